What follows belongs to an exercise in optimizing a design on an open flow for small area, a short achievable clock period and few clock cycles; a production flow would make more cautious choices. At most, simulation tests tie the RTL to the original design; equivalence was not proved. The runs stand in the order in which they began. Some may have run side by side, so a run need not build on the results above it, and the first need not be the original design. The series may have gaps, and a smaller design here may also do less where the tests do not look. The RTL of runs 3 to 9, 14, 19 and 20 was laid out without a check of its function.

**design/flow/config.mk**
```make
export PLATFORM = sky130hd
export DESIGN_NAME = Gcd
export DESIGN_NICKNAME = Gcd
export VERILOG_FILES = /design/flow/design.v
export SDC_FILE = /design/flow/constraint.sdc
export NUM_CORES = 4
export LEC_CHECK = 0
export CAP_MARGIN = 20
export CORE_MARGIN = 2
export CORE_UTILIZATION = 40
export PLACE_DENSITY = 0.6
export SLEW_MARGIN = 20
```
**design/flow/constraint.sdc**
```tcl
create_clock -name core_clock -period 4.5 [get_ports {clk}]
set_input_delay 0.9000 -clock core_clock [delete_from_list [all_inputs] [get_ports {clk}]]
set_output_delay 0.9000 -clock core_clock [all_outputs]
set_load 0.01 [all_outputs]
```
**design/flow/design.v**
```verilog
`timescale 1ns / 1ps
module Gcd(
	input [15:0] d1,
	input [15:0] d2,
	input clk,
	input rst,
	input start,
	output ready,
	output [15:0] gcd,
	output finished_flag
); 
reg [15:0] 	tmp1;
reg [15:0] 	tmp2;
reg [15:0]  result_q;
reg 		busy;
reg enable;
always@(posedge clk)begin
	if(~rst)begin
		tmp1 <= 16'd0;
		tmp2 <= 16'd0;
		result_q <= 16'd0;
		busy <= 1'b0;
		enable <= 1'b0;
	end
	else begin
		enable <= 1'b0;
		if(!busy)begin
			if(start)begin
				tmp1 <= d1;
				tmp2 <= d2;
				busy <= 1'b1;
			end
		end
		else begin
			if(tmp1==tmp2 || tmp1 == 0 || tmp2 == 0)begin
				busy <= 1'b0;
				result_q <= (tmp2 == 0) ? tmp1 : tmp2;
				enable <= 1'b1;
			end
			else if(tmp1 > tmp2)begin
				tmp1 <= tmp1 - tmp2;
			end
			else begin
				tmp2 <= tmp2 - tmp1;
			end
		end
	end
end
assign ready = ~busy;
assign gcd = result_q;
assign finished_flag = enable;
endmodule
```
**design/flow/run.sh**
```bash
#!/bin/bash
# synth_recipe.tcl (not shown) runs the flow's synth.tcl, then flattens the netlist and writes it again
# the make line also repeats each setting of config.mk as NAME=value (left out here)
make -C /OpenROAD-flow-scripts/flow DESIGN_CONFIG=/design/flow/config.mk WORK_HOME=/design/flow/orfs CLKGATE_MAP_FILE= SYNTH_SCRIPT=/design/flow/synth_recipe.tcl finish
```
==> flow_metrics.env, run 1 <==
export IMPL_synth_distinct_cells=67
export IMPL_reg2reg_slack_ps=1330
export IMPL_fp_row_count=37
export IMPL_die_h_microns=107
export IMPL_syn_inst=531
export IMPL_drt_iter0_drc=459
export IMPL_max_stage_delay_ps=610
export IMPL_grt_busiest_layer="met2"
export IMPL_drive_above_1_share=0.0662
export IMPL_ys_seq_area_frac=0.237
export IMPL_synth_adder_area_share=0.101
export IMPL_outcome="timing/DRC/antenna clean"
export IMPL_cts_repair_resized=0
export IMPL_via_per_inst=5.95
export IMPL_drt_pass1_iterations=6
export IMPL_fin_cells=695
export IMPL_gr_usage_met3=0.0310
export IMPL_clkTransAtPathRegs_ps=110
export IMPL_syn_nets=599
export IMPL_synth_top_family_by_area="compound AO/OA/AOI/OAI gates"
export IMPL_vias=4135
export IMPL_cts_tree="yes"
export IMPL_fin_tns_setup_ps=0
export IMPL_nets=626
export IMPL_synth_area_sq_um=4230
export IMPL_yosys_warnings=1
export IMPL_critPathSlowestCell="nor4_4"
export IMPL_drv_slew=0
export IMPL_finClkSkew_ps=15.9
export IMPL_clock_latency_ps=320
export IMPL_io_pins=53
export IMPL_regArea_sq_um=1000
export IMPL_min_to="result_q[2]"
export IMPL_die_x_microns=107
export IMPL_crit_reg2reg_launch="tmp1[9]"
export IMPL_port_buffers=52
export IMPL_htreeDepth=2
export IMPL_crit_path_start_kind="flip-flop"
export IMPL_grt_usage=0.242
export IMPL_hpwl_microns=10300
export IMPL_synth_mux_area_frac=0.0722
export IMPL_route_detailed_drc=0
export IMPL_synth_enable_flop_cells=0
export IMPL_synth_xor_area_frac=0.0124
export IMPL_fmax_ghz=0.316
export IMPL_relSlewSlack=0.310
export IMPL_diodes=0
export IMPL_syn_area_per_cell_sq_um=7.96
export IMPL_worst_pin_slew_ps=1030
export IMPL_cp_data_arrival_time_ps=3380
export IMPL_cts_buffer_depth=2
export IMPL_fin_crit_sh=0.704
export IMPL_synth_seq_cells=50
export IMPL_worstHoldStart="result_q[2]"
export IMPL_finalSetupViolations=0
export IMPL_async_reset_ff_frac=0
export IMPL_cts_setup_buffers=0
export IMPL_holdPathStages=2
export IMPL_hold_class="reg2reg"
export IMPL_cts_sinks=50
export IMPL_gr_total_overflow=0
export IMPL_ys_flop_type="dfxtp_1"
export IMPL_multi_input_area_sq_um=2900
export IMPL_rr_endpoint="tmp2[12]"
export IMPL_rsz0062_at_grt="no"
export IMPL_grt_antenna_before_repair=0
export IMPL_use_met1=0.342
export IMPL_grt_max_degree=45
export IMPL_cts_root_buf="clkbuf_8"
export IMPL_numCtsBuffers=5
export IMPL_reg2regPathDepth=8
export IMPL_ant_nets=0
export IMPL_nFillCells=1039
export IMPL_cp_required_ps=4720
export IMPL_maxCapViolCount=0
export IMPL_die_area_sq_um=11400
export IMPL_crit_fanout=12
export IMPL_area_growth_pct=16.0
export IMPL_period_minus_slack_ps=3170
export IMPL_crit_type="reg2reg"
export IMPL_holdBufCountCts=0
export IMPL_initial_core_util=0.411
export IMPL_synth_compound_area_frac=0.309
export IMPL_grt_util_met2=0.386
export IMPL_grt_pass1_vias=3865
export IMPL_avgRoutedWirePerCell_microns=19.7
export IMPL_grt_pass1_wl_microns=21400
export IMPL_crit_chain="inv_1 -> ha_1 -> nand4_4 -> nor4_4 -> nor3_2 -> a21oi_4 -> a21oi_2 -> a2111oi_2"
export IMPL_globalplace_congestion=0.972
export IMPL_place_inst=686
export IMPL_cp_end_kind="flip-flop"
export IMPL_wl_microns=13700
export IMPL_coreArea_sq_um=10300
export IMPL_hold_violations=0
export IMPL_synth_simple_area_share=0.191
critical path: cells and delay by family, from the launching register on:
kind	cells	cell delay, ps
AO/OA/AOI/OAI	3	790
buffers and inverters	1	80
flip-flops	1	490
adder cells (fa/ha/maj)	1	550
AND/OR/NAND/NOR	3	1150
cells in the mapped netlist (all sizes together), types with 3 or more instances:
master / instances / area [sq um]
a211oi: 33 / 248
a21o: 3 / 22.5
nor2b: 18 / 113
o221ai: 4 / 35.0
o21ai: 30 / 169
a311oi: 3 / 26.3
a221o: 4 / 40.0
nor2: 40 / 153
a22o: 3 / 26.3
o211ai: 8 / 60.1
dfxtp: 50 / 1000
buf: 24 / 133
and2: 3 / 18.8
o31a: 4 / 35.0
o21a: 4 / 30.0
nand2: 46 / 173
nor3: 10 / 55.1
nand3: 3 / 15.0
o31ai: 4 / 43.8
or3: 4 / 25.0
nand2b: 6 / 37.5
nor4: 9 / 71.3
ha: 31 / 388
mux2i: 26 / 260
mux2: 4 / 45.0
nand4: 8 / 86.3
a31oi: 5 / 31.3
a21oi: 49 / 272
a221oi: 6 / 65.1
inv: 39 / 146
clkbuf: 13 / 48.8
xnor2: 4 / 35.0
o211a: 5 / 50.1
kinds of logic after synthesis:
kind of cell	Yosys count
flops	50
fa+ha+maj	33
simple gates	155
compound gates	181
xor+xnor	6
buf+inv	76
mux	30
worst max-delay path by stage:
stage / from / end / slack [ps] / cells past startpoint
2_1_floorplan: tmp1[9] / tmp2[15] / 2080 / 10
3_3_place_gp: tmp1[9] / tmp2[12] / 1470 / 8
3_5_place_dp: tmp1[9] / tmp2[12] / 1410 / 8
4_1_cts: tmp1[9] / tmp2[12] / 1370 / 8
5_1_grt: tmp1[9] / tmp2[12] / 1070 / 8
6_report: tmp1[9] / tmp2[12] / 1330 / 8
per-layer routing:
layer,part of all wire,vias to the layer above,routed length [microns]
met4,0.023,0,310
met5,0,-,0
li1,-,2000,-
met1,0.45,1914,6220
met2,0.46,191,6250
met3,0.065,30,895
placed cells by master, fill, tap and decap left out, drive strengths merged, types with 4 or more instances in the layout:
master and instances:
nand4 8, a21oi 49, nor4 9, o211a 5, o21ai 30, o211ai 8, nor2b 18, nor2 40
clkdlybuf4s50 52, o31a 4, a31oi 5, mux2i 26, a221o 4, or3 4, dfxtp 50, o31ai 4
ha 31, nand2b 6, a211oi 33, o21a 4, mux2 4, xnor2 4, nor3 10, clkbuf 6
nand2 46, o221ai 4, inv 40, a221oi 6, buf 5
area by class of cell:
cell class / instances / share of cell area
flip-flops and latches: 50 / 0.204
well taps: 136 / 0.0347
clock inverters: 2 / 0.00791
clock buffers: 6 / 0.0168
multi-input cells: 405 / 0.591
repair buffers: 57 / 0.115
inverters: 39 / 0.0299
state kept, by name (all words and copies together) (netlist names):
name and count:
busy 1, tmp2 16, enable 1, tmp1 16, result_q 16
per-stage QoR:
| step | hold slack, ps | util | setup slack, ps | instance area (sq um) |
|---|---|---|---|---|
| 3_5_place_dp | 492 | 0.464 | 1410 | 4770 |
| 6_report | 502 | 0.477 | 1330 | 4900 |
| 2_1_floorplan | 479 | - | 2080 | 4230 |
| 4_1_cts | 506 | 0.476 | 1370 | 4890 |
| 5_1_grt | 525 | 0.477 | 1070 | 4900 |
| 3_3_place_gp | 488 | 0.464 | 1470 | 4770 |
Testbench counts, summed over its fixed seeds: cycles 513,033.
Power of run 1 is not shown: the default activity estimate is doubtful for this run.
==> inputs of run 2 (changes only) <==
==> design/flow/design.v (replaced) <==
`timescale 1ns / 1ps
module Gcd(
	input [15:0] d1,
	input [15:0] d2,
	input clk,
	input rst,
	input start,
	output ready,
	output [15:0] gcd,
	output finished_flag
);
reg [15:0] a;
reg [15:0] b;
reg        busy;
wire done = (a == b) | (a == 16'd0) | (b == 16'd0);
assign ready         = ~busy | done;
assign finished_flag = busy & done;
assign gcd           = a | b;
wire [15:0] p = a | b;
wire [15:0] zp;
genvar gi;
generate
	for (gi = 0; gi < 16; gi = gi + 1) begin : g_zp
		assign zp[gi] = ~|p[gi:0];
	end
endgenerate
wire [15:0] lo = p & {zp[14:0], 1'b1};
wire a_even = ~|(a & lo);    
wire b_even = ~|(b & lo);    
wire [15:0] y = a_even ? a : (a ^ b);
wire c1 = ~|(y & {zp[14:0], 1'b1});
wire c2 = ~|(y & {zp[13:0], 2'b11});
wire c3 = ~|(y & {zp[12:0], 3'b111});
wire [16:0] dab = {1'b0, a} - {1'b0, b};
wire [15:0] dba = b - a;
wire        a_lt_b = dab[16];
wire [15:0] dabs = a_lt_b ? dba : dab[15:0];
wire [15:0] x  = a_even ? a : dabs;
wire [15:0] a_step = c3 ? {3'b0, x[15:3]} : c2 ? {2'b0, x[15:2]} : c1 ? {1'b0, x[15:1]} : x;
wire b_take_a = ~a_even & (b_even | a_lt_b);
always @(posedge clk) begin
	if (ready) begin
		a <= d1;
		b <= d2;
	end else begin
		a <= a_step;
		if (b_take_a)
			b <= a;
	end
	if (~rst)
		busy <= 1'b0;
	else if (ready)
		busy <= start;
end
endmodule
==> run 2 against run 1 <==
Compared with the run above: worst setup slack lost 1200 ps; highest routed layer unchanged; critical path type is now reg2out; critical endpoint is now ready; sequential share of layout area shrank 6.7 points; critical path depth grew 1.
==> flow_metrics.env, run 2 <==
export IMPL_yosys_warnings=1
export IMPL_crit_path_end="ready"
export IMPL_ant_nets=0
export IMPL_initial_core_util=0.412
export IMPL_cp_data_arrival_time_ps=3450
export IMPL_grt_usage=0.320
export IMPL_crit_reg2reg_launch="a[13]"
export IMPL_syn_area_per_cell_sq_um=7.69
export IMPL_clock_latency_ps=290
export IMPL_cts_tree="yes"
export IMPL_reg2regPathDepth=12
export IMPL_crit_fanout=8
export IMPL_port_buffers=52
export IMPL_wl_microns=21100
export IMPL_relSlewSlack=0.329
export IMPL_final_cell_mix="inv_1 (61), clkdlybuf4s50_1 (52), buf_4 (51)"
export IMPL_synth_area_sq_um=4990
export IMPL_route_detailed_drc=0
export IMPL_gr_total_overflow=0
export IMPL_die_h_microns=116
export IMPL_nets=802
export IMPL_finalSetupViolations=0
export IMPL_worst_path_buf_inv=3
export IMPL_coreArea_sq_um=12100
export IMPL_crit_cells=9
export IMPL_synth_distinct_cells=85
export IMPL_drt_pass1_iterations=5
export IMPL_grt_antenna_before_repair=1
export IMPL_via_per_inst=6.20
export IMPL_cp_top_family="simple AND/OR/NAND/NOR gates"
export IMPL_crit_chain="inv_1 -> ha_1 -> or4_4 -> nor4_2 -> nand4_1 -> and3_1 -> and2_1 -> inv_1 -> clkdlybuf4s50_1"
export IMPL_vias=5491
export IMPL_cts_repair_resized=0
export IMPL_place_ws_ps=298
export IMPL_avgRoutedWirePerCell_microns=23.9
export IMPL_fp_row_count=40
export IMPL_io_pins=53
export IMPL_area_growth_pct=21.3
export IMPL_grt_pass1_vias=5320
export IMPL_drv_slew=0
export IMPL_reg2reg_slack_ps=240
export IMPL_cts_setup_buffers=0
export IMPL_critPathSlowestCell="or4_4"
export IMPL_synthTopCellsByArea="ha_1 (12%), edfxtp_1 (10%), dfxtp_1 (6.4%)"
export IMPL_finClkSkew_ps=6.19
export IMPL_ys_flop_type="edfxtp_1"
export IMPL_rsz0062_at_grt="no"
export IMPL_fin_tns_setup_ps=0
export IMPL_htreeDepth=2
export IMPL_period_minus_slack_ps=4350
export IMPL_grt_max_degree=52
export IMPL_ys_seq_area_frac=0.167
export IMPL_syn_inst=648
export IMPL_max_stage_delay_ps=540
export IMPL_synth_most_common_cell="inv_1"
export IMPL_crit_path_start="a[13]"
export IMPL_synth_area_leader_cell="ha_1"
export IMPL_syn_nets=733
export IMPL_cts_root_buf="clkbuf_16"
export IMPL_synthTopCellsByCount="inv_1 (61), ha_1 (48), nand2_1 (45)"
export IMPL_maxCapViolCount=0
export IMPL_diodes=0
export IMPL_synth_top_area_share=0.120
export IMPL_synth_enable_flop_cells=17
export IMPL_synth_seq_cells=33
export IMPL_cpMostUsedCell="inv_1"
export IMPL_drt_iter0_drc=643
export IMPL_hpwl_microns=17100
export IMPL_async_reset_ff_frac=0
export IMPL_holdBufCountCts=0
export IMPL_numCtsBuffers=5
export IMPL_globalplace_congestion=0.976
export IMPL_hold_class="reg2reg"
export IMPL_cp_end_kind="primary output"
export IMPL_clkTransAtPathRegs_ps=60
export IMPL_rr_endpoint="a[7]"
export IMPL_grt_pass1_wl_microns=31800
export IMPL_fmax_ghz=0.230
export IMPL_cts_sinks=33
export IMPL_outcome="timing/DRC/antenna clean"
export IMPL_crit_path_start_kind="flip-flop"
export IMPL_cts_buffer_depth=2
export IMPL_die_area_sq_um=13400
export IMPL_hold_violations=0
export IMPL_final_common_cell="inv_1"
export IMPL_cp_required_ps=3600
export IMPL_die_x_microns=116
export IMPL_fin_crit_sh=0.967
export IMPL_crit_type="reg2out"
export IMPL_drive_above_1_share=0.135
export IMPL_worst_pin_slew_ps=998
export IMPL_fin_ws_ps=150
export IMPL_largestRegisters="a x16, b x16, busy x1"
[run 2: changes by cell type after synthesis, moves of 9 or more]
cell / change
dfxtp_1: -34
ha_1: +17
a211oi_1: -28
inv_1: +23
buf_2: -11
o21ai_0: +10
nor3_1: +9
nand3_1: +30
edfxtp_1: +17
[run 2: worst register-to-register path: stages, from the launching register on]
cell and delay [ps]:
dfxtp_1 490, inv_1 150, ha_1 380, or4_4 540, or4_1 510, a211oi_2 300
a31o_1 280, mux2i_1 270, o211ai_1 200, or3_4 420, a31oi_4 310, o21ai_1 120
a221oi_2 210
[run 2: cells by family (layout without fill, tap and decap cells)]
logic type                 after synthesis  count (layout)  share of synthesized area
DFF                                     33              33                      0.167
and+or+nand+nor                        225             225                      0.237
adders and majority gates               50              50                      0.128
muxes                                   31              31                     0.0655
buffers and inverters                  105             175                      0.104
xor gates and xnor gates                11              11                     0.0208
AOI/OAI and AO/OA                      193             193                      0.278
[run 2: layout make-up]
cell class              count  area [sq um]
clock inverters             1          6.26
flip-flops and latches     33           831
repair buffers            105           943
well taps                 168           210
multi-input cells         510          3650
clock buffers               7           164
fillers                  1258          6060
inverters                  62           246
[run 2: metrics by stage]
step	util	std cells	hold slack, ps	cell area, sq um
floorplan	-	648	669	4990
global placement	0.484	878	666	5870
global route	0.499	886	737	6050
finish	0.499	886	689	6050
detailed placement	0.484	878	685	5870
CTS	0.498	886	701	6040
[run 2: worst min path at each step]
stage,slack (ps),cells after the start,end,from
global placement,670,2,b[14],a[14]
global route,740,2,b[14],a[14]
floorplan,670,2,b[15],a[15]
CTS,700,2,b[14],a[14]
detailed placement,690,2,b[14],a[14]
finish,690,2,b[14],a[14]
[run 2: layer usage]
| metal | wire length [microns] | GRT usage |
|---|---|---|
| met3 | 1860 | 0.0680 |
| met1 | 9670 | 0.459 |
| met2 | 8910 | 0.477 |
| met5 | 0 | 0 |
| met4 | 693 | 0.108 |
Testbench counts for the RTL of run 2, summed over its fixed seeds: cycles 23,269.
Power of run 2 is left out: the tool's default activity adds up to more than one toggle a clock period on the data nets, which glitch-free logic cannot reach.
==> inputs of run 3 (changes only) <==
--- a/design/flow/design.v
+++ b/design/flow/design.v
@@ -29,3 +29,3 @@
 wire b_even = ~|(b & lo);    
-wire [15:0] y = a_even ? a : (a ^ b);
+wire [15:0] y = a_even ? a : axb;
 wire c1 = ~|(y & {zp[14:0], 1'b1});
@@ -33,6 +33,16 @@
 wire c3 = ~|(y & {zp[12:0], 3'b111});
+wire [15:0] axb = a ^ b;
+wire [15:0] ox;
+generate
+	for (gi = 0; gi < 16; gi = gi + 1) begin : g_ox
+		if (gi == 0) begin : g0
+			assign ox[gi] = 1'b0;
+		end else begin : gn
+			assign ox[gi] = |axb[gi-1:0];
+		end
+	end
+endgenerate
 wire [16:0] dab = {1'b0, a} - {1'b0, b};
-wire [15:0] dba = b - a;
 wire        a_lt_b = dab[16];
-wire [15:0] dabs = a_lt_b ? dba : dab[15:0];
+wire [15:0] dabs = dab[15:0] ^ (ox & {16{a_lt_b}});
 wire [15:0] x  = a_even ? a : dabs;
--- a/design/flow/config.mk
+++ b/design/flow/config.mk
@@ -7,2 +7,3 @@
 export LEC_CHECK = 0
+export ABC_AREA = 1
 export CAP_MARGIN = 20
@@ -11,2 +12,3 @@
 export PLACE_DENSITY = 0.6
+export SETUP_SLACK_MARGIN = 1.2
 export SLEW_MARGIN = 20
==> run 3 against run 2 <==
Compared with the run above: register-to-register slack better by 1000 ps; synthesized area down 9.5%; utilization up 7.4 points; critical endpoint is now finished_flag; clock skew up 2.6 ps.
==> flow_metrics.env, run 3 <==
export IMPL_nets=936
export IMPL_crit_reg2reg_launch="b[10]"
export IMPL_crit_chain="buf_4 -> nor4_1 -> nand4_1 -> o41ai_1 -> a21oi_2 -> nand2b_4 -> inv_1 -> clkdlybuf4s15_2"
export IMPL_drt_pass1_iterations=5
export IMPL_synth_enable_flop_cells=17
export IMPL_crit_type="reg2out"
export IMPL_die_area_sq_um=12100
export IMPL_grt_max_degree=59
export IMPL_multi_input_area_sq_um=3500
export IMPL_cts_tree="yes"
export IMPL_route_detailed_drc=0
export IMPL_synthTopCellsByArea="nand2_1 (18%), edfxtp_1 (11%), nand3_1 (11%)"
export IMPL_via_per_inst=5.44
export IMPL_synth_seq_cells=33
export IMPL_critPathSlowestCell="nor4_1"
export IMPL_place_inst=936
export IMPL_synth_area_leader_cell="nand2_1"
export IMPL_drive_above_1_share=0.219
export IMPL_maxCapViolCount=0
export IMPL_grt_antenna_before_repair=0
export IMPL_fmax_ghz=0.307
export IMPL_drv_slew=0
export IMPL_fin_crit_sh=0.724
export IMPL_htreeDepth=2
export IMPL_ant_nets=0
export IMPL_syn_area_per_cell_sq_um=6.01
export IMPL_grt_pass1_vias=4926
export IMPL_hold_slack_ps=727
export IMPL_final_common_cell="nand2_1"
export IMPL_cp_data_arrival_time_ps=2360
export IMPL_ys_flop_type="edfxtp_1"
export IMPL_crit_fanout=2
export IMPL_vias=5487
export IMPL_cts_sinks=33
export IMPL_area_growth_pct=38.9
export IMPL_cts_buffer_depth=2
export IMPL_cp_required_ps=3600
export IMPL_hpwl_microns=12900
export IMPL_syn_inst=751
export IMPL_diodes=0
export IMPL_synth_top_area_share=0.178
export IMPL_port_buffers=52
export IMPL_crit_path_start="b[0]"
export IMPL_clock_latency_ps=300
export IMPL_largestRegisters="a x16, b x16, busy x1"
export IMPL_numCtsBuffers=5
export IMPL_die_h_microns=110
export IMPL_io_pins=53
export IMPL_regArea_sq_um=842
export IMPL_holdBufCountCts=0
export IMPL_ys_seq_area_frac=0.184
export IMPL_fin_tns_setup_ps=0
export IMPL_cp_end_kind="primary output"
export IMPL_hold_violations=0
export IMPL_coreArea_sq_um=10900
export IMPL_worst_pin_slew_ps=597
export IMPL_synthTopCellsByCount="nand2_1 (214), inv_1 (108), nand3_1 (97)"
export IMPL_gr_total_overflow=0
export IMPL_cts_root_buf="clkbuf_16"
export IMPL_wl_microns=17300
export IMPL_synth_area_sq_um=4510
export IMPL_fin_cells=1008
export IMPL_clkTransAtPathRegs_ps=60
export IMPL_drt_iter0_drc=558
export IMPL_relSlewSlack=0.599
export IMPL_grt_usage=0.280
export IMPL_rsz0062_at_grt="yes"
export IMPL_synth_most_common_cell="nand2_1"
export IMPL_finalSetupViolations=0
export IMPL_crit_path_start_kind="flip-flop"
export IMPL_fp_row_count=38
export IMPL_async_reset_ff_frac=0
export IMPL_syn_nets=820
export IMPL_period_minus_slack_ps=3260
export IMPL_max_stage_delay_ps=550
export IMPL_hold_class="reg2reg"
export IMPL_finClkSkew_ps=8.77
export IMPL_avgRoutedWirePerCell_microns=17.2
export IMPL_nFillCells=1094
export IMPL_worstHoldStart="a[14]"
export IMPL_die_x_microns=110
export IMPL_synth_distinct_cells=42
export IMPL_outcome="timing/DRC/antenna clean"
export IMPL_globalplace_congestion=0.999
export IMPL_final_cell_mix="nand2_1 (198), nand3_1 (95), inv_1 (91)"
export IMPL_grt_pass1_wl_microns=25600
export IMPL_yosys_warnings=1
export IMPL_initial_core_util=0.412
run 3: per-stage QoR:
step / setup slack (ps) / cell area, sq um / util
4_1_cts: 1190 / 5630 / 0.515
2_1_floorplan: 1220 / 4510 / -
6_report: 1240 / 6270 / 0.573
3_3_place_gp: 566 / 5190 / 0.474
5_1_grt: 1100 / 6270 / 0.573
3_5_place_dp: 550 / 5190 / 0.474
run 3: final timing paths:
check | to | slack (ps) | cells past startpoint
max reg2reg | a[9] | 1270 | 23
min reg2reg | b[14] | 730 | 2
max | finished_flag | 1240 | 8
min | b[14] | 730 | 2
run 3: cell type report:
type                    count  share of cell area
multi-input cells         587               0.558
inverters                 112              0.0697
repair buffers            128               0.186
flip-flops and latches     33               0.134
well taps                 140              0.0280
clock buffers               8              0.0234
run 3: per-layer routing:
layer	part of all wire	GRT usage
met5	0	0
met2	0.43	0.413
met4	0.027	0.107
met1	0.46	0.414
met3	0.081	0.0341
run 3: cells by family after synthesis:
kind of cell | count (synthesis) | share of synthesized area
AND/OR/NAND/NOR | 435 | 0.447
buffers and inverters | 132 | 0.120
AO/OA/AOI/OAI | 104 | 0.125
adder cells (fa/ha/maj) | 34 | 0.0960
flip-flops | 33 | 0.184
XOR/XNOR | 13 | 0.0283
run 3: worst max-delay path, delay by kind of cell, from the launching register on:
family	cells	cell delay [ps]
AOI/OAI and AO/OA	2	280
buffers and inverters	3	430
DFF	1	420
and+or+nand+nor	3	920
run 3: what timing repair did:
| item | 4_1_cts | 5_1_grt |
|---|---|---|
| pin swaps | 7 | 30 |
| cloned | 1 | 3 |
| gates resized for setup | 48 | 74 |
| buffers inserted | 14 | 46 |
| endpoints found under the setup margin | 35 | 27 |
Power of run 3 is not shown: the default activity estimate is doubtful for this run.
==> inputs of run 4 (changes only) <==
--- a/design/flow/config.mk
+++ b/design/flow/config.mk
@@ -12,3 +12,2 @@
 export PLACE_DENSITY = 0.6
-export SETUP_SLACK_MARGIN = 1.2
 export SLEW_MARGIN = 20
==> run 4 against run 3 <==
Compared with the run above: final cell count is 6.3% lower; cell area down 15%; hold slack got worse by 9.9 ps; critical path depth rose by 12; still clean; critical path type is now reg2reg; largest cell class unchanged; via count is 6.7% lower; clock skew shrank 5.7 ps; maximum frequency fell by 20%; first-iteration DRC count shrank 21%; wire length shrank 8.3%.
==> flow_metrics.env, run 4 <==
export IMPL_die_h_microns=110
export IMPL_synth_distinct_cells=42
export IMPL_drv_slew=0
export IMPL_regArea_sq_um=831
export IMPL_crit_path_start_kind="flip-flop"
export IMPL_synth_area_sq_um=4510
export IMPL_critPathSlowestCell="edfxtp_1"
export IMPL_drt_pass1_iterations=5
export IMPL_wl_microns=15900
export IMPL_globalplace_congestion=0.999
export IMPL_numCtsBuffers=5
export IMPL_synthTopCellsByArea="nand2_1 (18%), edfxtp_1 (11%), nand3_1 (11%)"
export IMPL_place_inst=936
export IMPL_finClkSkew_ps=3.10
export IMPL_diodes=0
export IMPL_syn_inst=751
export IMPL_drt_iter0_drc=443
export IMPL_grt_usage=0.273
export IMPL_hold_class="reg2reg"
export IMPL_nets=872
export IMPL_worst_path_buf_inv=4
export IMPL_cts_tree="yes"
export IMPL_cts_sinks=33
export IMPL_crit_reg2reg_launch="a[0]"
export IMPL_fin_tns_setup_ps=0
export IMPL_fmax_ghz=0.245
export IMPL_synth_area_leader_cell="nand2_1"
export IMPL_grt_pass1_vias=4813
export IMPL_cpMostUsedCell="nand2_1"
export IMPL_final_common_cell="nand2_1"
export IMPL_hpwl_microns=12900
export IMPL_ant_nets=0
export IMPL_largestRegisters="a x16, b x16, busy x1"
export IMPL_relSlewSlack=0.599
export IMPL_worst_pin_slew_ps=601
export IMPL_max_stage_delay_ps=430
export IMPL_syn_area_per_cell_sq_um=6.01
export IMPL_grt_antenna_before_repair=0
export IMPL_avgRoutedWirePerCell_microns=16.8
export IMPL_cts_buffer_depth=2
export IMPL_cp_end_kind="flip-flop"
export IMPL_clock_latency_ps=300
export IMPL_ys_flop_type="edfxtp_1"
export IMPL_crit_type="reg2reg"
export IMPL_syn_nets=820
export IMPL_fin_cells=944
export IMPL_crit_fanout=18
export IMPL_maxCapViolCount=0
export IMPL_grt_max_degree=59
export IMPL_drive_above_1_share=0.0622
export IMPL_rsz0062_at_grt="no"
export IMPL_port_buffers=52
export IMPL_holdPathStages=2
export IMPL_cts_root_buf="clkbuf_16"
export IMPL_final_cell_mix="nand2_1 (213), inv_1 (108), nand3_1 (97)"
export IMPL_die_area_sq_um=12100
export IMPL_synthTopCellsByCount="nand2_1 (214), inv_1 (108), nand3_1 (97)"
export IMPL_crit_cells=20
export IMPL_clkTransAtPathRegs_ps=60
export IMPL_worstHoldStart="a[14]"
export IMPL_synth_most_common_cell="nand2_1"
export IMPL_multi_input_area_sq_um=3140
export IMPL_io_pins=53
export IMPL_fin_crit_sh=0.909
export IMPL_outcome="timing/DRC/antenna clean"
export IMPL_finalSetupViolations=0
export IMPL_hold_slack_ps=717
export IMPL_fp_row_count=38
export IMPL_die_x_microns=110
export IMPL_cts_repair_resized=0
export IMPL_reg2reg_slack_ps=410
export IMPL_route_detailed_drc=0
export IMPL_area_growth_pct=18.3
export IMPL_synth_seq_cells=33
export IMPL_vias=5117
export IMPL_grt_pass1_wl_microns=24900
export IMPL_gr_total_overflow=0
export IMPL_ys_seq_area_frac=0.184
export IMPL_rr_endpoint="a[1]"
export IMPL_yosys_warnings=1
export IMPL_synth_top_area_share=0.178
export IMPL_htreeDepth=2
export IMPL_fin_util=0.488
export IMPL_via_per_inst=5.42
export IMPL_synth_enable_flop_cells=17
export IMPL_initial_core_util=0.412
export IMPL_period_minus_slack_ps=4090
export IMPL_async_reset_ff_frac=0
export IMPL_cp_required_ps=4690
export IMPL_crit_chain="inv_1 -> ha_1 -> inv_1 -> nand2_1 -> nand2_1 -> nor2_1 -> nand2_1 -> nor3_2 -> nand3_4 -> inv_2 -> nand2_1 -> nand3_1 -> nand2_1 -> nor2_1 -> nand2_1 -> nor2_4 -> inv_2 -> nand3_1 -> nand2_1 -> a21oi_1"
export IMPL_cp_top_family="simple AND/OR/NAND/NOR gates"
export IMPL_cts_setup_buffers=0
export IMPL_holdBufCountCts=0
export IMPL_cp_data_arrival_time_ps=4280
export IMPL_hold_violations=0
export IMPL_nFillCells=1175
export IMPL_min_to="b[14]"
export IMPL_reg2regPathDepth=20
export IMPL_coreArea_sq_um=10900
## run 4: how the worst max path moves through the flow
| stage | startpoint | end | slack (ps) |
|---|---|---|---|
| finish | a[0] | a[1] | 410 |
| global route | a[3] | a[1] | 110 |
| CTS | a[0] | a[1] | 480 |
| detailed placement | a[0] | a[1] | 550 |
| global placement | a[3] | a[1] | 570 |
| floorplan | a[0] | ready | 1220 |
## run 4: routing by layer
metal	share of wire	routed length, microns	up-vias	track usage
met5	0	0	-	0
met2	0.41	6480	204	0.391
met4	0.029	457	0	0.109
met1	0.49	7760	2320	0.409
li1	-	-	2568	-
met3	0.075	1200	25	0.0341
## run 4: layout make-up
| class | instances | share of cell area |
|---|---|---|
| timing repair buffer | 65 | 0.116 |
| tap | 140 | 0.0328 |
| inverter | 112 | 0.0788 |
| multi-input combinational | 586 | 0.589 |
| clock buffer | 8 | 0.0274 |
| sequential | 33 | 0.156 |
## run 4: logic make-up (layout without fill, tap and decap cells)
logic type	count (synthesis)	count (layout)	share of synthesized area
and+or+nand+nor	435	435	0.447
DFF	33	33	0.184
adders and majority gates	34	34	0.0960
AOI/OAI and AO/OA	104	104	0.125
xor gates and xnor gates	13	13	0.0283
buffers and inverters	132	185	0.120
## run 4: worst reg2reg max path, delay by kind of cell, from the launching register on
| family | cells | cell delay (ps) |
|---|---|---|
| AOI/OAI and AO/OA | 1 | 250 |
| adders and majority gates | 1 | 330 |
| and+or+nand+nor | 14 | 2220 |
| DFF | 1 | 430 |
| buffers and inverters | 4 | 740 |
## run 4: metrics by stage
stage / cell area, sq um / setup slack [ps]
after global routing: 5330 / 114
after floorplan: 4510 / 1220
after CTS: 5330 / 483
after detailed placement: 5190 / 550
after global placement: 5190 / 566
final: 5330 / 410
Power of run 4 is not shown: the default activity estimate is doubtful for this run.
==> inputs of run 5 (changes only) <==
==> design/flow/design.v (replaced) <==
`timescale 1ns / 1ps
module Gcd(
	input [15:0] d1,
	input [15:0] d2,
	input clk,
	input rst,
	input start,
	output ready,
	output [15:0] gcd,
	output finished_flag
);
reg [15:0] a;
reg [15:0] b;
reg        busy;
function [3:0] enc;
	input [15:0] h;
	begin
		enc[0] = |(h & 16'hAAAA);
		enc[1] = |(h & 16'hCCCC);
		enc[2] = |(h & 16'hF0F0);
		enc[3] = |(h & 16'hFF00);
	end
endfunction
wire [15:0] axb = a ^ b;
wire done = ~|axb | ~|a | ~|b;
assign ready         = ~busy | done;
assign finished_flag = busy & done;
assign gcd           = a | b;
function [15:0] lowbit;
	input [15:0] v;
	reg [15:0] o;
	integer l, i;
	begin
		o = v;
		for (l = 0; l < 4; l = l + 1)
			for (i = 0; i < 16; i = i + 1)
				if ((i >> l) & 1)
					o[i] = o[i] | o[((i >> l) << l) - 1];
		lowbit = v & ~{o[14:0], 1'b0};
	end
endfunction
wire [15:0] p  = a | b;
wire [15:0] lo = lowbit(p);      
wire [15:0] la = lowbit(a);
wire [15:0] lx = lowbit(axb);
wire a_even = ~|(a & lo);    
wire b_even = ~|(b & lo);    
wire [3:0]  tk = enc(lo);
wire [3:0]  ty = enc(la) ^ enc(lx) ^ tk;
wire [4:0]  sd = {1'b0, ty} - {1'b0, tk};
wire [2:0]  s  = sd[3] ? 3'd7 : sd[2:0];
genvar gi;
wire [15:0] ox;
generate
	for (gi = 0; gi < 16; gi = gi + 1) begin : g_ox
		if (gi == 0) begin : g0
			assign ox[gi] = 1'b0;
		end else begin : gn
			assign ox[gi] = |axb[gi-1:0];
		end
	end
endgenerate
reg [15:0] cg, cp;
reg [16:0] cy;
integer li, ii;
always @* begin
	cg = a & ~b;
	cp = ~axb;
	cg[0] = cg[0] | cp[0];    
	for (li = 0; li < 4; li = li + 1)
		for (ii = (2 << li) - 1; ii < 16; ii = ii + (2 << li)) begin
			cg[ii] = cg[ii] | (cp[ii] & cg[ii - (1 << li)]);
			cp[ii] = cp[ii] & cp[ii - (1 << li)];
		end
	for (li = 2; li >= 0; li = li - 1)
		for (ii = 3 * (1 << li) - 1; ii < 16; ii = ii + (2 << li)) begin
			cg[ii] = cg[ii] | (cp[ii] & cg[ii - (1 << li)]);
			cp[ii] = cp[ii] & cp[ii - (1 << li)];
		end
	cy = {cg, 1'b1};
end
wire [15:0] dab_lo = ~axb ^ cy[15:0];
wire        a_lt_b = ~cy[16];
wire [16:0] dab = {a_lt_b, dab_lo};
wire [15:0] dabs = dab[15:0] ^ (ox & {16{a_lt_b}});
wire [15:0] x = a_even ? a : dabs;
wire [15:0] a_step = x >> s;
wire b_take_a = ~a_even & (b_even | a_lt_b);
always @(posedge clk) begin
	if (ready) begin
		a <= d1;
		b <= d2;
	end else begin
		a <= a_step;
		if (b_take_a)
			b <= a;
	end
	if (~rst)
		busy <= 1'b0;
	else if (ready)
		busy <= start;
end
endmodule
--- a/design/flow/config.mk
+++ b/design/flow/config.mk
@@ -12,2 +12,3 @@
 export PLACE_DENSITY = 0.6
+export SETUP_SLACK_MARGIN = 0
 export SLEW_MARGIN = 20
==> run 5 against run 4 <==
Compared with the run above: largest cell class unchanged; critical endpoint is now a[7]; synthesized cell count fell by 4.1%; sequential share of layout area decreased by 0.29 points; flip-flop and latch count is the same; wire length shrank 1.6%; register-to-register slack got worse by 30 ps; die area grew 1.8%; global-route usage is 1.3 points lower; utilization is 0.77 points lower; still clean on timing, DRC and antenna; first-iteration DRC count is 18% lower; maximum frequency decreased by 0.62%.
==> flow_metrics.env, run 5 <==
export IMPL_outcome="timing/DRC/antenna clean"
export IMPL_synth_top_area_share=0.161
export IMPL_fp_row_count=39
export IMPL_ys_flop_type="edfxtp_1"
export IMPL_worst_pin_slew_ps=775
export IMPL_reg2regPathDepth=17
export IMPL_cts_tree="yes"
export IMPL_synthTopCellsByArea="nand2_1 (16%), nand3_1 (11%), edfxtp_1 (11%)"
export IMPL_relSlewSlack=0.482
export IMPL_drt_iter0_drc=363
export IMPL_synth_enable_flop_cells=17
export IMPL_synth_area_leader_cell="nand2_1"
export IMPL_ant_nets=0
export IMPL_final_cell_mix="nand2_1 (197), inv_1 (105), nand3_1 (102)"
export IMPL_synthTopCellsByCount="nand2_1 (197), inv_1 (105), nand3_1 (102)"
export IMPL_rr_endpoint="a[7]"
export IMPL_globalplace_congestion=0.970
export IMPL_crit_type="reg2reg"
export IMPL_holdPathStages=4
export IMPL_synth_area_sq_um=4590
export IMPL_diodes=0
export IMPL_die_x_microns=111
export IMPL_die_h_microns=111
export IMPL_clkTransAtPathRegs_ps=60
export IMPL_htreeDepth=2
export IMPL_synth_most_common_cell="nand2_1"
export IMPL_fmax_ghz=0.243
export IMPL_crit_cells=17
export IMPL_cts_sinks=33
export IMPL_reg2reg_slack_ps=380
export IMPL_coreArea_sq_um=11300
export IMPL_grt_antenna_before_repair=0
export IMPL_async_reset_ff_frac=0
export IMPL_yosys_warnings=1
export IMPL_rsz0062_at_grt="no"
export IMPL_largestRegisters="a x16, b x16, busy x1"
export IMPL_place_area_sq_um=5250
export IMPL_clock_latency_ps=300
export IMPL_place_inst=909
export IMPL_worst_path_buf_inv=1
export IMPL_avgRoutedWirePerCell_microns=17.1
export IMPL_period_minus_slack_ps=4120
export IMPL_crit_path_end="a[7]"
export IMPL_grt_usage=0.260
export IMPL_grt_pass1_vias=4908
export IMPL_finalInstanceArea_sq_um=5440
export IMPL_fin_crit_sh=0.915
export IMPL_maxCapViolCount=0
export IMPL_synth_seq_cells=33
export IMPL_finClkSkew_ps=9.15
export IMPL_cp_required_ps=4720
export IMPL_route_detailed_drc=0
export IMPL_vias=4935
export IMPL_gr_total_overflow=0
export IMPL_crit_fanout=18
export IMPL_hold_class="reg2reg"
export IMPL_grt_max_degree=28
export IMPL_via_per_inst=5.38
export IMPL_drive_above_1_share=0.103
export IMPL_final_common_cell="nand2_1"
export IMPL_syn_area_per_cell_sq_um=6.38
export IMPL_max_stage_delay_ps=510
export IMPL_cp_top_family="simple AND/OR/NAND/NOR gates"
export IMPL_syn_nets=796
export IMPL_crit_reg2reg_launch="a[5]"
export IMPL_grt_pass1_wl_microns=25400
export IMPL_port_buffers=52
export IMPL_syn_inst=720
export IMPL_initial_core_util=0.406
export IMPL_cts_buffer_depth=2
export IMPL_finalSetupViolations=0
export IMPL_drt_pass1_iterations=5
export IMPL_synth_distinct_cells=46
export IMPL_hold_slack_ps=667
export IMPL_cp_end_kind="flip-flop"
export IMPL_area_growth_pct=18.3
export IMPL_drv_slew=0
export IMPL_cp_data_arrival_time_ps=4340
export IMPL_io_pins=53
export IMPL_fin_tns_setup_ps=0
export IMPL_crit_chain="inv_1 -> ha_1 -> nor2_1 -> nand2_1 -> nor2_4 -> nand2_1 -> or2_2 -> o221ai_1 -> xnor2_1 -> ha_1 -> nor2_1 -> nand2_2 -> nand3_2 -> nand2_4 -> a21oi_2 -> nand3_1 -> nand3_1"
export IMPL_die_area_sq_um=12400
export IMPL_crit_path_start_kind="flip-flop"
export IMPL_ys_seq_area_frac=0.181
export IMPL_fin_cells=917
export IMPL_numCtsBuffers=5
export IMPL_crit_path_start="a[5]"
export IMPL_worstHoldStart="busy"
export IMPL_wl_microns=15600
export IMPL_critPathSlowestCell="a21oi_2"
export IMPL_hold_violations=0
export IMPL_cts_root_buf="clkbuf_16"
export IMPL_hpwl_microns=13000
export IMPL_nets=849
run 5: changes by cell type in the layout (fill, tap and decap cells not counted), moves of 4 or more:
cell	previous run	this run
a21oi_1	51	20
fa_1	1	8
nand2_1	213	197
nand2_2	4	11
nand3_1	97	102
nand3_2	0	16
nor2_1	53	40
o21ai_0	37	33
o22ai_1	0	7
xnor2_1	2	7
xor2_1	10	5
run 5: kinds of logic after synthesis:
logic type,synth area share
buf+inv,0.121
compound gates,0.0975
flops,0.181
simple gates,0.447
xor+xnor,0.0289
fa+ha+maj,0.125
run 5: metrics by stage:
step | worst slack, ps | util
final | 385 | 0.480
after global routing | 23.5 | 0.480
after CTS | 298 | 0.479
after detailed placement | 307 | 0.464
after global placement | 341 | 0.464
after floorplan | 1050 | -
run 5: timing repair:
| action | 4_1_cts | 5_1_grt |
|---|---|---|
| setup buffers | 0 | 0 |
| endpoints found under the setup margin | 0 | 5 |
| gates resized for setup | 0 | 3 |
| hold buffers | 0 | 0 |
run 5: final cells by class:
| cell class | count | area (sq um) |
|---|---|---|
| Timing Repair Buffer | 64 | 611 |
| Clock buffer | 8 | 168 |
| Multi-Input combinational cell | 556 | 3220 |
| Fill cell | 1181 | 5890 |
| Sequential cell | 33 | 831 |
| Inverter | 113 | 429 |
| Tap cell | 143 | 179 |
run 5: how the worst min path moves through the flow:
stage	endpoint	slack [ps]
global route	b[9]	710
floorplan	a[3]	580
global placement	a[1]	670
CTS	a[1]	680
finish	a[1]	670
detailed placement	a[1]	670
run 5: metal layers:
layer / share of wire / wire length [microns] / GRT usage / up-vias
met5: 0 / 0 / 0 / -
met4: 0.028 / 435 / 0.0856 / 0
met3: 0.044 / 686 / 0.0470 / 31
met2: 0.49 / 7650 / 0.453 / 142
met1: 0.44 / 6860 / 0.323 / 2294
li1: - / - / - / 2468
run 5: worst min-delay path, delay by kind of cell (launching register included):
kind	cells	cell delay (ps)
AND/OR/NAND/NOR	3	270
buffers and inverters	1	50
flip-flops	1	300
Power of run 5 is not shown: default switching activity piles up to over one toggle a cycle in this logic, so the estimate is an artifact.
==> inputs of run 6 (changes only) <==
--- a/design/flow/config.mk
+++ b/design/flow/config.mk
@@ -12,3 +12,3 @@
 export PLACE_DENSITY = 0.6
-export SETUP_SLACK_MARGIN = 0
+export SETUP_SLACK_MARGIN = 1.0
 export SLEW_MARGIN = 20
==> run 6 against run 5 <==
Compared with the run above: first-iteration DRC count is 20% lower; hold slack lost 57 ps; sequential share of layout area shrank 1.7 points; register-to-register slack gained 680 ps; via count rose by 6.6%; wire length up 9.5%; flip-flop and latch count stayed put; utilization is 8.1 points higher; die area stayed put; critical path depth is the same; worst setup slack improved by 680 ps; clock skew is 1.7 ps lower; critical path type unchanged.
==> flow_metrics.env, run 6 <==
export IMPL_outcome="timing/DRC/antenna clean"
export IMPL_die_area_sq_um=12400
export IMPL_cp_data_arrival_time_ps=3490
export IMPL_reg2reg_slack_ps=1060
export IMPL_vias=5263
export IMPL_htreeDepth=2
export IMPL_worst_pin_slew_ps=785
export IMPL_hold_class="reg2reg"
export IMPL_crit_type="reg2reg"
export IMPL_grt_pass1_wl_microns=26500
export IMPL_cp_required_ps=4550
export IMPL_fin_crit_sh=0.764
export IMPL_synth_most_common_cell="nand2_1"
export IMPL_fmax_ghz=0.291
export IMPL_globalplace_congestion=0.970
export IMPL_gr_total_overflow=0
export IMPL_area_growth_pct=38.4
export IMPL_maxCapViolCount=0
export IMPL_die_h_microns=111
export IMPL_hpwl_microns=13000
export IMPL_avgRoutedWirePerCell_microns=17.7
export IMPL_crit_reg2reg_launch="b[4]"
export IMPL_cts_root_buf="clkbuf_16"
export IMPL_cts_buffer_depth=2
export IMPL_synth_area_sq_um=4590
export IMPL_cts_tree="yes"
export IMPL_synth_seq_cells=33
export IMPL_port_buffers=52
export IMPL_crit_path_end="a[0]"
export IMPL_clock_latency_ps=300
export IMPL_largestRegisters="a x16, b x16, busy x1"
export IMPL_regArea_sq_um=861
export IMPL_grt_pass1_vias=5078
export IMPL_drv_slew=0
export IMPL_finalSetupViolations=0
export IMPL_ant_nets=0
export IMPL_drive_above_1_share=0.266
export IMPL_synthTopCellsByArea="nand2_1 (16%), nand3_1 (11%), edfxtp_1 (11%)"
export IMPL_relSlewSlack=0.476
export IMPL_syn_nets=796
export IMPL_holdPathStages=4
export IMPL_final_common_cell="nand2_1"
export IMPL_initial_core_util=0.406
export IMPL_grt_max_degree=28
export IMPL_synthTopCellsByCount="nand2_1 (197), inv_1 (105), nand3_1 (102)"
export IMPL_finClkSkew_ps=7.44
export IMPL_grt_usage=0.271
export IMPL_rsz0062_at_grt="yes"
export IMPL_numCtsBuffers=5
export IMPL_async_reset_ff_frac=0
export IMPL_synth_top_area_share=0.161
export IMPL_period_minus_slack_ps=3440
export IMPL_ys_flop_type="edfxtp_1"
export IMPL_die_x_microns=111
export IMPL_place_area_sq_um=5250
export IMPL_multi_input_area_sq_um=3680
export IMPL_rr_endpoint="a[0]"
export IMPL_io_pins=53
export IMPL_syn_inst=720
export IMPL_final_cell_mix="nand2_1 (187), nand3_1 (85), inv_1 (84)"
export IMPL_drt_iter0_drc=292
export IMPL_reg2regPathDepth=17
export IMPL_diodes=0
export IMPL_crit_path_start_kind="flip-flop"
export IMPL_cts_sinks=33
export IMPL_via_per_inst=5.45
export IMPL_clkTransAtPathRegs_ps=60
export IMPL_crit_fanout=8
export IMPL_synth_enable_flop_cells=17
export IMPL_hold_violations=0
export IMPL_fp_row_count=39
export IMPL_cp_end_kind="flip-flop"
export IMPL_grt_antenna_before_repair=0
export IMPL_drt_pass1_iterations=6
export IMPL_route_detailed_drc=0
export IMPL_nets=897
export IMPL_coreArea_sq_um=11300
export IMPL_wl_microns=17100
export IMPL_fin_tns_setup_ps=0
export IMPL_yosys_warnings=1
export IMPL_finalInstanceArea_sq_um=6360
export IMPL_synth_area_leader_cell="nand2_1"
export IMPL_nFillCells=1087
export IMPL_ys_seq_area_frac=0.181
export IMPL_syn_area_per_cell_sq_um=6.38
export IMPL_crit_path_start="b[4]"
export IMPL_synth_distinct_cells=46
[run 6: what timing repair did]
item,in CTS,in global routing
hold buffers,0,0
endpoints found under the setup margin,19,34
gates cloned,2,1
pin swaps,11,29
gates resized for setup,50,86
setup buffers,20,25
[run 6: cells by family after synthesis]
logic type | Yosys count | synth area share
and+or+nand+nor | 423 | 0.447
DFF | 33 | 0.181
xor gates and xnor gates | 13 | 0.0289
adders and majority gates | 41 | 0.125
AOI/OAI and AO/OA | 79 | 0.0975
buffers and inverters | 131 | 0.121
[run 6: routing by layer]
layer  track usage  part of all wire  wire length [microns]  vias up
met4        0.0938             0.027                    465        0
met5             0                 0                      0        -
met1         0.339              0.42                   7260     2488
met3        0.0454             0.050                    861       39
li1              -                 -                      -     2567
met2         0.470              0.50                   8540      169
[run 6: how the worst min path moves through the flow]
stage | from | end | slack (ps)
after floorplan | busy | a[3] | 580
after global placement | busy | a[1] | 670
after detailed placement | busy | a[1] | 670
after CTS | busy | a[2] | 620
after global routing | busy | a[1] | 640
final | busy | a[1] | 610
[run 6: worst max-delay path, stage by stage (launching register included)]
cell	delay [ps]
edfxtp_1	430
inv_2	120
ha_4	210
nor2_2	160
nand2_2	100
nor2_4	220
nand2_2	110
or2_4	250
o221ai_4	200
xnor2_1	140
ha_2	320
xnor2_4	220
buf_4	160
nand3_4	140
nand2_1	110
nand3_1	100
nand3_1	100
nand3_2	90
[run 6: per-stage QoR]
step	cells	utilization	hold slack, ps	worst slack (ps)
4_1_cts	939	0.515	622	957
3_5_place_dp	909	0.464	670	307
3_3_place_gp	909	0.464	670	341
5_1_grt	965	0.562	644	867
6_report	965	0.562	610	1060
2_1_floorplan	720	-	581	1050
[run 6: area by class of cell]
type,count,area share
clock buffer,8,0.0264
inverter,113,0.0693
multi-input combinational,558,0.580
sequential,33,0.135
tap,143,0.0281
timing repair buffer,109,0.160
timing repair inverter,1,0.00138
Power of run 6 is left out for the same reason.
==> inputs of run 7 (changes only) <==
--- a/design/flow/config.mk
+++ b/design/flow/config.mk
@@ -10,5 +10,5 @@
 export CORE_MARGIN = 2
-export CORE_UTILIZATION = 40
-export PLACE_DENSITY = 0.6
-export SETUP_SLACK_MARGIN = 1.0
+export CORE_UTILIZATION = 65
+export PLACE_DENSITY = 0.8
+export SETUP_SLACK_MARGIN = 0
 export SLEW_MARGIN = 20
==> run 7 against run 6 <==
Compared with the run above: wire length down 15%; maximum frequency down 17%; count of clock-buffer cells in the layout down 3; register-to-register slack worse by 730 ps; hold slack better by 60 ps; non-clock buffer count down 51; sequential share of layout area up 2.3 points; clock skew up 3.8 ps; die area down 37%.
==> flow_metrics.env, run 7 <==
export IMPL_cts_tree="yes"
export IMPL_synth_enable_flop_cells=17
export IMPL_synthTopCellsByArea="nand2_1 (16%), nand3_1 (11%), edfxtp_1 (11%)"
export IMPL_drv_slew=0
export IMPL_synth_seq_cells=33
export IMPL_finalInstanceArea_sq_um=5240
export IMPL_die_x_microns=88.1
export IMPL_nets=843
export IMPL_max_stage_delay_ps=450
export IMPL_drive_above_1_share=0.0977
export IMPL_synth_top_area_share=0.161
export IMPL_cts_repair_resized=0
export IMPL_finClkSkew_ps=11.3
export IMPL_synthTopCellsByCount="nand2_1 (197), inv_1 (105), nand3_1 (102)"
export IMPL_drt_pass1_iterations=6
export IMPL_final_common_cell="nand2_1"
export IMPL_synth_area_sq_um=4590
export IMPL_die_h_microns=88.1
export IMPL_holdBufCountCts=0
export IMPL_cts_root_buf="clkbuf_8"
export IMPL_initial_core_util=0.673
export IMPL_cts_setup_buffers=0
export IMPL_synth_adder_area_share=0.125
export IMPL_cts_buffer_depth=2
export IMPL_period_minus_slack_ps=4170
export IMPL_place_area_sq_um=5150
export IMPL_final_cell_mix="nand2_1 (197), inv_1 (105), nand3_1 (102)"
export IMPL_synth_mux_area_frac=0
export IMPL_syn_inst=720
export IMPL_crit_path_start_kind="flip-flop"
export IMPL_crit_chain="inv_1 -> ha_1 -> nor2_2 -> nand2_2 -> nor2_4 -> nand2_1 -> or2_2 -> o221ai_1 -> xnor2_1 -> ha_1 -> inv_1 -> nand3_2 -> nand2_1 -> nand3_2 -> nand3_2 -> inv_2 -> nand3_1 -> nand3_1 -> nand3_1"
export IMPL_maxCapViolCount=0
export IMPL_cp_top_family="simple AND/OR/NAND/NOR gates"
export IMPL_io_pins=53
export IMPL_synth_simple_area_share=0.447
export IMPL_ant_nets=0
export IMPL_cp_end_kind="flip-flop"
export IMPL_syn_area_per_cell_sq_um=6.38
export IMPL_grt_max_degree=35
export IMPL_route_detailed_drc=0
export IMPL_gr_total_overflow=0
export IMPL_largestRegisters="a x16, b x16, busy x1"
export IMPL_synth_most_common_cell="nand2_1"
export IMPL_htreeDepth=2
export IMPL_hold_class="reg2reg"
export IMPL_finalSetupViolations=0
export IMPL_fin_tns_setup_ps=0
export IMPL_grt_antenna_before_repair=0
export IMPL_ys_flop_type="edfxtp_1"
export IMPL_numCtsBuffers=5
export IMPL_grt_pass1_wl_microns=23600
export IMPL_grt_usage=0.390
export IMPL_globalplace_congestion=1.00
export IMPL_die_area_sq_um=7760
export IMPL_worst_path_buf_inv=3
export IMPL_avgRoutedWirePerCell_microns=16.9
export IMPL_relSlewSlack=0.533
export IMPL_synth_area_leader_cell="nand2_1"
export IMPL_grt_pass1_vias=4949
export IMPL_synth_distinct_cells=46
export IMPL_clock_latency_ps=300
export IMPL_cp_required_ps=4540
export IMPL_outcome="timing/DRC/antenna clean"
export IMPL_hold_violations=0
export IMPL_clkTransAtPathRegs_ps=70
export IMPL_synth_xor_area_frac=0.0289
export IMPL_rsz0062_at_grt="no"
export IMPL_critPathSlowestCell="dfxtp_1"
export IMPL_area_growth_pct=13.9
export IMPL_async_reset_ff_frac=0
export IMPL_via_per_inst=6.06
export IMPL_synth_top_family_by_area="simple AND/OR/NAND/NOR gates"
export IMPL_fmax_ghz=0.240
export IMPL_synth_compound_area_frac=0.0975
export IMPL_worst_pin_slew_ps=700
export IMPL_hold_slack_ps=670
export IMPL_fin_crit_sh=0.926
export IMPL_hpwl_microns=11600
export IMPL_port_buffers=52
export IMPL_coreArea_sq_um=6830
export IMPL_crit_fanout=14
export IMPL_fp_row_count=30
export IMPL_cts_sinks=33
export IMPL_cp_data_arrival_time_ps=4210
export IMPL_ys_seq_area_frac=0.181
export IMPL_syn_nets=796
export IMPL_vias=5232
export IMPL_yosys_warnings=1
export IMPL_wl_microns=14600
export IMPL_crit_type="reg2reg"
export IMPL_diodes=0
export IMPL_drt_iter0_drc=581
## run 7: cell counts after synthesis
No cell type changed its count.
## run 7: cells by family (layout without fill, tap and decap cells)
family / count (synthesis) / after routing
AND/OR/NAND/NOR: 423 / 423
buffers and inverters: 131 / 179
AO/OA/AOI/OAI: 79 / 79
adder cells (fa/ha/maj): 41 / 41
flip-flops: 33 / 33
XOR/XNOR: 13 / 13
## run 7: area by class of cell
| cell class | instances | area (sq um) |
|---|---|---|
| clock inverters | 3 | 17.5 |
| multi-input cells | 556 | 3210 |
| repair buffers | 58 | 566 |
| well taps | 96 | 120 |
| inverters | 113 | 427 |
| flip-flops and latches | 33 | 831 |
| clock buffers | 5 | 68.8 |
| fillers | 566 | 1600 |
## run 7: worst paths after layout
kind         start    to  slack, ps  cells after the start
min reg2reg   busy  a[1]        670                      4
min           busy  a[1]        670                      4
max           a[3]  a[0]        330                     19
max reg2reg   a[3]  a[0]        330                     19
## run 7: stage by stage
| step | std cells | worst slack, ps | util |
|---|---|---|---|
| after detailed placement | 856 | 479 | 0.754 |
| final | 864 | 335 | 0.766 |
| after global placement | 856 | 635 | 0.754 |
| after global routing | 864 | 63.0 | 0.766 |
| after CTS | 864 | 451 | 0.766 |
| after floorplan | 720 | 1050 | - |
## run 7: worst min-delay path: cells and delay by family (launching register included)
family	cells	cell delay, ps
simple gates	3	250
buf+inv	1	50
flops	1	320
## run 7: per-layer routing
layer | wire length, microns | up-vias | GRT usage
met2 | 7100 | 314 | 0.679
li1 | - | 2455 | -
met1 | 5520 | 2399 | 0.473
met5 | 0 | - | 0
met4 | 686 | 0 | 0.180
met3 | 1260 | 64 | 0.0594
Power of run 7 is left out for the same reason.
==> inputs of run 8 (changes only) <==
--- a/design/flow/config.mk
+++ b/design/flow/config.mk
@@ -12,3 +12,3 @@
 export PLACE_DENSITY = 0.8
-export SETUP_SLACK_MARGIN = 0
+export SETUP_SLACK_MARGIN = 0.6
 export SLEW_MARGIN = 20
==> run 8 against run 7 <==
Compared with the run above: worst setup slack better by 340 ps; wire length up 11%; register-to-register slack improved by 340 ps; critical path type unchanged; critical endpoint is now a[11].
==> flow_metrics.env, run 8 <==
export IMPL_diodes=0
export IMPL_cts_tree="yes"
export IMPL_crit_path_start_kind="flip-flop"
export IMPL_synth_area_leader_cell="nand2_1"
export IMPL_grt_pass1_wl_microns=23800
export IMPL_cp_top_family="simple AND/OR/NAND/NOR gates"
export IMPL_clkTransAtPathRegs_ps=80
export IMPL_worstHoldStart="busy"
export IMPL_synthTopCellsByArea="nand2_1 (16%), nand3_1 (11%), edfxtp_1 (11%)"
export IMPL_cts_buffer_depth=2
export IMPL_fin_tns_setup_ps=0
export IMPL_crit_type="reg2reg"
export IMPL_wl_microns=16200
export IMPL_cp_end_kind="flip-flop"
export IMPL_crit_fanout=8
export IMPL_drt_iter0_drc=928
export IMPL_async_reset_ff_frac=0
export IMPL_finClkSkew_ps=12.8
export IMPL_htreeDepth=2
export IMPL_hold_class="reg2reg"
export IMPL_port_buffers=52
export IMPL_largestRegisters="a x16, b x16, busy x1"
export IMPL_worst_pin_slew_ps=689
export IMPL_globalplace_congestion=1.00
export IMPL_rr_endpoint="a[11]"
export IMPL_synth_distinct_cells=46
export IMPL_fin_crit_sh=0.850
export IMPL_grt_usage=0.394
export IMPL_clock_latency_ps=300
export IMPL_gr_total_overflow=0
export IMPL_outcome="timing/DRC/antenna clean"
export IMPL_critPathSlowestCell="dfxtp_2"
export IMPL_numCtsBuffers=5
export IMPL_avgRoutedWirePerCell_microns=18.2
export IMPL_ys_seq_area_frac=0.181
export IMPL_drv_slew=0
export IMPL_crit_reg2reg_launch="a[6]"
export IMPL_coreArea_sq_um=6830
export IMPL_synth_seq_cells=33
export IMPL_period_minus_slack_ps=3830
export IMPL_io_pins=53
export IMPL_final_common_cell="nand2_1"
export IMPL_maxCapViolCount=0
export IMPL_max_stage_delay_ps=400
export IMPL_finalSetupViolations=0
export IMPL_crit_chain="inv_1 -> ha_1 -> nor2_2 -> nand2_2 -> nor2_4 -> nand2_1 -> or2_2 -> o221ai_1 -> xnor2_1 -> ha_1 -> inv_1 -> nand3_2 -> nand2_1 -> nand3_4 -> nand3_4 -> clkinvlp_4 -> nand2_1 -> nand3_1 -> nand3_1 -> nand3_1"
export IMPL_cts_root_buf="clkbuf_8"
export IMPL_hold_violations=0
export IMPL_hpwl_microns=11600
export IMPL_holdBufCountCts=0
export IMPL_die_h_microns=88.1
export IMPL_synth_most_common_cell="nand2_1"
export IMPL_rsz0062_at_grt="yes"
export IMPL_initial_core_util=0.673
export IMPL_synth_enable_flop_cells=17
export IMPL_die_area_sq_um=7760
export IMPL_nets=868
export IMPL_drt_pass1_iterations=16
export IMPL_cp_required_ps=4650
export IMPL_grt_max_degree=35
export IMPL_grt_antenna_before_repair=0
export IMPL_cp_data_arrival_time_ps=3980
export IMPL_vias=5641
export IMPL_fmax_ghz=0.261
export IMPL_syn_inst=720
export IMPL_synth_top_area_share=0.161
export IMPL_area_growth_pct=20.4
export IMPL_route_detailed_drc=0
export IMPL_ys_flop_type="edfxtp_1"
export IMPL_synth_area_sq_um=4590
export IMPL_holdPathStages=4
export IMPL_reg2reg_slack_ps=670
export IMPL_ant_nets=0
export IMPL_fp_row_count=30
export IMPL_relSlewSlack=0.540
export IMPL_drive_above_1_share=0.149
export IMPL_syn_area_per_cell_sq_um=6.38
export IMPL_reg2regPathDepth=20
export IMPL_grt_pass1_vias=4959
export IMPL_die_x_microns=88.1
export IMPL_cts_sinks=33
export IMPL_worst_path_buf_inv=3
export IMPL_via_per_inst=6.35
export IMPL_syn_nets=796
export IMPL_synthTopCellsByCount="nand2_1 (197), inv_1 (105), nand3_1 (102)"
export IMPL_min_to="a[3]"
export IMPL_final_cell_mix="nand2_1 (195), inv_1 (104), nand3_1 (102)"
export IMPL_yosys_warnings=1
run 8: cell counts after synthesis:
No cell type changed its count.
run 8: how the worst max path moves through the flow:
| stage | start | to | slack [ps] | cells after the start |
|---|---|---|---|---|
| floorplan | a[3] | a[0] | 1050 | 18 |
| global placement | a[6] | a[0] | 640 | 19 |
| detailed placement | a[3] | a[0] | 480 | 19 |
| CTS | a[6] | a[9] | 600 | 20 |
| global route | a[13] | a[7] | 540 | 19 |
| finish | a[6] | a[11] | 670 | 20 |
run 8: layer usage:
| metal | part of all wire | vias up | track usage |
|---|---|---|---|
| met4 | 0.072 | 0 | 0.174 |
| li1 | - | 2516 | - |
| met1 | 0.35 | 2529 | 0.477 |
| met5 | 0 | - | 0 |
| met2 | 0.46 | 458 | 0.687 |
| met3 | 0.11 | 138 | 0.0650 |
run 8: cell type report:
class | count | area [sq um]
timing repair buffer | 80 | 731
sequential | 33 | 841
tap | 96 | 120
clock buffer | 5 | 68.8
inverter | 113 | 435
multi-input combinational | 559 | 3320
clock inverter | 3 | 17.5
fill | 511 | 1300
run 8: worst min-delay path, cell delays in order, from the launching register on:
cell and delay, ps:
dfxtp_1 320, inv_1 60, nor2_2 70, nand2_1 80, nand3_1 50
run 8: what timing repair did:
action	CTS	global route
resized for setup	3	28
cloned	0	3
setup endpoints to repair	9	18
pin swaps	0	4
buffers inserted	0	22
run 8: cells by family (layout without fill, tap and decap cells):
group,count (synthesis),in the layout,synth area share
and+or+nand+nor,423,426,0.447
adders and majority gates,41,41,0.125
buffers and inverters,131,201,0.121
DFF,33,33,0.181
AOI/OAI and AO/OA,79,79,0.0975
xor gates and xnor gates,13,13,0.0289
run 8: through the flow:
stage          cells   util  hold slack, ps  worst slack (ps)  area [sq um]
6_report         889  0.810             623               674          5530
3_5_place_dp     856  0.754             665               479          5150
4_1_cts          864  0.769             677               602          5250
3_3_place_gp     856  0.754             630               635          5150
5_1_grt          889  0.810             687               544          5530
2_1_floorplan    720      -             581              1050          4590
Power of run 8 is left out for the same reason.
==> inputs of run 9 (changes only) <==
==> design/flow/flow/run.sh (new file) <==
#!/bin/bash
# Standard layout, except that synthesis leaves the adder cells (fa/ha) to
# abc instead of mapping them first (ADDER_MAP_FILE empty).
set -euo pipefail
bash standard.sh ADDER_MAP_FILE= synth > synth.log 2>&1
bash standard.sh > layout.log 2>&1
==> design/flow/standard.sh (new file) <==
#!/bin/bash
# synth_recipe.tcl (not shown) runs the flow's synth.tcl, then flattens the netlist and writes it again
# the make line also repeats each setting of config.mk as NAME=value (left out here)
make -C /OpenROAD-flow-scripts/flow DESIGN_CONFIG=/design/flow/config.mk WORK_HOME=/design/flow/orfs CLKGATE_MAP_FILE= SYNTH_SCRIPT=/design/flow/synth_recipe.tcl "${@:-finish}"
--- a/design/flow/config.mk
+++ b/design/flow/config.mk
@@ -10,5 +10,4 @@
 export CORE_MARGIN = 2
-export CORE_UTILIZATION = 65
-export PLACE_DENSITY = 0.8
-export SETUP_SLACK_MARGIN = 0.6
+export CORE_UTILIZATION = 40
+export PLACE_DENSITY = 0.6
 export SLEW_MARGIN = 20
removed: design/flow/run.sh
==> run 9 against run 8 <==
Compared with the run above: still clean on timing, DRC and antenna; non-clock buffer count fell by 25; die area rose by 47%; first-iteration DRC count down 44%; hold slack better by 100 ps; cell area decreased by 11%; sequential share of layout area is 1.6 points higher.
==> flow_metrics.env, run 9 <==
export IMPL_wl_met2_microns=6500
export IMPL_vias=5118
export IMPL_met3_length_microns=1160
export IMPL_avgRoutedWirePerCell_microns=16.9
export IMPL_via_per_inst=5.49
export IMPL_fmax_ghz=0.253
export IMPL_hold_violations=0
export IMPL_drt_pass1_iterations=7
export IMPL_port_buffers=52
export IMPL_rsz0062_at_grt="no"
export IMPL_yosys_warnings=1
export IMPL_cts_repair_resized=0
export IMPL_numCtsBuffers=5
export IMPL_finClkSkew_ps=13.1
export IMPL_cp_end_kind="flip-flop"
export IMPL_ys_flop_type="edfxtp_1"
export IMPL_crit_fanout=18
export IMPL_grt_pass1_vias=4597
export IMPL_wl_met1_microns=7630
export IMPL_worstHoldStart="a[6]"
export IMPL_ys_seq_area_frac=0.197
export IMPL_syn_nets=785
export IMPL_critPathSlowestCell="nand2_1"
export IMPL_io_pins=53
export IMPL_relSlewSlack=0.512
export IMPL_max_stage_delay_ps=500
export IMPL_ant_nets=0
export IMPL_htreeDepth=2
export IMPL_grt_max_degree=51
export IMPL_die_h_microns=107
export IMPL_syn_area_per_cell_sq_um=5.63
export IMPL_route_detailed_drc=0
export IMPL_synth_distinct_cells=50
export IMPL_hold_class="reg2reg"
export IMPL_crit_path_start="a[0]"
export IMPL_largestRegisters="a x16, b x16, busy x1"
export IMPL_nets=831
export IMPL_place_inst=925
export IMPL_syn_inst=750
export IMPL_area_growth_pct=17.1
export IMPL_initial_core_util=0.411
export IMPL_synth_area_sq_um=4220
export IMPL_synth_enable_flop_cells=17
export IMPL_cts_tree="yes"
export IMPL_async_reset_ff_frac=0
export IMPL_synth_most_common_cell="nand2_1"
export IMPL_cts_root_buf="clkbuf_8"
export IMPL_finalSetupViolations=0
export IMPL_holdBufCountCts=0
export IMPL_cts_sinks=33
export IMPL_die_area_sq_um=11400
export IMPL_diodes=0
export IMPL_drv_slew=0
export IMPL_die_x_microns=107
export IMPL_grt_usage=0.279
export IMPL_fin_cells=933
export IMPL_hpwl_microns=13200
export IMPL_fin_tns_setup_ps=0
export IMPL_nFillCells=1126
export IMPL_synthTopCellsByArea="nand2_1 (21%), nand3_1 (15%), edfxtp_1 (12%)"
export IMPL_drt_iter0_drc=517
export IMPL_cp_data_arrival_time_ps=3990
export IMPL_crit_reg2reg_launch="a[0]"
export IMPL_outcome="timing/DRC/antenna clean"
export IMPL_grt_pass1_wl_microns=24500
export IMPL_cts_setup_buffers=0
export IMPL_synthTopCellsByCount="nand2_1 (239), nand3_1 (126), inv_1 (87)"
export IMPL_crit_type="reg2reg"
export IMPL_final_cell_mix="nand2_1 (239), nand3_1 (125), inv_1 (87)"
export IMPL_crit_path_start_kind="flip-flop"
export IMPL_drive_above_1_share=0.0954
export IMPL_clock_latency_ps=300
export IMPL_cp_required_ps=4550
export IMPL_maxCapViolCount=0
export IMPL_crit_chain="nor2_1 -> nand2_1 -> nor2_2 -> inv_2 -> nor2_8 -> inv_2 -> nor4_1 -> nor2_1 -> nand2_1 -> buf_4 -> nor2_1 -> a21oi_1 -> nand4_1 -> nand3_1 -> nand2_1 -> nand2_1 -> nand3_1"
export IMPL_cpMostUsedCell="nand2_1"
export IMPL_coreArea_sq_um=10300
export IMPL_synth_seq_cells=33
export IMPL_highest_layer="met4"
export IMPL_fp_row_count=37
export IMPL_grt_antenna_before_repair=0
export IMPL_clkTransAtPathRegs_ps=80
export IMPL_globalplace_congestion=0.968
export IMPL_final_common_cell="nand2_1"
export IMPL_fin_crit_sh=0.877
export IMPL_synth_area_leader_cell="nand2_1"
export IMPL_cts_buffer_depth=2
export IMPL_wl_microns=15800
export IMPL_worst_pin_slew_ps=730
export IMPL_synth_top_area_share=0.213
export IMPL_period_minus_slack_ps=3950
export IMPL_gr_total_overflow=0
[run 9: cell count changes after synthesis, moves of 7 or more]
cell / change
o21ai_0: +7
nand3_1: +24
nand3_2: -13
fa_1: -8
inv_1: -18
nor2_1: +24
nand2_1: +42
inv_2: +13
ha_1: -33
[run 9: cell type report]
type | count | area [sq um] | share of cell area
Tap cell | 136 | 170 | 0.0344
Clock inverter | 2 | 33.8 | 0.00683
Timing Repair Buffer | 55 | 543 | 0.110
Multi-Input combinational cell | 592 | 2880 | 0.583
Clock buffer | 6 | 72.6 | 0.0147
Inverter | 109 | 410 | 0.0830
Sequential cell | 33 | 831 | 0.168
[run 9: cells by family after synthesis]
| logic type | count (synthesis) | synth area share |
|---|---|---|
| other | 1 | 0.000888 |
| and+or+nand+nor | 505 | 0.558 |
| buffers and inverters | 125 | 0.121 |
| xor gates and xnor gates | 5 | 0.0122 |
| AOI/OAI and AO/OA | 81 | 0.111 |
| DFF | 33 | 0.197 |
[run 9: metrics by stage]
step / hold WS, ps / setup slack [ps] / instance area (sq um) / utilization
detailed placement: 706 / 619 / 4840 / 0.471
global placement: 691 / 537 / 4840 / 0.471
finish: 726 / 555 / 4940 / 0.481
global route: 748 / 308 / 4940 / 0.481
floorplan: 635 / 1620 / 4220 / -
CTS: 720 / 587 / 4940 / 0.481
[run 9: routing by layer]
layer / vias to the layer above / GRT usage
met3: 24 / 0.0328
li1: 2534 / -
met5: - / 0
met1: 2322 / 0.424
met2: 238 / 0.409
met4: 0 / 0.0881
[run 9: path summary, 6_finish.rpt]
check	slack (ps)	cells past startpoint	to
max	550	17	a[0]
min reg2reg	730	2	b[6]
min	730	2	b[6]
max reg2reg	550	17	a[0]
[run 9: worst max-delay path: cells and delay by family (launching register included)]
family                 cells  cell delay (ps)
AOI/OAI and AO/OA          1              310
buffers and inverters      3              460
DFF                        1              490
and+or+nand+nor           13             2430
Power of run 9 is left out for the same reason.
==> inputs of run 10 (changes only) <==
--- a/design/flow/design.v
+++ b/design/flow/design.v
@@ -24,3 +24,3 @@
 wire [15:0] axb = a ^ b;
-wire done = ~|axb | ~|a | ~|b;
+wire done;
 assign ready         = ~busy | done;
@@ -28,8 +28,7 @@
 assign gcd           = a | b;
-function [15:0] lowbit;
+function [15:0] pfx;
 	input [15:0] v;
-	reg [15:0] o;
 	integer l, i;
 	begin
-		o = v;
+		pfx = v;
 		for (l = 0; l < 4; l = l + 1)
@@ -37,10 +36,13 @@
 				if ((i >> l) & 1)
-					o[i] = o[i] | o[((i >> l) << l) - 1];
-		lowbit = v & ~{o[14:0], 1'b0};
+					pfx[i] = pfx[i] | pfx[((i >> l) << l) - 1];
 	end
 endfunction
+wire [15:0] pp = pfx(a | b);
+wire [15:0] pa = pfx(a);
+wire [15:0] px = pfx(axb);
 wire [15:0] p  = a | b;
-wire [15:0] lo = lowbit(p);      
-wire [15:0] la = lowbit(a);
-wire [15:0] lx = lowbit(axb);
+assign done = ~px[15] | ~pa[15] | ~|b;
+wire [15:0] lo = p & ~{pp[14:0], 1'b0};      
+wire [15:0] la = a & ~{pa[14:0], 1'b0};
+wire [15:0] lx = axb & ~{px[14:0], 1'b0};
 wire a_even = ~|(a & lo);    
@@ -51,13 +53,3 @@
 wire [2:0]  s  = sd[3] ? 3'd7 : sd[2:0];
-genvar gi;
-wire [15:0] ox;
-generate
-	for (gi = 0; gi < 16; gi = gi + 1) begin : g_ox
-		if (gi == 0) begin : g0
-			assign ox[gi] = 1'b0;
-		end else begin : gn
-			assign ox[gi] = |axb[gi-1:0];
-		end
-	end
-endgenerate
+wire [15:0] ox = {px[14:0], 1'b0};
 reg [15:0] cg, cp;
--- a/design/flow/config.mk
+++ b/design/flow/config.mk
@@ -12,2 +12,3 @@
 export PLACE_DENSITY = 0.6
+export SETUP_SLACK_MARGIN = 0
 export SLEW_MARGIN = 20
==> run 10 against run 9 <==
Compared with the run above: still clean; count of clock-buffer cells in the layout increased by 1; utilization decreased by 0.35 points; wire length decreased by 10%; hold slack got worse by 27 ps; final cell count decreased by 1.2%; flip-flop and latch count unchanged; synthesized area decreased by 0.15%; maximum frequency increased by 7.6%; sequential share of layout area increased by 0.12 points; clock skew decreased by 6.3 ps; non-clock buffer count increased by 1; cell area decreased by 0.73%.
==> flow_metrics.env, run 10 <==
export IMPL_coreArea_sq_um=10300
export IMPL_ys_seq_area_frac=0.197
export IMPL_grt_antenna_before_repair=0
export IMPL_nFillCells=1149
export IMPL_maxCapViolCount=0
export IMPL_fmax_ghz=0.273
export IMPL_syn_inst=739
export IMPL_synth_top_area_share=0.212
export IMPL_crit_type="reg2reg"
export IMPL_synth_enable_flop_cells=17
export IMPL_outcome="timing/DRC/antenna clean"
export IMPL_cp_top_family="simple AND/OR/NAND/NOR gates"
export IMPL_grt_max_degree=30
export IMPL_fin_tns_setup_ps=0
export IMPL_io_pins=53
export IMPL_grt_pass1_wl_microns=22100
export IMPL_cpMostUsedCell="nand2_1"
export IMPL_drt_pass1_iterations=5
export IMPL_cts_repair_resized=0
export IMPL_synth_area_leader_cell="nand2_1"
export IMPL_gr_total_overflow=0
export IMPL_via_per_inst=5.36
export IMPL_hpwl_microns=12000
export IMPL_numCtsBuffers=5
export IMPL_ys_flop_type="edfxtp_1"
export IMPL_die_area_sq_um=11400
export IMPL_cts_root_buf="clkbuf_8"
export IMPL_route_detailed_drc=0
export IMPL_crit_chain="nor2_1 -> nand2_1 -> nor2_4 -> nand2_2 -> nor2_4 -> inv_1 -> nor3_1 -> nand2_1 -> o21ai_0 -> nor2_1 -> nand2_1 -> buf_4 -> nand2_1 -> o21ai_0 -> inv_1 -> nand3_1 -> nand2_1 -> nand2_1 -> nand3_1 -> nand3_1"
export IMPL_hold_class="reg2reg"
export IMPL_syn_nets=774
export IMPL_ant_nets=0
export IMPL_fin_crit_sh=0.815
export IMPL_clock_latency_ps=280
export IMPL_nets=820
export IMPL_port_buffers=52
export IMPL_crit_fanout=15
export IMPL_vias=4939
export IMPL_largestRegisters="a x16, b x16, busy x1"
export IMPL_globalplace_congestion=0.906
export IMPL_initial_core_util=0.410
export IMPL_synth_most_common_cell="nand2_1"
export IMPL_avgRoutedWirePerCell_microns=15.4
export IMPL_regArea_sq_um=831
export IMPL_worst_path_buf_inv=3
export IMPL_finalInstanceArea_sq_um=4910
export IMPL_hold_violations=0
export IMPL_clkTransAtPathRegs_ps=70
export IMPL_async_reset_ff_frac=0
export IMPL_synth_area_sq_um=4220
export IMPL_synthTopCellsByArea="nand2_1 (21%), nand3_1 (14%), edfxtp_1 (12%)"
export IMPL_grt_pass1_vias=4401
export IMPL_area_growth_pct=16.4
export IMPL_cts_setup_buffers=0
export IMPL_syn_area_per_cell_sq_um=5.70
export IMPL_synth_seq_cells=33
export IMPL_relSlewSlack=0.500
export IMPL_rsz0062_at_grt="no"
export IMPL_cp_end_kind="flip-flop"
export IMPL_reg2reg_slack_ps=830
export IMPL_drv_slew=0
export IMPL_diodes=0
export IMPL_synthTopCellsByCount="nand2_1 (238), nand3_1 (120), inv_1 (80)"
export IMPL_final_cell_mix="nand2_1 (238), nand3_1 (119), inv_1 (80)"
export IMPL_yosys_warnings=1
export IMPL_cp_required_ps=4650
export IMPL_drive_above_1_share=0.0903
export IMPL_drt_iter0_drc=417
export IMPL_htreeDepth=2
export IMPL_fp_row_count=37
export IMPL_finClkSkew_ps=6.79
export IMPL_wl_microns=14200
export IMPL_die_h_microns=107
export IMPL_finalSetupViolations=0
export IMPL_synth_distinct_cells=44
export IMPL_cp_data_arrival_time_ps=3820
export IMPL_cts_sinks=33
export IMPL_place_area_sq_um=4830
export IMPL_die_x_microns=107
export IMPL_period_minus_slack_ps=3670
export IMPL_crit_path_start_kind="flip-flop"
export IMPL_worst_pin_slew_ps=748
export IMPL_critPathSlowestCell="nand2_1"
export IMPL_max_stage_delay_ps=430
export IMPL_holdBufCountCts=0
export IMPL_multi_input_area_sq_um=2920
export IMPL_cts_buffer_depth=2
export IMPL_grt_usage=0.248
export IMPL_final_common_cell="nand2_1"
export IMPL_cts_tree="yes"
## run 10: cell families (layout without fill, tap and decap cells)
kind of cell    Yosys count  count (layout)  share of synthesized area
flops                    33              33                      0.197
other cells               1               1                   0.000890
simple gates            496             496                      0.544
compound gates           80              80                      0.108
buf+inv                 111             158                      0.111
xor+xnor                 18              18                     0.0392
## run 10: path summary, 6_finish.rpt
check / start / depth (start not counted) / end
worst max register to register: a[0] / 20 / a[0]
worst max-delay path: a[0] / 20 / a[0]
worst min register to register: a[1] / 2 / b[1]
worst min-delay path: a[1] / 2 / b[1]
## run 10: routing by layer
layer / wire length [microns] / global-route usage / vias up
met5: 0 / 0 / -
met4: 138 / 0.0492 / 0
met3: 863 / 0.0231 / 10
met2: 6450 / 0.408 / 172
met1: 6730 / 0.354 / 2259
li1: - / - / 2498
## run 10: cell type report
class / count / area share
multi-input combinational: 595 / 0.595
sequential: 33 / 0.169
clock inverter: 1 / 0.00102
clock buffer: 7 / 0.0155
timing repair buffer: 56 / 0.112
inverter: 94 / 0.0719
tap: 136 / 0.0347
## run 10: per-stage QoR
step | utilization | worst slack, ps | hold slack, ps | std cells
detailed placement | 0.470 | 876 | 690 | 914
global placement | 0.470 | 800 | 665 | 914
global route | 0.478 | 503 | 744 | 922
floorplan | - | 1780 | 633 | 739
finish | 0.478 | 833 | 699 | 922
CTS | 0.478 | 867 | 699 | 922
## run 10: worst register-to-register path: stages (launching register included)
cell	delay [ps]
edfxtp_1	420
nor2_1	330
nand2_1	170
nor2_4	170
nand2_2	120
nor2_4	300
inv_1	70
nor3_1	220
nand2_1	70
o21ai_0	80
nor2_1	60
nand2_1	430
buf_4	300
nand2_1	90
o21ai_0	150
inv_1	120
nand3_1	120
nand2_1	70
nand2_1	70
nand3_1	80
nand3_1	90
Testbench counts for the RTL of run 10, summed over its fixed seeds: cycles 21,359.
Power of run 10 is left out for the same reason.
==> inputs of run 11 (changes only) <==
--- a/design/flow/config.mk
+++ b/design/flow/config.mk
@@ -12,3 +12,3 @@
 export PLACE_DENSITY = 0.6
-export SETUP_SLACK_MARGIN = 0
+export SETUP_SLACK_MARGIN = 0.8
 export SLEW_MARGIN = 20
==> run 11 against run 10 <==
Compared with the run above: synthesized cell count did not move; hold slack gained 13 ps; count of clock-buffer cells in the layout is the same; die area stayed put; register-to-register slack improved by 290 ps; utilization up 0.94 points; global-route usage stayed put; non-clock buffer count is 11 higher; critical endpoint is now ready; largest cell class unchanged; highest routed layer unchanged.
==> flow_metrics.env, run 11 <==
export IMPL_cts_root_buf="clkbuf_8"
export IMPL_drv_slew=0
export IMPL_die_x_microns=107
export IMPL_globalplace_congestion=0.906
export IMPL_hold_class="reg2reg"
export IMPL_rsz0062_at_grt="no"
export IMPL_syn_nets=774
export IMPL_fin_crit_sh=0.784
export IMPL_ant_nets=0
export IMPL_avgRoutedWirePerCell_microns=15.4
export IMPL_yosys_warnings=1
export IMPL_fin_cells=933
export IMPL_diodes=0
export IMPL_fin_tns_setup_ps=0
export IMPL_clock_latency_ps=290
export IMPL_async_reset_ff_frac=0
export IMPL_maxCapViolCount=0
export IMPL_synth_seq_cells=33
export IMPL_coreArea_sq_um=10300
export IMPL_gr_total_overflow=0
export IMPL_largestRegisters="a x16, b x16, busy x1"
export IMPL_relSlewSlack=0.492
export IMPL_hold_violations=0
export IMPL_grt_pass1_wl_microns=22100
export IMPL_reg2regPathDepth=17
export IMPL_crit_type="reg2out"
export IMPL_crit_reg2reg_launch="a[0]"
export IMPL_area_growth_pct=18.7
export IMPL_drt_iter0_drc=419
export IMPL_place_inst=914
export IMPL_crit_path_start_kind="flip-flop"
export IMPL_cts_sinks=33
export IMPL_grt_pass1_vias=4401
export IMPL_ys_flop_type="edfxtp_1"
export IMPL_numCtsBuffers=5
export IMPL_finalSetupViolations=0
export IMPL_grt_antenna_before_repair=0
export IMPL_fmax_ghz=0.284
export IMPL_clkTransAtPathRegs_ps=70
export IMPL_ys_seq_area_frac=0.197
export IMPL_min_to="b[5]"
export IMPL_critPathSlowestCell="clkdlybuf4s50_1"
export IMPL_nets=831
export IMPL_via_per_inst=5.38
export IMPL_initial_core_util=0.410
export IMPL_fp_row_count=37
export IMPL_cpMostUsedCell="nor2_1"
export IMPL_cp_data_arrival_time_ps=2630
export IMPL_synthTopCellsByArea="nand2_1 (21%), nand3_1 (14%), edfxtp_1 (12%)"
export IMPL_synth_top_area_share=0.212
export IMPL_grt_max_degree=30
export IMPL_grt_usage=0.248
export IMPL_synth_most_common_cell="nand2_1"
export IMPL_route_detailed_drc=0
export IMPL_cp_required_ps=3600
export IMPL_period_minus_slack_ps=3530
export IMPL_syn_inst=739
export IMPL_worstHoldStart="a[5]"
export IMPL_max_stage_delay_ps=570
export IMPL_die_h_microns=107
export IMPL_io_pins=53
export IMPL_crit_chain="inv_1 -> nor2_1 -> nor2_1 -> inv_1 -> nor2_1 -> nand2_1 -> nor2_1 -> nand2_1 -> nand3_2 -> buf_6 -> clkdlybuf4s50_1"
export IMPL_port_buffers=52
export IMPL_syn_area_per_cell_sq_um=5.70
export IMPL_htreeDepth=2
export IMPL_final_cell_mix="nand2_1 (237), nand3_1 (119), inv_1 (79)"
export IMPL_die_area_sq_um=11400
export IMPL_rr_endpoint="a[8]"
export IMPL_holdPathStages=2
export IMPL_synth_area_sq_um=4220
export IMPL_drt_pass1_iterations=5
export IMPL_wl_microns=14400
export IMPL_final_common_cell="nand2_1"
export IMPL_synthTopCellsByCount="nand2_1 (238), nand3_1 (120), inv_1 (80)"
export IMPL_hpwl_microns=12000
export IMPL_reg2reg_slack_ps=1120
export IMPL_cp_end_kind="primary output"
export IMPL_finClkSkew_ps=6.56
export IMPL_synth_enable_flop_cells=17
export IMPL_synth_area_leader_cell="nand2_1"
export IMPL_crit_fanout=29
export IMPL_synth_distinct_cells=44
export IMPL_cts_tree="yes"
export IMPL_drive_above_1_share=0.109
export IMPL_vias=5017
export IMPL_cts_buffer_depth=2
export IMPL_worst_pin_slew_ps=757
export IMPL_outcome="timing/DRC/antenna clean"
## run 11: repair_timing
action                     CTS  global route
buffers inserted             0            11
gates resized for setup      0             6
hold buffers                 0             0
setup endpoints to repair    0            34
## run 11: kinds of logic (layout without fill, tap and decap cells)
logic type	after synthesis	after routing	synth area share
xor+xnor	18	18	0.0392
flops	33	33	0.197
compound gates	80	80	0.108
buf+inv	111	169	0.111
simple gates	496	496	0.544
other cells	1	1	0.000890
## run 11: worst max path at each step
stage	slack (ps)	depth (start not counted)	end	from
2_1_floorplan	1780	9	ready	b[3]
3_3_place_gp	800	20	a[0]	a[0]
3_5_place_dp	880	20	a[0]	a[0]
4_1_cts	870	20	a[0]	a[0]
5_1_grt	820	10	ready	b[10]
6_report	970	11	ready	b[15]
## run 11: layout make-up
type | count | area, sq um
Multi-Input combinational cell | 595 | 2930
Clock inverter | 1 | 5.00
Inverter | 94 | 353
Clock buffer | 7 | 76.3
Sequential cell | 33 | 831
Timing Repair Buffer | 67 | 637
Tap cell | 136 | 170
Fill cell | 1140 | 5270
## run 11: per-layer routing
| layer | GRT usage | vias to the layer above | part of all wire |
|---|---|---|---|
| li1 | - | 2519 | - |
| met1 | 0.354 | 2316 | 0.47 |
| met2 | 0.408 | 170 | 0.46 |
| met3 | 0.0231 | 12 | 0.061 |
| met4 | 0.0492 | 0 | 0.011 |
| met5 | 0 | - | 0 |
## run 11: critical path: cells and delay by family (launching register included)
family	cells	cell delay [ps]
buffers and inverters	4	1020
and+or+nand+nor	7	880
DFF	1	420
## run 11: through the flow
| stage | hold WS [ps] | setup slack [ps] | utilization | cell area [sq um] |
|---|---|---|---|---|
| 2_1_floorplan | 633 | 1780 | - | 4220 |
| 4_1_cts | 699 | 867 | 0.478 | 4910 |
| 6_report | 712 | 973 | 0.487 | 5000 |
| 5_1_grt | 744 | 815 | 0.487 | 5000 |
| 3_3_place_gp | 665 | 800 | 0.470 | 4830 |
| 3_5_place_dp | 690 | 876 | 0.470 | 4830 |
Power of run 11 is left out for the same reason.
==> inputs of run 12 (changes only) <==
--- a/design/flow/config.mk
+++ b/design/flow/config.mk
@@ -12,3 +12,3 @@
 export PLACE_DENSITY = 0.6
-export SETUP_SLACK_MARGIN = 0.8
+export SETUP_SLACK_MARGIN = 1.4
 export SLEW_MARGIN = 20
==> run 12 against run 11 <==
Compared with the run above: worst setup slack improved by 440 ps; die area did not move; register-to-register slack improved by 290 ps.
==> flow_metrics.env, run 12 <==
export IMPL_crit_type="reg2reg"
export IMPL_synth_area_sq_um=4220
export IMPL_grt_pass1_wl_microns=22600
export IMPL_coreArea_sq_um=10300
export IMPL_synth_top_area_share=0.212
export IMPL_die_x_microns=107
export IMPL_grt_max_degree=30
export IMPL_drt_iter0_drc=417
export IMPL_final_cell_mix="nand2_1 (215), nand3_1 (103), inv_1 (74)"
export IMPL_finClkSkew_ps=6.80
export IMPL_ant_nets=0
export IMPL_place_inst=914
export IMPL_holdPathStages=2
export IMPL_critPathSlowestCell="edfxtp_1"
export IMPL_cp_end_kind="flip-flop"
export IMPL_finalSetupViolations=0
export IMPL_synth_seq_cells=33
export IMPL_multi_input_area_sq_um=3370
export IMPL_async_reset_ff_frac=0
export IMPL_fmax_ghz=0.324
export IMPL_rsz0062_at_grt="yes"
export IMPL_grt_antenna_before_repair=0
export IMPL_initial_core_util=0.410
export IMPL_syn_inst=739
export IMPL_fin_util=0.560
export IMPL_final_common_cell="nand2_1"
export IMPL_ys_seq_area_frac=0.197
export IMPL_reg2regPathDepth=19
export IMPL_via_per_inst=5.49
export IMPL_grt_pass1_vias=4535
export IMPL_globalplace_congestion=0.906
export IMPL_cp_data_arrival_time_ps=3120
export IMPL_fin_cells=960
export IMPL_die_area_sq_um=11400
export IMPL_nFillCells=1073
export IMPL_fp_row_count=37
export IMPL_synthTopCellsByArea="nand2_1 (21%), nand3_1 (14%), edfxtp_1 (12%)"
export IMPL_hold_class="reg2reg"
export IMPL_port_buffers=52
export IMPL_die_h_microns=107
export IMPL_outcome="timing/DRC/antenna clean"
export IMPL_avgRoutedWirePerCell_microns=16.4
export IMPL_cts_root_buf="clkbuf_8"
export IMPL_largestRegisters="a x16, b x16, busy x1"
export IMPL_cts_sinks=33
export IMPL_yosys_warnings=1
export IMPL_htreeDepth=2
export IMPL_cts_tree="yes"
export IMPL_cts_buffer_depth=2
export IMPL_drive_above_1_share=0.229
export IMPL_maxCapViolCount=0
export IMPL_diodes=0
export IMPL_area_growth_pct=36.6
export IMPL_crit_chain="nor2_4 -> nand2_2 -> nor2_4 -> o2111ai_1 -> nand2_1 -> nor2_1 -> inv_1 -> nand3_2 -> nand2_2 -> nand2_2 -> nand2_4 -> nand2_4 -> nand2_8 -> buf_12 -> nand3b_4 -> nand3_1 -> nand2_1 -> nand2_1 -> nand3_1"
export IMPL_max_stage_delay_ps=500
export IMPL_synth_distinct_cells=44
export IMPL_grt_usage=0.253
export IMPL_vias=5267
export IMPL_clkTransAtPathRegs_ps=70
export IMPL_crit_fanout=15
export IMPL_fin_tns_setup_ps=0
export IMPL_nets=858
export IMPL_worst_pin_slew_ps=760
export IMPL_hold_violations=0
export IMPL_crit_path_start_kind="flip-flop"
export IMPL_drv_slew=0
export IMPL_hpwl_microns=12000
export IMPL_clock_latency_ps=290
export IMPL_numCtsBuffers=5
export IMPL_cp_required_ps=4540
export IMPL_synthTopCellsByCount="nand2_1 (238), nand3_1 (120), inv_1 (80)"
export IMPL_synth_most_common_cell="nand2_1"
export IMPL_drt_pass1_iterations=5
export IMPL_synth_area_leader_cell="nand2_1"
export IMPL_route_detailed_drc=0
export IMPL_io_pins=53
export IMPL_syn_area_per_cell_sq_um=5.70
export IMPL_syn_nets=774
export IMPL_period_minus_slack_ps=3090
export IMPL_regArea_sq_um=847
export IMPL_synth_enable_flop_cells=17
export IMPL_relSlewSlack=0.492
export IMPL_fin_crit_sh=0.686
export IMPL_gr_total_overflow=0
export IMPL_ys_flop_type="edfxtp_1"
export IMPL_wl_microns=15700
## run 12: final cells by class
class,instances,area share
multi-input combinational,598,0.585
timing repair buffer,91,0.161
sequential,33,0.147
inverter,94,0.0628
tap,136,0.0296
clock buffer,7,0.0133
clock inverter,1,0.000869
## run 12: stage by stage
step	hold slack [ps]	cell area (sq um)	setup WS (ps)
floorplan	633	4220	1780
global placement	665	4830	800
detailed placement	690	4830	876
CTS	660	5060	1340
global route	699	5760	1270
finish	670	5760	1410
## run 12: worst paths after layout
path	slack, ps	start	endpoint
worst max-delay path	1410	a[0]	a[0]
worst min-delay path	670	a[8]	b[8]
worst max register to register	1410	a[0]	a[0]
worst min register to register	670	a[8]	b[8]
## run 12: kinds of logic (layout without fill, tap and decap cells)
group / after synthesis / in the layout / share of synthesized area
AO/OA/AOI/OAI: 80 / 80 / 0.108
XOR/XNOR: 18 / 18 / 0.0392
buffers and inverters: 111 / 193 / 0.111
flip-flops: 33 / 33 / 0.197
other: 1 / 1 / 0.000890
AND/OR/NAND/NOR: 496 / 499 / 0.544
## run 12: routing by layer
metal,track usage,up-vias,part of all wire
met5,0,-,0
met4,0.0566,0,0.021
met3,0.0176,26,0.071
met2,0.421,209,0.47
met1,0.358,2450,0.44
li1,-,2582,-
## run 12: critical path: cells and delay by family (launching register included)
| kind | cells | cell delay, ps |
|---|---|---|
| flops | 1 | 500 |
| simple gates | 16 | 1900 |
| compound gates | 1 | 190 |
| buf+inv | 2 | 230 |
## run 12: what timing repair did
item                                    in CTS  in global routing
gates resized for setup                     28                110
gates cloned                                 1                  5
pin swaps                                    3                 33
setup buffers                               10                 22
endpoints found under the setup margin      34                 34
hold buffers                                 0                  0
Power of run 12 is left out for the same reason.
==> inputs of run 13 (changes only) <==
==> design/flow/design.v (replaced) <==
`timescale 1ns / 1ps
module Gcd(
	input [15:0] d1,
	input [15:0] d2,
	input clk,
	input rst,
	input start,
	output ready,
	output [15:0] gcd,
	output finished_flag
);
reg [15:0] a;
reg [15:0] b;
reg        busy;
function [15:0] pfx;
	input [15:0] v;
	integer l, i;
	begin
		pfx = v;
		for (l = 0; l < 4; l = l + 1)
			for (i = 0; i < 16; i = i + 1)
				if ((i >> l) & 1)
					pfx[i] = pfx[i] | pfx[((i >> l) << l) - 1];
	end
endfunction
function [3:0] enc;
	input [15:0] h;
	begin
		enc[0] = |(h & 16'hAAAA);
		enc[1] = |(h & 16'hCCCC);
		enc[2] = |(h & 16'hF0F0);
		enc[3] = |(h & 16'hFF00);
	end
endfunction
wire [15:0] axb = a ^ b;
wire [15:0] p   = a | b;
wire [15:0] pp  = pfx(p);
wire [15:0] px  = pfx(axb);
wire done = ~px[15] | ~|a | ~|b;
assign ready         = ~busy | done;
assign finished_flag = busy & done;
assign gcd           = a | b;
wire [15:0] lo = p & ~{pp[14:0], 1'b0};      
wire [15:0] lx = axb & ~{px[14:0], 1'b0};    
wire b_even = ~|(b & lo);                    
wire [3:0] s = enc(lx) - enc(lo);
reg [15:0] cg, cp;
integer li, ii;
always @* begin
	cg = a & ~b;
	cp = ~axb;
	cg[0] = cg[0] | cp[0];    
	for (li = 0; li < 4; li = li + 1)
		for (ii = (2 << li) - 1; ii < 16; ii = ii + (2 << li)) begin
			cg[ii] = cg[ii] | (cp[ii] & cg[ii - (1 << li)]);
			cp[ii] = cp[ii] & cp[ii - (1 << li)];
		end
	for (li = 2; li >= 0; li = li - 1)
		for (ii = 3 * (1 << li) - 1; ii < 16; ii = ii + (2 << li)) begin
			cg[ii] = cg[ii] | (cp[ii] & cg[ii - (1 << li)]);
			cp[ii] = cp[ii] & cp[ii - (1 << li)];
		end
end
wire [15:0] dab    = ~axb ^ {cg[14:0], 1'b1};
wire        a_lt_b = ~cg[15];
wire [15:0] dabs   = dab ^ ({px[14:0], 1'b0} & {16{a_lt_b}});
wire [15:0] a_step   = dabs >> s;
wire        b_take_a = b_even | a_lt_b;
always @(posedge clk) begin
	if (ready) begin
		a <= d1;
		b <= d2;
	end else begin
		a <= a_step;
		if (b_take_a)
			b <= a;
	end
	if (~rst)
		busy <= 1'b0;
	else if (ready)
		busy <= start;
end
endmodule
--- a/design/flow/config.mk
+++ b/design/flow/config.mk
@@ -12,3 +12,3 @@
 export PLACE_DENSITY = 0.6
-export SETUP_SLACK_MARGIN = 1.4
+export SETUP_SLACK_MARGIN = 0.8
 export SLEW_MARGIN = 20
==> run 13 against run 12 <==
Compared with the run above: still clean; synthesized cell count is 6.2% lower; global-route usage rose by 0.32 points; sequential share of layout area increased by 3.0 points.
==> flow_metrics.env, run 13 <==
export IMPL_hpwl_microns=10600
export IMPL_synth_simple_area_share=0.585
export IMPL_drv_slew=0
export IMPL_initial_core_util=0.407
export IMPL_ys_flop_type="dfxtp_1"
export IMPL_synth_distinct_cells=43
export IMPL_fp_row_count=36
export IMPL_outcome="timing/DRC/antenna clean"
export IMPL_rsz0062_at_grt="no"
export IMPL_grt_max_degree=54
export IMPL_period_minus_slack_ps=3460
export IMPL_synth_area_sq_um=3940
export IMPL_crit_type="reg2out"
export IMPL_synthTopCellsByCount="nand2_1 (257), nand3_1 (106), inv_1 (84)"
export IMPL_hold_class="reg2reg"
export IMPL_synth_xor_area_frac=0.0111
export IMPL_min_to="b[6]"
export IMPL_synth_area_leader_cell="nand2_1"
export IMPL_synth_mux_area_frac=0
export IMPL_clkTransAtPathRegs_ps=80
export IMPL_multi_input_area_sq_um=2670
export IMPL_vias=4456
export IMPL_gr_usage_met3=0.0343
export IMPL_via_per_inst=5.09
export IMPL_numCtsBuffers=5
export IMPL_cts_root_buf="clkbuf_8"
export IMPL_synth_enable_flop_cells=16
export IMPL_die_h_microns=103
export IMPL_globalplace_congestion=0.935
export IMPL_diodes=0
export IMPL_hold_violations=0
export IMPL_grt_pass1_vias=4324
export IMPL_synth_adder_area_share=0
export IMPL_area_growth_pct=17.9
export IMPL_cts_setup_buffers=0
export IMPL_io_pins=53
export IMPL_relSlewSlack=0.589
export IMPL_finalSetupViolations=0
export IMPL_fin_tns_setup_ps=0
export IMPL_die_area_sq_um=10700
export IMPL_synth_seq_cells=33
export IMPL_reg2regPathDepth=11
export IMPL_grt_pass1_wl_microns=20900
export IMPL_synthTopCellsByArea="nand2_1 (24%), nand3_1 (13%), edfxtp_1 (12%)"
export IMPL_ys_seq_area_frac=0.208
export IMPL_cp_data_arrival_time_ps=2560
export IMPL_coreArea_sq_um=9680
export IMPL_crit_fanout=13
export IMPL_nets=777
export IMPL_syn_nets=728
export IMPL_grt_usage=0.256
export IMPL_nFillCells=1051
export IMPL_yosys_warnings=1
export IMPL_reg2reg_slack_ps=1370
export IMPL_htreeDepth=2
export IMPL_cp_required_ps=3600
export IMPL_crit_reg2reg_launch="b[7]"
export IMPL_fin_crit_sh=0.768
export IMPL_maxCapViolCount=0
export IMPL_final_common_cell="nand2_1"
export IMPL_largestRegisters="a x16, b x16, busy x1"
export IMPL_clock_latency_ps=290
export IMPL_drt_iter0_drc=271
export IMPL_async_reset_ff_frac=0
export IMPL_cp_end_kind="primary output"
export IMPL_route_detailed_drc=0
export IMPL_grt_antenna_before_repair=0
export IMPL_avgRoutedWirePerCell_microns=14.6
export IMPL_port_buffers=52
export IMPL_worst_pin_slew_ps=608
export IMPL_drive_above_1_share=0.105
export IMPL_grt_busiest_layer="met2"
export IMPL_regArea_sq_um=821
export IMPL_syn_area_per_cell_sq_um=5.69
export IMPL_worstHoldStart="a[6]"
export IMPL_crit_path_start_kind="flip-flop"
export IMPL_synth_compound_area_frac=0.0797
export IMPL_synth_top_family_by_area="simple AND/OR/NAND/NOR gates"
export IMPL_cts_buffer_depth=2
export IMPL_use_met1=0.315
export IMPL_ant_nets=0
export IMPL_syn_inst=693
export IMPL_drt_pass1_iterations=4
export IMPL_finClkSkew_ps=7.42
export IMPL_die_x_microns=103
export IMPL_fmax_ghz=0.289
export IMPL_synth_most_common_cell="nand2_1"
export IMPL_final_cell_mix="nand2_1 (257), nand3_1 (105), inv_1 (84)"
export IMPL_holdPathStages=2
export IMPL_grt_util_met2=0.470
export IMPL_gr_total_overflow=0
export IMPL_cts_tree="yes"
export IMPL_synth_top_area_share=0.245
export IMPL_rr_endpoint="b[15]"
export IMPL_cts_sinks=33
export IMPL_wl_microns=12800
==> run 13: cell types whose count changed after synthesis, moves of 4 or more <==
| cell | change |
|---|---|
| a21oi_1 | -4 |
| xnor2_1 | -5 |
| o21ai_0 | -19 |
| xor2_1 | -7 |
| o211ai_1 | -6 |
| nand3_1 | -14 |
| inv_1 | +4 |
| nor2_1 | -11 |
| nand2_4 | +4 |
| nand2_1 | +19 |
| nor3_1 | -6 |
==> run 13: worst max-delay path by stage <==
stage | start | end | depth (start not counted)
finish | b[7] | finished_flag | 8
global placement | b[9] | finished_flag | 8
global route | b[14] | finished_flag | 10
floorplan | b[14] | ready | 10
CTS | b[14] | finished_flag | 10
detailed placement | b[14] | b[12] | 13
==> run 13: metrics by stage <==
step | hold WS [ps] | area (sq um) | std cells | setup WS [ps] | utilization
2_1_floorplan | 604 | 3940 | 693 | 1650 | -
3_3_place_gp | 648 | 4560 | 868 | 1380 | 0.471
3_5_place_dp | 650 | 4560 | 868 | 1370 | 0.471
4_1_cts | 662 | 4640 | 876 | 1030 | 0.479
5_1_grt | 700 | 4650 | 876 | 837 | 0.480
6_report | 668 | 4650 | 876 | 1040 | 0.480
==> run 13: logic make-up (layout without fill, tap and decap cells) <==
kind of cell / after synthesis / count (layout)
flops: 33 / 33
buf+inv: 109 / 159
simple gates: 493 / 493
compound gates: 53 / 53
xor+xnor: 5 / 5
==> run 13: what timing repair did <==
action                     in CTS  in global routing
gates resized for setup         0                  1
setup endpoints to repair       0                  1
hold buffers                    0                  0
==> run 13: worst max-delay path, cell delays in order, from the launching register on <==
cell and delay, ps:
edfxtp_1 440, nor2_1 230, nor2_2 100, nor2_1 150, nand2_2 110, nor2_4 300
nand2_1 150, a21boi_0 210, clkdlybuf4s50_1 570
==> run 13: layout make-up <==
| type | instances | share of cell area |
|---|---|---|
| Timing Repair Buffer | 55 | 0.117 |
| Inverter | 96 | 0.0781 |
| Multi-Input combinational cell | 551 | 0.575 |
| Clock buffer | 6 | 0.0156 |
| Tap cell | 133 | 0.0358 |
| Clock inverter | 2 | 0.00215 |
| Sequential cell | 33 | 0.177 |
==> run 13: routing by layer <==
metal,routed length [microns],share of wire
met5,0,0
met4,295,0.023
met3,483,0.038
met2,6290,0.49
met1,5720,0.45
Testbench counts for the RTL of run 13, summed over its fixed seeds: cycles 21,896.
Power of run 13 is not shown: the default activity estimate is doubtful for this run.
==> inputs of run 14 (changes only) <==
--- a/design/flow/design.v
+++ b/design/flow/design.v
@@ -14,2 +14,3 @@
 reg        busy;
+reg        zero;    
 function [15:0] pfx;
@@ -38,3 +39,3 @@
 wire [15:0] px  = pfx(axb);
-wire done = ~px[15] | ~|a | ~|b;
+wire done = ~px[15] | zero;
 assign ready         = ~busy | done;
@@ -72,2 +73,3 @@
 		b <= d2;
+		zero <= ~|d1 | ~|d2;
 	end else begin
==> run 14 against run 13 <==
Compared with the run above: critical path depth is 1 higher; still clean on timing, DRC and antenna; clock skew up 4.4 ps; non-clock buffer count down 1; die area is 3.2% higher; wire length rose by 6.2%; critical path type unchanged; via count is 1.8% higher; largest cell class unchanged; first-iteration DRC count grew 14%; critical endpoint is now ready; sequential share of layout area is essentially flat; count of clock-buffer cells in the layout stayed put; worst setup slack got worse by 17 ps; flip-flop and latch count is 1 higher.
==> flow_metrics.env, run 14 <==
export IMPL_place_area_sq_um=4680
export IMPL_synth_enable_flop_cells=17
export IMPL_gr_usage_met3=0.0281
export IMPL_grt_pass1_vias=4278
export IMPL_numCtsBuffers=5
export IMPL_cp_top_family="simple AND/OR/NAND/NOR gates"
export IMPL_io_pins=53
export IMPL_area_growth_pct=18.1
export IMPL_clkTransAtPathRegs_ps=80
export IMPL_grt_usage=0.251
export IMPL_yosys_warnings=1
export IMPL_synth_area_leader_cell="nand2_1"
export IMPL_fp_row_count=36
export IMPL_synth_top_family_by_area="simple AND/OR/NAND/NOR gates"
export IMPL_ys_seq_area_frac=0.209
export IMPL_ys_flop_type="edfxtp_1"
export IMPL_synth_distinct_cells=42
export IMPL_synthTopCellsByArea="nand2_1 (22%), edfxtp_1 (13%), nand3_1 (12%)"
export IMPL_regArea_sq_um=851
export IMPL_outcome="timing/DRC/antenna clean"
export IMPL_drt_pass1_iterations=5
export IMPL_holdBufCountCts=0
export IMPL_cts_buffer_depth=2
export IMPL_die_h_microns=105
export IMPL_via_per_inst=5.14
export IMPL_crit_reg2reg_launch="b[7]"
export IMPL_nets=785
export IMPL_min_to="b[0]"
export IMPL_final_common_cell="nand2_1"
export IMPL_route_detailed_drc=0
export IMPL_synth_simple_area_share=0.550
export IMPL_coreArea_sq_um=9820
export IMPL_holdPathStages=2
export IMPL_cp_data_arrival_time_ps=2570
export IMPL_reg2reg_slack_ps=1210
export IMPL_grt_antenna_before_repair=0
export IMPL_synth_compound_area_frac=0.0980
export IMPL_fmax_ghz=0.288
export IMPL_htreeDepth=2
export IMPL_syn_inst=703
export IMPL_vias=4537
export IMPL_rsz0062_at_grt="no"
export IMPL_crit_path_start="b[7]"
export IMPL_die_area_sq_um=11000
export IMPL_maxCapViolCount=0
export IMPL_crit_type="reg2out"
export IMPL_hold_class="reg2reg"
export IMPL_fin_tns_setup_ps=0
export IMPL_grt_pass1_wl_microns=21600
export IMPL_drive_above_1_share=0.105
export IMPL_worst_pin_slew_ps=920
export IMPL_largestRegisters="a x16, b x16"
export IMPL_nFillCells=1106
export IMPL_gr_total_overflow=0
export IMPL_synthTopCellsByCount="nand2_1 (240), nand3_1 (101), inv_1 (93)"
export IMPL_worstHoldStart="a[0]"
export IMPL_wl_microns=13600
export IMPL_rr_endpoint="b[3]"
export IMPL_crit_path_start_kind="flip-flop"
export IMPL_hpwl_microns=11500
export IMPL_worst_path_buf_inv=2
export IMPL_clock_latency_ps=290
export IMPL_hold_violations=0
export IMPL_reg2regPathDepth=11
export IMPL_grt_busiest_layer="met2"
export IMPL_period_minus_slack_ps=3470
export IMPL_diodes=0
export IMPL_async_reset_ff_frac=0
export IMPL_synth_adder_area_share=0
export IMPL_syn_nets=738
export IMPL_synth_xor_area_frac=0.0194
export IMPL_final_cell_mix="nand2_1 (240), nand3_1 (101), inv_1 (93)"
export IMPL_critPathSlowestCell="clkdlybuf4s50_1"
export IMPL_initial_core_util=0.415
export IMPL_cp_required_ps=3600
export IMPL_syn_area_per_cell_sq_um=5.79
export IMPL_synth_most_common_cell="nand2_1"
export IMPL_synth_area_sq_um=4070
export IMPL_port_buffers=52
export IMPL_use_met1=0.351
export IMPL_cts_root_buf="clkbuf_8"
export IMPL_relSlewSlack=0.385
export IMPL_globalplace_congestion=0.913
export IMPL_cts_tree="yes"
export IMPL_ant_nets=0
export IMPL_grt_max_degree=32
export IMPL_cts_sinks=34
export IMPL_fin_crit_sh=0.772
export IMPL_finalInstanceArea_sq_um=4810
export IMPL_cp_end_kind="primary output"
export IMPL_fin_util=0.490
export IMPL_grt_util_met2=0.402
export IMPL_crit_fanout=31
export IMPL_drv_slew=0
export IMPL_cpMostUsedCell="nor2_8"
export IMPL_synth_mux_area_frac=0
export IMPL_avgRoutedWirePerCell_microns=15.4
export IMPL_die_x_microns=105
export IMPL_synth_top_area_share=0.221
export IMPL_synth_seq_cells=34
export IMPL_crit_chain="nor2_2 -> nor2_4 -> nor2_8 -> nand2_2 -> nor2_8 -> nand2_1 -> nand3_1 -> buf_8 -> clkdlybuf4s50_1"
export IMPL_drt_iter0_drc=309
export IMPL_max_stage_delay_ps=570
export IMPL_multi_input_area_sq_um=2730
export IMPL_finalSetupViolations=0
export IMPL_finClkSkew_ps=11.9
==> run 14: cell types whose count changed after synthesis, sizes merged, moves of 5 or more <==
cell,previous run,this run
inv,95,108
nand2,282,266
nand3,111,106
nand4,13,6
==> run 14: worst max-delay path by stage <==
| stage | slack, ps | endpoint | cells after the start |
|---|---|---|---|
| finish | 1030 | ready | 9 |
| global route | 810 | ready | 10 |
| CTS | 810 | ready | 9 |
| detailed placement | 1140 | ready | 9 |
| global placement | 1200 | ready | 9 |
| floorplan | 1780 | b[0] | 12 |
==> run 14: tightest hold or removal path, stage by stage (launching register included) <==
cell	delay, ps
dfxtp_1	340
inv_2	70
o21ai_0	80
==> run 14: kinds of logic after synthesis <==
group,after synthesis
buffers and inverters,122
DFF,34
and+or+nand+nor,471
xor gates and xnor gates,9
AOI/OAI and AO/OA,67
==> run 14: timing repair <==
| action | CTS | global route |
|---|---|---|
| gates resized for setup | 0 | 5 |
| setup endpoints to repair | 0 | 2 |
| setup buffers | 0 | 0 |
==> run 14: routing by layer <==
metal	vias up	wire length, microns	share of wire
met3	23	636	0.047
li1	2350	-	-
met4	0	427	0.031
met5	-	0	0
met2	125	5940	0.44
met1	2039	6580	0.48
==> run 14: final cells by class <==
cell class                      count  area share
Tap cell                          133      0.0346
Sequential cell                    34       0.177
Clock inverter                      1     0.00625
Multi-Input combinational cell    547       0.567
Clock buffer                        6      0.0172
Timing Repair Buffer               54       0.113
Inverter                          108      0.0848
==> run 14: per-stage QoR <==
stage | worst slack [ps] | hold WS [ps] | cells
final | 1030 | 649 | 883
after detailed placement | 1140 | 644 | 876
after CTS | 807 | 655 | 883
after global placement | 1200 | 643 | 876
after floorplan | 1780 | 560 | 703
after global routing | 812 | 683 | 883
Power of run 14 is not shown: the default activity estimate is doubtful for this run.
==> inputs of run 15 (changes only) <==
--- a/design/flow/design.v
+++ b/design/flow/design.v
@@ -14,3 +14,2 @@
 reg        busy;
-reg        zero;    
 function [15:0] pfx;
@@ -39,3 +38,3 @@
 wire [15:0] px  = pfx(axb);
-wire done = ~px[15] | zero;
+wire done = ~px[15] | ~|a | ~|b;
 assign ready         = ~busy | done;
@@ -73,3 +72,2 @@
 		b <= d2;
-		zero <= ~|d1 | ~|d2;
 	end else begin
--- a/design/flow/config.mk
+++ b/design/flow/config.mk
@@ -10,4 +10,4 @@
 export CORE_MARGIN = 2
-export CORE_UTILIZATION = 40
-export PLACE_DENSITY = 0.6
+export CORE_UTILIZATION = 55
+export PLACE_DENSITY = 0.7
 export SETUP_SLACK_MARGIN = 0.8
==> run 15 against run 14 <==
Compared with the run above: wire length decreased by 9.9%; via count up 1.8%; flip-flop and latch count down 1; count of clock-buffer cells in the layout rose by 2; non-clock buffer count is 1 lower; utilization rose by 18 points; cell area decreased by 4.4%; synthesized area down 3.2%; first-iteration DRC count up 31%; hold slack gained 20 ps.
==> flow_metrics.env, run 15 <==
export IMPL_crit_chain="nor2_1 -> inv_1 -> nand2_1 -> nand2_1 -> nor2_2 -> inv_1 -> nor2_1 -> nand2_1 -> a21boi_1 -> clkdlybuf4s50_1"
export IMPL_outcome="timing/DRC/antenna clean"
export IMPL_cts_root_buf="clkbuf_8"
export IMPL_final_cell_mix="nand2_1 (257), nand3_1 (105), inv_1 (84)"
export IMPL_drt_iter0_drc=404
export IMPL_relSlewSlack=0.387
export IMPL_finClkSkew_ps=16.5
export IMPL_synth_area_leader_cell="nand2_1"
export IMPL_die_h_microns=88.7
export IMPL_synth_enable_flop_cells=16
export IMPL_hold_violations=0
export IMPL_cpMostUsedCell="nand2_1"
export IMPL_clock_latency_ps=300
export IMPL_fmax_ghz=0.284
export IMPL_via_per_inst=5.52
export IMPL_crit_fanout=5
export IMPL_numCtsBuffers=5
export IMPL_hpwl_microns=10000
export IMPL_period_minus_slack_ps=3520
export IMPL_cp_end_kind="primary output"
export IMPL_grt_pass1_wl_microns=19800
export IMPL_coreArea_sq_um=6870
export IMPL_critPathSlowestCell="clkdlybuf4s50_1"
export IMPL_synth_most_common_cell="nand2_1"
export IMPL_vias=4620
export IMPL_cts_setup_buffers=0
export IMPL_syn_inst=693
export IMPL_clkTransAtPathRegs_ps=80
export IMPL_place_inst=829
export IMPL_synthTopCellsByCount="nand2_1 (257), nand3_1 (106), inv_1 (84)"
export IMPL_largestRegisters="a x16, b x16, busy x1"
export IMPL_grt_pass1_vias=4210
export IMPL_ys_flop_type="dfxtp_1"
export IMPL_gr_total_overflow=0
export IMPL_crit_path_start_kind="flip-flop"
export IMPL_grt_antenna_before_repair=0
export IMPL_synth_distinct_cells=43
export IMPL_finalSetupViolations=0
export IMPL_synthTopCellsByArea="nand2_1 (24%), nand3_1 (13%), edfxtp_1 (12%)"
export IMPL_syn_area_per_cell_sq_um=5.69
export IMPL_initial_core_util=0.574
export IMPL_fin_crit_sh=0.782
export IMPL_max_stage_delay_ps=580
export IMPL_cts_sinks=33
export IMPL_fin_cells=837
export IMPL_cp_required_ps=3600
export IMPL_hold_class="reg2reg"
export IMPL_regArea_sq_um=821
export IMPL_nFillCells=663
export IMPL_crit_type="reg2out"
export IMPL_fp_row_count=30
export IMPL_port_buffers=52
export IMPL_cts_buffer_depth=2
export IMPL_ant_nets=0
export IMPL_die_area_sq_um=7860
export IMPL_wl_microns=12200
export IMPL_cts_tree="yes"
export IMPL_holdBufCountCts=0
export IMPL_cp_top_family="simple AND/OR/NAND/NOR gates"
export IMPL_synth_seq_cells=33
export IMPL_die_x_microns=88.7
export IMPL_yosys_warnings=1
export IMPL_io_pins=53
export IMPL_fin_tns_setup_ps=0
export IMPL_synth_area_sq_um=3940
export IMPL_multi_input_area_sq_um=2680
export IMPL_diodes=0
export IMPL_grt_max_degree=46
export IMPL_area_growth_pct=16.6
export IMPL_nets=775
export IMPL_htreeDepth=2
export IMPL_worst_pin_slew_ps=916
export IMPL_route_detailed_drc=0
export IMPL_async_reset_ff_frac=0
export IMPL_ys_seq_area_frac=0.208
export IMPL_globalplace_congestion=0.987
export IMPL_rsz0062_at_grt="yes"
export IMPL_final_common_cell="nand2_1"
export IMPL_drv_slew=0
export IMPL_synth_top_area_share=0.245
export IMPL_drt_pass1_iterations=5
export IMPL_drive_above_1_share=0.0999
export IMPL_grt_usage=0.329
export IMPL_avgRoutedWirePerCell_microns=14.6
export IMPL_cts_repair_resized=0
export IMPL_worst_path_buf_inv=3
export IMPL_syn_nets=728
export IMPL_maxCapViolCount=0
export IMPL_cp_data_arrival_time_ps=2620
run 15: cell families after synthesis:
kind of cell,synth area share
buffers and inverters,0.116
and+or+nand+nor,0.585
AOI/OAI and AO/OA,0.0797
xor gates and xnor gates,0.0111
DFF,0.208
run 15: stage by stage:
| stage | util | cell area [sq um] | hold slack (ps) | worst slack, ps |
|---|---|---|---|---|
| after floorplan | - | 3940 | 604 | 1650 |
| after global placement | 0.655 | 4500 | 652 | 1350 |
| after detailed placement | 0.655 | 4500 | 645 | 1280 |
| after CTS | 0.668 | 4590 | 659 | 962 |
| after global routing | 0.669 | 4600 | 681 | 786 |
| final | 0.669 | 4600 | 669 | 982 |
run 15: final timing paths:
path | from | end | slack, ps | cells past startpoint
setup / recovery | b[14] | finished_flag | 980 | 10
hold / removal | busy | a[1] | 670 | 3
setup reg to reg | b[11] | a[5] | 1330 | 16
hold reg to reg | busy | a[1] | 670 | 3
run 15: cell type report:
cell class	instances	share of cell area
repair buffers	53	0.115
clock buffers	8	0.0196
flip-flops and latches	33	0.179
well taps	96	0.0261
multi-input cells	551	0.582
inverters	96	0.0789
run 15: tightest hold or removal path, cell delays in order (launching register included):
cell	delay, ps
dfxtp_1	340
nand3_4	190
nand2_1	70
nand2_1	50
run 15: layer usage:
layer,vias up,part of all wire,track usage
met1,2049,0.41,0.409
met4,0,0.034,0.105
met3,33,0.075,0.0485
met5,-,0,0
li1,2320,-,-
met2,218,0.48,0.583
Testbench counts for the RTL of run 15, summed over its fixed seeds: cycles 21,896.
Power of run 15 is not shown: the default activity estimate is doubtful for this run.
==> inputs of run 16 (changes only) <==
--- a/design/flow/config.mk
+++ b/design/flow/config.mk
@@ -10,5 +10,5 @@
 export CORE_MARGIN = 2
-export CORE_UTILIZATION = 55
-export PLACE_DENSITY = 0.7
-export SETUP_SLACK_MARGIN = 0.8
+export CORE_UTILIZATION = 40
+export PLACE_DENSITY = 0.6
+export SETUP_SLACK_MARGIN = 1.6
 export SLEW_MARGIN = 20
==> run 16 against run 15 <==
Compared with the run above: largest cell class unchanged; non-clock buffer count is 39 higher; wire length is 12% higher; critical endpoint is now a[6]; worst setup slack better by 550 ps; synthesized area stayed put; utilization is 12 points lower; register-to-register slack better by 210 ps; final cell count is 9.2% higher; sequential share of layout area is 2.2 points lower; still clean; flip-flop and latch count stayed put; die area is 36% higher; highest routed layer unchanged.
==> flow_metrics.env, run 16 <==
export IMPL_cp_required_ps=4670
export IMPL_place_ws_ps=1370
export IMPL_via_per_inst=5.15
export IMPL_die_x_microns=103
export IMPL_grt_pass1_wl_microns=21100
export IMPL_rsz0062_at_grt="yes"
export IMPL_hpwl_microns=10600
export IMPL_die_h_microns=103
export IMPL_cp_data_arrival_time_ps=3130
export IMPL_crit_fanout=6
export IMPL_syn_area_per_cell_sq_um=5.69
export IMPL_hold_violations=0
export IMPL_outcome="timing/DRC/antenna clean"
export IMPL_yosys_warnings=1
export IMPL_gr_total_overflow=0
export IMPL_holdBufCountCts=0
export IMPL_crit_type="reg2reg"
export IMPL_grt_max_degree=54
export IMPL_wl_microns=13700
export IMPL_crit_path_start_kind="flip-flop"
export IMPL_ys_seq_area_frac=0.208
export IMPL_synth_area_leader_cell="nand2_1"
export IMPL_ant_nets=0
export IMPL_final_cell_mix="nand2_1 (237), nand3_1 (95), inv_1 (83)"
export IMPL_max_stage_delay_ps=440
export IMPL_synth_top_area_share=0.245
export IMPL_synth_distinct_cells=43
export IMPL_area_growth_pct=33.7
export IMPL_port_buffers=52
export IMPL_fin_tns_setup_ps=0
export IMPL_fin_crit_sh=0.659
export IMPL_crit_chain="buf_4 -> nor2_2 -> nor2_2 -> nor2_2 -> nand2_2 -> nor2_4 -> buf_6 -> nand3_2 -> nand2_2 -> nor2_4 -> nand3_4 -> nand2_4 -> nand2_4 -> nand2_8 -> nand2_4 -> nand2_4 -> nand2_8 -> buf_4 -> nand3_1 -> nand3_1 -> nand2_1"
export IMPL_grt_usage=0.259
export IMPL_die_area_sq_um=10700
export IMPL_worstHoldStart="a[6]"
export IMPL_finClkSkew_ps=7.16
export IMPL_final_common_cell="nand2_1"
export IMPL_io_pins=53
export IMPL_synthTopCellsByArea="nand2_1 (24%), nand3_1 (13%), edfxtp_1 (12%)"
export IMPL_vias=4706
export IMPL_reg2regPathDepth=21
export IMPL_synth_enable_flop_cells=16
export IMPL_fmax_ghz=0.337
export IMPL_critPathSlowestCell="edfxtp_1"
export IMPL_crit_reg2reg_launch="b[7]"
export IMPL_synth_most_common_cell="nand2_1"
export IMPL_worst_pin_slew_ps=579
export IMPL_numCtsBuffers=5
export IMPL_cts_buffer_depth=2
export IMPL_holdPathStages=2
export IMPL_coreArea_sq_um=9680
export IMPL_clkTransAtPathRegs_ps=80
export IMPL_finalSetupViolations=0
export IMPL_ys_flop_type="dfxtp_1"
export IMPL_cts_sinks=33
export IMPL_use_met1=0.315
export IMPL_syn_nets=728
export IMPL_globalplace_congestion=0.935
export IMPL_synth_area_sq_um=3940
export IMPL_relSlewSlack=0.609
export IMPL_diodes=0
export IMPL_drive_above_1_share=0.218
export IMPL_period_minus_slack_ps=2960
export IMPL_largestRegisters="a x16, b x16, busy x1"
export IMPL_syn_inst=693
export IMPL_drt_iter0_drc=304
export IMPL_min_to="b[6]"
export IMPL_grt_busiest_layer="met2"
export IMPL_cts_tree="yes"
export IMPL_async_reset_ff_frac=0
export IMPL_fin_ws_ps=1540
export IMPL_grt_pass1_vias=4425
export IMPL_cts_root_buf="clkbuf_8"
export IMPL_clock_latency_ps=300
export IMPL_htreeDepth=2
export IMPL_synth_seq_cells=33
export IMPL_cp_end_kind="flip-flop"
export IMPL_hold_slack_ps=672
export IMPL_maxCapViolCount=0
export IMPL_drv_slew=0
export IMPL_initial_core_util=0.407
export IMPL_grt_antenna_before_repair=0
export IMPL_gr_usage_met3=0.0410
export IMPL_nets=815
export IMPL_fp_row_count=36
export IMPL_synthTopCellsByCount="nand2_1 (257), nand3_1 (106), inv_1 (84)"
export IMPL_cpMostUsedCell="nand2_4"
export IMPL_route_detailed_drc=0
export IMPL_reg2reg_slack_ps=1540
export IMPL_grt_util_met2=0.471
export IMPL_avgRoutedWirePerCell_microns=15.0
export IMPL_drt_pass1_iterations=5
export IMPL_hold_class="reg2reg"
export IMPL_rr_endpoint="a[6]"
## run 16: cell count changes in the layout (fill, tap and decap cells not counted), sizes merged
cell	delta
buf	+40
clkdlybuf4s50	-2
clkbuf	-1
clkinv	+1
inv	+1
nand2	+1
## run 16: logic make-up after synthesis
kind of cell | count (synthesis) | synth area share
simple gates | 493 | 0.585
flops | 33 | 0.208
compound gates | 53 | 0.0797
xor+xnor | 5 | 0.0111
buf+inv | 109 | 0.116
## run 16: through the flow
| stage | cell area (sq um) | cells | utilization |
|---|---|---|---|
| 2_1_floorplan | 3940 | 693 | - |
| 3_3_place_gp | 4560 | 868 | 0.471 |
| 3_5_place_dp | 4560 | 868 | 0.471 |
| 4_1_cts | 4810 | 886 | 0.496 |
| 5_1_grt | 5270 | 914 | 0.544 |
| 6_report | 5270 | 914 | 0.544 |
## run 16: metal layers
metal,vias to the layer above,wire length [microns]
met2,117,6900
li1,2398,-
met5,-,0
met4,0,245
met3,19,496
met1,2172,6020
## run 16: worst max-delay path by stage
stage | startpoint | end | depth (start not counted)
4_1_cts | b[12] | finished_flag | 11
2_1_floorplan | b[14] | ready | 10
5_1_grt | b[9] | a[7] | 21
3_5_place_dp | b[14] | b[12] | 13
6_report | b[7] | a[6] | 21
3_3_place_gp | b[9] | finished_flag | 8
## run 16: layout make-up
class	instances	area, sq um
Clock inverter	2	10.0
Inverter	96	375
Clock buffer	6	72.6
Fill cell	993	4410
Sequential cell	33	823
Multi-Input combinational cell	552	2970
Tap cell	133	166
Timing Repair Buffer	92	856
## run 16: repair_timing
item	CTS	global route
endpoints found under the hold margin	0	0
cloned	0	2
setup buffers	10	26
pin swaps	4	31
gates resized for setup	26	71
setup endpoints to repair	30	34
## run 16: critical path, delay by kind of cell (launching register included)
family                 cells  cell delay [ps]
buffers and inverters      3              460
DFF                        1              440
and+or+nand+nor           18             1940
Power of run 16 is not shown: the default activity estimate is doubtful for this run.
==> inputs of run 17 (changes only) <==
--- a/design/flow/config.mk
+++ b/design/flow/config.mk
@@ -12,3 +12,3 @@
 export PLACE_DENSITY = 0.6
-export SETUP_SLACK_MARGIN = 1.6
+export SETUP_SLACK_MARGIN = 2.0
 export SLEW_MARGIN = 20
==> run 17 against run 16 <==
Compared with the run above: highest routed layer unchanged; worst setup slack improved by 95 ps; synthesized area did not move; non-clock buffer count rose by 56.
==> flow_metrics.env, run 17 <==
export IMPL_clkTransAtPathRegs_ps=80
export IMPL_period_minus_slack_ps=2870
export IMPL_die_h_microns=103
export IMPL_synth_area_leader_cell="nand2_1"
export IMPL_drt_pass1_iterations=5
export IMPL_cts_sinks=33
export IMPL_die_area_sq_um=10700
export IMPL_drv_slew=0
export IMPL_cp_end_kind="primary output"
export IMPL_die_x_microns=103
export IMPL_finalSetupViolations=0
export IMPL_synth_seq_cells=33
export IMPL_htreeDepth=2
export IMPL_gr_total_overflow=0
export IMPL_nFillCells=791
export IMPL_grt_pass1_vias=5017
export IMPL_worst_pin_slew_ps=599
export IMPL_fmax_ghz=0.349
export IMPL_syn_inst=693
export IMPL_holdBufCountCts=0
export IMPL_finalInstanceArea_sq_um=6700
export IMPL_diodes=0
export IMPL_nets=872
export IMPL_ys_flop_type="dfxtp_1"
export IMPL_cts_buffer_depth=2
export IMPL_syn_nets=728
export IMPL_crit_chain="nor2_2 -> inv_2 -> nand2_4 -> nand2_2 -> nor2_4 -> inv_2 -> nor2_4 -> nand2_2 -> a21boi_2 -> buf_2"
export IMPL_fin_tns_setup_ps=0
export IMPL_final_cell_mix="nand2_1 (187), inv_1 (74), nand2_2 (63)"
export IMPL_vias=5369
export IMPL_synth_enable_flop_cells=16
export IMPL_syn_area_per_cell_sq_um=5.69
export IMPL_wl_microns=17000
export IMPL_synth_top_area_share=0.245
export IMPL_port_buffers=52
export IMPL_cp_required_ps=3600
export IMPL_clock_latency_ps=300
export IMPL_critPathSlowestCell="edfxtp_1"
export IMPL_cts_tree="yes"
export IMPL_grt_antenna_before_repair=0
export IMPL_crit_type="reg2out"
export IMPL_ys_seq_area_frac=0.208
export IMPL_cts_root_buf="clkbuf_8"
export IMPL_fin_crit_sh=0.638
export IMPL_synthTopCellsByCount="nand2_1 (257), nand3_1 (106), inv_1 (84)"
export IMPL_numCtsBuffers=5
export IMPL_crit_fanout=5
export IMPL_yosys_warnings=1
export IMPL_hold_slack_ps=695
export IMPL_grt_usage=0.298
export IMPL_hold_class="reg2reg"
export IMPL_relSlewSlack=0.594
export IMPL_grt_max_degree=49
export IMPL_drive_above_1_share=0.419
export IMPL_grt_pass1_wl_microns=24400
export IMPL_via_per_inst=5.53
export IMPL_place_area_sq_um=4560
export IMPL_cp_data_arrival_time_ps=1970
export IMPL_io_pins=53
export IMPL_final_common_cell="nand2_1"
export IMPL_finClkSkew_ps=6.24
export IMPL_hpwl_microns=10600
export IMPL_synth_most_common_cell="nand2_1"
export IMPL_outcome="timing/DRC/antenna clean"
export IMPL_max_stage_delay_ps=440
export IMPL_route_detailed_drc=0
export IMPL_globalplace_congestion=0.936
export IMPL_initial_core_util=0.407
export IMPL_async_reset_ff_frac=0
export IMPL_hold_violations=0
export IMPL_synth_distinct_cells=43
export IMPL_largestRegisters="a x16, b x16, busy x1"
export IMPL_crit_path_start_kind="flip-flop"
export IMPL_synthTopCellsByArea="nand2_1 (24%), nand3_1 (13%), edfxtp_1 (12%)"
export IMPL_drt_iter0_drc=391
export IMPL_fp_row_count=36
export IMPL_ant_nets=0
export IMPL_synth_area_sq_um=3940
export IMPL_coreArea_sq_um=9680
export IMPL_maxCapViolCount=0
export IMPL_area_growth_pct=70.1
export IMPL_avgRoutedWirePerCell_microns=17.5
export IMPL_rsz0062_at_grt="yes"
run 17: cell counts after synthesis:
No cell type changed its count.
run 17: repair_timing:
action                     in CTS  in global routing
setup endpoints to repair      50                 55
pin swaps                      47                 76
setup buffers                  68                 24
resized for setup             157                158
gates cloned                    4                  1
run 17: final timing paths:
check	end	slack, ps	startpoint	depth (start not counted)
worst max-delay path	finished_flag	1630	b[14]	10
worst min-delay path	b[11]	700	a[11]	2
worst max register to register	a[7]	1650	b[3]	23
worst min register to register	b[11]	700	a[11]	2
run 17: area by class of cell:
class	count	area, sq um	share of cell area
multi-input cells	552	3700	0.551
repair buffers	148	1470	0.219
flip-flops and latches	33	833	0.124
inverters	96	397	0.0592
well taps	133	166	0.0248
clock buffers	5	68.8	0.0103
clock inverters	3	65.1	0.00971
repair inverters	1	11.3	0.00168
run 17: metal layers:
layer	up-vias	global-route usage	wire length, microns
li1	2515	-	-
met1	2496	0.359	6520
met2	284	0.522	8280
met3	74	0.0390	1160
met4	0	0.144	1000
met5	-	0	0
run 17: stage by stage:
| stage | setup slack, ps | utilization | instances |
|---|---|---|---|
| final | 1630 | 0.692 | 971 |
| after global routing | 1540 | 0.692 | 971 |
| after CTS | 1590 | 0.607 | 946 |
| after detailed placement | 1350 | 0.470 | 866 |
| after global placement | 1330 | 0.470 | 866 |
| after floorplan | 1990 | - | 693 |
run 17: critical path, delay by kind of cell (launching register included):
family	cells	cell delay [ps]
AOI/OAI and AO/OA	1	160
and+or+nand+nor	6	760
buffers and inverters	3	300
DFF	1	440
run 17: cells by family after synthesis:
family	Yosys count	share of synthesized area
AND/OR/NAND/NOR	493	0.585
buffers and inverters	109	0.116
AO/OA/AOI/OAI	53	0.0797
flip-flops	33	0.208
XOR/XNOR	5	0.0111
Power of run 17 is left out: the tool's default activity adds up to more than one toggle a clock period on the data nets, which glitch-free logic cannot reach.
==> inputs of run 18 (changes only) <==
--- a/design/flow/config.mk
+++ b/design/flow/config.mk
@@ -12,3 +12,3 @@
 export PLACE_DENSITY = 0.6
-export SETUP_SLACK_MARGIN = 2.0
+export SETUP_SLACK_MARGIN = 1.2
 export SLEW_MARGIN = 20
==> run 18 against run 17 <==
Compared with the run above: synthesized area did not move; via count fell by 15%; utilization shrank 20 points; global-route usage down 4.0 points.
==> flow_metrics.env, run 18 <==
export IMPL_outcome="timing/DRC/antenna clean"
export IMPL_cts_tree="yes"
export IMPL_die_x_microns=103
export IMPL_crit_fanout=5
export IMPL_yosys_warnings=1
export IMPL_clkTransAtPathRegs_ps=70
export IMPL_cts_root_buf="clkbuf_8"
export IMPL_final_common_cell="nand2_1"
export IMPL_initial_core_util=0.407
export IMPL_fin_crit_sh=0.695
export IMPL_fin_tns_setup_ps=0
export IMPL_synth_most_common_cell="nand2_1"
export IMPL_synth_area_sq_um=3940
export IMPL_drive_above_1_share=0.125
export IMPL_synth_enable_flop_cells=16
export IMPL_period_minus_slack_ps=3130
export IMPL_synth_distinct_cells=43
export IMPL_cp_data_arrival_time_ps=2230
export IMPL_worst_pin_slew_ps=638
export IMPL_cts_buffer_depth=2
export IMPL_coreArea_sq_um=9680
export IMPL_numCtsBuffers=5
export IMPL_ys_flop_type="dfxtp_1"
export IMPL_reg2regPathDepth=14
export IMPL_area_growth_pct=20.8
export IMPL_syn_nets=728
export IMPL_ant_nets=0
export IMPL_nets=785
export IMPL_clock_latency_ps=290
export IMPL_globalplace_congestion=0.935
export IMPL_synthTopCellsByCount="nand2_1 (257), nand3_1 (106), inv_1 (84)"
export IMPL_port_buffers=52
export IMPL_finalSetupViolations=0
export IMPL_holdPathStages=2
export IMPL_synth_top_area_share=0.245
export IMPL_grt_max_degree=54
export IMPL_fmax_ghz=0.320
export IMPL_vias=4544
export IMPL_cts_sinks=33
export IMPL_async_reset_ff_frac=0
export IMPL_hold_class="reg2reg"
export IMPL_finClkSkew_ps=9.64
export IMPL_die_area_sq_um=10700
export IMPL_largestRegisters="a x16, b x16, busy x1"
export IMPL_rsz0062_at_grt="no"
export IMPL_synthTopCellsByArea="nand2_1 (24%), nand3_1 (13%), edfxtp_1 (12%)"
export IMPL_grt_antenna_before_repair=0
export IMPL_max_stage_delay_ps=400
export IMPL_hold_violations=0
export IMPL_drv_slew=0
export IMPL_holdBufCountCts=0
export IMPL_synth_area_leader_cell="nand2_1"
export IMPL_die_h_microns=103
export IMPL_final_cell_mix="nand2_1 (253), nand3_1 (105), inv_1 (84)"
export IMPL_wl_microns=12900
export IMPL_synth_seq_cells=33
export IMPL_io_pins=53
export IMPL_cp_end_kind="primary output"
export IMPL_syn_inst=693
export IMPL_ys_seq_area_frac=0.208
export IMPL_critPathSlowestCell="edfxtp_1"
export IMPL_fp_row_count=36
export IMPL_maxCapViolCount=0
export IMPL_cp_required_ps=3600
export IMPL_grt_pass1_vias=4357
export IMPL_relSlewSlack=0.569
export IMPL_via_per_inst=5.14
export IMPL_avgRoutedWirePerCell_microns=14.6
export IMPL_syn_area_per_cell_sq_um=5.69
export IMPL_drt_pass1_iterations=6
export IMPL_crit_type="reg2out"
export IMPL_hpwl_microns=10600
export IMPL_diodes=0
export IMPL_crit_chain="inv_2 -> nand2_2 -> nand2_2 -> nor2_4 -> inv_1 -> nor2_2 -> inv_1 -> nor2_4 -> nand2_1 -> a21boi_0 -> dlygate4sd2_1"
export IMPL_route_detailed_drc=0
export IMPL_htreeDepth=2
export IMPL_crit_path_start_kind="flip-flop"
export IMPL_grt_pass1_wl_microns=20900
export IMPL_gr_total_overflow=0
export IMPL_drt_iter0_drc=261
export IMPL_grt_usage=0.258
## run 18: cell counts after synthesis
No cell type changed its count.
## run 18: critical path: cells and delay by family (launching register included)
| family | cells | cell delay (ps) |
|---|---|---|
| AND/OR/NAND/NOR | 6 | 780 |
| buffers and inverters | 4 | 560 |
| flip-flops | 1 | 400 |
| AO/OA/AOI/OAI | 1 | 200 |
## run 18: area by class of cell
| type | count | area, sq um |
|---|---|---|
| clock inverter | 2 | 10.0 |
| sequential | 33 | 822 |
| timing repair buffer | 63 | 604 |
| inverter | 96 | 363 |
| tap | 133 | 166 |
| fill | 1040 | 4920 |
| multi-input combinational | 551 | 2720 |
| clock buffer | 6 | 72.6 |
## run 18: layer usage
metal  track usage  vias up  wire length [microns]  part of all wire
met2         0.467      108                   6330              0.49
li1              -     2331                      -                 -
met5             0        -                      0                 0
met3        0.0410       20                    474             0.037
met4        0.0698        0                    329             0.025
met1         0.316     2085                   5790              0.45
## run 18: path summary, 6_finish.rpt
| check | startpoint | end | slack, ps |
|---|---|---|---|
| max | b[12] | finished_flag | 1370 |
| min | a[6] | b[6] | 670 |
| max reg2reg | b[12] | b[15] | 1420 |
| min reg2reg | a[6] | b[6] | 670 |
## run 18: cell families after synthesis
logic type                share of synthesized area
AOI/OAI and AO/OA                            0.0797
xor gates and xnor gates                     0.0111
buffers and inverters                         0.116
DFF                                           0.208
and+or+nand+nor                               0.585
## run 18: timing repair
item / 4_1_cts / 5_1_grt
buffers inserted: 1 / 7
pin swaps: 1 / 2
hold endpoints to repair: 0 / 0
resized for setup: 3 / 13
endpoints found under the setup margin: 2 / 28
## run 18: through the flow
step	setup WS, ps	hold WS (ps)	std cells	instance area (sq um)	utilization
2_1_floorplan	1650	604	693	3940	-
4_1_cts	1240	662	877	4660	0.481
3_3_place_gp	1380	648	868	4560	0.471
5_1_grt	1200	700	884	4760	0.492
3_5_place_dp	1370	650	868	4560	0.471
6_report	1370	670	884	4760	0.492
Power of run 18 is not shown: the default activity estimate is doubtful for this run.
==> inputs of run 19 (changes only) <==
--- a/design/flow/design.v
+++ b/design/flow/design.v
@@ -14,2 +14,3 @@
 reg        busy;
+reg        zero;    
 function [15:0] pfx;
@@ -38,3 +39,3 @@
 wire [15:0] px  = pfx(axb);
-wire done = ~px[15] | ~|a | ~|b;
+wire done = ~px[15] | zero;
 assign ready         = ~busy | done;
@@ -72,2 +73,3 @@
 		b <= d2;
+		zero <= ~|d1 | ~|d2;
 	end else begin
==> run 19 against run 18 <==
Compared with the run above: still clean on timing, DRC and antenna; critical path depth shrank 2; register-to-register slack improved by 70 ps; non-clock buffer count fell by 7; flip-flop and latch count is 1 higher; final cell count grew 0.11%; synthesized cell count up 1.4%; wire length is 6.5% higher; hold slack worse by 23 ps; count of clock-buffer cells in the layout did not move; critical path type unchanged; critical endpoint is now ready.
==> flow_metrics.env, run 19 <==
export IMPL_outcome="timing/DRC/antenna clean"
export IMPL_fin_crit_sh=0.689
export IMPL_drt_iter0_drc=311
export IMPL_synth_seq_cells=34
export IMPL_clkTransAtPathRegs_ps=80
export IMPL_final_common_cell="nand2_1"
export IMPL_cp_data_arrival_time_ps=2200
export IMPL_crit_chain="nor2_2 -> nor2_4 -> nor2_8 -> nand2_2 -> nor2_8 -> nand2_2 -> nand3_2 -> buf_12 -> dlygate4sd2_1"
export IMPL_cp_end_kind="primary output"
export IMPL_multi_input_area_sq_um=2750
export IMPL_crit_type="reg2out"
export IMPL_grt_pass1_vias=4309
export IMPL_drv_slew=0
export IMPL_maxCapViolCount=0
export IMPL_syn_area_per_cell_sq_um=5.79
export IMPL_async_reset_ff_frac=0
export IMPL_nets=787
export IMPL_relSlewSlack=0.600
export IMPL_die_x_microns=105
export IMPL_globalplace_congestion=0.913
export IMPL_worst_path_buf_inv=2
export IMPL_route_detailed_drc=0
export IMPL_yosys_warnings=1
export IMPL_critPathSlowestCell="edfxtp_1"
export IMPL_crit_path_start_kind="flip-flop"
export IMPL_fin_ws_ps=1400
export IMPL_crit_path_end="ready"
export IMPL_syn_inst=703
export IMPL_grt_antenna_before_repair=0
export IMPL_gr_total_overflow=0
export IMPL_synthTopCellsByArea="nand2_1 (22%), edfxtp_1 (13%), nand3_1 (12%)"
export IMPL_ys_flop_type="edfxtp_1"
export IMPL_reg2regPathDepth=18
export IMPL_hpwl_microns=11500
export IMPL_die_area_sq_um=11000
export IMPL_final_cell_mix="nand2_1 (239), nand3_1 (99), inv_1 (93)"
export IMPL_finClkSkew_ps=12.3
export IMPL_fin_tns_setup_ps=0
export IMPL_wl_microns=13800
export IMPL_synth_enable_flop_cells=17
export IMPL_htreeDepth=2
export IMPL_fp_row_count=36
export IMPL_initial_core_util=0.415
export IMPL_crit_fanout=16
export IMPL_numCtsBuffers=5
export IMPL_diodes=0
export IMPL_largestRegisters="a x16, b x16"
export IMPL_avgRoutedWirePerCell_microns=15.6
export IMPL_worst_pin_slew_ps=595
export IMPL_rsz0062_at_grt="no"
export IMPL_synth_simple_area_share=0.550
export IMPL_crit_reg2reg_launch="b[3]"
export IMPL_synth_xor_area_frac=0.0194
export IMPL_ant_nets=0
export IMPL_synth_top_family_by_area="simple AND/OR/NAND/NOR gates"
export IMPL_synth_mux_area_frac=0
export IMPL_cp_required_ps=3600
export IMPL_place_ws_ps=1140
export IMPL_period_minus_slack_ps=3100
export IMPL_synth_top_area_share=0.221
export IMPL_crit_path_start="b[7]"
export IMPL_die_h_microns=105
export IMPL_regArea_sq_um=851
export IMPL_holdBufCountCts=0
export IMPL_cts_buffer_depth=2
export IMPL_synth_compound_area_frac=0.0980
export IMPL_synth_adder_area_share=0
export IMPL_nFillCells=1107
export IMPL_synth_area_leader_cell="nand2_1"
export IMPL_synth_area_sq_um=4070
export IMPL_coreArea_sq_um=9820
export IMPL_cts_tree="yes"
export IMPL_finalSetupViolations=0
export IMPL_synthTopCellsByCount="nand2_1 (240), nand3_1 (101), inv_1 (93)"
export IMPL_hold_slack_ps=647
export IMPL_syn_nets=738
export IMPL_hold_violations=0
export IMPL_ys_seq_area_frac=0.209
export IMPL_grt_pass1_wl_microns=21800
export IMPL_clock_latency_ps=300
export IMPL_max_stage_delay_ps=460
export IMPL_synth_distinct_cells=42
export IMPL_reg2reg_slack_ps=1490
export IMPL_via_per_inst=5.18
export IMPL_drive_above_1_share=0.113
export IMPL_cts_root_buf="clkbuf_8"
export IMPL_grt_max_degree=18
export IMPL_io_pins=53
export IMPL_synth_most_common_cell="nand2_1"
export IMPL_fmax_ghz=0.323
export IMPL_drt_pass1_iterations=7
export IMPL_port_buffers=52
export IMPL_vias=4585
export IMPL_hold_class="reg2reg"
export IMPL_cts_sinks=34
export IMPL_grt_usage=0.254
export IMPL_area_growth_pct=19.7
export IMPL_crit_cells=9
export IMPL_cp_top_family="simple AND/OR/NAND/NOR gates"
export IMPL_rr_endpoint="a[7]"
[run 19: cell types whose count changed after synthesis, moves of 4 or more]
cell / previous run / this run
nand3_1: 106 / 101
nand2_1: 257 / 240
inv_1: 84 / 93
o21ai_1: 4 / 8
nand4_1: 13 / 6
inv_2: 10 / 14
a41oi_1: 0 / 4
nand3b_1: 2 / 6
nor2_2: 12 / 5
[run 19: worst register-to-register path, cell delays in order (launching register included)]
cell and delay, ps:
edfxtp_1 440, nand2_1 110, inv_1 70, nor2_4 170
nor2_1 60, nor2_1 130, nand2_1 140, nand2_1 110
nand2_1 120, nand2_2 310, nand2_1 210, nor2_1 200
nand3_1 130, nand3_1 130, nand3_1 80, nand2_1 110
nor2_1 50, o21ai_1 260, nand2_1 80
[run 19: kinds of logic after synthesis]
group,Yosys count
AOI/OAI and AO/OA,67
xor gates and xnor gates,9
buffers and inverters,122
DFF,34
and+or+nand+nor,471
[run 19: per-layer routing]
layer,routed length (microns),share of wire,track usage
met1,6420,0.47,0.356
met2,6080,0.44,0.404
met4,439,0.032,0.0819
met5,0,0,0
met3,819,0.060,0.0299
[run 19: timing repair]
item	4_1_cts	5_1_grt
pin swaps	1	1
cloned	1	0
setup endpoints to repair	2	29
setup buffers	1	0
gates resized for setup	11	3
[run 19: worst min path at each step]
stage / depth (start not counted) / startpoint / end
finish: 2 / a[0] / b[0]
global route: 2 / a[0] / b[0]
detailed placement: 2 / a[13] / b[13]
CTS: 2 / a[13] / b[13]
floorplan: 2 / a[7] / b[7]
global placement: 2 / a[0] / b[0]
[run 19: final cells by class]
cell class | instances | share of cell area
multi-input combinational | 547 | 0.564
sequential | 34 | 0.175
timing repair buffer | 56 | 0.120
inverter | 108 | 0.0837
tap | 133 | 0.0341
clock buffer | 6 | 0.0169
clock inverter | 1 | 0.00616
[run 19: metrics by stage]
stage | area (sq um) | utilization | std cells
CTS | 4860 | 0.495 | 885
floorplan | 4070 | - | 703
global placement | 4680 | 0.476 | 876
global route | 4870 | 0.496 | 885
detailed placement | 4680 | 0.476 | 876
finish | 4870 | 0.496 | 885
Power of run 19 is not shown: the default activity estimate is doubtful for this run.
==> inputs of run 20 (changes only) <==
--- a/design/flow/design.v
+++ b/design/flow/design.v
@@ -14,3 +14,2 @@
 reg        busy;
-reg        zero;    
 function [15:0] pfx;
@@ -39,3 +38,3 @@
 wire [15:0] px  = pfx(axb);
-wire done = ~px[15] | zero;
+wire done = ~px[15] | ~|a | ~|b;
 assign ready         = ~busy | done;
@@ -54,11 +53,7 @@
 	for (li = 0; li < 4; li = li + 1)
-		for (ii = (2 << li) - 1; ii < 16; ii = ii + (2 << li)) begin
-			cg[ii] = cg[ii] | (cp[ii] & cg[ii - (1 << li)]);
-			cp[ii] = cp[ii] & cp[ii - (1 << li)];
-		end
-	for (li = 2; li >= 0; li = li - 1)
-		for (ii = 3 * (1 << li) - 1; ii < 16; ii = ii + (2 << li)) begin
-			cg[ii] = cg[ii] | (cp[ii] & cg[ii - (1 << li)]);
-			cp[ii] = cp[ii] & cp[ii - (1 << li)];
-		end
+		for (ii = 0; ii < 16; ii = ii + 1)
+			if ((ii >> li) & 1) begin
+				cg[ii] = cg[ii] | (cp[ii] & cg[((ii >> li) << li) - 1]);
+				cp[ii] = cp[ii] & cp[((ii >> li) << li) - 1];
+			end
 end
@@ -73,3 +68,2 @@
 		b <= d2;
-		zero <= ~|d1 | ~|d2;
 	end else begin
==> run 20 against run 19 <==
Compared with the run above: sequential share of layout area shrank 1.8 points; highest routed layer unchanged; synthesized cell count grew 11%; die area grew 6.4%; maximum frequency grew 2.2%; cell area grew 7.7%; still clean; register-to-register slack lost 20 ps; synthesized area grew 6.6%; final cell count grew 11%; hold slack gained 3.1 ps.
==> flow_metrics.env, run 20 <==
export IMPL_crit_path_end="b[11]"
export IMPL_cts_tree="yes"
export IMPL_nets=878
export IMPL_reg2reg_slack_ps=1470
export IMPL_synth_enable_flop_cells=16
export IMPL_synth_most_common_cell="nand2_1"
export IMPL_largestRegisters="a x16, b x16, busy x1"
export IMPL_synthTopCellsByCount="nand2_1 (310), nand3_1 (108), inv_1 (82)"
export IMPL_drv_slew=0
export IMPL_relSlewSlack=0.346
export IMPL_outcome="timing/DRC/antenna clean"
export IMPL_finClkSkew_ps=7.52
export IMPL_coreArea_sq_um=10700
export IMPL_cp_data_arrival_time_ps=2970
export IMPL_async_reset_ff_frac=0
export IMPL_cp_end_kind="flip-flop"
export IMPL_ys_seq_area_frac=0.189
export IMPL_worst_pin_slew_ps=957
export IMPL_holdBufCountCts=0
export IMPL_die_x_microns=108
export IMPL_fin_tns_setup_ps=0
export IMPL_port_buffers=52
export IMPL_synthTopCellsByArea="nand2_1 (27%), nand3_1 (12%), edfxtp_1 (11%)"
export IMPL_initial_core_util=0.406
export IMPL_synth_area_leader_cell="nand2_1"
export IMPL_crit_path_start_kind="flip-flop"
export IMPL_synth_distinct_cells=43
export IMPL_globalplace_congestion=0.933
export IMPL_grt_pass1_vias=4860
export IMPL_diodes=0
export IMPL_vias=5137
export IMPL_io_pins=53
export IMPL_crit_fanout=16
export IMPL_grt_usage=0.266
export IMPL_drt_pass1_iterations=7
export IMPL_cts_buffer_depth=2
export IMPL_syn_nets=818
export IMPL_worstHoldStart="a[1]"
export IMPL_nFillCells=1186
export IMPL_numCtsBuffers=5
export IMPL_cts_sinks=33
export IMPL_hpwl_microns=12600
export IMPL_drt_iter0_drc=419
export IMPL_route_detailed_drc=0
export IMPL_ys_flop_type="dfxtp_1"
export IMPL_hold_violations=0
export IMPL_synth_seq_cells=33
export IMPL_die_h_microns=108
export IMPL_grt_max_degree=28
export IMPL_syn_inst=783
export IMPL_htreeDepth=2
export IMPL_gr_total_overflow=0
export IMPL_yosys_warnings=1
export IMPL_wl_microns=15500
export IMPL_final_common_cell="nand2_1"
export IMPL_crit_reg2reg_launch="b[10]"
export IMPL_rr_endpoint="b[11]"
export IMPL_crit_type="reg2reg"
export IMPL_reg2regPathDepth=9
export IMPL_fmax_ghz=0.330
export IMPL_syn_area_per_cell_sq_um=5.55
export IMPL_hold_class="reg2reg"
export IMPL_via_per_inst=5.22
export IMPL_synth_top_area_share=0.268
export IMPL_ant_nets=0
export IMPL_cp_required_ps=4440
export IMPL_die_area_sq_um=11700
export IMPL_finalSetupViolations=0
export IMPL_drive_above_1_share=0.141
export IMPL_rsz0062_at_grt="yes"
export IMPL_clock_latency_ps=290
export IMPL_fp_row_count=38
export IMPL_grt_pass1_wl_microns=23900
export IMPL_period_minus_slack_ps=3030
export IMPL_area_growth_pct=20.9
export IMPL_cts_root_buf="clkbuf_8"
export IMPL_synth_area_sq_um=4340
export IMPL_crit_path_start="b[10]"
export IMPL_fin_crit_sh=0.674
export IMPL_grt_antenna_before_repair=0
export IMPL_clkTransAtPathRegs_ps=70
export IMPL_avgRoutedWirePerCell_microns=15.7
export IMPL_maxCapViolCount=0
export IMPL_final_cell_mix="nand2_1 (305), nand3_1 (106), inv_1 (82)"
-- run 20: cell families (layout without fill, tap and decap cells) --
logic type,after synthesis,after routing,synth area share
AND/OR/NAND/NOR,559,560,0.593
AO/OA/AOI/OAI,63,63,0.0873
flip-flops,33,33,0.189
XOR/XNOR,6,6,0.0121
buffers and inverters,122,182,0.119
-- run 20: area by class of cell --
| type | count | area, sq um | share of cell area |
|---|---|---|---|
| Sequential cell | 33 | 821 | 0.156 |
| Clock inverter | 2 | 10.0 | 0.00191 |
| Multi-Input combinational cell | 629 | 3130 | 0.595 |
| Timing Repair Buffer | 68 | 646 | 0.123 |
| Inverter | 106 | 400 | 0.0763 |
| Tap cell | 140 | 175 | 0.0334 |
| Clock buffer | 6 | 72.6 | 0.0138 |
-- run 20: timing repair --
action	in CTS	in global routing
resized for setup	14	12
pin swaps	4	5
setup buffers	2	12
setup endpoints to repair	18	33
cloned	1	0
-- run 20: how the worst min path moves through the flow --
stage	to	slack [ps]	cells after the start
floorplan	b[15]	600	2
global placement	b[1]	640	2
global route	b[0]	680	2
detailed placement	b[1]	640	2
CTS	b[1]	660	2
finish	b[1]	650	2
-- run 20: critical path, cell delays in order (launching register included) --
cell	delay, ps
edfxtp_1	460
inv_1	110
nand2_1	90
inv_1	100
nor2_1	80
a221oi_1	260
a21oi_1	110
a2111oi_0	770
o21ai_0	280
nand3_2	410
-- run 20: metal layers --
metal  routed length, microns  GRT usage  vias to the layer above
met5                        0          0                        -
met4                      385     0.0742                        0
met3                      859     0.0428                       25
met2                     7500      0.475                      160
met1                     6710      0.329                     2342
li1                         -          -                     2610
-- run 20: through the flow --
stage / area [sq um] / instances / setup WS (ps) / util / hold WS (ps)
after floorplan: 4340 / 783 / 1800 / - / 604
after global placement: 4940 / 961 / 1100 / 0.462 / 635
after detailed placement: 4940 / 961 / 1110 / 0.462 / 643
after CTS: 5100 / 972 / 1140 / 0.477 / 657
after global routing: 5250 / 984 / 1120 / 0.491 / 683
final: 5250 / 984 / 1470 / 0.491 / 650
Power of run 20 is not shown: the default activity estimate is doubtful for this run.
==> inputs of run 21 (changes only) <==
--- a/design/flow/design.v
+++ b/design/flow/design.v
@@ -53,7 +53,11 @@
 	for (li = 0; li < 4; li = li + 1)
-		for (ii = 0; ii < 16; ii = ii + 1)
-			if ((ii >> li) & 1) begin
-				cg[ii] = cg[ii] | (cp[ii] & cg[((ii >> li) << li) - 1]);
-				cp[ii] = cp[ii] & cp[((ii >> li) << li) - 1];
-			end
+		for (ii = (2 << li) - 1; ii < 16; ii = ii + (2 << li)) begin
+			cg[ii] = cg[ii] | (cp[ii] & cg[ii - (1 << li)]);
+			cp[ii] = cp[ii] & cp[ii - (1 << li)];
+		end
+	for (li = 2; li >= 0; li = li - 1)
+		for (ii = 3 * (1 << li) - 1; ii < 16; ii = ii + (2 << li)) begin
+			cg[ii] = cg[ii] | (cp[ii] & cg[ii - (1 << li)]);
+			cp[ii] = cp[ii] & cp[ii - (1 << li)];
+		end
 end
==> design/flow/flow/run.sh (replaced) <==
#!/bin/bash
# Standard layout, except:
# - synthesis leaves the adder cells (fa/ha) to abc instead of mapping them
#   first (ADDER_MAP_FILE empty);
# - the port buffers are sky130_fd_sc_hd__buf_2 instead of the cell
#   buffer_ports picks by itself (clkdlybuf4s50_1).
set -euo pipefail
bash standard.sh ADDER_MAP_FILE= synth > synth.log 2>&1
bash standard.sh "BUFFER_PORTS_ARGS=-buffer_cell sky130_fd_sc_hd__buf_2" > layout.log 2>&1
==> run 21 against run 20 <==
Compared with the run above: first-iteration DRC count decreased by 22%; utilization decreased by 3.5 points; via count shrank 12%; count of clock-buffer cells in the layout is the same; synthesized area is 9.2% lower; synthesized cell count is 11% lower; hold slack lost 15 ps; largest cell class unchanged; still clean; critical path type is now reg2out; wire length decreased by 16%; flip-flop and latch count unchanged; final cell count shrank 11%; clock skew rose by 3.6 ps.
==> flow_metrics.env, run 21 <==
export IMPL_cts_buffer_depth=2
export IMPL_hold_class="reg2reg"
export IMPL_maxCapViolCount=0
export IMPL_hold_violations=0
export IMPL_vias=4521
export IMPL_cts_setup_buffers=0
export IMPL_diodes=0
export IMPL_cts_repair_resized=0
export IMPL_period_minus_slack_ps=3170
export IMPL_globalplace_congestion=0.934
export IMPL_die_area_sq_um=10700
export IMPL_fin_ws_ps=1330
export IMPL_finalSetupViolations=0
export IMPL_drt_iter0_drc=327
export IMPL_cts_root_buf="clkbuf_8"
export IMPL_drive_above_1_share=0.174
export IMPL_nets=775
export IMPL_synthTopCellsByArea="nand2_1 (24%), nand3_1 (13%), edfxtp_1 (12%)"
export IMPL_synth_distinct_cells=43
export IMPL_avgRoutedWirePerCell_microns=14.8
export IMPL_grt_pass1_vias=4377
export IMPL_cp_data_arrival_time_ps=2270
export IMPL_finClkSkew_ps=11.2
export IMPL_grt_antenna_before_repair=0
export IMPL_relSlewSlack=0.443
export IMPL_cp_end_kind="primary output"
export IMPL_nFillCells=1078
export IMPL_fmax_ghz=0.316
export IMPL_io_pins=53
export IMPL_crit_type="reg2out"
export IMPL_die_x_microns=103
export IMPL_synth_top_area_share=0.245
export IMPL_synth_most_common_cell="nand2_1"
export IMPL_synth_seq_cells=33
export IMPL_cp_required_ps=3600
export IMPL_fin_tns_setup_ps=0
export IMPL_synth_area_sq_um=3940
export IMPL_ant_nets=0
export IMPL_area_growth_pct=12.1
export IMPL_hpwl_microns=10700
export IMPL_grt_max_degree=51
export IMPL_syn_area_per_cell_sq_um=5.69
export IMPL_syn_inst=693
export IMPL_fp_row_count=36
export IMPL_largestRegisters="a x16, b x16, busy x1"
export IMPL_final_cell_mix="nand2_1 (257), nand3_1 (104), inv_1 (84)"
export IMPL_initial_core_util=0.407
export IMPL_drt_pass1_iterations=5
export IMPL_holdBufCountCts=0
export IMPL_fin_util=0.456
export IMPL_die_h_microns=103
export IMPL_crit_fanout=5
export IMPL_drv_slew=0
export IMPL_via_per_inst=5.17
export IMPL_yosys_warnings=1
export IMPL_wl_microns=12900
export IMPL_synth_area_leader_cell="nand2_1"
export IMPL_rsz0062_at_grt="yes"
export IMPL_final_common_cell="nand2_1"
export IMPL_fin_crit_sh=0.704
export IMPL_hold_slack_ps=635
export IMPL_cts_tree="yes"
export IMPL_async_reset_ff_frac=0
export IMPL_outcome="timing/DRC/antenna clean"
export IMPL_synthTopCellsByCount="nand2_1 (257), nand3_1 (106), inv_1 (84)"
export IMPL_gr_total_overflow=0
export IMPL_synth_enable_flop_cells=16
export IMPL_syn_nets=728
export IMPL_grt_pass1_wl_microns=21400
export IMPL_place_ws_ps=1270
export IMPL_cts_sinks=33
export IMPL_grt_usage=0.260
export IMPL_worst_pin_slew_ps=825
export IMPL_htreeDepth=2
export IMPL_route_detailed_drc=0
export IMPL_numCtsBuffers=5
export IMPL_coreArea_sq_um=9680
export IMPL_clkTransAtPathRegs_ps=80
export IMPL_crit_path_start_kind="flip-flop"
export IMPL_port_buffers=52
export IMPL_ys_seq_area_frac=0.208
export IMPL_clock_latency_ps=300
export IMPL_ys_flop_type="dfxtp_1"
## run 21: cell types whose count changed after synthesis, moves of 3 or more
cell | before | now
inv_2 | 21 | 10
nand2_1 | 310 | 257
a21oi_1 | 11 | 14
nand4_1 | 9 | 13
nor2_1 | 65 | 58
nand2_2 | 22 | 17
o21ai_0 | 31 | 22
## run 21: layout make-up
type | count | area [sq um] | area share
Clock buffer | 6 | 93.8 | 0.0212
Sequential cell | 33 | 821 | 0.186
Tap cell | 133 | 166 | 0.0377
Multi-Input combinational cell | 551 | 2690 | 0.609
Timing Repair Buffer | 53 | 268 | 0.0606
Inverter | 96 | 363 | 0.0821
Clock inverter | 2 | 16.3 | 0.00368
## run 21: metal layers
metal | share of wire | wire length (microns) | global-route usage
met1 | 0.46 | 5900 | 0.329
met2 | 0.48 | 6220 | 0.467
met3 | 0.036 | 466 | 0.0289
met4 | 0.027 | 350 | 0.0729
met5 | 0 | 0 | 0
## run 21: worst max-delay path: stages, from the launching register on
cell and delay, ps:
edfxtp_1 430, nor2_1 150, inv_1 90, nand2_1 150, nand2_1 120, nor2_2 190, inv_1 100, nor2_1 230
nand2_1 140, a21boi_0 200, buf_2 160
## run 21: logic make-up after synthesis
group,after synthesis,share of synthesized area
and+or+nand+nor,493,0.585
buffers and inverters,109,0.116
AOI/OAI and AO/OA,53,0.0797
DFF,33,0.208
xor gates and xnor gates,5,0.0111
## run 21: worst paths after layout
| path | from | endpoint | slack (ps) | cells past startpoint |
|---|---|---|---|---|
| min | busy | b[15] | 640 | 3 |
| min reg2reg | busy | b[15] | 640 | 3 |
| max | b[14] | finished_flag | 1330 | 10 |
| max reg2reg | b[3] | a[9] | 1480 | 16 |
## run 21: metrics by stage
stage	area (sq um)	cells
5_1_grt	4420	874
6_report	4420	874
3_5_place_dp	4290	866
2_1_floorplan	3940	693
4_1_cts	4400	874
3_3_place_gp	4290	866
Testbench counts for the RTL of run 21, summed over its fixed seeds: cycles 21,896.
Power of run 21 is not shown: the default activity estimate is doubtful for this run.
==> inputs of run 22 (changes only) <==
==> design/flow/flow/run.sh (replaced) <==
#!/bin/bash
# Standard layout, except:
# - synthesis leaves the adder cells (fa/ha) to abc instead of mapping them
#   first (ADDER_MAP_FILE empty);
# - the port buffers are sky130_fd_sc_hd__buf_1 instead of the cell
#   buffer_ports picks by itself (clkdlybuf4s50_1).
set -euo pipefail
bash standard.sh ADDER_MAP_FILE= synth > synth.log 2>&1
bash standard.sh "BUFFER_PORTS_ARGS=-buffer_cell sky130_fd_sc_hd__buf_1" > layout.log 2>&1
==> run 22 against run 21 <==
Compared with the run above: still clean; synthesized cell count unchanged; cell area shrank 1.0%; flip-flop and latch count stayed put; final cell count is 0.11% higher; clock skew up 0.79 ps; via count down 0.35%; utilization is 0.47 points lower; global-route usage shrank 1.3 points; maximum frequency up 0.91%; count of clock-buffer cells in the layout down 1; critical endpoint unchanged; largest cell class unchanged.
==> flow_metrics.env, run 22 <==
export IMPL_syn_nets=728
export IMPL_maxCapViolCount=0
export IMPL_drv_slew=0
export IMPL_worst_path_buf_inv=1
export IMPL_cpMostUsedCell="nor2_1"
export IMPL_io_pins=53
export IMPL_grt_antenna_before_repair=0
export IMPL_synth_distinct_cells=43
export IMPL_synthTopCellsByCount="nand2_1 (257), nand3_1 (106), inv_1 (84)"
export IMPL_crit_path_start_kind="flip-flop"
export IMPL_cp_data_arrival_time_ps=2240
export IMPL_syn_inst=693
export IMPL_grt_pass1_vias=4361
export IMPL_synthTopCellsByArea="nand2_1 (24%), nand3_1 (13%), edfxtp_1 (12%)"
export IMPL_max_stage_delay_ps=430
export IMPL_hold_violations=0
export IMPL_area_growth_pct=11.0
export IMPL_numCtsBuffers=5
export IMPL_cp_top_family="simple AND/OR/NAND/NOR gates"
export IMPL_ys_flop_type="dfxtp_1"
export IMPL_initial_core_util=0.407
export IMPL_final_cell_mix="nand2_1 (257), nand3_1 (104), inv_1 (84)"
export IMPL_ys_seq_area_frac=0.208
export IMPL_hold_class="reg2reg"
export IMPL_worst_pin_slew_ps=529
export IMPL_relSlewSlack=0.647
export IMPL_synth_simple_area_share=0.585
export IMPL_vias=4505
export IMPL_grt_pass1_wl_microns=20400
export IMPL_die_x_microns=103
export IMPL_drive_above_1_share=0.106
export IMPL_crit_fanout=13
export IMPL_crit_type="reg2out"
export IMPL_cp_end_kind="primary output"
export IMPL_synth_most_common_cell="nand2_1"
export IMPL_cts_buffer_depth=2
export IMPL_coreArea_sq_um=9680
export IMPL_syn_area_per_cell_sq_um=5.69
export IMPL_hold_slack_ps=668
export IMPL_die_area_sq_um=10700
export IMPL_port_buffers=52
export IMPL_synth_adder_area_share=0
export IMPL_synth_xor_area_frac=0.0111
export IMPL_async_reset_ff_frac=0
export IMPL_fp_row_count=36
export IMPL_globalplace_congestion=0.996
export IMPL_outcome="timing/DRC/antenna clean"
export IMPL_fin_crit_sh=0.698
export IMPL_synth_top_area_share=0.245
export IMPL_crit_path_start="b[7]"
export IMPL_hpwl_microns=10200
export IMPL_finalSetupViolations=0
export IMPL_wl_microns=12400
export IMPL_critPathSlowestCell="edfxtp_1"
export IMPL_synth_compound_area_frac=0.0797
export IMPL_worstHoldStart="busy"
export IMPL_fin_ws_ps=1360
export IMPL_crit_chain="nor2_1 -> nor2_2 -> nor2_1 -> nand2_2 -> nor2_4 -> nand2_1 -> a21boi_1 -> buf_1"
export IMPL_place_ws_ps=1360
export IMPL_fin_util=0.452
export IMPL_synth_top_family_by_area="simple AND/OR/NAND/NOR gates"
export IMPL_htreeDepth=2
export IMPL_final_common_cell="nand2_1"
export IMPL_route_detailed_drc=0
export IMPL_crit_reg2reg_launch="b[7]"
export IMPL_fin_tns_setup_ps=0
export IMPL_rsz0062_at_grt="yes"
export IMPL_finClkSkew_ps=11.9
export IMPL_synth_seq_cells=33
export IMPL_cts_root_buf="clkbuf_8"
export IMPL_ant_nets=0
export IMPL_avgRoutedWirePerCell_microns=14.2
export IMPL_cts_tree="yes"
export IMPL_die_h_microns=103
export IMPL_synth_mux_area_frac=0
export IMPL_cp_required_ps=3600
export IMPL_diodes=0
export IMPL_holdBufCountCts=0
export IMPL_fmax_ghz=0.319
export IMPL_grt_max_degree=52
export IMPL_via_per_inst=5.15
export IMPL_period_minus_slack_ps=3140
export IMPL_largestRegisters="a x16, b x16, busy x1"
export IMPL_drt_iter0_drc=325
export IMPL_nets=776
export IMPL_synth_area_leader_cell="nand2_1"
export IMPL_yosys_warnings=1
export IMPL_clock_latency_ps=300
export IMPL_drt_pass1_iterations=8
export IMPL_clkTransAtPathRegs_ps=90
export IMPL_grt_usage=0.247
export IMPL_synth_enable_flop_cells=16
export IMPL_cts_sinks=33
export IMPL_gr_total_overflow=0
export IMPL_synth_area_sq_um=3940
-- run 22: cell types whose count changed in the layout (fill, tap and decap cells not counted), sizes merged --
cell / previous run / this run
inv: 95 / 96
clkinv: 2 / 1
clkinvlp: 1 / 0
clkbuf: 6 / 5
bufinv: 0 / 2
buf: 53 / 54
-- run 22: logic make-up (layout without fill, tap and decap cells) --
group,count (synthesis),after routing
AO/OA/AOI/OAI,53,53
buffers and inverters,109,158
AND/OR/NAND/NOR,493,493
XOR/XNOR,5,5
flip-flops,33,33
-- run 22: layer usage --
metal  track usage  routed length (microns)  part of all wire  up-vias
li1              -                        -                 -     2313
met1         0.313                     5620              0.45     2053
met2         0.447                     5910              0.48      124
met3        0.0329                      671             0.054       15
met4        0.0516                      218             0.018        0
met5             0                        0                 0        -
-- run 22: final cells by class --
class,instances,area [sq um]
clock inverters,3,68.8
fillers,1059,5310
well taps,133,166
clock buffers,5,68.8
repair buffers,54,210
multi-input cells,551,2680
flip-flops and latches,33,821
inverters,96,363
-- run 22: path summary, 6_finish.rpt --
path | endpoint | slack, ps | depth (start not counted)
worst min-delay path | b[15] | 670 | 3
worst max register to register | a[0] | 1380 | 18
worst min register to register | b[15] | 670 | 3
worst max-delay path | finished_flag | 1360 | 8
-- run 22: tightest hold or removal path: stages, from the launching register on --
cell and delay, ps:
dfxtp_1 330, nand3_2 90, nand2_1 50, o21ai_0 70
-- run 22: timing repair --
action / in CTS / in global routing
endpoints found under the setup margin: 0 / 21
buffers inserted: 0 / 0
resized for setup: 0 / 3
-- run 22: through the flow --
stage / cell area, sq um / std cells
after floorplan: 3940 / 693
after global placement: 4230 / 867
after detailed placement: 4230 / 867
after CTS: 4370 / 875
after global routing: 4370 / 875
final: 4370 / 875
Power of run 22 is not shown: the default activity estimate is doubtful for this run.
==> inputs of run 23 (changes only) <==
==> design/flow/flow/run.sh (replaced) <==
#!/bin/bash
# Standard layout, except:
# - synthesis leaves the adder cells (fa/ha) to abc instead of mapping them
#   first (ADDER_MAP_FILE empty), and abc runs flow/abc.script: ORFS's area
#   script without its final upsize/dnsize passes (the layout's own repair
#   sizes the cells);
# - the port buffers are sky130_fd_sc_hd__buf_1 instead of the cell
#   buffer_ports picks by itself (clkdlybuf4s50_1).
set -euo pipefail
here=$PWD
cat > my_synth.tcl <<TCL
proc abc {args} {
  set i [lsearch -exact \$args -script]
  if {\$i >= 0} { lset args [expr {\$i + 1}] $here/flow/abc.script }
  puts "abc with script $here/flow/abc.script"
  yosys abc {*}\$args
}
TCL
cat synth_recipe.tcl >> my_synth.tcl
bash standard.sh ADDER_MAP_FILE= SYNTH_SCRIPT=$here/my_synth.tcl synth > synth.log 2>&1
bash standard.sh "BUFFER_PORTS_ARGS=-buffer_cell sky130_fd_sc_hd__buf_1" > layout.log 2>&1
==> design/flow/flow/abc.script (new file) <==
strash
dch
map -B 0.9
topo
stime -c
buffer -c
==> run 23 against run 22 <==
Compared with the run above: via count increased by 4.7%; die area down 4.2%; maximum frequency grew 0.25%; global-route usage increased by 0.68 points; critical path type unchanged; utilization up 2.1 points; flip-flop and latch count stayed put; hold slack improved by 17 ps; highest routed layer unchanged; synthesized cell count unchanged; clock skew decreased by 0.79 ps; count of clock-buffer cells in the layout up 2; critical path depth is 3 higher.
==> flow_metrics.env, run 23 <==
export IMPL_cts_tree="yes"
export IMPL_nets=798
export IMPL_holdPathStages=2
export IMPL_hold_class="reg2reg"
export IMPL_htreeDepth=2
export IMPL_syn_area_per_cell_sq_um=5.44
export IMPL_clkTransAtPathRegs_ps=80
export IMPL_die_h_microns=101
export IMPL_fin_ws_ps=1370
export IMPL_gr_total_overflow=0
export IMPL_grt_antenna_before_repair=0
export IMPL_grt_max_degree=24
export IMPL_die_x_microns=101
export IMPL_async_reset_ff_frac=0
export IMPL_numCtsBuffers=5
export IMPL_route_detailed_drc=0
export IMPL_synth_adder_area_share=0
export IMPL_outcome="timing/DRC/antenna clean"
export IMPL_synthTopCellsByArea="nand2_1 (28%), nand3_1 (15%), edfxtp_1 (13%)"
export IMPL_finClkSkew_ps=11.2
export IMPL_cts_sinks=33
export IMPL_reg2reg_slack_ps=1380
export IMPL_diodes=0
export IMPL_vias=4716
export IMPL_coreArea_sq_um=9200
export IMPL_syn_inst=693
export IMPL_globalplace_congestion=1.03
export IMPL_drive_above_1_share=0.0877
export IMPL_relSlewSlack=0.588
export IMPL_hold_violations=0
export IMPL_final_cell_mix="nand2_1 (270), nand3_1 (109), inv_1 (93)"
export IMPL_cts_buffer_depth=2
export IMPL_period_minus_slack_ps=3130
export IMPL_fp_row_count=35
export IMPL_grt_pass1_vias=4317
export IMPL_fin_crit_sh=0.696
export IMPL_clock_latency_ps=300
export IMPL_synthTopCellsByCount="nand2_1 (282), nand3_1 (110), inv_1 (95)"
export IMPL_reg2regPathDepth=18
export IMPL_cts_root_buf="clkbuf_8"
export IMPL_largestRegisters="a x16, b x16, busy x1"
export IMPL_crit_path_start_kind="flip-flop"
export IMPL_synth_area_leader_cell="nand2_1"
export IMPL_initial_core_util=0.410
export IMPL_rr_endpoint="a[12]"
export IMPL_holdBufCountCts=0
export IMPL_synth_area_sq_um=3770
export IMPL_rsz0062_at_grt="no"
export IMPL_synth_top_area_share=0.281
export IMPL_worst_pin_slew_ps=610
export IMPL_synth_enable_flop_cells=16
export IMPL_port_buffers=52
export IMPL_crit_path_start="b[12]"
export IMPL_min_to="b[2]"
export IMPL_grt_pass1_wl_microns=20500
export IMPL_io_pins=53
export IMPL_synth_most_common_cell="nand2_1"
export IMPL_wl_microns=13000
export IMPL_cp_required_ps=3600
export IMPL_cp_data_arrival_time_ps=2230
export IMPL_die_area_sq_um=10200
export IMPL_place_ws_ps=584
export IMPL_via_per_inst=5.39
export IMPL_synth_distinct_cells=30
export IMPL_final_common_cell="nand2_1"
export IMPL_fmax_ghz=0.319
export IMPL_cp_end_kind="primary output"
export IMPL_drt_pass1_iterations=6
export IMPL_synth_compound_area_frac=0.0790
export IMPL_area_growth_pct=15.3
export IMPL_ys_flop_type="dfxtp_1"
export IMPL_synth_seq_cells=33
export IMPL_crit_fanout=5
export IMPL_synth_mux_area_frac=0
export IMPL_syn_nets=728
export IMPL_avgRoutedWirePerCell_microns=14.8
export IMPL_hpwl_microns=9970
export IMPL_crit_type="reg2out"
export IMPL_ys_seq_area_frac=0.218
export IMPL_drv_slew=0
export IMPL_synth_simple_area_share=0.544
export IMPL_worstHoldStart="a[2]"
export IMPL_synth_top_family_by_area="simple AND/OR/NAND/NOR gates"
export IMPL_drt_iter0_drc=322
export IMPL_fin_tns_setup_ps=0
export IMPL_synth_xor_area_frac=0.0116
export IMPL_maxCapViolCount=0
export IMPL_finalSetupViolations=0
export IMPL_ant_nets=0
export IMPL_crit_reg2reg_launch="b[2]"
export IMPL_yosys_warnings=1
export IMPL_grt_usage=0.254
run 23: final cells by class:
type	count	area, sq um
Sequential cell	33	822
Clock inverter	1	30.0
Timing Repair Buffer	74	373
Multi-Input combinational cell	553	2530
Clock buffer	7	86.3
Fill cell	993	4850
Tap cell	111	139
Inverter	96	365
run 23: per-layer routing:
metal | track usage | wire (microns)
met1 | 0.331 | 5550
met5 | 0 | 0
met3 | 0.0333 | 930
met4 | 0.0852 | 441
met2 | 0.430 | 6070
run 23: repair_timing:
item / CTS / global route
gates cloned: 1 / 1
buffers inserted: 4 / 14
setup endpoints to repair: 33 / 18
pin swaps: 2 / 3
resized for setup: 11 / 30
endpoints found under the hold margin: 0 / 0
run 23: cells by family after synthesis:
group                     Yosys count
AOI/OAI and AO/OA                  53
xor gates and xnor gates            5
and+or+nand+nor                   493
buffers and inverters             109
DFF                                33
run 23: how the worst max path moves through the flow:
stage	end	slack, ps	depth (start not counted)
6_report	finished_flag	1370	11
5_1_grt	a[12]	1130	18
4_1_cts	finished_flag	1190	8
3_5_place_dp	a[12]	580	19
3_3_place_gp	a[0]	770	18
2_1_floorplan	a[7]	1580	22
run 23: critical path, stage by stage, from the launching register on:
cell and delay, ps:
edfxtp_1 370, inv_1 60, nand2_1 190, nand2_2 140, nor2_2 160, inv_1 90, nor2_1 140, inv_1 100
nor2_4 160, nand2_2 140, a21boi_0 200, buf_1 170
run 23: stage by stage:
stage	utilization	std cells	hold slack (ps)	instance area [sq um]
6_report	0.473	875	685	4350
5_1_grt	0.473	875	727	4350
4_1_cts	0.449	860	666	4130
3_5_place_dp	0.428	847	654	3940
3_3_place_gp	0.428	847	643	3940
2_1_floorplan	-	693	604	3770
Power of run 23 is not shown: the default activity estimate is doubtful for this run.
==> inputs of run 24 (changes only) <==
--- a/design/flow/flow/run.sh
+++ b/design/flow/flow/run.sh
@@ -6,3 +6,3 @@
 #   sizes the cells);
-# - the port buffers are sky130_fd_sc_hd__buf_1 instead of the cell
+# - the port buffers are sky130_fd_sc_hd__buf_2 instead of the cell
 #   buffer_ports picks by itself (clkdlybuf4s50_1).
@@ -20,2 +20,2 @@
 bash standard.sh ADDER_MAP_FILE= SYNTH_SCRIPT=$here/my_synth.tcl synth > synth.log 2>&1
-bash standard.sh "BUFFER_PORTS_ARGS=-buffer_cell sky130_fd_sc_hd__buf_1" > layout.log 2>&1
+bash standard.sh "BUFFER_PORTS_ARGS=-buffer_cell sky130_fd_sc_hd__buf_2" > layout.log 2>&1
==> design/flow/flow/abc.script (replaced) <==
strash
dc2
dch
map -B 0.9
topo
stime -c
buffer -c
==> run 24 against run 23 <==
Compared with the run above: maximum frequency down 0.91%; sequential share of layout area down 0.98 points; non-clock buffer count up 8; final cell count up 3.2%; synthesized cell count up 0.43%; worst setup slack worse by 29 ps; critical path depth up 6; global-route usage up 3.7 points; via count up 3.5%; register-to-register slack worse by 40 ps; utilization up 2.5 points; first-iteration DRC count up 2.8%; critical path type is now reg2reg; largest cell class unchanged.
==> flow_metrics.env, run 24 <==
export IMPL_fin_cells=903
export IMPL_drive_above_1_share=0.187
export IMPL_cp_end_kind="flip-flop"
export IMPL_clock_latency_ps=310
export IMPL_syn_inst=696
export IMPL_synth_top_area_share=0.233
export IMPL_die_area_sq_um=10400
export IMPL_hold_slack_ps=682
export IMPL_cp_required_ps=4680
export IMPL_synth_most_common_cell="nand2_1"
export IMPL_cpMostUsedCell="nand2_2"
export IMPL_async_reset_ff_frac=0
export IMPL_crit_fanout=5
export IMPL_ant_nets=0
export IMPL_grt_antenna_before_repair=0
export IMPL_avgRoutedWirePerCell_microns=16.2
export IMPL_grt_max_degree=48
export IMPL_diodes=0
export IMPL_initial_core_util=0.412
export IMPL_finalSetupViolations=0
export IMPL_rsz0062_at_grt="yes"
export IMPL_via_per_inst=5.41
export IMPL_coreArea_sq_um=9280
export IMPL_nFillCells=1026
export IMPL_crit_type="reg2reg"
export IMPL_yosys_warnings=1
export IMPL_port_buffers=52
export IMPL_io_pins=53
export IMPL_grt_pass1_wl_microns=23200
export IMPL_max_stage_delay_ps=470
export IMPL_final_cell_mix="nand2_1 (226), nand3_1 (125), inv_1 (107)"
export IMPL_ys_seq_area_frac=0.214
export IMPL_final_common_cell="nand2_1"
export IMPL_reg2reg_slack_ps=1340
export IMPL_crit_chain="nor2_2 -> nand2_1 -> nor2_4 -> nand2_2 -> nor2_4 -> nand2_2 -> or2_2 -> nand2_2 -> nand4_1 -> nand2_1 -> nand2_1 -> nand2_2 -> nand2_2 -> xnor2_1 -> nor2_1 -> nand3_1 -> nand2_1"
export IMPL_syn_area_per_cell_sq_um=5.50
export IMPL_drv_slew=0
export IMPL_cts_tree="yes"
export IMPL_place_inst=870
export IMPL_crit_path_start_kind="flip-flop"
export IMPL_fp_row_count=35
export IMPL_worst_pin_slew_ps=686
export IMPL_hpwl_microns=11900
export IMPL_clkTransAtPathRegs_ps=90
export IMPL_synth_seq_cells=33
export IMPL_finClkSkew_ps=16.8
export IMPL_crit_path_start="b[1]"
export IMPL_htreeDepth=2
export IMPL_cts_sinks=33
export IMPL_die_x_microns=102
export IMPL_hold_class="reg2reg"
export IMPL_worst_path_buf_inv=0
export IMPL_critPathSlowestCell="edfxtp_1"
export IMPL_relSlewSlack=0.537
export IMPL_route_detailed_drc=0
export IMPL_maxCapViolCount=0
export IMPL_vias=4881
export IMPL_cp_top_family="simple AND/OR/NAND/NOR gates"
export IMPL_largestRegisters="a x16, b x16, busy x1"
export IMPL_reg2regPathDepth=17
export IMPL_fin_tns_setup_ps=0
export IMPL_numCtsBuffers=5
export IMPL_globalplace_congestion=1.01
export IMPL_cts_root_buf="clkbuf_8"
export IMPL_ys_flop_type="dfxtp_1"
export IMPL_holdPathStages=2
export IMPL_grt_pass1_vias=4616
export IMPL_drt_pass1_iterations=5
export IMPL_crit_path_end="a[0]"
export IMPL_fin_crit_sh=0.702
export IMPL_syn_nets=731
export IMPL_period_minus_slack_ps=3160
export IMPL_synth_area_sq_um=3830
export IMPL_synth_area_leader_cell="nand2_1"
export IMPL_hold_violations=0
export IMPL_drt_iter0_drc=331
export IMPL_crit_reg2reg_launch="b[1]"
export IMPL_synth_distinct_cells=31
export IMPL_holdBufCountCts=0
export IMPL_cp_data_arrival_time_ps=3340
export IMPL_crit_cells=17
export IMPL_gr_total_overflow=0
export IMPL_synth_enable_flop_cells=16
export IMPL_die_h_microns=102
export IMPL_synthTopCellsByArea="nand2_1 (23%), nand3_1 (16%), edfxtp_1 (13%)"
export IMPL_area_growth_pct=20.8
export IMPL_outcome="timing/DRC/antenna clean"
export IMPL_fmax_ghz=0.316
export IMPL_rr_endpoint="a[0]"
export IMPL_fin_util=0.498
export IMPL_nets=808
export IMPL_grt_usage=0.291
export IMPL_cts_buffer_depth=2
export IMPL_synthTopCellsByCount="nand2_1 (238), nand3_1 (125), inv_1 (109)"
export IMPL_wl_microns=14600
## run 24: cells by family after synthesis
| logic type | after synthesis | share of synthesized area |
|---|---|---|
| flip-flops | 33 | 0.214 |
| XOR/XNOR | 6 | 0.0137 |
| AND/OR/NAND/NOR | 469 | 0.522 |
| buffers and inverters | 124 | 0.150 |
| AO/OA/AOI/OAI | 64 | 0.0991 |
## run 24: worst min-delay path by stage
stage	endpoint	slack (ps)	startpoint
after global placement	b[13]	670	a[13]
after floorplan	b[3]	560	a[3]
final	b[15]	680	a[15]
after detailed placement	b[15]	670	a[15]
after CTS	b[15]	680	a[15]
after global routing	b[15]	720	a[15]
## run 24: tightest hold or removal path, stage by stage (launching register included)
cell and delay, ps:
dfxtp_1 390, nand2_1 100, nand2_1 40
## run 24: layout make-up
| cell class | instances | area [sq um] | share of cell area |
|---|---|---|---|
| clock inverter | 2 | 13.8 | 0.00298 |
| timing repair buffer | 82 | 490 | 0.106 |
| clock buffer | 6 | 82.6 | 0.0179 |
| multi-input combinational | 539 | 2620 | 0.566 |
| sequential | 33 | 828 | 0.179 |
| tap | 129 | 161 | 0.0349 |
| inverter | 112 | 429 | 0.0928 |
## run 24: repair_timing
action / in CTS / in global routing
pin swaps: 0 / 12
endpoints found under the setup margin: 17 / 33
resized for setup: 12 / 60
buffers inserted: 3 / 22
## run 24: through the flow
step	cell area, sq um	setup slack [ps]
after floorplan	3830	1640
after global placement	4130	844
after detailed placement	4130	852
after CTS	4290	1200
after global routing	4620	1100
final	4620	1340
## run 24: layer usage
metal  wire length (microns)  global-route usage  vias up  part of all wire
met5                       0                   0        -                 0
li1                        -                   -     2402                 -
met3                    1120              0.0588       22             0.077
met1                    6430               0.380     2257              0.44
met2                    6820               0.498      200              0.47
met4                     250              0.0636        0             0.017
Power of run 24 is not shown: the default activity estimate is doubtful for this run.
==> inputs of run 25 (changes only) <==
==> design/flow/flow/abc.script (replaced) <==
strash
dch -f
map -B 0.9
topo
stime -c
buffer -c
==> run 25 against run 24 <==
Compared with the run above: first-iteration DRC count up 7.6%; final cell count fell by 3.0%; synthesized area fell by 1.0%; die area shrank 1.0%; hold slack better by 16 ps; wire length decreased by 8.5%; sequential share of layout area is 0.43 points higher; critical path type is now reg2out; critical endpoint is now ready; largest cell class unchanged; highest routed layer unchanged.
==> flow_metrics.env, run 25 <==
export IMPL_final_cell_mix="nand2_1 (275), nand3_1 (113), inv_1 (91)"
export IMPL_initial_core_util=0.412
export IMPL_outcome="timing/DRC/antenna clean"
export IMPL_cts_tree="yes"
export IMPL_synth_seq_cells=33
export IMPL_fp_row_count=35
export IMPL_io_pins=53
export IMPL_drive_above_1_share=0.154
export IMPL_vias=4752
export IMPL_clkTransAtPathRegs_ps=80
export IMPL_relSlewSlack=0.621
export IMPL_maxCapViolCount=0
export IMPL_grt_pass1_wl_microns=20800
export IMPL_synth_area_sq_um=3790
export IMPL_port_buffers=52
export IMPL_async_reset_ff_frac=0
export IMPL_highest_layer="met4"
export IMPL_synth_mux_area_frac=0
export IMPL_period_minus_slack_ps=3270
export IMPL_grt_max_degree=52
export IMPL_drv_slew=0
export IMPL_fin_crit_sh=0.726
export IMPL_route_detailed_drc=0
export IMPL_die_h_microns=101
export IMPL_synth_top_area_share=0.278
export IMPL_critPathSlowestCell="nor4_1"
export IMPL_die_x_microns=101
export IMPL_area_growth_pct=18.1
export IMPL_crit_fanout=26
export IMPL_final_common_cell="nand2_1"
export IMPL_clock_latency_ps=300
export IMPL_fin_cells=876
export IMPL_grt_antenna_before_repair=0
export IMPL_htreeDepth=2
export IMPL_crit_chain="buf_4 -> nor4_1 -> nand4_1 -> o41ai_1 -> inv_1 -> nand3_2 -> buf_12 -> buf_2"
export IMPL_via_per_inst=5.42
export IMPL_hold_violations=0
export IMPL_synthTopCellsByCount="nand2_1 (281), nand3_1 (114), inv_1 (95)"
export IMPL_grt_pass1_vias=4392
export IMPL_place_inst=846
export IMPL_synth_compound_area_frac=0.0859
export IMPL_cts_sinks=33
export IMPL_synth_adder_area_share=0
export IMPL_crit_path_start_kind="flip-flop"
export IMPL_ys_flop_type="dfxtp_1"
export IMPL_syn_inst=694
export IMPL_ant_nets=0
export IMPL_cp_data_arrival_time_ps=2370
export IMPL_fmax_ghz=0.306
export IMPL_largestRegisters="a x16, b x16, busy x1"
export IMPL_synth_enable_flop_cells=16
export IMPL_worst_pin_slew_ps=564
export IMPL_syn_area_per_cell_sq_um=5.46
export IMPL_fin_tns_setup_ps=0
export IMPL_syn_nets=729
export IMPL_coreArea_sq_um=9200
export IMPL_synthTopCellsByArea="nand2_1 (28%), nand3_1 (15%), edfxtp_1 (13%)"
export IMPL_grt_usage=0.258
export IMPL_drt_pass1_iterations=6
export IMPL_cp_required_ps=3600
export IMPL_finalSetupViolations=0
export IMPL_ys_seq_area_frac=0.217
export IMPL_synth_top_family_by_area="simple AND/OR/NAND/NOR gates"
export IMPL_synth_area_leader_cell="nand2_1"
export IMPL_synth_distinct_cells=30
export IMPL_wl_met2_microns=6150
export IMPL_max_stage_delay_ps=510
export IMPL_wl_met1_microns=5590
export IMPL_cp_end_kind="primary output"
export IMPL_cts_root_buf="clkbuf_8"
export IMPL_hold_class="reg2reg"
export IMPL_globalplace_congestion=0.949
export IMPL_synth_most_common_cell="nand2_1"
export IMPL_cts_buffer_depth=2
export IMPL_diodes=0
export IMPL_finClkSkew_ps=7.49
export IMPL_nets=799
export IMPL_avgRoutedWirePerCell_microns=15.3
export IMPL_yosys_warnings=1
export IMPL_synth_xor_area_frac=0.0162
export IMPL_wl_microns=13400
export IMPL_met3_length_microns=936
export IMPL_rsz0062_at_grt="yes"
export IMPL_crit_type="reg2out"
export IMPL_numCtsBuffers=5
export IMPL_gr_total_overflow=0
export IMPL_drt_iter0_drc=356
export IMPL_synth_simple_area_share=0.538
export IMPL_hpwl_microns=10200
export IMPL_holdBufCountCts=0
export IMPL_die_area_sq_um=10300
==> run 25: cell types whose count changed after synthesis, moves of 4 or more <==
cell	change
nand2_1	+43
nand4_1	-4
inv_1	-14
nor2_1	-7
o21ai_0	+7
nand3_1	-11
or2_2	-4
==> run 25: metrics by stage <==
stage / area [sq um] / utilization / hold slack (ps) / setup slack, ps
2_1_floorplan: 3790 / - / 605 / 1880
3_3_place_gp: 4010 / 0.436 / 684 / 845
3_5_place_dp: 4010 / 0.436 / 692 / 775
4_1_cts: 4210 / 0.458 / 706 / 1170
5_1_grt: 4470 / 0.487 / 725 / 1130
6_report: 4470 / 0.487 / 698 / 1230
==> run 25: cell type report <==
class                      instances  area [sq um]
fill                            1029          4720
multi-input combinational        553          2560
sequential                        33           821
timing repair buffer              74           468
inverter                          96           372
tap                              111           139
clock buffer                       5          68.8
clock inverter                     3          41.3
timing repair inverter             1          7.51
==> run 25: logic make-up after synthesis <==
logic type,after synthesis
and+or+nand+nor,487
xor gates and xnor gates,7
buffers and inverters,108
DFF,33
AOI/OAI and AO/OA,59
==> run 25: worst paths after layout <==
check | start | endpoint | slack, ps | cells after the start
setup reg to reg | b[2] | a[7] | 1410 | 19
hold / removal | a[9] | b[9] | 700 | 2
hold reg to reg | a[9] | b[9] | 700 | 2
setup / recovery | b[2] | ready | 1230 | 8
==> run 25: routing by layer <==
metal,global-route usage,up-vias
met4,0.119,0
li1,-,2367
met2,0.437,218
met3,0.0476,53
met5,0,-
met1,0.317,2114
==> run 25: timing repair <==
| item | CTS | global route |
|---|---|---|
| endpoints found under the hold margin | 0 | 0 |
| pin swaps | 1 | 5 |
| resized for setup | 11 | 35 |
| setup buffers | 5 | 15 |
| gates cloned | 0 | 2 |
| setup endpoints to repair | 34 | 34 |
==> run 25: critical path, delay by kind of cell, from the launching register on <==
family / cells / cell delay [ps]
simple gates: 3 / 870
buf+inv: 4 / 660
flops: 1 / 440
compound gates: 1 / 90
Power of run 25 is not shown: the default activity estimate is doubtful for this run.
==> inputs of run 26 (changes only) <==
==> design/flow/flow/abc.script (replaced) <==
strash
dch
map -B 0.9
topo
stime -c
buffer -c
--- a/design/flow/config.mk
+++ b/design/flow/config.mk
@@ -12,3 +12,3 @@
 export PLACE_DENSITY = 0.6
-export SETUP_SLACK_MARGIN = 1.2
+export SETUP_SLACK_MARGIN = 1.5
 export SLEW_MARGIN = 20
==> run 26 against run 25 <==
Compared with the run above: still clean on timing, DRC and antenna; final cell count increased by 1.1%; flip-flop and latch count unchanged; sequential share of layout area decreased by 0.81 points; synthesized cell count decreased by 0.14%; first-iteration DRC count decreased by 26%; clock skew increased by 3.9 ps; count of clock-buffer cells in the layout increased by 2; hold slack got worse by 23 ps; non-clock buffer count increased by 11; critical path type unchanged.
==> flow_metrics.env, run 26 <==
export IMPL_cts_buffer_depth=2
export IMPL_io_pins=53
export IMPL_drv_slew=0
export IMPL_fin_tns_setup_ps=0
export IMPL_synthTopCellsByArea="nand2_1 (28%), nand3_1 (15%), edfxtp_1 (13%)"
export IMPL_fin_crit_sh=0.655
export IMPL_gr_total_overflow=0
export IMPL_numCtsBuffers=5
export IMPL_synth_area_sq_um=3770
export IMPL_outcome="timing/DRC/antenna clean"
export IMPL_async_reset_ff_frac=0
export IMPL_grt_usage=0.269
export IMPL_final_common_cell="nand2_1"
export IMPL_die_x_microns=101
export IMPL_synth_most_common_cell="nand2_1"
export IMPL_fp_row_count=35
export IMPL_grt_max_degree=38
export IMPL_grt_pass1_wl_microns=21300
export IMPL_coreArea_sq_um=9200
export IMPL_clkTransAtPathRegs_ps=80
export IMPL_globalplace_congestion=0.968
export IMPL_ys_flop_type="dfxtp_1"
export IMPL_finalInstanceArea_sq_um=4700
export IMPL_finClkSkew_ps=11.3
export IMPL_syn_area_per_cell_sq_um=5.44
export IMPL_cp_data_arrival_time_ps=2050
export IMPL_syn_nets=728
export IMPL_synth_seq_cells=33
export IMPL_cp_required_ps=3600
export IMPL_ys_seq_area_frac=0.218
export IMPL_fmax_ghz=0.339
export IMPL_vias=4721
export IMPL_crit_fanout=4
export IMPL_synthTopCellsByCount="nand2_1 (282), nand3_1 (110), inv_1 (95)"
export IMPL_final_cell_mix="nand2_1 (253), nand3_1 (103), inv_1 (90)"
export IMPL_crit_type="reg2out"
export IMPL_route_detailed_drc=0
export IMPL_cp_end_kind="primary output"
export IMPL_grt_antenna_before_repair=0
export IMPL_avgRoutedWirePerCell_microns=15.5
export IMPL_synth_enable_flop_cells=16
export IMPL_die_h_microns=101
export IMPL_synth_distinct_cells=30
export IMPL_via_per_inst=5.33
export IMPL_ant_nets=0
export IMPL_relSlewSlack=0.648
export IMPL_rsz0062_at_grt="yes"
export IMPL_period_minus_slack_ps=2950
export IMPL_drt_iter0_drc=262
export IMPL_worst_pin_slew_ps=522
export IMPL_syn_inst=693
export IMPL_drive_above_1_share=0.225
export IMPL_drt_pass1_iterations=5
export IMPL_nets=809
export IMPL_htreeDepth=2
export IMPL_diodes=0
export IMPL_initial_core_util=0.410
export IMPL_hpwl_microns=10700
export IMPL_maxCapViolCount=0
export IMPL_clock_latency_ps=290
export IMPL_synth_top_area_share=0.281
export IMPL_wl_microns=13800
export IMPL_place_area_sq_um=4020
export IMPL_port_buffers=52
export IMPL_area_growth_pct=24.7
export IMPL_cts_sinks=33
export IMPL_crit_path_start_kind="flip-flop"
export IMPL_grt_pass1_vias=4306
export IMPL_hold_violations=0
export IMPL_finalSetupViolations=0
export IMPL_nFillCells=992
export IMPL_cts_root_buf="clkbuf_8"
export IMPL_cts_tree="yes"
export IMPL_yosys_warnings=1
export IMPL_holdBufCountCts=0
export IMPL_synth_area_leader_cell="nand2_1"
export IMPL_largestRegisters="a x16, b x16, busy x1"
export IMPL_hold_class="reg2reg"
export IMPL_die_area_sq_um=10200
-- run 26: changes by cell type after synthesis, sizes merged, moves of 2 or more --
cell,change
a21oi,+5
nor2,+11
nand2,-3
nand4,+3
o21ai,-12
nand3,-4
xor2,-3
o211ai,-2
o21bai,+2
-- run 26: cell type report --
class / instances / area (sq um) / share of cell area
inverter: 96 / 370 / 0.0787
multi-input combinational: 552 / 2750 / 0.584
timing repair inverter: 1 / 7.51 / 0.00160
tap: 111 / 139 / 0.0295
clock inverter: 1 / 6.26 / 0.00133
clock buffer: 7 / 76.3 / 0.0162
timing repair buffer: 85 / 532 / 0.113
sequential: 33 / 825 / 0.175
-- run 26: worst max-delay path: stages (launching register included) --
cell and delay, ps:
edfxtp_1 530, inv_2 120, nand2_2 90, nor4_4 350
nand4_1 180, o41ai_2 80, inv_1 140, a21boi_1 130
buf_2 140
-- run 26: path summary, 6_finish.rpt --
path | from | to | slack (ps) | depth (start not counted)
max | b[0] | finished_flag | 1550 | 8
min | a[2] | b[2] | 670 | 2
max reg2reg | b[0] | a[8] | 1600 | 18
min reg2reg | a[2] | b[2] | 670 | 2
-- run 26: metrics by stage --
| step | cells | util | setup WS, ps | hold WS (ps) |
|---|---|---|---|---|
| after CTS | 865 | 0.465 | 1490 | 667 |
| after detailed placement | 849 | 0.437 | 582 | 657 |
| after floorplan | 693 | - | 1580 | 604 |
| after global routing | 886 | 0.511 | 1370 | 731 |
| after global placement | 849 | 0.437 | 741 | 644 |
| final | 886 | 0.511 | 1550 | 675 |
-- run 26: what timing repair did --
action	4_1_cts	5_1_grt
pin swaps	2	18
resized for setup	37	76
setup endpoints to repair	51	34
buffers inserted	6	21
gates cloned	2	0
-- run 26: kinds of logic after synthesis --
family,synth area share
buf+inv,0.147
compound gates,0.0790
simple gates,0.544
flops,0.218
xor+xnor,0.0116
-- run 26: metal layers --
layer,up-vias,part of all wire,GRT usage
met3,23,0.055,0.0388
met1,2161,0.43,0.344
li1,2377,-,-
met2,160,0.49,0.469
met4,0,0.027,0.0769
met5,-,0,0
Power of run 26 is not shown: the default activity estimate is doubtful for this run.
==> inputs of run 27 (changes only) <==
--- a/design/flow/config.mk
+++ b/design/flow/config.mk
@@ -12,3 +12,3 @@
 export PLACE_DENSITY = 0.6
-export SETUP_SLACK_MARGIN = 1.5
+export SETUP_SLACK_MARGIN = 1.0
 export SLEW_MARGIN = 20
==> run 27 against run 26 <==
Compared with the run above: clock skew down 3.0 ps; maximum frequency down 8.8%; critical path type is now reg2reg; critical path depth up 11; count of clock-buffer cells in the layout unchanged; largest cell class unchanged; global-route usage down 0.53 points; synthesized area unchanged; first-iteration DRC count down 2.3%; wire length down 4.8%; still clean; utilization down 5.4 points; highest routed layer unchanged; synthesized cell count unchanged; sequential share of layout area up 2.0 points.
==> flow_metrics.env, run 27 <==
export IMPL_outcome="timing/DRC/antenna clean"
export IMPL_syn_nets=728
export IMPL_worstHoldStart="busy"
export IMPL_synth_enable_flop_cells=16
export IMPL_finalSetupViolations=0
export IMPL_place_area_sq_um=4020
export IMPL_holdPathStages=3
export IMPL_fmax_ghz=0.309
export IMPL_nets=786
export IMPL_final_cell_mix="nand2_1 (277), nand3_1 (110), inv_1 (95)"
export IMPL_diodes=0
export IMPL_fp_row_count=35
export IMPL_cts_root_buf="clkbuf_8"
export IMPL_grt_max_degree=38
export IMPL_fin_tns_setup_ps=0
export IMPL_synthTopCellsByArea="nand2_1 (28%), nand3_1 (15%), edfxtp_1 (13%)"
export IMPL_gr_total_overflow=0
export IMPL_syn_area_per_cell_sq_um=5.44
export IMPL_io_pins=53
export IMPL_reg2regPathDepth=19
export IMPL_drv_slew=0
export IMPL_synth_top_area_share=0.281
export IMPL_yosys_warnings=1
export IMPL_wl_microns=13100
export IMPL_crit_fanout=16
export IMPL_numCtsBuffers=5
export IMPL_globalplace_congestion=0.968
export IMPL_synth_area_sq_um=3770
export IMPL_cts_sinks=33
export IMPL_synth_distinct_cells=30
export IMPL_async_reset_ff_frac=0
export IMPL_grt_pass1_vias=4241
export IMPL_die_h_microns=101
export IMPL_ant_nets=0
export IMPL_clkTransAtPathRegs_ps=80
export IMPL_syn_inst=693
export IMPL_place_ws_ps=582
export IMPL_rsz0062_at_grt="no"
export IMPL_ys_flop_type="dfxtp_1"
export IMPL_grt_antenna_before_repair=0
export IMPL_nFillCells=1040
export IMPL_clock_latency_ps=290
export IMPL_cts_tree="yes"
export IMPL_largestRegisters="a x16, b x16, busy x1"
export IMPL_rr_endpoint="a[5]"
export IMPL_final_common_cell="nand2_1"
export IMPL_route_detailed_drc=0
export IMPL_synthTopCellsByCount="nand2_1 (282), nand3_1 (110), inv_1 (95)"
export IMPL_grt_usage=0.264
export IMPL_ys_seq_area_frac=0.218
export IMPL_hold_slack_ps=582
export IMPL_avgRoutedWirePerCell_microns=15.2
export IMPL_crit_type="reg2reg"
export IMPL_finClkSkew_ps=8.35
export IMPL_crit_path_start_kind="flip-flop"
export IMPL_htreeDepth=2
export IMPL_reg2reg_slack_ps=1270
export IMPL_cts_buffer_depth=2
export IMPL_coreArea_sq_um=9200
export IMPL_synth_area_leader_cell="nand2_1"
export IMPL_hpwl_microns=10700
export IMPL_die_x_microns=101
export IMPL_synth_seq_cells=33
export IMPL_initial_core_util=0.410
export IMPL_die_area_sq_um=10200
export IMPL_area_growth_pct=11.5
export IMPL_min_to="a[7]"
export IMPL_worst_pin_slew_ps=580
export IMPL_holdBufCountCts=0
export IMPL_synth_most_common_cell="nand2_1"
export IMPL_cp_data_arrival_time_ps=3470
export IMPL_relSlewSlack=0.610
export IMPL_drt_iter0_drc=256
export IMPL_cp_end_kind="flip-flop"
export IMPL_maxCapViolCount=0
export IMPL_hold_violations=0
export IMPL_fin_ws_ps=1270
export IMPL_via_per_inst=5.30
export IMPL_vias=4574
export IMPL_fin_crit_sh=0.718
export IMPL_crit_reg2reg_launch="a[10]"
export IMPL_drt_pass1_iterations=5
export IMPL_period_minus_slack_ps=3230
export IMPL_drive_above_1_share=0.118
export IMPL_hold_class="reg2reg"
export IMPL_grt_pass1_wl_microns=20900
export IMPL_cp_required_ps=4730
export IMPL_port_buffers=52
export IMPL_finalInstanceArea_sq_um=4210
[run 27: cell families (layout without fill, tap and decap cells)]
family,after synthesis,count (layout),synth area share
compound gates,53,53,0.0790
xor+xnor,5,5,0.0116
buf+inv,109,167,0.147
flops,33,33,0.218
simple gates,493,494,0.544
[run 27: through the flow]
step / utilization / std cells
after floorplan: - / 693
after global placement: 0.437 / 849
after detailed placement: 0.437 / 849
after CTS: 0.447 / 857
after global routing: 0.457 / 863
final: 0.457 / 863
[run 27: layout make-up]
type / count / area, sq um / share of cell area
Sequential cell: 33 / 821 / 0.195
Multi-Input combinational cell: 552 / 2460 / 0.584
Timing Repair Buffer: 63 / 343 / 0.0815
Tap cell: 111 / 139 / 0.0330
Clock inverter: 1 / 6.26 / 0.00149
Inverter: 96 / 364 / 0.0866
Clock buffer: 7 / 76.3 / 0.0181
[run 27: worst max-delay path: stages (launching register included)]
cell	delay, ps
dfxtp_1	440
inv_1	130
nand2_1	90
nand2_1	100
nor2_1	240
nand2_1	200
nor2_1	190
nand3_1	90
nand2_1	80
nor2_1	60
nand3_1	160
nand2_1	80
buf_4	190
inv_1	290
nand3_1	200
nand2_1	120
nand3_1	120
nand2_1	110
nand3_1	150
nand2_1	120
[run 27: repair_timing]
item | in CTS | in global routing
endpoints found under the hold margin | 0 | 0
setup buffers | 0 | 5
endpoints found under the setup margin | 18 | 17
pin swaps | 0 | 2
resized for setup | 3 | 16
gates cloned | 0 | 1
[run 27: worst max-delay path by stage]
stage                     start    end  slack (ps)  cells after the start
after floorplan            b[3]   a[7]        1580                     22
after global placement     b[3]   a[2]         740                     19
after detailed placement   b[3]   a[7]         580                     21
after CTS                  b[3]  ready        1030                      8
after global routing      b[10]   a[0]        1000                     20
final                     a[10]   a[5]        1270                     19
[run 27: routing by layer]
metal / vias up / part of all wire / GRT usage
met5: - / 0 / 0
met4: 0 / 0.029 / 0.0728
met3: 19 / 0.062 / 0.0451
met2: 150 / 0.47 / 0.460
met1: 2071 / 0.43 / 0.334
li1: 2334 / - / -
Power of run 27 is not shown: the default activity estimate is doubtful for this run.
==> inputs of run 28 (changes only) <==
--- a/design/flow/config.mk
+++ b/design/flow/config.mk
@@ -12,3 +12,3 @@
 export PLACE_DENSITY = 0.6
-export SETUP_SLACK_MARGIN = 1.0
+export SETUP_SLACK_MARGIN = 1.2
 export SLEW_MARGIN = 20
==> run 28 against run 27 <==
Compared with the run above: still clean on timing, DRC and antenna; non-clock buffer count grew 7; synthesized cell count stayed put; worst setup slack improved by 130 ps; flip-flop and latch count unchanged; register-to-register slack better by 240 ps; highest routed layer unchanged.
==> flow_metrics.env, run 28 <==
export IMPL_outcome="timing/DRC/antenna clean"
export IMPL_gr_total_overflow=0
export IMPL_vias=4619
export IMPL_avgRoutedWirePerCell_microns=15.2
export IMPL_clock_latency_ps=290
export IMPL_grt_usage=0.265
export IMPL_grt_pass1_wl_microns=21000
export IMPL_grt_pass1_vias=4259
export IMPL_holdPathStages=2
export IMPL_synthTopCellsByArea="nand2_1 (28%), nand3_1 (15%), edfxtp_1 (13%)"
export IMPL_crit_fanout=5
export IMPL_coreArea_sq_um=9200
export IMPL_nets=794
export IMPL_ant_nets=0
export IMPL_area_growth_pct=15.7
export IMPL_die_x_microns=101
export IMPL_cp_data_arrival_time_ps=2210
export IMPL_fp_row_count=35
export IMPL_ys_flop_type="dfxtp_1"
export IMPL_drt_pass1_iterations=5
export IMPL_synth_top_area_share=0.281
export IMPL_synth_distinct_cells=30
export IMPL_htreeDepth=2
export IMPL_synth_area_leader_cell="nand2_1"
export IMPL_die_area_sq_um=10200
export IMPL_wl_microns=13300
export IMPL_drive_above_1_share=0.149
export IMPL_ys_seq_area_frac=0.218
export IMPL_fmax_ghz=0.322
export IMPL_fin_tns_setup_ps=0
export IMPL_cts_sinks=33
export IMPL_hold_violations=0
export IMPL_io_pins=53
export IMPL_syn_area_per_cell_sq_um=5.44
export IMPL_drv_slew=0
export IMPL_numCtsBuffers=5
export IMPL_grt_max_degree=38
export IMPL_rr_endpoint="a[5]"
export IMPL_fin_crit_sh=0.690
export IMPL_finalSetupViolations=0
export IMPL_fin_cells=871
export IMPL_min_to="b[2]"
export IMPL_die_h_microns=101
export IMPL_fin_util=0.474
export IMPL_synth_seq_cells=33
export IMPL_syn_nets=728
export IMPL_period_minus_slack_ps=3110
export IMPL_clkTransAtPathRegs_ps=80
export IMPL_largestRegisters="a x16, b x16, busy x1"
export IMPL_reg2regPathDepth=19
export IMPL_crit_type="reg2out"
export IMPL_grt_antenna_before_repair=0
export IMPL_cp_required_ps=3600
export IMPL_relSlewSlack=0.622
export IMPL_drt_iter0_drc=252
export IMPL_finClkSkew_ps=10.8
export IMPL_final_common_cell="nand2_1"
export IMPL_nFillCells=1033
export IMPL_place_inst=849
export IMPL_cts_root_buf="clkbuf_8"
export IMPL_synth_area_sq_um=3770
export IMPL_diodes=0
export IMPL_syn_inst=693
export IMPL_globalplace_congestion=0.968
export IMPL_initial_core_util=0.410
export IMPL_hold_class="reg2reg"
export IMPL_synth_most_common_cell="nand2_1"
export IMPL_crit_reg2reg_launch="b[7]"
export IMPL_yosys_warnings=1
export IMPL_cts_tree="yes"
export IMPL_rsz0062_at_grt="no"
export IMPL_final_cell_mix="nand2_1 (273), nand3_1 (109), inv_1 (93)"
export IMPL_async_reset_ff_frac=0
export IMPL_worst_pin_slew_ps=566
export IMPL_route_detailed_drc=0
export IMPL_cts_buffer_depth=2
export IMPL_reg2reg_slack_ps=1510
export IMPL_port_buffers=52
export IMPL_maxCapViolCount=0
export IMPL_synth_enable_flop_cells=16
export IMPL_worstHoldStart="a[2]"
export IMPL_via_per_inst=5.30
export IMPL_synthTopCellsByCount="nand2_1 (282), nand3_1 (110), inv_1 (95)"
export IMPL_hpwl_microns=10700
export IMPL_cp_end_kind="primary output"
export IMPL_crit_path_start_kind="flip-flop"
[run 28: cell count changes in the layout (fill, tap and decap cells not counted), moves of 2 or more]
cell / previous run / this run
nand2_1: 277 / 273
nor2_1: 68 / 63
nor2_4: 2 / 5
inv_1: 95 / 93
buf_4: 11 / 16
nor2_2: 9 / 11
nand2_4: 0 / 3
clkinvlp_4: 1 / 3
[run 28: layer usage]
metal  vias up  share of wire  global-route usage
met5         -              0                   0
met4         0          0.031              0.0748
met3        21          0.057              0.0402
met2       151           0.47               0.461
met1      2088           0.44               0.338
li1       2359              -                   -
[run 28: layout make-up]
type	count	area, sq um	area share
Multi-Input combinational cell	552	2530	0.580
Timing Repair inverter	1	7.51	0.00172
Clock buffer	7	76.3	0.0175
Timing Repair Buffer	70	412	0.0944
Inverter	96	370	0.0849
Tap cell	111	139	0.0318
Sequential cell	33	822	0.188
Clock inverter	1	6.26	0.00143
[run 28: cell families after synthesis]
group / after synthesis / synth area share
and+or+nand+nor: 493 / 0.544
buffers and inverters: 109 / 0.147
AOI/OAI and AO/OA: 53 / 0.0790
DFF: 33 / 0.218
xor gates and xnor gates: 5 / 0.0116
[run 28: through the flow]
stage                     area [sq um]  hold slack [ps]  setup slack [ps]
final                             4360              674              1390
after global placement            4020              644               741
after CTS                         4170              667              1210
after global routing              4360              732              1200
after floorplan                   3770              604              1580
after detailed placement          4020              657               582
[run 28: critical path: stages, from the launching register on]
cell and delay, ps:
edfxtp_1 380, inv_1 80, nand2_2 120, nand2_1 150, nor2_2 170, inv_1 80
nor2_1 140, inv_1 100, nor2_2 170, nand2_1 170, a21boi_0 190, buf_2 150
[run 28: worst max-delay path by stage]
| stage | startpoint | to | slack (ps) | cells after the start |
|---|---|---|---|---|
| final | b[12] | finished_flag | 1390 | 11 |
| after global routing | b[12] | finished_flag | 1200 | 11 |
| after CTS | b[3] | a[5] | 1210 | 19 |
| after detailed placement | b[3] | a[7] | 580 | 21 |
| after global placement | b[3] | a[2] | 740 | 19 |
| after floorplan | b[3] | a[7] | 1580 | 22 |
[run 28: repair_timing]
item / in CTS / in global routing
hold buffers: 0 / 0
pin swaps: 2 / 3
cloned: 0 / 2
setup endpoints to repair: 34 / 18
resized for setup: 9 / 35
setup buffers: 4 / 8
Power of run 28 is not shown: the default activity estimate is doubtful for this run.
==> inputs of run 29 (changes only) <==
--- a/design/flow/config.mk
+++ b/design/flow/config.mk
@@ -10,4 +10,4 @@
 export CORE_MARGIN = 2
-export CORE_UTILIZATION = 40
-export PLACE_DENSITY = 0.6
+export CORE_UTILIZATION = 55
+export PLACE_DENSITY = 0.7
 export SETUP_SLACK_MARGIN = 1.2
==> run 29 against run 28 <==
Compared with the run above: still clean on timing, DRC and antenna; worst setup slack got worse by 76 ps; utilization increased by 16 points; cell area decreased by 1.9%; critical path type unchanged.
==> flow_metrics.env, run 29 <==
export IMPL_yosys_warnings=1
export IMPL_io_pins=53
export IMPL_crit_path_start_kind="flip-flop"
export IMPL_synth_simple_area_share=0.544
export IMPL_htreeDepth=2
export IMPL_cp_end_kind="primary output"
export IMPL_clkTransAtPathRegs_ps=80
export IMPL_cts_buffer_depth=2
export IMPL_place_ws_ps=770
export IMPL_fin_crit_sh=0.707
export IMPL_outcome="timing/DRC/antenna clean"
export IMPL_diodes=0
export IMPL_async_reset_ff_frac=0
export IMPL_vias=4802
export IMPL_maxCapViolCount=0
export IMPL_drt_pass1_iterations=6
export IMPL_ys_seq_area_frac=0.218
export IMPL_cts_root_buf="clkbuf_8"
export IMPL_hold_class="reg2reg"
export IMPL_synth_area_sq_um=3770
export IMPL_holdBufCountCts=0
export IMPL_synth_distinct_cells=30
export IMPL_synth_compound_area_frac=0.0790
export IMPL_grt_antenna_before_repair=0
export IMPL_synth_area_leader_cell="nand2_1"
export IMPL_synth_top_area_share=0.281
export IMPL_gr_total_overflow=0
export IMPL_synth_adder_area_share=0
export IMPL_syn_nets=728
export IMPL_grt_pass1_vias=4218
export IMPL_drv_slew=0
export IMPL_fmax_ghz=0.314
export IMPL_rsz0062_at_grt="yes"
export IMPL_ys_flop_type="dfxtp_1"
export IMPL_grt_max_degree=34
export IMPL_synth_most_common_cell="nand2_1"
export IMPL_hpwl_microns=10200
export IMPL_route_detailed_drc=0
export IMPL_globalplace_congestion=1.01
export IMPL_cts_sinks=33
export IMPL_crit_type="reg2out"
export IMPL_nets=789
export IMPL_fin_util=0.637
export IMPL_period_minus_slack_ps=3180
export IMPL_area_growth_pct=13.5
export IMPL_wl_microns=12800
export IMPL_relSlewSlack=0.607
export IMPL_place_inst=818
export IMPL_numCtsBuffers=5
export IMPL_clock_latency_ps=300
export IMPL_die_x_microns=86.8
export IMPL_synth_mux_area_frac=0
export IMPL_finClkSkew_ps=11.1
export IMPL_ant_nets=0
export IMPL_grt_usage=0.340
export IMPL_synthTopCellsByArea="nand2_1 (28%), nand3_1 (15%), edfxtp_1 (13%)"
export IMPL_finalSetupViolations=0
export IMPL_avgRoutedWirePerCell_microns=15.3
export IMPL_fin_ws_ps=1320
export IMPL_initial_core_util=0.561
export IMPL_drive_above_1_share=0.147
export IMPL_die_h_microns=86.8
export IMPL_die_area_sq_um=7540
export IMPL_final_cell_mix="nand2_1 (270), nand3_1 (109), inv_1 (94)"
export IMPL_syn_inst=693
export IMPL_synth_top_family_by_area="simple AND/OR/NAND/NOR gates"
export IMPL_synthTopCellsByCount="nand2_1 (282), nand3_1 (110), inv_1 (95)"
export IMPL_worst_pin_slew_ps=587
export IMPL_fp_row_count=30
export IMPL_syn_area_per_cell_sq_um=5.44
export IMPL_cp_required_ps=3600
export IMPL_synth_enable_flop_cells=16
export IMPL_coreArea_sq_um=6720
export IMPL_drt_iter0_drc=608
export IMPL_nFillCells=668
export IMPL_port_buffers=52
export IMPL_final_common_cell="nand2_1"
export IMPL_largestRegisters="a x16, b x16, busy x1"
export IMPL_hold_violations=0
export IMPL_cp_data_arrival_time_ps=2280
export IMPL_synth_xor_area_frac=0.0116
export IMPL_cts_tree="yes"
export IMPL_grt_pass1_wl_microns=20100
export IMPL_fin_cells=835
export IMPL_fin_tns_setup_ps=0
export IMPL_via_per_inst=5.75
export IMPL_crit_fanout=20
export IMPL_synth_seq_cells=33
run 29: cell counts after synthesis:
Identical to the previous run, type by type.
run 29: per-layer routing:
metal,track usage,wire (microns),vias up,share of wire
met5,0,0,-,0
met4,0.146,692,0,0.054
met3,0.0543,1180,58,0.092
met2,0.566,5830,287,0.46
met1,0.431,5100,2116,0.40
li1,-,-,2341,-
run 29: cell families after synthesis:
kind of cell / Yosys count
and+or+nand+nor: 493
buffers and inverters: 109
xor gates and xnor gates: 5
DFF: 33
AOI/OAI and AO/OA: 53
run 29: what timing repair did:
action | 4_1_cts | 5_1_grt
setup endpoints to repair | 34 | 34
resized for setup | 7 | 34
gates cloned | 0 | 1
pin swaps | 1 | 1
buffers inserted | 2 | 6
run 29: final cells by class:
class                      count  area, sq um  share of cell area
clock buffer                   5         68.8              0.0161
clock inverter                 3         46.3              0.0108
inverter                      96          363              0.0848
multi-input combinational    552         2510               0.587
sequential                    33          821               0.192
tap                           80          100              0.0234
timing repair buffer          66          369              0.0862
run 29: path summary, 6_finish.rpt:
kind / startpoint / endpoint / slack (ps) / cells past startpoint
setup reg to reg: b[3] / a[5] / 1440 / 18
hold reg to reg: a[14] / b[14] / 660 / 2
hold / removal: a[14] / b[14] / 660 / 2
setup / recovery: b[12] / ready / 1320 / 12
run 29: critical path, stage by stage (launching register included):
cell and delay [ps]:
edfxtp_1 400, inv_1 100, nand2_4 130, nand2_2 140
nor2_2 170, inv_1 80, nor2_2 120, inv_1 100
nor2_4 130, nand2_1 130, nand3_2 120, buf_6 190
buf_2 160
run 29: stage by stage:
stage               hold WS, ps  area, sq um
finish                      662         4280
CTS                         662         4130
floorplan                   604         3770
global placement            646         3980
detailed placement          650         3980
global route                729         4280
Power of run 29 is left out: the tool's default activity adds up to more than one toggle a clock period on the data nets, which glitch-free logic cannot reach.
==> inputs of run 30 (changes only) <==
--- a/design/flow/design.v
+++ b/design/flow/design.v
@@ -45,3 +45,4 @@
 wire b_even = ~|(b & lo);                    
-wire [3:0] s = enc(lx) - enc(lo);
+wire [3:0] sd = enc(lx) - enc(lo);
+wire [2:0] s  = sd[3] ? 3'd7 : sd[2:0];
 reg [15:0] cg, cp;
--- a/design/flow/config.mk
+++ b/design/flow/config.mk
@@ -10,4 +10,5 @@
 export CORE_MARGIN = 2
-export CORE_UTILIZATION = 55
-export PLACE_DENSITY = 0.7
+export CORE_UTILIZATION = 40
+export GPL_TIMING_DRIVEN = 1
+export PLACE_DENSITY = 0.6
 export SETUP_SLACK_MARGIN = 1.2
==> run 30 against run 29 <==
Compared with the run above: cell area down 0.88%; non-clock buffer count grew 4; global-route usage decreased by 8.1 points; critical path type unchanged.
==> flow_metrics.env, run 30 <==
export IMPL_outcome="timing/DRC/antenna clean"
export IMPL_crit_fanout=4
export IMPL_grt_max_degree=30
export IMPL_period_minus_slack_ps=3120
export IMPL_worst_pin_slew_ps=400
export IMPL_crit_type="reg2out"
export IMPL_nets=737
export IMPL_drt_pass1_iterations=7
export IMPL_cts_root_buf="clkbuf_8"
export IMPL_clock_latency_ps=300
export IMPL_yosys_warnings=1
export IMPL_fin_tns_setup_ps=0
export IMPL_drt_iter0_drc=325
export IMPL_grt_usage=0.259
export IMPL_htreeDepth=2
export IMPL_synth_top_area_share=0.202
export IMPL_via_per_inst=5.44
export IMPL_diodes=0
export IMPL_reg2reg_slack_ps=1470
export IMPL_synthTopCellsByCount="nand2_1 (196), nand3_1 (105), nor2_1 (92)"
export IMPL_final_cell_mix="nand2_1 (189), nand3_1 (104), inv_1 (87)"
export IMPL_coreArea_sq_um=8760
export IMPL_async_reset_ff_frac=0
export IMPL_fmax_ghz=0.321
export IMPL_max_stage_delay_ps=430
export IMPL_crit_path_start="b[1]"
export IMPL_vias=4413
export IMPL_final_common_cell="nand2_1"
export IMPL_synth_area_leader_cell="nand2_1"
export IMPL_cts_sinks=33
export IMPL_die_area_sq_um=9870
export IMPL_finClkSkew_ps=11.0
export IMPL_io_pins=53
export IMPL_crit_path_start_kind="flip-flop"
export IMPL_synth_most_common_cell="nand2_1"
export IMPL_initial_core_util=0.415
export IMPL_cp_required_ps=3600
export IMPL_rsz0062_at_grt="yes"
export IMPL_synthTopCellsByArea="nand2_1 (20%), nand3_1 (14%), edfxtp_1 (13%)"
export IMPL_clkTransAtPathRegs_ps=80
export IMPL_globalplace_congestion=0.986
export IMPL_syn_area_per_cell_sq_um=5.71
export IMPL_synth_enable_flop_cells=16
export IMPL_drive_above_1_share=0.162
export IMPL_cts_buffer_depth=2
export IMPL_cts_tree="yes"
export IMPL_wl_microns=12600
export IMPL_hpwl_microns=10000
export IMPL_synth_area_sq_um=3640
export IMPL_ant_nets=0
export IMPL_cp_data_arrival_time_ps=2220
export IMPL_hold_slack_ps=693
export IMPL_hold_class="reg2reg"
export IMPL_port_buffers=52
export IMPL_drv_slew=0
export IMPL_synth_seq_cells=33
export IMPL_die_h_microns=99.4
export IMPL_maxCapViolCount=0
export IMPL_largestRegisters="a x16, b x16, busy x1"
export IMPL_hold_violations=0
export IMPL_avgRoutedWirePerCell_microns=15.6
export IMPL_numCtsBuffers=5
export IMPL_synth_distinct_cells=28
export IMPL_ys_flop_type="dfxtp_1"
export IMPL_area_growth_pct=16.6
export IMPL_fin_crit_sh=0.692
export IMPL_ys_seq_area_frac=0.226
export IMPL_crit_chain="inv_1 -> nand2_1 -> nand2_1 -> inv_1 -> nand2_1 -> nor2_2 -> nand2_1 -> nor2_1 -> nand2_2 -> a21boi_0 -> buf_2"
export IMPL_critPathSlowestCell="edfxtp_1"
export IMPL_die_x_microns=99.4
export IMPL_cp_end_kind="primary output"
export IMPL_fp_row_count=34
export IMPL_grt_pass1_vias=4093
export IMPL_holdBufCountCts=0
export IMPL_relSlewSlack=0.731
export IMPL_syn_nets=672
export IMPL_cpMostUsedCell="nand2_1"
export IMPL_syn_inst=637
export IMPL_crit_reg2reg_launch="b[6]"
export IMPL_gr_total_overflow=0
export IMPL_route_detailed_drc=0
export IMPL_grt_pass1_wl_microns=20300
export IMPL_finalSetupViolations=0
export IMPL_grt_antenna_before_repair=0
export IMPL_worstHoldStart="a[14]"
[run 30: through the flow]
step                setup WS (ps)  instances   util  area [sq um]
floorplan                    1580        637      -          3640
global placement              914        791  0.448          3930
detailed placement            812        791  0.448          3930
CTS                          1200        799  0.460          4030
global route                 1150        811  0.484          4240
finish                       1380        811  0.484          4240
[run 30: repair_timing]
action                                 in CTS  in global routing
endpoints found under the hold margin       0                  0
cloned                                      0                  1
pin swaps                                   1                  2
setup endpoints to repair                  17                 18
gates resized for setup                     6                 36
buffers inserted                            0                 11
[run 30: cell type report]
cell class                 count  area (sq um)
clock buffer                   6          72.6
clock inverter                 2          10.0
fill                         975          4520
inverter                      87           327
multi-input combinational    505          2470
sequential                    33           825
tap                          108           135
timing repair buffer          70           403
[run 30: cells by family after synthesis]
logic type,synth area share
buffers and inverters,0.136
flip-flops,0.226
AND/OR/NAND/NOR,0.500
AO/OA/AOI/OAI,0.0922
XOR/XNOR,0.0458
[run 30: final timing paths]
check / end / cells after the start
max reg2reg: a[6] / 20
min: b[14] / 2
min reg2reg: b[14] / 2
max: finished_flag / 11
[run 30: per-layer routing]
layer,wire [microns],GRT usage,up-vias
met5,0,0,-
met4,427,0.0864,0
met3,755,0.0401,25
met2,5910,0.438,166
met1,5550,0.337,2026
li1,-,-,2196
[run 30: worst max-delay path, delay by kind of cell (launching register included)]
family	cells	cell delay [ps]
DFF	1	430
AOI/OAI and AO/OA	1	200
buffers and inverters	3	340
and+or+nand+nor	7	940
Testbench counts for the RTL of run 30, summed over its fixed seeds: cycles 22,013.
Power of run 30 is not shown: the default activity estimate is doubtful for this run.
==> inputs of run 31 (changes only) <==
--- a/design/flow/config.mk
+++ b/design/flow/config.mk
@@ -11,3 +11,2 @@
 export CORE_UTILIZATION = 40
-export GPL_TIMING_DRIVEN = 1
 export PLACE_DENSITY = 0.6
==> run 31 against run 30 <==
Compared with the run above: synthesized area stayed put; first-iteration DRC count stayed put; worst setup slack stayed put; sequential share of layout area stayed put; register-to-register slack hardly changed; clock skew stayed put; critical path depth stayed put; die area stayed put; cell area stayed put; via count stayed put.
==> flow_metrics.env, run 31 <==
export IMPL_cts_root_buf="clkbuf_8"
export IMPL_clock_latency_ps=300
export IMPL_cts_sinks=33
export IMPL_async_reset_ff_frac=0
export IMPL_initial_core_util=0.415
export IMPL_cp_required_ps=3600
export IMPL_cp_data_arrival_time_ps=2220
export IMPL_ys_flop_type="dfxtp_1"
export IMPL_place_inst=791
export IMPL_grt_max_degree=30
export IMPL_grt_usage=0.259
export IMPL_regArea_sq_um=825
export IMPL_nets=737
export IMPL_cts_tree="yes"
export IMPL_drt_iter0_drc=325
export IMPL_grt_antenna_before_repair=0
export IMPL_period_minus_slack_ps=3120
export IMPL_io_pins=53
export IMPL_grt_pass1_wl_microns=20300
export IMPL_route_detailed_drc=0
export IMPL_hpwl_microns=10000
export IMPL_via_per_inst=5.44
export IMPL_finClkSkew_ps=11.0
export IMPL_vias=4413
export IMPL_worst_pin_slew_ps=400
export IMPL_synthTopCellsByCount="nand2_1 (196), nand3_1 (105), nor2_1 (92)"
export IMPL_relSlewSlack=0.731
export IMPL_cts_buffer_depth=2
export IMPL_numCtsBuffers=5
export IMPL_ys_seq_area_frac=0.226
export IMPL_fmax_ghz=0.321
export IMPL_coreArea_sq_um=8760
export IMPL_fp_row_count=34
export IMPL_yosys_warnings=1
export IMPL_wl_met2_microns=5910
export IMPL_finalSetupViolations=0
export IMPL_synth_enable_flop_cells=16
export IMPL_drive_above_1_share=0.162
export IMPL_syn_nets=672
export IMPL_cp_end_kind="primary output"
export IMPL_finalInstanceArea_sq_um=4240
export IMPL_crit_type="reg2out"
export IMPL_final_common_cell="nand2_1"
export IMPL_crit_path_start_kind="flip-flop"
export IMPL_ant_nets=0
export IMPL_synth_seq_cells=33
export IMPL_syn_inst=637
export IMPL_synth_top_area_share=0.202
export IMPL_fin_crit_sh=0.692
export IMPL_hold_violations=0
export IMPL_avgRoutedWirePerCell_microns=15.6
export IMPL_nFillCells=975
export IMPL_drt_pass1_iterations=7
export IMPL_globalplace_congestion=0.986
export IMPL_met3_length_microns=755
export IMPL_hold_class="reg2reg"
export IMPL_area_growth_pct=16.6
export IMPL_diodes=0
export IMPL_port_buffers=52
export IMPL_wl_met1_microns=5550
export IMPL_maxCapViolCount=0
export IMPL_rsz0062_at_grt="yes"
export IMPL_synth_distinct_cells=28
export IMPL_fin_cells=811
export IMPL_die_area_sq_um=9870
export IMPL_outcome="timing/DRC/antenna clean"
export IMPL_wl_microns=12600
export IMPL_die_h_microns=99.4
export IMPL_gr_total_overflow=0
export IMPL_htreeDepth=2
export IMPL_final_cell_mix="nand2_1 (189), nand3_1 (104), inv_1 (87)"
export IMPL_synth_area_leader_cell="nand2_1"
export IMPL_die_x_microns=99.4
export IMPL_multi_input_area_sq_um=2470
export IMPL_drv_slew=0
export IMPL_highest_layer="met4"
export IMPL_synthTopCellsByArea="nand2_1 (20%), nand3_1 (14%), edfxtp_1 (13%)"
export IMPL_syn_area_per_cell_sq_um=5.71
export IMPL_place_area_sq_um=3930
export IMPL_fin_tns_setup_ps=0
export IMPL_crit_fanout=4
export IMPL_clkTransAtPathRegs_ps=80
export IMPL_synth_area_sq_um=3640
export IMPL_synth_most_common_cell="nand2_1"
export IMPL_largestRegisters="a x16, b x16, busy x1"
export IMPL_grt_pass1_vias=4093
run 31: timing repair:
action	CTS	global route
hold buffers	0	0
gates cloned	0	1
setup endpoints to repair	17	18
resized for setup	6	36
buffers inserted	0	11
pin swaps	1	2
run 31: metal layers:
layer	vias to the layer above	GRT usage
met4	0	0.0864
met5	-	0
met3	25	0.0401
met1	2026	0.337
li1	2196	-
met2	166	0.438
run 31: layout make-up:
type	instances	share of cell area
clock buffers	6	0.0171
clock inverters	2	0.00236
inverters	87	0.0770
multi-input cells	505	0.582
flip-flops and latches	33	0.194
well taps	108	0.0318
repair buffers	70	0.0950
run 31: worst max-delay path, cell delays in order, from the launching register on:
cell and delay [ps]:
edfxtp_1 430, inv_1 100, nand2_1 110, nand2_1 130, inv_1 90, nand2_1 80
nor2_2 160, nand2_1 130, nor2_1 180, nand2_2 150, a21boi_0 200, buf_2 150
run 31: kinds of logic (layout without fill, tap and decap cells):
kind of cell	Yosys count	in the layout	share of synthesized area
flip-flops	33	33	0.226
AND/OR/NAND/NOR	426	427	0.500
XOR/XNOR	19	19	0.0458
buffers and inverters	100	165	0.136
AO/OA/AOI/OAI	59	59	0.0922
run 31: final timing paths:
check / start / end / slack [ps] / cells past startpoint
worst max-delay path: b[1] / finished_flag / 1380 / 11
worst min-delay path: a[14] / b[14] / 690 / 2
worst max register to register: b[6] / a[6] / 1470 / 20
worst min register to register: a[14] / b[14] / 690 / 2
run 31: per-stage QoR:
stage / worst slack [ps] / utilization / hold slack (ps)
finish: 1380 / 0.484 / 693
global route: 1150 / 0.484 / 714
CTS: 1200 / 0.460 / 688
detailed placement: 812 / 0.448 / 676
global placement: 914 / 0.448 / 666
floorplan: 1580 / - / 561
Power of run 31 is not shown: the default activity estimate is doubtful for this run.
==> inputs of run 32 (changes only) <==
==> design/flow/flow/abc.script (replaced) <==
strash
dch
map -B 0.9
topo
stime -c
buffer -c
dnsize -c
==> run 32 against run 31 <==
Compared with the run above: still clean; cell area grew 0.97%; non-clock buffer count grew 7; utilization grew 1.2 points; final cell count grew 0.62%; count of clock-buffer cells in the layout is the same; clock skew shrank 7.0 ps; global-route usage shrank 0.23 points; synthesized cell count is the same; register-to-register slack lost 80 ps; critical path type is now reg2reg.
==> flow_metrics.env, run 32 <==
export IMPL_crit_fanout=9
export IMPL_fmax_ghz=0.321
export IMPL_fin_cells=816
export IMPL_wl_microns=12500
export IMPL_syn_inst=637
export IMPL_io_pins=53
export IMPL_multi_input_area_sq_um=2470
export IMPL_die_h_microns=97.8
export IMPL_synth_most_common_cell="nand2_1"
export IMPL_grt_max_degree=35
export IMPL_grt_antenna_before_repair=0
export IMPL_period_minus_slack_ps=3110
export IMPL_coreArea_sq_um=8640
export IMPL_cp_required_ps=4680
export IMPL_cts_root_buf="clkbuf_8"
export IMPL_vias=4382
export IMPL_via_per_inst=5.37
export IMPL_fin_crit_sh=0.691
export IMPL_fin_ws_ps=1390
export IMPL_synth_area_sq_um=3520
export IMPL_area_growth_pct=21.7
export IMPL_cts_tree="yes"
export IMPL_regArea_sq_um=823
export IMPL_nets=743
export IMPL_clkTransAtPathRegs_ps=80
export IMPL_crit_path_start_kind="flip-flop"
export IMPL_grt_pass1_vias=4089
export IMPL_clock_latency_ps=290
export IMPL_relSlewSlack=0.703
export IMPL_hold_violations=0
export IMPL_synth_enable_flop_cells=16
export IMPL_synth_distinct_cells=30
export IMPL_fp_row_count=34
export IMPL_synthTopCellsByCount="nand2_1 (196), nand3_1 (106), nor2_1 (92)"
export IMPL_ys_flop_type="dfxtp_1"
export IMPL_gr_total_overflow=0
export IMPL_synth_area_leader_cell="nand2_1"
export IMPL_final_common_cell="nand2_1"
export IMPL_drive_above_1_share=0.161
export IMPL_ant_nets=0
export IMPL_cp_end_kind="flip-flop"
export IMPL_yosys_warnings=1
export IMPL_fin_util=0.496
export IMPL_crit_type="reg2reg"
export IMPL_reg2reg_slack_ps=1390
export IMPL_die_x_microns=97.8
export IMPL_die_area_sq_um=9570
export IMPL_fin_tns_setup_ps=0
export IMPL_synth_top_area_share=0.209
export IMPL_finClkSkew_ps=4.08
export IMPL_hpwl_microns=9980
export IMPL_place_inst=792
export IMPL_cp_data_arrival_time_ps=3290
export IMPL_finalSetupViolations=0
export IMPL_port_buffers=52
export IMPL_largestRegisters="a x16, b x16, busy x1"
export IMPL_drt_pass1_iterations=6
export IMPL_cts_sinks=33
export IMPL_htreeDepth=2
export IMPL_diodes=0
export IMPL_hold_class="reg2reg"
export IMPL_numCtsBuffers=5
export IMPL_synthTopCellsByArea="nand2_1 (21%), nand3_1 (15%), edfxtp_1 (14%)"
export IMPL_grt_usage=0.257
export IMPL_route_detailed_drc=0
export IMPL_place_ws_ps=802
export IMPL_outcome="timing/DRC/antenna clean"
export IMPL_async_reset_ff_frac=0
export IMPL_globalplace_congestion=0.956
export IMPL_maxCapViolCount=0
export IMPL_synth_seq_cells=33
export IMPL_drt_iter0_drc=322
export IMPL_initial_core_util=0.408
export IMPL_drv_slew=0
export IMPL_holdBufCountCts=0
export IMPL_worst_pin_slew_ps=440
export IMPL_ys_seq_area_frac=0.233
export IMPL_syn_area_per_cell_sq_um=5.53
export IMPL_grt_pass1_wl_microns=19800
export IMPL_avgRoutedWirePerCell_microns=15.4
export IMPL_syn_nets=672
export IMPL_nFillCells=982
export IMPL_final_cell_mix="nand2_1 (191), nand3_1 (103), inv_1 (87)"
export IMPL_rsz0062_at_grt="no"
export IMPL_cts_buffer_depth=2
## run 32: cell types whose count changed in the layout (fill, tap and decap cells not counted), sizes merged
cell	delta
buf	+7
clkinv	-1
nand3	-1
## run 32: through the flow
stage | hold WS (ps) | instance area [sq um]
2_1_floorplan | 561 | 3520
3_3_place_gp | 673 | 3930
3_5_place_dp | 680 | 3930
4_1_cts | 691 | 4040
5_1_grt | 711 | 4280
6_report | 673 | 4280
## run 32: path summary, 6_finish.rpt
path / from / to / cells past startpoint
worst max-delay path: b[1] / a[5] / 20
worst min-delay path: a[13] / b[13] / 2
worst max register to register: b[1] / a[5] / 20
worst min register to register: a[13] / b[13] / 2
## run 32: layout make-up
class,count,share of cell area
flip-flops and latches,33,0.192
repair buffers,77,0.106
inverters,87,0.0762
clock inverters,1,0.000876
clock buffers,6,0.0169
well taps,108,0.0315
multi-input cells,504,0.577
## run 32: cells by family (layout without fill, tap and decap cells)
family / Yosys count / count (layout) / share of synthesized area
buffers and inverters: 100 / 171 / 0.109
DFF: 33 / 33 / 0.233
xor gates and xnor gates: 19 / 19 / 0.0473
AOI/OAI and AO/OA: 59 / 59 / 0.0953
and+or+nand+nor: 426 / 426 / 0.515
## run 32: metal layers
metal | part of all wire | vias up | wire, microns | track usage
met4 | 0.017 | 0 | 213 | 0.0588
met2 | 0.49 | 147 | 6130 | 0.459
li1 | - | 2210 | - | -
met1 | 0.43 | 2010 | 5450 | 0.331
met3 | 0.060 | 15 | 751 | 0.0308
met5 | 0 | - | 0 | 0
## run 32: critical path, stage by stage, from the launching register on
cell	delay, ps
edfxtp_1	480
nor2_4	170
nand2_1	100
nor2_1	130
buf_4	170
nand2_2	120
nor2_4	160
o31ai_1	90
o21ai_1	160
nand2_1	130
nand2_1	130
inv_1	80
nand3_2	120
nand2_2	90
nand2_4	120
nand2_1	110
nor2_4	120
buf_2	210
nand3_1	110
nand3_1	110
nand3_1	80
## run 32: what timing repair did
action                     4_1_cts  5_1_grt
buffers inserted                 0       16
pin swaps                        0        5
gates cloned                     0        1
resized for setup                7       36
setup endpoints to repair       17       18
hold endpoints to repair         0        0
Power of run 32 is not shown: the default activity estimate is doubtful for this run.
==> inputs of run 33 (changes only) <==
==> design/flow/flow/abc.script (replaced) <==
strash
dch
map -B 0.9
==> run 33 against run 32 <==
Compared with the run above: cell area is 1.3% higher; worst setup slack better by 14 ps; synthesized cell count decreased by 2.0%; hold slack got worse by 30 ps; non-clock buffer count rose by 3; wire length decreased by 0.29%; global-route usage grew 0.69 points; maximum frequency is 0.44% higher; clock skew grew 2.8 ps.
==> flow_metrics.env, run 33 <==
export IMPL_synth_distinct_cells=24
export IMPL_diodes=0
export IMPL_synth_area_leader_cell="nand2_1"
export IMPL_synth_top_family_by_area="simple AND/OR/NAND/NOR gates"
export IMPL_globalplace_congestion=0.976
export IMPL_final_common_cell="nand2_1"
export IMPL_io_pins=53
export IMPL_drive_above_1_share=0.185
export IMPL_rsz0062_at_grt="no"
export IMPL_htreeDepth=2
export IMPL_coreArea_sq_um=8300
export IMPL_synth_adder_area_share=0
export IMPL_die_area_sq_um=9390
export IMPL_async_reset_ff_frac=0
export IMPL_finalSetupViolations=0
export IMPL_clkTransAtPathRegs_ps=80
export IMPL_gr_total_overflow=0
export IMPL_area_growth_pct=25.7
export IMPL_crit_path_start_kind="flip-flop"
export IMPL_numCtsBuffers=5
export IMPL_cts_buffer_depth=2
export IMPL_outcome="timing/DRC/antenna clean"
export IMPL_fin_tns_setup_ps=0
export IMPL_synth_area_sq_um=3450
export IMPL_grt_antenna_before_repair=0
export IMPL_finClkSkew_ps=6.83
export IMPL_fp_row_count=33
export IMPL_fin_crit_sh=0.688
export IMPL_synth_xor_area_frac=0.0482
export IMPL_ant_nets=0
export IMPL_fmax_ghz=0.323
export IMPL_grt_pass1_vias=4094
export IMPL_ys_flop_type="dfxtp_1"
export IMPL_drv_slew=0
export IMPL_maxCapViolCount=0
export IMPL_crit_chain="nor2_2 -> clkinv_1 -> nand2_1 -> nand2_1 -> nor2_2 -> nand2_1 -> nor2_2 -> nand2_1 -> nand3_4 -> buf_2"
export IMPL_cts_sinks=33
export IMPL_grt_usage=0.263
export IMPL_hold_violations=0
export IMPL_synthTopCellsByArea="nand2_1 (22%), nand3_1 (16%), edfxtp_1 (14%)"
export IMPL_via_per_inst=5.39
export IMPL_vias=4403
export IMPL_ys_seq_area_frac=0.238
export IMPL_final_cell_mix="nand2_1 (190), nand3_1 (103), clkinv_1 (84)"
export IMPL_synth_mux_area_frac=0
export IMPL_route_detailed_drc=0
export IMPL_synth_simple_area_share=0.522
export IMPL_synthTopCellsByCount="nand2_1 (198), nand3_1 (107), nor2_1 (92)"
export IMPL_grt_max_degree=30
export IMPL_port_buffers=52
export IMPL_clock_latency_ps=300
export IMPL_nFillCells=918
export IMPL_grt_pass1_wl_microns=20000
export IMPL_worst_pin_slew_ps=413
export IMPL_hold_class="reg2reg"
export IMPL_holdPathStages=2
export IMPL_fin_util=0.523
export IMPL_synth_seq_cells=33
export IMPL_initial_core_util=0.416
export IMPL_crit_type="reg2out"
export IMPL_cp_end_kind="primary output"
export IMPL_synth_top_area_share=0.215
export IMPL_die_x_microns=96.9
export IMPL_synth_compound_area_frac=0.0971
export IMPL_period_minus_slack_ps=3100
export IMPL_drt_iter0_drc=247
export IMPL_hpwl_microns=9910
export IMPL_holdBufCountCts=0
export IMPL_relSlewSlack=0.724
export IMPL_syn_inst=624
export IMPL_max_stage_delay_ps=450
export IMPL_cpMostUsedCell="nand2_1"
export IMPL_cts_root_buf="clkbuf_8"
export IMPL_drt_pass1_iterations=5
export IMPL_nets=746
export IMPL_largestRegisters="a x16, b x16, busy x1"
export IMPL_wl_microns=12500
export IMPL_critPathSlowestCell="edfxtp_1"
export IMPL_cts_tree="yes"
export IMPL_reg2regPathDepth=19
export IMPL_syn_nets=659
export IMPL_syn_area_per_cell_sq_um=5.53
export IMPL_synth_enable_flop_cells=16
export IMPL_avgRoutedWirePerCell_microns=15.3
export IMPL_synth_most_common_cell="nand2_1"
export IMPL_cp_required_ps=3600
export IMPL_yosys_warnings=1
export IMPL_die_h_microns=96.9
export IMPL_cp_data_arrival_time_ps=2200
export IMPL_crit_fanout=8
-- run 33: cell count changes after synthesis, sizes merged --
| cell | before | now |
|---|---|---|
| clkbuf | 7 | 0 |
| buf | 6 | 0 |
| inv | 87 | 0 |
| clkinv | 0 | 87 |
-- run 33: worst max-delay path: cells and delay by family, from the launching register on --
kind | cells | cell delay [ps]
AND/OR/NAND/NOR | 8 | 1150
flip-flops | 1 | 450
buffers and inverters | 2 | 300
-- run 33: cell type report --
type | count | area [sq um] | share of cell area
Clock buffer | 6 | 82.6 | 0.0190
Inverter | 87 | 330 | 0.0761
Sequential cell | 33 | 830 | 0.191
Timing Repair Buffer | 80 | 482 | 0.111
Tap cell | 105 | 131 | 0.0303
Multi-Input combinational cell | 504 | 2480 | 0.570
Clock inverter | 2 | 8.76 | 0.00202
-- run 33: worst paths after layout --
kind                            startpoint  endpoint  slack, ps
worst max-delay path                  b[3]     ready       1400
worst min-delay path                  a[6]      b[6]        640
worst max register to register       b[11]     a[12]       1440
worst min register to register        a[6]      b[6]        640
-- run 33: through the flow --
| step | instances | hold slack [ps] | worst slack (ps) | cell area [sq um] |
|---|---|---|---|---|
| 5_1_grt | 817 | 697 | 1170 | 4340 |
| 3_3_place_gp | 790 | 664 | 921 | 3930 |
| 6_report | 817 | 643 | 1400 | 4340 |
| 2_1_floorplan | 624 | 568 | 1200 | 3460 |
| 3_5_place_dp | 790 | 667 | 923 | 3930 |
| 4_1_cts | 798 | 677 | 1210 | 4050 |
-- run 33: kinds of logic after synthesis --
logic type / count (synthesis)
AO/OA/AOI/OAI: 59
AND/OR/NAND/NOR: 426
flip-flops: 33
buffers and inverters: 87
XOR/XNOR: 19
-- run 33: what timing repair did --
item | 4_1_cts | 5_1_grt
pin swaps | 0 | 4
buffers inserted | 0 | 17
gates resized for setup | 8 | 53
endpoints found under the hold margin | 0 | 0
setup endpoints to repair | 16 | 18
gates cloned | 0 | 2
-- run 33: per-layer routing --
layer  part of all wire  GRT usage
met1               0.45      0.349
met2               0.45      0.426
met3              0.056     0.0332
met4              0.043      0.121
met5                  0          0
Power of run 33 is not shown: the default activity estimate is doubtful for this run.
==> inputs of run 34 (changes only) <==
--- a/design/flow/design.v
+++ b/design/flow/design.v
@@ -14,2 +14,3 @@
 reg        busy;
+reg        zero;    
 function [15:0] pfx;
@@ -38,3 +39,3 @@
 wire [15:0] px  = pfx(axb);
-wire done = ~px[15] | ~|a | ~|b;
+wire done = ~px[15] | zero;
 assign ready         = ~busy | done;
@@ -73,2 +74,3 @@
 		b <= d2;
+		zero <= ~|d1 | ~|d2;
 	end else begin
==> design/flow/flow/abc.script (replaced) <==
strash
dch
map -B 0.9
topo
stime -c
buffer -c
==> run 34 against run 33 <==
Compared with the run above: still clean; synthesized cell count decreased by 2.9%; worst setup slack got worse by 30 ps; flip-flop and latch count up 1; maximum frequency shrank 0.96%; hold slack about the same; register-to-register slack lost 40 ps; critical path type unchanged; critical endpoint unchanged.
==> flow_metrics.env, run 34 <==
export IMPL_outcome="timing/DRC/antenna clean"
export IMPL_synth_seq_cells=34
export IMPL_nFillCells=968
export IMPL_multi_input_area_sq_um=2310
export IMPL_synth_top_area_share=0.212
export IMPL_synth_mux_area_frac=0
export IMPL_vias=4098
export IMPL_grt_pass1_wl_microns=17500
export IMPL_hold_class="reg2reg"
export IMPL_crit_chain="inv_1 -> nand2_1 -> nand2_1 -> nor2_1 -> nand2_2 -> nor3_1 -> nand2_1 -> nand3_4 -> buf_2"
export IMPL_finClkSkew_ps=5.55
export IMPL_syn_area_per_cell_sq_um=5.85
export IMPL_coreArea_sq_um=8640
export IMPL_die_h_microns=98.1
export IMPL_gr_total_overflow=0
export IMPL_relSlewSlack=0.436
export IMPL_synth_simple_area_share=0.482
export IMPL_synth_area_sq_um=3540
export IMPL_synth_distinct_cells=27
export IMPL_max_stage_delay_ps=430
export IMPL_final_cell_mix="nand2_1 (194), nand3_1 (106), inv_1 (80)"
export IMPL_drt_iter0_drc=263
export IMPL_ys_seq_area_frac=0.240
export IMPL_maxCapViolCount=0
export IMPL_synthTopCellsByArea="nand2_1 (21%), nand3_1 (15%), edfxtp_1 (14%)"
export IMPL_final_common_cell="nand2_1"
export IMPL_wl_met2_microns=5440
export IMPL_largestRegisters="a x16, b x16"
export IMPL_area_growth_pct=15.0
export IMPL_synth_enable_flop_cells=17
export IMPL_fin_crit_sh=0.695
export IMPL_met3_length_microns=488
export IMPL_highest_layer="met4"
export IMPL_initial_core_util=0.410
export IMPL_synth_top_family_by_area="simple AND/OR/NAND/NOR gates"
export IMPL_cts_sinks=34
export IMPL_drive_above_1_share=0.144
export IMPL_async_reset_ff_frac=0
export IMPL_synthTopCellsByCount="nand2_1 (200), nand3_1 (108), inv_1 (80)"
export IMPL_htreeDepth=2
export IMPL_grt_pass1_vias=3824
export IMPL_numCtsBuffers=5
export IMPL_route_detailed_drc=0
export IMPL_drv_slew=0
export IMPL_holdBufCountCts=0
export IMPL_grt_max_degree=39
export IMPL_die_area_sq_um=9630
export IMPL_cpMostUsedCell="nand2_1"
export IMPL_critPathSlowestCell="dfxtp_1"
export IMPL_crit_path_start_kind="flip-flop"
export IMPL_io_pins=53
export IMPL_wl_microns=10800
export IMPL_grt_usage=0.223
export IMPL_synth_area_leader_cell="nand2_1"
export IMPL_regArea_sq_um=851
export IMPL_grt_antenna_before_repair=0
export IMPL_cp_required_ps=3600
export IMPL_port_buffers=52
export IMPL_drt_pass1_iterations=5
export IMPL_hold_violations=0
export IMPL_synth_compound_area_frac=0.0876
export IMPL_yosys_warnings=1
export IMPL_ys_flop_type="edfxtp_1"
export IMPL_synth_xor_area_frac=0.0544
export IMPL_syn_inst=606
export IMPL_via_per_inst=5.29
export IMPL_fmax_ghz=0.320
export IMPL_cts_buffer_depth=2
export IMPL_cp_end_kind="primary output"
export IMPL_hpwl_microns=8800
export IMPL_finalSetupViolations=0
export IMPL_crit_type="reg2out"
export IMPL_clkTransAtPathRegs_ps=70
export IMPL_clock_latency_ps=290
export IMPL_diodes=0
export IMPL_die_x_microns=98.1
export IMPL_period_minus_slack_ps=3130
export IMPL_cp_data_arrival_time_ps=2230
export IMPL_syn_nets=641
export IMPL_avgRoutedWirePerCell_microns=13.9
export IMPL_fp_row_count=34
export IMPL_nets=701
export IMPL_fin_tns_setup_ps=0
export IMPL_wl_met1_microns=4730
export IMPL_ant_nets=0
export IMPL_cts_tree="yes"
export IMPL_crit_fanout=16
export IMPL_cts_root_buf="clkbuf_8"
export IMPL_reg2reg_slack_ps=1400
export IMPL_rsz0062_at_grt="yes"
export IMPL_worst_pin_slew_ps=844
export IMPL_globalplace_congestion=0.917
export IMPL_synth_most_common_cell="nand2_1"
export IMPL_synth_adder_area_share=0
-- run 34: metal layers --
metal | GRT usage | vias up
met5 | 0 | -
met4 | 0.0534 | 0
met3 | 0.0308 | 9
met2 | 0.410 | 104
met1 | 0.273 | 1892
li1 | - | 2093
-- run 34: cell type report --
| type | count | area share |
|---|---|---|
| Clock buffer | 7 | 0.0236 |
| Inverter | 80 | 0.0737 |
| Timing Repair Buffer | 66 | 0.0936 |
| Sequential cell | 34 | 0.209 |
| Clock inverter | 1 | 0.000921 |
| Tap cell | 108 | 0.0331 |
| Multi-Input combinational cell | 479 | 0.566 |
-- run 34: worst max-delay path, delay by kind of cell (launching register included) --
kind                   cells  cell delay (ps)
DFF                        1              430
and+or+nand+nor            7             1230
buffers and inverters      2              270
-- run 34: metrics by stage --
step,cell area (sq um),std cells,hold slack (ps),setup WS (ps),utilization
after CTS,3920,765,662,1240,0.454
after detailed placement,3790,757,646,718,0.439
after global placement,3790,757,638,850,0.439
final,4080,775,643,1370,0.472
after global routing,4080,775,683,1170,0.472
after floorplan,3540,606,590,1700,-
-- run 34: repair_timing --
action,CTS,global route
gates resized for setup,7,19
pin swaps,0,3
setup buffers,0,9
gates cloned,0,1
endpoints found under the setup margin,34,34
endpoints found under the hold margin,0,0
-- run 34: logic make-up after synthesis --
family	Yosys count
DFF	34
AOI/OAI and AO/OA	55
and+or+nand+nor	401
buffers and inverters	94
xor gates and xnor gates	22
-- run 34: final timing paths --
path	cells after the start	startpoint	end
worst max register to register	16	b[7]	a[4]
worst min register to register	3	busy	a[15]
worst min-delay path	3	busy	a[15]
worst max-delay path	9	a[9]	ready
Testbench counts for the RTL of run 34, summed over its fixed seeds: cycles 22,013.
Power of run 34 is not shown: the default activity estimate is doubtful for this run.
==> inputs of run 35 (changes only) <==
--- a/design/flow/config.mk
+++ b/design/flow/config.mk
@@ -12,3 +12,3 @@
 export PLACE_DENSITY = 0.6
-export SETUP_SLACK_MARGIN = 1.2
+export SETUP_SLACK_MARGIN = 1.0
 export SLEW_MARGIN = 20
==> run 35 against run 34 <==
Compared with the run above: flip-flop and latch count did not move; worst setup slack got worse by 130 ps; synthesized area did not move; largest cell class unchanged; sequential share of layout area rose by 0.55 points.
==> flow_metrics.env, run 35 <==
export IMPL_grt_usage=0.223
export IMPL_diodes=0
export IMPL_holdPathStages=2
export IMPL_clkTransAtPathRegs_ps=70
export IMPL_initial_core_util=0.410
export IMPL_crit_path_start="a[9]"
export IMPL_numCtsBuffers=5
export IMPL_grt_busiest_layer="met2"
export IMPL_ant_nets=0
export IMPL_hold_class="reg2reg"
export IMPL_maxCapViolCount=0
export IMPL_worst_path_buf_inv=2
export IMPL_async_reset_ff_frac=0
export IMPL_drv_slew=0
export IMPL_die_x_microns=98.1
export IMPL_cts_sinks=34
export IMPL_cp_top_family="simple AND/OR/NAND/NOR gates"
export IMPL_die_area_sq_um=9630
export IMPL_route_detailed_drc=0
export IMPL_relSlewSlack=0.429
export IMPL_grt_pass1_wl_microns=17500
export IMPL_cp_required_ps=3600
export IMPL_gr_usage_met3=0.0308
export IMPL_reg2reg_slack_ps=1280
export IMPL_hpwl_microns=8800
export IMPL_drive_above_1_share=0.114
export IMPL_gr_total_overflow=0
export IMPL_finClkSkew_ps=7.22
export IMPL_max_stage_delay_ps=430
export IMPL_final_cell_mix="nand2_1 (198), nand3_1 (107), inv_1 (80)"
export IMPL_fin_tns_setup_ps=0
export IMPL_htreeDepth=2
export IMPL_io_pins=53
export IMPL_wl_microns=10600
export IMPL_cts_buffer_depth=2
export IMPL_area_growth_pct=12.1
export IMPL_multi_input_area_sq_um=2250
export IMPL_via_per_inst=5.25
export IMPL_clock_latency_ps=300
export IMPL_reg2regPathDepth=9
export IMPL_grt_max_degree=39
export IMPL_fmax_ghz=0.307
export IMPL_syn_nets=641
export IMPL_crit_type="reg2out"
export IMPL_fin_ws_ps=1240
export IMPL_synth_area_sq_um=3540
export IMPL_grt_pass1_vias=3830
export IMPL_crit_path_end="ready"
export IMPL_crit_path_start_kind="flip-flop"
export IMPL_syn_area_per_cell_sq_um=5.85
export IMPL_regArea_sq_um=851
export IMPL_drt_pass1_iterations=7
export IMPL_synthTopCellsByArea="nand2_1 (21%), nand3_1 (15%), edfxtp_1 (14%)"
export IMPL_hold_violations=0
export IMPL_synth_top_area_share=0.212
export IMPL_syn_inst=606
export IMPL_synthTopCellsByCount="nand2_1 (200), nand3_1 (108), inv_1 (80)"
export IMPL_synth_seq_cells=34
export IMPL_place_ws_ps=718
export IMPL_cp_data_arrival_time_ps=2360
export IMPL_grt_util_met2=0.415
export IMPL_synth_distinct_cells=27
export IMPL_largestRegisters="a x16, b x16"
export IMPL_fin_crit_sh=0.724
export IMPL_avgRoutedWirePerCell_microns=13.8
export IMPL_synth_area_leader_cell="nand2_1"
export IMPL_period_minus_slack_ps=3260
export IMPL_rr_endpoint="b[1]"
export IMPL_yosys_warnings=1
export IMPL_critPathSlowestCell="dfxtp_1"
export IMPL_crit_cells=9
export IMPL_cpMostUsedCell="nand2_1"
export IMPL_nets=694
export IMPL_finalSetupViolations=0
export IMPL_grt_antenna_before_repair=0
export IMPL_crit_fanout=16
export IMPL_port_buffers=52
export IMPL_ys_seq_area_frac=0.240
export IMPL_coreArea_sq_um=8640
export IMPL_crit_chain="inv_1 -> nand2_1 -> nand2_1 -> nor2_1 -> nand2_1 -> nor3_1 -> nand2_1 -> nand3_2 -> buf_2"
export IMPL_drt_iter0_drc=201
export IMPL_globalplace_congestion=0.917
export IMPL_synth_enable_flop_cells=17
export IMPL_vias=4034
export IMPL_ys_flop_type="edfxtp_1"
export IMPL_outcome="timing/DRC/antenna clean"
export IMPL_rsz0062_at_grt="no"
export IMPL_fp_row_count=34
export IMPL_cts_root_buf="clkbuf_8"
export IMPL_cts_tree="yes"
export IMPL_synth_most_common_cell="nand2_1"
export IMPL_final_common_cell="nand2_1"
export IMPL_cp_end_kind="primary output"
export IMPL_nFillCells=967
export IMPL_crit_reg2reg_launch="a[9]"
export IMPL_die_h_microns=98.1
export IMPL_use_met1=0.272
export IMPL_worst_pin_slew_ps=854
run 35: cell counts after synthesis:
No cell type changed its count.
run 35: what timing repair did:
item	CTS	global route
pin swaps	0	2
hold buffers	0	0
endpoints found under the setup margin	17	17
setup buffers	0	3
gates resized for setup	3	6
run 35: worst min path at each step:
stage / start / to / slack, ps
2_1_floorplan: a[7] / b[7] / 590
3_3_place_gp: a[0] / b[0] / 640
3_5_place_dp: a[13] / b[13] / 650
4_1_cts: a[13] / b[13] / 660
5_1_grt: a[13] / b[13] / 680
6_report: a[13] / b[13] / 660
run 35: worst reg2reg max path, delay by kind of cell (launching register included):
kind	cells	cell delay (ps)
AND/OR/NAND/NOR	8	2200
buffers and inverters	1	110
flip-flops	1	430
run 35: kinds of logic after synthesis:
kind of cell | Yosys count | synth area share
AND/OR/NAND/NOR | 401 | 0.482
flip-flops | 34 | 0.240
XOR/XNOR | 22 | 0.0544
buffers and inverters | 94 | 0.136
AO/OA/AOI/OAI | 55 | 0.0876
run 35: cell type report:
class                           instances  share of cell area
Multi-Input combinational cell        478               0.567
Sequential cell                        34               0.214
Timing Repair Buffer                   60              0.0838
Inverter                               80              0.0756
Tap cell                              108              0.0340
Clock buffer                            7              0.0243
Clock inverter                          1            0.000945
run 35: metrics by stage:
| step | cell area (sq um) | hold slack (ps) | instances | util |
|---|---|---|---|---|
| 3_3_place_gp | 3790 | 638 | 757 | 0.439 |
| 3_5_place_dp | 3790 | 646 | 757 | 0.439 |
| 2_1_floorplan | 3540 | 590 | 606 | - |
| 6_report | 3970 | 656 | 768 | 0.460 |
| 5_1_grt | 3970 | 683 | 768 | 0.460 |
| 4_1_cts | 3900 | 662 | 765 | 0.452 |
run 35: layer usage:
layer | wire length [microns] | up-vias
met1 | 4750 | 1846
met3 | 419 | 14
met2 | 5300 | 95
li1 | - | 2079
met4 | 169 | 0
met5 | 0 | -
Power of run 35 is not shown: the default activity estimate is doubtful for this run.
==> inputs of run 36 (changes only) <==
--- a/design/flow/config.mk
+++ b/design/flow/config.mk
@@ -12,3 +12,3 @@
 export PLACE_DENSITY = 0.6
-export SETUP_SLACK_MARGIN = 1.0
+export SETUP_SLACK_MARGIN = 1.6
 export SLEW_MARGIN = 20
==> run 36 against run 35 <==
Compared with the run above: still clean; maximum frequency grew 13%; sequential share of layout area shrank 4.0 points; wire length grew 17%; cell area grew 24%; final cell count grew 4.7%; clock skew is essentially flat; global-route usage grew 0.69 points; hold slack lost 1.2 ps; count of clock-buffer cells in the layout is the same; highest routed layer unchanged.
==> flow_metrics.env, run 36 <==
export IMPL_nets=730
export IMPL_route_detailed_drc=0
export IMPL_port_buffers=52
export IMPL_grt_pass1_wl_microns=18100
export IMPL_fin_ws_ps=1610
export IMPL_cp_top_family="simple AND/OR/NAND/NOR gates"
export IMPL_max_stage_delay_ps=400
export IMPL_finClkSkew_ps=6.98
export IMPL_async_reset_ff_frac=0
export IMPL_vias=4360
export IMPL_holdBufCountCts=0
export IMPL_area_growth_pct=38.9
export IMPL_grt_usage=0.229
export IMPL_synth_distinct_cells=27
export IMPL_maxCapViolCount=0
export IMPL_cp_data_arrival_time_ps=3070
export IMPL_fin_tns_setup_ps=0
export IMPL_final_common_cell="nand2_1"
export IMPL_numCtsBuffers=5
export IMPL_die_x_microns=98.1
export IMPL_drive_above_1_share=0.330
export IMPL_avgRoutedWirePerCell_microns=15.5
export IMPL_clock_latency_ps=300
export IMPL_largestRegisters="a x16, b x16"
export IMPL_cp_required_ps=4680
export IMPL_synthTopCellsByArea="nand2_1 (21%), nand3_1 (15%), edfxtp_1 (14%)"
export IMPL_cts_buffer_depth=2
export IMPL_hold_slack_ps=654
export IMPL_syn_inst=606
export IMPL_grt_max_degree=39
export IMPL_drv_slew=0
export IMPL_finalSetupViolations=0
export IMPL_multi_input_area_sq_um=2910
export IMPL_fin_crit_sh=0.643
export IMPL_syn_nets=641
export IMPL_diodes=0
export IMPL_globalplace_congestion=0.917
export IMPL_synth_most_common_cell="nand2_1"
export IMPL_cts_sinks=34
export IMPL_synth_top_area_share=0.212
export IMPL_cts_root_buf="clkbuf_8"
export IMPL_synth_enable_flop_cells=17
export IMPL_relSlewSlack=0.645
export IMPL_synthTopCellsByCount="nand2_1 (200), nand3_1 (108), inv_1 (80)"
export IMPL_ys_flop_type="edfxtp_1"
export IMPL_critPathSlowestCell="edfxtp_1"
export IMPL_drt_pass1_iterations=5
export IMPL_htreeDepth=2
export IMPL_via_per_inst=5.42
export IMPL_hpwl_microns=8800
export IMPL_nFillCells=828
export IMPL_coreArea_sq_um=8640
export IMPL_cp_end_kind="flip-flop"
export IMPL_fp_row_count=34
export IMPL_wl_microns=12500
export IMPL_crit_type="reg2reg"
export IMPL_regArea_sq_um=857
export IMPL_period_minus_slack_ps=2890
export IMPL_hold_class="reg2reg"
export IMPL_clkTransAtPathRegs_ps=80
export IMPL_die_h_microns=98.1
export IMPL_outcome="timing/DRC/antenna clean"
export IMPL_crit_path_start_kind="flip-flop"
export IMPL_fmax_ghz=0.346
export IMPL_worst_path_buf_inv=4
export IMPL_grt_pass1_vias=3917
export IMPL_worst_pin_slew_ps=528
export IMPL_gr_total_overflow=0
export IMPL_yosys_warnings=1
export IMPL_rsz0062_at_grt="yes"
export IMPL_place_ws_ps=718
export IMPL_drt_iter0_drc=367
export IMPL_synth_area_leader_cell="nand2_1"
export IMPL_final_cell_mix="nand2_1 (163), inv_1 (76), nand3_1 (65)"
export IMPL_io_pins=53
export IMPL_hold_violations=0
export IMPL_crit_chain="inv_1 -> nand2_2 -> nand2_2 -> nor2_4 -> nand2_4 -> nor2_4 -> inv_1 -> or2_2 -> xor2_4 -> inv_2 -> nand3_4 -> a21boi_4 -> buf_8 -> nand3_4 -> nand3_2 -> nand3_1"
export IMPL_ant_nets=0
export IMPL_synth_area_sq_um=3540
export IMPL_syn_area_per_cell_sq_um=5.85
export IMPL_fin_cells=804
export IMPL_synth_seq_cells=34
export IMPL_ys_seq_area_frac=0.240
export IMPL_grt_antenna_before_repair=0
export IMPL_initial_core_util=0.410
export IMPL_crit_fanout=5
export IMPL_place_inst=757
export IMPL_die_area_sq_um=9630
export IMPL_cts_tree="yes"
==> run 36: changes by cell type in the layout (fill, tap and decap cells not counted), sizes merged <==
| cell | previous run | this run |
|---|---|---|
| nor2 | 67 | 68 |
| buf | 60 | 94 |
| nand3 | 109 | 110 |
==> run 36: worst paths after layout <==
path,cells past startpoint,slack (ps),start,to
worst max register to register,16,1610,b[1],a[4]
worst max-delay path,16,1610,b[1],a[4]
worst min register to register,2,650,a[13],b[13]
worst min-delay path,2,650,a[13],b[13]
==> run 36: worst min-delay path: stages (launching register included) <==
cell and delay [ps]:
dfxtp_1 340, inv_1 80, o21ai_0 80
==> run 36: repair_timing <==
item / 4_1_cts / 5_1_grt
endpoints found under the hold margin: 0 / 0
setup endpoints to repair: 46 / 18
resized for setup: 40 / 150
setup buffers: 7 / 27
gates cloned: 1 / 4
pin swaps: 5 / 43
==> run 36: cell families after synthesis <==
kind of cell,after synthesis,share of synthesized area
DFF,34,0.240
xor gates and xnor gates,22,0.0544
AOI/OAI and AO/OA,55,0.0876
and+or+nand+nor,401,0.482
buffers and inverters,94,0.136
==> run 36: cell type report <==
class | instances | area share
multi-input cells | 480 | 0.592
clock inverters | 1 | 0.000763
inverters | 80 | 0.0620
well taps | 108 | 0.0275
repair buffers | 94 | 0.124
clock buffers | 7 | 0.0196
flip-flops and latches | 34 | 0.174
==> run 36: layer usage <==
metal / up-vias / track usage / share of wire
met2: 130 / 0.428 / 0.52
met1: 2044 / 0.281 / 0.41
met5: - / 0 / 0
met4: 0 / 0.0449 / 0.029
li1: 2152 / - / -
met3: 34 / 0.0308 / 0.046
==> run 36: stage by stage <==
| stage | utilization | instance area, sq um |
|---|---|---|
| floorplan | - | 3540 |
| global route | 0.570 | 4920 |
| finish | 0.570 | 4920 |
| detailed placement | 0.439 | 3790 |
| CTS | 0.473 | 4090 |
| global placement | 0.439 | 3790 |
Power of run 36 is not shown: the default activity estimate is doubtful for this run.
==> inputs of run 37 (changes only) <==
--- a/design/flow/config.mk
+++ b/design/flow/config.mk
@@ -12,3 +12,3 @@
 export PLACE_DENSITY = 0.6
-export SETUP_SLACK_MARGIN = 1.6
+export SETUP_SLACK_MARGIN = 1.8
 export SLEW_MARGIN = 20
==> run 37 against run 36 <==
Compared with the run above: flip-flop and latch count unchanged; cell area is 3.5% lower; via count is 0.53% higher; count of clock-buffer cells in the layout increased by 1; utilization decreased by 2.0 points; final cell count increased by 0.50%; critical path type unchanged; critical endpoint is now a[7]; largest cell class unchanged.
==> flow_metrics.env, run 37 <==
export IMPL_cp_data_arrival_time_ps=2960
export IMPL_drive_above_1_share=0.294
export IMPL_fp_row_count=34
export IMPL_vias=4383
export IMPL_synth_area_leader_cell="nand2_1"
export IMPL_drt_iter0_drc=196
export IMPL_via_per_inst=5.42
export IMPL_grt_antenna_before_repair=0
export IMPL_wl_microns=12000
export IMPL_synth_seq_cells=34
export IMPL_htreeDepth=2
export IMPL_route_detailed_drc=0
export IMPL_yosys_warnings=1
export IMPL_port_buffers=52
export IMPL_syn_nets=641
export IMPL_drv_slew=0
export IMPL_worst_pin_slew_ps=486
export IMPL_crit_path_start_kind="flip-flop"
export IMPL_io_pins=53
export IMPL_largestRegisters="a x16, b x16"
export IMPL_numCtsBuffers=5
export IMPL_diodes=0
export IMPL_synth_top_area_share=0.212
export IMPL_cts_sinks=34
export IMPL_crit_type="reg2reg"
export IMPL_synth_distinct_cells=27
export IMPL_hold_violations=0
export IMPL_syn_inst=606
export IMPL_coreArea_sq_um=8640
export IMPL_fin_crit_sh=0.619
export IMPL_die_area_sq_um=9630
export IMPL_area_growth_pct=34.0
export IMPL_gr_total_overflow=0
export IMPL_grt_pass1_wl_microns=18700
export IMPL_synth_area_sq_um=3540
export IMPL_critPathSlowestCell="edfxtp_1"
export IMPL_final_common_cell="nand2_1"
export IMPL_cts_buffer_depth=2
export IMPL_clock_latency_ps=300
export IMPL_crit_chain="nor2_1 -> nor2_2 -> nor2_2 -> nand2_4 -> buf_4 -> o21ai_0 -> nand2_1 -> nand2_2 -> inv_1 -> nor2_1 -> a21oi_4 -> nand2_4 -> nand2_4 -> a21boi_4 -> buf_6 -> nand3_1 -> nand3_1 -> nand3_1"
export IMPL_avgRoutedWirePerCell_microns=14.8
export IMPL_grt_usage=0.238
export IMPL_initial_core_util=0.410
export IMPL_cts_root_buf="clkbuf_8"
export IMPL_die_h_microns=98.1
export IMPL_hpwl_microns=8720
export IMPL_cp_end_kind="flip-flop"
export IMPL_die_x_microns=98.1
export IMPL_final_cell_mix="nand2_1 (162), nand3_1 (99), inv_1 (74)"
export IMPL_fmax_ghz=0.359
export IMPL_grt_pass1_vias=4058
export IMPL_ys_seq_area_frac=0.240
export IMPL_synth_most_common_cell="nand2_1"
export IMPL_finClkSkew_ps=12.4
export IMPL_grt_max_degree=37
export IMPL_finalSetupViolations=0
export IMPL_syn_area_per_cell_sq_um=5.85
export IMPL_max_stage_delay_ps=450
export IMPL_cp_required_ps=4680
export IMPL_synthTopCellsByCount="nand2_1 (200), nand3_1 (108), inv_1 (80)"
export IMPL_synthTopCellsByArea="nand2_1 (21%), nand3_1 (15%), edfxtp_1 (14%)"
export IMPL_drt_pass1_iterations=8
export IMPL_nets=734
export IMPL_maxCapViolCount=0
export IMPL_async_reset_ff_frac=0
export IMPL_fin_tns_setup_ps=0
export IMPL_globalplace_congestion=0.883
export IMPL_crit_fanout=6
export IMPL_synth_enable_flop_cells=17
export IMPL_ys_flop_type="edfxtp_1"
export IMPL_period_minus_slack_ps=2790
export IMPL_hold_class="reg2reg"
export IMPL_rsz0062_at_grt="yes"
export IMPL_cts_tree="yes"
export IMPL_clkTransAtPathRegs_ps=70
export IMPL_ant_nets=0
export IMPL_outcome="timing/DRC/antenna clean"
export IMPL_relSlewSlack=0.673
-- run 37: cell counts after synthesis --
No cell type changed its count.
-- run 37: layer usage --
layer / part of all wire / track usage
met3: 0.048 / 0.0286
met4: 0.050 / 0.112
met2: 0.49 / 0.415
met5: 0 / 0
met1: 0.42 / 0.291
-- run 37: worst paths after layout --
check                           slack [ps]  cells after the start    end   from
worst max-delay path                  1710                     18   a[7]  b[11]
worst min-delay path                   650                      2  b[15]  a[15]
worst max register to register        1710                     18   a[7]  b[11]
worst min register to register         650                      2  b[15]  a[15]
-- run 37: cell families (layout without fill, tap and decap cells) --
logic type | after synthesis | count (layout) | share of synthesized area
xor gates and xnor gates | 22 | 22 | 0.0544
buffers and inverters | 94 | 186 | 0.136
and+or+nand+nor | 401 | 403 | 0.482
DFF | 34 | 34 | 0.240
AOI/OAI and AO/OA | 55 | 55 | 0.0876
-- run 37: cell type report --
cell class / instances / area (sq um)
Multi-Input combinational cell: 480 / 2720
Sequential cell: 34 / 860
Inverter: 80 / 300
Clock buffer: 8 / 80.1
Fill cell: 851 / 3890
Timing Repair Buffer: 98 / 648
Tap cell: 108 / 135
-- run 37: per-stage QoR --
stage               setup WS (ps)  hold slack, ps  cell area, sq um  utilization  cells
floorplan                    1820             590              3560            -    606
global placement              673             639              3780        0.437    753
detailed placement            507             646              3780        0.437    753
CTS                          1800             655              4420        0.511    796
global route                 1520             687              4750        0.550    808
finish                       1710             646              4750        0.550    808
-- run 37: what timing repair did --
action,in CTS,in global routing
setup buffers,34,11
pin swaps,32,19
setup endpoints to repair,46,34
hold endpoints to repair,0,0
hold buffers,0,0
gates cloned,1,1
gates resized for setup,90,51
-- run 37: worst max-delay path: cells and delay by family, from the launching register on --
| family | cells | cell delay (ps) |
|---|---|---|
| AND/OR/NAND/NOR | 12 | 1440 |
| flip-flops | 1 | 450 |
| AO/OA/AOI/OAI | 3 | 440 |
| buffers and inverters | 3 | 350 |
Power of run 37 is not shown: the default activity estimate is doubtful for this run.
==> inputs of run 38 (changes only) <==
--- a/design/flow/config.mk
+++ b/design/flow/config.mk
@@ -12,3 +12,3 @@
 export PLACE_DENSITY = 0.6
-export SETUP_SLACK_MARGIN = 1.8
+export SETUP_SLACK_MARGIN = 1.4
 export SLEW_MARGIN = 20
==> run 38 against run 37 <==
Compared with the run above: die area is the same; global-route usage shrank 1.3 points; hold slack gained 8.2 ps; highest routed layer unchanged; clock skew shrank 7.0 ps.
==> flow_metrics.env, run 38 <==
export IMPL_outcome="timing/DRC/antenna clean"
export IMPL_crit_reg2reg_launch="b[8]"
export IMPL_gr_total_overflow=0
export IMPL_cts_tree="yes"
export IMPL_synth_area_leader_cell="nand2_1"
export IMPL_cp_data_arrival_time_ps=2040
export IMPL_clkTransAtPathRegs_ps=80
export IMPL_syn_nets=641
export IMPL_area_growth_pct=18.1
export IMPL_yosys_warnings=1
export IMPL_globalplace_congestion=0.917
export IMPL_hold_class="reg2reg"
export IMPL_avgRoutedWirePerCell_microns=14.0
export IMPL_finalInstanceArea_sq_um=4190
export IMPL_syn_inst=606
export IMPL_crit_path_start_kind="flip-flop"
export IMPL_fp_row_count=34
export IMPL_finClkSkew_ps=5.42
export IMPL_worst_pin_slew_ps=516
export IMPL_crit_type="reg2out"
export IMPL_ant_nets=0
export IMPL_route_detailed_drc=0
export IMPL_rsz0062_at_grt="yes"
export IMPL_grt_pass1_vias=3853
export IMPL_drt_pass1_iterations=5
export IMPL_min_to="b[13]"
export IMPL_worstHoldStart="a[13]"
export IMPL_synth_top_family_by_area="simple AND/OR/NAND/NOR gates"
export IMPL_nFillCells=956
export IMPL_htreeDepth=2
export IMPL_hpwl_microns=8800
export IMPL_ys_flop_type="edfxtp_1"
export IMPL_synth_most_common_cell="nand2_1"
export IMPL_synth_compound_area_frac=0.0876
export IMPL_syn_area_per_cell_sq_um=5.85
export IMPL_fin_crit_sh=0.652
export IMPL_drive_above_1_share=0.174
export IMPL_relSlewSlack=0.653
export IMPL_rr_endpoint="a[8]"
export IMPL_cp_required_ps=3600
export IMPL_synth_enable_flop_cells=17
export IMPL_holdPathStages=2
export IMPL_final_common_cell="nand2_1"
export IMPL_drt_iter0_drc=267
export IMPL_grt_antenna_before_repair=0
export IMPL_reg2reg_slack_ps=1600
export IMPL_coreArea_sq_um=8640
export IMPL_synthTopCellsByCount="nand2_1 (200), nand3_1 (108), inv_1 (80)"
export IMPL_cts_root_buf="clkbuf_8"
export IMPL_ys_seq_area_frac=0.240
export IMPL_port_buffers=52
export IMPL_diodes=0
export IMPL_synth_area_sq_um=3540
export IMPL_place_area_sq_um=3790
export IMPL_synthTopCellsByArea="nand2_1 (21%), nand3_1 (15%), edfxtp_1 (14%)"
export IMPL_hold_violations=0
export IMPL_fin_tns_setup_ps=0
export IMPL_crit_fanout=10
export IMPL_vias=4091
export IMPL_holdBufCountCts=0
export IMPL_via_per_inst=5.24
export IMPL_period_minus_slack_ps=2940
export IMPL_die_x_microns=98.1
export IMPL_wl_microns=10900
export IMPL_fmax_ghz=0.341
export IMPL_synth_distinct_cells=27
export IMPL_io_pins=53
export IMPL_multi_input_area_sq_um=2390
export IMPL_synth_seq_cells=34
export IMPL_grt_usage=0.224
export IMPL_synth_xor_area_frac=0.0544
export IMPL_synth_mux_area_frac=0
export IMPL_nets=706
export IMPL_fin_util=0.485
export IMPL_fin_cells=780
export IMPL_initial_core_util=0.410
export IMPL_reg2regPathDepth=17
export IMPL_async_reset_ff_frac=0
export IMPL_largestRegisters="a x16, b x16"
export IMPL_grt_max_degree=39
export IMPL_cp_end_kind="primary output"
export IMPL_synth_adder_area_share=0
export IMPL_clock_latency_ps=300
export IMPL_numCtsBuffers=5
export IMPL_final_cell_mix="nand2_1 (192), nand3_1 (103), inv_1 (79)"
export IMPL_finalSetupViolations=0
export IMPL_maxCapViolCount=0
export IMPL_die_area_sq_um=9630
export IMPL_die_h_microns=98.1
export IMPL_synth_top_area_share=0.212
export IMPL_drv_slew=0
export IMPL_grt_pass1_wl_microns=17700
export IMPL_synth_simple_area_share=0.482
export IMPL_cts_sinks=34
export IMPL_regArea_sq_um=853
export IMPL_cts_buffer_depth=2
export IMPL_place_inst=757
==> run 38: kinds of logic after synthesis <==
kind of cell,after synthesis
XOR/XNOR,22
flip-flops,34
AO/OA/AOI/OAI,55
AND/OR/NAND/NOR,401
buffers and inverters,94
==> run 38: worst max-delay path, stage by stage (launching register included) <==
cell      delay [ps]
edfxtp_1         400
inv_1             50
nand2_1          110
nand2_1          160
nor2_2           210
nand2_2          140
nor3_2           190
nand2_1          160
nand3_4          170
buf_2            150
==> run 38: repair_timing <==
item,in CTS,in global routing
pin swaps,2,5
buffers inserted,5,9
setup endpoints to repair,34,18
resized for setup,12,37
gates cloned,0,1
==> run 38: worst max-delay path by stage <==
| stage | from | end | slack (ps) | cells after the start |
|---|---|---|---|---|
| after global placement | b[3] | a[1] | 850 | 15 |
| after detailed placement | b[3] | a[3] | 720 | 15 |
| after CTS | b[6] | a[8] | 1420 | 20 |
| final | b[8] | ready | 1560 | 9 |
| after floorplan | b[3] | a[9] | 1700 | 19 |
| after global routing | b[8] | a[8] | 1360 | 17 |
==> run 38: routing by layer <==
metal | global-route usage | routed length, microns | share of wire | vias up
met5 | 0 | 0 | 0 | -
met4 | 0.0449 | 200 | 0.018 | 0
met3 | 0.0308 | 459 | 0.042 | 11
met2 | 0.419 | 5470 | 0.50 | 100
met1 | 0.274 | 4790 | 0.44 | 1876
li1 | - | - | - | 2104
==> run 38: through the flow <==
step	worst slack (ps)	hold WS, ps
final	1560	654
after global routing	1360	681
after CTS	1420	651
after detailed placement	718	646
after global placement	850	638
after floorplan	1700	590
==> run 38: final cells by class <==
type	instances	share of cell area
multi-input combinational	479	0.570
sequential	34	0.204
timing repair buffer	71	0.0981
inverter	80	0.0717
tap	108	0.0323
clock buffer	7	0.0230
clock inverter	1	0.000897
Power of run 38 is not shown: the default activity estimate is doubtful for this run.
==> inputs of run 39 (changes only) <==
--- a/design/flow/config.mk
+++ b/design/flow/config.mk
@@ -12,3 +12,3 @@
 export PLACE_DENSITY = 0.6
-export SETUP_SLACK_MARGIN = 1.4
+export SETUP_SLACK_MARGIN = 1.3
 export SLEW_MARGIN = 20
==> run 39 against run 38 <==
Compared with the run above: synthesized cell count did not move; critical path depth unchanged; first-iteration DRC count shrank 16%; sequential share of layout area grew 0.099 points; final cell count unchanged; still clean on timing, DRC and antenna; highest routed layer unchanged; hold slack lost 3.5 ps; wire length fell by 0.16%; clock skew is 1.9 ps higher; utilization down 0.38 points; maximum frequency fell by 3.9%.
==> flow_metrics.env, run 39 <==
export IMPL_synth_distinct_cells=27
export IMPL_cpMostUsedCell="nor2_2"
export IMPL_gr_total_overflow=0
export IMPL_ant_nets=0
export IMPL_synth_most_common_cell="nand2_1"
export IMPL_hold_violations=0
export IMPL_worst_path_buf_inv=2
export IMPL_reg2regPathDepth=18
export IMPL_crit_path_end="ready"
export IMPL_largestRegisters="a x16, b x16"
export IMPL_grt_pass1_vias=3823
export IMPL_drv_slew=0
export IMPL_max_stage_delay_ps=460
export IMPL_htreeDepth=2
export IMPL_route_detailed_drc=0
export IMPL_drt_iter0_drc=224
export IMPL_grt_usage=0.223
export IMPL_highest_layer="met4"
export IMPL_wl_microns=10900
export IMPL_async_reset_ff_frac=0
export IMPL_coreArea_sq_um=8640
export IMPL_ys_flop_type="edfxtp_1"
export IMPL_initial_core_util=0.410
export IMPL_fp_row_count=34
export IMPL_finalSetupViolations=0
export IMPL_vias=4130
export IMPL_synth_area_leader_cell="nand2_1"
export IMPL_worst_pin_slew_ps=515
export IMPL_drt_pass1_iterations=5
export IMPL_crit_path_start_kind="flip-flop"
export IMPL_rr_endpoint="a[8]"
export IMPL_maxCapViolCount=0
export IMPL_hpwl_microns=8800
export IMPL_cp_end_kind="primary output"
export IMPL_synth_seq_cells=34
export IMPL_port_buffers=52
export IMPL_synthTopCellsByArea="nand2_1 (21%), nand3_1 (15%), edfxtp_1 (14%)"
export IMPL_final_cell_mix="nand2_1 (193), nand3_1 (104), inv_1 (79)"
export IMPL_reg2reg_slack_ps=1480
export IMPL_cts_root_buf="clkbuf_8"
export IMPL_cts_sinks=34
export IMPL_clkTransAtPathRegs_ps=80
export IMPL_die_x_microns=98.1
export IMPL_crit_reg2reg_launch="b[7]"
export IMPL_cts_tree="yes"
export IMPL_syn_inst=606
export IMPL_rsz0062_at_grt="no"
export IMPL_synth_top_area_share=0.212
export IMPL_grt_pass1_wl_microns=17600
export IMPL_place_area_sq_um=3790
export IMPL_crit_type="reg2out"
export IMPL_fin_crit_sh=0.679
export IMPL_grt_antenna_before_repair=0
export IMPL_cts_buffer_depth=2
export IMPL_die_area_sq_um=9630
export IMPL_wl_met1_microns=4800
export IMPL_relSlewSlack=0.653
export IMPL_outcome="timing/DRC/antenna clean"
export IMPL_yosys_warnings=1
export IMPL_cp_top_family="simple AND/OR/NAND/NOR gates"
export IMPL_period_minus_slack_ps=3060
export IMPL_finalInstanceArea_sq_um=4150
export IMPL_finClkSkew_ps=7.34
export IMPL_final_common_cell="nand2_1"
export IMPL_die_h_microns=98.1
export IMPL_fmax_ghz=0.327
export IMPL_syn_nets=641
export IMPL_critPathSlowestCell="edfxtp_1"
export IMPL_io_pins=53
export IMPL_synth_enable_flop_cells=17
export IMPL_crit_fanout=10
export IMPL_crit_cells=9
export IMPL_ys_seq_area_frac=0.240
export IMPL_crit_path_start="b[7]"
export IMPL_syn_area_per_cell_sq_um=5.85
export IMPL_drive_above_1_share=0.167
export IMPL_wl_met2_microns=5490
export IMPL_crit_chain="nor2_2 -> nor2_2 -> nor2_1 -> nand2_2 -> nor2_4 -> buf_4 -> nand2_1 -> nand3_4 -> buf_2"
export IMPL_synth_area_sq_um=3540
export IMPL_cp_required_ps=3600
export IMPL_clock_latency_ps=300
export IMPL_diodes=0
export IMPL_synthTopCellsByCount="nand2_1 (200), nand3_1 (108), inv_1 (80)"
export IMPL_grt_max_degree=39
export IMPL_avgRoutedWirePerCell_microns=14.0
export IMPL_area_growth_pct=17.2
export IMPL_via_per_inst=5.29
export IMPL_cp_data_arrival_time_ps=2160
export IMPL_fin_tns_setup_ps=0
export IMPL_numCtsBuffers=5
export IMPL_met3_length_microns=457
export IMPL_globalplace_congestion=0.917
export IMPL_nets=706
export IMPL_hold_class="reg2reg"
## run 39: cells by family (layout without fill, tap and decap cells)
group                  after synthesis  in the layout  synth area share
AO/OA/AOI/OAI                       55             55            0.0876
XOR/XNOR                            22             22            0.0544
AND/OR/NAND/NOR                    401            402             0.482
buffers and inverters               94            159             0.136
flip-flops                          34             34             0.240
## run 39: worst min path at each step
stage / start / endpoint / cells after the start
detailed placement: a[13] / b[13] / 2
finish: a[13] / b[13] / 2
global placement: a[0] / b[0] / 2
global route: a[13] / b[13] / 2
floorplan: a[7] / b[7] / 2
CTS: busy / a[15] / 3
## run 39: per-stage QoR
step | util | setup slack [ps] | hold slack [ps] | cells
2_1_floorplan | - | 1700 | 590 | 606
5_1_grt | 0.481 | 1280 | 681 | 780
3_5_place_dp | 0.439 | 718 | 646 | 757
3_3_place_gp | 0.439 | 850 | 638 | 757
6_report | 0.481 | 1440 | 650 | 780
4_1_cts | 0.457 | 1320 | 651 | 765
## run 39: area by class of cell
class,count,area [sq um]
repair buffers,71,419
inverters,80,300
clock inverters,1,3.75
clock buffers,7,96.3
multi-input cells,479,2350
well taps,108,135
flip-flops and latches,34,851
fillers,963,4480
## run 39: worst min-delay path, cell delays in order (launching register included)
cell,delay [ps]
dfxtp_1,330
inv_1,70
o21ai_0,80
## run 39: repair_timing
item / 4_1_cts / 5_1_grt
hold buffers: 0 / 0
setup buffers: 0 / 14
setup endpoints to repair: 34 / 18
resized for setup: 10 / 28
pin swaps: 0 / 4
cloned: 0 / 1
## run 39: routing by layer
layer / vias up / track usage
li1: 2106 / -
met1: 1904 / 0.275
met2: 111 / 0.410
met3: 9 / 0.0308
met4: 0 / 0.0534
met5: - / 0
Power of run 39 is not shown: the default activity estimate is doubtful for this run.
==> inputs of run 40 (changes only) <==
--- a/design/flow/config.mk
+++ b/design/flow/config.mk
@@ -12,3 +12,3 @@
 export PLACE_DENSITY = 0.6
-export SETUP_SLACK_MARGIN = 1.3
+export SETUP_SLACK_MARGIN = 1.5
 export SLEW_MARGIN = 20
==> run 40 against run 39 <==
Compared with the run above: via count increased by 1.8%; largest cell class unchanged; sequential share of layout area shrank 1.2 points; final cell count is 1.2% higher; wire length is 2.8% higher; flip-flop and latch count unchanged; maximum frequency up 5.4%; still clean; critical endpoint is now a[6]; critical path depth is 7 higher; utilization grew 3.3 points; critical path type is now reg2reg.
==> flow_metrics.env, run 40 <==
export IMPL_synth_area_leader_cell="nand2_1"
export IMPL_grt_pass1_wl_microns=17700
export IMPL_nets=715
export IMPL_reg2reg_slack_ps=1600
export IMPL_clock_latency_ps=300
export IMPL_cts_sinks=34
export IMPL_synth_xor_area_frac=0.0544
export IMPL_grt_max_degree=39
export IMPL_fin_tns_setup_ps=0
export IMPL_synth_enable_flop_cells=17
export IMPL_die_h_microns=98.1
export IMPL_place_inst=757
export IMPL_fin_cells=789
export IMPL_cp_end_kind="flip-flop"
export IMPL_io_pins=53
export IMPL_synth_seq_cells=34
export IMPL_crit_fanout=7
export IMPL_globalplace_congestion=0.917
export IMPL_period_minus_slack_ps=2900
export IMPL_fmax_ghz=0.345
export IMPL_syn_inst=606
export IMPL_synthTopCellsByArea="nand2_1 (21%), nand3_1 (15%), edfxtp_1 (14%)"
export IMPL_final_common_cell="nand2_1"
export IMPL_avgRoutedWirePerCell_microns=14.2
export IMPL_synth_simple_area_share=0.482
export IMPL_ant_nets=0
export IMPL_cp_required_ps=4690
export IMPL_coreArea_sq_um=8640
export IMPL_cts_buffer_depth=2
export IMPL_synth_most_common_cell="nand2_1"
export IMPL_rr_endpoint="a[6]"
export IMPL_drt_pass1_iterations=6
export IMPL_htreeDepth=2
export IMPL_synth_distinct_cells=27
export IMPL_drive_above_1_share=0.226
export IMPL_final_cell_mix="nand2_1 (181), nand3_1 (97), inv_1 (77)"
export IMPL_fp_row_count=34
export IMPL_initial_core_util=0.410
export IMPL_diodes=0
export IMPL_synthTopCellsByCount="nand2_1 (200), nand3_1 (108), inv_1 (80)"
export IMPL_grt_usage=0.225
export IMPL_crit_reg2reg_launch="b[1]"
export IMPL_cts_tree="yes"
export IMPL_hold_violations=0
export IMPL_holdBufCountCts=0
export IMPL_grt_antenna_before_repair=0
export IMPL_fin_crit_sh=0.644
export IMPL_drv_slew=0
export IMPL_cts_root_buf="clkbuf_8"
export IMPL_clkTransAtPathRegs_ps=80
export IMPL_finClkSkew_ps=7.78
export IMPL_die_x_microns=98.1
export IMPL_maxCapViolCount=0
export IMPL_crit_path_end="a[6]"
export IMPL_ys_seq_area_frac=0.240
export IMPL_port_buffers=52
export IMPL_finalSetupViolations=0
export IMPL_worst_pin_slew_ps=515
export IMPL_drt_iter0_drc=269
export IMPL_route_detailed_drc=0
export IMPL_fin_ws_ps=1600
export IMPL_gr_total_overflow=0
export IMPL_cp_data_arrival_time_ps=3090
export IMPL_area_growth_pct=25.2
export IMPL_synth_area_sq_um=3540
export IMPL_async_reset_ff_frac=0
export IMPL_hold_class="reg2reg"
export IMPL_crit_path_start="b[1]"
export IMPL_synth_compound_area_frac=0.0876
export IMPL_ys_flop_type="edfxtp_1"
export IMPL_syn_nets=641
export IMPL_hpwl_microns=8800
export IMPL_synth_mux_area_frac=0
export IMPL_via_per_inst=5.33
export IMPL_die_area_sq_um=9630
export IMPL_outcome="timing/DRC/antenna clean"
export IMPL_relSlewSlack=0.654
export IMPL_fin_util=0.514
export IMPL_rsz0062_at_grt="no"
export IMPL_largestRegisters="a x16, b x16"
export IMPL_grt_pass1_vias=3861
export IMPL_crit_type="reg2reg"
export IMPL_vias=4203
export IMPL_numCtsBuffers=5
export IMPL_yosys_warnings=1
export IMPL_synth_adder_area_share=0
export IMPL_synth_top_area_share=0.212
export IMPL_synth_top_family_by_area="simple AND/OR/NAND/NOR gates"
export IMPL_wl_microns=11200
export IMPL_syn_area_per_cell_sq_um=5.85
export IMPL_reg2regPathDepth=16
export IMPL_crit_path_start_kind="flip-flop"
export IMPL_place_ws_ps=718
run 40: area by class of cell:
cell class	count	area, sq um
timing repair buffer	80	489
clock buffer	7	96.3
inverter	80	300
fill	918	4200
tap	108	135
multi-input combinational	479	2560
sequential	34	855
clock inverter	1	3.75
run 40: worst min-delay path by stage:
stage          startpoint    end  slack, ps  cells past startpoint
2_1_floorplan        a[7]   b[7]        590                      2
3_3_place_gp         a[0]   b[0]        640                      2
3_5_place_dp        a[13]  b[13]        650                      2
4_1_cts              busy  a[15]        650                      3
5_1_grt              a[5]   b[5]        680                      2
6_report            a[13]  b[13]        650                      2
run 40: routing by layer:
metal | track usage | wire length (microns)
met1 | 0.275 | 4860
met2 | 0.421 | 5610
met3 | 0.0308 | 435
met4 | 0.0438 | 301
met5 | 0 | 0
run 40: timing repair:
item	in CTS	in global routing
resized for setup	20	76
gates cloned	0	2
pin swaps	2	17
setup buffers	5	17
endpoints found under the setup margin	34	18
run 40: per-stage QoR:
stage	hold slack [ps]	instance area, sq um
floorplan	590	3540
global placement	638	3790
detailed placement	646	3790
CTS	651	4010
global route	678	4440
finish	651	4440
run 40: cells by family after synthesis:
kind of cell | after synthesis
and+or+nand+nor | 401
buffers and inverters | 94
AOI/OAI and AO/OA | 55
DFF | 34
xor gates and xnor gates | 22
run 40: worst max-delay path, cell delays in order (launching register included):
cell      delay [ps]
edfxtp_1         400
inv_1            100
nand2_2           90
nand2_2          110
nor2_4           170
nand2_2          120
nor2_4           240
inv_1            100
or2_2            350
xor2_4           180
inv_2            100
nand3_2          140
a21boi_4         250
buf_6            150
nand3_1          100
nand3_1          130
nand3_1           80
Power of run 40 is not shown: the default activity estimate is doubtful for this run.

port drivers added, routing unchanged:
How much do the figures lean on ideal ports? The routed layouts below were timed once more, with nothing changed but the port constraints.
Step 1, drivers: a clkbuf_16 drives clk and a buf_2 each remaining input, both assumed.
Step 2 times the ports against the registers' clock, not the clock port: input delays grow and output delays shrink by t, the midpoint of the rising clock arrivals with the driver on.
Slacks: ideal ports / drivers / drivers and shift; pairs: ideal ports / drivers.
run | shift t [ns] | setup WS [ns] | worst setup path at the end | latest minus earliest clock arrival (ns)
run 1 | 0.353 | 1.333 / 1.333 / 1.333 | register to register | 0.016 / 0.016
run 2 | 0.325 | 0.150 / 0.111 / 0.245 | register to register | 0.006 / 0.006
run 3 | 0.336 | 1.242 / 1.205 / 1.267 | register to register | 0.009 / 0.008
run 4 | 0.337 | 0.410 / 0.410 / 0.410 | register to register | 0.003 / 0.003
run 5 | 0.333 | 0.385 / 0.385 / 0.385 | register to register | 0.009 / 0.009
run 6 | 0.332 | 1.060 / 1.060 / 1.060 | register to register | 0.008 / 0.007
run 7 | 0.326 | 0.335 / 0.335 / 0.335 | register to register | 0.012 / 0.011
run 8 | 0.330 | 0.674 / 0.666 / 0.674 | register to register | 0.012 / 0.013
run 9 | 0.316 | 0.555 / 0.555 / 0.555 | register to register | 0.013 / 0.014
run 10 | 0.312 | 0.833 / 0.814 / 0.833 | register to register | 0.007 / 0.006
run 11 | 0.315 | 0.973 / 0.942 / 1.120 | register to register | 0.007 / 0.007
run 12 | 0.314 | 1.414 / 1.414 / 1.414 | register to register | 0.007 / 0.006
run 13 | 0.319 | 1.043 / 1.012 / 1.331 | register to output | 0.007 / 0.007
run 14 | 0.318 | 1.026 / 0.996 / 1.210 | register to register | 0.012 / 0.012
run 15 | 0.317 | 0.982 / 0.956 / 1.273 | register to output | 0.017 / 0.016
run 16 | 0.323 | 1.536 / 1.536 / 1.536 | register to register | 0.007 / 0.007
run 17 | 0.336 | 1.631 / 1.597 / 1.653 | register to register | 0.007 / 0.007
run 18 | 0.318 | 1.375 / 1.344 / 1.424 | register to register | 0.010 / 0.010
run 19 | 0.321 | 1.401 / 1.369 / 1.489 | register to register | 0.012 / 0.012
run 20 | 0.314 | 1.468 / 1.449 / 1.468 | register to register | 0.008 / 0.007
run 21 | 0.324 | 1.333 / 1.303 / 1.483 | register to register | 0.012 / 0.011
run 22 | 0.325 | 1.361 / 1.331 / 1.383 | register to register | 0.012 / 0.012
run 23 | 0.328 | 1.369 / 1.341 / 1.382 | register to register | 0.011 / 0.011
run 24 | 0.332 | 1.340 / 1.340 / 1.340 | register to register | 0.017 / 0.017
run 25 | 0.322 | 1.232 / 1.203 / 1.411 | register to register | 0.008 / 0.008
run 26 | 0.314 | 1.551 / 1.526 / 1.596 | register to register | 0.012 / 0.011
run 27 | 0.311 | 1.267 / 1.267 / 1.267 | register to register | 0.008 / 0.009
run 28 | 0.315 | 1.394 / 1.369 / 1.505 | register to register | 0.010 / 0.011
run 29 | 0.317 | 1.319 / 1.292 / 1.438 | register to register | 0.011 / 0.012
run 30 | 0.322 | 1.384 / 1.360 / 1.473 | register to register | 0.011 / 0.011
run 31 | 0.322 | 1.384 / 1.360 / 1.473 | register to register | 0.011 / 0.011
run 32 | 0.320 | 1.390 / 1.384 / 1.390 | register to register | 0.004 / 0.004
run 33 | 0.321 | 1.403 / 1.375 / 1.438 | register to register | 0.007 / 0.007
run 34 | 0.317 | 1.373 / 1.348 / 1.405 | register to register | 0.005 / 0.005
run 35 | 0.321 | 1.241 / 1.215 / 1.283 | register to register | 0.007 / 0.007
run 36 | 0.322 | 1.607 / 1.607 / 1.607 | register to register | 0.007 / 0.007
run 37 | 0.316 | 1.713 / 1.711 / 1.713 | register to register | 0.013 / 0.013
run 38 | 0.320 | 1.565 / 1.539 / 1.604 | register to register | 0.006 / 0.005
run 39 | 0.319 | 1.444 / 1.419 / 1.484 | register to register | 0.007 / 0.007
run 40 | 0.320 | 1.600 / 1.600 / 1.600 | register to register | 0.008 / 0.007
After both steps setup and hold are still met in every run listed.
